What follows belongs to an exercise in optimizing a design on an open flow for small area and a short achievable clock period; a production flow would make more cautious choices. Where RTL was checked, it was by simulation tests only, not by an equivalence proof against the original. The runs stand in the order in which they began. Some may have run side by side, so a run need not build on the results above it, and the first need not be the original design. Not every run is shown, and edits may drop behaviour that the tests do not exercise. Only the layout flow was run in runs 3 to 6, 8 to 13, 15, 16, 22, 25, 36, 40, 42 to 44 and 46; the RTL was not checked for function there. Power figures rest on the tool's default switching activity, not on a simulated workload.

==> design.v <==
module height_to_id (
    input  wire [4:0] strip_height_i,  
    output reg  [3:0] strip_id_o  
);
    always @(*) begin
        if ((9 <= strip_height_i) && (strip_height_i <= 12)) begin  
            strip_id_o = (strip_height_i << 1) - 15;  
        end else if ((4 <= strip_height_i) && (strip_height_i <= 7)) begin  
            strip_id_o = -(strip_height_i << 1) + 18;  
        end else begin  
            strip_id_o = 4'd0;  
        end
    end
endmodule
module program_height_to_id (
    input  wire [4:0] program_height_i,  
    output reg  [3:0] strip_id_0_o,  
    output reg  [3:0] strip_id_1_o,  
    output reg  [3:0] strip_id_2_o  
);
    wire [3:0] strip_id_h0;
    wire [3:0] strip_id_h1;
    height_to_id hti_0 (
        .strip_height_i(program_height_i),
        .strip_id_o(strip_id_h0)
    );
    height_to_id hti_1 (
        .strip_height_i(program_height_i + 5'b1),
        .strip_id_o(strip_id_h1)
    );
    always @(*) begin
        if (program_height_i == 8) begin  
            strip_id_0_o = 4'd1;  
            strip_id_1_o = 4'd2;
            strip_id_2_o = strip_id_h1;
        end else if (program_height_i == 7) begin  
            strip_id_0_o = strip_id_h0;  
            strip_id_1_o = 4'd1;  
            strip_id_2_o = 4'd2;
        end else if (program_height_i >= 13) begin  
            strip_id_0_o = 4'd13;  
            strip_id_1_o = 4'd12;
            strip_id_2_o = 4'd11;
        end else begin
            strip_id_0_o = strip_id_h0;  
            strip_id_1_o = (program_height_i == 12) ? 4'd0 : strip_id_h1;  
            strip_id_2_o = 4'd0;  
        end
    end
endmodule
module latency #(
    parameter LENGTH = 5,  
    parameter WIDTH = 8  
) (
    input  wire clk,
    input  wire rst,
    input  wire [WIDTH-1:0] in,
    output wire [WIDTH-1:0] out
);
    reg [WIDTH-1:0] ff_chain [LENGTH-1:0];    
    integer i;
    always @(posedge clk) begin
        if(rst) begin
            for (i = 0; i < LENGTH; i=i+1) begin
                ff_chain[i] <= 8'b0;
            end
        end else begin
            ff_chain[0] <= in;
            for (i = 1; i < LENGTH; i=i+1) begin
                ff_chain[i] <= ff_chain[i-1];
            end
        end
    end
    assign out = ff_chain[LENGTH-1];
endmodule
module least_strip #(
    parameter MAX_WIDTH = 128
) (
    input  wire       clk_i,
    input  wire       rst_i,
    input  wire [3:0] strip_id_0_i,
    input  wire [7:0] strip_width_0_i,
    input  wire [3:0] strip_id_1_i,
    input  wire [7:0] strip_width_1_i,
    input  wire [3:0] strip_id_2_i,
    input  wire [7:0] strip_width_2_i,
    output reg [3:0] strip_id_o,
    output reg [7:0] strip_width_o
);
    reg id_0_smallest_reg, id_1_smallest_reg, id_2_smallest_reg;
    always @(posedge clk_i) begin
        if(rst_i) begin
            id_0_smallest_reg <= 1'b0;
            id_1_smallest_reg <= 1'b0;
            id_2_smallest_reg <= 1'b0;
            strip_id_o <= 4'b0;
            strip_width_o <= MAX_WIDTH;
        end else begin
            id_0_smallest_reg <= (strip_width_0_i <= strip_width_1_i) && (strip_width_0_i <= strip_width_2_i);
            id_1_smallest_reg <= (strip_width_1_i <= strip_width_0_i) && (strip_width_1_i <= strip_width_2_i);
            id_2_smallest_reg <= (strip_width_2_i <= strip_width_0_i) && (strip_width_2_i <= strip_width_1_i);
            if (id_0_smallest_reg) begin
                strip_id_o <= strip_id_0_i;
                strip_width_o <= strip_width_0_i;
            end else if (id_1_smallest_reg) begin
                strip_id_o <= strip_id_1_i;
                strip_width_o <= strip_width_1_i;
            end else if (id_2_smallest_reg) begin
                strip_id_o <= strip_id_2_i;
                strip_width_o <= strip_width_2_i;
            end else begin
                strip_id_o <= 4'b0;  
                strip_width_o <= MAX_WIDTH;  
            end
        end
    end
endmodule
module id_to_y (
    input  wire [3:0] strip_id_i,  
    output reg  [7:0] y_o  
);
    always @(*) begin
        if ((1 <= strip_id_i) && (strip_id_i <= 11)) begin
            if (strip_id_i[0] == 1'b1) begin  
                y_o = (strip_id_i - 1) << 3;
            end else begin  
                y_o = (strip_id_i << 3) - (9 - (strip_id_i >> 1));
            end
        end else if ((12 <= strip_id_i) && (strip_id_i <= 13)) begin  
            y_o = (strip_id_i << 4) - 96;
        end else begin
            y_o = 0;  
        end
    end
endmodule
module M216A_TopModule(
    input  wire       clk_i,
    input  wire       rst_i,
    input  wire [4:0] width_i,
    input  wire [4:0] height_i,
    output wire [7:0] index_x_o,
    output wire [7:0] index_y_o,
    output wire [3:0] strike_o
);
    localparam MAX_WIDTH = 128;
    localparam MAX_HEIGHT = 128;
    localparam CYCLES_PER_PROGRAM = 4;
    localparam OUTPUT_LATENCY = 8;
    wire valid_program = (width_i > 0) && (height_i > 0);
    reg started;
    always @(posedge clk_i) begin
        if(rst_i) begin
            started <= 1'b0;
        end else if (valid_program) begin
            started <= 1'b1;
        end
    end
    wire active = valid_program | started;
    reg [2:0] counter;
    wire [2:0] program_cycle = counter + active;
    always @(posedge clk_i) begin
        if(rst_i) begin
            counter <= 0;
        end else if (active) begin
            counter <= (counter >= CYCLES_PER_PROGRAM - 1) ? 0 : counter + 1;
        end
    end
    reg [4:0] width_i_reg, height_i_reg;
    always @(posedge clk_i) begin
        if(rst_i) begin
            width_i_reg <= 5'b0;
            height_i_reg <= 5'b0;
        end else if (program_cycle == 1) begin
            width_i_reg <= width_i;
            height_i_reg <= height_i;
        end
    end
    wire [4:0] delayed_width_i_reg, delayed_height_i_reg;
    latency #(
        .LENGTH(2),
        .WIDTH(10)
    ) latency_width_i (
        .clk(clk_i),
        .rst(rst_i),
        .in({width_i_reg, height_i_reg}),
        .out({delayed_width_i_reg, delayed_height_i_reg})
    );
    wire [4:0] extra_delayed_width_i_reg;
    latency #(
        .LENGTH(1),
        .WIDTH(5)
    ) latency_delayed_width_i_reg (
        .clk(clk_i),
        .rst(rst_i),
        .in(delayed_width_i_reg),
        .out(extra_delayed_width_i_reg)
    );
    reg [7:0] strip_widths [13:0];
    wire [3:0] strip_id_0, strip_id_1, strip_id_2;
    reg  [3:0] strip_id_0_reg, strip_id_1_reg, strip_id_2_reg;  
    program_height_to_id program_height_to_id_0 (
        .program_height_i(delayed_height_i_reg),
        .strip_id_0_o(strip_id_0),
        .strip_id_1_o(strip_id_1),
        .strip_id_2_o(strip_id_2)
    );
    always @(posedge clk_i) begin
        if(rst_i) begin
            strip_id_0_reg <= 4'b0;
            strip_id_1_reg <= 4'b0;
            strip_id_2_reg <= 4'b0;
        end else if (program_cycle == 4) begin
            strip_id_0_reg <= strip_id_0;
            strip_id_1_reg <= strip_id_1;
            strip_id_2_reg <= strip_id_2;
        end
    end
    wire [3:0] chosen_strip_id_reg;
    wire [7:0] chosen_strip_width_reg;
    least_strip #(
        .MAX_WIDTH(MAX_WIDTH)
    ) least_strip_0 (
        .clk_i(clk_i),
        .rst_i(rst_i),
        .strip_id_0_i(strip_id_0_reg),
        .strip_width_0_i(strip_widths[strip_id_0_reg]),
        .strip_id_1_i(strip_id_1_reg),
        .strip_width_1_i(strip_widths[strip_id_1_reg]),
        .strip_id_2_i(strip_id_2_reg),
        .strip_width_2_i(strip_widths[strip_id_2_reg]),
        .strip_id_o(chosen_strip_id_reg),
        .strip_width_o(chosen_strip_width_reg)
    );
    wire [7:0] new_width = chosen_strip_width_reg + extra_delayed_width_i_reg;
    reg  [7:0] new_width_reg;
    always @(posedge clk_i) begin
        if(rst_i) begin
            new_width_reg <= MAX_WIDTH;
        end else if (program_cycle == 3) begin
            new_width_reg <= new_width;
        end
    end
    wire place_program = (chosen_strip_id_reg != 0) & (new_width_reg <= MAX_WIDTH);
    integer i;
    always @(posedge clk_i) begin
        if(rst_i) begin
            for (i = 1; i <= 13; i=i+1) begin
                strip_widths[i] <= 8'b0;
            end
            strip_widths[0] <= MAX_WIDTH[7:0];
        end else if (program_cycle == 4) begin
            if (place_program) begin
                strip_widths[chosen_strip_id_reg] <= new_width_reg;
            end
        end
    end
    wire [7:0] strip_y_position;
    id_to_y ity_0 (
        .strip_id_i(chosen_strip_id_reg),
        .y_o(strip_y_position)
    );
    reg [7:0] index_x_o_reg;
    reg [7:0] index_y_o_reg;
    reg [3:0] strike_o_reg;
    always @(posedge clk_i) begin
        if(rst_i) begin
            index_x_o_reg <= 8'b0;
            index_y_o_reg <= 8'b0;
            strike_o_reg <= 4'b0;
        end else if (program_cycle == 4) begin
            if (place_program) begin
                index_x_o_reg <= chosen_strip_width_reg;
                index_y_o_reg <= strip_y_position;
            end else if (chosen_strip_id_reg != 0) begin
                index_x_o_reg <= MAX_WIDTH;
                index_y_o_reg <= MAX_HEIGHT;
                strike_o_reg <= strike_o_reg + 1;
            end
        end
    end
    assign index_x_o = index_x_o_reg;
    assign index_y_o = index_y_o_reg;
    assign strike_o = strike_o_reg;
endmodule
==> run.sh <==
#!/bin/bash
# synth_recipe.tcl (not shown) runs the flow's synth.tcl, then flattens the netlist and writes it again
# the make line also repeats each setting of config.mk as NAME=value (left out here)
make -C /OpenROAD-flow-scripts/flow DESIGN_CONFIG=/design/flow/config.mk WORK_HOME=/design/flow/orfs CLKGATE_MAP_FILE= SYNTH_SCRIPT=/design/flow/synth_recipe.tcl finish
==> config.mk <==
export PLATFORM = sky130hd
export DESIGN_NAME = M216A_TopModule
export DESIGN_NICKNAME = M216A_TopModule
export VERILOG_FILES = /design/flow/design.v
export SDC_FILE = /design/flow/constraint.sdc
export NUM_CORES = 4
export LEC_CHECK = 0
export CAP_MARGIN = 20
export CORE_MARGIN = 2
export CORE_UTILIZATION = 40
export SLEW_MARGIN = 20
==> constraint.sdc <==
create_clock -name core_clock -period 4.0 [get_ports {clk_i}]
set_input_delay 0.8000 -clock core_clock [delete_from_list [all_inputs] [get_ports {clk_i}]]
set_output_delay 0.8000 -clock core_clock [all_outputs]
set_load 0.01 [all_outputs]
==> out/results.ini, run 1 <==
[logic_synthesis]
synth_edf_count = 128
synth_area_um2 = 12900
synth_cells = 1071
yosysSeqAreaShare = 0.463
async_reset_ff_frac = 0
synth_area_per_cell_um2 = 12.0
synth_warnings = 9
ys_ff_latch = 234
synthDistinctLibCells = 64
synthFlopType = edfxtp_1

[drt]
avgRoutedWirePerCell_um = 24.5
drt-pass1-iter-count = 6
drt_iter0_drc = 876
drt-total-wl_mm = 38.3
vias_per_cell = 5.91
antenna_left = 0
vias = 9251
drc_errors = 0

[critical_path]
cp-start-kind = input pin
crit_family = simple AND/OR/NAND/NOR gates
cp.required_ns = 4.25
path_buf_inv = 3
end_kind = register
slowest_stage = or4_1
crit_chain = clkdlybuf4s50_1 > or4_1 > o22ai_1 > nand2b_1 > ha_1 > ha_1 > nor2_1 > and3_1 > nand2_2 > buf_4 > nor3_1 > and3_1 > or2_1 > buf_4
critPathMaxStageDelay_ns = 0.57
worstPathArrival_ns = 3.97
criticalPathCategory = input pin to register
path_max_fanout = 5
r2r_slack_ns = 0.59

[floorplanning]
initial_core_util = 0.407
die_h_um = 183
num_io_pins = 32
die_w_um = 183
num_rows = 65
floorplan.die_area_um2 = 33700
core_um2 = 31600

[timing]
setup_viol = 0
slew_violations = 0
fin_tns_setup_ns = 0
grt_setup_unrepaired = no
timing.fmax_mhz = 270
finalWorstSetupSlack_ns = 0.290
hold_viol = 0
relSlewSlack = 0.294
finalClockSkew_ns = 0.00818
finalCritPeriodShare = 0.928
tightestPinTransition_ns = 1.06
period_minus_slack_ns = 3.71

[placement]
io_buffers = 31
gp_congestion = 0.950
post-place-ws_ns = -0.267
hpwl_mm = 27.7

[clock_network]
ctsHtreeMaxLevel = 1
ctsLongestPathBuffers = 3
postCtsHoldBufs = 0
cts_resized = 0
clkLatencyLatePin_ns = 0.54
clkTransAtPathRegs_ns = 0.06
cts_sinks = 234
root_buffer = clkbuf_16
cts_tree = done
cts_buffers = 26
post_cts_buffers = 0

[power]
irDropWorstVdd_mv = 0.375
p_per_area_nw_per_um2 = 412
leakage_uw = 0.00569

[layout]
biggestRegsByFlops = strip_widths (128), latency_width_i.ff_chain (20)
final_nets = 1208
top_register = strip_widths
area_growth_pct = 17.2
largest_reg_flops = 128
drive_gt1_frac = 0.208
utilization = 0.477

[global_route]
grt_first_pass_wirelength_mm = 57.5
grt_pass1_vias = 9016
grt_overflow_total = 0
grt_use_total = 0.232
antenna_found_initial = 0
grt_max_degree = 39

[outcome]
outcome = complete, no violations

[run]
cap_violations = 0

[min_path]
hold_class = register to register

## path summary, 6_finish.rpt
kind              cells after the start                               to                      startpoint
setup / recovery                     14              strip_widths[10][5]                      width_i[1]
hold / removal                        1   latency_width_i.ff_chain[1][4]  latency_width_i.ff_chain[0][4]
setup reg to reg                     10  least_strip_0.id_0_smallest_reg                        register
hold reg to reg                       1   latency_width_i.ff_chain[1][4]  latency_width_i.ff_chain[0][4]
## logic make-up after synthesis
group / synth area share
AO/OA/AOI/OAI: 0.0854
XOR/XNOR: 0.0102
adder cells (fa/ha/maj): 0.0530
buffers and inverters: 0.0371
flip-flops: 0.463
multiplexers: 0.202
other: 0.000583
AND/OR/NAND/NOR: 0.148
## worst register-to-register path: stages, from the launching register on
cell	delay (ns)
dfxtp_1	0.92
mux4_2	0.38
mux2i_1	0.08
a21oi_1	0.63
ha_1	0.36
nor2b_1	0.13
o21a_1	0.17
o21a_1	0.16
o21bai_1	0.16
nand2_1	0.07
o221a_2	0.24
## power by group
part           internal, uW  switching, uW
Clock                  1650           1010
Sequential             2650            179
Combinational           348            390
## synth_stat cells (all sizes together), types with 4 or more instances
library cell,number,area share
edfxtp,128,0.30
dfxtp,106,0.16
mux4,94,0.16
and2,76,0.037
nor2,72,0.021
clkbuf,54,0.016
ha,53,0.051
a21oi,49,0.019
nor2b,45,0.022
mux2i,44,0.034
nand2,43,0.013
and3,42,0.020
inv,38,0.011
buf,23,0.010
a211oi,22,0.013
o21ai,20,0.0078
a221oi,16,0.011
nor3,16,0.0062
a21o,11,0.0064
nand3,11,0.0043
or2,9,0.0044
xor2,9,0.0061
nand4,7,0.0034
xnor2,6,0.0041
a22o,5,0.0034
a22oi,5,0.0029
a31oi,4,0.0019
mux2,4,0.0035
nand3b,4,0.0023
nor4b,4,0.0032
o21a,4,0.0023
or4,4,0.0023
## metal layers
layer  vias to the layer above  share of wire  global-route usage
met4                         0          0.048               0.101
met1                      4566           0.41               0.320
met3                        89          0.085              0.0412
met2                       427           0.45               0.359
met5                         -              0                   0
li1                       4169              -                   -
## cells in the final DEF, fill, tap and decap left out, types with 4 or more instances in the layout
| cell type | instances |
|---|---|
| nor2_1 | 71 |
| a21oi_1 | 49 |
| ha_1 | 53 |
| nand3b_1 | 4 |
| a221oi_1 | 16 |
| dfxtp_1 | 103 |
| inv_2 | 5 |
| nand2_1 | 42 |
| bufinv_16 | 5 |
| o21ai_1 | 6 |
| xor2_1 | 9 |
| clkinv_2 | 4 |
| edfxtp_1 | 128 |
| nand3_1 | 11 |
| and3_1 | 42 |
| or2_1 | 9 |
| a31oi_1 | 4 |
| and2_1 | 76 |
| buf_12 | 9 |
| a22oi_1 | 5 |
| mux2_2 | 4 |
| buf_4 | 75 |
| or4_1 | 4 |
| conb_1 | 8 |
| nor2b_1 | 45 |
| o21a_1 | 4 |
| a22o_1 | 5 |
| inv_1 | 33 |
| a21o_1 | 11 |
| clkdlybuf4s50_1 | 30 |
| o21ai_0 | 14 |
| clkbuf_16 | 28 |
| nand4_1 | 7 |
| mux2i_1 | 44 |
| nor3_1 | 16 |
| xnor2_1 | 6 |
| mux4_2 | 94 |
| a211oi_1 | 22 |
## final cells by class
cell class                      instances  area [um2]
Clock inverter                         14         215
Multi-Input combinational cell        727        6460
Fill cell                            2824       16500
Tap cell                              402         503
Sequential cell                       234        5970
Inverter                               39         146
Antenna cell                            1        2.50
Clock buffer                           34         753
Timing Repair Buffer                  114        1040
## per-stage QoR
step	std cells	instance area (um2)	power [uW]	hold WS [ns]
finish	1565	15100	6220	0.435
global route	1564	15100	6450	0.467
CTS	1564	15100	6260	0.439
detailed placement	1516	14100	3610	0.424
global placement	1516	14100	3600	0.420
floorplan	1077	12900	3290	0.414
==> run 2, diff against run 1 <==
==> design.v (replaced) <==
module M216A_TopModule(
    input  wire       clk_i,
    input  wire       rst_i,
    input  wire [4:0] width_i,
    input  wire [4:0] height_i,
    output wire [7:0] index_x_o,
    output wire [7:0] index_y_o,
    output wire [3:0] strike_o
);
    wire [4:0] h = height_i;
    wire [4:0] w = width_i;
    wire valid = |h[4:2];
    reg       started;
    reg [1:0] q;
    always @(posedge clk_i) begin
        if (rst_i) begin
            started <= 1'b0;
            q <= 2'd0;
        end else begin
            if (valid) started <= 1'b1;
            if (valid | started) q <= q + 2'd1;
        end
    end
    wire clr = rst_i | ~started;
    reg  [52:1] RH, RT;
    wire [3:0] T1  = RT[4:1],   T2  = RT[8:5],   T3  = RT[12:9],  T4  = RT[16:13];
    wire [3:0] T5  = RT[20:17], T6  = RT[24:21], T7  = RT[28:25], T8  = RT[32:29];
    wire [3:0] T9  = RT[36:33], T10 = RT[40:37], T11 = RT[44:41], T12 = RT[48:45];
    wire [3:0] T13 = RT[52:49];
    reg [3:0] A0, A1, A2;
    always @(*) begin
        A1 = 4'hF;
        A2 = 4'hF;
        case (h)
            5'd4:  begin A0 = T10; A1 = T8;  end
            5'd5:  begin A0 = T8;  A1 = T6;  end
            5'd6:  begin A0 = T6;  A1 = T4;  end
            5'd7:  begin A0 = T4;  A1 = T1;  A2 = T2; end
            5'd8:  begin A0 = T1;  A1 = T2;  A2 = T3; end
            5'd9:  begin A0 = T3;  A1 = T5;  end
            5'd10: begin A0 = T5;  A1 = T7;  end
            5'd11: begin A0 = T7;  A1 = T9;  end
            5'd12: begin A0 = T9;  end
            default: begin A0 = T13; A1 = T12; A2 = T11; end
        endcase
    end
    wire [3:0] klo = 4'd0 - w[3:0];           
    reg le01_l, le02_l, le12_l, f0_l, f1_l, f2_l;
    always @(posedge clk_i) begin
        le01_l <= ~started | (A0 <= A1);
        le02_l <= ~started | (A0 <= A2);
        le12_l <= ~started | (A1 <= A2);
        f0_l   <= ~started | (A0 <= klo);
        f1_l   <= ~started | (A1 <= klo);
        f2_l   <= ~started | (A2 <= klo);
    end
    wire le01 = (A0 < A1) | ((A0 == A1) & le01_l);
    wire le02 = (A0 < A2) | ((A0 == A2) & le02_l);
    wire le12 = (A1 < A2) | ((A1 == A2) & le12_l);
    wire f0 = (A0 < 4'd7) | ((A0 == 4'd7) & f0_l);
    wire f1 = (A1 < 4'd7) | ((A1 == 4'd7) & f1_l);
    wire f2 = (A2 < 4'd7) | ((A2 == 4'd7) & f2_l);
    wire win0 = le01 & le02;
    wire win1 = ~le01 & le12;
    wire fit = win0 ? f0 : (win1 ? f1 : f2);
    reg [1:0] dec;
    always @(posedge clk_i) begin
        if (q == 2'd1)
            dec <= ~fit ? 2'd3 : (win0 ? 2'd0 : (win1 ? 2'd1 : 2'd2));
    end
    wire place = valid & ~dec[1] | valid & ~dec[0];
    wire [3:0] Tsel = dec[1] ? A2 : (dec[0] ? A1 : A0);
    reg [3:0] cid;    
    always @(*) begin
        cid = 4'd13;
        case (h)
            5'd4:  cid = dec[0] ? 4'd8 : 4'd10;
            5'd5:  cid = dec[0] ? 4'd6 : 4'd8;
            5'd6:  cid = dec[0] ? 4'd4 : 4'd6;
            5'd7:  cid = dec[1] ? 4'd2 : (dec[0] ? 4'd1 : 4'd4);
            5'd8:  cid = dec[1] ? 4'd3 : (dec[0] ? 4'd2 : 4'd1);
            5'd9:  cid = dec[0] ? 4'd5 : 4'd3;
            5'd10: cid = dec[0] ? 4'd7 : 4'd5;
            5'd11: cid = dec[0] ? 4'd9 : 4'd7;
            5'd12: cid = 4'd9;
            default: cid = dec[1] ? 4'd11 : (dec[0] ? 4'd12 : 4'd13);
        endcase
    end
    reg inc;
    wire [3:0] addend = q[0] ? {3'b0, inc} : w[3:0];
    wire [4:0] sum = Tsel + addend;
    reg [3:0] xlo1;
    always @(posedge clk_i) begin
        inc  <= sum[4] | w[4];
        xlo1 <= Tsel;
    end
    wire upd = q[1] & place;
    integer s;
    always @(posedge clk_i) begin
        for (s = 1; s <= 13; s = s + 1) begin
            RT[4*s -: 4] <= RH[4*s -: 4];
            if (clr)
                RH[4*s -: 4] <= 4'd0;
            else if (upd && cid == s)
                RH[4*s -: 4] <= sum[3:0];
            else
                RH[4*s -: 4] <= RT[4*s -: 4];
        end
    end
    reg [7:0] xq;
    reg [3:0] code;    
    always @(posedge clk_i) begin
        if (q == 2'd3) begin
            xq <= place ? {Tsel, xlo1} : 8'd128;
        end
    end
    always @(posedge clk_i) begin
        if (rst_i)
            code <= 4'd0;
        else if (q == 2'd3)
            code <= ~valid ? 4'd0 : (place ? cid : 4'd15);
    end
    reg [7:0] ytab;
    always @(*) begin
        case (code)
            4'd1:  ytab = 8'd0;
            4'd2:  ytab = 8'd8;
            4'd3:  ytab = 8'd16;
            4'd4:  ytab = 8'd25;
            4'd5:  ytab = 8'd32;
            4'd6:  ytab = 8'd42;
            4'd7:  ytab = 8'd48;
            4'd8:  ytab = 8'd59;
            4'd9:  ytab = 8'd64;
            4'd10: ytab = 8'd76;
            4'd11: ytab = 8'd80;
            4'd12: ytab = 8'd96;
            4'd13: ytab = 8'd112;
            default: ytab = 8'd128;
        endcase
    end
    reg [7:0] xo, yo;
    reg [3:0] so;
    always @(posedge clk_i) begin
        if (rst_i) begin
            xo <= 8'd0;
            yo <= 8'd0;
            so <= 4'd0;
        end else if (q == 2'd3 && code != 4'd0) begin
            xo <= xq;
            yo <= ytab;
            if (code == 4'd15) so <= so + 4'd1;
        end
    end
    assign index_x_o = xo;
    assign index_y_o = yo;
    assign strike_o  = so;
endmodule
==> run 2 against run 1 <==
Still clean on timing, DRC and antenna. Via count down 35%. Fmax shrank 5.1%. Sequential power shrank 43%. Cell area down 40%. Flip-flop and latch count decreased by 82. Global-route usage up 0.56 points. Worst setup slack lost 0.20 ns. First-iteration DRC count decreased by 41%. Largest cell class unchanged. Largest power group is now clock. Highest routed layer unchanged.
==> out/results.ini, run 2 <==
[outcome]
outcome = complete, no violations

[timing]
tightestPinTransition_ns = 0.926
setup_viol = 0
hold_viol = 0
relSlewSlack = 0.380
timing.fmax_mhz = 256
finalClockSkew_ns = 0.0154
slew_violations = 0
finalCritPeriodShare = 0.978
period_minus_slack_ns = 3.91

[drt]
drt-pass1-iter-count = 5
drt-total-wl_mm = 21.4
avgRoutedWirePerCell_um = 19.5
drc_errors = 0
antenna_left = 0
drt_iter0_drc = 521
vias = 5982
vias_per_cell = 5.44

[clock_network]
ctsLongestPathBuffers = 2
cts_sinks = 152
clkLatencyLatePin_ns = 0.43
ctsHtreeMaxLevel = 4
clkTransAtPathRegs_ns = 0.07
cts_tree = done
postCtsHoldBufs = 0
root_buffer = clkbuf_16
cts_buffers = 17

[floorplanning]
core_um2 = 17400
die_w_um = 137
initial_core_util = 0.410
num_io_pins = 32
floorplan.die_area_um2 = 18900
num_rows = 48
die_h_um = 137

[power]
irDropWorstVdd_mv = 0.325
p_per_area_nw_per_um2 = 428
leakage_uw = 0.00388
total_power_uw = 3900

[critical_path]
rr_endpoint = dec[1]
worstPathArrival_ns = 4.08
r2r-start = RT[31]
endpoint = dec[1]
cp-start-kind = input pin
cp.required_ns = 4.17
criticalPathCategory = input pin to register
end_kind = register
r2r_slack_ns = 0.86
cp-startpoint = height_i[2]
path_max_fanout = 8
ff2ff_path_depth = 13

[placement]
gp_congestion = 0.990
io_buffers = 31
hpwl_mm = 16.0
placed_cells = 1065

[logic_synthesis]
synth_common_cells = 142 x dfxtp_1, 100 x nand2_1, 57 x mux2i_1, 41 x a21oi_1, 37 x ha_1
yosys.area.top_type = dfxtp_1
netlist.area_leader.share = 0.399
synth_edf_count = 10
yosys.cell_count.top_type = dfxtp_1
synthFlopType = dfxtp_1
yosysSeqAreaShare = 0.441
synth_warnings = 1
synth_area_um2 = 7120
synth_area_per_cell_um2 = 9.56
synth_area_leaders = dfxtp_1 40%, mux2i_1 8.0%, ha_1 6.5%
synth_cells = 745
ys_ff_latch = 152
async_reset_ff_frac = 0
synthDistinctLibCells = 88

[layout]
area_growth_pct = 28.1
final_nets = 911
stdcell_count = 1099
diodes = 0
biggestRegsByFlops = RH (52), RT (52)
layout_common_cells = 142 x dfxtp_1, 105 x buf_4, 100 x nand2_1, 56 x mux2i_1, 39 x a21oi_1
num-fill-cells = 1572
layout_commonest_cell = dfxtp_1
drive_gt1_frac = 0.222

[global_route]
antenna_found_initial = 0
grt_first_pass_wirelength_mm = 33.4
grt_overflow_total = 0
grt_pass1_vias = 6057
grt_max_degree = 34
grt_use_total = 0.237

[min_path]
hold_class = register to register

[run]
cap_violations = 0

## run 2: layout make-up
class | instances | area (um2) | area share
Clock inverter | 13 | 155 | 0.0170
Timing Repair Buffer | 144 | 1260 | 0.138
Sequential cell | 152 | 3140 | 0.345
Inverter | 32 | 120 | 0.0132
Clock buffer | 19 | 464 | 0.0509
Tap cell | 225 | 282 | 0.0309
Multi-Input combinational cell | 514 | 3700 | 0.406
## run 2: kinds of logic (layout without fill, tap and decap cells)
kind of cell,count (synthesis),in the layout,synth area share
buffers and inverters,79,208,0.0502
flip-flops,152,152,0.441
AND/OR/NAND/NOR,237,237,0.174
XOR/XNOR,9,9,0.0111
AO/OA/AOI/OAI,161,161,0.157
adder cells (fa/ha/maj),38,38,0.0678
multiplexers,69,69,0.0991
## run 2: worst min-delay path by stage
stage | start | to | slack (ns) | cells after the start
after CTS | RH[14] | RT[14] | 0.32 | 0
after floorplan | RH[10] | RT[10] | 0.31 | 0
after global placement | RH[40] | RT[40] | 0.31 | 0
after global routing | RH[43] | RT[43] | 0.33 | 0
after detailed placement | RH[1] | RT[1] | 0.31 | 0
final | RH[14] | RT[14] | 0.32 | 0
## run 2: power by group
group / internal, uW / switching [uW] / leakage (uW)
clock: 992 / 689 / 0.000306
sequential: 1570 / 31.9 / 0.00124
combinational: 283 / 339 / 0.00233
## run 2: what timing repair did
action,in CTS,in global routing
cloned,0,0
setup endpoints to repair,15,27
resized for setup,3,13
buffers inserted,1,1
pin swaps,1,4
## run 2: per-stage QoR
step | util | area [um2] | hold WS (ns) | setup TNS (ns) | worst slack [ns]
after CTS | 0.522 | 9060 | 0.318 | 0 | 0.000148
final | 0.526 | 9120 | 0.320 | 0 | 0.0887
after detailed placement | 0.485 | 8420 | 0.312 | -14.52 | -0.740
after floorplan | - | 7120 | 0.310 | 0 | 0.334
after global placement | 0.485 | 8420 | 0.310 | -11.69 | -0.667
after global routing | 0.526 | 9120 | 0.331 | -0.0528 | -0.0288
## run 2: metal layers
metal | up-vias | wire length, um | track usage
li1 | 2906 | - | -
met1 | 2862 | 9710 | 0.304
met2 | 174 | 10100 | 0.391
met3 | 40 | 974 | 0.0423
met4 | 0 | 679 | 0.104
met5 | - | 0 | 0
## run 2: critical path, cell delays in order
cell             delay, ns
clkdlybuf4s50_1       0.46
buf_4                 0.20
and2_1                0.21
a222oi_1              0.36
nor2b_2               0.15
nor4_2                0.19
buf_4                 0.17
inv_1                 0.09
ha_1                  0.31
nand4_1               0.12
or2_2                 0.30
a22o_1                0.29
a311oi_2              0.22
buf_4                 0.16
a31oi_1               0.04
==> run 3, diff against run 2 <==
--- a/design.v
+++ b/design.v
@@ -46,2 +46,14 @@
     end
+    function cmp4;
+        input [3:0] a, b;
+        input c;
+        integer i;
+        reg r;
+        begin
+            r = c;
+            for (i = 0; i < 4; i = i + 1)
+                r = (~a[i] & b[i]) | (~a[i] & r) | (b[i] & r);
+            cmp4 = r;
+        end
+    endfunction
     wire [3:0] klo = 4'd0 - w[3:0];           
@@ -49,15 +61,15 @@
     always @(posedge clk_i) begin
-        le01_l <= ~started | (A0 <= A1);
-        le02_l <= ~started | (A0 <= A2);
-        le12_l <= ~started | (A1 <= A2);
-        f0_l   <= ~started | (A0 <= klo);
-        f1_l   <= ~started | (A1 <= klo);
-        f2_l   <= ~started | (A2 <= klo);
+        le01_l <= ~started | cmp4(A0, A1, 1'b1);
+        le02_l <= ~started | cmp4(A0, A2, 1'b1);
+        le12_l <= ~started | cmp4(A1, A2, 1'b1);
+        f0_l   <= ~started | cmp4(A0, klo, 1'b1);
+        f1_l   <= ~started | cmp4(A1, klo, 1'b1);
+        f2_l   <= ~started | cmp4(A2, klo, 1'b1);
     end
-    wire le01 = (A0 < A1) | ((A0 == A1) & le01_l);
-    wire le02 = (A0 < A2) | ((A0 == A2) & le02_l);
-    wire le12 = (A1 < A2) | ((A1 == A2) & le12_l);
-    wire f0 = (A0 < 4'd7) | ((A0 == 4'd7) & f0_l);
-    wire f1 = (A1 < 4'd7) | ((A1 == 4'd7) & f1_l);
-    wire f2 = (A2 < 4'd7) | ((A2 == 4'd7) & f2_l);
+    wire le01 = cmp4(A0, A1, le01_l);
+    wire le02 = cmp4(A0, A2, le02_l);
+    wire le12 = cmp4(A1, A2, le12_l);
+    wire f0 = cmp4(A0, 4'd7, f0_l);
+    wire f1 = cmp4(A1, 4'd7, f1_l);
+    wire f2 = cmp4(A2, 4'd7, f2_l);
     wire win0 = le01 & le02;
@@ -97,3 +109,9 @@
     wire upd = q[1] & place;
+    wire [3:0] wdat = clr ? 4'd0 : sum[3:0];
+    reg  [13:1] wen;
     integer s;
+    always @(*) begin
+        for (s = 1; s <= 13; s = s + 1)
+            wen[s] = clr | (upd & (cid == s));
+    end
     always @(posedge clk_i) begin
@@ -101,8 +119,3 @@
             RT[4*s -: 4] <= RH[4*s -: 4];
-            if (clr)
-                RH[4*s -: 4] <= 4'd0;
-            else if (upd && cid == s)
-                RH[4*s -: 4] <= sum[3:0];
-            else
-                RH[4*s -: 4] <= RT[4*s -: 4];
+            RH[4*s -: 4] <= wen[s] ? wdat : RT[4*s -: 4];
         end
--- a/config.mk
+++ b/config.mk
@@ -10,2 +10,3 @@
 export CORE_UTILIZATION = 40
+export GPL_TIMING_DRIVEN = 0
 export SLEW_MARGIN = 20
==> run 3 against run 2 <==
Critical path type unchanged. Total power down 0.75%. Fmax about the same. Worst hold slack better by 0.0044 ns. Sequential share of layout area up 3.2 points. Core utilization down 2.1 points. Cell area down 8.5%. Register-to-register slack worse by 0.14 ns. Clock skew down 0.0033 ns. Highest routed layer unchanged.
==> out/results.ini, run 3 <==
[logic_synthesis]
async_reset_ff_frac = 0
synth_area_leaders = dfxtp_1 42%, nor2_1 5.5%, mux2i_1 4.9%
synth_cells = 726
synthFlopType = dfxtp_1
synth_common_cells = 142 x dfxtp_1, 99 x nor2_1, 59 x nand2_1, 42 x a21oi_1, 33 x mux2i_1
yosys.area.top_type = dfxtp_1
yosysSeqAreaShare = 0.467
netlist.area_leader.share = 0.422
yosys.cell_count.top_type = dfxtp_1
synthDistinctLibCells = 87
ys_ff_latch = 152
synth_area_per_cell_um2 = 9.27
synth_edf_count = 10
synth_area_um2 = 6730
synth_warnings = 1

[critical_path]
cp-startpoint = height_i[4]
criticalPathCategory = input pin to register
slowest_stage = clkdlybuf4s50_1
cp.required_ns = 4.30
end_kind = register
crit_chain = clkdlybuf4s50_1 > or2_4 > nor3_2 > a221o_1 > o32a_1 > buf_6 > and2_1 > o31ai_4 > inv_1 > ha_1 > a21o_1 > a21oi_4 > xnor2_4 > buf_8 > mux2i_2 > nor2_1
critPathMaxStageDelay_ns = 0.53
worstPathArrival_ns = 4.21
path_max_fanout = 10
path_buf_inv = 4
crit_family = compound AO/OA/AOI/OAI gates
cp-start-kind = input pin
r2r-start = RT[26]

[layout]
num-fill-cells = 1535
drive_gt1_frac = 0.163
area_growth_pct = 23.9
utilization = 0.505
stdcell_count = 1025
layout_common_cells = 142 x dfxtp_1, 97 x nor2_1, 56 x nand2_1, 39 x a21oi_1, 32 x mux2i_1
final_nets = 817
layout_commonest_cell = dfxtp_1
biggestRegsByFlops = RH (52), RT (52)
regArea_um2 = 3140
diodes = 0
multi_input_area_um2 = 3520

[timing]
whs_ns = 0.324
tightestPinTransition_ns = 0.820
relSlewSlack = 0.451
finalClockSkew_ns = 0.0121
setup_viol = 0
period_minus_slack_ns = 3.91
hold_viol = 0
slew_violations = 0
timing.fmax_mhz = 256
finalCritPeriodShare = 0.978

[placement]
io_buffers = 30
placed_cells = 976
hpwl_mm = 14.3
gp_congestion = 0.954

[floorplanning]
num_io_pins = 32
num_rows = 47
floorplan.die_area_um2 = 17900
die_h_um = 134
die_w_um = 134
core_um2 = 16500
initial_core_util = 0.407

[drt]
vias = 5817
drc_errors = 0
vias_per_cell = 5.68
drt-pass1-iter-count = 6
drt_iter0_drc = 485
antenna_left = 0
avgRoutedWirePerCell_um = 19.5
drt-total-wl_mm = 20.0

[clock_network]
cts_sinks = 152
postCtsHoldBufs = 0
cts_tree = done
ctsLongestPathBuffers = 2
clkLatencyLatePin_ns = 0.44
ctsHtreeMaxLevel = 4
root_buffer = clkbuf_16
cts_buffers = 17
clkTransAtPathRegs_ns = 0.07

[global_route]
grt_use_total = 0.229
antenna_found_initial = 0
grt_overflow_total = 0
grt_first_pass_wirelength_mm = 31.2
grt_pass1_vias = 5578
grt_max_degree = 17

[min_path]
min-delay-start = RH[25]
hold_class = register to register

[outcome]
outcome = complete, no violations

[power]
leakage_uw = 0.00318
irDropWorstVdd_mv = 0.321
p_per_area_nw_per_um2 = 464

[run]
cap_violations = 0

run 3: cell count changes in the layout (fill, tap and decap cells not counted), sizes merged, moves of 10 or more:
cell,change
buf,-74
clkbuf,+25
ha,-25
inv,-10
mux2i,-24
nand2,-41
nand3,-13
nor2,+77
o21a,-10
run 3: worst reg2reg max path: cells and delay by family, from the launching register on:
kind,cells,cell delay [ns]
flops,1,0.35
compound gates,7,1.54
simple gates,2,0.24
xor+xnor,1,0.15
buf+inv,3,0.41
fa+ha+maj,1,0.30
mux,1,0.16
run 3: worst paths after layout:
check           end  slack (ns)  cells past startpoint
max          RH[12]        0.09                     16
min          RT[25]        0.32                      0
max reg2reg  RH[12]        0.72                     15
min reg2reg  RT[25]        0.32                      0
run 3: final cells by class:
| cell class | instances | area share |
|---|---|---|
| clock inverter | 13 | 0.0187 |
| buffer | 47 | 0.0343 |
| timing repair buffer | 47 | 0.0532 |
| sequential | 152 | 0.377 |
| clock buffer | 19 | 0.0531 |
| inverter | 20 | 0.00900 |
| tap | 220 | 0.0330 |
| multi-input combinational | 507 | 0.422 |
run 3: layer usage:
metal / routed length (um) / vias up / GRT usage
li1: - / 2745 / -
met1: 9100 / 2796 / 0.315
met2: 9030 / 240 / 0.355
met3: 1410 / 36 / 0.0502
met4: 473 / 0 / 0.0816
met5: 0 / - / 0
run 3: through the flow:
step,instance area (um2),worst slack [ns],total power (uW),TNS (ns)
global placement,7310,-1.13,2130,-39.63
detailed placement,7310,-1.24,2140,-42.79
CTS,8120,0.00586,3830,0
global route,8340,-0.0267,4020,-0.190
floorplan,6730,0.0868,1980,0
finish,8340,0.0886,3870,0
run 3: kinds of logic (layout without fill, tap and decap cells):
group | count (synthesis) | count (layout) | synth area share
xor gates and xnor gates | 7 | 7 | 0.00911
adders and majority gates | 21 | 21 | 0.0379
buffers and inverters | 67 | 146 | 0.0468
DFF | 152 | 152 | 0.467
AOI/OAI and AO/OA | 174 | 174 | 0.181
and+or+nand+nor | 260 | 260 | 0.189
muxes | 45 | 45 | 0.0691
run 3: repair_timing:
item,in CTS,in global routing
gates resized for setup,38,36
setup endpoints to repair,50,49
setup buffers,4,10
pin swaps,5,11
gates cloned,1,2
run 3: power by group:
| group | switching [uW] | internal, uW | total [uW] |
|---|---|---|---|
| clock | 683 | 954 | 1640 |
| combinational | 363 | 253 | 615 |
| sequential | 36.0 | 1590 | 1620 |
==> run 4, diff against run 3 <==
--- a/config.mk
+++ b/config.mk
@@ -11,2 +11,3 @@
 export GPL_TIMING_DRIVEN = 0
+export SETUP_SLACK_MARGIN = 1.5
 export SLEW_MARGIN = 20
==> run 4 against run 3 <==
Cell count up 5.9%. Wire length grew 8.5%. Worst hold slack got worse by 0.0091 ns. Cell area is 13% higher. Sequential power about the same. Via count is 5.9% higher. Total power grew 4.7%. Sequential share of layout area is 4.4 points lower. Clock-buffer cell count up 2. Flip-flop and latch count unchanged. Clock power fell by 4%.
==> out/results.ini, run 4 <==
[placement]
gp_congestion = 0.936
hpwl_mm = 14.9
io_buffers = 30
place_area_um2 = 7530

[drt]
antenna_left = 0
vias_per_cell = 5.68
drt-pass1-iter-count = 6
vias = 6160
avgRoutedWirePerCell_um = 20.0
drt-total-wl_mm = 21.7
drc_errors = 0
drt_iter0_drc = 648

[clock_network]
ctsLongestPathBuffers = 2
cts_tree = done
postCtsHoldBufs = 0
cts_sinks = 152
clkLatencyLatePin_ns = 0.44
ctsHtreeMaxLevel = 4
clkTransAtPathRegs_ns = 0.07
cts_buffers = 17
root_buffer = clkbuf_16

[timing]
finalCritPeriodShare = 0.866
grt_setup_unrepaired = yes
relSlewSlack = 0.496
hold_viol = 0
finalClockSkew_ns = 0.0163
period_minus_slack_ns = 3.46
tightestPinTransition_ns = 0.756
setup_viol = 0
slew_violations = 0
timing.fmax_mhz = 289

[critical_path]
cp-start-kind = input pin
rr_endpoint = RH[8]
path_max_fanout = 8
end_kind = register
crit_chain = buf_8 > buf_6 > buf_8 > nand2_2 > o21ai_2 > a221o_1 > o32a_1 > buf_6 > and2_4 > o31ai_4 > inv_2 > ha_4 > a21o_1 > a21oi_2 > xnor2_2 > clkbuf_8 > mux2i_1 > nor2_1
slowest_stage = o32a_1
ff2ff_path_depth = 15
criticalPathCategory = input pin to register
r2r_slack_ns = 0.78
cp.required_ns = 4.36
worstPathArrival_ns = 3.82
critPathMaxStageDelay_ns = 0.39
r2r-start = RT[26]

[global_route]
grt_max_degree = 17
grt_pass1_vias = 5936
antenna_found_initial = 0
grt_first_pass_wirelength_mm = 33.5
grt_use_total = 0.247
grt_overflow_total = 0

[outcome]
outcome = complete, no violations

[layout]
layout_commonest_cell = dfxtp_1
layout_common_cells = 142 x dfxtp_1, 83 x nor2_1, 58 x buf_4, 52 x nand2_1
num-fill-cells = 1419
final_nets = 877
biggestRegsByFlops = RH (52), RT (52)
utilization = 0.572
drive_gt1_frac = 0.319
area_growth_pct = 40.4
diodes = 0
final_cell_area_um2 = 9450

[min_path]
hold_class = register to register
min_to = RT[28]
hold_depth = 0
min-delay-start = RH[28]

[logic_synthesis]
synth_area_per_cell_um2 = 9.27
yosysSeqAreaShare = 0.467
synth_warnings = 1
synthFlopType = dfxtp_1
netlist.area_leader.share = 0.422
synth_common_cells = 142 x dfxtp_1, 99 x nor2_1, 59 x nand2_1, 42 x a21oi_1, 33 x mux2i_1
synth_cells = 726
ys_ff_latch = 152
synth_area_leaders = dfxtp_1 42%, nor2_1 5.5%, mux2i_1 4.9%
synthDistinctLibCells = 87
synth_edf_count = 10
yosys.area.top_type = dfxtp_1
async_reset_ff_frac = 0
synth_area_um2 = 6730
yosys.cell_count.top_type = dfxtp_1

[power]
irDropWorstVdd_mv = 0.509
leakage_uw = 0.00362
total_power_uw = 4060
p_per_area_nw_per_um2 = 429

[floorplanning]
die_w_um = 134
num_io_pins = 32
floorplan.die_area_um2 = 17900
core_um2 = 16500
die_h_um = 134
initial_core_util = 0.407
num_rows = 47

[run]
cap_violations = 0

[run 4: cell counts after synthesis]
Identical to the previous run, type by type.
[run 4: worst max path at each step]
stage,start,slack [ns],cells after the start,endpoint
3_3_place_gp,height_i[4],-0.73,17,RH[28]
4_1_cts,height_i[2],0.60,17,RH[20]
3_5_place_dp,height_i[4],-0.74,17,RH[28]
6_report,height_i[2],0.54,18,RH[8]
2_1_floorplan,height_i[2],0.42,16,RH[28]
5_1_grt,height_i[2],0.46,18,RH[36]
[run 4: routing by layer]
metal	vias to the layer above	wire length (um)	track usage
met4	0	412	0.0898
li1	2874	-	-
met1	2994	9510	0.318
met3	39	1490	0.0647
met5	-	0	0
met2	253	10300	0.398
[run 4: report_power, final]
part	switching [uW]	total, uW	leakage, uW	internal [uW]
logic	452	859	0.00210	407
registers	38.1	1620	0.00124	1590
clock network	623	1570	0.000280	950
total	1110	4060	0.00362	2940
[run 4: cell families after synthesis]
group                      after synthesis  share of synthesized area
muxes                                   45                     0.0691
and+or+nand+nor                        260                      0.189
xor gates and xnor gates                 7                    0.00911
adders and majority gates               21                     0.0379
DFF                                    152                      0.467
buffers and inverters                   67                     0.0468
AOI/OAI and AO/OA                      174                      0.181
[run 4: cell type report]
type	instances	area (um2)	share of cell area
clock buffer	21	460	0.0487
timing repair buffer	107	1000	0.106
inverter	20	82.6	0.00874
buffer	47	407	0.0430
tap	220	275	0.0291
sequential	152	3140	0.333
clock inverter	11	121	0.0128
multi-input combinational	507	3960	0.419
[run 4: what timing repair did]
item | CTS | global route
hold endpoints to repair | 0 | 0
setup endpoints to repair | 72 | 66
resized for setup | 128 | 65
buffers inserted | 56 | 17
pin swaps | 50 | 43
gates cloned | 4 | 0
[run 4: per-stage QoR]
step / setup TNS (ns) / std cells / hold slack, ns / setup WS, ns
floorplan: 0 / 726 / 0.310 / 0.421
global placement: -23.08 / 976 / 0.310 / -0.732
detailed placement: -23.94 / 976 / 0.312 / -0.736
CTS: 0 / 1068 / 0.326 / 0.598
global route: 0 / 1085 / 0.325 / 0.461
finish: 0 / 1085 / 0.315 / 0.538
[run 4: worst max-delay path, delay by kind of cell]
family,cells,cell delay [ns]
adder cells (fa/ha/maj),1,0.26
multiplexers,1,0.08
AO/OA/AOI/OAI,6,1.21
buffers and inverters,6,0.80
XOR/XNOR,1,0.34
AND/OR/NAND/NOR,3,0.32
==> run 5, diff against run 4 <==
==> design.v (replaced) <==
module M216A_TopModule(
    input  wire       clk_i,
    input  wire       rst_i,
    input  wire [4:0] width_i,
    input  wire [4:0] height_i,
    output wire [7:0] index_x_o,
    output wire [7:0] index_y_o,
    output wire [3:0] strike_o
);
    reg [4:0] hr, wr;
    always @(posedge clk_i) begin
        hr <= height_i;
        wr <= width_i;
    end
    wire valid = |hr[4:2];
    reg       started;
    reg [1:0] p;
    always @(posedge clk_i) begin
        if (rst_i) begin
            started <= 1'b0;
            p <= 2'd0;
        end else begin
            if (valid) started <= 1'b1;
            if (valid | started) p <= p + 2'd1;
        end
    end
    wire clr = rst_i | ~started;
    reg  [52:1] RH, RT;
    wire [3:0] T1  = RT[4:1],   T2  = RT[8:5],   T3  = RT[12:9],  T4  = RT[16:13];
    wire [3:0] T5  = RT[20:17], T6  = RT[24:21], T7  = RT[28:25], T8  = RT[32:29];
    wire [3:0] T9  = RT[36:33], T10 = RT[40:37], T11 = RT[44:41], T12 = RT[48:45];
    wire [3:0] T13 = RT[52:49];
    reg [3:0] A0, A1, A2;
    always @(*) begin
        A1 = 4'hF;
        A2 = 4'hF;
        case (hr)
            5'd4:  begin A0 = T10; A1 = T8;  end
            5'd5:  begin A0 = T8;  A1 = T6;  end
            5'd6:  begin A0 = T6;  A1 = T4;  end
            5'd7:  begin A0 = T4;  A1 = T1;  A2 = T2; end
            5'd8:  begin A0 = T1;  A1 = T2;  A2 = T3; end
            5'd9:  begin A0 = T3;  A1 = T5;  end
            5'd10: begin A0 = T5;  A1 = T7;  end
            5'd11: begin A0 = T7;  A1 = T9;  end
            5'd12: begin A0 = T9;  end
            default: begin A0 = T13; A1 = T12; A2 = T11; end
        endcase
    end
    function cmp4;
        input [3:0] a, b;
        input c;
        integer i;
        reg r;
        begin
            r = c;
            for (i = 0; i < 4; i = i + 1)
                r = (~a[i] & b[i]) | (~a[i] & r) | (b[i] & r);
            cmp4 = r;
        end
    endfunction
    wire [3:0] klo = 4'd0 - wr[3:0];
    reg le01_l, le02_l, le12_l, f0_l, f1_l, f2_l;
    always @(posedge clk_i) begin
        le01_l <= cmp4(A0, A1, 1'b1);
        le02_l <= cmp4(A0, A2, 1'b1);
        le12_l <= cmp4(A1, A2, 1'b1);
        f0_l   <= cmp4(A0, klo, 1'b1);
        f1_l   <= cmp4(A1, klo, 1'b1);
        f2_l   <= cmp4(A2, klo, 1'b1);
    end
    reg le01, le02, le12, f0, f1, f2;
    always @(posedge clk_i) begin
        if (p == 2'd1) begin
            le01 <= cmp4(A0, A1, le01_l);
            le02 <= cmp4(A0, A2, le02_l);
            le12 <= cmp4(A1, A2, le12_l);
            f0   <= cmp4(A0, 4'd7, f0_l);
            f1   <= cmp4(A1, 4'd7, f1_l);
            f2   <= cmp4(A2, 4'd7, f2_l);
        end
    end
    wire win0 = le01 & le02;
    wire win1 = ~le01 & le12;
    wire win2 = ~win0 & ~win1;
    wire fit = win0 & f0 | win1 & f1 | win2 & f2;
    wire [3:0] Tsel = {4{win0}} & A0 | {4{win1}} & A1 | {4{win2}} & A2;
    reg [3:0] cid;    
    always @(*) begin
        case (hr)
            5'd4:  cid = win0 ? 4'd10 : 4'd8;
            5'd5:  cid = win0 ? 4'd8  : 4'd6;
            5'd6:  cid = win0 ? 4'd6  : 4'd4;
            5'd7:  cid = win0 ? 4'd4  : (win1 ? 4'd1 : 4'd2);
            5'd8:  cid = win0 ? 4'd1  : (win1 ? 4'd2 : 4'd3);
            5'd9:  cid = win0 ? 4'd3  : 4'd5;
            5'd10: cid = win0 ? 4'd5  : 4'd7;
            5'd11: cid = win0 ? 4'd7  : 4'd9;
            5'd12: cid = 4'd9;
            default: cid = win0 ? 4'd13 : (win1 ? 4'd12 : 4'd11);
        endcase
    end
    reg inc;
    wire [3:0] addend = p[0] ? {3'b0, inc} : wr[3:0];
    wire [4:0] sum = Tsel + addend;
    reg [3:0] sumr, xlo;
    always @(posedge clk_i) begin
        inc  <= sum[4] | wr[4];
        sumr <= sum[3:0];
        xlo  <= Tsel;
    end
    reg [3:0] code;
    reg [7:0] xq;
    always @(posedge clk_i) begin
        if (rst_i)
            code <= 4'd0;
        else if (p == 2'd2)
            code <= ~valid ? 4'd0 : (fit ? cid : 4'd15);
    end
    always @(posedge clk_i) begin
        if (p == 2'd3)
            xq <= (code == 4'd15) ? 8'd128 : {Tsel, xlo};
    end
    wire wph = p[0] ~^ p[1];    
    wire [3:0] wdat = clr ? 4'd0 : sumr;
    reg  [13:1] wen;
    integer s;
    always @(*) begin
        for (s = 1; s <= 13; s = s + 1)
            wen[s] = clr | (wph & (code == s));
    end
    always @(posedge clk_i) begin
        for (s = 1; s <= 13; s = s + 1) begin
            RH[4*s -: 4] <= RT[4*s -: 4];
            RT[4*s -: 4] <= wen[s] ? wdat : RH[4*s -: 4];
        end
    end
    reg [7:0] ytab;
    always @(*) begin
        case (code)
            4'd1:  ytab = 8'd0;
            4'd2:  ytab = 8'd8;
            4'd3:  ytab = 8'd16;
            4'd4:  ytab = 8'd25;
            4'd5:  ytab = 8'd32;
            4'd6:  ytab = 8'd42;
            4'd7:  ytab = 8'd48;
            4'd8:  ytab = 8'd59;
            4'd9:  ytab = 8'd64;
            4'd10: ytab = 8'd76;
            4'd11: ytab = 8'd80;
            4'd12: ytab = 8'd96;
            4'd13: ytab = 8'd112;
            default: ytab = 8'd128;
        endcase
    end
    reg [7:0] xo, yo;
    reg [3:0] so;
    always @(posedge clk_i) begin
        if (rst_i) begin
            xo <= 8'd0;
            yo <= 8'd0;
            so <= 4'd0;
        end else if (p == 2'd2 && code != 4'd0) begin
            xo <= xq;
            yo <= ytab;
            if (code == 4'd15) so <= so + 4'd1;
        end
    end
    assign index_x_o = xo;
    assign index_y_o = yo;
    assign strike_o  = so;
endmodule
--- a/config.mk
+++ b/config.mk
@@ -11,3 +11,2 @@
 export GPL_TIMING_DRIVEN = 0
-export SETUP_SLACK_MARGIN = 1.5
 export SLEW_MARGIN = 20
==> run 5 against run 4 <==
Worst setup slack worse by 0.017 ns. Clock skew is 0.0090 ns lower. Cell area is 11% lower. Total power is 1.1% higher. Clock-buffer cell count shrank 4. Synthesized cell count rose by 0.41%. Die area up 6.6%. First-iteration DRC count fell by 34%. Clock power up 12%. Still clean. Sequential power is 13% higher. Fmax down 0.50%. Wire length shrank 16%.
==> out/results.ini, run 5 <==
[critical_path]
cp-start-kind = register
end_kind = register
ff2ff_path_depth = 11
criticalPathCategory = register to register
worstPathArrival_ns = 3.80
path_max_fanout = 10
cp.required_ns = 4.32

[power]
p_per_area_nw_per_um2 = 488
irDropWorstVdd_mv = 0.318
total_power_uw = 4100
leakage_uw = 0.00337

[layout]
drive_gt1_frac = 0.0999
area_growth_pct = 16.9
layout_common_cells = 156 x dfxtp_1, 99 x nor2_1, 69 x mux2i_1, 57 x nand2_1, 40 x a21oi_1
multi_input_area_um2 = 3360
biggestRegsByFlops = RH (52), RT (52)
final_nets = 804
layout_commonest_cell = dfxtp_1
regArea_um2 = 3540
utilization = 0.473
diodes = 0
num-fill-cells = 1656

[drt]
avgRoutedWirePerCell_um = 18.0
drt-total-wl_mm = 18.3
drt-pass1-iter-count = 5
drc_errors = 0
vias = 5516
antenna_left = 0
vias_per_cell = 5.41
drt_iter0_drc = 428

[logic_synthesis]
synth_common_cells = 156 x dfxtp_1, 99 x nor2_1, 69 x mux2i_1, 57 x nand2_1, 40 x a21oi_1
ys_ff_latch = 170
synth_warnings = 1
synth_area_per_cell_um2 = 9.87
synthDistinctLibCells = 81
synth_area_leaders = dfxtp_1 43%, mux2i_1 9.6%, edfxtp_1 5.8%
netlist.area_leader.share = 0.434
synthFlopType = dfxtp_1
synth_edf_count = 14
synth_cells = 729
async_reset_ff_frac = 0
synth_area_um2 = 7190
yosys.cell_count.top_type = dfxtp_1
yosysSeqAreaShare = 0.493
yosys.area.top_type = dfxtp_1

[floorplanning]
core_um2 = 17800
die_w_um = 138
initial_core_util = 0.405
floorplan.die_area_um2 = 19100
die_h_um = 138
num_io_pins = 32
num_rows = 49

[clock_network]
clkLatencyLatePin_ns = 0.43
clkTransAtPathRegs_ns = 0.07
post_cts_buffers = 0
postCtsHoldBufs = 0
ctsLongestPathBuffers = 2
cts_resized = 0
cts_sinks = 170
ctsHtreeMaxLevel = 4
cts_tree = done
root_buffer = clkbuf_16
cts_buffers = 17

[timing]
timing.fmax_mhz = 287
slew_violations = 0
finalCritPeriodShare = 0.870
setup_viol = 0
grt_setup_unrepaired = no
hold_viol = 0
finalClockSkew_ns = 0.00732
tightestPinTransition_ns = 1.13
relSlewSlack = 0.244
period_minus_slack_ns = 3.48
fin_tns_setup_ns = 0

[placement]
gp_congestion = 0.921
io_buffers = 30
hpwl_mm = 13.4

[min_path]
hold_depth = 0
hold_class = register to register

[global_route]
grt_first_pass_wirelength_mm = 29.7
grt_max_degree = 17
antenna_found_initial = 0
grt_pass1_vias = 5392
grt_overflow_total = 0
grt_use_total = 0.197

[outcome]
outcome = complete, no violations

[run]
cap_violations = 0

[run 5: changes by cell type after synthesis, moves of 5 or more]
cell / before / now
dfxtp_1: 142 / 156
o22ai_1: 10 / 2
o41ai_1: 5 / 0
nand2b_1: 16 / 6
mux2i_1: 33 / 69
o211ai_1: 7 / 2
nor2b_1: 8 / 14
a22oi_1: 10 / 2
[run 5: final cells by class]
cell class,count,share of cell area
multi-input combinational,493,0.399
clock buffer,17,0.0506
clock inverter,15,0.0244
buffer,44,0.0251
tap,229,0.0341
inverter,22,0.00982
sequential,170,0.421
timing repair buffer,30,0.0357
[run 5: critical path, cell delays in order (launching register included)]
cell and delay, ns:
dfxtp_1 0.30, buf_4 0.17, nor3b_2 0.62, buf_2 0.37
a22oi_1 0.13, a21oi_1 0.59, a21oi_1 0.15, a21oi_1 0.35
ha_1 0.33, nor2b_1 0.14, o21ai_0 0.15, nand2_1 0.07
[run 5: where the power goes]
part	total, uW	internal (uW)	switching (uW)
registers	1830	1790	45.8
clock network	1760	1060	707
logic	505	185	320
total	4100	3030	1070
[run 5: path summary, 6_finish.rpt]
check,startpoint,end,slack (ns)
hold reg to reg,RT[50],RH[50],0.35
setup / recovery,hr[4],inc,0.52
hold / removal,RT[50],RH[50],0.35
setup reg to reg,hr[4],inc,0.52
[run 5: per-layer routing]
metal,global-route usage,routed length [um],vias to the layer above
met1,0.258,8190,2609
met2,0.324,8640,182
met5,0,0,-
li1,-,-,2683
met4,0.0752,547,0
met3,0.0371,926,42
[run 5: stage by stage]
step	std cells	setup WS (ns)	hold WS, ns	instance area, um2
floorplan	729	1.20	0.330	7190
global placement	988	0.515	0.336	7780
detailed placement	988	0.573	0.343	7780
CTS	1020	0.553	0.351	8410
global route	1020	0.238	0.359	8410
finish	1020	0.520	0.352	8410
[run 5: kinds of logic after synthesis]
logic type	count (synthesis)	synth area share
AND/OR/NAND/NOR	240	0.155
multiplexers	77	0.113
XOR/XNOR	8	0.00974
adder cells (fa/ha/maj)	22	0.0376
AO/OA/AOI/OAI	146	0.151
flip-flops	170	0.493
buffers and inverters	66	0.0409
==> run 6, diff against run 5 <==
--- a/config.mk
+++ b/config.mk
@@ -10,3 +10,5 @@
 export CORE_UTILIZATION = 40
+export CTS_BUF_LIST = sky130_fd_sc_hd__clkbuf_4 sky130_fd_sc_hd__clkbuf_8
 export GPL_TIMING_DRIVEN = 0
+export SETUP_SLACK_MARGIN = 1.5
 export SLEW_MARGIN = 20
==> run 6 against run 5 <==
Still clean on timing, DRC and antenna. Sequential share of layout area shrank 3.6 points. Wire length grew 9.6%. Non-clock buffer count grew 58. First-iteration DRC count grew 7.9%. Flip-flop and latch count is the same. Total power shrank 7.9%. Highest routed layer unchanged.
==> out/results.ini, run 6 <==
[power]
total_power_uw = 3780
irDropWorstVdd_mv = 0.217
share_comb_of_total_power = 0.172
leakage_uw = 0.00369
p_per_area_nw_per_um2 = 409
seq_power_share = 0.485
p_sw_uw = 1090
clockPowerShare = 0.343
sw_frac_of_total = 0.288
p_int_uw = 2690

[logic_synthesis]
async_reset_ff_frac = 0
synth_cells = 729
synthDistinctLibCells = 81
synth_area_um2 = 7190
yosysSeqAreaShare = 0.493
synth_common_cells = 156 x dfxtp_1, 99 x nor2_1, 69 x mux2i_1, 57 x nand2_1, 40 x a21oi_1
synth_warnings = 1
ys_ff_latch = 170
synth_edf_count = 14
yosys.cell_count.top_type = dfxtp_1
netlist.area_leader.share = 0.434
synth_area_leaders = dfxtp_1 43%, mux2i_1 9.6%, edfxtp_1 5.8%
synth_area_per_cell_um2 = 9.87
yosys.area.top_type = dfxtp_1
synthFlopType = dfxtp_1

[layout]
final_nets = 862
diodes = 0
biggestRegsByFlops = RH (52), RT (52)
area_growth_pct = 28.5
layout_common_cells = 151 x dfxtp_1, 95 x nor2_1, 66 x mux2i_1, 55 x nand2_1, 41 x buf_4
drive_gt1_frac = 0.243
layout_commonest_cell = dfxtp_1

[timing]
finalCritPeriodShare = 0.674
finalClockSkew_ns = 0.0178
timing.fmax_mhz = 371
fin_tns_setup_ns = 0
finalWorstSetupSlack_ns = 1.30
grt_setup_unrepaired = yes
slew_violations = 0
setup_viol = 0
period_minus_slack_ns = 2.70
relSlewSlack = 0.534
hold_viol = 0
tightestPinTransition_ns = 0.691

[placement]
post-place-ws_ns = 0.519
io_buffers = 30
hpwl_mm = 13.8
gp_congestion = 0.928

[critical_path]
criticalPathCategory = register to register
worstPathArrival_ns = 3.10
path_max_fanout = 4
cp-start-kind = register
cp.required_ns = 4.40
end_kind = register

[floorplanning]
floorplan.die_area_um2 = 19100
die_w_um = 138
initial_core_util = 0.405
core_um2 = 17800
die_h_um = 138
num_rows = 49
num_io_pins = 32

[global_route]
grt_pass1_vias = 5742
grt_overflow_total = 0
grt_max_degree = 17
grt_use_total = 0.209
grt_first_pass_wirelength_mm = 31.7
antenna_found_initial = 0

[clock_network]
clkTransAtPathRegs_ns = 0.09
postCtsHoldBufs = 0
ctsHtreeMaxLevel = 4
clkLatencyLatePin_ns = 0.47
cts_buffers = 17
ctsLongestPathBuffers = 2
root_buffer = clkbuf_8
cts_sinks = 170
cts_tree = done

[drt]
drt_iter0_drc = 462
vias = 5937
avgRoutedWirePerCell_um = 18.6
drt-pass1-iter-count = 8
antenna_left = 0
vias_per_cell = 5.51
drc_errors = 0
drt-total-wl_mm = 20.1

[min_path]
hold_class = register to register

[run]
cap_violations = 0

[outcome]
outcome = complete, no violations

run 6: cell counts after synthesis:
No cell type changed its count.
run 6: power by group through the flow:
| stage | Clock [uW] | Sequential (uW) | Combinational [uW] |
|---|---|---|---|
| floorplan | 0 | 1860 | 356 |
| global placement | 0 | 1870 | 499 |
| detailed placement | 0 | 1870 | 510 |
| CTS | 1310 | 1830 | 594 |
| global route | 1390 | 1840 | 700 |
| finish | 1290 | 1830 | 651 |
run 6: cell families after synthesis:
logic type,after synthesis,synth area share
and+or+nand+nor,240,0.155
xor gates and xnor gates,8,0.00974
adders and majority gates,22,0.0376
muxes,77,0.113
AOI/OAI and AO/OA,146,0.151
DFF,170,0.493
buffers and inverters,66,0.0409
run 6: through the flow:
stage | area, um2 | cells | hold WS [ns] | util
CTS | 8870 | 1056 | 0.359 | 0.499
detailed placement | 7840 | 988 | 0.343 | 0.441
global placement | 7840 | 988 | 0.338 | 0.441
finish | 9240 | 1078 | 0.352 | 0.520
global route | 9240 | 1078 | 0.365 | 0.520
floorplan | 7250 | 729 | 0.330 | -
run 6: area by class of cell:
type                       instances  area, um2
inverter                          22       82.6
tap                              229        287
multi-input combinational        493       3730
timing repair buffer              88        866
clock inverter                    15        184
sequential                       170       3560
buffer                            44        303
fill                            1560       8540
clock buffer                      17        234
run 6: repair_timing:
action / 4_1_cts / 5_1_grt
resized for setup: 79 / 52
setup endpoints to repair: 23 / 19
cloned: 1 / 2
pin swaps: 31 / 35
buffers inserted: 35 / 20
run 6: critical path, cell delays in order (launching register included):
cell	delay, ns
dfxtp_2	0.32
buf_6	0.13
nor3b_4	0.30
buf_4	0.18
nor2_4	0.04
a311o_1	0.34
o22ai_4	0.20
a21oi_2	0.07
mux2_4	0.31
ha_4	0.17
inv_2	0.04
fa_2	0.43
inv_2	0.09
run 6: routing by layer:
| metal | vias up | track usage | wire length, um |
|---|---|---|---|
| met3 | 43 | 0.0506 | 1340 |
| met1 | 2861 | 0.270 | 8710 |
| met5 | - | 0 | 0 |
| li1 | 2799 | - | - |
| met2 | 234 | 0.349 | 9650 |
| met4 | 0 | 0.0639 | 380 |
run 6: final timing paths:
check	from	to	slack (ns)	depth (start not counted)
worst max-delay path	hr[4]	sumr[1]	1.30	12
worst min register to register	RT[47]	RH[47]	0.35	0
worst min-delay path	RT[47]	RH[47]	0.35	0
worst max register to register	hr[4]	sumr[1]	1.30	12
==> run 7, diff against run 6 <==
--- a/design.v
+++ b/design.v
@@ -9,8 +9,18 @@
 );
-    reg [4:0] hr, wr;
+    reg k4, k5, k6, k7, k8, k9, k10, k11, k12, k13;
+    reg [4:0] wr;
     always @(posedge clk_i) begin
-        hr <= height_i;
-        wr <= width_i;
+        k4  <= height_i == 5'd4;
+        k5  <= height_i == 5'd5;
+        k6  <= height_i == 5'd6;
+        k7  <= height_i == 5'd7;
+        k8  <= height_i == 5'd8;
+        k9  <= height_i == 5'd9;
+        k10 <= height_i == 5'd10;
+        k11 <= height_i == 5'd11;
+        k12 <= height_i == 5'd12;
+        k13 <= height_i >= 5'd13;
+        wr  <= width_i;
     end
-    wire valid = |hr[4:2];
+    wire valid = k4 | k5 | k6 | k7 | k8 | k9 | k10 | k11 | k12 | k13;
     reg       started;
@@ -32,19 +42,10 @@
     wire [3:0] T13 = RT[52:49];
-    reg [3:0] A0, A1, A2;
-    always @(*) begin
-        A1 = 4'hF;
-        A2 = 4'hF;
-        case (hr)
-            5'd4:  begin A0 = T10; A1 = T8;  end
-            5'd5:  begin A0 = T8;  A1 = T6;  end
-            5'd6:  begin A0 = T6;  A1 = T4;  end
-            5'd7:  begin A0 = T4;  A1 = T1;  A2 = T2; end
-            5'd8:  begin A0 = T1;  A1 = T2;  A2 = T3; end
-            5'd9:  begin A0 = T3;  A1 = T5;  end
-            5'd10: begin A0 = T5;  A1 = T7;  end
-            5'd11: begin A0 = T7;  A1 = T9;  end
-            5'd12: begin A0 = T9;  end
-            default: begin A0 = T13; A1 = T12; A2 = T11; end
-        endcase
-    end
+    wire [3:0] A0 = {4{k4}} & T10 | {4{k5}} & T8 | {4{k6}} & T6 | {4{k7}} & T4
+                  | {4{k8}} & T1  | {4{k9}} & T3 | {4{k10}} & T5 | {4{k11}} & T7
+                  | {4{k12}} & T9 | {4{k13}} & T13;
+    wire [3:0] A1 = {4{k4}} & T8  | {4{k5}} & T6 | {4{k6}} & T4 | {4{k7}} & T1
+                  | {4{k8}} & T2  | {4{k9}} & T5 | {4{k10}} & T7 | {4{k11}} & T9
+                  | {4{k12}} | {4{k13}} & T12;
+    wire [3:0] A2 = {4{k7}} & T2 | {4{k8}} & T3 | {4{k13}} & T11
+                  | {4{~(k7 | k8 | k13)}};
     function cmp4;
@@ -87,17 +88,12 @@
     wire [3:0] Tsel = {4{win0}} & A0 | {4{win1}} & A1 | {4{win2}} & A2;
-    reg [3:0] cid;    
-    always @(*) begin
-        case (hr)
-            5'd4:  cid = win0 ? 4'd10 : 4'd8;
-            5'd5:  cid = win0 ? 4'd8  : 4'd6;
-            5'd6:  cid = win0 ? 4'd6  : 4'd4;
-            5'd7:  cid = win0 ? 4'd4  : (win1 ? 4'd1 : 4'd2);
-            5'd8:  cid = win0 ? 4'd1  : (win1 ? 4'd2 : 4'd3);
-            5'd9:  cid = win0 ? 4'd3  : 4'd5;
-            5'd10: cid = win0 ? 4'd5  : 4'd7;
-            5'd11: cid = win0 ? 4'd7  : 4'd9;
-            5'd12: cid = 4'd9;
-            default: cid = win0 ? 4'd13 : (win1 ? 4'd12 : 4'd11);
-        endcase
-    end
+    wire [3:0] cid = {4{k4 & win0}} & 4'd10 | {4{k4 & ~win0}} & 4'd8
+                   | {4{k5 & win0}} & 4'd8  | {4{k5 & ~win0}} & 4'd6
+                   | {4{k6 & win0}} & 4'd6  | {4{k6 & ~win0}} & 4'd4
+                   | {4{k7 & win0}} & 4'd4  | {4{k7 & win1}} & 4'd1 | {4{k7 & win2}} & 4'd2
+                   | {4{k8 & win0}} & 4'd1  | {4{k8 & win1}} & 4'd2 | {4{k8 & win2}} & 4'd3
+                   | {4{k9 & win0}} & 4'd3  | {4{k9 & ~win0}} & 4'd5
+                   | {4{k10 & win0}} & 4'd5 | {4{k10 & ~win0}} & 4'd7
+                   | {4{k11 & win0}} & 4'd7 | {4{k11 & ~win0}} & 4'd9
+                   | {4{k12}} & 4'd9
+                   | {4{k13 & win0}} & 4'd13 | {4{k13 & win1}} & 4'd12 | {4{k13 & win2}} & 4'd11;
     reg inc;
--- a/config.mk
+++ b/config.mk
@@ -12,3 +12,3 @@
 export GPL_TIMING_DRIVEN = 0
-export SETUP_SLACK_MARGIN = 1.5
+export SETUP_SLACK_MARGIN = 2.2
 export SLEW_MARGIN = 20
==> run 7 against run 6 <==
Cell count is 6.2% lower. Clock skew is 0.0059 ns lower. Synthesized area is 6.9% lower. Die area is 6.7% lower. Highest routed layer unchanged. Wire length is 12% lower. Critical endpoint unchanged. Clock power hardly changed. Worst hold slack better by 0.0059 ns. Combinational power is 46% lower. Via count is 10% lower. Non-clock buffer count is 5 higher. Cell area is 3.1% lower. Largest power group unchanged.
==> out/results.ini, run 7 <==
[logic_synthesis]
yosys.area.top_type = dfxtp_1
synth_xor_area_frac = 0.0105
synth_warnings = 1
synth_common_cells = 161 x dfxtp_1, 83 x nor2_1, 53 x mux2i_1, 49 x nand2_1, 35 x a22oi_1
netlist.area_leader.share = 0.481
synth_edf_count = 14
async_reset_ff_frac = 0
synth_area_um2 = 6700
synth_mux_area_frac = 0.0792
synth_area_leaders = dfxtp_1 48%, mux2i_1 7.9%, edfxtp_1 6.3%
synth_cells = 662
synthFlopType = dfxtp_1
synth_area_per_cell_um2 = 10.1
yosys.cell_count.top_type = dfxtp_1
ys_ff_latch = 175
synth_compound_area_frac = 0.118
synthDistinctLibCells = 55
yosysSeqAreaShare = 0.544
synth-simple-area-share = 0.157
synthAdderAreaFrac = 0.0551
synth_top_family_by_area = simple AND/OR/NAND/NOR gates

[power]
p_per_area_nw_per_um2 = 386
clockPowerShare = 0.371
p_int_uw = 2550
p_sw_uw = 901
irDropWorstVdd_mv = 0.230
seq_power_share = 0.528
share_comb_of_total_power = 0.101
sw_frac_of_total = 0.261
total_power_uw = 3450
leakage_uw = 0.00363

[placement]
post-place-ws_ns = 1.46
io_buffers = 30
hpwl_mm = 11.8
gp_congestion = 0.848
place_area_um2 = 7420

[layout]
final_nets = 804
final_cell_area_um2 = 8960
num-fill-cells = 1463
biggestRegsByFlops = RH (52), RT (52)
utilization = 0.544
layout_commonest_cell = dfxtp_1
area_growth_pct = 33.7
drive_gt1_frac = 0.350
diodes = 0
layout_common_cells = 130 x dfxtp_1, 78 x nor2_1, 53 x mux2i_1, 47 x nand2_1, 43 x buf_4

[clock_network]
postCtsHoldBufs = 0
ctsHtreeMaxLevel = 4
clkLatencyLatePin_ns = 0.47
cts_buffers = 17
cts_sinks = 175
clkTransAtPathRegs_ns = 0.09
root_buffer = clkbuf_8
cts_tree = done
ctsLongestPathBuffers = 2

[critical_path]
cp-start-kind = register
ff2ff_path_depth = 11
r2r-start = k13
worstPathArrival_ns = 2.70
cp.required_ns = 4.37
r2r_slack_ns = 1.67
end_kind = register
path_max_fanout = 6
rr_endpoint = sumr[1]
criticalPathCategory = register to register

[timing]
finalWorstSetupSlack_ns = 1.67
hold_viol = 0
slew_violations = 0
finalClockSkew_ns = 0.0119
finalCritPeriodShare = 0.583
timing.fmax_mhz = 429
fin_tns_setup_ns = 0
relSlewSlack = 0.636
grt_setup_unrepaired = yes
tightestPinTransition_ns = 0.546
period_minus_slack_ns = 2.33
setup_viol = 0

[drt]
drt-total-wl_mm = 17.8
antenna_left = 0
drt_iter0_drc = 357
avgRoutedWirePerCell_um = 17.6
vias = 5334
vias_per_cell = 5.28
drc_errors = 0
drt-pass1-iter-count = 5

[floorplanning]
num_rows = 47
num_io_pins = 32
die_h_um = 133
floorplan.die_area_um2 = 17800
core_um2 = 16500
initial_core_util = 0.407
die_w_um = 133

[min_path]
min-delay-start = RT[43]
hold_depth = 0
hold_class = register to register
min_to = RH[43]

[run]
cap_violations = 0

[global_route]
grt_first_pass_wirelength_mm = 27.2
grt_pass1_vias = 5193
grt_overflow_total = 0
grt_use_total = 0.198
grt_max_degree = 17
antenna_found_initial = 0

[outcome]
outcome = complete, no violations

[run 7: changes by cell type after synthesis, moves of 7 or more]
cell / delta
nand2b_1: +7
a31oi_1: -12
a22oi_1: +33
nand2_1: -8
maj3_1: +11
a21oi_1: -11
nand4_1: +9
nor2_1: -16
mux2i_1: -16
[run 7: timing repair]
| item | in CTS | in global routing |
|---|---|---|
| setup endpoints to repair | 114 | 90 |
| pin swaps | 41 | 36 |
| setup buffers | 44 | 23 |
| resized for setup | 201 | 74 |
[run 7: final cells by class]
cell class              count  area (um2)  area share
well taps                 220         275      0.0307
multi-input cells         431        3360       0.375
repair buffers             97         831      0.0928
clock buffers              20         269      0.0300
clock inverters            12         149      0.0166
plain buffers              40         325      0.0363
inverters                  16        60.1     0.00670
flip-flops and latches    175        3690       0.412
[run 7: worst max path at each step]
| stage | start | to | slack (ns) | depth (start not counted) |
|---|---|---|---|---|
| final | k13 | sumr[1] | 1.67 | 11 |
| after global routing | k6 | sumr[3] | 1.59 | 11 |
| after CTS | k4 | sumr[3] | 1.75 | 11 |
| after detailed placement | k6 | sumr[3] | 1.46 | 11 |
| after global placement | k9 | inc | 1.52 | 10 |
| after floorplan | k10 | sumr[3] | 1.84 | 11 |
[run 7: routing by layer]
metal  global-route usage  wire, um  part of all wire
met1                0.239      7700              0.43
met2                0.348      8780              0.49
met3               0.0479       833             0.047
met4               0.0668       456             0.026
met5                    0         0                 0
[run 7: critical path, stage by stage, from the launching register on]
cell	delay [ns]
dfxtp_2	0.32
buf_6	0.14
or3_4	0.33
buf_6	0.13
and4_4	0.14
buf_6	0.13
nor2_4	0.12
a211oi_4	0.06
buf_4	0.16
buf_6	0.11
fa_2	0.56
inv_2	0.04
[run 7: metrics by stage]
step | instances | hold slack, ns
3_5_place_dp | 912 | 0.342
6_report | 1011 | 0.358
2_1_floorplan | 662 | 0.330
3_3_place_gp | 912 | 0.338
4_1_cts | 988 | 0.359
5_1_grt | 1011 | 0.366
[run 7: power groups by stage]
stage,registers (uW),clock network [uW],logic (uW)
finish,1820,1280,349
global route,1830,1370,374
CTS,1820,1300,301
detailed placement,1860,0,254
global placement,1860,0,250
floorplan,1860,0,172
[run 7: kinds of logic (layout without fill, tap and decap cells)]
kind of cell / Yosys count / in the layout
AND/OR/NAND/NOR: 222 / 222
flip-flops: 175 / 175
AO/OA/AOI/OAI: 116 / 116
buffers and inverters: 56 / 185
multiplexers: 53 / 53
adder cells (fa/ha/maj): 32 / 32
XOR/XNOR: 8 / 8
==> run 8, diff against run 7 <==
--- a/design.v
+++ b/design.v
@@ -63,20 +63,12 @@
     wire [3:0] klo = 4'd0 - wr[3:0];
-    reg le01_l, le02_l, le12_l, f0_l, f1_l, f2_l;
-    always @(posedge clk_i) begin
-        le01_l <= cmp4(A0, A1, 1'b1);
-        le02_l <= cmp4(A0, A2, 1'b1);
-        le12_l <= cmp4(A1, A2, 1'b1);
-        f0_l   <= cmp4(A0, klo, 1'b1);
-        f1_l   <= cmp4(A1, klo, 1'b1);
-        f2_l   <= cmp4(A2, klo, 1'b1);
-    end
+    wire [3:0] kn  = p[0] ? 4'd7 : klo;
     reg le01, le02, le12, f0, f1, f2;
     always @(posedge clk_i) begin
-        if (p == 2'd1) begin
-            le01 <= cmp4(A0, A1, le01_l);
-            le02 <= cmp4(A0, A2, le02_l);
-            le12 <= cmp4(A1, A2, le12_l);
-            f0   <= cmp4(A0, 4'd7, f0_l);
-            f1   <= cmp4(A1, 4'd7, f1_l);
-            f2   <= cmp4(A2, 4'd7, f2_l);
+        if (~p[1]) begin
+            le01 <= cmp4(A0, A1, ~p[0] | le01);
+            le02 <= cmp4(A0, A2, ~p[0] | le02);
+            le12 <= cmp4(A1, A2, ~p[0] | le12);
+            f0   <= cmp4(A0, kn, ~p[0] | f0);
+            f1   <= cmp4(A1, kn, ~p[0] | f1);
+            f2   <= cmp4(A2, kn, ~p[0] | f2);
         end
@@ -101,3 +93,3 @@
     wire [4:0] sum = Tsel + addend;
-    reg [3:0] sumr, xlo;
+    reg [3:0] sumr;
     always @(posedge clk_i) begin
@@ -105,3 +97,2 @@
         sumr <= sum[3:0];
-        xlo  <= Tsel;
     end
@@ -116,4 +107,4 @@
     always @(posedge clk_i) begin
-        if (p == 2'd3)
-            xq <= (code == 4'd15) ? 8'd128 : {Tsel, xlo};
+        if (p == 2'd2) xq[3:0] <= Tsel;
+        if (p == 2'd3) xq[7:4] <= Tsel;
     end
@@ -160,3 +151,3 @@
         end else if (p == 2'd2 && code != 4'd0) begin
-            xo <= xq;
+            xo <= (code == 4'd15) ? 8'd128 : xq;
             yo <= ytab;
==> flow/run.sh (new file) <==
#!/bin/bash
# Standard layout, but with faster port buffers than the default pick.
cp standard.sh standard_sh.txt
export BUFFER_PORTS_ARGS="-buffer_cell sky130_fd_sc_hd__buf_4"
bash standard.sh > standard.log 2>&1
==> standard.sh (new file) <==
#!/bin/bash
# synth_recipe.tcl (not shown) runs the flow's synth.tcl, then flattens the netlist and writes it again
# the make line also repeats each setting of config.mk as NAME=value (left out here)
make -C /OpenROAD-flow-scripts/flow DESIGN_CONFIG=/design/flow/config.mk WORK_HOME=/design/flow/orfs CLKGATE_MAP_FILE= SYNTH_SCRIPT=/design/flow/synth_recipe.tcl "${@:-finish}"
--- a/config.mk
+++ b/config.mk
@@ -12,3 +12,3 @@
 export GPL_TIMING_DRIVEN = 0
-export SETUP_SLACK_MARGIN = 2.2
+export SETUP_SLACK_MARGIN = 1.5
 export SLEW_MARGIN = 20
removed: run.sh
==> run 8 against run 7 <==
Core utilization decreased by 6.8 points. Cell area fell by 16%. Fmax down 12%. Combinational power shrank 28%. Worst hold slack got worse by 0.0025 ns. Critical path type unchanged. Highest routed layer unchanged.
==> out/results.ini, run 8 <==
[timing]
grt_setup_unrepaired = yes
timing.fmax_mhz = 379
slew_violations = 0
tightestPinTransition_ns = 0.572
setup_viol = 0
finalCritPeriodShare = 0.659
relSlewSlack = 0.618
hold_viol = 0
fin_tns_setup_ns = 0
finalClockSkew_ns = 0.0100
period_minus_slack_ns = 2.64

[drt]
avgRoutedWirePerCell_um = 16.7
drt_iter0_drc = 387
vias_per_cell = 5.29
drt-total-wl_mm = 15.4
vias = 4879
drc_errors = 0
drt-pass1-iter-count = 5
antenna_left = 0

[critical_path]
worstPathArrival_ns = 2.85
crit_family = adder cells
critPathMaxStageDelay_ns = 0.34
criticalPathCategory = register to register
path_max_fanout = 3
cp_common_cell = maj3_2
end_kind = register
cp-start-kind = register
path_buf_inv = 1
cp.required_ns = 4.21
slowest_stage = dfxtp_2
crit_chain = buf_8 > a22o_1 > a221oi_2 > nand4_1 > maj3_2 > maj3_2 > maj3_2 > maj3_2

[layout]
area_growth_pct = 17.4
layout_common_cells = 147 x dfxtp_1, 84 x nor2_1, 53 x mux2i_1, 42 x buf_4, 36 x nand2_1
final_nets = 719
biggestRegsByFlops = RH (52), RT (52)
drive_gt1_frac = 0.167
num-fill-cells = 1473
layout_commonest_cell = dfxtp_1
diodes = 0

[logic_synthesis]
ys_ff_latch = 165
synth_warnings = 1
yosys.cell_count.top_type = dfxtp_1
yosysSeqAreaShare = 0.540
synth_area_per_cell_um2 = 10.1
synth_edf_count = 14
synthFlopType = dfxtp_1
synth_cells = 632
synth_common_cells = 151 x dfxtp_1, 84 x nor2_1, 53 x mux2i_1, 38 x nand2_1, 29 x clkbuf_1
synth_area_leaders = dfxtp_1 47%, mux2i_1 8.3%, edfxtp_1 6.6%
netlist.area_leader.share = 0.474
async_reset_ff_frac = 0
synthDistinctLibCells = 57
yosys.area.top_type = dfxtp_1
synth_area_um2 = 6380

[placement]
gp_congestion = 0.870
hpwl_mm = 11.0
io_buffers = 30

[run]
cap_violations = 0

[global_route]
grt_first_pass_wirelength_mm = 25.0
antenna_found_initial = 0
grt_pass1_vias = 4716
grt_use_total = 0.194
grt_max_degree = 17
grt_overflow_total = 0

[power]
total_power_uw = 3280
p_per_area_nw_per_um2 = 438
leakage_uw = 0.00304
irDropWorstVdd_mv = 0.229

[clock_network]
cts_tree = done
clkLatencyLatePin_ns = 0.46
postCtsHoldBufs = 0
cts_buffers = 17
cts_sinks = 165
ctsHtreeMaxLevel = 4
ctsLongestPathBuffers = 2
root_buffer = clkbuf_8
clkTransAtPathRegs_ns = 0.09

[floorplanning]
num_io_pins = 32
num_rows = 46
floorplan.die_area_um2 = 17000
core_um2 = 15700
die_w_um = 130
die_h_um = 130
initial_core_util = 0.406

[outcome]
outcome = complete, no violations

[min_path]
hold_class = register to register

## run 8: changes by cell type in the layout (fill, tap and decap cells not counted), moves of 8 or more
cell             change
buf_6               -27
maj3_2              -11
a22oi_2             -15
clkdlybuf4s50_1     -10
nand3_4              -8
dfxtp_1             +17
dfxtp_2             -25
clkbuf_2            -10
nand2_1             -11
buf_2               -14
clkbuf_1            +18
nand3_1             +22
## run 8: cell families after synthesis
| family | synth area share |
|---|---|
| AO/OA/AOI/OAI | 0.130 |
| flip-flops | 0.540 |
| buffers and inverters | 0.0384 |
| AND/OR/NAND/NOR | 0.152 |
| multiplexers | 0.0849 |
| adder cells (fa/ha/maj) | 0.0432 |
| XOR/XNOR | 0.0110 |
## run 8: routing by layer
| metal | GRT usage | up-vias | part of all wire |
|---|---|---|---|
| met3 | 0.0385 | 25 | 0.053 |
| met1 | 0.256 | 2323 | 0.45 |
| met2 | 0.312 | 158 | 0.47 |
| met4 | 0.0803 | 0 | 0.025 |
| met5 | 0 | - | 0 |
| li1 | - | 2373 | - |
## run 8: final cells by class
type | count | area (um2) | share of cell area
Buffer | 40 | 203 | 0.0271
Clock buffer | 20 | 269 | 0.0359
Clock inverter | 12 | 164 | 0.0219
Inverter | 17 | 63.8 | 0.00852
Multi-Input combinational cell | 410 | 2750 | 0.367
Sequential cell | 165 | 3450 | 0.461
Tap cell | 216 | 270 | 0.0361
Timing Repair Buffer | 43 | 320 | 0.0428
## run 8: power breakdown
part	switching [uW]	internal [uW]	total (uW)
clock network	633	671	1300
logic	166	85.6	251
registers	24.4	1700	1720
## run 8: timing repair
| action | 4_1_cts | 5_1_grt |
|---|---|---|
| hold endpoints to repair | 0 | 0 |
| setup endpoints to repair | 4 | 7 |
| gates resized for setup | 15 | 18 |
| cloned | 0 | 0 |
| buffers inserted | 9 | 3 |
| pin swaps | 9 | 5 |
## run 8: metrics by stage
step	instance area [um2]	worst slack (ns)	hold WS, ns	std cells	utilization
final	7490	1.36	0.355	923	0.476
after global routing	7490	1.34	0.368	923	0.476
after CTS	7430	1.40	0.360	920	0.473
after detailed placement	6890	1.13	0.341	879	0.438
after global placement	6870	0.764	0.338	878	0.437
after floorplan	6380	1.59	0.330	632	-
## run 8: worst paths after layout
kind | startpoint | endpoint | slack (ns) | depth (start not counted)
worst min-delay path | RT[44] | RH[44] | 0.36 | 0
worst min register to register | RT[44] | RH[44] | 0.36 | 0
worst max-delay path | k5 | le01 | 1.36 | 8
worst max register to register | k5 | le01 | 1.36 | 8
==> run 9, diff against run 8 <==
==> run.sh (new file) <==
#!/bin/bash
# synth_recipe.tcl (not shown) runs the flow's synth.tcl, then flattens the netlist and writes it again
# the make line also repeats each setting of config.mk as NAME=value (left out here)
make -C /OpenROAD-flow-scripts/flow DESIGN_CONFIG=/design/flow/config.mk WORK_HOME=/design/flow/orfs CLKGATE_MAP_FILE= SYNTH_SCRIPT=/design/flow/synth_recipe.tcl finish
removed: flow/run.sh
removed: standard.sh
==> run 9 against run 8 <==
Cell area rose by 0.75%. Still clean. Fmax rose by 1.4%. Register-to-register slack better by 0.04 ns. Critical endpoint unchanged. Synthesized cell count stayed put. Highest routed layer unchanged.
==> out/results.ini, run 9 <==
[drt]
antenna_left = 0
drt-total-wl_mm = 15.8
avgRoutedWirePerCell_um = 17.1
vias = 4936
vias_per_cell = 5.35
drt-pass1-iter-count = 6
drt_iter0_drc = 281
drc_errors = 0

[layout]
final_nets = 719
biggestRegsByFlops = RH (52), RT (52)
layout_commonest_cell = dfxtp_1
utilization = 0.480
num-fill-cells = 1488
drive_gt1_frac = 0.129
layout_common_cells = 149 x dfxtp_1, 84 x nor2_1, 53 x mux2i_1, 37 x nand2_1, 30 x clkdlybuf4s50_1
area_growth_pct = 18.2
diodes = 0

[floorplanning]
floorplan.die_area_um2 = 17000
die_w_um = 130
num_io_pins = 32
initial_core_util = 0.406
die_h_um = 130
num_rows = 46
core_um2 = 15700

[global_route]
grt_use_total = 0.196
grt_first_pass_wirelength_mm = 25.1
antenna_found_initial = 0
grt_max_degree = 17
grt_overflow_total = 0
grt_pass1_vias = 4882

[logic_synthesis]
synth_warnings = 1
synth_area_per_cell_um2 = 10.1
netlist.area_leader.share = 0.474
synthDistinctLibCells = 57
async_reset_ff_frac = 0
synthFlopType = dfxtp_1
ys_ff_latch = 165
yosys.cell_count.top_type = dfxtp_1
synth_cells = 632
synth_area_leaders = dfxtp_1 47%, mux2i_1 8.3%, edfxtp_1 6.6%
synth_edf_count = 14
yosysSeqAreaShare = 0.540
synth_common_cells = 151 x dfxtp_1, 84 x nor2_1, 53 x mux2i_1, 38 x nand2_1, 29 x clkbuf_1
yosys.area.top_type = dfxtp_1
synth_area_um2 = 6380

[clock_network]
clkTransAtPathRegs_ns = 0.09
cts_sinks = 165
clkLatencyLatePin_ns = 0.47
ctsHtreeMaxLevel = 4
cts_tree = done
root_buffer = clkbuf_8
cts_buffers = 17
ctsLongestPathBuffers = 2

[timing]
grt_setup_unrepaired = yes
finalCritPeriodShare = 0.650
whs_ns = 0.355
slew_violations = 0
hold_viol = 0
fin_tns_setup_ns = 0
finalClockSkew_ns = 0.0109
timing.fmax_mhz = 385
period_minus_slack_ns = 2.60
setup_viol = 0
tightestPinTransition_ns = 0.556
relSlewSlack = 0.629

[placement]
hpwl_mm = 11.2
io_buffers = 30
gp_congestion = 0.871

[outcome]
outcome = complete, no violations

[power]
total_power_uw = 3200
p_per_area_nw_per_um2 = 424
leakage_uw = 0.00297
irDropWorstVdd_mv = 0.270

[critical_path]
path_max_fanout = 2
crit_family = adder cells
criticalPathCategory = register to register
cp-start-kind = register
path_buf_inv = 1
end_kind = register
critPathMaxStageDelay_ns = 0.33
cp.required_ns = 4.22
worstPathArrival_ns = 2.82
crit_chain = buf_6 > a22o_1 > a221oi_2 > nand4_1 > maj3_2 > maj3_2 > maj3_2 > maj3_2
slowest_stage = dfxtp_2
cp_common_cell = maj3_2

[min_path]
hold_class = register to register

[run]
cap_violations = 0

-- run 9: cell count changes in the layout (fill, tap and decap cells not counted), moves of 4 or more --
cell and change:
nand3_1 -4, nand3_2 +4, buf_4 -29, clkdlybuf4s50_1 +30
-- run 9: path summary, 6_finish.rpt --
check        startpoint     end  slack [ns]  cells past startpoint
max                  k5    le01        1.40                      8
min              RT[42]  RH[42]        0.35                      0
max reg2reg          k5    le01        1.40                      8
min reg2reg      RT[42]  RH[42]        0.35                      0
-- run 9: cell type report --
class                      instances  area [um2]  area share
inverter                          17        63.8     0.00846
timing repair buffer              43         395      0.0524
clock buffer                      18         241      0.0320
clock inverter                    13         149      0.0197
tap                              216         270      0.0358
sequential                       165        3450       0.457
multi-input combinational        410        2780       0.368
buffer                            40         198      0.0262
-- run 9: routing by layer --
| metal | up-vias | GRT usage | part of all wire |
|---|---|---|---|
| met1 | 2366 | 0.244 | 0.44 |
| met2 | 155 | 0.321 | 0.48 |
| met4 | 0 | 0.0911 | 0.030 |
| met5 | - | 0 | 0 |
| li1 | 2379 | - | - |
| met3 | 36 | 0.0484 | 0.050 |
-- run 9: what timing repair did --
item	4_1_cts	5_1_grt
hold buffers	0	0
setup endpoints to repair	4	17
pin swaps	8	5
cloned	0	0
gates resized for setup	13	24
setup buffers	8	4
-- run 9: cells by family after synthesis --
logic type / count (synthesis) / share of synthesized area
buffers and inverters: 57 / 0.0384
adder cells (fa/ha/maj): 23 / 0.0432
multiplexers: 54 / 0.0849
flip-flops: 165 / 0.540
AND/OR/NAND/NOR: 210 / 0.152
AO/OA/AOI/OAI: 115 / 0.130
XOR/XNOR: 8 / 0.0110
-- run 9: where the power goes --
group	internal, uW	total (uW)	switching, uW	leakage [uW]
Combinational	90.7	263	172	0.00143
Sequential	1700	1720	24.2	0.00135
Clock	570	1210	642	0.000197
-- run 9: through the flow --
stage	setup slack [ns]	instance area (um2)	std cells
global placement	0.763	6950	878
floorplan	1.59	6380	632
global route	1.34	7540	922
detailed placement	1.14	6960	879
CTS	1.42	7440	918
finish	1.40	7540	922
==> run 10, diff against run 9 <==
--- a/design.v
+++ b/design.v
@@ -25,4 +25,4 @@
     wire valid = k4 | k5 | k6 | k7 | k8 | k9 | k10 | k11 | k12 | k13;
-    reg       started;
-    reg [1:0] p;
+    reg started;
+    reg ph0, ph1, ph2, ph3;
     always @(posedge clk_i) begin
@@ -30,6 +30,6 @@
             started <= 1'b0;
-            p <= 2'd0;
+            {ph0, ph1, ph2, ph3} <= 4'b1000;
         end else begin
             if (valid) started <= 1'b1;
-            if (valid | started) p <= p + 2'd1;
+            if (valid | started) {ph0, ph1, ph2, ph3} <= {ph3, ph0, ph1, ph2};
         end
@@ -53,9 +53,8 @@
         input c;
-        integer i;
-        reg r;
+        reg [3:0] lt, le;
         begin
-            r = c;
-            for (i = 0; i < 4; i = i + 1)
-                r = (~a[i] & b[i]) | (~a[i] & r) | (b[i] & r);
-            cmp4 = r;
+            lt = ~a & b;
+            le = ~a | b;
+            cmp4 = lt[3] | le[3] & lt[2] | le[3] & le[2] & lt[1]
+                 | le[3] & le[2] & le[1] & lt[0] | (&le) & c;
         end
@@ -63,12 +62,12 @@
     wire [3:0] klo = 4'd0 - wr[3:0];
-    wire [3:0] kn  = p[0] ? 4'd7 : klo;
+    wire [3:0] kn  = ph1 ? 4'd7 : klo;
     reg le01, le02, le12, f0, f1, f2;
     always @(posedge clk_i) begin
-        if (~p[1]) begin
-            le01 <= cmp4(A0, A1, ~p[0] | le01);
-            le02 <= cmp4(A0, A2, ~p[0] | le02);
-            le12 <= cmp4(A1, A2, ~p[0] | le12);
-            f0   <= cmp4(A0, kn, ~p[0] | f0);
-            f1   <= cmp4(A1, kn, ~p[0] | f1);
-            f2   <= cmp4(A2, kn, ~p[0] | f2);
+        if (ph0 | ph1) begin
+            le01 <= cmp4(A0, A1, ph0 | le01);
+            le02 <= cmp4(A0, A2, ph0 | le02);
+            le12 <= cmp4(A1, A2, ph0 | le12);
+            f0   <= cmp4(A0, kn, ph0 | f0);
+            f1   <= cmp4(A1, kn, ph0 | f1);
+            f2   <= cmp4(A2, kn, ph0 | f2);
         end
@@ -91,8 +90,12 @@
     reg inc;
-    wire [3:0] addend = p[0] ? {3'b0, inc} : wr[3:0];
-    wire [4:0] sum = Tsel + addend;
+    wire [3:0] d = ph3 ? {3'b0, inc} : wr[3:0];
+    wire c1 = d[0] & Tsel[0];
+    wire c2 = d[1] ? (Tsel[1] | c1) : (Tsel[1] & c1);
+    wire c3 = d[2] ? (Tsel[2] | c2) : (Tsel[2] & c2);
+    wire c4 = d[3] ? (Tsel[3] | c3) : (Tsel[3] & c3);
+    wire [3:0] sum = Tsel ^ d ^ {c3, c2, c1, 1'b0};
     reg [3:0] sumr;
     always @(posedge clk_i) begin
-        inc  <= sum[4] | wr[4];
-        sumr <= sum[3:0];
+        inc  <= c4 | wr[4];
+        sumr <= sum;
     end
@@ -103,3 +106,3 @@
             code <= 4'd0;
-        else if (p == 2'd2)
+        else if (ph2)
             code <= ~valid ? 4'd0 : (fit ? cid : 4'd15);
@@ -107,13 +110,7 @@
     always @(posedge clk_i) begin
-        if (p == 2'd2) xq[3:0] <= Tsel;
-        if (p == 2'd3) xq[7:4] <= Tsel;
+        if (ph2) xq[3:0] <= Tsel;
+        if (ph3) xq[7:4] <= Tsel;
     end
-    wire wph = p[0] ~^ p[1];    
-    wire [3:0] wdat = clr ? 4'd0 : sumr;
-    reg  [13:1] wen;
+    wire wph = ph3 | ph0;
     integer s;
-    always @(*) begin
-        for (s = 1; s <= 13; s = s + 1)
-            wen[s] = clr | (wph & (code == s));
-    end
     always @(posedge clk_i) begin
@@ -121,4 +118,14 @@
             RH[4*s -: 4] <= RT[4*s -: 4];
-            RT[4*s -: 4] <= wen[s] ? wdat : RH[4*s -: 4];
+            if (clr)
+                RT[4*s -: 4] <= 4'd0;
+            else if (wph && code == s)
+                RT[4*s -: 4] <= sumr;
+            else
+                RT[4*s -: 4] <= RH[4*s -: 4];
         end
+    end
+    reg ld, strk;
+    always @(posedge clk_i) begin
+        ld   <= ~rst_i & ph1 & (code != 4'd0);
+        strk <= code == 4'd15;
     end
@@ -150,6 +157,6 @@
             so <= 4'd0;
-        end else if (p == 2'd2 && code != 4'd0) begin
-            xo <= (code == 4'd15) ? 8'd128 : xq;
+        end else if (ld) begin
+            xo <= strk ? 8'd128 : xq;
             yo <= ytab;
-            if (code == 4'd15) so <= so + 4'd1;
+            if (strk) so <= so + 4'd1;
         end
--- a/config.mk
+++ b/config.mk
@@ -7,2 +7,3 @@
 export LEC_CHECK = 0
+export ABC_CLOCK_PERIOD_IN_PS = 1500
 export CAP_MARGIN = 20
@@ -12,3 +13,3 @@
 export GPL_TIMING_DRIVEN = 0
-export SETUP_SLACK_MARGIN = 1.5
+export SETUP_SLACK_MARGIN = 1.8
 export SLEW_MARGIN = 20
==> run 10 against run 9 <==
Still clean on timing, DRC and antenna. Worst setup slack improved by 0.11 ns. Clock skew is 0.0062 ns higher. Sequential share of layout area decreased by 0.99 points. Synthesized cell count increased by 11%. Global-route usage shrank 0.20 points. Clock-buffer cell count grew 1. First-iteration DRC count rose by 97%. Wire length increased by 8.0%. Critical path depth increased by 1. Flip-flop and latch count is 4 higher. Critical path type unchanged. Highest routed layer unchanged.
==> out/results.ini, run 10 <==
[global_route]
grt_first_pass_wirelength_mm = 26.7
antenna_found_initial = 0
grt_pass1_vias = 4962
grt_overflow_total = 0
grt_use_total = 0.194
grt_max_degree = 17

[drt]
drt-total-wl_mm = 17.0
vias_per_cell = 5.39
antenna_left = 0
drt_iter0_drc = 554
avgRoutedWirePerCell_um = 17.1
vias = 5350
drt-pass1-iter-count = 5
drc_errors = 0

[floorplanning]
num_rows = 47
floorplan.die_area_um2 = 17600
die_w_um = 133
num_io_pins = 32
die_h_um = 133
initial_core_util = 0.404
core_um2 = 16400

[clock_network]
clkLatencyLatePin_ns = 0.47
cts_buffers = 17
cts_sinks = 169
ctsHtreeMaxLevel = 4
root_buffer = clkbuf_8
clkTransAtPathRegs_ns = 0.09
postCtsHoldBufs = 0
cts_tree = done
ctsLongestPathBuffers = 2

[placement]
post-place-ws_ns = 1.15
io_buffers = 31
gp_congestion = 0.926
hpwl_mm = 12.2
place_area_um2 = 7220
placed_cells = 950

[critical_path]
criticalPathCategory = register to register
path_max_fanout = 8
cp.required_ns = 4.33
worstPathArrival_ns = 2.82
cp-start-kind = register
end_kind = register

[logic_synthesis]
synthFlopType = dfxtp_1
netlist.area_leader.share = 0.468
yosys.cell_count.top_type = dfxtp_1
async_reset_ff_frac = 0
synth_warnings = 1
synth_cells = 699
synth_edf_count = 14
ys_ff_latch = 169
synthDistinctLibCells = 58
synth_area_leaders = dfxtp_1 47%, edfxtp_1 6.3%, a21oi_1 4.6%
synth_area_um2 = 6630
yosys.area.top_type = dfxtp_1
yosysSeqAreaShare = 0.531
synth_common_cells = 155 x dfxtp_1, 72 x nand2_1, 68 x nor2_1, 61 x a21oi_1, 50 x nand3_1
synth_area_per_cell_um2 = 9.49

[layout]
area_growth_pct = 19.1
final_cell_area_um2 = 7900
layout_common_cells = 150 x dfxtp_1, 69 x nand2_1, 66 x nor2_1, 59 x a21oi_1, 50 x nand3_1
diodes = 0
layout_commonest_cell = dfxtp_1
drive_gt1_frac = 0.136
final_nets = 779
num-fill-cells = 1539
regArea_um2 = 3530
biggestRegsByFlops = RH (52), RT (52)
multi_input_area_um2 = 2970
utilization = 0.481
stdcell_count = 993

[power]
leakage_uw = 0.00296
p_per_area_nw_per_um2 = 416
total_power_uw = 3290
irDropWorstVdd_mv = 0.234

[timing]
slew_violations = 0
grt_setup_unrepaired = yes
whs_ns = 0.371
finalWorstSetupSlack_ns = 1.51
period_minus_slack_ns = 2.49
finalCritPeriodShare = 0.621
relSlewSlack = 0.400
setup_viol = 0
timing.fmax_mhz = 402
tightestPinTransition_ns = 0.900
fin_tns_setup_ns = 0
finalClockSkew_ns = 0.0171
hold_viol = 0

[min_path]
hold_class = register to register

[outcome]
outcome = complete, no violations

[run]
cap_violations = 0

run 10: cell count changes after synthesis, moves of 5 or more:
| cell | delta |
|---|---|
| ha_1 | -5 |
| nor2_1 | -16 |
| clkbuf_1 | +7 |
| nand2_1 | +34 |
| mux2i_1 | -25 |
| a21oi_1 | +35 |
| nand3_1 | +22 |
| maj3_2 | +6 |
| o21ai_0 | -6 |
run 10: power breakdown:
group / total [uW] / switching [uW] / internal (uW)
clock: 1310 / 654 / 659
sequential: 1750 / 22.2 / 1730
combinational: 225 / 143 / 81.6
run 10: timing repair:
| item | 4_1_cts | 5_1_grt |
|---|---|---|
| buffers inserted | 9 | 2 |
| pin swaps | 15 | 22 |
| gates resized for setup | 30 | 24 |
| endpoints found under the setup margin | 25 | 42 |
run 10: cell families after synthesis:
kind of cell / count (synthesis) / synth area share
xor+xnor: 8 / 0.0106
compound gates: 156 / 0.163
fa+ha+maj: 22 / 0.0377
mux: 28 / 0.0423
flops: 169 / 0.531
buf+inv: 63 / 0.0385
simple gates: 253 / 0.177
run 10: area by class of cell:
class,count,area share
buffer,48,0.0282
clock buffer,19,0.0323
clock inverter,13,0.0231
inverter,15,0.00713
multi-input combinational,467,0.376
sequential,169,0.447
tap,220,0.0349
timing repair buffer,42,0.0516
run 10: worst max-delay path, cell delays in order (launching register included):
cell and delay (ns):
dfxtp_2 0.32, buf_6 0.13, a222oi_1 0.49, nand2_2 0.22, o21ai_1 0.26, o32ai_4 0.18, maj3_2 0.37, a2bb2oi_1 0.14
o211a_1 0.13, xnor2_1 0.12
run 10: final timing paths:
kind / startpoint / to / slack, ns / cells past startpoint
worst min-delay path: RT[45] / RH[45] / 0.37 / 0
worst min register to register: RT[45] / RH[45] / 0.37 / 0
worst max register to register: k13 / sumr[3] / 1.51 / 9
worst max-delay path: k13 / sumr[3] / 1.51 / 9
run 10: metal layers:
metal | GRT usage | up-vias | part of all wire
met3 | 0.0464 | 39 | 0.063
met1 | 0.268 | 2520 | 0.46
met4 | 0.0717 | 0 | 0.030
met5 | 0 | - | 0
met2 | 0.296 | 192 | 0.45
li1 | - | 2599 | -
==> run 11, diff against run 10 <==
==> flow/run.sh (new file) <==
#!/bin/bash
# Standard layout, but with faster port buffers than the default pick.
cp standard.sh standard_sh.txt
export BUFFER_PORTS_ARGS="-buffer_cell sky130_fd_sc_hd__buf_4"
bash standard.sh > standard.log 2>&1
==> standard.sh (new file) <==
#!/bin/bash
# synth_recipe.tcl (not shown) runs the flow's synth.tcl, then flattens the netlist and writes it again
# the make line also repeats each setting of config.mk as NAME=value (left out here)
make -C /OpenROAD-flow-scripts/flow DESIGN_CONFIG=/design/flow/config.mk WORK_HOME=/design/flow/orfs CLKGATE_MAP_FILE= SYNTH_SCRIPT=/design/flow/synth_recipe.tcl "${@:-finish}"
--- a/config.mk
+++ b/config.mk
@@ -13,3 +13,3 @@
 export GPL_TIMING_DRIVEN = 0
-export SETUP_SLACK_MARGIN = 1.8
+export SETUP_SLACK_MARGIN = 2.2
 export SLEW_MARGIN = 20
removed: run.sh
==> run 11 against run 10 <==
Still clean. Largest power group unchanged. Total power shrank 3.2%. Critical endpoint unchanged. Critical path type unchanged. First-iteration DRC count shrank 29%. Highest routed layer unchanged. Via count grew 2.9%.
==> out/results.ini, run 11 <==
[logic_synthesis]
async_reset_ff_frac = 0
synth_area_um2 = 6630
synth_area_per_cell_um2 = 9.49
synthFlopType = dfxtp_1
netlist.area_leader.share = 0.468
synth_area_leaders = dfxtp_1 47%, edfxtp_1 6.3%, a21oi_1 4.6%
yosys.area.top_type = dfxtp_1
synthDistinctLibCells = 58
ys_ff_latch = 169
synth_edf_count = 14
yosys.cell_count.top_type = dfxtp_1
synth_cells = 699
synth_common_cells = 155 x dfxtp_1, 72 x nand2_1, 68 x nor2_1, 61 x a21oi_1, 50 x nand3_1
synth_warnings = 1
yosysSeqAreaShare = 0.531

[floorplanning]
die_h_um = 133
num_rows = 47
initial_core_util = 0.404
num_io_pins = 32
die_w_um = 133
floorplan.die_area_um2 = 17600
core_um2 = 16400

[drt]
vias = 5507
drt_iter0_drc = 391
avgRoutedWirePerCell_um = 17.6
antenna_left = 0
drt-total-wl_mm = 17.8
vias_per_cell = 5.45
drt-pass1-iter-count = 5
drc_errors = 0

[global_route]
met1_usage = 0.276
grt_use_met2 = 0.316
grt_pass1_vias = 5175
grt-busiest-layer = met2
grt_overflow_total = 0
grt_max_degree = 19
grt_first_pass_wirelength_mm = 28.1
grt_use_total = 0.203
grt_use_met3 = 0.0406
antenna_found_initial = 0

[power]
p_int_uw = 2300
seq_power_share = 0.550
irDropWorstVdd_mv = 0.236
clockPowerShare = 0.371
p_sw_uw = 881
p_per_area_nw_per_um2 = 391
sw_frac_of_total = 0.277
share_comb_of_total_power = 0.078
leakage_uw = 0.00307

[critical_path]
rr_endpoint = sumr[3]
worstPathArrival_ns = 2.86
path_buf_inv = 1
crit_family = compound AO/OA/AOI/OAI gates
cp.required_ns = 4.36
r2r_slack_ns = 1.50
criticalPathCategory = register to register
critPathMaxStageDelay_ns = 0.34
crit_chain = buf_8 > a22o_1 > a221oi_2 > and4_4 > nand2_2 > o211ai_1 > o21ai_2 > ha_4 > maj3_2 > a2bb2oi_2 > o211a_1 > xnor2_1
r2r-start = k12
end_kind = register
path_max_fanout = 4
cp-start-kind = register
ff2ff_path_depth = 12
slowest_stage = dfxtp_2

[min_path]
hold_depth = 0
min_to = RH[38]
min-delay-start = RT[38]
hold_class = register to register

[clock_network]
clkLatencyLatePin_ns = 0.47
postCtsHoldBufs = 0
cts_sinks = 169
cts_tree = done
clkTransAtPathRegs_ns = 0.10
ctsLongestPathBuffers = 2
ctsHtreeMaxLevel = 4
root_buffer = clkbuf_8
cts_buffers = 17

[timing]
finalCritPeriodShare = 0.626
fin_tns_setup_ns = 0
finalClockSkew_ns = 0.0155
grt_setup_unrepaired = yes
relSlewSlack = 0.453
tightestPinTransition_ns = 0.819
period_minus_slack_ns = 2.50
setup_viol = 0
timing.fmax_mhz = 400
slew_violations = 0
hold_viol = 0

[placement]
gp_congestion = 0.946
hpwl_mm = 12.5
io_buffers = 31

[layout]
drive_gt1_frac = 0.246
final_nets = 796
num-fill-cells = 1515
layout_commonest_cell = dfxtp_1
utilization = 0.497
biggestRegsByFlops = RH (52), RT (52)
layout_common_cells = 142 x dfxtp_1, 67 x nand2_1, 62 x nor2_1, 58 x a21oi_1, 53 x buf_4
diodes = 0
area_growth_pct = 22.9

[run]
cap_violations = 0

[outcome]
outcome = complete, no violations

[run 11: cell counts after synthesis]
No cell type changed its count.
[run 11: logic make-up after synthesis]
group,count (synthesis),synth area share
multiplexers,28,0.0423
XOR/XNOR,8,0.0106
AND/OR/NAND/NOR,253,0.177
adder cells (fa/ha/maj),22,0.0377
AO/OA/AOI/OAI,156,0.163
buffers and inverters,63,0.0385
flip-flops,169,0.531
[run 11: layer usage]
layer,routed length [um],share of wire
met1,8070,0.45
met2,8190,0.46
met3,964,0.054
met4,529,0.030
met5,0,0
[run 11: worst reg2reg max path: stages (launching register included)]
cell and delay, ns:
dfxtp_2 0.34, buf_8 0.11, a22o_1 0.21, a221oi_2 0.21, and4_4 0.29, nand2_2 0.05, o211ai_1 0.11, o21ai_2 0.12
ha_4 0.19, maj3_2 0.34, a2bb2oi_2 0.17, o211a_1 0.13, xnor2_1 0.12
[run 11: timing repair]
item	4_1_cts	5_1_grt
pin swaps	24	29
buffers inserted	18	10
gates cloned	0	0
gates resized for setup	69	50
setup endpoints to repair	76	70
hold endpoints to repair	0	0
[run 11: final cells by class]
cell class | count | area, um2 | share of cell area
Clock buffer | 18 | 248 | 0.0304
Multi-Input combinational cell | 467 | 3120 | 0.383
Buffer | 48 | 277 | 0.0339
Clock inverter | 14 | 146 | 0.0180
Timing Repair Buffer | 59 | 477 | 0.0585
Tap cell | 220 | 275 | 0.0338
Inverter | 15 | 56.3 | 0.00691
Sequential cell | 169 | 3550 | 0.435
[run 11: power groups by stage]
| stage | clock network [uW] | registers (uW) | logic [uW] |
|---|---|---|---|
| global placement | 0 | 1790 | 203 |
| detailed placement | 0 | 1790 | 206 |
| CTS | 1200 | 1750 | 231 |
| global route | 1280 | 1760 | 271 |
| floorplan | 0 | 1780 | 142 |
| finish | 1180 | 1750 | 250 |
[run 11: worst max-delay path by stage]
stage,startpoint,end,cells after the start
final,k12,sumr[3],12
after floorplan,k12,sumr[3],12
after global placement,k4,le01,7
after CTS,k12,sumr[3],12
after detailed placement,k4,le01,7
after global routing,k13,sumr[3],13
[run 11: through the flow]
step / hold WS (ns) / total power, uW / area, um2 / cells / setup WS [ns]
finish: 0.373 / 3190 / 8150 / 1010 / 1.50
global route: 0.389 / 3300 / 8150 / 1010 / 1.41
CTS: 0.378 / 3190 / 7940 / 1000 / 1.51
detailed placement: 0.358 / 2000 / 7160 / 950 / 1.15
global placement: 0.358 / 1990 / 7160 / 950 / 1.17
floorplan: 0.330 / 1930 / 6660 / 699 / 1.66
==> run 12, diff against run 11 <==
--- a/design.v
+++ b/design.v
@@ -9,18 +9,24 @@
 );
-    reg k4, k5, k6, k7, k8, k9, k10, k11, k12, k13;
+    wire [4:0] h = height_i;
+    reg s10, s4, s3, s9, s13, s8, s78, s5, s6, s7;
+    reg ab0, ab1, ab2, vr;
     reg [4:0] wr;
     always @(posedge clk_i) begin
-        k4  <= height_i == 5'd4;
-        k5  <= height_i == 5'd5;
-        k6  <= height_i == 5'd6;
-        k7  <= height_i == 5'd7;
-        k8  <= height_i == 5'd8;
-        k9  <= height_i == 5'd9;
-        k10 <= height_i == 5'd10;
-        k11 <= height_i == 5'd11;
-        k12 <= height_i == 5'd12;
-        k13 <= height_i >= 5'd13;
+        s10 <= h == 5'd4;
+        s4  <= h == 5'd6 || h == 5'd7;
+        s3  <= h == 5'd8 || h == 5'd9;
+        s9  <= h == 5'd11 || h == 5'd12;
+        s13 <= h >= 5'd13;
+        s8  <= h == 5'd4 || h == 5'd5;
+        s78 <= h == 5'd7 || h == 5'd8;
+        s5  <= h == 5'd9 || h == 5'd10;
+        s6  <= h == 5'd5 || h == 5'd6;
+        s7  <= h == 5'd10 || h == 5'd11;
+        ab0 <= h == 5'd5 || h == 5'd10;
+        ab1 <= h == 5'd6 || h == 5'd11 || h == 5'd12;
+        ab2 <= h == 5'd4 || h == 5'd9 || h == 5'd12;
+        vr  <= |h[4:2];
         wr  <= width_i;
     end
-    wire valid = k4 | k5 | k6 | k7 | k8 | k9 | k10 | k11 | k12 | k13;
+    wire valid = vr;
     reg started;
@@ -42,10 +48,11 @@
     wire [3:0] T13 = RT[52:49];
-    wire [3:0] A0 = {4{k4}} & T10 | {4{k5}} & T8 | {4{k6}} & T6 | {4{k7}} & T4
-                  | {4{k8}} & T1  | {4{k9}} & T3 | {4{k10}} & T5 | {4{k11}} & T7
-                  | {4{k12}} & T9 | {4{k13}} & T13;
-    wire [3:0] A1 = {4{k4}} & T8  | {4{k5}} & T6 | {4{k6}} & T4 | {4{k7}} & T1
-                  | {4{k8}} & T2  | {4{k9}} & T5 | {4{k10}} & T7 | {4{k11}} & T9
-                  | {4{k12}} | {4{k13}} & T12;
-    wire [3:0] A2 = {4{k7}} & T2 | {4{k8}} & T3 | {4{k13}} & T11
-                  | {4{~(k7 | k8 | k13)}};
+    wire [3:0] A0 = {4{s10}} & T10 | {4{s4}} & T4 | {4{s3}} & T3 | {4{s9}} & T9
+                  | {4{s13}} & T13 | {4{ab0}};
+    wire [3:0] A1 = {4{s8}} & T8 | {4{s78}} & T1 | {4{s5}} & T5 | {4{s13}} & T12
+                  | {4{ab1}};
+    wire [3:0] A2 = {4{s6}} & T6 | {4{s78}} & T2 | {4{s7}} & T7 | {4{s13}} & T11
+                  | {4{ab2}};
+    wire k8 = s78 & s3;
+    wire p01 = ~k8;
+    wire p02 = ~(k8 | s4 & s6 | s9 & s7);
     function cmp4;
@@ -66,4 +73,4 @@
         if (ph0 | ph1) begin
-            le01 <= cmp4(A0, A1, ph0 | le01);
-            le02 <= cmp4(A0, A2, ph0 | le02);
+            le01 <= cmp4(A0, A1, ph0 ? p01 : le01);
+            le02 <= cmp4(A0, A2, ph0 ? p02 : le02);
             le12 <= cmp4(A1, A2, ph0 | le12);
@@ -79,12 +86,8 @@
     wire [3:0] Tsel = {4{win0}} & A0 | {4{win1}} & A1 | {4{win2}} & A2;
-    wire [3:0] cid = {4{k4 & win0}} & 4'd10 | {4{k4 & ~win0}} & 4'd8
-                   | {4{k5 & win0}} & 4'd8  | {4{k5 & ~win0}} & 4'd6
-                   | {4{k6 & win0}} & 4'd6  | {4{k6 & ~win0}} & 4'd4
-                   | {4{k7 & win0}} & 4'd4  | {4{k7 & win1}} & 4'd1 | {4{k7 & win2}} & 4'd2
-                   | {4{k8 & win0}} & 4'd1  | {4{k8 & win1}} & 4'd2 | {4{k8 & win2}} & 4'd3
-                   | {4{k9 & win0}} & 4'd3  | {4{k9 & ~win0}} & 4'd5
-                   | {4{k10 & win0}} & 4'd5 | {4{k10 & ~win0}} & 4'd7
-                   | {4{k11 & win0}} & 4'd7 | {4{k11 & ~win0}} & 4'd9
-                   | {4{k12}} & 4'd9
-                   | {4{k13 & win0}} & 4'd13 | {4{k13 & win1}} & 4'd12 | {4{k13 & win2}} & 4'd11;
+    wire [3:0] cid = {4{win0 & s10}} & 4'd10 | {4{win0 & s4}} & 4'd4 | {4{win0 & s3}} & 4'd3
+                   | {4{win0 & s9}} & 4'd9 | {4{win0 & s13}} & 4'd13
+                   | {4{win1 & s8}} & 4'd8 | {4{win1 & s78}} & 4'd1 | {4{win1 & s5}} & 4'd5
+                   | {4{win1 & s13}} & 4'd12
+                   | {4{win2 & s6}} & 4'd6 | {4{win2 & s78}} & 4'd2 | {4{win2 & s7}} & 4'd7
+                   | {4{win2 & s13}} & 4'd11;
     reg inc;
--- a/config.mk
+++ b/config.mk
@@ -7,3 +7,2 @@
 export LEC_CHECK = 0
-export ABC_CLOCK_PERIOD_IN_PS = 1500
 export CAP_MARGIN = 20
==> run 12 against run 11 <==
Highest routed layer unchanged. Largest cell class unchanged. Register-to-register slack worse by 0.05 ns. Cell count down 3.4%. Combinational power up 47%. Wire length is 4.3% lower. Still clean.
==> out/results.ini, run 12 <==
[critical_path]
cp.required_ns = 4.35
path_max_fanout = 4
cp-start-kind = register
r2r_slack_ns = 1.45
worstPathArrival_ns = 2.90
path_buf_inv = 1
critical_path_depth = 9
cp-startpoint = s6
slowest_stage = a222oi_1
crit_chain = a222oi_1 > and2_1 > buf_6 > nor3_2 > a221o_2 > ha_4 > or3_4 > a32oi_2 > xnor2_1
r2r-start = s6
criticalPathCategory = register to register
crit_family = compound AO/OA/AOI/OAI gates
end_kind = register
ff2ff_path_depth = 9
critPathMaxStageDelay_ns = 0.49

[timing]
whs_ns = 0.356
grt_setup_unrepaired = yes
setup_viol = 0
tightestPinTransition_ns = 0.680
relSlewSlack = 0.547
finalWorstSetupSlack_ns = 1.45
slew_violations = 0
timing.fmax_mhz = 392
hold_viol = 0
fin_tns_setup_ns = 0
finalClockSkew_ns = 0.00668
period_minus_slack_ns = 2.55
finalCritPeriodShare = 0.638

[global_route]
antenna_found_initial = 0
grt_overflow_total = 0
grt_first_pass_wirelength_mm = 26.6
grt_pass1_vias = 4948
grt_max_degree = 17
grt_use_total = 0.197

[drt]
dr.max_layer_used = met4
vias_per_cell = 5.34
antenna_left = 0
drt-total-wl_mm = 17.0
vias = 5212
drt_iter0_drc = 562
drt-pass1-iter-count = 6
m1WireLength_mm = 7.71
wl_met3_um = 896
avgRoutedWirePerCell_um = 17.4
drc_errors = 0
wl_met2_mm = 7.86

[clock_network]
cts_buffers = 17
cts_sinks = 173
cts_tree = done
clkTransAtPathRegs_ns = 0.08
ctsHtreeMaxLevel = 4
root_buffer = clkbuf_8
clkLatencyLatePin_ns = 0.46
ctsLongestPathBuffers = 2

[logic_synthesis]
ys_ff_latch = 173
synth_area_um2 = 6480
synth_area_per_cell_um2 = 9.70
yosys.cell_count.top_type = dfxtp_1
synth_edf_count = 14
synthFlopType = dfxtp_1
synth_common_cells = 159 x dfxtp_1, 81 x nor2_1, 62 x a21oi_1, 58 x nand2_1, 39 x o21ai_0
yosysSeqAreaShare = 0.556
synth_area_leaders = dfxtp_1 49%, edfxtp_1 6.5%, mux2i_1 4.9%
yosys.area.top_type = dfxtp_1
async_reset_ff_frac = 0
synth_warnings = 1
synthDistinctLibCells = 55
synth_cells = 668
netlist.area_leader.share = 0.491

[layout]
diodes = 0
final_nets = 766
biggestRegsByFlops = RH (52), RT (52)
area_growth_pct = 21.7
drive_gt1_frac = 0.232
layout_common_cells = 150 x dfxtp_1, 75 x nor2_1, 60 x a21oi_1, 56 x nand2_1, 52 x buf_4
layout_commonest_cell = dfxtp_1

[floorplanning]
num_io_pins = 32
initial_core_util = 0.408
floorplan.die_area_um2 = 17200
die_h_um = 131
die_w_um = 131
num_rows = 46
core_um2 = 15900

[power]
p_sw_uw = 869
irDropWorstVdd_mv = 0.335
leakage_uw = 0.00292
sw_frac_of_total = 0.261
clockPowerShare = 0.341
share_comb_of_total_power = 0.110
p_per_area_nw_per_um2 = 421
p_int_uw = 2450
seq_power_share = 0.548

[placement]
post-place-ws_ns = 1.28
io_buffers = 30
hpwl_mm = 11.6
gp_congestion = 0.880

[min_path]
hold_class = register to register
min-delay-start = RT[35]
hold_depth = 0

[outcome]
outcome = complete, no violations

[run]
cap_violations = 0

[run 12: power groups by stage]
stage | Combinational [uW] | Clock [uW] | Sequential (uW)
after global placement | 289 | 0 | 1860
after detailed placement | 294 | 0 | 1860
after global routing | 393 | 1230 | 1830
after floorplan | 205 | 0 | 1850
final | 367 | 1130 | 1820
after CTS | 343 | 1160 | 1820
[run 12: area by class of cell]
type,instances,area (um2)
inverters,14,52.6
multi-input cells,440,2850
well taps,216,270
fillers,1496,8000
plain buffers,41,244
repair buffers,60,480
flip-flops and latches,173,3620
clock inverters,11,92.6
clock buffers,21,270
[run 12: path summary, 6_finish.rpt]
kind | to
worst max-delay path | sumr[3]
worst min-delay path | RH[35]
worst max register to register | sumr[3]
worst min register to register | RH[35]
[run 12: cell families (layout without fill, tap and decap cells)]
family	Yosys count	count (layout)	synth area share
AO/OA/AOI/OAI	160	160	0.154
adder cells (fa/ha/maj)	19	19	0.0332
multiplexers	33	33	0.0512
buffers and inverters	55	147	0.0379
AND/OR/NAND/NOR	216	216	0.151
XOR/XNOR	12	12	0.0162
flip-flops	173	173	0.556
[run 12: metrics by stage]
| stage | power, uW | instances | util | instance area, um2 |
|---|---|---|---|---|
| 6_report | 3320 | 976 | 0.496 | 7880 |
| 3_5_place_dp | 2160 | 914 | 0.441 | 7000 |
| 3_3_place_gp | 2150 | 914 | 0.441 | 7000 |
| 5_1_grt | 3450 | 976 | 0.496 | 7880 |
| 4_1_cts | 3320 | 969 | 0.489 | 7760 |
| 2_1_floorplan | 2050 | 668 | - | 6510 |
[run 12: metal layers]
layer  up-vias  global-route usage
li1       2497                   -
met3        40              0.0432
met5         -                   0
met2       191               0.314
met1      2484               0.258
met4         0              0.0870
[run 12: repair_timing]
action | 4_1_cts | 5_1_grt
cloned | 0 | 0
setup buffers | 23 | 7
hold buffers | 0 | 0
gates resized for setup | 64 | 27
pin swaps | 33 | 23
setup endpoints to repair | 76 | 79
==> run 13, diff against run 12 <==
==> run.sh (new file) <==
#!/bin/bash
# synth_recipe.tcl (not shown) runs the flow's synth.tcl, then flattens the netlist and writes it again
# the make line also repeats each setting of config.mk as NAME=value (left out here)
make -C /OpenROAD-flow-scripts/flow DESIGN_CONFIG=/design/flow/config.mk WORK_HOME=/design/flow/orfs CLKGATE_MAP_FILE= SYNTH_SCRIPT=/design/flow/synth_recipe.tcl finish
--- a/config.mk
+++ b/config.mk
@@ -12,3 +12,3 @@
 export GPL_TIMING_DRIVEN = 0
-export SETUP_SLACK_MARGIN = 2.2
+export SETUP_SLACK_MARGIN = 1.8
 export SLEW_MARGIN = 20
removed: flow/run.sh
removed: standard.sh
==> run 13 against run 12 <==
Sequential power about the same. Worst hold slack worse by 0.0077 ns. Register-to-register slack better by 0.02 ns. Clock-buffer cell count down 4. Die area did not move. Critical endpoint unchanged. Largest cell class unchanged.
==> out/results.ini, run 13 <==
[outcome]
outcome = complete, no violations

[critical_path]
cp-startpoint = s7
worstPathArrival_ns = 2.93
path_max_fanout = 6
end_kind = register
cp-start-kind = register
path_buf_inv = 1
r2r-start = s7
cp.required_ns = 4.39
crit_family = compound AO/OA/AOI/OAI gates
critPathMaxStageDelay_ns = 0.47
slowest_stage = a222oi_1
criticalPathCategory = register to register
crit_chain = a222oi_1 > and2_1 > buf_6 > nor3_2 > a221o_2 > ha_4 > or3_4 > a32oi_4 > xnor2_1

[timing]
finalWorstSetupSlack_ns = 1.47
period_minus_slack_ns = 2.53
timing.fmax_mhz = 395
hold_viol = 0
finalCritPeriodShare = 0.633
whs_ns = 0.348
tightestPinTransition_ns = 0.685
fin_tns_setup_ns = 0
relSlewSlack = 0.543
slew_violations = 0
finalClockSkew_ns = 0.0105
grt_setup_unrepaired = yes
setup_viol = 0

[drt]
vias_per_cell = 5.25
drt_iter0_drc = 418
drc_errors = 0
vias = 5062
drt-total-wl_mm = 16.3
avgRoutedWirePerCell_um = 16.9
drt-pass1-iter-count = 5
antenna_left = 0

[global_route]
antenna_found_initial = 0
grt_use_total = 0.192
grt_max_degree = 18
grt_overflow_total = 0
grt_pass1_vias = 4871
grt_first_pass_wirelength_mm = 25.9

[placement]
post-place-ws_ns = 1.35
hpwl_mm = 11.5
io_buffers = 30
place_area_um2 = 7070
gp_congestion = 0.910
placed_cells = 914

[power]
clockPowerShare = 0.368
sw_frac_of_total = 0.269
share_comb_of_total_power = 0.098
seq_power_share = 0.534
total_power_uw = 3410
p_int_uw = 2490
irDropWorstVdd_mv = 0.236
p_sw_uw = 918
p_per_area_nw_per_um2 = 438
leakage_uw = 0.00283

[layout]
area_growth_pct = 20.2
utilization = 0.490
layout_commonest_cell = dfxtp_1
biggestRegsByFlops = RH (52), RT (52)
layout_common_cells = 154 x dfxtp_1, 81 x nor2_1, 61 x a21oi_1, 56 x nand2_1, 37 x o21ai_0
drive_gt1_frac = 0.136
stdcell_count = 964
final_nets = 754
diodes = 0
final_cell_area_um2 = 7790

[logic_synthesis]
yosys.cell_count.top_type = dfxtp_1
synth_area_um2 = 6480
yosysSeqAreaShare = 0.556
synth_top_family_by_area = compound AO/OA/AOI/OAI gates
ys_ff_latch = 173
synth_cells = 668
netlist.area_leader.share = 0.491
synth_mux_area_frac = 0.0512
synthAdderAreaFrac = 0.0332
async_reset_ff_frac = 0
synthFlopType = dfxtp_1
synth_compound_area_frac = 0.154
synth_edf_count = 14
synth-simple-area-share = 0.151
synth_warnings = 1
synth_area_per_cell_um2 = 9.70
yosys.area.top_type = dfxtp_1
synth_xor_area_frac = 0.0162
synth_area_leaders = dfxtp_1 49%, edfxtp_1 6.5%, mux2i_1 4.9%
synth_common_cells = 159 x dfxtp_1, 81 x nor2_1, 62 x a21oi_1, 58 x nand2_1, 39 x o21ai_0
synthDistinctLibCells = 55

[floorplanning]
die_w_um = 131
num_io_pins = 32
die_h_um = 131
num_rows = 46
floorplan.die_area_um2 = 17200
core_um2 = 15900
initial_core_util = 0.408

[clock_network]
cts_tree = done
ctsHtreeMaxLevel = 4
cts_sinks = 173
root_buffer = clkbuf_8
ctsLongestPathBuffers = 2
clkTransAtPathRegs_ns = 0.10
postCtsHoldBufs = 0
clkLatencyLatePin_ns = 0.46
cts_buffers = 17

[min_path]
hold_class = register to register
min-delay-start = RT[35]

[run]
cap_violations = 0

==> run 13: cell types whose count changed in the layout (fill, tap and decap cells not counted), sizes merged <==
| cell | before | now |
|---|---|---|
| buf | 70 | 29 |
| bufinv | 1 | 2 |
| clkbuf | 52 | 47 |
| clkdlybuf4s50 | 0 | 26 |
| clkinv | 6 | 3 |
| clkinvlp | 3 | 1 |
| dlygate4sd2 | 0 | 2 |
| dlymetal6s2s | 0 | 2 |
| inv | 15 | 23 |
==> run 13: layer usage <==
layer / share of wire / vias to the layer above / routed length [um] / GRT usage
met2: 0.46 / 168 / 7470 / 0.318
met3: 0.046 / 37 / 757 / 0.0374
li1: - / 2470 / - / -
met5: 0 / - / 0 / 0
met1: 0.46 / 2387 / 7560 / 0.247
met4: 0.032 / 0 / 530 / 0.0791
==> run 13: area by class of cell <==
class	instances	area (um2)
flip-flops and latches	173	3610
plain buffers	41	219
clock buffers	17	234
repair buffers	48	457
well taps	216	270
clock inverters	15	174
multi-input cells	440	2770
fillers	1512	8100
inverters	14	52.6
==> run 13: power by group through the flow <==
stage	logic (uW)	clock network [uW]	registers (uW)
5_1_grt	367	1340	1830
6_report	336	1250	1820
2_1_floorplan	205	0	1850
3_3_place_gp	293	0	1860
3_5_place_dp	298	0	1860
4_1_cts	320	1280	1820
==> run 13: timing repair <==
item                                    CTS  global route
gates cloned                              0             0
pin swaps                                23            17
endpoints found under the setup margin   16            21
resized for setup                        25            22
buffers inserted                         14             4
==> run 13: worst paths after layout <==
kind         cells past startpoint  endpoint  slack (ns)
min reg2reg                      0    RH[35]        0.35
max                              9   sumr[3]        1.47
max reg2reg                      9   sumr[3]        1.47
min                              0    RH[35]        0.35
==> run 13: cell families (layout without fill, tap and decap cells) <==
family / after synthesis / count (layout)
AO/OA/AOI/OAI: 160 / 160
XOR/XNOR: 12 / 12
adder cells (fa/ha/maj): 19 / 19
buffers and inverters: 55 / 135
flip-flops: 173 / 173
multiplexers: 33 / 33
AND/OR/NAND/NOR: 216 / 216
==> run 13: worst reg2reg max path, delay by kind of cell (launching register included) <==
| kind | cells | cell delay (ns) |
|---|---|---|
| AO/OA/AOI/OAI | 3 | 1.08 |
| AND/OR/NAND/NOR | 3 | 0.58 |
| flip-flops | 1 | 0.39 |
| adder cells (fa/ha/maj) | 1 | 0.18 |
| XOR/XNOR | 1 | 0.14 |
| buffers and inverters | 1 | 0.10 |
==> run 14, diff against run 13 <==
==> design.v: back to that of run 7 <==
--- a/config.mk
+++ b/config.mk
@@ -12,3 +12,3 @@
 export GPL_TIMING_DRIVEN = 0
-export SETUP_SLACK_MARGIN = 1.8
+export SETUP_SLACK_MARGIN = 1.5
 export SLEW_MARGIN = 20
==> run 14 against run 13 <==
Synthesized area grew 3.4%. Total power shrank 1.9%. Worst hold slack gained 0.0076 ns. Clock skew shrank 0.0019 ns. Die area grew 3.3%. Cell count shrank 1.0%. Core utilization shrank 0.92 points. Sequential power is essentially flat. Critical endpoint is now inc. Synthesized cell count shrank 0.90%. Fmax grew 4.4%. First-iteration DRC count shrank 38%. Combinational power shrank 24%.
==> out/results.ini, run 14 <==
[layout]
drive_gt1_frac = 0.123
utilization = 0.481
diodes = 0
layout_commonest_cell = dfxtp_1
layout_common_cells = 158 x dfxtp_1, 80 x nor2_1, 53 x mux2i_1, 48 x nand2_1, 30 x clkdlybuf4s50_1
regArea_um2 = 3650
area_growth_pct = 18.3
biggestRegsByFlops = RH (52), RT (52)
multi_input_area_um2 = 2920
final_nets = 747
num-fill-cells = 1575

[logic_synthesis]
synth_compound_area_frac = 0.118
synth_mux_area_frac = 0.0792
synth_cells = 662
synth_top_family_by_area = simple AND/OR/NAND/NOR gates
synth_xor_area_frac = 0.0105
synth_area_per_cell_um2 = 10.1
synth_area_leaders = dfxtp_1 48%, mux2i_1 7.9%, edfxtp_1 6.3%
synth_area_um2 = 6700
synth_edf_count = 14
yosys.cell_count.top_type = dfxtp_1
yosys.area.top_type = dfxtp_1
synth_warnings = 1
ys_ff_latch = 175
synth_common_cells = 161 x dfxtp_1, 83 x nor2_1, 53 x mux2i_1, 49 x nand2_1, 35 x a22oi_1
synth-simple-area-share = 0.157
netlist.area_leader.share = 0.481
synthDistinctLibCells = 55
async_reset_ff_frac = 0
synthFlopType = dfxtp_1
synthAdderAreaFrac = 0.0551
yosysSeqAreaShare = 0.544

[global_route]
grt_pass1_vias = 4980
grt_first_pass_wirelength_mm = 26.5
grt_max_degree = 17
antenna_found_initial = 0
grt_overflow_total = 0
grt_use_total = 0.192

[timing]
hold_viol = 0
timing.fmax_mhz = 412
tightestPinTransition_ns = 0.618
finalCritPeriodShare = 0.606
setup_viol = 0
finalClockSkew_ns = 0.00856
relSlewSlack = 0.584
fin_tns_setup_ns = 0
period_minus_slack_ns = 2.42
grt_setup_unrepaired = yes
slew_violations = 0

[critical_path]
worstPathArrival_ns = 2.79
cp-start-kind = register
cp.required_ns = 4.37
end_kind = register
path_max_fanout = 10
criticalPathCategory = register to register

[placement]
hpwl_mm = 11.8
io_buffers = 30
gp_congestion = 0.834

[floorplanning]
floorplan.die_area_um2 = 17800
num_io_pins = 32
initial_core_util = 0.407
die_w_um = 133
num_rows = 47
die_h_um = 133
core_um2 = 16500

[drt]
drt-pass1-iter-count = 5
drc_errors = 0
vias_per_cell = 5.29
avgRoutedWirePerCell_um = 17.4
vias = 5045
drt-total-wl_mm = 16.6
drt_iter0_drc = 261
antenna_left = 0

[power]
total_power_uw = 3350
leakage_uw = 0.00311
p_per_area_nw_per_um2 = 422
irDropWorstVdd_mv = 0.232

[clock_network]
ctsLongestPathBuffers = 2
clkTransAtPathRegs_ns = 0.09
clkLatencyLatePin_ns = 0.47
cts_sinks = 175
cts_buffers = 17
root_buffer = clkbuf_8
cts_tree = done
ctsHtreeMaxLevel = 4

[outcome]
outcome = complete, no violations

[min_path]
hold_class = register to register

[run]
cap_violations = 0

[run 14: cell type report]
class | instances | share of cell area
clock buffers | 19 | 0.0330
inverters | 16 | 0.00758
clock inverters | 13 | 0.0190
plain buffers | 40 | 0.0295
well taps | 220 | 0.0347
multi-input cells | 431 | 0.368
flip-flops and latches | 175 | 0.460
repair buffers | 40 | 0.0474
[run 14: timing repair]
action,in CTS,in global routing
setup buffers,7,3
setup endpoints to repair,9,5
hold buffers,0,0
pin swaps,7,12
gates resized for setup,13,36
[run 14: logic make-up (layout without fill, tap and decap cells)]
| group | Yosys count | count (layout) |
|---|---|---|
| XOR/XNOR | 8 | 8 |
| flip-flops | 175 | 175 |
| adder cells (fa/ha/maj) | 32 | 32 |
| AND/OR/NAND/NOR | 222 | 222 |
| AO/OA/AOI/OAI | 116 | 116 |
| multiplexers | 53 | 53 |
| buffers and inverters | 56 | 128 |
[run 14: power by group]
group | internal, uW | switching (uW) | leakage (uW)
Clock | 600 | 667 | 0.000205
Sequential | 1800 | 25.9 | 0.00142
Combinational | 94.6 | 161 | 0.00148
[run 14: worst paths after layout]
kind	startpoint	end	slack, ns	depth (start not counted)
worst max-delay path	k13	inc	1.58	9
worst min-delay path	RT[41]	RH[41]	0.36	0
worst max register to register	k13	inc	1.58	9
worst min register to register	RT[41]	RH[41]	0.36	0
[run 14: critical path, stage by stage (launching register included)]
cell and delay, ns:
dfxtp_1 0.30, buf_4 0.16, clkbuf_4 0.20, a22oi_1 0.18, nand4_1 0.17, a211oi_4 0.44
o221ai_1 0.31, ha_1 0.38, o21ai_0 0.09, nand2_1 0.07
[run 14: routing by layer]
layer / wire, um / share of wire / up-vias / track usage
li1: - / - / 2461 / -
met1: 7560 / 0.46 / 2414 / 0.246
met2: 7970 / 0.48 / 132 / 0.322
met3: 666 / 0.040 / 38 / 0.0411
met4: 370 / 0.022 / 0 / 0.0703
met5: 0 / 0 / - / 0
[run 14: stage by stage]
step	std cells	hold WS (ns)	setup slack [ns]	area, um2
finish	954	0.356	1.58	7920
global route	954	0.370	1.46	7920
CTS	951	0.357	1.50	7810
detailed placement	912	0.339	0.717	7290
global placement	912	0.338	0.757	7280
floorplan	662	0.330	1.51	6710
==> run 15, diff against run 14 <==
==> design.v (replaced) <==
module M216A_TopModule(
    input  wire       clk_i,
    input  wire       rst_i,
    input  wire [4:0] width_i,
    input  wire [4:0] height_i,
    output wire [7:0] index_x_o,
    output wire [7:0] index_y_o,
    output wire [3:0] strike_o
);
    wire [4:0] h = height_i;
    reg s10, s4, s3, s9, s13, s8, s78, s5, s6, s7;
    reg ab0, ab1, ab2, vr;
    reg [4:0] wr;
    always @(posedge clk_i) begin
        s10 <= h == 5'd4;
        s4  <= h == 5'd6 || h == 5'd7;
        s3  <= h == 5'd8 || h == 5'd9;
        s9  <= h == 5'd11 || h == 5'd12;
        s13 <= h >= 5'd13;
        s8  <= h == 5'd4 || h == 5'd5;
        s78 <= h == 5'd7 || h == 5'd8;
        s5  <= h == 5'd9 || h == 5'd10;
        s6  <= h == 5'd5 || h == 5'd6;
        s7  <= h == 5'd10 || h == 5'd11;
        ab0 <= h == 5'd5 || h == 5'd10;
        ab1 <= h == 5'd6 || h == 5'd11 || h == 5'd12;
        ab2 <= h == 5'd4 || h == 5'd9 || h == 5'd12;
        vr  <= |h[4:2];
        wr  <= width_i;
    end
    wire valid = vr;
    reg started;
    reg ph0, ph1, ph2, ph3;
    always @(posedge clk_i) begin
        if (rst_i) begin
            started <= 1'b0;
            {ph0, ph1, ph2, ph3} <= 4'b1000;
        end else begin
            if (valid) started <= 1'b1;
            if (valid | started) {ph0, ph1, ph2, ph3} <= {ph3, ph0, ph1, ph2};
        end
    end
    wire clr = rst_i | ~started;
    reg  [52:1] RH, RT;
    wire [3:0] T1  = RT[4:1],   T2  = RT[8:5],   T3  = RT[12:9],  T4  = RT[16:13];
    wire [3:0] T5  = RT[20:17], T6  = RT[24:21], T7  = RT[28:25], T8  = RT[32:29];
    wire [3:0] T9  = RT[36:33], T10 = RT[40:37], T11 = RT[44:41], T12 = RT[48:45];
    wire [3:0] T13 = RT[52:49];
    wire [3:0] A0 = {4{s10}} & T10 | {4{s4}} & T4 | {4{s3}} & T3 | {4{s9}} & T9
                  | {4{s13}} & T13 | {4{ab0}};
    wire [3:0] A1 = {4{s8}} & T8 | {4{s78}} & T1 | {4{s5}} & T5 | {4{s13}} & T12
                  | {4{ab1}};
    wire [3:0] A2 = {4{s6}} & T6 | {4{s78}} & T2 | {4{s7}} & T7 | {4{s13}} & T11
                  | {4{ab2}};
    wire k8 = s78 & s3;
    wire p01 = ~k8;
    wire p02 = ~(k8 | s4 & s6 | s9 & s7);
    function cmp4;
        input [3:0] a, b;
        input c;
        reg [3:0] lt, le;
        begin
            lt = ~a & b;
            le = ~a | b;
            cmp4 = lt[3] | le[3] & lt[2] | le[3] & le[2] & lt[1]
                 | le[3] & le[2] & le[1] & lt[0] | (&le) & c;
        end
    endfunction
    wire [3:0] klo = 4'd0 - wr[3:0];
    wire [3:0] kn  = ph1 ? 4'd7 : klo;
    reg le01, le02, le12, f0, f1, f2;
    always @(posedge clk_i) begin
        le01 <= cmp4(A0, A1, ph0 ? p01 : le01);
        le02 <= cmp4(A0, A2, ph0 ? p02 : le02);
        le12 <= cmp4(A1, A2, ph0 | le12);
        f0   <= cmp4(A0, kn, ph0 | f0);
        f1   <= cmp4(A1, kn, ph0 | f1);
        f2   <= cmp4(A2, kn, ph0 | f2);
    end
    wire win0 = le01 & le02;
    wire win1 = ~le01 & le12;
    wire win2 = ~win0 & ~win1;
    wire fit = win0 & f0 | win1 & f1 | win2 & f2;
    reg w0r, w1r, w2r;
    always @(posedge clk_i) begin
        w0r <= win0;
        w1r <= win1;
        w2r <= win2;
    end
    wire [3:0] Tsel = ph3 ? ({4{w0r}} & A0 | {4{w1r}} & A1 | {4{w2r}} & A2)
                          : ({4{win0}} & A0 | {4{win1}} & A1 | {4{win2}} & A2);
    wire [3:0] cid = {4{win0 & s10}} & 4'd10 | {4{win0 & s4}} & 4'd4 | {4{win0 & s3}} & 4'd3
                   | {4{win0 & s9}} & 4'd9 | {4{win0 & s13}} & 4'd13
                   | {4{win1 & s8}} & 4'd8 | {4{win1 & s78}} & 4'd1 | {4{win1 & s5}} & 4'd5
                   | {4{win1 & s13}} & 4'd12
                   | {4{win2 & s6}} & 4'd6 | {4{win2 & s78}} & 4'd2 | {4{win2 & s7}} & 4'd7
                   | {4{win2 & s13}} & 4'd11;
    function [4:0] add4;
        input [3:0] t, d;
        reg c1, c2, c3, c4;
        begin
            c1 = d[0] & t[0];
            c2 = d[1] ? (t[1] | c1) : (t[1] & c1);
            c3 = d[2] ? (t[2] | c2) : (t[2] & c2);
            c4 = d[3] ? (t[3] | c3) : (t[3] & c3);
            add4 = {c4, t ^ d ^ {c3, c2, c1, 1'b0}};
        end
    endfunction
    reg [4:0] S0, S1, S2;
    always @(posedge clk_i) begin
        if (ph0) begin
            S0 <= add4(A0, wr[3:0]);
            S1 <= add4(A1, wr[3:0]);
            S2 <= add4(A2, wr[3:0]);
        end
    end
    wire [4:0] Ssel = {5{win0}} & S0 | {5{win1}} & S1 | {5{win2}} & S2;
    reg inc;
    wire [3:0] hinc = Tsel + {3'b0, inc};
    reg [3:0] sumr;
    always @(posedge clk_i) begin
        inc  <= Ssel[4] | wr[4];
        sumr <= ph3 ? hinc : Ssel[3:0];
    end
    reg [3:0] code;
    reg [7:0] xq;
    always @(posedge clk_i) begin
        if (rst_i)
            code <= 4'd0;
        else if (ph2)
            code <= ~valid ? 4'd0 : (fit ? cid : 4'd15);
    end
    always @(posedge clk_i) begin
        if (ph2) xq[3:0] <= Tsel;
        if (ph3) xq[7:4] <= Tsel;
    end
    wire wph = ph3 | ph0;
    integer s;
    always @(posedge clk_i) begin
        for (s = 1; s <= 13; s = s + 1) begin
            RH[4*s -: 4] <= RT[4*s -: 4];
            if (clr)
                RT[4*s -: 4] <= 4'd0;
            else if (wph && code == s)
                RT[4*s -: 4] <= sumr;
            else
                RT[4*s -: 4] <= RH[4*s -: 4];
        end
    end
    reg ld, strk;
    always @(posedge clk_i) begin
        ld   <= ~rst_i & ph1 & (code != 4'd0);
        strk <= code == 4'd15;
    end
    reg [7:0] ytab;
    always @(*) begin
        case (code)
            4'd1:  ytab = 8'd0;
            4'd2:  ytab = 8'd8;
            4'd3:  ytab = 8'd16;
            4'd4:  ytab = 8'd25;
            4'd5:  ytab = 8'd32;
            4'd6:  ytab = 8'd42;
            4'd7:  ytab = 8'd48;
            4'd8:  ytab = 8'd59;
            4'd9:  ytab = 8'd64;
            4'd10: ytab = 8'd76;
            4'd11: ytab = 8'd80;
            4'd12: ytab = 8'd96;
            4'd13: ytab = 8'd112;
            default: ytab = 8'd128;
        endcase
    end
    reg [7:0] xo, yo;
    reg [3:0] so;
    always @(posedge clk_i) begin
        if (rst_i) begin
            xo <= 8'd0;
            yo <= 8'd0;
            so <= 4'd0;
        end else if (ld) begin
            xo <= strk ? 8'd128 : xq;
            yo <= ytab;
            if (strk) so <= so + 4'd1;
        end
    end
    assign index_x_o = xo;
    assign index_y_o = yo;
    assign strike_o  = so;
endmodule
==> flow/run.sh (new file) <==
#!/bin/bash
# Standard layout, but with faster port buffers than the default pick.
cp standard.sh standard_sh.txt
export BUFFER_PORTS_ARGS="-buffer_cell sky130_fd_sc_hd__buf_2"
bash standard.sh > standard.log 2>&1
==> standard.sh (new file) <==
#!/bin/bash
# synth_recipe.tcl (not shown) runs the flow's synth.tcl, then flattens the netlist and writes it again
# the make line also repeats each setting of config.mk as NAME=value (left out here)
make -C /OpenROAD-flow-scripts/flow DESIGN_CONFIG=/design/flow/config.mk WORK_HOME=/design/flow/orfs CLKGATE_MAP_FILE= SYNTH_SCRIPT=/design/flow/synth_recipe.tcl "${@:-finish}"
--- a/config.mk
+++ b/config.mk
@@ -12,3 +12,3 @@
 export GPL_TIMING_DRIVEN = 0
-export SETUP_SLACK_MARGIN = 1.5
+export SETUP_SLACK_MARGIN = 2.2
 export SLEW_MARGIN = 20
removed: run.sh
==> run 15 against run 14 <==
Sequential share of layout area down 3.0 points. Critical path depth up 5. Die area up 11%.
==> out/results.ini, run 15 <==
[timing]
period_minus_slack_ns = 2.59
tightestPinTransition_ns = 0.798
relSlewSlack = 0.468
grt_setup_unrepaired = yes
hold_viol = 0
finalCritPeriodShare = 0.647
fin_tns_setup_ns = 0
slew_violations = 0
finalClockSkew_ns = 0.0126
setup_viol = 0
timing.fmax_mhz = 386
finalWorstSetupSlack_ns = 1.41

[drt]
drt-pass1-iter-count = 8
vias_per_cell = 5.48
antenna_left = 0
drt-total-wl_mm = 20.8
drt_iter0_drc = 550
drc_errors = 0
avgRoutedWirePerCell_um = 18.3
vias = 6249

[global_route]
grt_overflow_total = 0
grt_first_pass_wirelength_mm = 32.1
grt_use_total = 0.214
grt_pass1_vias = 5851
antenna_found_initial = 1
grt_max_degree = 18

[floorplanning]
die_w_um = 140
die_h_um = 140
initial_core_util = 0.411
num_rows = 49
num_io_pins = 32
core_um2 = 18100
floorplan.die_area_um2 = 19700

[logic_synthesis]
yosys.area.top_type = dfxtp_1
synth_edf_count = 23
async_reset_ff_frac = 0
synth_area_per_cell_um2 = 9.64
synth_area_um2 = 7430
synth_common_cells = 168 x dfxtp_1, 91 x nand2_1, 87 x a21oi_1, 53 x nand3_1, 45 x clkbuf_1
synth_area_leaders = dfxtp_1 45%, edfxtp_1 9.3%, a21oi_1 5.9%
netlist.area_leader.share = 0.453
synthDistinctLibCells = 58
synth_warnings = 1
ys_ff_latch = 191
synthFlopType = dfxtp_1
yosys.cell_count.top_type = dfxtp_1
synth_cells = 770
yosysSeqAreaShare = 0.546

[clock_network]
ctsHtreeMaxLevel = 4
clkLatencyLatePin_ns = 0.48
cts_buffers = 17
cts_sinks = 191
cts_tree = done
clkTransAtPathRegs_ns = 0.10
ctsLongestPathBuffers = 2
root_buffer = clkbuf_8

[placement]
placed_cells = 1029
post-place-ws_ns = 1.05
hpwl_mm = 13.9
io_buffers = 30
gp_congestion = 0.861

[critical_path]
crit_chain = buf_6 > buf_4 > a22oi_2 > and3_4 > buf_4 > o22ai_1 > a211oi_1 > a21oi_2 > ha_4 > inv_1 > a311oi_1 > a311oi_2 > a41o_1 > nor3_1
cp_common_cell = buf_4
path_max_fanout = 6
critPathMaxStageDelay_ns = 0.33
critical_path_depth = 14
criticalPathCategory = register to register
ff2ff_path_depth = 14
cp-start-kind = register
endpoint = sumr[3]
crit_family = compound AO/OA/AOI/OAI gates
cp.required_ns = 4.39
r2r_slack_ns = 1.41
path_buf_inv = 4
r2r-start = s13
end_kind = register
cp-startpoint = s13
rr_endpoint = sumr[3]
worstPathArrival_ns = 2.98
slowest_stage = dfxtp_2

[power]
irDropWorstVdd_mv = 0.213
p_per_area_nw_per_um2 = 406
leakage_uw = 0.00358

[layout]
area_growth_pct = 28.6
utilization = 0.528
final_nets = 922
diodes = 0
biggestRegsByFlops = RH (52), RT (52)
drive_gt1_frac = 0.316
stdcell_count = 1141
layout_commonest_cell = dfxtp_1
layout_common_cells = 144 x dfxtp_1, 83 x nand2_1, 81 x a21oi_1, 51 x nand3_1, 51 x buf_4

[outcome]
outcome = complete, no violations

[run]
cap_violations = 0

[min_path]
hold_class = register to register

-- run 15: cell types whose count changed after synthesis, sizes merged, moves of 8 or more --
cell and delta:
mux2i -40, nand3 +37, a22oi -16, nand4 -8, edfxtp +9, nor2 -42, a21oi +58, xnor2 +13
nand2 +43, a222oi +10, clkbuf +18, o211ai +11
-- run 15: per-layer routing --
| metal | GRT usage | share of wire |
|---|---|---|
| met1 | 0.284 | 0.44 |
| met5 | 0 | 0 |
| met4 | 0.0898 | 0.030 |
| met2 | 0.337 | 0.46 |
| met3 | 0.0489 | 0.068 |
-- run 15: final cells by class --
| type | count | area [um2] |
|---|---|---|
| Inverter | 17 | 73.8 |
| Buffer | 51 | 308 |
| Clock buffer | 22 | 297 |
| Tap cell | 229 | 287 |
| Clock inverter | 10 | 75.1 |
| Multi-Input combinational cell | 511 | 3530 |
| Fill cell | 1639 | 8540 |
| Timing Repair Buffer | 110 | 875 |
| Sequential cell | 191 | 4110 |
-- run 15: worst min-delay path by stage --
stage               startpoint      to  slack [ns]  depth (start not counted)
finish                   RT[8]   RH[8]        0.35                          0
global route             RT[4]   RH[4]        0.36                          0
CTS                      RT[4]   RH[4]        0.35                          0
detailed placement       RT[8]   RH[8]        0.34                          0
global placement        RT[17]  RH[17]        0.33                          0
floorplan               RT[17]  RH[17]        0.33                          0
-- run 15: logic make-up after synthesis --
| kind of cell | Yosys count | synth area share |
|---|---|---|
| XOR/XNOR | 25 | 0.0295 |
| buffers and inverters | 68 | 0.0366 |
| AND/OR/NAND/NOR | 252 | 0.159 |
| adder cells (fa/ha/maj) | 27 | 0.0411 |
| flip-flops | 191 | 0.546 |
| AO/OA/AOI/OAI | 193 | 0.169 |
| multiplexers | 14 | 0.0190 |
-- run 15: what timing repair did --
item                                    4_1_cts  5_1_grt
setup buffers                                62       18
resized for setup                           113       69
pin swaps                                    50       32
hold buffers                                  0        0
endpoints found under the setup margin       87       83
-- run 15: through the flow --
step / hold WS, ns / total power (uW) / cell area (um2)
finish: 0.353 / 3880 / 9550
global route: 0.361 / 4020 / 9550
CTS: 0.355 / 3820 / 9180
detailed placement: 0.338 / 2560 / 7950
global placement: 0.332 / 2560 / 7950
floorplan: 0.330 / 2400 / 7510
-- run 15: report_power, final --
| group | internal [uW] | leakage (uW) | total, uW | switching [uW] |
|---|---|---|---|---|
| logic | 241 | 0.00179 | 584 | 344 |
| registers | 2010 | 0.00160 | 2080 | 73.5 |
| clock network | 513 | 0.000199 | 1210 | 702 |
==> run 16, diff against run 15 <==
--- a/design.v
+++ b/design.v
@@ -97,28 +97,13 @@
                    | {4{win2 & s13}} & 4'd11;
-    function [4:0] add4;
-        input [3:0] t, d;
-        reg c1, c2, c3, c4;
-        begin
-            c1 = d[0] & t[0];
-            c2 = d[1] ? (t[1] | c1) : (t[1] & c1);
-            c3 = d[2] ? (t[2] | c2) : (t[2] & c2);
-            c4 = d[3] ? (t[3] | c3) : (t[3] & c3);
-            add4 = {c4, t ^ d ^ {c3, c2, c1, 1'b0}};
-        end
-    endfunction
-    reg [4:0] S0, S1, S2;
-    always @(posedge clk_i) begin
-        if (ph0) begin
-            S0 <= add4(A0, wr[3:0]);
-            S1 <= add4(A1, wr[3:0]);
-            S2 <= add4(A2, wr[3:0]);
-        end
-    end
-    wire [4:0] Ssel = {5{win0}} & S0 | {5{win1}} & S1 | {5{win2}} & S2;
     reg inc;
-    wire [3:0] hinc = Tsel + {3'b0, inc};
+    wire [3:0] d = ph3 ? {3'b0, inc} : wr[3:0];
+    wire c1 = d[0] & Tsel[0];
+    wire c2 = d[1] ? (Tsel[1] | c1) : (Tsel[1] & c1);
+    wire c3 = d[2] ? (Tsel[2] | c2) : (Tsel[2] & c2);
+    wire c4 = d[3] ? (Tsel[3] | c3) : (Tsel[3] & c3);
+    wire [3:0] sum = Tsel ^ d ^ {c3, c2, c1, 1'b0};
     reg [3:0] sumr;
     always @(posedge clk_i) begin
-        inc  <= Ssel[4] | wr[4];
-        sumr <= ph3 ? hinc : Ssel[3:0];
+        inc  <= c4 | wr[4];
+        sumr <= sum;
     end
==> run 16 against run 15 <==
Register-to-register slack lost 0.39 ns. Cell area down 16%. Critical endpoint unchanged. Clock skew shrank 0.0018 ns. Clock-buffer cell count grew 1. Total power shrank 6.3%. Fmax is 13% lower. Sequential power fell by about 10%. Synthesized area fell by 11%. Sequential share of layout area grew 2.2 points. Combinational power shrank 29%. Wire length shrank 16%. Via count decreased by 15%.
==> out/results.ini, run 16 <==
[floorplanning]
initial_core_util = 0.411
floorplan.die_area_um2 = 17500
num_rows = 46
num_io_pins = 32
die_w_um = 132
die_h_um = 132
core_um2 = 16000

[placement]
io_buffers = 30
gp_congestion = 0.903
post-place-ws_ns = 0.918
hpwl_mm = 12.3
place_area_um2 = 7080

[global_route]
antenna_found_initial = 0
grt_pass1_vias = 5201
grt_max_degree = 17
grt_first_pass_wirelength_mm = 27.9
grt_overflow_total = 0
grt_use_total = 0.204

[timing]
relSlewSlack = 0.470
fin_tns_setup_ns = 0
finalWorstSetupSlack_ns = 1.02
setup_viol = 0
timing.fmax_mhz = 336
period_minus_slack_ns = 2.98
finalCritPeriodShare = 0.745
whs_ns = 0.354
slew_violations = 0
hold_viol = 0
grt_setup_unrepaired = yes
tightestPinTransition_ns = 0.796
finalClockSkew_ns = 0.0108

[critical_path]
end_kind = register
crit_chain = buf_6 > a222oi_1 > nand2_1 > a222oi_1 > a21oi_2 > ha_4 > a2111oi_4 > o31ai_4 > and2_1 > a2bb2oi_1 > o221ai_1
critical_path_depth = 11
crit_family = compound AO/OA/AOI/OAI gates
path_buf_inv = 1
path_max_fanout = 5
ff2ff_path_depth = 11
criticalPathCategory = register to register
cp.required_ns = 4.33
cp_common_cell = a222oi_1
critPathMaxStageDelay_ns = 0.46
slowest_stage = a222oi_1
cp-start-kind = register
worstPathArrival_ns = 3.31

[clock_network]
cts_buffers = 17
cts_sinks = 176
ctsLongestPathBuffers = 2
clkTransAtPathRegs_ns = 0.09
cts_tree = done
ctsHtreeMaxLevel = 4
clkLatencyLatePin_ns = 0.46
postCtsHoldBufs = 0
root_buffer = clkbuf_8

[layout]
diodes = 0
layout_commonest_cell = dfxtp_1
drive_gt1_frac = 0.232
regArea_um2 = 3620
biggestRegsByFlops = RH (52), RT (52)
layout_common_cells = 162 x dfxtp_1, 71 x nor2_1, 63 x a21oi_1, 57 x nand2_1, 38 x o21ai_0
final_cell_area_um2 = 7990
final_nets = 787
num-fill-cells = 1507
utilization = 0.500
multi_input_area_um2 = 2950
area_growth_pct = 21.6

[drt]
drt-total-wl_mm = 17.4
drc_errors = 0
drt-pass1-iter-count = 6
antenna_left = 0
avgRoutedWirePerCell_um = 17.5
vias = 5324
drt_iter0_drc = 492
vias_per_cell = 5.34

[logic_synthesis]
synth_warnings = 1
ys_ff_latch = 176
async_reset_ff_frac = 0
synth_cells = 682
synthDistinctLibCells = 58
yosysSeqAreaShare = 0.548
netlist.area_leader.share = 0.512
synth_area_leaders = dfxtp_1 51%, a21oi_1 4.9%, mux2i_1 4.7%
yosys.cell_count.top_type = dfxtp_1
synth_edf_count = 8
synthFlopType = dfxtp_1
synth_area_um2 = 6570
synth_common_cells = 168 x dfxtp_1, 78 x nor2_1, 65 x a21oi_1, 61 x nand2_1, 38 x o21ai_0
synth_area_per_cell_um2 = 9.64
yosys.area.top_type = dfxtp_1

[power]
irDropWorstVdd_mv = 0.309
leakage_uw = 0.00302
p_per_area_nw_per_um2 = 455

[run]
cap_violations = 0

[outcome]
outcome = complete, no violations

[min_path]
hold_class = register to register
hold_depth = 0

==> run 16: changes by cell type after synthesis, moves of 12 or more <==
cell      change
xnor2_1      -15
mux2i_1      +18
a21oi_1      -22
nand2_1      -30
nor2_1       +37
o211ai_1     -12
edfxtp_1     -15
nand3_1      -40
clkbuf_1     -18
o21ai_0      +29
==> run 16: power by group <==
| group | internal [uW] | total, uW | switching [uW] |
|---|---|---|---|
| sequential | 1810 | 1870 | 53.1 |
| combinational | 156 | 414 | 258 |
| clock | 743 | 1360 | 614 |
==> run 16: layout make-up <==
cell class | instances | share of cell area
Timing Repair Buffer | 67 | 0.0563
Clock buffer | 23 | 0.0365
Buffer | 37 | 0.0233
Inverter | 20 | 0.00970
Tap cell | 216 | 0.0338
Multi-Input combinational cell | 449 | 0.369
Sequential cell | 176 | 0.452
Clock inverter | 9 | 0.0194
==> run 16: final timing paths <==
| check | start | endpoint | slack (ns) |
|---|---|---|---|
| max | s78 | sumr[3] | 1.02 |
| min | RT[40] | RH[40] | 0.35 |
| max reg2reg | s78 | sumr[3] | 1.02 |
| min reg2reg | RT[40] | RH[40] | 0.35 |
==> run 16: repair_timing <==
| item | CTS | global route |
|---|---|---|
| endpoints found under the setup margin | 79 | 80 |
| pin swaps | 27 | 16 |
| gates resized for setup | 27 | 45 |
| buffers inserted | 23 | 14 |
| cloned | 0 | 0 |
==> run 16: through the flow <==
stage	power, uW	cells
3_3_place_gp	2250	928
2_1_floorplan	2130	682
3_5_place_dp	2260	928
6_report	3640	997
4_1_cts	3630	983
5_1_grt	3770	997
==> run 16: metal layers <==
metal | up-vias | track usage | share of wire
met5 | - | 0 | 0
met4 | 0 | 0.0639 | 0.016
met3 | 22 | 0.0431 | 0.044
met2 | 148 | 0.331 | 0.48
met1 | 2585 | 0.273 | 0.46
li1 | 2569 | - | -
==> run 16: kinds of logic (layout without fill, tap and decap cells) <==
logic type,after synthesis,after routing,synth area share
buffers and inverters,57,156,0.0352
AO/OA/AOI/OAI,166,166,0.159
AND/OR/NAND/NOR,212,212,0.145
adder cells (fa/ha/maj),29,29,0.0499
flip-flops,176,176,0.548
XOR/XNOR,9,9,0.0120
multiplexers,33,33,0.0510
==> run 17, diff against run 16 <==
==> design.v: back to that of run 7 <==
==> run.sh (new file) <==
#!/bin/bash
# synth_recipe.tcl (not shown) runs the flow's synth.tcl, then flattens the netlist and writes it again
# the make line also repeats each setting of config.mk as NAME=value (left out here)
make -C /OpenROAD-flow-scripts/flow DESIGN_CONFIG=/design/flow/config.mk WORK_HOME=/design/flow/orfs CLKGATE_MAP_FILE= SYNTH_SCRIPT=/design/flow/synth_recipe.tcl finish
--- a/config.mk
+++ b/config.mk
@@ -11,4 +11,6 @@
 export CTS_BUF_LIST = sky130_fd_sc_hd__clkbuf_4 sky130_fd_sc_hd__clkbuf_8
+export CTS_CLUSTER_DIAMETER = 200
+export CTS_CLUSTER_SIZE = 50
 export GPL_TIMING_DRIVEN = 0
-export SETUP_SLACK_MARGIN = 2.2
+export SETUP_SLACK_MARGIN = 1.5
 export SLEW_MARGIN = 20
removed: flow/run.sh
removed: standard.sh
==> run 17 against run 16 <==
Synthesized cell count fell by 2.9%. Via count fell by 5.2%. Non-clock buffer count fell by 24. Register-to-register slack better by 0.56 ns. Clock-buffer cell count down 4. Critical path depth decreased by 2. Cell count decreased by 4.3%. Highest routed layer unchanged.
==> out/results.ini, run 17 <==
[outcome]
outcome = complete, no violations

[power]
p_seq_uw = 1820
p_int_uw = 2490
irDropWorstVdd_mv = 0.232
p_clk_uw = 1270
pg_comb_uw = 255
p_per_area_nw_per_um2 = 422
share_comb_of_total_power = 0.076
p_sw_uw = 854
sw_frac_of_total = 0.255
clockPowerShare = 0.379
power_leader = sequential cells
seq_power_share = 0.545
leakage_uw = 0.00311

[layout]
stdcell_count = 954
diodes = 0
final_nets = 747
area_growth_pct = 18.3
biggestRegsByFlops = RH (52), RT (52)
layout_common_cells = 158 x dfxtp_1, 80 x nor2_1, 53 x mux2i_1, 48 x nand2_1, 30 x clkdlybuf4s50_1
layout_commonest_cell = dfxtp_1
drive_gt1_frac = 0.123

[timing]
finalClockSkew_ns = 0.00856
grt_setup_unrepaired = yes
fin_tns_setup_ns = 0
tightestPinTransition_ns = 0.618
finalCritPeriodShare = 0.606
hold_viol = 0
setup_viol = 0
relSlewSlack = 0.584
timing.fmax_mhz = 412
slew_violations = 0
period_minus_slack_ns = 2.42

[critical_path]
path_max_fanout = 10
slowest_stage = a211oi_4
crit_chain = buf_4 > clkbuf_4 > a22oi_1 > nand4_1 > a211oi_4 > o221ai_1 > ha_1 > o21ai_0 > nand2_1
r2r_slack_ns = 1.58
cp.required_ns = 4.37
worstPathArrival_ns = 2.79
cp-start-kind = register
cp-startpoint = k13
endpoint = inc
critPathMaxStageDelay_ns = 0.44
rr_endpoint = inc
criticalPathCategory = register to register
end_kind = register
r2r-start = k13
ff2ff_path_depth = 9

[global_route]
grt_overflow_total = 0
grt_first_pass_wirelength_mm = 26.5
grt-busiest-layer = met2
grt_pass1_vias = 4980
grt_use_total = 0.192
grt_max_degree = 17
grt_use_met3 = 0.0411
met1_usage = 0.246
grt_use_met2 = 0.322
antenna_found_initial = 0

[logic_synthesis]
synth_warnings = 1
synthDistinctLibCells = 55
synth_area_per_cell_um2 = 10.1
synth_edf_count = 14
async_reset_ff_frac = 0
yosysSeqAreaShare = 0.544
synth_cells = 662
synth_common_cells = 161 x dfxtp_1, 83 x nor2_1, 53 x mux2i_1, 49 x nand2_1, 35 x a22oi_1
synth_area_um2 = 6700
netlist.area_leader.share = 0.481
yosys.area.top_type = dfxtp_1
yosys.cell_count.top_type = dfxtp_1
synthFlopType = dfxtp_1
ys_ff_latch = 175
synth_area_leaders = dfxtp_1 48%, mux2i_1 7.9%, edfxtp_1 6.3%

[placement]
placed_cells = 912
io_buffers = 30
gp_congestion = 0.834
hpwl_mm = 11.8

[min_path]
hold_class = register to register

[drt]
dr.max_layer_used = met4
avgRoutedWirePerCell_um = 17.4
drt_iter0_drc = 261
drt-total-wl_mm = 16.6
m1WireLength_mm = 7.56
wl_met3_um = 666
wl_met2_mm = 7.97
drt-pass1-iter-count = 5
vias_per_cell = 5.29
vias = 5045
antenna_left = 0
drc_errors = 0

[floorplanning]
die_w_um = 133
initial_core_util = 0.407
num_rows = 47
core_um2 = 16500
num_io_pins = 32
die_h_um = 133
floorplan.die_area_um2 = 17800

[clock_network]
clkTransAtPathRegs_ns = 0.09
root_buffer = clkbuf_8
ctsHtreeMaxLevel = 4
ctsLongestPathBuffers = 2
cts_buffers = 17
cts_sinks = 175
cts_tree = done
clkLatencyLatePin_ns = 0.47

[run]
cap_violations = 0

## run 17: cell count changes in the layout (fill, tap and decap cells not counted), sizes merged, moves of 13 or more
cell,change
clkdlybuf4s50,+30
nand2,-13
a21oi,-36
o21ai,-26
buf,-55
a22oi,+25
mux2i,+21
## run 17: critical path: cells and delay by family (launching register included)
| family | cells | cell delay, ns |
|---|---|---|
| compound gates | 4 | 1.02 |
| fa+ha+maj | 1 | 0.38 |
| buf+inv | 2 | 0.36 |
| flops | 1 | 0.30 |
| simple gates | 2 | 0.24 |
## run 17: repair_timing
item | CTS | global route
gates cloned | 0 | 0
endpoints found under the setup margin | 9 | 5
resized for setup | 13 | 36
pin swaps | 7 | 12
hold buffers | 0 | 0
setup buffers | 7 | 3
## run 17: worst min-delay path by stage
| stage | startpoint | endpoint | slack, ns | cells after the start |
|---|---|---|---|---|
| after floorplan | RT[44] | RH[44] | 0.33 | 0 |
| after global placement | RT[39] | RH[39] | 0.34 | 0 |
| after detailed placement | RT[41] | RH[41] | 0.34 | 0 |
| after CTS | RT[41] | RH[41] | 0.36 | 0 |
| after global routing | RT[41] | RH[41] | 0.37 | 0 |
| final | RT[41] | RH[41] | 0.36 | 0 |
## run 17: kinds of logic (layout without fill, tap and decap cells)
logic type               count (synthesis)  count (layout)  synth area share
adder cells (fa/ha/maj)                 32              32            0.0551
buffers and inverters                   56             128            0.0370
multiplexers                            53              53            0.0792
AND/OR/NAND/NOR                        222             222             0.157
XOR/XNOR                                 8               8            0.0105
AO/OA/AOI/OAI                          116             116             0.118
flip-flops                             175             175             0.544
## run 17: final cells by class
| type | instances | area [um2] |
|---|---|---|
| inverters | 16 | 60.1 |
| flip-flops and latches | 175 | 3650 |
| repair buffers | 40 | 375 |
| well taps | 220 | 275 |
| clock buffers | 19 | 262 |
| fillers | 1575 | 8540 |
| clock inverters | 13 | 150 |
| plain buffers | 40 | 234 |
| multi-input cells | 431 | 2920 |
## run 17: through the flow
step | utilization | setup WS, ns | total power (uW) | hold slack [ns] | area, um2
4_1_cts | 0.474 | 1.50 | 3360 | 0.357 | 7810
2_1_floorplan | - | 1.51 | 2020 | 0.330 | 6710
3_5_place_dp | 0.442 | 0.717 | 2110 | 0.339 | 7290
3_3_place_gp | 0.442 | 0.757 | 2110 | 0.338 | 7280
5_1_grt | 0.481 | 1.46 | 3480 | 0.370 | 7920
6_report | 0.481 | 1.58 | 3350 | 0.356 | 7920
==> run 18, diff against run 17 <==
--- a/design.v
+++ b/design.v
@@ -10,3 +10,2 @@
     reg k4, k5, k6, k7, k8, k9, k10, k11, k12, k13;
-    reg [4:0] wr;
     always @(posedge clk_i) begin
@@ -22,4 +21,4 @@
         k13 <= height_i >= 5'd13;
-        wr  <= width_i;
     end
+    wire [4:0] w = width_i;
     wire valid = k4 | k5 | k6 | k7 | k8 | k9 | k10 | k11 | k12 | k13;
@@ -62,3 +61,3 @@
     endfunction
-    wire [3:0] klo = 4'd0 - wr[3:0];
+    wire [3:0] klo = 4'd0 - w[3:0];
     reg le01_l, le02_l, le12_l, f0_l, f1_l, f2_l;
@@ -99,9 +98,8 @@
     reg inc;
-    wire [3:0] addend = p[0] ? {3'b0, inc} : wr[3:0];
+    wire [3:0] addend = p[0] ? {3'b0, inc} : w[3:0];
     wire [4:0] sum = Tsel + addend;
-    reg [3:0] sumr, xlo;
+    reg [3:0] sumr;
     always @(posedge clk_i) begin
-        inc  <= sum[4] | wr[4];
+        inc  <= sum[4] | w[4];
         sumr <= sum[3:0];
-        xlo  <= Tsel;
     end
@@ -116,7 +114,7 @@
     always @(posedge clk_i) begin
-        if (p == 2'd3)
-            xq <= (code == 4'd15) ? 8'd128 : {Tsel, xlo};
+        if (p == 2'd2) xq[3:0] <= Tsel;
+        if (p == 2'd3) xq[7:4] <= Tsel;
     end
     wire wph = p[0] ~^ p[1];    
-    wire [3:0] wdat = clr ? 4'd0 : sumr;
+    wire [3:0] wdat = sumr & {4{~clr}};
     reg  [13:1] wen;
@@ -160,3 +158,3 @@
         end else if (p == 2'd2 && code != 4'd0) begin
-            xo <= xq;
+            xo <= (code == 4'd15) ? 8'd128 : xq;
             yo <= ytab;
==> flow/run.sh (new file) <==
#!/bin/bash
# Standard layout, but with faster port buffers than the default pick.
cp standard.sh standard_sh.txt
export BUFFER_PORTS_ARGS="-buffer_cell sky130_fd_sc_hd__buf_2"
bash standard.sh > standard.log 2>&1
==> standard.sh (new file) <==
#!/bin/bash
# synth_recipe.tcl (not shown) runs the flow's synth.tcl, then flattens the netlist and writes it again
# the make line also repeats each setting of config.mk as NAME=value (left out here)
make -C /OpenROAD-flow-scripts/flow DESIGN_CONFIG=/design/flow/config.mk WORK_HOME=/design/flow/orfs CLKGATE_MAP_FILE= SYNTH_SCRIPT=/design/flow/synth_recipe.tcl "${@:-finish}"
--- a/config.mk
+++ b/config.mk
@@ -11,6 +11,4 @@
 export CTS_BUF_LIST = sky130_fd_sc_hd__clkbuf_4 sky130_fd_sc_hd__clkbuf_8
-export CTS_CLUSTER_DIAMETER = 200
-export CTS_CLUSTER_SIZE = 50
 export GPL_TIMING_DRIVEN = 0
-export SETUP_SLACK_MARGIN = 1.5
+export SETUP_SLACK_MARGIN = 1.8
 export SLEW_MARGIN = 20
removed: run.sh
==> run 18 against run 17 <==
Register-to-register slack better by 0.13 ns. Flip-flop and latch count fell by 9. Cell area shrank 1.5%. Via count up 0.20%. Synthesized cell count decreased by 2.9%. Sequential share of layout area fell by 1.6 points. Total power up 0.35%. Sequential power is 5% lower. Clock power is 6% higher. Highest routed layer unchanged.
==> out/results.ini, run 18 <==
[floorplanning]
floorplan.die_area_um2 = 17300
die_w_um = 131
core_um2 = 15900
num_rows = 46
num_io_pins = 32
die_h_um = 131
initial_core_util = 0.409

[logic_synthesis]
async_reset_ff_frac = 0
synth_area_per_cell_um2 = 10.1
synthFlopType = dfxtp_1
yosys.cell_count.top_type = dfxtp_1
synth_edf_count = 14
yosysSeqAreaShare = 0.533
yosys.area.top_type = dfxtp_1
ys_ff_latch = 166
synth_warnings = 1
synthDistinctLibCells = 56
synth_area_um2 = 6490
synth_area_leaders = dfxtp_1 47%, mux2i_1 8.3%, edfxtp_1 6.5%
synth_cells = 643
synth_common_cells = 152 x dfxtp_1, 81 x nor2_1, 54 x mux2i_1, 41 x nand2_1, 29 x a22oi_1
netlist.area_leader.share = 0.469

[layout]
multi_input_area_um2 = 2990
drive_gt1_frac = 0.213
area_growth_pct = 20.2
regArea_um2 = 3470
utilization = 0.491
diodes = 0
biggestRegsByFlops = RH (52), RT (52)
final_nets = 740
final_cell_area_um2 = 7800
layout_commonest_cell = dfxtp_1
layout_common_cells = 150 x dfxtp_1, 79 x nor2_1, 54 x mux2i_1, 37 x nand2_1, 34 x buf_2
num-fill-cells = 1474

[placement]
hpwl_mm = 11.5
io_buffers = 30
place_area_um2 = 6990
gp_congestion = 0.823
post-place-ws_ns = 1.33

[clock_network]
root_buffer = clkbuf_8
cts_buffers = 17
postCtsHoldBufs = 0
cts_sinks = 166
clkLatencyLatePin_ns = 0.46
ctsHtreeMaxLevel = 4
ctsLongestPathBuffers = 2
cts_tree = done
clkTransAtPathRegs_ns = 0.09

[critical_path]
criticalPathCategory = register to register
end_kind = register
crit_chain = buf_4 > a22oi_1 > nand2_1 > nor2_4 > o221ai_4 > ha_2 > buf_4 > a21o_1 > a21oi_2 > xnor2_1
cp.required_ns = 4.38
slowest_stage = a22oi_1
path_max_fanout = 10
critPathMaxStageDelay_ns = 0.35
cp_common_cell = buf_4
worstPathArrival_ns = 2.68
cp-start-kind = register

[power]
irDropWorstVdd_mv = 0.299
leakage_uw = 0.00317
p_per_area_nw_per_um2 = 430

[timing]
hold_viol = 0
setup_viol = 0
finalWorstSetupSlack_ns = 1.70
finalCritPeriodShare = 0.575
finalClockSkew_ns = 0.00986
slew_violations = 0
tightestPinTransition_ns = 0.608
relSlewSlack = 0.594
timing.fmax_mhz = 435
fin_tns_setup_ns = 0
period_minus_slack_ns = 2.30
grt_setup_unrepaired = yes

[outcome]
outcome = complete, no violations

[drt]
drt_iter0_drc = 319
vias = 5055
avgRoutedWirePerCell_um = 17.7
drc_errors = 0
drt-total-wl_mm = 16.7
drt-pass1-iter-count = 5
antenna_left = 0
vias_per_cell = 5.37

[global_route]
grt_pass1_vias = 5034
grt_max_degree = 17
grt_overflow_total = 0
antenna_found_initial = 0
grt_first_pass_wirelength_mm = 26.4
grt_use_total = 0.193

[run]
cap_violations = 0

[min_path]
hold_class = register to register

-- run 18: cell types whose count changed after synthesis, moves of 4 or more --
cell      previous run  this run
a22oi_1             35        29
a221oi_1             2         8
a21oi_1             29        25
nor2b_1             11         7
nand3_1             17        26
maj3_1              13         4
nand2_1             49        41
dfxtp_1            161       152
-- run 18: layer usage --
layer	global-route usage	vias to the layer above	wire length, um
met5	0	-	0
met4	0.0707	0	269
met3	0.0378	27	795
met2	0.329	154	8160
met1	0.242	2437	7450
li1	-	2437	-
-- run 18: cell type report --
class	instances	area share
Buffer	40	0.0314
Clock buffer	18	0.0317
Clock inverter	13	0.0245
Inverter	17	0.00818
Multi-Input combinational cell	420	0.383
Sequential cell	166	0.444
Tap cell	216	0.0346
Timing Repair Buffer	52	0.0418
-- run 18: kinds of logic (layout without fill, tap and decap cells) --
family	count (synthesis)	count (layout)	synth area share
and+or+nand+nor	211	211	0.153
muxes	54	54	0.0832
AOI/OAI and AO/OA	123	123	0.138
DFF	166	166	0.533
buffers and inverters	57	140	0.0376
adders and majority gates	24	24	0.0447
xor gates and xnor gates	8	8	0.0108
-- run 18: what timing repair did --
action / CTS / global route
endpoints found under the setup margin: 10 / 63
hold endpoints to repair: 0 / 0
gates resized for setup: 28 / 34
pin swaps: 16 / 16
buffers inserted: 14 / 8
-- run 18: metrics by stage --
stage,hold slack [ns],instances,total power [uW]
final,0.356,942,3360
after CTS,0.358,934,3350
after floorplan,0.330,643,1940
after global routing,0.363,942,3480
after detailed placement,0.343,889,2020
after global placement,0.337,889,2010
-- run 18: critical path: cells and delay by family (launching register included) --
| kind | cells | cell delay, ns |
|---|---|---|
| xor gates and xnor gates | 1 | 0.14 |
| adders and majority gates | 1 | 0.22 |
| buffers and inverters | 2 | 0.31 |
| DFF | 1 | 0.33 |
| and+or+nand+nor | 2 | 0.44 |
| AOI/OAI and AO/OA | 4 | 0.79 |
-- run 18: where the power goes --
| group | switching [uW] | leakage, uW | total (uW) | internal, uW |
|---|---|---|---|---|
| logic | 180 | 0.00160 | 285 | 105 |
| clock network | 638 | 0.000227 | 1340 | 705 |
| registers | 23.0 | 0.00135 | 1730 | 1710 |
-- run 18: final timing paths --
kind | slack (ns) | cells after the start | endpoint | startpoint
max | 1.70 | 10 | sumr[3] | k4
min | 0.36 | 0 | RH[42] | RT[42]
max reg2reg | 1.70 | 10 | sumr[3] | k4
min reg2reg | 0.36 | 0 | RH[42] | RT[42]
==> run 19, diff against run 18 <==
==> flow/run.sh (replaced) <==
#!/bin/bash
# Standard layout with two changes: the port buffers are buf_2 cells, and
# synthesis maps the logic with flow/abc.script instead of ORFS's
# abc_speed.script (same synthesis otherwise, so the registers are the
# standard synthesis's).  Each step's output goes to its own log here.
set -e
rm -rf scripts_abc
cp -r "$FLOW_HOME/scripts" scripts_abc
cp flow/abc.script scripts_abc/abc_speed.script
export BUFFER_PORTS_ARGS="-buffer_cell sky130_fd_sc_hd__buf_2"
bash standard.sh SCRIPTS_DIR="$PWD/scripts_abc" finish > standard.log 2>&1
==> flow/abc.script (new file) <==
strash
&get -n
&fraig -x
&put
scorr
dc2
dretime
strash
&get -n
&dch -f
&nf
&put
==> run 19 against run 18 <==
Sequential share of layout area up 3.2 points. Largest cell class unchanged. Clock skew up 0.0054 ns. Critical path depth unchanged. Largest power group unchanged.
==> out/results.ini, run 19 <==
[outcome]
outcome = complete, no violations

[timing]
finalCritPeriodShare = 0.569
tightestPinTransition_ns = 0.736
whs_ns = 0.355
setup_viol = 0
grt_setup_unrepaired = yes
fin_tns_setup_ns = 0
finalClockSkew_ns = 0.0153
slew_violations = 0
hold_viol = 0
timing.fmax_mhz = 439
relSlewSlack = 0.510
period_minus_slack_ns = 2.28
finalWorstSetupSlack_ns = 1.72

[global_route]
antenna_found_initial = 0
grt_overflow_total = 0
grt_pass1_vias = 4567
grt_first_pass_wirelength_mm = 25.2
grt_use_total = 0.204
grt_max_degree = 30

[clock_network]
clkLatencyLatePin_ns = 0.47
ctsLongestPathBuffers = 2
clkTransAtPathRegs_ns = 0.09
cts_sinks = 166
cts_buffers = 17
root_buffer = clkbuf_8
cts_tree = done
postCtsHoldBufs = 0
ctsHtreeMaxLevel = 4

[critical_path]
path_max_fanout = 8
critPathMaxStageDelay_ns = 0.39
cp.required_ns = 4.39
crit_family = compound AO/OA/AOI/OAI gates
worstPathArrival_ns = 2.67
crit_chain = buf_6 > a222oi_1 > and2_4 > nor3_2 > a221oi_4 > clkinv_2 > ha_4 > a21o_1 > a21oi_2 > xnor2_1
path_buf_inv = 2
slowest_stage = dfxtp_4
end_kind = register
criticalPathCategory = register to register
cp-start-kind = register

[layout]
diodes = 0
layout_common_cells = 141 x dfxtp_1, 57 x nand2_1, 50 x nor2_1, 49 x a22o_1, 32 x buf_2
layout_commonest_cell = dfxtp_1
final_nets = 680
area_growth_pct = 23.1
drive_gt1_frac = 0.231
biggestRegsByFlops = RH (52), RT (52)

[placement]
io_buffers = 31
hpwl_mm = 10.6
post-place-ws_ns = 1.24
gp_congestion = 0.895

[logic_synthesis]
synthFlopType = dfxtp_1
async_reset_ff_frac = 0
yosys.area.top_type = dfxtp_1
synthDistinctLibCells = 48
synth_edf_count = 14
synth_cells = 571
synth_common_cells = 152 x dfxtp_1, 59 x nor2_1, 58 x nand2_1, 49 x a22o_1, 29 x a21oi_1
yosysSeqAreaShare = 0.580
synth_warnings = 1
yosys.cell_count.top_type = dfxtp_1
synth_area_per_cell_um2 = 10.5
synth_area_um2 = 5970
synth_area_leaders = dfxtp_1 51%, a22o_1 7.2%, edfxtp_1 7.0%
netlist.area_leader.share = 0.510
ys_ff_latch = 166

[min_path]
hold_class = register to register

[drt]
drt-total-wl_mm = 16.1
drt_iter0_drc = 591
vias_per_cell = 5.77
antenna_left = 0
drt-pass1-iter-count = 6
drc_errors = 0
vias = 4911
avgRoutedWirePerCell_um = 18.9

[floorplanning]
num_rows = 44
die_w_um = 126
num_io_pins = 32
core_um2 = 14500
floorplan.die_area_um2 = 15900
die_h_um = 126
initial_core_util = 0.411

[power]
p_per_area_nw_per_um2 = 456
irDropWorstVdd_mv = 0.234
leakage_uw = 0.00282

[run]
cap_violations = 0

## run 19: cell types whose count changed after synthesis, moves of 11 or more
cell      previous run  this run
buf_2               12         0
a22o_1               4        49
nor2_1              81        59
inv_1               17         0
clkinv_1             0        11
clkbuf_1            25         0
nand2_1             41        58
mux2i_1             54         0
## run 19: area by class of cell
cell class / count / area (um2)
Clock buffer: 20 / 269
Clock inverter: 12 / 191
Fill cell: 1308 / 7190
Inverter: 11 / 43.8
Multi-Input combinational cell: 394 / 2700
Sequential cell: 166 / 3500
Tap cell: 184 / 230
Timing Repair Buffer: 64 / 415
## run 19: power by group
part	internal [uW]	leakage [uW]	total [uW]	switching, uW
clock	734	0.000231	1370	635
sequential	1710	0.00135	1740	34.6
combinational	85.1	0.00124	240	155
## run 19: metal layers
layer	wire length (um)	GRT usage	part of all wire	up-vias
li1	-	-	-	2332
met1	7310	0.280	0.45	2330
met2	7360	0.312	0.46	217
met3	1030	0.0472	0.064	32
met4	394	0.0840	0.024	0
met5	0	0	0	-
## run 19: per-stage QoR
step / std cells / util / total power [uW] / instance area [um2]
after floorplan: 571 / - / 1910 / 5990
after global placement: 786 / 0.439 / 1990 / 6380
after detailed placement: 786 / 0.439 / 1990 / 6380
after CTS: 838 / 0.493 / 3350 / 7170
after global routing: 851 / 0.506 / 3460 / 7350
final: 851 / 0.506 / 3350 / 7350
## run 19: logic make-up after synthesis
group,after synthesis,synth area share
XOR/XNOR,6,0.00881
flip-flops,166,0.580
adder cells (fa/ha/maj),14,0.0306
multiplexers,1,0.00189
AO/OA/AOI/OAI,174,0.218
buffers and inverters,11,0.00692
AND/OR/NAND/NOR,199,0.154
## run 19: path summary, 6_finish.rpt
path / from / endpoint / slack, ns / cells after the start
worst max-delay path: k8 / sumr[3] / 1.72 / 10
worst min-delay path: RT[44] / RH[44] / 0.35 / 0
worst max register to register: k8 / sumr[3] / 1.72 / 10
worst min register to register: RT[44] / RH[44] / 0.35 / 0
## run 19: repair_timing
item	in CTS	in global routing
setup endpoints to repair	59	34
setup buffers	20	13
resized for setup	57	27
pin swaps	15	14
==> run 20, diff against run 19 <==
--- a/flow/abc.script
+++ b/flow/abc.script
@@ -12 +12,4 @@
 &put
+buffer
+upsize
+dnsize
==> run 20 against run 19 <==
Largest cell class unchanged. Sequential share of layout area is 1.1 points lower. Synthesized area is 3.1% higher. Core utilization is 0.99 points lower. Clock-buffer cell count is 3 lower. Combinational power is 12% higher. Still clean. Cell count is 2.6% higher.
==> out/results.ini, run 20 <==
[floorplanning]
core_um2 = 15100
floorplan.die_area_um2 = 16400
die_w_um = 128
num_rows = 45
die_h_um = 128
initial_core_util = 0.408
num_io_pins = 32

[outcome]
outcome = complete, no violations

[clock_network]
clkLatencyLatePin_ns = 0.47
cts_tree = done
ctsHtreeMaxLevel = 4
root_buffer = clkbuf_8
cts_sinks = 166
ctsLongestPathBuffers = 2
postCtsHoldBufs = 0
clkTransAtPathRegs_ns = 0.08
cts_buffers = 17

[critical_path]
cp-start-kind = register
criticalPathCategory = register to register
worstPathArrival_ns = 2.74
crit_chain = buf_6 > a22oi_2 > nand3_2 > or2_4 > a221oi_4 > inv_2 > ha_1 > a21o_1 > a21oi_2 > xnor2_2
critPathMaxStageDelay_ns = 0.33
slowest_stage = dfxtp_1
end_kind = register
path_max_fanout = 10
path_buf_inv = 2
cp.required_ns = 4.40
crit_family = compound AO/OA/AOI/OAI gates

[placement]
io_buffers = 31
place_area_um2 = 6630
gp_congestion = 0.907
placed_cells = 819
post-place-ws_ns = 1.38
hpwl_mm = 11.8

[global_route]
grt_overflow_total = 0
grt_use_total = 0.213
grt_max_degree = 17
grt_pass1_vias = 4759
grt_first_pass_wirelength_mm = 26.4
antenna_found_initial = 0

[power]
irDropWorstVdd_mv = 0.193
seq_power_share = 0.511
p_per_area_nw_per_um2 = 454
share_comb_of_total_power = 0.079
p_int_uw = 2560
clockPowerShare = 0.410
total_power_uw = 3390
sw_frac_of_total = 0.247
leakage_uw = 0.00294
p_sw_uw = 839

[timing]
slew_violations = 0
fin_tns_setup_ns = 0
finalCritPeriodShare = 0.585
hold_viol = 0
finalWorstSetupSlack_ns = 1.66
relSlewSlack = 0.509
timing.fmax_mhz = 428
tightestPinTransition_ns = 0.736
period_minus_slack_ns = 2.34
grt_setup_unrepaired = yes
finalClockSkew_ns = 0.0117
setup_viol = 0

[layout]
area_growth_pct = 21.6
drive_gt1_frac = 0.241
final_cell_area_um2 = 7480
biggestRegsByFlops = RH (52), RT (52)
diodes = 0
final_nets = 700
layout_commonest_cell = dfxtp_1
stdcell_count = 873
layout_common_cells = 147 x dfxtp_1, 56 x nand2_1, 53 x nor2_1, 49 x a22o_1, 31 x buf_2

[drt]
drt-total-wl_mm = 16.7
drt-pass1-iter-count = 6
antenna_left = 0
avgRoutedWirePerCell_um = 19.1
vias = 4969
vias_per_cell = 5.69
drt_iter0_drc = 627
drc_errors = 0

[min_path]
hold_class = register to register

[run]
cap_violations = 0

[logic_synthesis]
synth_cells = 600
synth_area_leaders = dfxtp_1 49%, a22o_1 7.0%, edfxtp_1 6.8%
synth_area_um2 = 6150
synthDistinctLibCells = 63
ys_ff_latch = 166
synth_common_cells = 152 x dfxtp_1, 59 x nor2_1, 58 x nand2_1, 49 x a22o_1, 29 x a21oi_1
synth_area_per_cell_um2 = 10.3
yosys.area.top_type = dfxtp_1
async_reset_ff_frac = 0
synthFlopType = dfxtp_1
yosys.cell_count.top_type = dfxtp_1
synth_edf_count = 14
synth_warnings = 1
netlist.area_leader.share = 0.495
yosysSeqAreaShare = 0.563

[run 20: final timing paths]
path | from | cells after the start | endpoint | slack [ns]
worst max-delay path | k6 | 10 | sumr[3] | 1.66
worst min-delay path | RT[43] | 0 | RH[43] | 0.36
worst max register to register | k6 | 10 | sumr[3] | 1.66
worst min register to register | RT[43] | 0 | RH[43] | 0.36
[run 20: what timing repair did]
action / CTS / global route
setup endpoints to repair: 20 / 27
setup buffers: 16 / 8
endpoints found under the hold margin: 0 / 0
gates resized for setup: 40 / 33
pin swaps: 16 / 23
[run 20: power groups by stage]
stage	Sequential [uW]	Clock [uW]	Combinational [uW]
after floorplan	1770	0	167
after global placement	1770	0	235
after detailed placement	1780	0	239
after CTS	1740	1410	254
after global routing	1740	1480	294
final	1740	1390	268
[run 20: metrics by stage]
stage / utilization / hold slack [ns]
floorplan: - / 0.330
global placement: 0.439 / 0.349
detailed placement: 0.439 / 0.340
CTS: 0.486 / 0.362
global route: 0.496 / 0.366
finish: 0.496 / 0.359
[run 20: kinds of logic after synthesis]
group,count (synthesis),synth area share
fa+ha+maj,14,0.0297
flops,166,0.563
mux,1,0.00183
buf+inv,40,0.0287
simple gates,199,0.154
compound gates,174,0.214
xor+xnor,6,0.00854
[run 20: metal layers]
layer / vias to the layer above / global-route usage / wire length [um]
met5: - / 0 / 0
met4: 0 / 0.0905 / 597
met3: 46 / 0.0526 / 911
met2: 185 / 0.321 / 7300
met1: 2380 / 0.293 / 7870
li1: 2358 / - / -
[run 20: cell type report]
type	instances	area [um2]
plain buffers	29	206
clock buffers	17	234
clock inverters	13	220
fillers	1380	7610
inverters	11	41.3
multi-input cells	394	2730
flip-flops and latches	166	3470
well taps	188	235
repair buffers	55	335
==> run 21, diff against run 20 <==
--- a/design.v
+++ b/design.v
@@ -62,20 +62,12 @@
     wire [3:0] klo = 4'd0 - w[3:0];
-    reg le01_l, le02_l, le12_l, f0_l, f1_l, f2_l;
-    always @(posedge clk_i) begin
-        le01_l <= cmp4(A0, A1, 1'b1);
-        le02_l <= cmp4(A0, A2, 1'b1);
-        le12_l <= cmp4(A1, A2, 1'b1);
-        f0_l   <= cmp4(A0, klo, 1'b1);
-        f1_l   <= cmp4(A1, klo, 1'b1);
-        f2_l   <= cmp4(A2, klo, 1'b1);
-    end
+    wire [3:0] kn  = p[0] ? 4'd7 : klo;
     reg le01, le02, le12, f0, f1, f2;
     always @(posedge clk_i) begin
-        if (p == 2'd1) begin
-            le01 <= cmp4(A0, A1, le01_l);
-            le02 <= cmp4(A0, A2, le02_l);
-            le12 <= cmp4(A1, A2, le12_l);
-            f0   <= cmp4(A0, 4'd7, f0_l);
-            f1   <= cmp4(A1, 4'd7, f1_l);
-            f2   <= cmp4(A2, 4'd7, f2_l);
+        if (~p[1]) begin
+            le01 <= cmp4(A0, A1, ~p[0] | le01);
+            le02 <= cmp4(A0, A2, ~p[0] | le02);
+            le12 <= cmp4(A1, A2, ~p[0] | le12);
+            f0   <= cmp4(A0, kn, ~p[0] | f0);
+            f1   <= cmp4(A1, kn, ~p[0] | f1);
+            f2   <= cmp4(A2, kn, ~p[0] | f2);
         end
@@ -106,3 +98,3 @@
     reg [3:0] code;
-    reg [7:0] xq;
+    reg [6:0] xq;    
     always @(posedge clk_i) begin
@@ -115,3 +107,3 @@
         if (p == 2'd2) xq[3:0] <= Tsel;
-        if (p == 2'd3) xq[7:4] <= Tsel;
+        if (p == 2'd3) xq[6:4] <= Tsel[2:0];
     end
@@ -150,17 +142,21 @@
     end
-    reg [7:0] xo, yo;
+    reg [6:0] xo, yo;
+    reg       xy7;
     reg [3:0] so;
+    wire strike = code == 4'd15;
     always @(posedge clk_i) begin
         if (rst_i) begin
-            xo <= 8'd0;
-            yo <= 8'd0;
-            so <= 4'd0;
+            xo  <= 7'd0;
+            yo  <= 7'd0;
+            xy7 <= 1'b0;
+            so  <= 4'd0;
         end else if (p == 2'd2 && code != 4'd0) begin
-            xo <= (code == 4'd15) ? 8'd128 : xq;
-            yo <= ytab;
-            if (code == 4'd15) so <= so + 4'd1;
+            xo  <= strike ? 7'd0 : xq;
+            yo  <= ytab[6:0];
+            xy7 <= strike;
+            if (strike) so <= so + 4'd1;
         end
     end
-    assign index_x_o = xo;
-    assign index_y_o = yo;
+    assign index_x_o = {xy7, xo};
+    assign index_y_o = {xy7, yo};
     assign strike_o  = so;
==> flow/abc.script (replaced) <==
strash
&get -n
&fraig -x
&put
scorr
dc2
dretime
strash
&get -n
&dch -f
&nf
&put
==> run 21 against run 20 <==
Still clean. Clock skew barely moved. Clock power decreased by 17%. Fmax is 5.1% higher. Clock-buffer cell count is the same. Cell count is 4.2% lower. Sequential power is 5% lower. Sequential share of layout area grew 0.25 points. Via count down 1.9%. Critical path type unchanged. Largest cell class unchanged. Highest routed layer unchanged.
==> out/results.ini, run 21 <==
[outcome]
outcome = complete, no violations

[critical_path]
criticalPathCategory = register to register
critPathMaxStageDelay_ns = 0.48
r2r-start = le01
worstPathArrival_ns = 2.61
end_kind = register
crit_chain = nor2b_2 > nor2_4 > inv_2 > a21oi_1 > nor3_4 > clkinv_2 > ha_4 > a21o_1 > a21oi_2 > xnor2_1
cp.required_ns = 4.39
r2r_slack_ns = 1.77
path_max_fanout = 5
cp-startpoint = le01
slowest_stage = edfxtp_1
cp-start-kind = register

[layout]
layout_commonest_cell = dfxtp_1
layout_common_cells = 133 x dfxtp_1, 55 x nand2_1, 53 x a22o_1, 49 x nor2_1, 44 x buf_4
num-fill-cells = 1259
final_nets = 668
diodes = 0
drive_gt1_frac = 0.258
final_cell_area_um2 = 7130
biggestRegsByFlops = RH (52), RT (52)
area_growth_pct = 24.7

[placement]
hpwl_mm = 10.1
post-place-ws_ns = 1.12
io_buffers = 31
gp_congestion = 0.875
place_area_um2 = 6110

[global_route]
antenna_found_initial = 0
grt_pass1_vias = 4402
grt_max_degree = 29
grt_use_met2 = 0.329
grt-busiest-layer = met2
met1_usage = 0.283
grt_first_pass_wirelength_mm = 24.0
grt_use_met3 = 0.0420
grt_use_total = 0.210
grt_overflow_total = 0

[drt]
antenna_left = 0
drt-pass1-iter-count = 6
vias_per_cell = 5.83
drc_errors = 0
drt_iter0_drc = 616
drt-total-wl_mm = 15.6
vias = 4875
avgRoutedWirePerCell_um = 18.7

[floorplanning]
initial_core_util = 0.410
die_w_um = 124
die_h_um = 124
core_um2 = 13900
floorplan.die_area_um2 = 15300
num_rows = 43
num_io_pins = 32

[logic_synthesis]
synthFlopType = dfxtp_1
yosys.cell_count.top_type = dfxtp_1
netlist.area_leader.share = 0.508
synth_edf_count = 13
synthDistinctLibCells = 49
yosys.area.top_type = dfxtp_1
synth_common_cells = 145 x dfxtp_1, 60 x nor2_1, 58 x nand2_1, 53 x a22o_1, 33 x a21oi_1
synth_warnings = 1
synth_area_leaders = dfxtp_1 51%, a22o_1 8.1%, edfxtp_1 6.8%
synth_area_per_cell_um2 = 10.5
ys_ff_latch = 158
async_reset_ff_frac = 0
synth_cells = 547
synth_area_um2 = 5720
yosysSeqAreaShare = 0.576

[min_path]
hold_class = register to register
min-delay-start = RT[48]

[timing]
fin_tns_setup_ns = 0
tightestPinTransition_ns = 0.732
whs_ns = 0.360
hold_viol = 0
grt_setup_unrepaired = yes
timing.fmax_mhz = 449
relSlewSlack = 0.512
slew_violations = 0
finalWorstSetupSlack_ns = 1.77
finalCritPeriodShare = 0.556
setup_viol = 0
finalClockSkew_ns = 0.0118
period_minus_slack_ns = 2.23

[power]
irDropWorstVdd_mv = 0.208
total_power_uw = 3050
p_per_area_nw_per_um2 = 427
leakage_uw = 0.00280

[clock_network]
postCtsHoldBufs = 0
ctsHtreeMaxLevel = 4
cts_sinks = 158
clkLatencyLatePin_ns = 0.46
clkTransAtPathRegs_ns = 0.09
root_buffer = clkbuf_8
cts_buffers = 17
ctsLongestPathBuffers = 2
cts_tree = done

[run]
cap_violations = 0

run 21: final timing paths:
kind | to | cells past startpoint
min reg2reg | RH[48] | 0
max | sumr[3] | 10
min | RH[48] | 0
max reg2reg | sumr[3] | 10
run 21: metal layers:
| metal | vias to the layer above | part of all wire |
|---|---|---|
| met5 | - | 0 |
| met4 | 0 | 0.028 |
| met3 | 47 | 0.068 |
| met2 | 228 | 0.46 |
| met1 | 2330 | 0.44 |
| li1 | 2270 | - |
run 21: layout make-up:
type                       instances  area [um2]  share of cell area
timing repair buffer              77         509              0.0714
tap                              180         225              0.0316
multi-input combinational        372        2610               0.366
clock inverter                    15         146              0.0205
inverter                          15        61.3             0.00860
clock buffer                      17         234              0.0328
buffer                             2        15.0             0.00211
sequential                       158        3330               0.467
run 21: critical path: cells and delay by family (launching register included):
family | cells | cell delay, ns
buffers and inverters | 2 | 0.22
adders and majority gates | 1 | 0.25
AOI/OAI and AO/OA | 3 | 0.37
DFF | 1 | 0.48
and+or+nand+nor | 3 | 0.71
xor gates and xnor gates | 1 | 0.12
run 21: per-stage QoR:
step,util,instances
5_1_grt,0.512,836
6_report,0.512,836
4_1_cts,0.493,815
2_1_floorplan,-,547
3_5_place_dp,0.438,758
3_3_place_gp,0.438,758
run 21: where the power goes:
group,internal [uW],total (uW),switching [uW]
registers,1620,1660,37.8
clock network,510,1150,639
logic,84.9,237,152
run 21: cell families after synthesis:
family / share of synthesized area
adders and majority gates: 0.0315
and+or+nand+nor: 0.145
AOI/OAI and AO/OA: 0.229
xor gates and xnor gates: 0.00613
DFF: 0.576
buffers and inverters: 0.0125
run 21: what timing repair did:
item,CTS,global route
endpoints found under the setup margin,77,50
gates cloned,0,0
setup buffers,25,21
resized for setup,71,27
pin swaps,14,22
==> run 22, diff against run 21 <==
--- a/design.v
+++ b/design.v
@@ -9,17 +9,18 @@
 );
-    reg k4, k5, k6, k7, k8, k9, k10, k11, k12, k13;
+    wire [4:0] h = height_i;
+    reg s10, s4, s3, s9, s13, s8, s78, s5, s6, s7;
     always @(posedge clk_i) begin
-        k4  <= height_i == 5'd4;
-        k5  <= height_i == 5'd5;
-        k6  <= height_i == 5'd6;
-        k7  <= height_i == 5'd7;
-        k8  <= height_i == 5'd8;
-        k9  <= height_i == 5'd9;
-        k10 <= height_i == 5'd10;
-        k11 <= height_i == 5'd11;
-        k12 <= height_i == 5'd12;
-        k13 <= height_i >= 5'd13;
+        s10 <= h == 5'd4;
+        s4  <= h == 5'd6 || h == 5'd7;
+        s3  <= h == 5'd8 || h == 5'd9;
+        s9  <= h == 5'd11 || h == 5'd12;
+        s13 <= h >= 5'd13;
+        s8  <= h == 5'd4 || h == 5'd5;
+        s78 <= h == 5'd7 || h == 5'd8;
+        s5  <= h == 5'd9 || h == 5'd10;
+        s6  <= h == 5'd5 || h == 5'd6;
+        s7  <= h == 5'd10 || h == 5'd11;
     end
     wire [4:0] w = width_i;
-    wire valid = k4 | k5 | k6 | k7 | k8 | k9 | k10 | k11 | k12 | k13;
+    wire valid = s10 | s4 | s3 | s9 | s13 | s8 | s78 | s5 | s6 | s7;
     reg       started;
@@ -41,10 +42,13 @@
     wire [3:0] T13 = RT[52:49];
-    wire [3:0] A0 = {4{k4}} & T10 | {4{k5}} & T8 | {4{k6}} & T6 | {4{k7}} & T4
-                  | {4{k8}} & T1  | {4{k9}} & T3 | {4{k10}} & T5 | {4{k11}} & T7
-                  | {4{k12}} & T9 | {4{k13}} & T13;
-    wire [3:0] A1 = {4{k4}} & T8  | {4{k5}} & T6 | {4{k6}} & T4 | {4{k7}} & T1
-                  | {4{k8}} & T2  | {4{k9}} & T5 | {4{k10}} & T7 | {4{k11}} & T9
-                  | {4{k12}} | {4{k13}} & T12;
-    wire [3:0] A2 = {4{k7}} & T2 | {4{k8}} & T3 | {4{k13}} & T11
-                  | {4{~(k7 | k8 | k13)}};
+    wire ab0 = ~(s10 | s4 | s3 | s9 | s13);
+    wire ab1 = ~(s8 | s78 | s5 | s13);
+    wire ab2 = ~(s6 | s78 | s7 | s13);
+    wire [3:0] A0 = {4{s10}} & T10 | {4{s4}} & T4 | {4{s3}} & T3 | {4{s9}} & T9
+                  | {4{s13}} & T13 | {4{ab0}};
+    wire [3:0] A1 = {4{s8}} & T8 | {4{s78}} & T1 | {4{s5}} & T5 | {4{s13}} & T12
+                  | {4{ab1}};
+    wire [3:0] A2 = {4{s6}} & T6 | {4{s78}} & T2 | {4{s7}} & T7 | {4{s13}} & T11
+                  | {4{ab2}};
+    wire p01 = ~(s78 & s3);
+    wire p02 = ~(s78 & s3 | s4 & s6 | s9 & s7);
     function cmp4;
@@ -66,4 +70,4 @@
         if (~p[1]) begin
-            le01 <= cmp4(A0, A1, ~p[0] | le01);
-            le02 <= cmp4(A0, A2, ~p[0] | le02);
+            le01 <= cmp4(A0, A1, p[0] ? le01 : p01);
+            le02 <= cmp4(A0, A2, p[0] ? le02 : p02);
             le12 <= cmp4(A1, A2, ~p[0] | le12);
@@ -79,12 +83,8 @@
     wire [3:0] Tsel = {4{win0}} & A0 | {4{win1}} & A1 | {4{win2}} & A2;
-    wire [3:0] cid = {4{k4 & win0}} & 4'd10 | {4{k4 & ~win0}} & 4'd8
-                   | {4{k5 & win0}} & 4'd8  | {4{k5 & ~win0}} & 4'd6
-                   | {4{k6 & win0}} & 4'd6  | {4{k6 & ~win0}} & 4'd4
-                   | {4{k7 & win0}} & 4'd4  | {4{k7 & win1}} & 4'd1 | {4{k7 & win2}} & 4'd2
-                   | {4{k8 & win0}} & 4'd1  | {4{k8 & win1}} & 4'd2 | {4{k8 & win2}} & 4'd3
-                   | {4{k9 & win0}} & 4'd3  | {4{k9 & ~win0}} & 4'd5
-                   | {4{k10 & win0}} & 4'd5 | {4{k10 & ~win0}} & 4'd7
-                   | {4{k11 & win0}} & 4'd7 | {4{k11 & ~win0}} & 4'd9
-                   | {4{k12}} & 4'd9
-                   | {4{k13 & win0}} & 4'd13 | {4{k13 & win1}} & 4'd12 | {4{k13 & win2}} & 4'd11;
+    wire [3:0] cid = {4{win0 & s10}} & 4'd10 | {4{win0 & s4}} & 4'd4 | {4{win0 & s3}} & 4'd3
+                   | {4{win0 & s9}} & 4'd9 | {4{win0 & s13}} & 4'd13
+                   | {4{win1 & s8}} & 4'd8 | {4{win1 & s78}} & 4'd1 | {4{win1 & s5}} & 4'd5
+                   | {4{win1 & s13}} & 4'd12
+                   | {4{win2 & s6}} & 4'd6 | {4{win2 & s78}} & 4'd2 | {4{win2 & s7}} & 4'd7
+                   | {4{win2 & s13}} & 4'd11;
     reg inc;
--- a/flow/run.sh
+++ b/flow/run.sh
@@ -10,2 +10,2 @@
 export BUFFER_PORTS_ARGS="-buffer_cell sky130_fd_sc_hd__buf_2"
-bash standard.sh SCRIPTS_DIR="$PWD/scripts_abc" finish > standard.log 2>&1
+bash standard.sh SCRIPTS_DIR="$PWD/scripts_abc" CTS_ARGS='-sink_clustering_enable -repair_clock_nets -dont_use_dummy_load -buf_list {sky130_fd_sc_hd__clkbuf_4 sky130_fd_sc_hd__clkbuf_8}' finish > standard.log 2>&1
==> run 22 against run 21 <==
Clock-buffer cell count did not move. Combinational power rose to 2.7 times the previous value. Via count fell by 10%. Core utilization fell by 2.5 points. Largest cell class unchanged. Sequential share of layout area rose by 2.6 points. Worst setup slack got worse by 0.068 ns. Still clean. Flip-flop and latch count did not move. Global-route usage fell by 1.2 points. Highest routed layer unchanged. Synthesized cell count fell by 2.2%.
==> out/results.ini, run 22 <==
[outcome]
outcome = complete, no violations

[logic_synthesis]
synth_warnings = 1
async_reset_ff_frac = 0
synthDistinctLibCells = 44
synth_area_per_cell_um2 = 10.5
yosysSeqAreaShare = 0.585
synth_area_leaders = dfxtp_1 52%, a22o_1 7.6%, edfxtp_1 6.9%
synthFlopType = dfxtp_1
yosys.area.top_type = dfxtp_1
synth_area_um2 = 5630
yosys.cell_count.top_type = dfxtp_1
synth_cells = 535
ys_ff_latch = 158
netlist.area_leader.share = 0.516
synth_edf_count = 13
synth_common_cells = 145 x dfxtp_1, 57 x nand2_1, 49 x a22o_1, 46 x nor2_1, 32 x a21oi_1

[floorplanning]
num_io_pins = 32
initial_core_util = 0.407
num_rows = 43
die_h_um = 123
die_w_um = 123
floorplan.die_area_um2 = 15000
core_um2 = 13800

[layout]
diodes = 0
layout_common_cells = 135 x dfxtp_1, 57 x nand2_1, 49 x a22o_1, 34 x nor2_1, 32 x buf_2
biggestRegsByFlops = RH (52), RT (52)
regArea_um2 = 3320
num-fill-cells = 1275
multi_input_area_um2 = 2510
utilization = 0.487
area_growth_pct = 19.7
layout_commonest_cell = dfxtp_1
drive_gt1_frac = 0.222
final_nets = 634

[power]
share_comb_of_total_power = 0.194
irDropWorstVdd_mv = 0.258
sw_frac_of_total = 0.285
clockPowerShare = 0.263
seq_power_share = 0.542
p_sw_uw = 926
p_per_area_nw_per_um2 = 482
p_int_uw = 2320
leakage_uw = 0.00262

[drt]
antenna_left = 0
avgRoutedWirePerCell_um = 17.8
drt-total-wl_mm = 14.0
drt_iter0_drc = 422
drt-pass1-iter-count = 5
vias_per_cell = 5.55
vias = 4364
drc_errors = 0

[timing]
relSlewSlack = 0.499
grt_setup_unrepaired = yes
slew_violations = 0
whs_ns = 0.336
finalCritPeriodShare = 0.573
period_minus_slack_ns = 2.29
tightestPinTransition_ns = 0.751
setup_viol = 0
hold_viol = 0
fin_tns_setup_ns = 0
timing.fmax_mhz = 436
finalWorstSetupSlack_ns = 1.71
finalClockSkew_ns = 0.0215

[global_route]
grt_pass1_vias = 4316
grt_first_pass_wirelength_mm = 22.3
grt_overflow_total = 0
grt_max_degree = 29
grt_use_total = 0.197
antenna_found_initial = 0

[min_path]
hold_class = register to register

[critical_path]
cp-startpoint = s13
r2r_slack_ns = 1.71
end_kind = register
ff2ff_path_depth = 7
criticalPathCategory = register to register
rr_endpoint = f2
r2r-start = s13
crit_family = simple AND/OR/NAND/NOR gates
endpoint = f2
cp.required_ns = 4.20
critical_path_depth = 7
slowest_stage = or4_4
path_buf_inv = 3
crit_chain = or4_4 > buf_4 > nand3_2 > buf_4 > clkinv_1 > maj3_2 > maj3_2
cp-start-kind = register
path_max_fanout = 6
worstPathArrival_ns = 2.49
critPathMaxStageDelay_ns = 0.55

[placement]
post-place-ws_ns = 1.16
io_buffers = 31
hpwl_mm = 9.35
gp_congestion = 0.905

[run]
cap_violations = 0

[clock_network]
clkLatencyLatePin_ns = 0.45
cts_sinks = 158
cts_buffers = 17
clkTransAtPathRegs_ns = 0.08
cts_tree = done
root_buffer = clkbuf_8
ctsHtreeMaxLevel = 4
postCtsHoldBufs = 0
ctsLongestPathBuffers = 2

-- run 22: cell types whose count changed after synthesis, sizes merged, moves of 3 or more --
| cell | delta |
|---|---|
| o21ai | +4 |
| nor3b | +3 |
| nand3 | +7 |
| a22o | -4 |
| and3 | -3 |
| maj3 | +5 |
| a21o | -4 |
| a22oi | +8 |
| a222oi | -12 |
| nor2 | -14 |
| o21a | +3 |
| nor2b | +3 |
-- run 22: what timing repair did --
action	in CTS	in global routing
endpoints found under the hold margin	0	0
pin swaps	10	17
buffers inserted	19	5
resized for setup	44	32
endpoints found under the setup margin	78	59
-- run 22: power by group through the flow --
stage | registers, uW | logic (uW) | clock network [uW]
floorplan | 1780 | 347 | 0
global placement | 1800 | 480 | 0
detailed placement | 1800 | 484 | 0
CTS | 1760 | 576 | 880
global route | 1770 | 686 | 947
finish | 1760 | 631 | 854
-- run 22: worst min path at each step --
stage                      start  endpoint  slack, ns  depth (start not counted)
after floorplan           RT[30]    RH[30]       0.33                          0
after global placement     RT[3]     RH[3]       0.34                          0
after detailed placement  RT[13]    RH[13]       0.34                          0
after CTS                 RT[38]    RH[38]       0.34                          0
after global routing      RT[38]    RH[38]       0.34                          0
final                     RT[38]    RH[38]       0.34                          0
-- run 22: kinds of logic (layout without fill, tap and decap cells) --
logic type      Yosys count  in the layout  synth area share
compound gates          157            157             0.204
xor+xnor                  5              5           0.00779
fa+ha+maj                19             19            0.0409
buf+inv                  18             90            0.0133
flops                   158            158             0.585
mux                       1              1           0.00200
simple gates            177            177             0.147
-- run 22: worst register-to-register path, delay by kind of cell (launching register included) --
kind | cells | cell delay (ns)
DFF | 1 | 0.38
adders and majority gates | 2 | 0.60
and+or+nand+nor | 2 | 0.70
buffers and inverters | 3 | 0.38
-- run 22: cell type report --
cell class	count	share of cell area
well taps	180	0.0334
repair buffers	55	0.0524
multi-input cells	359	0.373
plain buffers	2	0.00223
flip-flops and latches	158	0.493
inverters	16	0.0108
clock buffers	17	0.0347
-- run 22: through the flow --
step                      instances  instance area, um2  power, uW
after floorplan                 535                5680       2120
after global placement          746                6060       2280
after detailed placement        746                6060       2280
after CTS                       782                6580       3210
after global routing            787                6730       3400
final                           787                6730       3250
-- run 22: routing by layer --
metal | part of all wire | GRT usage
met1 | 0.45 | 0.254
met5 | 0 | 0
met4 | 0.021 | 0.0790
met3 | 0.047 | 0.0534
met2 | 0.48 | 0.315
==> run 23, diff against run 22 <==
==> design.v: back to that of run 21 <==
==> run 23 against run 22 <==
Global-route usage rose by 0.90 points. Synthesized area rose by 1.6%. Worst setup slack improved by 0.12 ns. Cell area rose by 1.1%. Non-clock buffer count rose by 5. Fmax rose by 5.6%. Cell count rose by 2.2%. Total power fell by 15%. Sequential share of layout area fell by 0.37 points. Synthesized cell count rose by 2.2%. Via count rose by 6.9%. Critical path type unchanged. Critical endpoint is now sumr[3]. Largest cell class unchanged. Largest power group unchanged.
==> out/results.ini, run 23 <==
[power]
p_per_area_nw_per_um2 = 404
irDropWorstVdd_mv = 0.211
seq_power_share = 0.604
total_power_uw = 2750
share_comb_of_total_power = 0.083
sw_frac_of_total = 0.245
clockPowerShare = 0.313
leakage_uw = 0.00262
p_sw_uw = 674
p_int_uw = 2080

[timing]
finalWorstSetupSlack_ns = 1.83
timing.fmax_mhz = 460
hold_viol = 0
period_minus_slack_ns = 2.17
finalClockSkew_ns = 0.0334
slew_violations = 0
whs_ns = 0.353
setup_viol = 0
tightestPinTransition_ns = 0.706
grt_setup_unrepaired = yes
finalCritPeriodShare = 0.543
relSlewSlack = 0.529
fin_tns_setup_ns = 0

[drt]
drt-pass1-iter-count = 6
wl_met3_um = 893
drt_iter0_drc = 570
vias = 4665
avgRoutedWirePerCell_um = 18.6
m1WireLength_mm = 6.83
wl_met2_mm = 6.84
dr.max_layer_used = met4
vias_per_cell = 5.80
antenna_left = 0
drt-total-wl_mm = 15.0
drc_errors = 0

[critical_path]
r2r_slack_ns = 1.83
slowest_stage = dfxtp_4
cp-start-kind = register
critPathMaxStageDelay_ns = 0.38
cp.required_ns = 4.37
crit_family = simple AND/OR/NAND/NOR gates
worstPathArrival_ns = 2.54
criticalPathCategory = register to register
end_kind = register
path_max_fanout = 7
path_buf_inv = 2
crit_chain = buf_4 > a22oi_1 > nand2_1 > nor2_4 > nor2_2 > nor3_4 > clkinv_2 > ha_4 > a21o_1 > a21oi_2 > xnor2_1

[floorplanning]
num_io_pins = 32
num_rows = 43
die_h_um = 124
core_um2 = 13900
die_w_um = 124
floorplan.die_area_um2 = 15300
initial_core_util = 0.410

[logic_synthesis]
synth_common_cells = 145 x dfxtp_1, 60 x nor2_1, 58 x nand2_1, 53 x a22o_1, 33 x a21oi_1
synth_edf_count = 13
synth_area_um2 = 5720
ys_ff_latch = 158
synth_cells = 547
synth_warnings = 1
yosys.area.top_type = dfxtp_1
netlist.area_leader.share = 0.508
synth_area_leaders = dfxtp_1 51%, a22o_1 8.1%, edfxtp_1 6.8%
yosysSeqAreaShare = 0.576
synth_area_per_cell_um2 = 10.5
async_reset_ff_frac = 0
yosys.cell_count.top_type = dfxtp_1
synthFlopType = dfxtp_1
synthDistinctLibCells = 49

[clock_network]
clkTransAtPathRegs_ns = 0.08
postCtsHoldBufs = 0
cts_sinks = 158
clkLatencyLatePin_ns = 0.46
cts_tree = done
root_buffer = clkbuf_8
ctsLongestPathBuffers = 2
ctsHtreeMaxLevel = 4
cts_buffers = 17

[placement]
gp_congestion = 0.875
io_buffers = 31
post-place-ws_ns = 1.12
hpwl_mm = 10.1

[run]
cap_violations = 0

[layout]
layout_common_cells = 133 x dfxtp_1, 55 x nand2_1, 53 x a22o_1, 48 x nor2_1
final_nets = 651
num-fill-cells = 1293
area_growth_pct = 19.1
biggestRegsByFlops = RH (52), RT (52)
drive_gt1_frac = 0.216
layout_commonest_cell = dfxtp_1
utilization = 0.489
diodes = 0

[global_route]
grt_use_total = 0.206
grt_overflow_total = 0
grt_max_degree = 29
grt_first_pass_wirelength_mm = 23.6
grt_pass1_vias = 4363
antenna_found_initial = 0

[outcome]
outcome = complete, no violations

[min_path]
hold_class = register to register

[run 23: changes by cell type after synthesis, moves of 3 or more]
cell | previous run | this run
a21o_1 | 1 | 5
a222oi_1 | 8 | 20
a22o_1 | 49 | 53
a22oi_1 | 20 | 12
and3_1 | 7 | 10
maj3_1 | 6 | 1
nand3_1 | 18 | 11
nor2_1 | 46 | 60
nor2b_1 | 10 | 7
nor3b_1 | 3 | 0
o21a_1 | 4 | 1
o21ai_0 | 15 | 11
[run 23: kinds of logic after synthesis]
kind of cell / synth area share
simple gates: 0.145
fa+ha+maj: 0.0315
flops: 0.576
compound gates: 0.229
xor+xnor: 0.00613
buf+inv: 0.0125
[run 23: timing repair]
item,4_1_cts,5_1_grt
pin swaps,16,14
buffers inserted,20,9
gates resized for setup,68,20
endpoints found under the setup margin,78,51
[run 23: path summary, 6_finish.rpt]
check,startpoint,end,cells past startpoint
worst max-delay path,k5,sumr[3],11
worst min-delay path,RT[49],RH[49],0
worst max register to register,k5,sumr[3],11
worst min register to register,RT[49],RH[49],0
[run 23: final cells by class]
type | instances | area, um2 | area share
well taps | 180 | 225 | 0.0331
repair buffers | 60 | 373 | 0.0547
plain buffers | 2 | 15.0 | 0.00220
inverters | 15 | 60.1 | 0.00882
flip-flops and latches | 158 | 3330 | 0.489
multi-input cells | 372 | 2570 | 0.377
clock buffers | 17 | 234 | 0.0344
[run 23: power by group through the flow]
stage	combinational (uW)	clock (uW)	sequential [uW]
2_1_floorplan	138	0	1690
3_3_place_gp	196	0	1700
3_5_place_dp	200	0	1700
4_1_cts	216	878	1660
5_1_grt	253	940	1660
6_report	228	861	1660
[run 23: per-stage QoR]
stage | area (um2) | std cells
finish | 6810 | 804
global route | 6810 | 804
CTS | 6680 | 795
detailed placement | 6110 | 758
global placement | 6110 | 758
floorplan | 5730 | 547
[run 23: metal layers]
metal	global-route usage	up-vias
met5	0	-
met4	0.0845	0
met3	0.0475	33
met2	0.319	183
met1	0.279	2227
li1	-	2222
==> run 24, diff against run 23 <==
--- a/design.v
+++ b/design.v
@@ -9,17 +9,18 @@
 );
-    reg k4, k5, k6, k7, k8, k9, k10, k11, k12, k13;
+    wire [4:0] h = height_i;
+    reg s10, s4, s3, s9, s13, s8, s78, s5, s6, s7;
     always @(posedge clk_i) begin
-        k4  <= height_i == 5'd4;
-        k5  <= height_i == 5'd5;
-        k6  <= height_i == 5'd6;
-        k7  <= height_i == 5'd7;
-        k8  <= height_i == 5'd8;
-        k9  <= height_i == 5'd9;
-        k10 <= height_i == 5'd10;
-        k11 <= height_i == 5'd11;
-        k12 <= height_i == 5'd12;
-        k13 <= height_i >= 5'd13;
+        s10 <= h == 5'd4;
+        s4  <= h == 5'd6 || h == 5'd7;
+        s3  <= h == 5'd8 || h == 5'd9;
+        s9  <= h == 5'd11 || h == 5'd12;
+        s13 <= h >= 5'd13;
+        s8  <= h == 5'd4 || h == 5'd5;
+        s78 <= h == 5'd7 || h == 5'd8;
+        s5  <= h == 5'd9 || h == 5'd10;
+        s6  <= h == 5'd5 || h == 5'd6;
+        s7  <= h == 5'd10 || h == 5'd11;
     end
     wire [4:0] w = width_i;
-    wire valid = k4 | k5 | k6 | k7 | k8 | k9 | k10 | k11 | k12 | k13;
+    wire valid = s10 | s4 | s3 | s9 | s13 | s8 | s78 | s5 | s6 | s7;
     reg       started;
@@ -35,3 +36,3 @@
     end
-    wire clr = rst_i | ~started;
+    wire clr = ~started;
     reg  [52:1] RH, RT;
@@ -41,10 +42,13 @@
     wire [3:0] T13 = RT[52:49];
-    wire [3:0] A0 = {4{k4}} & T10 | {4{k5}} & T8 | {4{k6}} & T6 | {4{k7}} & T4
-                  | {4{k8}} & T1  | {4{k9}} & T3 | {4{k10}} & T5 | {4{k11}} & T7
-                  | {4{k12}} & T9 | {4{k13}} & T13;
-    wire [3:0] A1 = {4{k4}} & T8  | {4{k5}} & T6 | {4{k6}} & T4 | {4{k7}} & T1
-                  | {4{k8}} & T2  | {4{k9}} & T5 | {4{k10}} & T7 | {4{k11}} & T9
-                  | {4{k12}} | {4{k13}} & T12;
-    wire [3:0] A2 = {4{k7}} & T2 | {4{k8}} & T3 | {4{k13}} & T11
-                  | {4{~(k7 | k8 | k13)}};
+    wire ab0 = ~(s10 | s4 | s3 | s9 | s13);
+    wire ab1 = ~(s8 | s78 | s5 | s13);
+    wire ab2 = ~(s6 | s78 | s7 | s13);
+    wire [3:0] A0 = {4{s10}} & T10 | {4{s4}} & T4 | {4{s3}} & T3 | {4{s9}} & T9
+                  | {4{s13}} & T13 | {4{ab0}};
+    wire [3:0] A1 = {4{s8}} & T8 | {4{s78}} & T1 | {4{s5}} & T5 | {4{s13}} & T12
+                  | {4{ab1}};
+    wire [3:0] A2 = {4{s6}} & T6 | {4{s78}} & T2 | {4{s7}} & T7 | {4{s13}} & T11
+                  | {4{ab2}};
+    wire p01 = ~(s78 & s3);
+    wire p02 = ~(s78 & s3 | s4 & s6 | s9 & s7);
     function cmp4;
@@ -66,4 +70,4 @@
         if (~p[1]) begin
-            le01 <= cmp4(A0, A1, ~p[0] | le01);
-            le02 <= cmp4(A0, A2, ~p[0] | le02);
+            le01 <= cmp4(A0, A1, p[0] ? le01 : p01);
+            le02 <= cmp4(A0, A2, p[0] ? le02 : p02);
             le12 <= cmp4(A1, A2, ~p[0] | le12);
@@ -79,22 +83,21 @@
     wire [3:0] Tsel = {4{win0}} & A0 | {4{win1}} & A1 | {4{win2}} & A2;
-    wire [3:0] cid = {4{k4 & win0}} & 4'd10 | {4{k4 & ~win0}} & 4'd8
-                   | {4{k5 & win0}} & 4'd8  | {4{k5 & ~win0}} & 4'd6
-                   | {4{k6 & win0}} & 4'd6  | {4{k6 & ~win0}} & 4'd4
-                   | {4{k7 & win0}} & 4'd4  | {4{k7 & win1}} & 4'd1 | {4{k7 & win2}} & 4'd2
-                   | {4{k8 & win0}} & 4'd1  | {4{k8 & win1}} & 4'd2 | {4{k8 & win2}} & 4'd3
-                   | {4{k9 & win0}} & 4'd3  | {4{k9 & ~win0}} & 4'd5
-                   | {4{k10 & win0}} & 4'd5 | {4{k10 & ~win0}} & 4'd7
-                   | {4{k11 & win0}} & 4'd7 | {4{k11 & ~win0}} & 4'd9
-                   | {4{k12}} & 4'd9
-                   | {4{k13 & win0}} & 4'd13 | {4{k13 & win1}} & 4'd12 | {4{k13 & win2}} & 4'd11;
+    wire [3:0] cid = {4{win0 & s10}} & 4'd10 | {4{win0 & s4}} & 4'd4 | {4{win0 & s3}} & 4'd3
+                   | {4{win0 & s9}} & 4'd9 | {4{win0 & s13}} & 4'd13
+                   | {4{win1 & s8}} & 4'd8 | {4{win1 & s78}} & 4'd1 | {4{win1 & s5}} & 4'd5
+                   | {4{win1 & s13}} & 4'd12
+                   | {4{win2 & s6}} & 4'd6 | {4{win2 & s78}} & 4'd2 | {4{win2 & s7}} & 4'd7
+                   | {4{win2 & s13}} & 4'd11;
+    reg [4:0] wr;    
+    reg [6:0] xq;
     reg inc;
-    wire [3:0] addend = p[0] ? {3'b0, inc} : w[3:0];
-    wire [4:0] sum = Tsel + addend;
-    reg [3:0] sumr;
     always @(posedge clk_i) begin
-        inc  <= sum[4] | w[4];
-        sumr <= sum[3:0];
+        wr <= width_i;
+        if (p == 2'd2) xq[3:0] <= Tsel;
+        if (p == 2'd3) xq[6:4] <= Tsel[2:0];
     end
+    wire [4:0] lsum = xq[3:0] + wr[3:0];
+    always @(posedge clk_i) inc <= lsum[4] | wr[4];
+    wire [3:0] hsum = {1'b0, xq[6:4]} + {3'b0, inc};
+    wire [3:0] sum = p[0] ? lsum[3:0] : hsum;    
     reg [3:0] code;
-    reg [6:0] xq;    
     always @(posedge clk_i) begin
@@ -105,8 +108,4 @@
     end
-    always @(posedge clk_i) begin
-        if (p == 2'd2) xq[3:0] <= Tsel;
-        if (p == 2'd3) xq[6:4] <= Tsel[2:0];
-    end
     wire wph = p[0] ~^ p[1];    
-    wire [3:0] wdat = sumr & {4{~clr}};
+    wire [3:0] wdat = sum & {4{~clr}};
     reg  [13:1] wen;
@@ -142,2 +141,7 @@
     end
+    reg ld, strike;
+    always @(posedge clk_i) begin
+        ld     <= ~rst_i & (p == 2'd1) & (code != 4'd0);
+        strike <= code == 4'd15;
+    end
     reg [6:0] xo, yo;
@@ -145,3 +149,2 @@
     reg [3:0] so;
-    wire strike = code == 4'd15;
     always @(posedge clk_i) begin
@@ -152,3 +155,3 @@
             so  <= 4'd0;
-        end else if (p == 2'd2 && code != 4'd0) begin
+        end else if (ld) begin
             xo  <= strike ? 7'd0 : xq;
--- a/flow/run.sh
+++ b/flow/run.sh
@@ -10,2 +10,2 @@
 export BUFFER_PORTS_ARGS="-buffer_cell sky130_fd_sc_hd__buf_2"
-bash standard.sh SCRIPTS_DIR="$PWD/scripts_abc" CTS_ARGS='-sink_clustering_enable -repair_clock_nets -dont_use_dummy_load -buf_list {sky130_fd_sc_hd__clkbuf_4 sky130_fd_sc_hd__clkbuf_8}' finish > standard.log 2>&1
+bash standard.sh SCRIPTS_DIR="$PWD/scripts_abc" CTS_ARGS='-sink_clustering_enable -repair_clock_nets -dont_use_dummy_load -buf_list {sky130_fd_sc_hd__clkbuf_4 sky130_fd_sc_hd__clkbuf_8}' RECOVER_POWER=100 finish > standard.log 2>&1
==> run 24 against run 23 <==
Cell area decreased by 5.0%. Flip-flop and latch count increased by 3. Fmax decreased by 22%. Sequential power increased by 8%. Combinational power increased by 110%. Synthesized area increased by 0.81%. Critical path type unchanged. Largest cell class unchanged.
==> out/results.ini, run 24 <==
[outcome]
outcome = complete, no violations

[drt]
antenna_left = 0
wl_met3_um = 891
vias_per_cell = 5.54
wl_met2_mm = 6.28
avgRoutedWirePerCell_um = 17.1
m1WireLength_mm = 6.56
vias = 4522
drt_iter0_drc = 321
drc_errors = 0
dr.max_layer_used = met4
drt-pass1-iter-count = 5
drt-total-wl_mm = 14.0

[placement]
io_buffers = 31
place_area_um2 = 6200
hpwl_mm = 9.59
placed_cells = 793
gp_congestion = 0.878

[global_route]
grt_overflow_total = 0
grt_first_pass_wirelength_mm = 22.3
grt_pass1_vias = 4296
grt_use_total = 0.193
antenna_found_initial = 0
grt_max_degree = 39

[logic_synthesis]
yosysSeqAreaShare = 0.582
synth_edf_count = 13
synth_warnings = 1
synth_area_um2 = 5760
netlist.area_leader.share = 0.514
ys_ff_latch = 161
synth_common_cells = 148 x dfxtp_1, 74 x o21ai_0, 64 x nand2_1, 56 x nand3_1, 35 x nor2_1
synth_area_leaders = dfxtp_1 51%, edfxtp_1 6.8%, o21ai_0 6.4%
synthDistinctLibCells = 49
synth_cells = 579
yosys.area.top_type = dfxtp_1
yosys.cell_count.top_type = dfxtp_1
async_reset_ff_frac = 0
synthFlopType = dfxtp_1
synth_area_per_cell_um2 = 9.95

[floorplanning]
die_w_um = 124
floorplan.die_area_um2 = 15400
initial_core_util = 0.412
core_um2 = 14000
die_h_um = 124
num_rows = 43
num_io_pins = 32

[timing]
fin_tns_setup_ns = 0
tightestPinTransition_ns = 0.916
finalCritPeriodShare = 0.693
finalClockSkew_ns = 0.0100
period_minus_slack_ns = 2.77
slew_violations = 0
relSlewSlack = 0.388
hold_viol = 0
grt_setup_unrepaired = yes
setup_viol = 0
timing.fmax_mhz = 361

[critical_path]
worstPathArrival_ns = 3.06
cp-start-kind = register
cp.required_ns = 4.29
criticalPathCategory = register to register
path_max_fanout = 21
end_kind = register

[min_path]
hold_class = register to register

[layout]
stdcell_count = 816
layout_common_cells = 144 x dfxtp_1, 74 x o21ai_0, 63 x nand2_1, 56 x nand3_1, 35 x nor2_1
layout_commonest_cell = dfxtp_1
diodes = 0
area_growth_pct = 12.2
final_cell_area_um2 = 6470
biggestRegsByFlops = RH (52), RT (52)
drive_gt1_frac = 0.0676
final_nets = 666

[power]
p_per_area_nw_per_um2 = 483
irDropWorstVdd_mv = 0.227
leakage_uw = 0.00234
total_power_uw = 3120

[clock_network]
clkLatencyLatePin_ns = 0.44
ctsHtreeMaxLevel = 4
cts_buffers = 17
cts_sinks = 161
clkTransAtPathRegs_ns = 0.07
ctsLongestPathBuffers = 2
root_buffer = clkbuf_8
cts_tree = done
postCtsHoldBufs = 0

[run]
cap_violations = 0

-- run 24: worst max-delay path: stages, from the launching register on --
cell and delay (ns):
dfxtp_1 0.85, clkinvlp_2 0.56, ha_4 0.47, nand4_1 0.26
and2_0 0.31, nand2_1 0.08, o21ai_0 0.08
-- run 24: cells by family (layout without fill, tap and decap cells) --
| group | count (synthesis) | after routing | synth area share |
|---|---|---|---|
| and+or+nand+nor | 217 | 217 | 0.181 |
| AOI/OAI and AO/OA | 165 | 165 | 0.179 |
| DFF | 161 | 161 | 0.582 |
| adders and majority gates | 17 | 17 | 0.0378 |
| buffers and inverters | 12 | 69 | 0.00912 |
| xor gates and xnor gates | 5 | 5 | 0.00760 |
| muxes | 2 | 2 | 0.00369 |
-- run 24: what timing repair did --
action	CTS	global route
pin swaps	2	0
setup buffers	3	3
resized for setup	8	9
endpoints found under the setup margin	67	32
-- run 24: stage by stage --
stage	hold slack, ns	setup slack [ns]	util
final	0.347	1.23	0.462
after global routing	0.356	1.00	0.462
after CTS	0.347	1.80	0.463
after detailed placement	0.340	1.12	0.443
after global placement	0.335	0.959	0.440
after floorplan	0.330	1.82	-
-- run 24: area by class of cell --
cell class	instances	area (um2)
multi-input combinational	406	2390
timing repair buffer	40	206
sequential	161	3360
fill	1375	7520
tap	180	225
inverter	10	38.8
clock buffer	17	234
buffer	2	15.0
-- run 24: final timing paths --
path         start  endpoint  slack [ns]  cells past startpoint
max reg2reg   p[0]    RT[45]        1.23                      6
max           p[0]    RT[45]        1.23                      6
min reg2reg  RT[2]     RH[2]        0.35                      0
min          RT[2]     RH[2]        0.35                      0
-- run 24: power breakdown --
group	total [uW]	internal [uW]	switching [uW]	leakage (uW)
Combinational	474	174	300	0.000897
Clock	857	375	482	0.000122
Sequential	1790	1710	81.5	0.00132
-- run 24: routing by layer --
metal,vias up,track usage
met5,-,0
met3,17,0.0453
met4,0,0.0709
met2,155,0.307
met1,2117,0.256
li1,2233,-
==> run 25, diff against run 24 <==
--- a/design.v
+++ b/design.v
@@ -10,4 +10,5 @@
     wire [4:0] h = height_i;
-    reg s10, s4, s3, s9, s13, s8, s78, s5, s6, s7;
+    reg s10, s4, s3, s9, s13, s8, s78, s5, s6, s7, valid;
     always @(posedge clk_i) begin
+        valid <= |h[4:2];
         s10 <= h == 5'd4;
@@ -24,3 +25,2 @@
     wire [4:0] w = width_i;
-    wire valid = s10 | s4 | s3 | s9 | s13 | s8 | s78 | s5 | s6 | s7;
     reg       started;
--- a/flow/run.sh
+++ b/flow/run.sh
@@ -10,2 +10,2 @@
 export BUFFER_PORTS_ARGS="-buffer_cell sky130_fd_sc_hd__buf_2"
-bash standard.sh SCRIPTS_DIR="$PWD/scripts_abc" CTS_ARGS='-sink_clustering_enable -repair_clock_nets -dont_use_dummy_load -buf_list {sky130_fd_sc_hd__clkbuf_4 sky130_fd_sc_hd__clkbuf_8}' RECOVER_POWER=100 finish > standard.log 2>&1
+bash standard.sh SCRIPTS_DIR="$PWD/scripts_abc" CTS_ARGS='-sink_clustering_enable -repair_clock_nets -dont_use_dummy_load -buf_list {sky130_fd_sc_hd__clkbuf_4 sky130_fd_sc_hd__clkbuf_8}' finish > standard.log 2>&1
==> run 25 against run 24 <==
Cell count fell by 1.5%. Synthesized area down 0.35%. Fmax rose by 28%. Total power down 1.4%. Wire length up 0.36%. Via count shrank 1.2%. First-iteration DRC count is 3.4% lower. Global-route usage is 0.11 points lower. Largest power group unchanged.
==> out/results.ini, run 25 <==
[outcome]
outcome = complete, no violations

[layout]
area_growth_pct = 13.5
drive_gt1_frac = 0.125
layout_common_cells = 144 x dfxtp_1, 62 x o21ai_0, 53 x nand2_1, 51 x nand3_1, 32 x a21oi_1
multi_input_area_um2 = 2370
layout_commonest_cell = dfxtp_1
diodes = 0
num-fill-cells = 1314
stdcell_count = 804
final_nets = 654
regArea_um2 = 3380
biggestRegsByFlops = RH (52), RT (52)

[critical_path]
end_kind = register
ff2ff_path_depth = 5
r2r_slack_ns = 1.84
path_max_fanout = 19
r2r-start = s13
rr_endpoint = le12
worstPathArrival_ns = 2.37
cp-start-kind = register
criticalPathCategory = register to register
cp.required_ns = 4.20

[drt]
avgRoutedWirePerCell_um = 17.5
vias = 4467
antenna_left = 0
drt-pass1-iter-count = 5
drc_errors = 0
drt-total-wl_mm = 14.0
vias_per_cell = 5.56
drt_iter0_drc = 310

[logic_synthesis]
yosysSeqAreaShare = 0.587
synth_warnings = 1
synth_area_leaders = dfxtp_1 52%, edfxtp_1 6.8%, o21ai_0 5.6%
yosys.cell_count.top_type = dfxtp_1
synth_cells = 566
yosys.area.top_type = dfxtp_1
synth_edf_count = 13
synth_common_cells = 149 x dfxtp_1, 64 x o21ai_0, 53 x nand2_1, 53 x nand3_1, 33 x a21oi_1
synth_area_per_cell_um2 = 10.1
ys_ff_latch = 162
synthDistinctLibCells = 51
async_reset_ff_frac = 0
netlist.area_leader.share = 0.519
synth_area_um2 = 5740
synthFlopType = dfxtp_1

[placement]
io_buffers = 31
placed_cells = 780
gp_congestion = 0.845
hpwl_mm = 9.57

[clock_network]
root_buffer = clkbuf_8
ctsHtreeMaxLevel = 4
cts_buffers = 17
ctsLongestPathBuffers = 2
cts_sinks = 162
clkLatencyLatePin_ns = 0.46
cts_tree = done
clkTransAtPathRegs_ns = 0.08

[power]
total_power_uw = 3080
leakage_uw = 0.00246
p_int_uw = 2240
p_per_area_nw_per_um2 = 472
irDropWorstVdd_mv = 0.233
seq_power_share = 0.577
p_sw_uw = 835
share_comb_of_total_power = 0.138
clockPowerShare = 0.285
sw_frac_of_total = 0.271

[min_path]
min-delay-start = RT[16]
hold_depth = 0
min_to = RH[16]
hold_class = register to register

[timing]
grt_setup_unrepaired = yes
finalClockSkew_ns = 0.0199
slew_violations = 0
tightestPinTransition_ns = 0.843
fin_tns_setup_ns = 0
finalCritPeriodShare = 0.541
timing.fmax_mhz = 462
relSlewSlack = 0.437
setup_viol = 0
period_minus_slack_ns = 2.16
hold_viol = 0

[global_route]
grt_use_total = 0.192
grt_pass1_vias = 4232
met1_usage = 0.244
grt_use_met2 = 0.306
grt_first_pass_wirelength_mm = 22.1
grt_overflow_total = 0
grt-busiest-layer = met2
grt_use_met3 = 0.0531
grt_max_degree = 35
antenna_found_initial = 0

[floorplanning]
core_um2 = 13900
floorplan.die_area_um2 = 15300
num_rows = 43
die_w_um = 124
num_io_pins = 32
die_h_um = 124
initial_core_util = 0.412

[run]
cap_violations = 0

-- run 25: per-layer routing --
metal / vias up / share of wire
li1: 2187 / -
met1: 2101 / 0.46
met2: 153 / 0.46
met3: 26 / 0.059
met4: 0 / 0.024
met5: - / 0
-- run 25: worst max-delay path, cell delays in order, from the launching register on --
cell	delay, ns
dfxtp_4	0.43
or4_1	0.61
and3_2	0.26
maj3_1	0.35
o221ai_1	0.15
a21oi_1	0.11
-- run 25: worst max-delay path by stage --
stage | start | to | slack [ns]
2_1_floorplan | width_i[0] | f0 | 1.81
3_3_place_gp | xq[0] | RT[11] | 0.55
3_5_place_dp | p[0] | RT[9] | 1.19
4_1_cts | p[0] | RT[9] | 1.83
5_1_grt | le01 | code[1] | 1.76
6_report | s13 | le12 | 1.84
-- run 25: cell families after synthesis --
| family | Yosys count | share of synthesized area |
|---|---|---|
| buffers and inverters | 14 | 0.0105 |
| adders and majority gates | 20 | 0.0431 |
| DFF | 162 | 0.587 |
| muxes | 1 | 0.00174 |
| xor gates and xnor gates | 5 | 0.00762 |
| and+or+nand+nor | 195 | 0.164 |
| AOI/OAI and AO/OA | 169 | 0.186 |
-- run 25: repair_timing --
action                     4_1_cts  5_1_grt
gates resized for setup          9        9
hold buffers                     0        0
pin swaps                        1        2
setup endpoints to repair       63       27
buffers inserted                 1        6
-- run 25: layout make-up --
class / instances / area share
Sequential cell: 162 / 0.519
Tap cell: 180 / 0.0346
Buffer: 2 / 0.00230
Clock buffer: 17 / 0.0359
Multi-Input combinational cell: 390 / 0.363
Timing Repair Buffer: 41 / 0.0378
Inverter: 12 / 0.00710
-- run 25: power groups by stage --
stage | logic (uW) | registers, uW | clock network, uW
after global routing | 465 | 1790 | 961
after global placement | 355 | 1820 | 0
after detailed placement | 380 | 1810 | 0
after floorplan | 253 | 1790 | 0
after CTS | 390 | 1780 | 901
final | 425 | 1780 | 877
-- run 25: stage by stage --
| stage | setup WS (ns) | util | area, um2 | hold slack, ns |
|---|---|---|---|---|
| floorplan | 1.81 | - | 5750 | 0.330 |
| global placement | 0.552 | 0.440 | 6130 | 0.335 |
| detailed placement | 1.19 | 0.444 | 6180 | 0.338 |
| CTS | 1.83 | 0.463 | 6450 | 0.341 |
| global route | 1.76 | 0.468 | 6520 | 0.347 |
| finish | 1.84 | 0.468 | 6520 | 0.345 |
==> run 26, diff against run 25 <==
--- a/design.v
+++ b/design.v
@@ -10,5 +10,4 @@
     wire [4:0] h = height_i;
-    reg s10, s4, s3, s9, s13, s8, s78, s5, s6, s7, valid;
+    reg s10, s4, s3, s9, s13, s8, s78, s5, s6, s7;
     always @(posedge clk_i) begin
-        valid <= |h[4:2];
         s10 <= h == 5'd4;
@@ -25,2 +24,3 @@
     wire [4:0] w = width_i;
+    wire valid = s10 | s4 | s3 | s9 | s13 | s8 | s78 | s5 | s6 | s7;
     reg       started;
==> run 26 against run 25 <==
Still clean. Cell area increased by 0.25%. Highest routed layer unchanged. Synthesized area increased by 0.35%. Wire length decreased by 0.42%.
==> out/results.ini, run 26 <==
[global_route]
grt_first_pass_wirelength_mm = 22.3
grt_use_total = 0.193
grt_overflow_total = 0
antenna_found_initial = 0
grt_max_degree = 39
grt_pass1_vias = 4296

[logic_synthesis]
netlist.area_leader.share = 0.514
ys_ff_latch = 161
yosysSeqAreaShare = 0.582
synthFlopType = dfxtp_1
yosys.cell_count.top_type = dfxtp_1
synth_cells = 579
synth_warnings = 1
yosys.area.top_type = dfxtp_1
async_reset_ff_frac = 0
synth_edf_count = 13
synthDistinctLibCells = 49
synth_area_leaders = dfxtp_1 51%, edfxtp_1 6.8%, o21ai_0 6.4%
synth_area_per_cell_um2 = 9.95
synth_common_cells = 148 x dfxtp_1, 74 x o21ai_0, 64 x nand2_1, 56 x nand3_1, 35 x nor2_1
synth_area_um2 = 5760

[timing]
period_minus_slack_ns = 2.14
fin_tns_setup_ns = 0
finalCritPeriodShare = 0.534
grt_setup_unrepaired = yes
timing.fmax_mhz = 468
relSlewSlack = 0.438
finalWorstSetupSlack_ns = 1.86
slew_violations = 0
hold_viol = 0
tightestPinTransition_ns = 0.842
finalClockSkew_ns = 0.0106
setup_viol = 0

[power]
share_comb_of_total_power = 0.154
sw_frac_of_total = 0.276
p_sw_uw = 866
p_per_area_nw_per_um2 = 479
p_int_uw = 2270
clockPowerShare = 0.274
irDropWorstVdd_mv = 0.228
seq_power_share = 0.572
total_power_uw = 3130
leakage_uw = 0.00246

[floorplanning]
floorplan.die_area_um2 = 15400
num_rows = 43
die_w_um = 124
initial_core_util = 0.412
die_h_um = 124
num_io_pins = 32
core_um2 = 14000

[critical_path]
crit_family = simple AND/OR/NAND/NOR gates
r2r-start = s13
slowest_stage = or4_4
path_buf_inv = 0
r2r_slack_ns = 1.86
end_kind = register
rr_endpoint = p[1]
ff2ff_path_depth = 5
criticalPathCategory = register to register
cp-start-kind = register
worstPathArrival_ns = 2.51
path_max_fanout = 8
crit_chain = or4_4 > or4b_4 > nor2_4 > mux2_1 > nor2_1
cp.required_ns = 4.37
critPathMaxStageDelay_ns = 0.58

[layout]
area_growth_pct = 13.4
num-fill-cells = 1358
final_cell_area_um2 = 6530
regArea_um2 = 3370
drive_gt1_frac = 0.118
multi_input_area_um2 = 2410
biggestRegsByFlops = RH (52), RT (52)
final_nets = 666
stdcell_count = 816
layout_commonest_cell = dfxtp_1
diodes = 0
layout_common_cells = 143 x dfxtp_1, 74 x o21ai_0, 63 x nand2_1, 56 x nand3_1, 34 x nor2_1

[drt]
drt_iter0_drc = 312
drt-pass1-iter-count = 8
vias_per_cell = 5.52
drc_errors = 0
antenna_left = 0
wl_met3_um = 814
wl_met2_mm = 6.30
vias = 4504
m1WireLength_mm = 6.61
drt-total-wl_mm = 14.0
dr.max_layer_used = met4
avgRoutedWirePerCell_um = 17.1

[clock_network]
ctsLongestPathBuffers = 2
clkTransAtPathRegs_ns = 0.07
root_buffer = clkbuf_8
clkLatencyLatePin_ns = 0.44
cts_tree = done
cts_sinks = 161
ctsHtreeMaxLevel = 4
cts_buffers = 17

[placement]
gp_congestion = 0.878
post-place-ws_ns = 1.12
placed_cells = 793
place_area_um2 = 6200
io_buffers = 31
hpwl_mm = 9.59

[outcome]
outcome = complete, no violations

[run]
cap_violations = 0

[min_path]
hold_depth = 0
min_to = RH[2]
hold_class = register to register
min-delay-start = RT[2]

==> run 26: how the worst max path moves through the flow <==
stage / start / end / slack (ns) / depth (start not counted)
finish: s13 / p[1] / 1.86 / 5
global route: s3 / le02 / 1.80 / 5
CTS: xq[0] / RT[11] / 1.80 / 7
detailed placement: p[0] / RT[45] / 1.12 / 6
global placement: started / RT[4] / 0.96 / 2
floorplan: s13 / p[1] / 1.82 / 5
==> run 26: what timing repair did <==
action                                  CTS  global route
setup buffers                             3             3
pin swaps                                 2             0
gates resized for setup                   8             9
endpoints found under the setup margin   67            32
hold buffers                              0             0
==> run 26: layer usage <==
| metal | global-route usage | vias to the layer above |
|---|---|---|
| li1 | - | 2229 |
| met1 | 0.256 | 2125 |
| met2 | 0.307 | 131 |
| met3 | 0.0453 | 19 |
| met4 | 0.0709 | 0 |
| met5 | 0 | - |
==> run 26: cells by family after synthesis <==
family,share of synthesized area
and+or+nand+nor,0.181
xor gates and xnor gates,0.00760
AOI/OAI and AO/OA,0.179
buffers and inverters,0.00912
adders and majority gates,0.0378
DFF,0.582
muxes,0.00369
==> run 26: per-stage QoR <==
stage                      util  hold WS (ns)
after floorplan               -         0.330
after global placement    0.440         0.335
after detailed placement  0.443         0.340
after CTS                 0.463         0.347
after global routing      0.467         0.356
final                     0.467         0.348
==> run 26: final cells by class <==
type / instances / area share
sequential: 161 / 0.515
multi-input combinational: 406 / 0.369
inverter: 10 / 0.00632
timing repair buffer: 40 / 0.0366
clock buffer: 17 / 0.0358
tap: 180 / 0.0345
buffer: 2 / 0.00230
==> run 26: power groups by stage <==
stage,combinational (uW),clock (uW),sequential [uW]
2_1_floorplan,299,0,1810
3_3_place_gp,420,0,1830
3_5_place_dp,452,0,1830
4_1_cts,463,884,1790
5_1_grt,537,951,1800
6_report,483,857,1790
==> run 27, diff against run 26 <==
--- a/design.v
+++ b/design.v
@@ -10,4 +10,9 @@
     wire [4:0] h = height_i;
-    reg s10, s4, s3, s9, s13, s8, s78, s5, s6, s7;
+    reg s10, s4, s3, s9, s13, s8, s78, s5, s6, s7, valid;
+    reg ab0, ab1, ab2;    
     always @(posedge clk_i) begin
+        valid <= |h[4:2];
+        ab0 <= h == 5'd5 || h == 5'd10;
+        ab1 <= h == 5'd6 || h == 5'd11 || h == 5'd12;
+        ab2 <= h == 5'd4 || h == 5'd9 || h == 5'd12;
         s10 <= h == 5'd4;
@@ -24,3 +29,2 @@
     wire [4:0] w = width_i;
-    wire valid = s10 | s4 | s3 | s9 | s13 | s8 | s78 | s5 | s6 | s7;
     reg       started;
@@ -42,5 +46,2 @@
     wire [3:0] T13 = RT[52:49];
-    wire ab0 = ~(s10 | s4 | s3 | s9 | s13);
-    wire ab1 = ~(s8 | s78 | s5 | s13);
-    wire ab2 = ~(s6 | s78 | s7 | s13);
     wire [3:0] A0 = {4{s10}} & T10 | {4{s4}} & T4 | {4{s3}} & T3 | {4{s9}} & T9
@@ -69,10 +70,8 @@
     always @(posedge clk_i) begin
-        if (~p[1]) begin
-            le01 <= cmp4(A0, A1, p[0] ? le01 : p01);
-            le02 <= cmp4(A0, A2, p[0] ? le02 : p02);
-            le12 <= cmp4(A1, A2, ~p[0] | le12);
-            f0   <= cmp4(A0, kn, ~p[0] | f0);
-            f1   <= cmp4(A1, kn, ~p[0] | f1);
-            f2   <= cmp4(A2, kn, ~p[0] | f2);
-        end
+        le01 <= cmp4(A0, A1, p[0] ? le01 : p01);
+        le02 <= cmp4(A0, A2, p[0] ? le02 : p02);
+        le12 <= cmp4(A1, A2, ~p[0] | le12);
+        f0   <= cmp4(A0, kn, ~p[0] | f0);
+        f1   <= cmp4(A1, kn, ~p[0] | f1);
+        f2   <= cmp4(A2, kn, ~p[0] | f2);
     end
@@ -82,3 +81,12 @@
     wire fit = win0 & f0 | win1 & f1 | win2 & f2;
-    wire [3:0] Tsel = {4{win0}} & A0 | {4{win1}} & A1 | {4{win2}} & A2;
+    reg wr0, wr1, wr2;
+    always @(posedge clk_i) begin
+        wr0 <= win0;
+        wr1 <= win1;
+        wr2 <= win2;
+    end
+    wire sel0 = p[0] ? wr0 : win0;    
+    wire sel1 = p[0] ? wr1 : win1;
+    wire sel2 = p[0] ? wr2 : win2;
+    wire [3:0] Tsel = {4{sel0}} & A0 | {4{sel1}} & A1 | {4{sel2}} & A2;
     wire [3:0] cid = {4{win0 & s10}} & 4'd10 | {4{win0 & s4}} & 4'd4 | {4{win0 & s3}} & 4'd3
==> run 27 against run 26 <==
First-iteration DRC count is 13% higher. Cell count is 0.12% higher. Clock skew is 0.010 ns higher. Combinational power is 34% lower. Largest cell class unchanged. Cell area is 0.25% lower.
==> out/results.ini, run 27 <==
[min_path]
hold_class = register to register

[timing]
setup_viol = 0
tightestPinTransition_ns = 0.862
period_minus_slack_ns = 2.06
slew_violations = 0
finalCritPeriodShare = 0.515
finalClockSkew_ns = 0.0210
grt_setup_unrepaired = no
fin_tns_setup_ns = 0
hold_viol = 0
timing.fmax_mhz = 485
relSlewSlack = 0.425

[clock_network]
cts_sinks = 168
clkLatencyLatePin_ns = 0.45
clkTransAtPathRegs_ns = 0.08
ctsHtreeMaxLevel = 4
root_buffer = clkbuf_8
cts_buffers = 17
ctsLongestPathBuffers = 2
cts_tree = done
postCtsHoldBufs = 0

[floorplanning]
num_rows = 44
die_h_um = 125
num_io_pins = 32
floorplan.die_area_um2 = 15500
die_w_um = 125
core_um2 = 14400
initial_core_util = 0.405

[logic_synthesis]
synth_common_cells = 161 x dfxtp_1, 69 x o21ai_0, 63 x nand2_1, 48 x nand3_1, 37 x a21oi_1
synth_area_um2 = 5820
synth_area_per_cell_um2 = 10.0
synthFlopType = dfxtp_1
synth_warnings = 1
yosys.area.top_type = dfxtp_1
synth_area_leaders = dfxtp_1 55%, o21ai_0 5.9%, nand3_1 4.1%
async_reset_ff_frac = 0
synth_edf_count = 7
synth_cells = 581
netlist.area_leader.share = 0.554
synthDistinctLibCells = 45
yosys.cell_count.top_type = dfxtp_1
ys_ff_latch = 168
yosysSeqAreaShare = 0.590

[global_route]
grt_pass1_vias = 4275
antenna_found_initial = 0
grt_use_total = 0.185
grt_first_pass_wirelength_mm = 22.5
grt_max_degree = 39
grt_overflow_total = 0

[layout]
biggestRegsByFlops = RH (52), RT (52)
final_cell_area_um2 = 6520
diodes = 0
layout_commonest_cell = dfxtp_1
drive_gt1_frac = 0.0995
area_growth_pct = 12.0
final_nets = 663
layout_common_cells = 158 x dfxtp_1, 69 x o21ai_0, 62 x nand2_1, 48 x nand3_1, 37 x a21oi_1

[drt]
vias_per_cell = 5.54
drt-total-wl_mm = 13.9
antenna_left = 0
drc_errors = 0
drt-pass1-iter-count = 5
vias = 4523
drt_iter0_drc = 354
avgRoutedWirePerCell_um = 17.0

[power]
p_per_area_nw_per_um2 = 459
irDropWorstVdd_mv = 0.229
leakage_uw = 0.00248

[critical_path]
criticalPathCategory = register to register
path_max_fanout = 13
cp.required_ns = 4.37
worstPathArrival_ns = 2.43
end_kind = register
cp-start-kind = register

[placement]
place_area_um2 = 6240
io_buffers = 31
hpwl_mm = 9.61
gp_congestion = 0.806

[outcome]
outcome = complete, no violations

[run]
cap_violations = 0

run 27: cell count changes in the layout (fill, tap and decap cells not counted), sizes merged, moves of 4 or more:
cell	before	now
a21oi	21	37
dfxtp	148	161
nand3	56	48
edfxtp	13	7
buf	42	37
clkinv	9	14
nor3	10	5
nor3b	6	1
o21ai	74	69
a22oi	17	13
run 27: where the power goes:
| part | total, uW | switching (uW) | internal [uW] | leakage (uW) |
|---|---|---|---|---|
| clock | 878 | 503 | 375 | 0.000122 |
| sequential | 1800 | 54.6 | 1740 | 0.00137 |
| combinational | 318 | 200 | 118 | 0.000984 |
run 27: logic make-up after synthesis:
family                   Yosys count  share of synthesized area
adder cells (fa/ha/maj)           18                     0.0391
flip-flops                       168                      0.590
XOR/XNOR                           5                    0.00752
AND/OR/NAND/NOR                  197                      0.159
AO/OA/AOI/OAI                    174                      0.187
multiplexers                       3                    0.00559
buffers and inverters             16                     0.0116
run 27: worst max-delay path, cell delays in order, from the launching register on:
cell	delay [ns]
edfxtp_1	0.43
ha_1	0.25
fa_1	0.41
nand2_1	0.11
nand2_1	0.06
o22ai_1	0.18
nand2_2	0.28
o21ai_0	0.28
run 27: path summary, 6_finish.rpt:
check / startpoint / to / slack, ns / cells after the start
setup / recovery: xq[0] / RT[3] / 1.94 / 7
setup reg to reg: xq[0] / RT[3] / 1.94 / 7
hold reg to reg: RT[34] / RH[34] / 0.35 / 0
hold / removal: RT[34] / RH[34] / 0.35 / 0
run 27: repair_timing:
action                     in CTS  in global routing
buffers inserted                1                  1
pin swaps                       1                  1
setup endpoints to repair      64                  9
gates resized for setup         5                  3
run 27: routing by layer:
layer,global-route usage,share of wire
met3,0.0442,0.060
met4,0.0820,0.023
met1,0.248,0.47
met2,0.284,0.45
met5,0,0
run 27: cell type report:
cell class              count  area [um2]
multi-input cells         397        2350
inverters                  14        53.8
repair buffers             35         198
flip-flops and latches    168        3440
well taps                 184         230
plain buffers               2        15.0
fillers                  1375        7850
clock buffers              17         234
run 27: through the flow:
stage	util	hold WS, ns	power (uW)	setup WS (ns)	cells
after floorplan	-	0.330	2020	1.86	581
after global placement	0.432	0.334	2120	0.992	796
after detailed placement	0.434	0.336	2140	1.10	798
after CTS	0.452	0.352	3010	1.86	816
after global routing	0.454	0.353	3120	1.84	817
final	0.454	0.348	2990	1.94	817
==> run 28, diff against run 27 <==
--- a/flow/run.sh
+++ b/flow/run.sh
@@ -10,2 +10,2 @@
 export BUFFER_PORTS_ARGS="-buffer_cell sky130_fd_sc_hd__buf_2"
-bash standard.sh SCRIPTS_DIR="$PWD/scripts_abc" CTS_ARGS='-sink_clustering_enable -repair_clock_nets -dont_use_dummy_load -buf_list {sky130_fd_sc_hd__clkbuf_4 sky130_fd_sc_hd__clkbuf_8}' finish > standard.log 2>&1
+bash standard.sh SCRIPTS_DIR="$PWD/scripts_abc" CTS_ARGS='-sink_clustering_enable -repair_clock_nets -dont_use_dummy_load -sink_clustering_size 30 -sink_clustering_max_diameter 100 -buf_list {sky130_fd_sc_hd__clkbuf_4 sky130_fd_sc_hd__clkbuf_8}' finish > standard.log 2>&1
==> run 28 against run 27 <==
Flip-flop and latch count stayed put. Global-route usage stayed put. Wire length did not move. Via count did not move. Core utilization unchanged. Clock-buffer cell count is the same. Combinational power about the same. Synthesized area is the same. Cell count unchanged. Clock power hardly changed. Clock skew unchanged.
==> out/results.ini, run 28 <==
[placement]
gp_congestion = 0.806
placed_cells = 798
post-place-ws_ns = 1.10
hpwl_mm = 9.61
io_buffers = 31

[global_route]
grt_use_total = 0.185
grt_max_degree = 39
grt_overflow_total = 0
grt_first_pass_wirelength_mm = 22.5
antenna_found_initial = 0
grt_pass1_vias = 4275

[layout]
num-fill-cells = 1375
diodes = 0
drive_gt1_frac = 0.0995
area_growth_pct = 12.0
layout_common_cells = 158 x dfxtp_1, 69 x o21ai_0, 62 x nand2_1, 48 x nand3_1, 37 x a21oi_1
final_nets = 663
layout_commonest_cell = dfxtp_1
biggestRegsByFlops = RH (52), RT (52)
stdcell_count = 817
utilization = 0.454

[floorplanning]
initial_core_util = 0.405
core_um2 = 14400
num_rows = 44
num_io_pins = 32
floorplan.die_area_um2 = 15500
die_h_um = 125
die_w_um = 125

[power]
irDropWorstVdd_mv = 0.229
total_power_uw = 2990
p_per_area_nw_per_um2 = 459
leakage_uw = 0.00248

[critical_path]
cp.required_ns = 4.37
criticalPathCategory = register to register
critPathMaxStageDelay_ns = 0.43
path_max_fanout = 13
r2r_slack_ns = 1.94
ff2ff_path_depth = 7
end_kind = register
slowest_stage = edfxtp_1
worstPathArrival_ns = 2.43
rr_endpoint = RT[3]
r2r-start = xq[0]
cp-start-kind = register
crit_chain = ha_1 > fa_1 > nand2_1 > nand2_1 > o22ai_1 > nand2_2 > o21ai_0
cp_common_cell = nand2_1

[logic_synthesis]
yosysSeqAreaShare = 0.590
yosys.area.top_type = dfxtp_1
synth_area_leaders = dfxtp_1 55%, o21ai_0 5.9%, nand3_1 4.1%
synthFlopType = dfxtp_1
synth_area_per_cell_um2 = 10.0
synth_area_um2 = 5820
synth_common_cells = 161 x dfxtp_1, 69 x o21ai_0, 63 x nand2_1, 48 x nand3_1, 37 x a21oi_1
ys_ff_latch = 168
async_reset_ff_frac = 0
synthDistinctLibCells = 45
yosys.cell_count.top_type = dfxtp_1
synth_edf_count = 7
netlist.area_leader.share = 0.554
synth_warnings = 1
synth_cells = 581

[min_path]
hold_depth = 0
min-delay-start = RT[34]
hold_class = register to register
min_to = RH[34]

[drt]
drc_errors = 0
drt-total-wl_mm = 13.9
vias_per_cell = 5.54
drt_iter0_drc = 354
drt-pass1-iter-count = 5
vias = 4523
avgRoutedWirePerCell_um = 17.0
antenna_left = 0

[clock_network]
cts_buffers = 17
ctsHtreeMaxLevel = 4
postCtsHoldBufs = 0
clkTransAtPathRegs_ns = 0.08
root_buffer = clkbuf_8
cts_tree = done
cts_sinks = 168
clkLatencyLatePin_ns = 0.45
ctsLongestPathBuffers = 2

[timing]
tightestPinTransition_ns = 0.862
grt_setup_unrepaired = no
setup_viol = 0
period_minus_slack_ns = 2.06
hold_viol = 0
timing.fmax_mhz = 485
relSlewSlack = 0.425
finalClockSkew_ns = 0.0210
finalCritPeriodShare = 0.515
finalWorstSetupSlack_ns = 1.94
fin_tns_setup_ns = 0
slew_violations = 0

[outcome]
outcome = complete, no violations

[run]
cap_violations = 0

run 28: cell counts after synthesis:
Identical to the previous run, type by type.
run 28: worst max-delay path by stage:
stage | start | to | cells past startpoint
2_1_floorplan | width_i[0] | f2 | 7
3_3_place_gp | started | RT[32] | 2
3_5_place_dp | p[0] | RT[7] | 6
4_1_cts | s13 | xq[6] | 4
5_1_grt | xq[0] | RT[51] | 7
6_report | xq[0] | RT[3] | 7
run 28: cell families after synthesis:
logic type                 after synthesis  synth area share
and+or+nand+nor                        197             0.159
AOI/OAI and AO/OA                      174             0.187
xor gates and xnor gates                 5           0.00752
muxes                                    3           0.00559
DFF                                    168             0.590
adders and majority gates               18            0.0391
buffers and inverters                   16            0.0116
run 28: per-stage QoR:
stage                     hold WS (ns)  instance area, um2
after global routing             0.353                6520
after detailed placement         0.336                6240
after CTS                        0.352                6490
final                            0.348                6520
after floorplan                  0.330                5820
after global placement           0.334                6200
run 28: where the power goes:
part,leakage (uW),total [uW],internal (uW),switching (uW)
clock,0.000122,878,375,503
combinational,0.000984,318,118,200
sequential,0.00137,1800,1740,54.6
total,0.00248,2990,2240,758
run 28: what timing repair did:
| item | CTS | global route |
|---|---|---|
| gates resized for setup | 5 | 3 |
| cloned | 0 | 0 |
| buffers inserted | 1 | 1 |
| pin swaps | 1 | 1 |
| endpoints found under the setup margin | 64 | 9 |
| hold endpoints to repair | 0 | 0 |
run 28: metal layers:
metal / global-route usage / wire (um) / up-vias
li1: - / - / 2206
met2: 0.284 / 6180 / 148
met5: 0 / 0 / -
met1: 0.248 / 6550 / 2143
met3: 0.0442 / 833 / 26
met4: 0.0820 / 314 / 0
run 28: worst max-delay path: cells and delay by family (launching register included):
kind | cells | cell delay [ns]
fa+ha+maj | 2 | 0.66
flops | 1 | 0.43
compound gates | 2 | 0.46
simple gates | 3 | 0.45
run 28: cell type report:
class	instances	area, um2	area share
inverters	14	53.8	0.00825
clock buffers	17	234	0.0359
plain buffers	2	15.0	0.00230
repair buffers	35	198	0.0303
well taps	184	230	0.0353
multi-input cells	397	2350	0.360
flip-flops and latches	168	3440	0.528
==> run 29, diff against run 28 <==
--- a/flow/run.sh
+++ b/flow/run.sh
@@ -10,2 +10,2 @@
 export BUFFER_PORTS_ARGS="-buffer_cell sky130_fd_sc_hd__buf_2"
-bash standard.sh SCRIPTS_DIR="$PWD/scripts_abc" CTS_ARGS='-sink_clustering_enable -repair_clock_nets -dont_use_dummy_load -sink_clustering_size 30 -sink_clustering_max_diameter 100 -buf_list {sky130_fd_sc_hd__clkbuf_4 sky130_fd_sc_hd__clkbuf_8}' finish > standard.log 2>&1
+bash standard.sh SCRIPTS_DIR="$PWD/scripts_abc" CTS_ARGS='-sink_clustering_enable -repair_clock_nets -dont_use_dummy_load -buf_list {sky130_fd_sc_hd__clkbuf_4 sky130_fd_sc_hd__clkbuf_8}' finish > standard.log 2>&1
--- a/config.mk
+++ b/config.mk
@@ -12,3 +12,3 @@
 export GPL_TIMING_DRIVEN = 0
-export SETUP_SLACK_MARGIN = 1.8
+export SETUP_SLACK_MARGIN = 2.4
 export SLEW_MARGIN = 20
==> run 29 against run 28 <==
Still clean. Combinational power is 65% higher. Synthesized area stayed put. Critical path depth stayed put. Cell count is 7.7% higher. Register-to-register slack better by 0.22 ns. Critical endpoint is now le12. Largest cell class unchanged.
==> out/results.ini, run 29 <==
[drt]
vias_per_cell = 5.62
drt-pass1-iter-count = 6
drt-total-wl_mm = 16.3
drc_errors = 0
drt_iter0_drc = 397
vias = 4945
antenna_left = 0
avgRoutedWirePerCell_um = 18.5

[run]
cap_violations = 0

[clock_network]
postCtsHoldBufs = 0
cts_buffers = 17
clkLatencyLatePin_ns = 0.46
root_buffer = clkbuf_8
cts_sinks = 168
ctsHtreeMaxLevel = 4
clkTransAtPathRegs_ns = 0.08
cts_tree = done
ctsLongestPathBuffers = 2

[power]
total_power_uw = 3230
p_per_area_nw_per_um2 = 413
leakage_uw = 0.00299
irDropWorstVdd_mv = 0.258

[logic_synthesis]
yosysSeqAreaShare = 0.590
synth_area_leaders = dfxtp_1 55%, o21ai_0 5.9%, nand3_1 4.1%
synth_area_per_cell_um2 = 10.0
synth_area_um2 = 5820
synth_cells = 581
yosys.cell_count.top_type = dfxtp_1
yosys.area.top_type = dfxtp_1
synth_common_cells = 161 x dfxtp_1, 69 x o21ai_0, 63 x nand2_1, 48 x nand3_1, 37 x a21oi_1
synth_warnings = 1
synth_edf_count = 7
synthFlopType = dfxtp_1
ys_ff_latch = 168
netlist.area_leader.share = 0.554
async_reset_ff_frac = 0
synthDistinctLibCells = 45

[global_route]
grt_use_total = 0.209
grt_pass1_vias = 4759
grt_max_degree = 44
grt_overflow_total = 0
antenna_found_initial = 0
grt_first_pass_wirelength_mm = 25.3

[layout]
biggestRegsByFlops = RH (52), RT (52)
final_nets = 726
drive_gt1_frac = 0.353
area_growth_pct = 34.3
num-fill-cells = 1212
diodes = 0
layout_common_cells = 128 x dfxtp_1, 53 x nand2_1, 48 x buf_4, 36 x nand3_1, 36 x buf_6
layout_commonest_cell = dfxtp_1

[floorplanning]
num_rows = 44
core_um2 = 14400
die_h_um = 125
initial_core_util = 0.405
floorplan.die_area_um2 = 15500
die_w_um = 125
num_io_pins = 32

[critical_path]
criticalPathCategory = register to register
end_kind = register
cp.required_ns = 4.38
critPathMaxStageDelay_ns = 0.45
slowest_stage = a222oi_1
worstPathArrival_ns = 2.22
ff2ff_path_depth = 7
cp-start-kind = register
crit_chain = a222oi_1 > nand2_1 > buf_4 > buf_6 > a22o_1 > a21o_1 > a22oi_1
path_max_fanout = 5

[timing]
setup_viol = 0
grt_setup_unrepaired = yes
slew_violations = 0
period_minus_slack_ns = 1.84
finalCritPeriodShare = 0.461
tightestPinTransition_ns = 0.588
finalClockSkew_ns = 0.0225
relSlewSlack = 0.608
fin_tns_setup_ns = 0
timing.fmax_mhz = 542
hold_viol = 0

[placement]
gp_congestion = 0.828
hpwl_mm = 9.76
io_buffers = 31

[min_path]
hold_depth = 0
hold_class = register to register

[outcome]
outcome = complete, no violations

[run 29: cell counts after synthesis]
No cell type changed its count.
[run 29: per-layer routing]
metal,track usage,share of wire,vias up
met5,0,0,-
met4,0.0879,0.032,0
met3,0.0524,0.059,44
met2,0.338,0.48,184
met1,0.266,0.43,2369
li1,-,-,2348
[run 29: kinds of logic (layout without fill, tap and decap cells)]
logic type	after synthesis	count (layout)	share of synthesized area
multiplexers	3	3	0.00559
AND/OR/NAND/NOR	197	198	0.159
buffers and inverters	16	129	0.0116
AO/OA/AOI/OAI	174	175	0.187
flip-flops	168	168	0.590
XOR/XNOR	5	5	0.00752
adder cells (fa/ha/maj)	18	18	0.0391
[run 29: report_power, final]
part,internal [uW],switching [uW]
Clock,375,519
Sequential,1740,65.5
Combinational,238,288
Total,2360,872
[run 29: per-stage QoR]
stage                     utilization  hold WS (ns)  cells  worst slack [ns]  cell area, um2
after floorplan                     -         0.330    581              2.06            5920
after global placement          0.439         0.335    796              1.28            6310
after detailed placement        0.440         0.337    798              1.73            6330
after CTS                       0.520         0.347    866              2.16            7480
after global routing            0.544         0.356    880              2.09            7820
final                           0.544         0.345    880              2.16            7820
[run 29: final cells by class]
type | count | area, um2 | share of cell area
buffer | 2 | 22.5 | 0.00288
clock buffer | 17 | 234 | 0.0299
inverter | 14 | 90.1 | 0.0115
multi-input combinational | 399 | 2870 | 0.367
sequential | 168 | 3490 | 0.447
tap | 184 | 230 | 0.0295
timing repair buffer | 96 | 878 | 0.112
[run 29: worst paths after layout]
check	slack [ns]	endpoint	startpoint
setup / recovery	2.16	le12	s8
hold / removal	0.34	RH[14]	RT[14]
setup reg to reg	2.16	le12	s8
hold reg to reg	0.34	RH[14]	RT[14]
[run 29: what timing repair did]
item | 4_1_cts | 5_1_grt
cloned | 2 | 0
resized for setup | 164 | 54
endpoints found under the setup margin | 102 | 94
buffers inserted | 49 | 14
pin swaps | 58 | 21
[run 29: critical path, delay by kind of cell (launching register included)]
kind,cells,cell delay [ns]
AO/OA/AOI/OAI,4,0.93
flip-flops,1,0.36
buffers and inverters,2,0.29
AND/OR/NAND/NOR,1,0.17
==> run 30, diff against run 29 <==
--- a/config.mk
+++ b/config.mk
@@ -12,3 +12,3 @@
 export GPL_TIMING_DRIVEN = 0
-export SETUP_SLACK_MARGIN = 2.4
+export SETUP_SLACK_MARGIN = 1.5
 export SLEW_MARGIN = 20
==> run 30 against run 29 <==
Still clean on timing, DRC and antenna. Clock power is 1% lower. Core utilization is 9.2 points lower. Synthesized cell count stayed put. Fmax is 18% lower. Cell count is 7.3% lower. Register-to-register slack worse by 0.41 ns. Sequential power hardly changed. Global-route usage is 2.4 points lower. Sequential share of layout area is 8.2 points higher. Worst hold slack better by 0.0027 ns. Critical path type unchanged.
==> out/results.ini, run 30 <==
[outcome]
outcome = complete, no violations

[timing]
period_minus_slack_ns = 2.25
timing.fmax_mhz = 444
slew_violations = 0
finalCritPeriodShare = 0.563
fin_tns_setup_ns = 0
grt_setup_unrepaired = no
setup_viol = 0
finalClockSkew_ns = 0.0236
hold_viol = 0
relSlewSlack = 0.427
tightestPinTransition_ns = 0.858

[clock_network]
clkTransAtPathRegs_ns = 0.08
clkLatencyLatePin_ns = 0.46
cts_buffers = 17
root_buffer = clkbuf_8
ctsHtreeMaxLevel = 4
cts_sinks = 168
postCtsHoldBufs = 0
cts_tree = done
ctsLongestPathBuffers = 2

[critical_path]
cp.required_ns = 4.37
worstPathArrival_ns = 2.62
ff2ff_path_depth = 7
criticalPathCategory = register to register
rr_endpoint = RT[3]
r2r_slack_ns = 1.75
end_kind = register
path_max_fanout = 13
cp-start-kind = register
r2r-start = xq[0]

[logic_synthesis]
yosys.cell_count.top_type = dfxtp_1
async_reset_ff_frac = 0
synth_cells = 581
yosysSeqAreaShare = 0.590
synth_edf_count = 7
synth_common_cells = 161 x dfxtp_1, 69 x o21ai_0, 63 x nand2_1, 48 x nand3_1, 37 x a21oi_1
ys_ff_latch = 168
synth_area_per_cell_um2 = 10.0
netlist.area_leader.share = 0.554
synthFlopType = dfxtp_1
synth_area_um2 = 5820
yosys.area.top_type = dfxtp_1
synth_area_leaders = dfxtp_1 55%, o21ai_0 5.9%, nand3_1 4.1%
synthDistinctLibCells = 45
synth_warnings = 1

[floorplanning]
die_w_um = 125
initial_core_util = 0.405
num_io_pins = 32
core_um2 = 14400
die_h_um = 125
floorplan.die_area_um2 = 15500
num_rows = 44

[layout]
layout_commonest_cell = dfxtp_1
num-fill-cells = 1375
drive_gt1_frac = 0.0934
final_nets = 662
biggestRegsByFlops = RH (52), RT (52)
diodes = 0
area_growth_pct = 11.6
layout_common_cells = 159 x dfxtp_1, 69 x o21ai_0, 63 x nand2_1, 48 x nand3_1, 37 x a21oi_1

[power]
leakage_uw = 0.00247
sw_frac_of_total = 0.254
p_int_uw = 2230
irDropWorstVdd_mv = 0.228
p_sw_uw = 759
seq_power_share = 0.601
share_comb_of_total_power = 0.105
total_power_uw = 2990
clockPowerShare = 0.295
p_per_area_nw_per_um2 = 461

[drt]
drt_iter0_drc = 359
antenna_left = 0
drt-total-wl_mm = 13.9
drt-pass1-iter-count = 5
drc_errors = 0
vias_per_cell = 5.51
vias = 4495
avgRoutedWirePerCell_um = 17.0

[run]
cap_violations = 0

[min_path]
min-delay-start = RT[34]
min_to = RH[34]
hold_depth = 0
hold_class = register to register

[placement]
gp_congestion = 0.806
io_buffers = 31
hpwl_mm = 9.61

[global_route]
antenna_found_initial = 0
grt_first_pass_wirelength_mm = 22.5
grt_max_degree = 39
grt_overflow_total = 0
grt_pass1_vias = 4261
grt_use_total = 0.185

==> run 30: stage by stage <==
stage	cells	instance area [um2]	setup slack, ns	hold WS [ns]	util
global route	816	6490	1.61	0.353	0.452
detailed placement	798	6240	1.10	0.336	0.434
floorplan	581	5820	1.86	0.330	-
CTS	815	6480	1.56	0.352	0.451
finish	816	6490	1.75	0.348	0.452
global placement	796	6200	0.992	0.334	0.432
==> run 30: power groups by stage <==
| stage | clock network, uW | registers, uW | logic, uW |
|---|---|---|---|
| 6_report | 881 | 1800 | 313 |
| 5_1_grt | 968 | 1800 | 345 |
| 4_1_cts | 901 | 1800 | 310 |
| 3_5_place_dp | 0 | 1830 | 306 |
| 3_3_place_gp | 0 | 1840 | 285 |
| 2_1_floorplan | 0 | 1820 | 200 |
==> run 30: critical path, stage by stage, from the launching register on <==
cell and delay [ns]:
edfxtp_1 0.42, ha_1 0.25, fa_1 0.41, nand2_1 0.11
nand2_1 0.06, o22ai_1 0.15, nand2_1 0.44, o21ai_0 0.34
==> run 30: how the worst max path moves through the flow <==
stage / endpoint / startpoint / slack (ns) / cells after the start
after detailed placement: RT[7] / p[0] / 1.10 / 6
after floorplan: f2 / width_i[0] / 1.86 / 7
after global placement: RT[32] / started / 0.99 / 2
final: RT[3] / xq[0] / 1.75 / 7
after global routing: RT[51] / xq[0] / 1.61 / 7
after CTS: RT[7] / p[0] / 1.56 / 6
==> run 30: area by class of cell <==
class	count	area [um2]	share of cell area
inverters	14	56.3	0.00867
plain buffers	2	15.0	0.00231
flip-flops and latches	168	3440	0.530
clock buffers	17	234	0.0360
multi-input cells	397	2330	0.359
repair buffers	34	190	0.0293
well taps	184	230	0.0355
==> run 30: per-layer routing <==
layer,GRT usage,routed length (um)
met1,0.247,6550
met2,0.284,6170
met3,0.0442,799
met4,0.0820,341
met5,0,0
==> run 30: kinds of logic (layout without fill, tap and decap cells) <==
logic type                 count (synthesis)  after routing  share of synthesized area
adders and majority gates                 18             18                     0.0391
AOI/OAI and AO/OA                        174            174                      0.187
buffers and inverters                     16             67                     0.0116
and+or+nand+nor                          197            197                      0.159
xor gates and xnor gates                   5              5                    0.00752
muxes                                      3              3                    0.00559
DFF                                      168            168                      0.590
==> run 30: repair_timing <==
item / 4_1_cts / 5_1_grt
resized for setup: 2 / 2
buffers inserted: 0 / 1
endpoints found under the setup margin: 54 / 26
pin swaps: 0 / 1
==> run 31, diff against run 30 <==
--- a/config.mk
+++ b/config.mk
@@ -12,3 +12,3 @@
 export GPL_TIMING_DRIVEN = 0
-export SETUP_SLACK_MARGIN = 1.5
+export SETUP_SLACK_MARGIN = 2.2
 export SLEW_MARGIN = 20
==> run 31 against run 30 <==
Worst setup slack better by 0.41 ns. Wire length increased by 10%. Flip-flop and latch count did not move. Combinational power grew 32%. Core utilization grew 4.0 points. Global-route usage grew 1.2 points. Sequential share of layout area is 3.9 points lower. Worst hold slack got worse by 0.016 ns. Critical path type unchanged. Largest cell class unchanged.
==> out/results.ini, run 31 <==
[clock_network]
ctsHtreeMaxLevel = 4
cts_sinks = 168
cts_tree = done
ctsLongestPathBuffers = 2
clkLatencyLatePin_ns = 0.45
cts_buffers = 17
clkTransAtPathRegs_ns = 0.07
root_buffer = clkbuf_8

[critical_path]
criticalPathCategory = register to register
worstPathArrival_ns = 2.16
end_kind = register
cp-start-kind = register
r2r_slack_ns = 2.16
cp.required_ns = 4.32
path_max_fanout = 4

[outcome]
outcome = complete, no violations

[drt]
drt-pass1-iter-count = 5
drt-total-wl_mm = 15.3
avgRoutedWirePerCell_um = 18.2
vias = 4660
vias_per_cell = 5.55
antenna_left = 0
drt_iter0_drc = 342
drc_errors = 0

[timing]
setup_viol = 0
hold_viol = 0
period_minus_slack_ns = 1.84
finalCritPeriodShare = 0.461
finalClockSkew_ns = 0.0203
grt_setup_unrepaired = yes
slew_violations = 0
relSlewSlack = 0.500
tightestPinTransition_ns = 0.750
fin_tns_setup_ns = 0
timing.fmax_mhz = 542
finalWorstSetupSlack_ns = 2.16

[global_route]
grt_pass1_vias = 4302
grt_use_total = 0.197
grt_max_degree = 39
grt_overflow_total = 0
antenna_found_initial = 0
grt_first_pass_wirelength_mm = 23.7

[floorplanning]
num_rows = 44
die_h_um = 125
num_io_pins = 32
die_w_um = 125
core_um2 = 14400
initial_core_util = 0.405
floorplan.die_area_um2 = 15500

[placement]
hpwl_mm = 9.62
placed_cells = 798
io_buffers = 31
gp_congestion = 0.831
post-place-ws_ns = 1.53
place_area_um2 = 6300

[logic_synthesis]
synth_area_leaders = dfxtp_1 55%, o21ai_0 5.9%, nand3_1 4.1%
yosysSeqAreaShare = 0.590
synth_edf_count = 7
ys_ff_latch = 168
synthDistinctLibCells = 45
synth_warnings = 1
synth_common_cells = 161 x dfxtp_1, 69 x o21ai_0, 63 x nand2_1, 48 x nand3_1, 37 x a21oi_1
async_reset_ff_frac = 0
synthFlopType = dfxtp_1
synth_cells = 581
yosys.area.top_type = dfxtp_1
synth_area_per_cell_um2 = 10.0
yosys.cell_count.top_type = dfxtp_1
synth_area_um2 = 5820
netlist.area_leader.share = 0.554

[power]
irDropWorstVdd_mv = 0.175
p_int_uw = 2280
p_per_area_nw_per_um2 = 437
seq_power_share = 0.581
sw_frac_of_total = 0.262
leakage_uw = 0.00270
share_comb_of_total_power = 0.133
p_sw_uw = 808
clockPowerShare = 0.285

[layout]
stdcell_count = 839
layout_common_cells = 147 x dfxtp_1, 55 x nand2_1, 48 x nand3_1, 39 x o21ai_0, 36 x a21oi_1
layout_commonest_cell = dfxtp_1
drive_gt1_frac = 0.220
diodes = 0
biggestRegsByFlops = RH (52), RT (52)
final_nets = 685
final_cell_area_um2 = 7070
area_growth_pct = 21.5
utilization = 0.492

[min_path]
hold_class = register to register

[run]
cap_violations = 0

run 31: cell counts after synthesis:
No cell type changed its count.
run 31: worst max-delay path, stage by stage (launching register included):
cell and delay (ns):
edfxtp_1 0.47, ha_4 0.25, a21o_1 0.19, a21oi_2 0.15
xnor2_1 0.09, o211ai_1 0.16, buf_4 0.21, buf_8 0.15
o21ai_1 0.06
run 31: stage by stage:
| step | total power, uW | hold WS [ns] |
|---|---|---|
| 3_3_place_gp | 2130 | 0.337 |
| 4_1_cts | 3080 | 0.337 |
| 3_5_place_dp | 2150 | 0.337 |
| 2_1_floorplan | 2030 | 0.330 |
| 5_1_grt | 3230 | 0.352 |
| 6_report | 3090 | 0.332 |
run 31: path summary, 6_finish.rpt:
check | from | to | cells past startpoint
min | RT[28] | RH[28] | 0
max reg2reg | xq[1] | RT[8] | 8
min reg2reg | RT[28] | RH[28] | 0
max | xq[1] | RT[8] | 8
run 31: layout make-up:
type                       count  area (um2)
sequential                   168        3470
buffer                         2        22.5
tap                          184         230
fill                        1319        7300
multi-input combinational    399        2620
inverter                      14        82.6
timing repair buffer          55         417
clock buffer                  17         234
run 31: layer usage:
layer,routed length (um),vias to the layer above,part of all wire,GRT usage
li1,-,2259,-,-
met1,7030,2246,0.46,0.259
met2,7010,131,0.46,0.297
met3,844,24,0.055,0.0588
met4,377,0,0.025,0.0932
met5,0,-,0,0
run 31: cell families after synthesis:
group	Yosys count	share of synthesized area
AOI/OAI and AO/OA	174	0.187
xor gates and xnor gates	5	0.00752
adders and majority gates	18	0.0391
buffers and inverters	16	0.0116
DFF	168	0.590
muxes	3	0.00559
and+or+nand+nor	197	0.159
run 31: power by group through the flow:
| stage | combinational, uW | clock (uW) | sequential, uW |
|---|---|---|---|
| floorplan | 207 | 0 | 1820 |
| global placement | 293 | 0 | 1840 |
| detailed placement | 313 | 0 | 1840 |
| CTS | 373 | 909 | 1790 |
| global route | 448 | 982 | 1800 |
| finish | 412 | 881 | 1790 |
run 31: repair_timing:
item                       in CTS  in global routing
gates cloned                    2                  1
setup endpoints to repair      72                 71
resized for setup              52                 69
hold buffers                    0                  0
setup buffers                  12                  9
pin swaps                      17                 19
==> run 32, diff against run 31 <==
--- a/config.mk
+++ b/config.mk
@@ -9,6 +9,7 @@
 export CORE_MARGIN = 2
-export CORE_UTILIZATION = 40
+export CORE_UTILIZATION = 65
 export CTS_BUF_LIST = sky130_fd_sc_hd__clkbuf_4 sky130_fd_sc_hd__clkbuf_8
 export GPL_TIMING_DRIVEN = 0
-export SETUP_SLACK_MARGIN = 2.2
+export PLACE_DENSITY = 0.75
+export SETUP_SLACK_MARGIN = 2.05
 export SLEW_MARGIN = 20
==> run 32 against run 31 <==
Still clean. Clock power fell by 1%. Core utilization rose by 27 points. Worst setup slack worse by 0.057 ns. Synthesized area stayed put. Clock-buffer cell count unchanged. Via count fell by 0.26%. Combinational power shrank 14%. Critical endpoint is now xq[6]. Highest routed layer unchanged.
==> out/results.ini, run 32 <==
[logic_synthesis]
synthFlopType = dfxtp_1
synth_mux_area_frac = 0.00559
yosys.cell_count.top_type = dfxtp_1
netlist.area_leader.share = 0.554
synth_cells = 581
ys_ff_latch = 168
synth_xor_area_frac = 0.00753
yosysSeqAreaShare = 0.590
synth_common_cells = 161 x dfxtp_1, 69 x o21ai_0, 63 x nand2_1, 48 x nand3_1, 37 x a21oi_1
synthAdderAreaFrac = 0.0391
synth_top_family_by_area = compound AO/OA/AOI/OAI gates
async_reset_ff_frac = 0
synth_area_per_cell_um2 = 10.0
synth_area_um2 = 5820
synth_area_leaders = dfxtp_1 55%, o21ai_0 5.9%, nand3_1 4.1%
yosys.area.top_type = dfxtp_1
synth_warnings = 1
synthDistinctLibCells = 45
synth_edf_count = 7
synth_compound_area_frac = 0.187
synth-simple-area-share = 0.159

[global_route]
grt_max_degree = 29
met1_usage = 0.371
grt_overflow_total = 0
grt-busiest-layer = met2
grt_use_total = 0.285
grt_pass1_vias = 4445
antenna_found_initial = 0
grt_use_met3 = 0.0738
grt_use_met2 = 0.465
grt_first_pass_wirelength_mm = 21.7

[layout]
biggestRegsByFlops = RH (52), RT (52)
layout_commonest_cell = dfxtp_1
layout_common_cells = 154 x dfxtp_1, 61 x nand2_1, 60 x o21ai_0, 48 x nand3_1, 37 x a21oi_1
diodes = 0
drive_gt1_frac = 0.146
final_nets = 675
stdcell_count = 753
area_growth_pct = 13.7
num-fill-cells = 640

[power]
irDropWorstVdd_mv = 0.356
p_per_area_nw_per_um2 = 456
leakage_uw = 0.00257

[critical_path]
crit_family = compound AO/OA/AOI/OAI gates
r2r-start = s5
cp_common_cell = a222oi_1
cp-startpoint = s5
cp-start-kind = register
endpoint = xq[6]
end_kind = register
criticalPathCategory = register to register
path_buf_inv = 1
ff2ff_path_depth = 4
cp.required_ns = 4.17
rr_endpoint = xq[6]
critical_path_depth = 4
worstPathArrival_ns = 2.07
crit_chain = a222oi_1 > nand2_1 > a222oi_1 > inv_2
r2r_slack_ns = 2.10
critPathMaxStageDelay_ns = 0.49
slowest_stage = a222oi_1
path_max_fanout = 6

[clock_network]
cts_tree = done
clkTransAtPathRegs_ns = 0.09
ctsHtreeMaxLevel = 4
cts_sinks = 168
clkLatencyLatePin_ns = 0.44
cts_buffers = 17
root_buffer = clkbuf_8
postCtsHoldBufs = 0
ctsLongestPathBuffers = 2

[floorplanning]
die_h_um = 98.6
num_rows = 34
initial_core_util = 0.667
core_um2 = 8720
die_w_um = 98.6
floorplan.die_area_um2 = 9730
num_io_pins = 32

[timing]
whs_ns = 0.329
finalCritPeriodShare = 0.475
period_minus_slack_ns = 1.90
grt_setup_unrepaired = yes
finalClockSkew_ns = 0.0321
tightestPinTransition_ns = 0.814
hold_viol = 0
relSlewSlack = 0.456
timing.fmax_mhz = 526
slew_violations = 0
setup_viol = 0
fin_tns_setup_ns = 0

[outcome]
outcome = complete, no violations

[drt]
vias_per_cell = 6.17
drc_errors = 0
drt_iter0_drc = 393
antenna_left = 0
drt-pass1-iter-count = 7
avgRoutedWirePerCell_um = 17.9
vias = 4648
drt-total-wl_mm = 13.5

[placement]
io_buffers = 31
gp_congestion = 0.905
hpwl_mm = 9.19
placed_cells = 722

[run]
cap_violations = 0

[min_path]
hold_class = register to register

## run 32: how the worst min path moves through the flow
stage / end / startpoint / slack [ns] / cells past startpoint
after floorplan: RH[31] / RT[31] / 0.33 / 0
after global placement: RH[21] / RT[21] / 0.34 / 0
after detailed placement: RH[30] / RT[30] / 0.34 / 0
after CTS: RH[27] / RT[27] / 0.32 / 0
after global routing: RH[4] / RT[4] / 0.33 / 0
final: RH[27] / RT[27] / 0.33 / 0
## run 32: logic make-up after synthesis
| group | Yosys count |
|---|---|
| flops | 168 |
| compound gates | 174 |
| simple gates | 197 |
| mux | 3 |
| buf+inv | 16 |
| fa+ha+maj | 18 |
| xor+xnor | 5 |
## run 32: what timing repair did
item / 4_1_cts / 5_1_grt
setup endpoints to repair: 61 / 56
resized for setup: 18 / 18
setup buffers: 5 / 8
pin swaps: 4 / 5
cloned: 1 / 0
## run 32: per-layer routing
| layer | up-vias | wire [um] |
|---|---|---|
| met3 | 35 | 923 |
| met4 | 0 | 310 |
| met5 | - | 0 |
| li1 | 2238 | - |
| met1 | 2183 | 5880 |
| met2 | 192 | 6380 |
## run 32: layout make-up
| type | count | area [um2] | area share |
|---|---|---|---|
| Clock buffer | 17 | 234 | 0.0353 |
| Tap cell | 108 | 135 | 0.0204 |
| Sequential cell | 168 | 3450 | 0.521 |
| Inverter | 14 | 57.6 | 0.00870 |
| Buffer | 2 | 15.0 | 0.00227 |
| Multi-Input combinational cell | 398 | 2430 | 0.367 |
| Timing Repair Buffer | 46 | 300 | 0.0454 |
## run 32: power breakdown
| group | leakage (uW) | internal (uW) | total (uW) | switching (uW) |
|---|---|---|---|---|
| clock | 0.000122 | 376 | 871 | 495 |
| sequential | 0.00138 | 1740 | 1800 | 53.6 |
| combinational | 0.00107 | 140 | 355 | 215 |
| total | 0.00257 | 2260 | 3020 | 763 |
## run 32: metrics by stage
stage	instance area [um2]	setup WS (ns)	utilization	total power, uW
2_1_floorplan	5850	1.99	-	2030
3_3_place_gp	6140	1.08	0.704	2120
3_5_place_dp	6180	1.49	0.709	2140
4_1_cts	6520	2.04	0.747	3010
5_1_grt	6620	1.98	0.759	3130
6_report	6620	2.10	0.759	3020
==> run 33, diff against run 32 <==
--- a/config.mk
+++ b/config.mk
@@ -9,6 +9,5 @@
 export CORE_MARGIN = 2
-export CORE_UTILIZATION = 65
+export CORE_UTILIZATION = 40
 export CTS_BUF_LIST = sky130_fd_sc_hd__clkbuf_4 sky130_fd_sc_hd__clkbuf_8
 export GPL_TIMING_DRIVEN = 0
-export PLACE_DENSITY = 0.75
 export SETUP_SLACK_MARGIN = 2.05
==> run 33 against run 32 <==
Synthesized area did not move. Flip-flop and latch count did not move. Cell area rose by 1.6%.
==> out/results.ini, run 33 <==
[layout]
drive_gt1_frac = 0.154
final_cell_area_um2 = 6730
final_nets = 674
biggestRegsByFlops = RH (52), RT (52)
multi_input_area_um2 = 2470
layout_common_cells = 157 x dfxtp_1, 59 x nand2_1, 58 x o21ai_0, 48 x nand3_1, 36 x a21oi_1
regArea_um2 = 3440
area_growth_pct = 15.6
num-fill-cells = 1360
layout_commonest_cell = dfxtp_1
diodes = 0

[clock_network]
clkLatencyLatePin_ns = 0.46
ctsHtreeMaxLevel = 4
postCtsHoldBufs = 0
clkTransAtPathRegs_ns = 0.08
cts_tree = done
cts_buffers = 17
root_buffer = clkbuf_8
ctsLongestPathBuffers = 2
cts_sinks = 168

[drt]
drt_iter0_drc = 287
antenna_left = 0
drt-pass1-iter-count = 5
drc_errors = 0
vias = 4578
vias_per_cell = 5.53
drt-total-wl_mm = 14.5
avgRoutedWirePerCell_um = 17.5

[global_route]
grt_pass1_vias = 4415
grt_max_degree = 39
grt_overflow_total = 0
grt_first_pass_wirelength_mm = 23.1
antenna_found_initial = 0
grt_use_total = 0.189

[logic_synthesis]
synthFlopType = dfxtp_1
synth_warnings = 1
ys_ff_latch = 168
synth_edf_count = 7
synth_area_um2 = 5820
synth_area_leaders = dfxtp_1 55%, o21ai_0 5.9%, nand3_1 4.1%
synth_mux_area_frac = 0.00559
synth_top_family_by_area = compound AO/OA/AOI/OAI gates
synth_area_per_cell_um2 = 10.0
synth_cells = 581
synth-simple-area-share = 0.159
synth_compound_area_frac = 0.187
synthAdderAreaFrac = 0.0391
yosys.area.top_type = dfxtp_1
async_reset_ff_frac = 0
synth_common_cells = 161 x dfxtp_1, 69 x o21ai_0, 63 x nand2_1, 48 x nand3_1, 37 x a21oi_1
synthDistinctLibCells = 45
netlist.area_leader.share = 0.554
yosys.cell_count.top_type = dfxtp_1
yosysSeqAreaShare = 0.590
synth_xor_area_frac = 0.00753

[power]
p_per_area_nw_per_um2 = 452
irDropWorstVdd_mv = 0.256
leakage_uw = 0.00256

[critical_path]
crit_chain = ha_2 > fa_2 > nand2_2 > nand2_2 > o22ai_4 > nand2_8 > o21ai_2
worstPathArrival_ns = 2.28
criticalPathCategory = register to register
slowest_stage = edfxtp_1
end_kind = register
path_max_fanout = 7
cp-start-kind = register
cp.required_ns = 4.38
critPathMaxStageDelay_ns = 0.42
cp_common_cell = nand2_2

[outcome]
outcome = complete, no violations

[timing]
whs_ns = 0.349
finalWorstSetupSlack_ns = 2.10
slew_violations = 0
timing.fmax_mhz = 527
tightestPinTransition_ns = 0.835
period_minus_slack_ns = 1.90
grt_setup_unrepaired = yes
relSlewSlack = 0.442
finalCritPeriodShare = 0.475
setup_viol = 0
hold_viol = 0
fin_tns_setup_ns = 0
finalClockSkew_ns = 0.0184

[floorplanning]
die_w_um = 125
num_rows = 44
die_h_um = 125
num_io_pins = 32
core_um2 = 14400
floorplan.die_area_um2 = 15500
initial_core_util = 0.405

[placement]
post-place-ws_ns = 1.34
gp_congestion = 0.815
place_area_um2 = 6270
io_buffers = 31
hpwl_mm = 9.85

[min_path]
hold_class = register to register

[run]
cap_violations = 0

## run 33: cell counts after synthesis
No cell type changed its count.
## run 33: area by class of cell
type                    count  area share
flip-flops and latches    168       0.512
repair buffers             45      0.0406
multi-input cells         398       0.367
plain buffers               2     0.00223
inverters                  14     0.00893
well taps                 184      0.0342
clock buffers              17      0.0348
## run 33: report_power, final
group | switching, uW | leakage [uW] | internal [uW]
registers | 54.1 | 0.00137 | 1740
clock network | 511 | 0.000122 | 374
logic | 222 | 0.00107 | 137
total | 786 | 0.00256 | 2250
## run 33: logic make-up after synthesis
| family | Yosys count |
|---|---|
| AO/OA/AOI/OAI | 174 |
| multiplexers | 3 |
| adder cells (fa/ha/maj) | 18 |
| XOR/XNOR | 5 |
| flip-flops | 168 |
| buffers and inverters | 16 |
| AND/OR/NAND/NOR | 197 |
## run 33: layer usage
layer | vias up | track usage | share of wire
met4 | 0 | 0.0839 | 0.028
li1 | 2234 | - | -
met5 | - | 0 | 0
met2 | 157 | 0.286 | 0.45
met1 | 2159 | 0.248 | 0.46
met3 | 28 | 0.0593 | 0.063
## run 33: path summary, 6_finish.rpt
kind               start      to  slack, ns  cells past startpoint
setup / recovery   xq[0]  RT[27]       2.10                      7
hold / removal    RT[50]  RH[50]       0.35                      0
setup reg to reg   xq[0]  RT[27]       2.10                      7
hold reg to reg   RT[50]  RH[50]       0.35                      0
## run 33: stage by stage
stage	cells	utilization	total power, uW
floorplan	581	-	2030
CTS	821	0.459	3030
finish	828	0.468	3040
global placement	796	0.434	2130
global route	828	0.468	3170
detailed placement	798	0.436	2150
## run 33: repair_timing
action                     4_1_cts  5_1_grt
pin swaps                        3        9
resized for setup               10       34
setup endpoints to repair       64       58
gates cloned                     0        1
setup buffers                    6        6
## run 33: critical path: cells and delay by family (launching register included)
family / cells / cell delay [ns]
fa+ha+maj: 2 / 0.56
compound gates: 2 / 0.50
flops: 1 / 0.42
simple gates: 3 / 0.33
==> run 34, diff against run 33 <==
==> flow/abc.script (replaced) <==
strash
&get -n
&fraig -x
&put
scorr
dc2
dretime
strash
&get -n
&dch -f
&nf -R 1000
&put
==> run 34 against run 33 <==
Core utilization rose by 1.6 points. Die area fell by 0.38%. Clock power fell by 1%. Worst setup slack got worse by 0.042 ns. Still clean. Worst hold slack got worse by 0.013 ns. Fmax fell by 2.1%. Critical path depth rose by 1. Synthesized cell count rose by 1.4%. Flip-flop and latch count did not move. Largest power group unchanged.
==> out/results.ini, run 34 <==
[outcome]
outcome = complete, no violations

[timing]
setup_viol = 0
whs_ns = 0.336
period_minus_slack_ns = 1.94
tightestPinTransition_ns = 0.847
finalClockSkew_ns = 0.0156
hold_viol = 0
finalWorstSetupSlack_ns = 2.06
grt_setup_unrepaired = yes
fin_tns_setup_ns = 0
relSlewSlack = 0.434
slew_violations = 0
finalCritPeriodShare = 0.485
timing.fmax_mhz = 515

[layout]
biggestRegsByFlops = RH (52), RT (52)
layout_common_cells = 151 x dfxtp_1, 67 x o21ai_0, 65 x nand2_1, 51 x nand3_1, 39 x a21oi_1
area_growth_pct = 17.3
layout_commonest_cell = dfxtp_1
diodes = 0
drive_gt1_frac = 0.172
final_nets = 691

[clock_network]
ctsHtreeMaxLevel = 4
cts_buffers = 17
root_buffer = clkbuf_8
ctsLongestPathBuffers = 2
postCtsHoldBufs = 0
clkTransAtPathRegs_ns = 0.08
clkLatencyLatePin_ns = 0.45
cts_tree = done
cts_sinks = 168

[min_path]
hold_class = register to register

[global_route]
grt_pass1_vias = 4319
antenna_found_initial = 0
grt_max_degree = 38
grt_use_total = 0.181
grt_first_pass_wirelength_mm = 22.5
grt_overflow_total = 0

[logic_synthesis]
yosys.cell_count.top_type = dfxtp_1
synth_area_um2 = 5800
synth_cells = 589
yosysSeqAreaShare = 0.592
yosys.area.top_type = dfxtp_1
netlist.area_leader.share = 0.556
synth_common_cells = 161 x dfxtp_1, 72 x o21ai_0, 70 x nand2_1, 51 x nand3_1
synthFlopType = dfxtp_1
synth_edf_count = 7
synth_warnings = 1
synth_area_leaders = dfxtp_1 56%, o21ai_0 6.2%, nand2_1 4.5%
async_reset_ff_frac = 0
synthDistinctLibCells = 41
synth_area_per_cell_um2 = 9.84
ys_ff_latch = 168

[critical_path]
ff2ff_path_depth = 8
criticalPathCategory = register to register
path_max_fanout = 6
critPathMaxStageDelay_ns = 0.41
r2r_slack_ns = 2.06
cp_common_cell = nand2_1
slowest_stage = edfxtp_1
cp.required_ns = 4.36
worstPathArrival_ns = 2.30
crit_chain = ha_1 > fa_1 > nand2_1 > nand2_1 > o22ai_4 > buf_12 > nand2_4 > o21ai_0
r2r-start = xq[0]
cp-startpoint = xq[0]
cp-start-kind = register
endpoint = RT[47]
end_kind = register
rr_endpoint = RT[47]

[drt]
vias = 4616
avgRoutedWirePerCell_um = 17.0
drt_iter0_drc = 369
vias_per_cell = 5.49
drc_errors = 0
antenna_left = 0
drt-total-wl_mm = 14.3
drt-pass1-iter-count = 7

[floorplanning]
die_w_um = 124
floorplan.die_area_um2 = 15500
core_um2 = 14000
num_rows = 43
initial_core_util = 0.413
num_io_pins = 32
die_h_um = 124

[run]
cap_violations = 0

[power]
leakage_uw = 0.00259
irDropWorstVdd_mv = 0.238
p_per_area_nw_per_um2 = 447

[placement]
post-place-ws_ns = 1.48
io_buffers = 31
gp_congestion = 0.853
hpwl_mm = 9.63

-- run 34: cell count changes after synthesis, sizes merged, moves of 3 or more --
cell     previous run  this run
o211ai              1         4
a21oi              37        40
nand2              63        70
o21ai              69        72
nor2               34        40
nand3              48        51
a2bb2oi             4         0
maj3                2         5
a22oi              13         6
-- run 34: worst min path at each step --
stage / cells past startpoint / from / slack (ns) / end
finish: 0 / RT[52] / 0.34 / RH[52]
global route: 0 / RT[36] / 0.35 / RH[36]
CTS: 0 / RT[52] / 0.34 / RH[52]
detailed placement: 0 / RT[37] / 0.34 / RH[37]
global placement: 0 / RT[23] / 0.33 / RH[23]
floorplan: 0 / RT[31] / 0.33 / RH[31]
-- run 34: layout make-up --
class / instances / area [um2]
Sequential cell: 168 / 3460
Tap cell: 180 / 225
Timing Repair Buffer: 54 / 363
Inverter: 15 / 80.1
Buffer: 2 / 15.0
Multi-Input combinational cell: 405 / 2430
Fill cell: 1313 / 7240
Clock buffer: 17 / 234
-- run 34: critical path: cells and delay by family, from the launching register on --
family	cells	cell delay [ns]
flops	1	0.41
fa+ha+maj	2	0.62
simple gates	3	0.27
buf+inv	1	0.15
compound gates	2	0.42
-- run 34: cells by family after synthesis --
| group | after synthesis | share of synthesized area |
|---|---|---|
| AND/OR/NAND/NOR | 213 | 0.171 |
| multiplexers | 1 | 0.00194 |
| AO/OA/AOI/OAI | 164 | 0.171 |
| flip-flops | 168 | 0.592 |
| XOR/XNOR | 5 | 0.00755 |
| adder cells (fa/ha/maj) | 21 | 0.0445 |
| buffers and inverters | 17 | 0.0123 |
-- run 34: report_power, final --
group,switching (uW),internal [uW],leakage (uW)
Combinational,230,148,0.00109
Clock,498,375,0.000122
Sequential,49.0,1740,0.00138
-- run 34: per-layer routing --
metal  vias to the layer above  GRT usage  wire length, um
li1                       2261          -                -
met4                         0     0.0522              148
met2                       157      0.280             6450
met5                         -          0                0
met1                      2176      0.248             6870
met3                        22     0.0515              844
-- run 34: repair_timing --
| item | in CTS | in global routing |
|---|---|---|
| cloned | 0 | 1 |
| endpoints found under the setup margin | 63 | 55 |
| resized for setup | 20 | 29 |
| buffers inserted | 5 | 15 |
| pin swaps | 3 | 7 |
-- run 34: through the flow --
stage | total power [uW] | utilization | cell area [um2] | cells
floorplan | 2030 | - | 5840 | 589
global placement | 2130 | 0.443 | 6220 | 800
detailed placement | 2150 | 0.447 | 6270 | 803
CTS | 3020 | 0.469 | 6590 | 825
global route | 3170 | 0.484 | 6800 | 841
finish | 3040 | 0.484 | 6800 | 841
==> run 35, diff against run 34 <==
--- a/flow/run.sh
+++ b/flow/run.sh
@@ -9,3 +9,3 @@
 cp flow/abc.script scripts_abc/abc_speed.script
-export BUFFER_PORTS_ARGS="-buffer_cell sky130_fd_sc_hd__buf_2"
+export BUFFER_PORTS_ARGS="-buffer_cell sky130_fd_sc_hd__buf_1"
 bash standard.sh SCRIPTS_DIR="$PWD/scripts_abc" CTS_ARGS='-sink_clustering_enable -repair_clock_nets -dont_use_dummy_load -buf_list {sky130_fd_sc_hd__clkbuf_4 sky130_fd_sc_hd__clkbuf_8}' finish > standard.log 2>&1
==> flow/abc.script (replaced) <==
strash
&get -n
&fraig -x
&put
scorr
dc2
dretime
strash
&get -n
&dch -f
&nf
&put
==> run 35 against run 34 <==
Still clean. Synthesized cell count down 1.4%. Non-clock buffer count is 3 lower. Die area up 0.38%. Global-route usage hardly changed. Core utilization down 1.5 points. Register-to-register slack better by 0.06 ns. Combinational power shrank 3%. Critical path type unchanged.
==> out/results.ini, run 35 <==
[drt]
drt-total-wl_mm = 14.4
vias = 4529
drc_errors = 0
drt-pass1-iter-count = 5
vias_per_cell = 5.43
avgRoutedWirePerCell_um = 17.3
antenna_left = 0
drt_iter0_drc = 318

[logic_synthesis]
netlist.area_leader.share = 0.554
yosys.area.top_type = dfxtp_1
synth_edf_count = 7
synth_area_leaders = dfxtp_1 55%, o21ai_0 5.9%, nand3_1 4.1%
synth_area_per_cell_um2 = 10.0
synthFlopType = dfxtp_1
synth_warnings = 1
async_reset_ff_frac = 0
yosys.cell_count.top_type = dfxtp_1
synth_cells = 581
yosysSeqAreaShare = 0.590
synth_area_um2 = 5820
synth_common_cells = 161 x dfxtp_1, 69 x o21ai_0, 63 x nand2_1, 48 x nand3_1, 37 x a21oi_1
synthDistinctLibCells = 45
ys_ff_latch = 168

[critical_path]
criticalPathCategory = register to register
rr_endpoint = RT[51]
r2r-start = xq[0]
crit_chain = ha_1 > fa_2 > nand2_2 > nand2_1 > o22ai_4 > buf_12 > nand2_4 > o21ai_1
path_buf_inv = 1
ff2ff_path_depth = 8
cp-start-kind = register
path_max_fanout = 6
slowest_stage = edfxtp_1
r2r_slack_ns = 2.12
worstPathArrival_ns = 2.26
end_kind = register
critPathMaxStageDelay_ns = 0.41
crit_family = adder cells
cp.required_ns = 4.38

[clock_network]
clkLatencyLatePin_ns = 0.46
ctsHtreeMaxLevel = 4
ctsLongestPathBuffers = 2
root_buffer = clkbuf_8
cts_sinks = 168
cts_buffers = 17
clkTransAtPathRegs_ns = 0.09
cts_tree = done

[layout]
final_cell_area_um2 = 6740
diodes = 0
area_growth_pct = 15.8
layout_common_cells = 153 x dfxtp_1, 58 x nand2_1, 51 x o21ai_0, 48 x nand3_1, 36 x a21oi_1
biggestRegsByFlops = RH (52), RT (52)
drive_gt1_frac = 0.112
layout_commonest_cell = dfxtp_1
utilization = 0.469
final_nets = 680

[min_path]
min-delay-start = RT[34]
min_to = RH[34]
hold_class = register to register
hold_depth = 0

[timing]
slew_violations = 0
period_minus_slack_ns = 1.88
finalCritPeriodShare = 0.470
finalWorstSetupSlack_ns = 2.12
setup_viol = 0
relSlewSlack = 0.437
timing.fmax_mhz = 532
grt_setup_unrepaired = no
hold_viol = 0
tightestPinTransition_ns = 0.844
finalClockSkew_ns = 0.0259
fin_tns_setup_ns = 0

[placement]
gp_congestion = 0.809
post-place-ws_ns = 1.39
io_buffers = 31
hpwl_mm = 9.70
place_area_um2 = 6230

[global_route]
antenna_found_initial = 0
met1_usage = 0.239
grt_use_total = 0.182
grt_pass1_vias = 4252
grt_overflow_total = 0
grt_max_degree = 38
grt_first_pass_wirelength_mm = 22.3
grt_use_met2 = 0.287
grt-busiest-layer = met2
grt_use_met3 = 0.0511

[power]
p_per_area_nw_per_um2 = 451
leakage_uw = 0.00248
total_power_uw = 3040
irDropWorstVdd_mv = 0.197

[floorplanning]
num_io_pins = 32
floorplan.die_area_um2 = 15500
die_w_um = 125
num_rows = 44
core_um2 = 14400
initial_core_util = 0.405
die_h_um = 125

[run]
cap_violations = 0

[outcome]
outcome = complete, no violations

run 35: cell count changes after synthesis, moves of 3 or more:
cell,change
a21oi_1,-3
a22oi_1,+7
a2bb2oi_1,+4
maj3_1,-3
nand2_1,-7
nand3_1,-3
nor2_1,-6
o211ai_1,-3
o21ai_0,-3
run 35: report_power, final:
group / switching [uW] / internal, uW / total, uW / leakage, uW
Sequential: 51.8 / 1740 / 1790 / 0.00138
Clock: 508 / 375 / 883 / 0.000122
Combinational: 224 / 142 / 366 / 0.000980
Total: 784 / 2260 / 3040 / 0.00248
run 35: per-stage QoR:
stage          cells  hold slack, ns
3_5_place_dp     798           0.339
2_1_floorplan    581           0.330
5_1_grt          834           0.354
4_1_cts          820           0.349
3_3_place_gp     796           0.335
6_report         834           0.343
run 35: cell families (layout without fill, tap and decap cells):
kind of cell             count (synthesis)  count (layout)  synth area share
AO/OA/AOI/OAI                          174             174             0.187
XOR/XNOR                                 5               5           0.00752
adder cells (fa/ha/maj)                 18              18            0.0391
multiplexers                             3               3           0.00559
flip-flops                             168             168             0.590
buffers and inverters                   16              84            0.0116
AND/OR/NAND/NOR                        197             198             0.159
run 35: timing repair:
| action | CTS | global route |
|---|---|---|
| pin swaps | 4 | 6 |
| setup endpoints to repair | 67 | 57 |
| hold buffers | 0 | 0 |
| resized for setup | 9 | 43 |
| cloned | 0 | 1 |
| setup buffers | 5 | 13 |
run 35: worst max-delay path by stage:
stage / startpoint / slack (ns) / endpoint / depth (start not counted)
after global placement: started / 1.03 / RT[12] / 2
after CTS: xq[0] / 2.04 / RT[19] / 7
after detailed placement: p[0] / 1.39 / RT[6] / 6
final: xq[0] / 2.12 / RT[51] / 8
after floorplan: width_i[1] / 1.99 / f2 / 7
after global routing: xq[1] / 2.05 / RT[44] / 8
run 35: layout make-up:
| cell class | count | area (um2) |
|---|---|---|
| Multi-Input combinational cell | 398 | 2460 |
| Inverter | 14 | 60.1 |
| Tap cell | 184 | 230 |
| Buffer | 2 | 15.0 |
| Sequential cell | 168 | 3450 |
| Clock buffer | 17 | 234 |
| Fill cell | 1354 | 7630 |
| Timing Repair Buffer | 51 | 297 |
run 35: per-layer routing:
metal  vias up  share of wire
met5         -              0
met4         0          0.016
met3        22          0.058
met2       130           0.46
met1      2135           0.47
li1       2242              -
==> run 36, diff against run 35 <==
--- a/design.v
+++ b/design.v
@@ -105,3 +105,5 @@
     end
-    wire [4:0] lsum = xq[3:0] + wr[3:0];
+    reg [3:0] xl;    
+    always @(posedge clk_i) xl <= Tsel;
+    wire [4:0] lsum = xl + wr[3:0];
     always @(posedge clk_i) inc <= lsum[4] | wr[4];
--- a/flow/run.sh
+++ b/flow/run.sh
@@ -9,3 +9,3 @@
 cp flow/abc.script scripts_abc/abc_speed.script
-export BUFFER_PORTS_ARGS="-buffer_cell sky130_fd_sc_hd__buf_1"
+export BUFFER_PORTS_ARGS="-buffer_cell sky130_fd_sc_hd__buf_2"
 bash standard.sh SCRIPTS_DIR="$PWD/scripts_abc" CTS_ARGS='-sink_clustering_enable -repair_clock_nets -dont_use_dummy_load -buf_list {sky130_fd_sc_hd__clkbuf_4 sky130_fd_sc_hd__clkbuf_8}' finish > standard.log 2>&1
==> run 36 against run 35 <==
Cell count fell by 0.84%. Non-clock buffer count down 8. Synthesized cell count rose by 0.34%. Clock power up 2%. Wire length down 0.88%. Synthesized area grew 1.3%. Flip-flop and latch count is 4 higher. Global-route usage increased by 0.68 points. Highest routed layer unchanged.
==> out/results.ini, run 36 <==
[logic_synthesis]
synthFlopType = dfxtp_1
netlist.area_leader.share = 0.560
ys_ff_latch = 172
synth_edf_count = 7
synth_common_cells = 165 x dfxtp_1, 66 x o21ai_0, 64 x nand2_1, 50 x nand3_1, 35 x a21oi_1
yosys.cell_count.top_type = dfxtp_1
yosysSeqAreaShare = 0.596
synth_area_per_cell_um2 = 10.1
async_reset_ff_frac = 0
synth_warnings = 1
synth_cells = 583
synth_area_leaders = dfxtp_1 56%, o21ai_0 5.6%, nand3_1 4.2%
yosys.area.top_type = dfxtp_1
synthDistinctLibCells = 45
synth_area_um2 = 5900

[drt]
vias = 4594
drt-pass1-iter-count = 5
avgRoutedWirePerCell_um = 17.2
drt-total-wl_mm = 14.3
drt_iter0_drc = 273
vias_per_cell = 5.56
drc_errors = 0
antenna_left = 0

[power]
p_per_area_nw_per_um2 = 459
seq_power_share = 0.597
p_int_uw = 2300
p_sw_uw = 794
sw_frac_of_total = 0.257
share_comb_of_total_power = 0.112
clockPowerShare = 0.291
leakage_uw = 0.00259
irDropWorstVdd_mv = 0.203

[critical_path]
path_max_fanout = 6
slowest_stage = a222oi_1
crit_family = compound AO/OA/AOI/OAI gates
path_buf_inv = 1
worstPathArrival_ns = 2.07
crit_chain = a222oi_1 > nand2_2 > a222oi_1 > inv_2
end_kind = register
criticalPathCategory = register to register
cp_common_cell = a222oi_1
critPathMaxStageDelay_ns = 0.52
cp-start-kind = register
cp.required_ns = 4.18

[timing]
finalClockSkew_ns = 0.0270
slew_violations = 0
hold_viol = 0
setup_viol = 0
fin_tns_setup_ns = 0
grt_setup_unrepaired = yes
timing.fmax_mhz = 528
finalCritPeriodShare = 0.474
tightestPinTransition_ns = 0.838
relSlewSlack = 0.441
period_minus_slack_ns = 1.90

[placement]
place_area_um2 = 6350
hpwl_mm = 9.76
io_buffers = 31
gp_congestion = 0.870

[layout]
layout_common_cells = 159 x dfxtp_1, 66 x o21ai_0, 61 x nand2_1, 49 x nand3_1, 35 x a21oi_1
area_growth_pct = 14.3
biggestRegsByFlops = RH (52), RT (52)
final_nets = 673
diodes = 0
layout_commonest_cell = dfxtp_1
final_cell_area_um2 = 6740
drive_gt1_frac = 0.145

[global_route]
grt_max_degree = 38
grt_use_total = 0.188
grt_first_pass_wirelength_mm = 23.3
grt_overflow_total = 0
grt_pass1_vias = 4519
antenna_found_initial = 0

[floorplanning]
die_w_um = 125
initial_core_util = 0.407
floorplan.die_area_um2 = 15700
num_rows = 44
die_h_um = 125
num_io_pins = 32
core_um2 = 14500

[clock_network]
root_buffer = clkbuf_8
ctsLongestPathBuffers = 2
clkTransAtPathRegs_ns = 0.08
clkLatencyLatePin_ns = 0.46
cts_buffers = 17
ctsHtreeMaxLevel = 4
cts_tree = done
cts_sinks = 172

[outcome]
outcome = complete, no violations

[run]
cap_violations = 0

[min_path]
hold_class = register to register

run 36: changes by cell type after synthesis, moves of 2 or more:
cell and change:
a22oi_1 +2, and2_0 -2, a21o_1 -2, dfxtp_1 +4
o21ai_0 -3, nand3_1 +2, a221o_1 +2, a21oi_1 -2
and3_1 +2
run 36: worst paths after layout:
| path | cells past startpoint | slack [ns] | to | from |
|---|---|---|---|---|
| worst max-delay path | 4 | 2.10 | xq[6] | s3 |
| worst min-delay path | 0 | 0.34 | RH[13] | RT[13] |
| worst max register to register | 4 | 2.10 | xq[6] | s3 |
| worst min register to register | 0 | 0.34 | RH[13] | RT[13] |
run 36: per-layer routing:
metal / routed length, um / global-route usage
met1: 6620 / 0.241
met2: 6670 / 0.311
met3: 734 / 0.0449
met4: 242 / 0.0693
met5: 0 / 0
run 36: cell families after synthesis:
family / count (synthesis) / share of synthesized area
compound gates: 171 / 0.184
xor+xnor: 5 / 0.00743
fa+ha+maj: 19 / 0.0403
buf+inv: 15 / 0.0108
flops: 172 / 0.596
mux: 2 / 0.00361
simple gates: 199 / 0.158
run 36: power by group through the flow:
stage	Sequential [uW]	Clock [uW]	Combinational (uW)
global placement	1890	0	291
finish	1850	901	348
global route	1850	992	383
detailed placement	1880	0	310
floorplan	1870	0	204
CTS	1840	916	329
run 36: layout make-up:
type                            count  area [um2]
Clock buffer                       17         234
Sequential cell                   172        3520
Timing Repair Buffer               43         258
Tap cell                          184         230
Multi-Input combinational cell    396        2420
Buffer                              2        15.0
Inverter                           13        52.6
Fill cell                        1399        7740
run 36: repair_timing:
| action | in CTS | in global routing |
|---|---|---|
| endpoints found under the setup margin | 70 | 37 |
| buffers inserted | 6 | 4 |
| pin swaps | 6 | 8 |
| resized for setup | 11 | 16 |
| hold buffers | 0 | 0 |
run 36: metrics by stage:
step	utilization	hold slack, ns	std cells	worst slack [ns]	power [uW]
after CTS	0.460	0.339	823	2.05	3090
after floorplan	-	0.330	583	2.04	2070
final	0.465	0.338	827	2.10	3090
after global placement	0.436	0.336	798	1.00	2180
after detailed placement	0.438	0.339	800	1.37	2190
after global routing	0.465	0.342	827	1.99	3230
==> run 37, diff against run 36 <==
--- a/design.v
+++ b/design.v
@@ -105,5 +105,3 @@
     end
-    reg [3:0] xl;    
-    always @(posedge clk_i) xl <= Tsel;
-    wire [4:0] lsum = xl + wr[3:0];
+    wire [4:0] lsum = xq[3:0] + wr[3:0];
     always @(posedge clk_i) inc <= lsum[4] | wr[4];
--- a/flow/run.sh
+++ b/flow/run.sh
@@ -9,3 +9,3 @@
 cp flow/abc.script scripts_abc/abc_speed.script
-export BUFFER_PORTS_ARGS="-buffer_cell sky130_fd_sc_hd__buf_2"
+export BUFFER_PORTS_ARGS="-buffer_cell sky130_fd_sc_hd__buf_1"
 bash standard.sh SCRIPTS_DIR="$PWD/scripts_abc" CTS_ARGS='-sink_clustering_enable -repair_clock_nets -dont_use_dummy_load -buf_list {sky130_fd_sc_hd__clkbuf_4 sky130_fd_sc_hd__clkbuf_8}' finish > standard.log 2>&1
--- a/config.mk
+++ b/config.mk
@@ -14 +14,2 @@
 export SLEW_MARGIN = 20
+export TNS_END_PERCENT = 5
==> run 37 against run 36 <==
Cell count decreased by 0.73%. Global-route usage decreased by 0.75 points. Total power down 2.7%. Core utilization down 0.99 points. Register-to-register slack worse by 0.11 ns. Synthesized area is 1.3% lower. Worst setup slack worse by 0.11 ns. Sequential power shrank 3%. Flip-flop and latch count fell by 4.
==> out/results.ini, run 37 <==
[timing]
whs_ns = 0.340
relSlewSlack = 0.447
hold_viol = 0
finalCritPeriodShare = 0.502
setup_viol = 0
timing.fmax_mhz = 498
fin_tns_setup_ns = 0
finalClockSkew_ns = 0.0230
tightestPinTransition_ns = 0.829
period_minus_slack_ns = 2.01
slew_violations = 0
grt_setup_unrepaired = yes

[logic_synthesis]
synth_cells = 581
synth_common_cells = 161 x dfxtp_1, 69 x o21ai_0, 63 x nand2_1, 48 x nand3_1, 37 x a21oi_1
netlist.area_leader.share = 0.554
synth-simple-area-share = 0.159
synth_edf_count = 7
synth_area_per_cell_um2 = 10.0
synth_compound_area_frac = 0.187
synth_area_um2 = 5820
synth_area_leaders = dfxtp_1 55%, o21ai_0 5.9%, nand3_1 4.1%
synthFlopType = dfxtp_1
synthDistinctLibCells = 45
yosysSeqAreaShare = 0.590
async_reset_ff_frac = 0
yosys.area.top_type = dfxtp_1
synth_xor_area_frac = 0.00753
yosys.cell_count.top_type = dfxtp_1
synth_mux_area_frac = 0.00559
ys_ff_latch = 168
synth_warnings = 1
synth_top_family_by_area = compound AO/OA/AOI/OAI gates
synthAdderAreaFrac = 0.0391

[clock_network]
ctsHtreeMaxLevel = 4
cts_tree = done
postCtsHoldBufs = 0
ctsLongestPathBuffers = 2
root_buffer = clkbuf_8
cts_buffers = 17
clkTransAtPathRegs_ns = 0.08
cts_sinks = 168
clkLatencyLatePin_ns = 0.45

[global_route]
grt_overflow_total = 0
grt_max_degree = 39
grt_pass1_vias = 4157
antenna_found_initial = 0
grt_first_pass_wirelength_mm = 22.1
grt_use_total = 0.181

[placement]
io_buffers = 31
hpwl_mm = 9.55
gp_congestion = 0.816

[drt]
drc_errors = 0
vias = 4524
avgRoutedWirePerCell_um = 17.3
drt-pass1-iter-count = 5
drt-total-wl_mm = 14.2
vias_per_cell = 5.51
drt_iter0_drc = 338
antenna_left = 0

[critical_path]
slowest_stage = dfxtp_2
cp-start-kind = register
path_max_fanout = 16
criticalPathCategory = register to register
critPathMaxStageDelay_ns = 0.45
worstPathArrival_ns = 2.16
end_kind = register
crit_chain = a221oi_1 > nand2_1 > a222oi_1 > clkinv_1
cp.required_ns = 4.15

[power]
leakage_uw = 0.00239
irDropWorstVdd_mv = 0.251
p_per_area_nw_per_um2 = 460

[floorplanning]
die_h_um = 125
core_um2 = 14400
floorplan.die_area_um2 = 15500
num_io_pins = 32
initial_core_util = 0.405
die_w_um = 125
num_rows = 44

[layout]
layout_common_cells = 158 x dfxtp_1, 67 x o21ai_0, 62 x nand2_1, 48 x nand3_1, 37 x a21oi_1
final_nets = 667
area_growth_pct = 12.4
layout_commonest_cell = dfxtp_1
drive_gt1_frac = 0.0628
biggestRegsByFlops = RH (52), RT (52)
diodes = 0

[min_path]
hold_class = register to register

[outcome]
outcome = complete, no violations

[run]
cap_violations = 0

## run 37: changes by cell type in the layout (fill, tap and decap cells not counted), moves of 3 or more
cell      change
buf_2        -31
buf_1        +30
and2_0        +5
buf_4         -5
clkinv_1      +5
a221oi_1      +3
clkinv_2      -3
dfxtp_2       -3
## run 37: cell type report
cell class	count	area, um2
fillers	1372	7830
flip-flops and latches	168	3440
multi-input cells	398	2380
clock buffers	17	234
well taps	184	230
repair buffers	38	183
inverters	14	57.6
plain buffers	2	15.0
## run 37: cells by family (layout without fill, tap and decap cells)
| family | Yosys count | after routing |
|---|---|---|
| compound gates | 174 | 175 |
| xor+xnor | 5 | 5 |
| fa+ha+maj | 18 | 18 |
| buf+inv | 16 | 71 |
| flops | 168 | 168 |
| mux | 3 | 3 |
| simple gates | 197 | 197 |
## run 37: final timing paths
kind | end | slack, ns | start | cells after the start
setup / recovery | xq[6] | 1.99 | s13 | 4
hold / removal | RH[17] | 0.34 | RT[17] | 0
setup reg to reg | xq[6] | 1.99 | s13 | 4
hold reg to reg | RH[17] | 0.34 | RT[17] | 0
## run 37: repair_timing
item / 4_1_cts / 5_1_grt
resized for setup: 9 / 6
buffers inserted: 4 / 1
pin swaps: 2 / 1
setup endpoints to repair: 67 / 62
cloned: 0 / 1
## run 37: metal layers
| metal | vias up | part of all wire | GRT usage |
|---|---|---|---|
| li1 | 2222 | - | - |
| met1 | 2130 | 0.47 | 0.244 |
| met2 | 155 | 0.45 | 0.278 |
| met3 | 17 | 0.069 | 0.0438 |
| met4 | 0 | 0.018 | 0.0760 |
| met5 | - | 0 | 0 |
## run 37: metrics by stage
stage	power, uW	setup WS [ns]	area, um2	cells	util
2_1_floorplan	2020	1.89	5820	581	-
4_1_cts	3020	1.98	6500	819	0.452
6_report	3010	1.99	6540	821	0.455
5_1_grt	3130	1.87	6540	821	0.455
3_3_place_gp	2120	1.07	6170	796	0.429
3_5_place_dp	2140	1.43	6210	798	0.432
## run 37: worst max-delay path: cells and delay by family, from the launching register on
family          cells  cell delay [ns]
flops               1             0.45
buf+inv             1             0.17
simple gates        1             0.28
compound gates      2             0.80
## run 37: power breakdown
group          switching [uW]  internal, uW  leakage, uW
clock                     506           375     0.000122
sequential               58.0          1740      0.00137
combinational             207           121     0.000892
total                     770          2240      0.00239
==> run 38, diff against run 37 <==
--- a/config.mk
+++ b/config.mk
@@ -12,4 +12,4 @@
 export GPL_TIMING_DRIVEN = 0
-export SETUP_SLACK_MARGIN = 2.05
+export SETUP_SLACK_MARGIN = 2.2
 export SLEW_MARGIN = 20
-export TNS_END_PERCENT = 5
+export TNS_END_PERCENT = 0
==> run 38 against run 37 <==
Cell area increased by 3.2%. Clock power increased by 0.6%. Flip-flop and latch count unchanged. Critical path depth increased by 1. Worst hold slack improved by 0.013 ns. Synthesized cell count unchanged. Worst setup slack improved by 0.14 ns. Cell count increased by 0.97%.
==> out/results.ini, run 38 <==
[layout]
area_growth_pct = 16.1
layout_common_cells = 154 x dfxtp_1, 57 x nand2_1, 56 x o21ai_0, 48 x nand3_1, 36 x a21oi_1
final_nets = 674
final_cell_area_um2 = 6750
drive_gt1_frac = 0.118
biggestRegsByFlops = RH (52), RT (52)
regArea_um2 = 3450
layout_commonest_cell = dfxtp_1
num-fill-cells = 1338
multi_input_area_um2 = 2500

[placement]
place_area_um2 = 6270
hpwl_mm = 9.69
io_buffers = 31
post-place-ws_ns = 1.52
gp_congestion = 0.822

[global_route]
grt_max_degree = 39
grt_overflow_total = 0
grt_use_total = 0.186
grt_pass1_vias = 4243
grt_first_pass_wirelength_mm = 22.7
antenna_found_initial = 1

[timing]
fin_tns_setup_ns = 0
period_minus_slack_ns = 1.87
finalCritPeriodShare = 0.467
tightestPinTransition_ns = 0.855
grt_setup_unrepaired = yes
relSlewSlack = 0.430
finalClockSkew_ns = 0.0237
slew_violations = 0
finalWorstSetupSlack_ns = 2.13
hold_viol = 0
timing.fmax_mhz = 535
setup_viol = 0

[min_path]
hold_class = register to register
min-delay-start = RT[23]
hold_depth = 0
min_to = RH[23]

[power]
clockPowerShare = 0.290
leakage_uw = 0.00247
seq_power_share = 0.589
p_per_area_nw_per_um2 = 452
irDropWorstVdd_mv = 0.189
sw_frac_of_total = 0.261
p_sw_uw = 796
share_comb_of_total_power = 0.121
p_int_uw = 2250

[drt]
drt-pass1-iter-count = 5
drc_errors = 0
antenna_left = 0
avgRoutedWirePerCell_um = 17.8
vias = 4590
drt_iter0_drc = 287
drt-total-wl_mm = 14.7
vias_per_cell = 5.54

[critical_path]
crit_chain = ha_2 > fa_2 > o21ai_4 > o21bai_4 > o21ai_0
r2r_slack_ns = 2.13
ff2ff_path_depth = 5
r2r-start = xq[0]
path_max_fanout = 7
rr_endpoint = RT[2]
criticalPathCategory = register to register
cp-start-kind = register
path_buf_inv = 0
crit_family = compound AO/OA/AOI/OAI gates
end_kind = register
cp.required_ns = 4.33
slowest_stage = fa_2
worstPathArrival_ns = 2.20
critPathMaxStageDelay_ns = 0.44

[logic_synthesis]
synth_warnings = 1
synthFlopType = dfxtp_1
yosys.area.top_type = dfxtp_1
synth_area_per_cell_um2 = 10.0
synth_area_leaders = dfxtp_1 55%, o21ai_0 5.9%, nand3_1 4.1%
synthDistinctLibCells = 45
synth_area_um2 = 5820
netlist.area_leader.share = 0.554
yosysSeqAreaShare = 0.590
yosys.cell_count.top_type = dfxtp_1
async_reset_ff_frac = 0
ys_ff_latch = 168
synth_common_cells = 161 x dfxtp_1, 69 x o21ai_0, 63 x nand2_1, 48 x nand3_1, 37 x a21oi_1
synth_edf_count = 7
synth_cells = 581

[floorplanning]
die_h_um = 125
num_io_pins = 32
floorplan.die_area_um2 = 15500
num_rows = 44
initial_core_util = 0.405
die_w_um = 125
core_um2 = 14400

[clock_network]
postCtsHoldBufs = 0
ctsLongestPathBuffers = 2
clkTransAtPathRegs_ns = 0.08
cts_buffers = 17
cts_tree = done
clkLatencyLatePin_ns = 0.46
root_buffer = clkbuf_8
cts_sinks = 168
ctsHtreeMaxLevel = 4

[run]
cap_violations = 0

[outcome]
outcome = complete, no violations

## run 38: cell counts after synthesis
Identical to the previous run, type by type.
## run 38: logic make-up (layout without fill, tap and decap cells)
logic type	Yosys count	count (layout)	synth area share
flops	168	168	0.590
simple gates	197	198	0.159
mux	3	3	0.00559
buf+inv	16	77	0.0116
compound gates	174	175	0.187
xor+xnor	5	5	0.00752
fa+ha+maj	18	18	0.0391
other cells	0	1	0
## run 38: worst max path at each step
stage / cells after the start / end / from
finish: 5 / RT[2] / xq[0]
global route: 4 / xq[6] / s3
CTS: 8 / f2 / width_i[1]
detailed placement: 6 / RT[6] / p[0]
global placement: 2 / RT[12] / started
floorplan: 7 / f2 / width_i[1]
## run 38: what timing repair did
item,CTS,global route
resized for setup,22,33
setup buffers,6,4
setup endpoints to repair,74,83
gates cloned,1,1
pin swaps,4,12
## run 38: final cells by class
| cell class | count | share of cell area |
|---|---|---|
| Sequential cell | 168 | 0.511 |
| Multi-Input combinational cell | 399 | 0.370 |
| Timing Repair Buffer | 44 | 0.0359 |
| Clock buffer | 17 | 0.0346 |
| Tap cell | 184 | 0.0341 |
| Inverter | 14 | 0.0122 |
| Buffer | 2 | 0.00222 |
| Antenna cell | 1 | 0.000371 |
## run 38: through the flow
stage          instances  total power, uW  utilization  hold WS, ns
2_1_floorplan        581             2030            -        0.330
3_3_place_gp         796             2130        0.433        0.337
3_5_place_dp         799             2150        0.436        0.336
4_1_cts              823             3040        0.461        0.351
5_1_grt              828             3170        0.470        0.349
6_report             829             3050        0.470        0.353
## run 38: power by group through the flow
| stage | registers [uW] | logic (uW) | clock network, uW |
|---|---|---|---|
| after global placement | 1840 | 289 | 0 |
| after detailed placement | 1840 | 310 | 0 |
| final | 1800 | 370 | 886 |
| after global routing | 1800 | 402 | 967 |
| after CTS | 1790 | 340 | 911 |
| after floorplan | 1820 | 207 | 0 |
## run 38: metal layers
layer	vias up	GRT usage	wire, um
li1	2242	-	-
met1	2173	0.246	6650
met2	155	0.292	6890
met3	20	0.0451	939
met4	0	0.0773	271
met5	-	0	0
==> run 39, diff against run 38 <==
--- a/config.mk
+++ b/config.mk
@@ -12,4 +12,4 @@
 export GPL_TIMING_DRIVEN = 0
-export SETUP_SLACK_MARGIN = 2.2
+export SETUP_SLACK_MARGIN = 2.35
 export SLEW_MARGIN = 20
-export TNS_END_PERCENT = 0
+export TNS_END_PERCENT = 5
==> run 39 against run 38 <==
Worst setup slack gained 0.0017 ns. Synthesized area is the same. Wire length up 1.3%. Clock power fell by 0.7%. Critical path depth is the same. Clock-buffer cell count unchanged. Total power is 0.37% higher. Critical endpoint is now RT[30]. Sequential share of layout area decreased by 0.35 points. Sequential power about the same. Fmax is essentially flat. Cell count up 0.12%. First-iteration DRC count grew 70%.
==> out/results.ini, run 39 <==
[logic_synthesis]
synth_area_per_cell_um2 = 10.0
synth_common_cells = 161 x dfxtp_1, 69 x o21ai_0, 63 x nand2_1, 48 x nand3_1, 37 x a21oi_1
ys_ff_latch = 168
synthDistinctLibCells = 45
yosys.cell_count.top_type = dfxtp_1
netlist.area_leader.share = 0.554
async_reset_ff_frac = 0
synth_area_um2 = 5820
synth_warnings = 1
yosysSeqAreaShare = 0.590
synth_cells = 581
yosys.area.top_type = dfxtp_1
synthFlopType = dfxtp_1
synth_area_leaders = dfxtp_1 55%, o21ai_0 5.9%, nand3_1 4.1%
synth_edf_count = 7

[critical_path]
crit_chain = ha_4 > fa_2 > o21ai_2 > o21bai_4 > o21ai_0
path_max_fanout = 7
cp-start-kind = register
critical_path_depth = 5
r2r-start = xq[0]
ff2ff_path_depth = 5
path_buf_inv = 0
slowest_stage = edfxtp_1
criticalPathCategory = register to register
end_kind = register
cp.required_ns = 4.31
critPathMaxStageDelay_ns = 0.43
r2r_slack_ns = 2.13
cp-startpoint = xq[0]
endpoint = RT[30]
crit_family = compound AO/OA/AOI/OAI gates
worstPathArrival_ns = 2.18
rr_endpoint = RT[30]

[timing]
finalClockSkew_ns = 0.0319
slew_violations = 0
tightestPinTransition_ns = 0.802
hold_viol = 0
setup_viol = 0
finalCritPeriodShare = 0.467
period_minus_slack_ns = 1.87
timing.fmax_mhz = 536
grt_setup_unrepaired = yes
fin_tns_setup_ns = 0
relSlewSlack = 0.465

[clock_network]
ctsLongestPathBuffers = 2
clkTransAtPathRegs_ns = 0.09
root_buffer = clkbuf_8
cts_sinks = 168
postCtsHoldBufs = 0
cts_tree = done
cts_buffers = 17
clkLatencyLatePin_ns = 0.45
ctsHtreeMaxLevel = 4

[power]
leakage_uw = 0.00250
p_per_area_nw_per_um2 = 451
irDropWorstVdd_mv = 0.235

[layout]
layout_common_cells = 155 x dfxtp_1, 58 x nand2_1, 48 x nand3_1, 46 x o21ai_0, 36 x a21oi_1
diodes = 0
biggestRegsByFlops = RH (52), RT (52)
final_cell_area_um2 = 6790
area_growth_pct = 16.7
drive_gt1_frac = 0.124
final_nets = 676
layout_commonest_cell = dfxtp_1

[run]
cap_violations = 0

[drt]
drt-total-wl_mm = 14.9
vias = 4594
drc_errors = 0
antenna_left = 0
vias_per_cell = 5.53
avgRoutedWirePerCell_um = 18.0
drt_iter0_drc = 489
drt-pass1-iter-count = 5

[placement]
place_area_um2 = 6290
io_buffers = 31
hpwl_mm = 9.71
gp_congestion = 0.809

[floorplanning]
num_rows = 44
die_w_um = 125
die_h_um = 125
num_io_pins = 32
initial_core_util = 0.405
core_um2 = 14400
floorplan.die_area_um2 = 15500

[min_path]
hold_class = register to register

[global_route]
grt_pass1_vias = 4420
grt_overflow_total = 0
grt_max_degree = 29
grt_first_pass_wirelength_mm = 23.9
antenna_found_initial = 0
grt_use_total = 0.197

[outcome]
outcome = complete, no violations

[run 39: cell counts after synthesis]
Identical to the previous run, type by type.
[run 39: how the worst min path moves through the flow]
stage          cells past startpoint   start      to  slack [ns]
2_1_floorplan                      0  RT[31]  RH[31]        0.33
3_3_place_gp                       0   RT[2]   RH[2]        0.34
3_5_place_dp                       0   RT[2]   RH[2]        0.34
4_1_cts                            0  RT[23]  RH[23]        0.34
5_1_grt                            0  RT[45]  RH[45]        0.34
6_report                           0  RT[23]  RH[23]        0.33
[run 39: cell families after synthesis]
logic type | count (synthesis) | synth area share
buffers and inverters | 16 | 0.0116
adders and majority gates | 18 | 0.0391
DFF | 168 | 0.590
xor gates and xnor gates | 5 | 0.00752
muxes | 3 | 0.00559
AOI/OAI and AO/OA | 174 | 0.187
and+or+nand+nor | 197 | 0.159
[run 39: what timing repair did]
| item | CTS | global route |
|---|---|---|
| setup buffers | 10 | 3 |
| pin swaps | 11 | 10 |
| resized for setup | 39 | 23 |
| cloned | 2 | 0 |
| setup endpoints to repair | 99 | 100 |
| endpoints found under the hold margin | 0 | 0 |
[run 39: worst register-to-register path, stage by stage, from the launching register on]
cell and delay [ns]:
edfxtp_1 0.43, ha_4 0.19, fa_2 0.41, o21ai_2 0.26, o21bai_4 0.28, o21ai_0 0.16
[run 39: area by class of cell]
cell class | count | area (um2)
repair buffers | 46 | 279
clock buffers | 17 | 234
multi-input cells | 399 | 2510
flip-flops and latches | 168 | 3450
plain buffers | 2 | 15.0
inverters | 14 | 82.6
fillers | 1356 | 7580
well taps | 184 | 230
[run 39: report_power, final]
group	switching, uW	total (uW)	internal [uW]
Sequential	55.2	1800	1740
Clock	506	880	375
Combinational	236	384	149
Total	796	3060	2270
[run 39: metrics by stage]
stage                     setup WS [ns]  hold WS, ns  utilization  instances  power [uW]
after floorplan                    2.06        0.330            -        581        2040
after global placement            0.972        0.337        0.435        796        2140
after detailed placement           1.58        0.336        0.438        798        2150
after CTS                          2.15        0.338        0.467        827        3060
after global routing               2.03        0.342        0.473        830        3200
final                              2.13        0.335        0.473        830        3060
[run 39: metal layers]
metal / up-vias / part of all wire / track usage
li1: 2238 / - / -
met1: 2187 / 0.47 / 0.264
met2: 152 / 0.46 / 0.310
met3: 17 / 0.057 / 0.0485
met4: 0 / 0.019 / 0.0740
met5: - / 0 / 0
==> run 40, diff against run 39 <==
--- a/design.v
+++ b/design.v
@@ -10,9 +10,9 @@
     wire [4:0] h = height_i;
-    reg s10, s4, s3, s9, s13, s8, s78, s5, s6, s7, valid;
+    reg s10, s4, s3, s9, s13, s8, s78, s5, s6, s7;
     reg ab0, ab1, ab2;    
+    wire idle = ~|h[4:2];
     always @(posedge clk_i) begin
-        valid <= |h[4:2];
-        ab0 <= h == 5'd5 || h == 5'd10;
-        ab1 <= h == 5'd6 || h == 5'd11 || h == 5'd12;
-        ab2 <= h == 5'd4 || h == 5'd9 || h == 5'd12;
+        ab0 <= idle || h == 5'd5 || h == 5'd10;
+        ab1 <= idle || h == 5'd6 || h == 5'd11 || h == 5'd12;
+        ab2 <= idle || h == 5'd4 || h == 5'd9 || h == 5'd12;
         s10 <= h == 5'd4;
@@ -29,2 +29,3 @@
     wire [4:0] w = width_i;
+    wire valid = ~(ab0 & ab1 & ab2);
     reg       started;
@@ -149,7 +150,4 @@
     end
-    reg ld, strike;
-    always @(posedge clk_i) begin
-        ld     <= ~rst_i & (p == 2'd1) & (code != 4'd0);
-        strike <= code == 4'd15;
-    end
+    wire ld = (p == 2'd2) & (code != 4'd0);
+    wire strike = code == 4'd15;
     reg [6:0] xo, yo;
--- a/config.mk
+++ b/config.mk
@@ -12,3 +12,3 @@
 export GPL_TIMING_DRIVEN = 0
-export SETUP_SLACK_MARGIN = 2.35
+export SETUP_SLACK_MARGIN = 2.2
 export SLEW_MARGIN = 20
==> run 40 against run 39 <==
Cell count is 2.5% lower. Largest cell class unchanged. Critical path depth is the same. Clock power about the same. Fmax is 1.5% lower. Still clean. Worst hold slack improved by 0.011 ns. Clock skew down 0.015 ns. Highest routed layer unchanged. Total power shrank 1.2%. First-iteration DRC count shrank 22%.
==> out/results.ini, run 40 <==
[clock_network]
root_buffer = clkbuf_8
postCtsHoldBufs = 0
ctsLongestPathBuffers = 2
cts_buffers = 17
ctsHtreeMaxLevel = 4
cts_sinks = 165
clkLatencyLatePin_ns = 0.46
cts_tree = done
clkTransAtPathRegs_ns = 0.08

[critical_path]
cp-start-kind = register
worstPathArrival_ns = 2.06
cp.required_ns = 4.17
end_kind = register
path_max_fanout = 6
criticalPathCategory = register to register

[layout]
area_growth_pct = 15.0
final_cell_area_um2 = 6570
layout_common_cells = 153 x dfxtp_1, 58 x nand3_1, 58 x nand2_1, 52 x o21ai_0, 36 x a21oi_1
biggestRegsByFlops = RH (52), RT (52)
layout_commonest_cell = dfxtp_1
diodes = 0
final_nets = 658
stdcell_count = 809
drive_gt1_frac = 0.108

[global_route]
grt_max_degree = 39
grt_first_pass_wirelength_mm = 22.5
grt_pass1_vias = 4252
antenna_found_initial = 0
grt_overflow_total = 0
grt_use_total = 0.196

[drt]
drc_errors = 0
vias_per_cell = 5.62
antenna_left = 0
drt-total-wl_mm = 14.3
drt_iter0_drc = 379
avgRoutedWirePerCell_um = 17.7
drt-pass1-iter-count = 5
vias = 4545

[floorplanning]
initial_core_util = 0.410
die_h_um = 124
num_io_pins = 32
num_rows = 43
floorplan.die_area_um2 = 15300
core_um2 = 13900
die_w_um = 124

[logic_synthesis]
yosys.area.top_type = dfxtp_1
async_reset_ff_frac = 0
synth_edf_count = 7
synthFlopType = dfxtp_1
synth_common_cells = 158 x dfxtp_1, 63 x nand2_1, 62 x o21ai_0, 60 x nand3_1, 37 x a21oi_1
synth_warnings = 1
yosysSeqAreaShare = 0.590
ys_ff_latch = 165
synthDistinctLibCells = 48
synth_area_per_cell_um2 = 10.1
yosys.cell_count.top_type = dfxtp_1
synth_area_um2 = 5710
netlist.area_leader.share = 0.554
synth_cells = 567
synth_area_leaders = dfxtp_1 55%, o21ai_0 5.4%, nand3_1 5.3%

[timing]
period_minus_slack_ns = 1.90
finalCritPeriodShare = 0.474
grt_setup_unrepaired = yes
whs_ns = 0.346
fin_tns_setup_ns = 0
timing.fmax_mhz = 527
relSlewSlack = 0.474
hold_viol = 0
finalWorstSetupSlack_ns = 2.10
finalClockSkew_ns = 0.0171
setup_viol = 0
slew_violations = 0
tightestPinTransition_ns = 0.788

[placement]
io_buffers = 31
place_area_um2 = 6130
hpwl_mm = 9.59
gp_congestion = 0.878
placed_cells = 780
post-place-ws_ns = 1.69

[power]
leakage_uw = 0.00236
p_per_area_nw_per_um2 = 461
irDropWorstVdd_mv = 0.234

[run]
cap_violations = 0

[min_path]
hold_class = register to register

[outcome]
outcome = complete, no violations

[run 40: cell types whose count changed in the layout (fill, tap and decap cells not counted), moves of 6 or more]
cell	before	now
a221oi_1	3	9
nor2b_1	11	4
nand3_1	48	58
o21ai_1	16	5
o21ai_0	46	52
nor2_1	32	21
[run 40: critical path: stages (launching register included)]
cell,delay (ns)
dfxtp_1,0.40
a222oi_1,0.37
buf_4,0.18
nand2_1,0.14
a222oi_1,0.36
clkinv_1,0.17
[run 40: power by group]
| group | switching [uW] | total [uW] | internal, uW |
|---|---|---|---|
| Combinational | 238 | 373 | 135 |
| Clock | 506 | 881 | 375 |
| Sequential | 52.7 | 1770 | 1720 |
[run 40: area by class of cell]
class | instances | area (um2)
inverters | 14 | 63.8
flip-flops and latches | 165 | 3390
fillers | 1317 | 7370
repair buffers | 44 | 228
clock buffers | 17 | 234
multi-input cells | 387 | 2410
well taps | 180 | 225
plain buffers | 2 | 15.0
[run 40: final timing paths]
path           end  slack (ns)  startpoint  cells past startpoint
max          xq[1]        2.10         s10                      5
min          RH[5]        0.35       RT[5]                      0
max reg2reg  xq[1]        2.10         s10                      5
min reg2reg  RH[5]        0.35       RT[5]                      0
[run 40: routing by layer]
layer / vias to the layer above / part of all wire / track usage
met5: - / 0 / 0
met4: 0 / 0.017 / 0.0845
met3: 21 / 0.045 / 0.0466
met2: 123 / 0.47 / 0.300
met1: 2181 / 0.47 / 0.265
li1: 2220 / - / -
[run 40: through the flow]
step,power [uW],utilization
2_1_floorplan,2020,-
3_3_place_gp,2120,0.438
3_5_place_dp,2140,0.440
4_1_cts,3020,0.463
5_1_grt,3160,0.471
6_report,3030,0.471
[run 40: kinds of logic (layout without fill, tap and decap cells)]
logic type,Yosys count,in the layout,share of synthesized area
AND/OR/NAND/NOR,194,195,0.161
AO/OA/AOI/OAI,167,167,0.186
adder cells (fa/ha/maj),17,17,0.0377
XOR/XNOR,5,5,0.00767
multiplexers,3,3,0.00569
buffers and inverters,16,77,0.0118
flip-flops,165,165,0.590
[run 40: repair_timing]
item	in CTS	in global routing
pin swaps	8	7
cloned	0	1
endpoints found under the setup margin	88	88
gates resized for setup	16	24
setup buffers	6	5
==> run 41, diff against run 40 <==
--- a/design.v
+++ b/design.v
@@ -10,9 +10,9 @@
     wire [4:0] h = height_i;
-    reg s10, s4, s3, s9, s13, s8, s78, s5, s6, s7;
+    reg s10, s4, s3, s9, s13, s8, s78, s5, s6, s7, valid;
     reg ab0, ab1, ab2;    
-    wire idle = ~|h[4:2];
     always @(posedge clk_i) begin
-        ab0 <= idle || h == 5'd5 || h == 5'd10;
-        ab1 <= idle || h == 5'd6 || h == 5'd11 || h == 5'd12;
-        ab2 <= idle || h == 5'd4 || h == 5'd9 || h == 5'd12;
+        valid <= |h[4:2];
+        ab0 <= h == 5'd5 || h == 5'd10;
+        ab1 <= h == 5'd6 || h == 5'd11 || h == 5'd12;
+        ab2 <= h == 5'd4 || h == 5'd9 || h == 5'd12;
         s10 <= h == 5'd4;
@@ -29,3 +29,2 @@
     wire [4:0] w = width_i;
-    wire valid = ~(ab0 & ab1 & ab2);
     reg       started;
@@ -150,4 +149,7 @@
     end
-    wire ld = (p == 2'd2) & (code != 4'd0);
-    wire strike = code == 4'd15;
+    reg ld, strike;
+    always @(posedge clk_i) begin
+        ld     <= ~rst_i & (p == 2'd1) & (code != 4'd0);
+        strike <= code == 4'd15;
+    end
     reg [6:0] xo, yo;
==> run 41 against run 40 <==
Still clean. Global-route usage fell by 1.1 points. First-iteration DRC count fell by 21%. Fmax rose by 1.5%. Wire length rose by 2.8%. Core utilization rose by 0.082 points. Cell count rose by 2.3%. Worst setup slack improved by 0.028 ns. Die area rose by 1.8%. Clock power rose by 0.8%. Sequential share of layout area fell by 0.72 points. Non-clock buffer count did not move. Highest routed layer unchanged.
==> out/results.ini, run 41 <==
[critical_path]
path_max_fanout = 7
critPathMaxStageDelay_ns = 0.47
crit_family = adder cells
r2r_slack_ns = 2.13
worstPathArrival_ns = 2.20
end_kind = register
slowest_stage = fa_2
cp-start-kind = register
rr_endpoint = RT[22]
r2r-start = xq[0]
ff2ff_path_depth = 5
crit_chain = ha_4 > fa_2 > o21ai_4 > o21bai_4 > o21ai_1
path_buf_inv = 0
cp.required_ns = 4.34
criticalPathCategory = register to register

[global_route]
antenna_found_initial = 0
grt_pass1_vias = 4240
grt_overflow_total = 0
grt_first_pass_wirelength_mm = 22.7
grt_use_total = 0.186
grt_max_degree = 39

[clock_network]
ctsHtreeMaxLevel = 4
clkLatencyLatePin_ns = 0.47
cts_tree = done
cts_sinks = 168
root_buffer = clkbuf_8
clkTransAtPathRegs_ns = 0.07
ctsLongestPathBuffers = 2
cts_buffers = 17
postCtsHoldBufs = 0

[logic_synthesis]
ys_ff_latch = 168
synth_edf_count = 7
yosys.cell_count.top_type = dfxtp_1
synthDistinctLibCells = 45
synth_area_um2 = 5820
netlist.area_leader.share = 0.554
async_reset_ff_frac = 0
synth_area_per_cell_um2 = 10.0
synth_cells = 581
synth_common_cells = 161 x dfxtp_1, 69 x o21ai_0, 63 x nand2_1, 48 x nand3_1, 37 x a21oi_1
yosys.area.top_type = dfxtp_1
yosysSeqAreaShare = 0.590
synthFlopType = dfxtp_1
synth_warnings = 1
synth_area_leaders = dfxtp_1 55%, o21ai_0 5.9%, nand3_1 4.1%

[timing]
finalWorstSetupSlack_ns = 2.13
tightestPinTransition_ns = 0.866
finalClockSkew_ns = 0.0221
relSlewSlack = 0.422
slew_violations = 0
fin_tns_setup_ns = 0
whs_ns = 0.353
grt_setup_unrepaired = yes
timing.fmax_mhz = 535
hold_viol = 0
finalCritPeriodShare = 0.467
period_minus_slack_ns = 1.87
setup_viol = 0

[layout]
final_nets = 674
drive_gt1_frac = 0.121
final_cell_area_um2 = 6780
regArea_um2 = 3450
biggestRegsByFlops = RH (52), RT (52)
diodes = 0
num-fill-cells = 1334
layout_commonest_cell = dfxtp_1
utilization = 0.472
multi_input_area_um2 = 2530
layout_common_cells = 154 x dfxtp_1, 57 x nand2_1, 52 x o21ai_0, 48 x nand3_1, 36 x a21oi_1
area_growth_pct = 16.6

[drt]
vias = 4623
drt-pass1-iter-count = 5
avgRoutedWirePerCell_um = 17.7
antenna_left = 0
drc_errors = 0
drt-total-wl_mm = 14.7
drt_iter0_drc = 299
vias_per_cell = 5.58

[power]
p_per_area_nw_per_um2 = 451
leakage_uw = 0.00248
irDropWorstVdd_mv = 0.189

[floorplanning]
die_w_um = 125
num_io_pins = 32
initial_core_util = 0.405
core_um2 = 14400
die_h_um = 125
num_rows = 44
floorplan.die_area_um2 = 15500

[min_path]
hold_class = register to register
min-delay-start = RT[23]
hold_depth = 0
min_to = RH[23]

[run]
cap_violations = 0

[placement]
io_buffers = 31
gp_congestion = 0.822
post-place-ws_ns = 1.52
place_area_um2 = 6270
hpwl_mm = 9.69

[outcome]
outcome = complete, no violations

-- run 41: worst max path at each step --
| stage | end | depth (start not counted) | slack [ns] | from |
|---|---|---|---|---|
| 3_3_place_gp | RT[12] | 2 | 1.13 | started |
| 6_report | RT[22] | 5 | 2.13 | xq[0] |
| 3_5_place_dp | RT[6] | 6 | 1.52 | p[0] |
| 5_1_grt | RT[23] | 7 | 2.07 | xq[0] |
| 2_1_floorplan | f2 | 7 | 2.06 | width_i[1] |
| 4_1_cts | f2 | 8 | 2.08 | width_i[1] |
-- run 41: final cells by class --
class | instances | area share
Timing Repair Buffer | 44 | 0.0358
Clock buffer | 17 | 0.0345
Inverter | 14 | 0.0122
Sequential cell | 168 | 0.508
Multi-Input combinational cell | 399 | 0.373
Tap cell | 184 | 0.0339
Buffer | 2 | 0.00221
-- run 41: worst register-to-register path, stage by stage (launching register included) --
cell and delay [ns]:
edfxtp_1 0.43, ha_4 0.19, fa_2 0.47, o21ai_4 0.26
o21bai_4 0.28, o21ai_1 0.12
-- run 41: metrics by stage --
stage | total power [uW] | std cells
after global routing | 3180 | 828
after detailed placement | 2150 | 799
after global placement | 2130 | 796
after floorplan | 2030 | 581
after CTS | 3050 | 823
final | 3060 | 828
-- run 41: what timing repair did --
item                       CTS  global route
gates resized for setup     25            40
buffers inserted             6             4
setup endpoints to repair   74            83
cloned                       1             1
pin swaps                    6            20
-- run 41: where the power goes --
group,internal [uW],total (uW),switching (uW),leakage (uW)
Sequential,1740,1800,55.2,0.00138
Combinational,141,372,230,0.000978
Clock,374,888,513,0.000122
Total,2260,3060,799,0.00248
-- run 41: kinds of logic after synthesis --
kind of cell             synth area share
AO/OA/AOI/OAI                       0.187
XOR/XNOR                          0.00752
multiplexers                      0.00559
AND/OR/NAND/NOR                     0.159
buffers and inverters              0.0116
adder cells (fa/ha/maj)            0.0391
flip-flops                          0.590
-- run 41: routing by layer --
layer | vias up | track usage | share of wire | wire, um
met3 | 35 | 0.0451 | 0.067 | 984
met1 | 2194 | 0.246 | 0.44 | 6530
met4 | 0 | 0.0773 | 0.033 | 487
met2 | 162 | 0.292 | 0.46 | 6690
li1 | 2232 | - | - | -
met5 | - | 0 | 0 | 0
==> run 42, diff against run 41 <==
--- a/design.v
+++ b/design.v
@@ -10,9 +10,9 @@
     wire [4:0] h = height_i;
-    reg s10, s4, s3, s9, s13, s8, s78, s5, s6, s7, valid;
+    reg s10, s4, s3, s9, s13, s8, s78, s5, s6, s7;
     reg ab0, ab1, ab2;    
+    wire idle = ~|h[4:2];
     always @(posedge clk_i) begin
-        valid <= |h[4:2];
-        ab0 <= h == 5'd5 || h == 5'd10;
-        ab1 <= h == 5'd6 || h == 5'd11 || h == 5'd12;
-        ab2 <= h == 5'd4 || h == 5'd9 || h == 5'd12;
+        ab0 <= idle || h == 5'd5 || h == 5'd10;
+        ab1 <= idle || h == 5'd6 || h == 5'd11 || h == 5'd12;
+        ab2 <= idle || h == 5'd4 || h == 5'd9 || h == 5'd12;
         s10 <= h == 5'd4;
@@ -29,2 +29,3 @@
     wire [4:0] w = width_i;
+    wire valid = ~(ab0 & ab1 & ab2);
     reg       started;
@@ -149,7 +150,4 @@
     end
-    reg ld, strike;
-    always @(posedge clk_i) begin
-        ld     <= ~rst_i & (p == 2'd1) & (code != 4'd0);
-        strike <= code == 4'd15;
-    end
+    wire ld = (p == 2'd2) & (code != 4'd0);
+    wire strike = code == 4'd15;
     reg [6:0] xo, yo;
--- a/flow/run.sh
+++ b/flow/run.sh
@@ -10,2 +10,2 @@
 export BUFFER_PORTS_ARGS="-buffer_cell sky130_fd_sc_hd__buf_1"
-bash standard.sh SCRIPTS_DIR="$PWD/scripts_abc" CTS_ARGS='-sink_clustering_enable -repair_clock_nets -dont_use_dummy_load -buf_list {sky130_fd_sc_hd__clkbuf_4 sky130_fd_sc_hd__clkbuf_8}' finish > standard.log 2>&1
+bash standard.sh SCRIPTS_DIR="$PWD/scripts_abc" CTS_ARGS='-sink_clustering_enable -repair_clock_nets -dont_use_dummy_load -buf_list {sky130_fd_sc_hd__clkbuf_4 sky130_fd_sc_hd__clkbuf_8} -root_buf sky130_fd_sc_hd__clkbuf_16 -sink_clustering_buffer sky130_fd_sc_hd__clkbuf_4' finish > standard.log 2>&1
==> run 42 against run 41 <==
Still clean on timing, DRC and antenna. Critical endpoint is now f1. Clock skew down 0.0079 ns. Core utilization hardly changed. Sequential share of layout area up 0.64 points. Highest routed layer unchanged.
==> out/results.ini, run 42 <==
[critical_path]
cp-start-kind = input pin
end_kind = register
r2r_slack_ns = 2.09
criticalPathCategory = input pin to register
path_max_fanout = 6
cp.required_ns = 4.26
worstPathArrival_ns = 2.22

[logic_synthesis]
netlist.area_leader.share = 0.554
synthFlopType = dfxtp_1
yosysSeqAreaShare = 0.590
synthDistinctLibCells = 48
ys_ff_latch = 165
async_reset_ff_frac = 0
synth_area_leaders = dfxtp_1 55%, o21ai_0 5.4%, nand3_1 5.3%
synth_warnings = 1
synth_common_cells = 158 x dfxtp_1, 63 x nand2_1, 62 x o21ai_0, 60 x nand3_1, 37 x a21oi_1
synth_area_um2 = 5710
synth_cells = 567
synth_area_per_cell_um2 = 10.1
synth_edf_count = 7
yosys.cell_count.top_type = dfxtp_1
yosys.area.top_type = dfxtp_1

[global_route]
antenna_found_initial = 0
grt_max_degree = 39
grt_overflow_total = 0
grt_pass1_vias = 4261
grt_use_total = 0.197
grt_first_pass_wirelength_mm = 22.5

[placement]
io_buffers = 31
hpwl_mm = 9.59
gp_congestion = 0.878

[timing]
slew_violations = 0
tightestPinTransition_ns = 0.759
whs_ns = 0.345
finalClockSkew_ns = 0.0141
setup_viol = 0
fin_tns_setup_ns = 0
finalCritPeriodShare = 0.491
relSlewSlack = 0.494
timing.fmax_mhz = 509
grt_setup_unrepaired = yes
period_minus_slack_ns = 1.96
hold_viol = 0

[power]
p_int_uw = 2260
share_comb_of_total_power = 0.122
clockPowerShare = 0.297
leakage_uw = 0.00237
p_sw_uw = 797
irDropWorstVdd_mv = 0.273
seq_power_share = 0.580
p_per_area_nw_per_um2 = 464
sw_frac_of_total = 0.261

[floorplanning]
core_um2 = 13900
initial_core_util = 0.410
floorplan.die_area_um2 = 15300
num_rows = 43
die_w_um = 124
die_h_um = 124
num_io_pins = 32

[clock_network]
ctsHtreeMaxLevel = 4
clkTransAtPathRegs_ns = 0.07
root_buffer = clkbuf_16
postCtsHoldBufs = 0
ctsLongestPathBuffers = 2
clkLatencyLatePin_ns = 0.38
cts_tree = done
cts_buffers = 17
cts_sinks = 165

[min_path]
hold_class = register to register

[drt]
avgRoutedWirePerCell_um = 17.6
vias_per_cell = 5.64
antenna_left = 0
vias = 4566
drt-total-wl_mm = 14.3
drt_iter0_drc = 429
drc_errors = 0
drt-pass1-iter-count = 6

[layout]
drive_gt1_frac = 0.108
diodes = 0
final_nets = 658
area_growth_pct = 15.2
layout_common_cells = 153 x dfxtp_1, 58 x nand3_1, 58 x nand2_1, 52 x o21ai_0, 36 x a21oi_1
layout_commonest_cell = dfxtp_1
biggestRegsByFlops = RH (52), RT (52)

[outcome]
outcome = complete, no violations

[run]
cap_violations = 0

## run 42: cell count changes in the layout (fill, tap and decap cells not counted), sizes merged, moves of 4 or more
cell | before | now
a211oi | 5 | 1
a221oi | 5 | 10
nand3 | 48 | 60
nor2 | 34 | 23
nor2b | 13 | 5
o21ai | 69 | 62
## run 42: power by group through the flow
stage          Combinational, uW  Sequential (uW)  Clock [uW]
4_1_cts                      347             1770         928
3_3_place_gp                 308             1820           0
2_1_floorplan                223             1800           0
3_5_place_dp                 329             1810           0
5_1_grt                      412             1780         996
6_report                     374             1770         907
## run 42: layout make-up
class / instances / area (um2)
Multi-Input combinational cell: 387 / 2410
Buffer: 2 / 15.0
Inverter: 14 / 63.8
Fill cell: 1315 / 7360
Tap cell: 180 / 225
Timing Repair Buffer: 44 / 228
Clock buffer: 17 / 245
Sequential cell: 165 / 3390
## run 42: per-stage QoR
step	instances	utilization	total power, uW	cell area, um2	setup WS (ns)
after floorplan	567	-	2020	5760	2.06
after global placement	778	0.438	2120	6100	0.978
after detailed placement	780	0.440	2140	6130	1.69
after CTS	803	0.464	3050	6470	2.05
after global routing	809	0.472	3190	6580	1.95
final	809	0.472	3050	6580	2.04
## run 42: worst paths after layout
path,startpoint,endpoint,cells after the start
setup / recovery,width_i[0],f1,8
hold / removal,RT[5],RH[5],0
setup reg to reg,s10,xq[1],5
hold reg to reg,RT[5],RH[5],0
## run 42: repair_timing
| action | in CTS | in global routing |
|---|---|---|
| resized for setup | 16 | 24 |
| endpoints found under the hold margin | 0 | 0 |
| buffers inserted | 6 | 5 |
| cloned | 0 | 1 |
| pin swaps | 8 | 7 |
| setup endpoints to repair | 84 | 81 |
## run 42: routing by layer
layer  share of wire  GRT usage
met5               0          0
met4           0.015     0.0696
met3           0.063     0.0590
met2            0.46      0.300
met1            0.46      0.266
## run 42: cells by family after synthesis
family / synth area share
buffers and inverters: 0.0118
and+or+nand+nor: 0.161
muxes: 0.00569
xor gates and xnor gates: 0.00767
AOI/OAI and AO/OA: 0.186
DFF: 0.590
adders and majority gates: 0.0377
## run 42: worst max-delay path, stage by stage
cell and delay [ns]:
buf_1 0.19, clkinv_2 0.10, ha_4 0.17, xnor2_2 0.13, nor2_2 0.25, o22ai_1 0.13
a2bb2oi_1 0.15, maj3_2 0.29
==> run 43, diff against run 42 <==
--- a/flow/run.sh
+++ b/flow/run.sh
@@ -10,2 +10,2 @@
 export BUFFER_PORTS_ARGS="-buffer_cell sky130_fd_sc_hd__buf_1"
-bash standard.sh SCRIPTS_DIR="$PWD/scripts_abc" CTS_ARGS='-sink_clustering_enable -repair_clock_nets -dont_use_dummy_load -buf_list {sky130_fd_sc_hd__clkbuf_4 sky130_fd_sc_hd__clkbuf_8} -root_buf sky130_fd_sc_hd__clkbuf_16 -sink_clustering_buffer sky130_fd_sc_hd__clkbuf_4' finish > standard.log 2>&1
+bash standard.sh SCRIPTS_DIR="$PWD/scripts_abc" CTS_ARGS='-repair_clock_nets -dont_use_dummy_load -buf_list {sky130_fd_sc_hd__clkbuf_8}' finish > standard.log 2>&1
==> run 43 against run 42 <==
Largest cell class unchanged. Global-route usage down 0.098 points. Worst setup slack better by 0.067 ns. Clock-buffer cell count unchanged. Die area unchanged. Core utilization down 0.081 points. Clock power down 2.9%. Worst hold slack better by 0.0014 ns. Register-to-register slack about the same. Cell count unchanged. Synthesized cell count unchanged. Critical path depth down 3.
==> out/results.ini, run 43 <==
[timing]
fin_tns_setup_ns = 0
period_minus_slack_ns = 1.90
setup_viol = 0
finalCritPeriodShare = 0.474
tightestPinTransition_ns = 0.788
finalClockSkew_ns = 0.0171
relSlewSlack = 0.474
grt_setup_unrepaired = yes
slew_violations = 0
hold_viol = 0
timing.fmax_mhz = 527

[drt]
vias_per_cell = 5.62
avgRoutedWirePerCell_um = 17.7
drt-total-wl_mm = 14.3
drt-pass1-iter-count = 5
drc_errors = 0
vias = 4545
drt_iter0_drc = 379
antenna_left = 0

[clock_network]
cts_buffers = 17
postCtsHoldBufs = 0
ctsLongestPathBuffers = 2
ctsHtreeMaxLevel = 4
clkTransAtPathRegs_ns = 0.08
clkLatencyLatePin_ns = 0.46
cts_sinks = 165
cts_tree = done
root_buffer = clkbuf_8

[layout]
layout_common_cells = 153 x dfxtp_1, 58 x nand3_1, 58 x nand2_1, 52 x o21ai_0, 36 x a21oi_1
stdcell_count = 809
area_growth_pct = 15.0
final_nets = 658
diodes = 0
biggestRegsByFlops = RH (52), RT (52)
layout_commonest_cell = dfxtp_1
drive_gt1_frac = 0.108
num-fill-cells = 1317

[min_path]
hold_class = register to register
min-delay-start = RT[5]

[global_route]
grt_max_degree = 39
antenna_found_initial = 0
grt_overflow_total = 0
grt_use_total = 0.196
grt_pass1_vias = 4252
grt_first_pass_wirelength_mm = 22.5

[power]
irDropWorstVdd_mv = 0.234
p_per_area_nw_per_um2 = 461
leakage_uw = 0.00236
total_power_uw = 3030

[placement]
placed_cells = 780
io_buffers = 31
gp_congestion = 0.878
hpwl_mm = 9.59

[logic_synthesis]
async_reset_ff_frac = 0
synth_cells = 567
synthFlopType = dfxtp_1
synth_common_cells = 158 x dfxtp_1, 63 x nand2_1, 62 x o21ai_0, 60 x nand3_1, 37 x a21oi_1
yosysSeqAreaShare = 0.590
synth_area_um2 = 5710
ys_ff_latch = 165
yosys.area.top_type = dfxtp_1
synth_area_leaders = dfxtp_1 55%, o21ai_0 5.4%, nand3_1 5.3%
synth_edf_count = 7
yosys.cell_count.top_type = dfxtp_1
synthDistinctLibCells = 48
synth_warnings = 1
synth_area_per_cell_um2 = 10.1
netlist.area_leader.share = 0.554

[floorplanning]
die_w_um = 124
initial_core_util = 0.410
floorplan.die_area_um2 = 15300
num_io_pins = 32
die_h_um = 124
core_um2 = 13900
num_rows = 43

[critical_path]
criticalPathCategory = register to register
cp.required_ns = 4.17
worstPathArrival_ns = 2.06
cp-start-kind = register
r2r-start = s10
cp-startpoint = s10
path_max_fanout = 6
end_kind = register

[outcome]
outcome = complete, no violations

[run]
cap_violations = 0

[run 43: changes by cell type in the layout (fill, tap and decap cells not counted)]
| cell | change |
|---|---|
| clkbuf_16 | -1 |
| clkbuf_8 | +1 |
[run 43: power breakdown]
part,switching (uW),leakage [uW],internal (uW),total [uW]
registers,52.7,0.00135,1720,1770
clock network,506,0.000122,375,881
logic,238,0.000892,135,373
total,797,0.00236,2230,3030
[run 43: path summary, 6_finish.rpt]
check             endpoint  cells past startpoint  slack, ns
setup reg to reg     xq[1]                      5       2.10
setup / recovery     xq[1]                      5       2.10
hold reg to reg      RH[5]                      0       0.35
hold / removal       RH[5]                      0       0.35
[run 43: metal layers]
metal	global-route usage	share of wire	vias up
li1	-	-	2220
met5	0	0	-
met1	0.265	0.47	2181
met4	0.0845	0.017	0
met3	0.0466	0.045	21
met2	0.300	0.47	123
[run 43: cells by family after synthesis]
logic type,synth area share
xor+xnor,0.00767
mux,0.00569
fa+ha+maj,0.0377
buf+inv,0.0118
simple gates,0.161
flops,0.590
compound gates,0.186
[run 43: layout make-up]
| cell class | count | area [um2] | area share |
|---|---|---|---|
| Multi-Input combinational cell | 387 | 2410 | 0.368 |
| Buffer | 2 | 15.0 | 0.00229 |
| Clock buffer | 17 | 234 | 0.0356 |
| Sequential cell | 165 | 3390 | 0.516 |
| Tap cell | 180 | 225 | 0.0343 |
| Inverter | 14 | 63.8 | 0.00972 |
| Timing Repair Buffer | 44 | 228 | 0.0347 |
[run 43: critical path, stage by stage (launching register included)]
cell,delay [ns]
dfxtp_1,0.40
a222oi_1,0.37
buf_4,0.18
nand2_1,0.14
a222oi_1,0.36
clkinv_1,0.17
[run 43: timing repair]
item / 4_1_cts / 5_1_grt
gates cloned: 0 / 1
gates resized for setup: 16 / 24
pin swaps: 8 / 7
setup buffers: 6 / 5
endpoints found under the setup margin: 88 / 88
[run 43: per-stage QoR]
| step | setup slack, ns | utilization | hold slack [ns] | cell area [um2] |
|---|---|---|---|---|
| floorplan | 2.06 | - | 0.330 | 5760 |
| global placement | 0.978 | 0.438 | 0.335 | 6100 |
| detailed placement | 1.69 | 0.440 | 0.338 | 6130 |
| CTS | 2.05 | 0.463 | 0.345 | 6460 |
| global route | 1.95 | 0.471 | 0.348 | 6570 |
| finish | 2.10 | 0.471 | 0.346 | 6570 |
==> run 44, diff against run 43 <==
--- a/design.v
+++ b/design.v
@@ -42,13 +42,19 @@
     wire clr = ~started;
-    reg  [52:1] RH, RT;
-    wire [3:0] T1  = RT[4:1],   T2  = RT[8:5],   T3  = RT[12:9],  T4  = RT[16:13];
-    wire [3:0] T5  = RT[20:17], T6  = RT[24:21], T7  = RT[28:25], T8  = RT[32:29];
-    wire [3:0] T9  = RT[36:33], T10 = RT[40:37], T11 = RT[44:41], T12 = RT[48:45];
-    wire [3:0] T13 = RT[52:49];
-    wire [3:0] A0 = {4{s10}} & T10 | {4{s4}} & T4 | {4{s3}} & T3 | {4{s9}} & T9
-                  | {4{s13}} & T13 | {4{ab0}};
-    wire [3:0] A1 = {4{s8}} & T8 | {4{s78}} & T1 | {4{s5}} & T5 | {4{s13}} & T12
-                  | {4{ab1}};
-    wire [3:0] A2 = {4{s6}} & T6 | {4{s78}} & T2 | {4{s7}} & T7 | {4{s13}} & T11
-                  | {4{ab2}};
+    wire lo_ph = ~p[0];    
+    reg  [39:1] RH, RT;
+    reg  [13:1] L3;
+    wire [3:0] T1  = {L3[1],  RT[3:1]},   T2  = {L3[2],  RT[6:4]};
+    wire [3:0] T3  = {L3[3],  RT[9:7]},   T4  = {L3[4],  RT[12:10]};
+    wire [3:0] T5  = {L3[5],  RT[15:13]}, T6  = {L3[6],  RT[18:16]};
+    wire [3:0] T7  = {L3[7],  RT[21:19]}, T8  = {L3[8],  RT[24:22]};
+    wire [3:0] T9  = {L3[9],  RT[27:25]}, T10 = {L3[10], RT[30:28]};
+    wire [3:0] T11 = {L3[11], RT[33:31]}, T12 = {L3[12], RT[36:34]};
+    wire [3:0] T13 = {L3[13], RT[39:37]};
+    wire [3:0] P0 = {4{s10}} & T10 | {4{s4}} & T4 | {4{s3}} & T3 | {4{s9}} & T9
+                  | {4{s13}} & T13;
+    wire [3:0] P1 = {4{s8}} & T8 | {4{s78}} & T1 | {4{s5}} & T5 | {4{s13}} & T12;
+    wire [3:0] P2 = {4{s6}} & T6 | {4{s78}} & T2 | {4{s7}} & T7 | {4{s13}} & T11;
+    wire [3:0] A0 = {P0[3] & lo_ph, P0[2:0]} | {4{ab0}};
+    wire [3:0] A1 = {P1[3] & lo_ph, P1[2:0]} | {4{ab1}};
+    wire [3:0] A2 = {P2[3] & lo_ph, P2[2:0]} | {4{ab2}};
     wire p01 = ~(s78 & s3);
@@ -67,5 +73,4 @@
     endfunction
-    wire [3:0] klo = 4'd0 - w[3:0];
-    wire [3:0] kn  = p[0] ? 4'd7 : klo;
-    reg le01, le02, le12, f0, f1, f2;
+    wire [3:0] kn = p[0] ? {3'b011, ~w[4]} : ~w[3:0];
+    reg le01, le02, le12, f0, f1, f2, z0, z1, z2;
     always @(posedge clk_i) begin
@@ -77,2 +82,5 @@
         f2   <= cmp4(A2, kn, ~p[0] | f2);
+        z0   <= ~|A0 & (~p[0] | z0);
+        z1   <= ~|A1 & (~p[0] | z1);
+        z2   <= ~|A2 & (~p[0] | z2);
     end
@@ -98,14 +106,17 @@
                    | {4{win2 & s13}} & 4'd11;
-    reg [4:0] wr;    
+    reg [3:0] wm;    
     reg [6:0] xq;
-    reg inc;
+    reg emp, inc;
     always @(posedge clk_i) begin
-        wr <= width_i;
-        if (p == 2'd2) xq[3:0] <= Tsel;
+        wm <= width_i[3:0] - 4'd1;
+        if (p == 2'd2) begin
+            xq[3:0] <= Tsel;
+            emp <= win0 & z0 | win1 & z1 | win2 & z2;
+        end
         if (p == 2'd3) xq[6:4] <= Tsel[2:0];
     end
-    wire [4:0] lsum = xq[3:0] + wr[3:0];
-    always @(posedge clk_i) inc <= lsum[4] | wr[4];
-    wire [3:0] hsum = {1'b0, xq[6:4]} + {3'b0, inc};
-    wire [3:0] sum = p[0] ? lsum[3:0] : hsum;    
+    wire [4:0] lsum = xq[3:0] + wm + {3'b0, ~emp};
+    always @(posedge clk_i) inc <= lsum[4];
+    wire [2:0] hsum = xq[6:4] + {2'b0, inc};
+    wire [3:0] sum = p[0] ? lsum[3:0] : {1'b0, hsum};    
     reg [3:0] code;
@@ -119,2 +130,3 @@
     wire [3:0] wdat = sum & {4{~clr}};
+    wire lo_wr = clr | p[0];    
     reg  [13:1] wen;
@@ -127,4 +139,5 @@
         for (s = 1; s <= 13; s = s + 1) begin
-            RH[4*s -: 4] <= RT[4*s -: 4];
-            RT[4*s -: 4] <= wen[s] ? wdat : RH[4*s -: 4];
+            RH[3*s -: 3] <= RT[3*s -: 3];
+            RT[3*s -: 3] <= wen[s] ? wdat[2:0] : RH[3*s -: 3];
+            if (wen[s] & lo_wr) L3[s] <= wdat[3];
         end
@@ -152,2 +165,3 @@
     wire strike = code == 4'd15;
+    wire [6:0] xw = emp ? 7'd0 : xq + 7'd1;
     reg [6:0] xo, yo;
@@ -162,3 +176,3 @@
         end else if (ld) begin
-            xo  <= strike ? 7'd0 : xq;
+            xo  <= strike ? 7'd0 : xw;
             yo  <= ytab[6:0];
--- a/flow/run.sh
+++ b/flow/run.sh
@@ -10,2 +10,2 @@
 export BUFFER_PORTS_ARGS="-buffer_cell sky130_fd_sc_hd__buf_1"
-bash standard.sh SCRIPTS_DIR="$PWD/scripts_abc" CTS_ARGS='-repair_clock_nets -dont_use_dummy_load -buf_list {sky130_fd_sc_hd__clkbuf_8}' finish > standard.log 2>&1
+bash standard.sh SCRIPTS_DIR="$PWD/scripts_abc" CTS_ARGS='-sink_clustering_enable -repair_clock_nets -dont_use_dummy_load -buf_list {sky130_fd_sc_hd__clkbuf_4 sky130_fd_sc_hd__clkbuf_8}' finish > standard.log 2>&1
==> run 44 against run 43 <==
Via count up 1.1%. Worst hold slack worse by 0.0069 ns. Cell area up 3.2%. Flip-flop and latch count down 10. Clock-buffer cell count unchanged. Combinational power up 85%. Die area up 1.1%. Wire length up 0.66%. Critical endpoint is now RT[2]. Largest power group unchanged.
==> out/results.ini, run 44 <==
[power]
p_per_area_nw_per_um2 = 515
irDropWorstVdd_mv = 0.229
leakage_uw = 0.00259

[layout]
diodes = 0
drive_gt1_frac = 0.132
num-fill-cells = 1328
biggestRegsByFlops = RH (39), RT (39), L3 (13)
layout_common_cells = 125 x dfxtp_1, 76 x nor2_1, 65 x a21oi_1, 43 x nand2_1, 30 x buf_1
area_growth_pct = 17.3
layout_commonest_cell = dfxtp_1
final_nets = 672

[clock_network]
clkTransAtPathRegs_ns = 0.07
ctsHtreeMaxLevel = 4
postCtsHoldBufs = 0
cts_tree = done
cts_buffers = 17
root_buffer = clkbuf_8
ctsLongestPathBuffers = 2
cts_sinks = 155
clkLatencyLatePin_ns = 0.46

[critical_path]
end_kind = register
crit_family = adder cells
critPathMaxStageDelay_ns = 0.45
cp_common_cell = fa_2
cp-start-kind = register
path_max_fanout = 13
slowest_stage = fa_2
worstPathArrival_ns = 2.24
cp.required_ns = 4.38
criticalPathCategory = register to register
path_buf_inv = 2
crit_chain = fa_2 > inv_2 > fa_2 > nor2_4 > a21oi_4 > buf_12 > a21oi_1

[logic_synthesis]
synth_area_per_cell_um2 = 10.1
synth_compound_area_frac = 0.201
synth_common_cells = 134 x dfxtp_1, 79 x nor2_1, 70 x a21oi_1, 48 x nand2_1, 22 x o21ai_0
ys_ff_latch = 155
async_reset_ff_frac = 0
synth_area_um2 = 5780
synth_cells = 573
synth_warnings = 1
synth_area_leaders = dfxtp_1 46%, edfxtp_1 11%, a21oi_1 6.1%
synthFlopType = dfxtp_1
synthDistinctLibCells = 51
yosys.cell_count.top_type = dfxtp_1
synth_xor_area_frac = 0.0106
synth_mux_area_frac = 0.00931
synth_edf_count = 21
yosysSeqAreaShare = 0.573
synth_top_family_by_area = compound AO/OA/AOI/OAI gates
synthAdderAreaFrac = 0.0390
netlist.area_leader.share = 0.464
yosys.area.top_type = dfxtp_1
synth-simple-area-share = 0.155

[global_route]
grt_use_total = 0.199
grt_max_degree = 27
antenna_found_initial = 0
grt_pass1_vias = 4526
grt_first_pass_wirelength_mm = 23.0
grt_overflow_total = 0

[timing]
finalCritPeriodShare = 0.466
grt_setup_unrepaired = yes
finalWorstSetupSlack_ns = 2.14
tightestPinTransition_ns = 0.564
timing.fmax_mhz = 536
finalClockSkew_ns = 0.0320
hold_viol = 0
slew_violations = 0
fin_tns_setup_ns = 0
setup_viol = 0
period_minus_slack_ns = 1.86
relSlewSlack = 0.624

[placement]
gp_congestion = 0.869
io_buffers = 31
hpwl_mm = 10.1
post-place-ws_ns = 1.39

[drt]
avgRoutedWirePerCell_um = 17.5
drt-pass1-iter-count = 5
vias_per_cell = 5.59
drt-total-wl_mm = 14.4
drt_iter0_drc = 416
vias = 4596
antenna_left = 0
drc_errors = 0

[floorplanning]
die_h_um = 124
core_um2 = 14000
num_rows = 43
initial_core_util = 0.413
num_io_pins = 32
floorplan.die_area_um2 = 15400
die_w_um = 124

[run]
cap_violations = 0

[outcome]
outcome = complete, no violations

[min_path]
hold_class = register to register

[run 44: changes by cell type in the layout (fill, tap and decap cells not counted), sizes merged, moves of 7 or more]
cell / before / now
a21oi: 37 / 70
a22oi: 13 / 20
and2: 12 / 5
buf: 45 / 53
dfxtp: 158 / 134
edfxtp: 7 / 21
nand2: 64 / 48
nand3: 60 / 11
nor2: 23 / 79
nor2b: 5 / 19
o21ai: 62 / 22
[run 44: repair_timing]
item	4_1_cts	5_1_grt
gates resized for setup	37	14
setup buffers	14	6
pin swaps	13	10
setup endpoints to repair	98	90
[run 44: cell families after synthesis]
logic type,count (synthesis)
AOI/OAI and AO/OA,176
muxes,5
DFF,155
xor gates and xnor gates,7
buffers and inverters,16
and+or+nand+nor,197
adders and majority gates,17
[run 44: through the flow]
| step | hold slack [ns] | instances | instance area (um2) | total power, uW | util |
|---|---|---|---|---|---|
| 6_report | 0.339 | 822 | 6780 | 3490 | 0.484 |
| 2_1_floorplan | 0.330 | 573 | 5830 | 2360 | - |
| 4_1_cts | 0.340 | 816 | 6680 | 3480 | 0.478 |
| 3_5_place_dp | 0.339 | 785 | 6190 | 2570 | 0.443 |
| 5_1_grt | 0.346 | 822 | 6780 | 3670 | 0.484 |
| 3_3_place_gp | 0.336 | 784 | 6170 | 2540 | 0.441 |
[run 44: layout make-up]
type | count | area, um2 | share of cell area
inverter | 14 | 60.1 | 0.00886
timing repair buffer | 52 | 304 | 0.0449
multi-input combinational | 402 | 2600 | 0.384
buffer | 2 | 15.0 | 0.00222
clock buffer | 17 | 234 | 0.0345
sequential | 155 | 3330 | 0.492
tap | 180 | 225 | 0.0332
[run 44: power breakdown]
part           total (uW)  leakage (uW)  switching (uW)  internal [uW]
Combinational         689       0.00114             406            284
Clock                 852      0.000122             478            374
Sequential           1950       0.00133             134           1810
Total                3490       0.00259            1020           2470
[run 44: final timing paths]
kind              startpoint     end  slack (ns)  depth (start not counted)
setup / recovery       xq[0]   RT[2]        2.14                          7
hold / removal        RT[32]  RH[32]        0.34                          0
setup reg to reg       xq[0]   RT[2]        2.14                          7
hold reg to reg       RT[32]  RH[32]        0.34                          0
[run 44: routing by layer]
layer | global-route usage | part of all wire
met1 | 0.253 | 0.45
met2 | 0.325 | 0.47
met3 | 0.0504 | 0.057
met4 | 0.0801 | 0.024
met5 | 0 | 0
==> run 45, diff against run 44 <==
==> design.v (replaced) <==
module M216A_TopModule(
    input  wire       clk_i,
    input  wire       rst_i,
    input  wire [4:0] width_i,
    input  wire [4:0] height_i,
    output wire [7:0] index_x_o,
    output wire [7:0] index_y_o,
    output wire [3:0] strike_o
);
    wire [4:0] h = height_i;
    reg s10, s4, s3, s9, s13, s8, s78, s5, s6, s7;
    reg ab0, ab1, ab2;    
    wire idle = ~|h[4:2];
    always @(posedge clk_i) begin
        ab0 <= idle || h == 5'd5 || h == 5'd10;
        ab1 <= idle || h == 5'd6 || h == 5'd11 || h == 5'd12;
        ab2 <= idle || h == 5'd4 || h == 5'd9 || h == 5'd12;
        s10 <= h == 5'd4;
        s4  <= h == 5'd6 || h == 5'd7;
        s3  <= h == 5'd8 || h == 5'd9;
        s9  <= h == 5'd11 || h == 5'd12;
        s13 <= h >= 5'd13;
        s8  <= h == 5'd4 || h == 5'd5;
        s78 <= h == 5'd7 || h == 5'd8;
        s5  <= h == 5'd9 || h == 5'd10;
        s6  <= h == 5'd5 || h == 5'd6;
        s7  <= h == 5'd10 || h == 5'd11;
    end
    wire [4:0] w = width_i;
    wire valid = ~(ab0 & ab1 & ab2);
    reg       started;
    reg [1:0] p;
    always @(posedge clk_i) begin
        if (rst_i) begin
            started <= 1'b0;
            p <= 2'd0;
        end else begin
            if (valid) started <= 1'b1;
            if (valid | started) p <= p + 2'd1;
        end
    end
    wire clr = ~started;
    reg  [52:1] RH, RT;
    wire [3:0] T1  = RT[4:1],   T2  = RT[8:5],   T3  = RT[12:9],  T4  = RT[16:13];
    wire [3:0] T5  = RT[20:17], T6  = RT[24:21], T7  = RT[28:25], T8  = RT[32:29];
    wire [3:0] T9  = RT[36:33], T10 = RT[40:37], T11 = RT[44:41], T12 = RT[48:45];
    wire [3:0] T13 = RT[52:49];
    wire [3:0] A0 = {4{s10}} & T10 | {4{s4}} & T4 | {4{s3}} & T3 | {4{s9}} & T9
                  | {4{s13}} & T13 | {4{ab0}};
    wire [3:0] A1 = {4{s8}} & T8 | {4{s78}} & T1 | {4{s5}} & T5 | {4{s13}} & T12
                  | {4{ab1}};
    wire [3:0] A2 = {4{s6}} & T6 | {4{s78}} & T2 | {4{s7}} & T7 | {4{s13}} & T11
                  | {4{ab2}};
    wire p01 = ~(s78 & s3);
    wire p02 = ~(s78 & s3 | s4 & s6 | s9 & s7);
    function cmp4;
        input [3:0] a, b;
        input c;
        integer i;
        reg r;
        begin
            r = c;
            for (i = 0; i < 4; i = i + 1)
                r = (~a[i] & b[i]) | (~a[i] & r) | (b[i] & r);
            cmp4 = r;
        end
    endfunction
    wire [3:0] klo = 4'd0 - w[3:0];
    wire [3:0] kn  = p[0] ? 4'd7 : klo;
    reg le01, le02, le12, f0, f1, f2;
    always @(posedge clk_i) begin
        le01 <= cmp4(A0, A1, p[0] ? le01 : p01);
        le02 <= cmp4(A0, A2, p[0] ? le02 : p02);
        le12 <= cmp4(A1, A2, ~p[0] | le12);
        f0   <= cmp4(A0, kn, ~p[0] | f0);
        f1   <= cmp4(A1, kn, ~p[0] | f1);
        f2   <= cmp4(A2, kn, ~p[0] | f2);
    end
    wire win0 = le01 & le02;
    wire win1 = ~le01 & le12;
    wire win2 = ~win0 & ~win1;
    wire fit = win0 & f0 | win1 & f1 | win2 & f2;
    reg wr0, wr1, wr2;
    always @(posedge clk_i) begin
        wr0 <= win0;
        wr1 <= win1;
        wr2 <= win2;
    end
    wire sel0 = p[0] ? wr0 : win0;    
    wire sel1 = p[0] ? wr1 : win1;
    wire sel2 = p[0] ? wr2 : win2;
    wire [3:0] Tsel = {4{sel0}} & A0 | {4{sel1}} & A1 | {4{sel2}} & A2;
    wire [3:0] cid = {4{win0 & s10}} & 4'd9 | {4{win0 & s4}} & 4'd3 | {4{win0 & s3}} & 4'd2
                   | {4{win0 & s9}} & 4'd8 | {4{win0 & s13}} & 4'd14
                   | {4{win1 & s8}} & 4'd7 | {4{win1 & s78}} & 4'd0 | {4{win1 & s5}} & 4'd4
                   | {4{win1 & s13}} & 4'd12
                   | {4{win2 & s6}} & 4'd5 | {4{win2 & s78}} & 4'd1 | {4{win2 & s7}} & 4'd6
                   | {4{win2 & s13}} & 4'd10;
    reg [4:0] wr;    
    reg [6:0] xq;
    reg inc;
    always @(posedge clk_i) begin
        wr <= width_i;
        if (p == 2'd2) xq[3:0] <= Tsel;
        if (p == 2'd3) xq[6:4] <= Tsel[2:0];
    end
    wire [4:0] lsum = xq[3:0] + wr[3:0];
    always @(posedge clk_i) inc <= lsum[4] | wr[4];
    wire [3:0] hsum = {1'b0, xq[6:4]} + {3'b0, inc};
    wire [3:0] sum = p[0] ? lsum[3:0] : hsum;    
    localparam NONE = 4'd15, STRIKE = 4'd13;
    reg [3:0] code;
    always @(posedge clk_i) begin
        if (rst_i)
            code <= NONE;
        else if (p == 2'd2)
            code <= ~valid ? NONE : (fit ? cid : STRIKE);
    end
    wire wph = p[0] ~^ p[1];    
    function [3:0] sc;    
        input integer s;
        sc = s <= 11 ? s - 1 : (s == 12 ? 4'd12 : 4'd14);
    endfunction
    wire [3:0] wdat = sum & {4{~clr}};
    reg  [13:1] wen;
    integer s;
    always @(*) begin
        for (s = 1; s <= 13; s = s + 1)
            wen[s] = clr | (wph & (code == sc(s)));
    end
    always @(posedge clk_i) begin
        for (s = 1; s <= 13; s = s + 1) begin
            RH[4*s -: 4] <= RT[4*s -: 4];
            RT[4*s -: 4] <= wen[s] ? wdat : RH[4*s -: 4];
        end
    end
    wire [6:0] ytab = {code, code == 4'd9, code == 4'd5 || code == 4'd7,
                       code == 4'd3 || code == 4'd7};
    wire ld = (p == 2'd2) & (code != NONE);
    wire strike = code == STRIKE;
    reg [6:0] xo, yo;
    reg       xy7;
    reg [3:0] so;
    always @(posedge clk_i) begin
        if (rst_i) begin
            xo  <= 7'd0;
            yo  <= 7'd0;
            xy7 <= 1'b0;
            so  <= 4'd0;
        end else if (ld) begin
            xo  <= strike ? 7'd0 : xq;
            yo  <= strike ? 7'd0 : ytab;
            xy7 <= strike;
            if (strike) so <= so + 4'd1;
        end
    end
    assign index_x_o = {xy7, xo};
    assign index_y_o = {xy7, yo};
    assign strike_o  = so;
endmodule
==> run 45 against run 44 <==
Still clean. Sequential share of layout area grew 1.1 points. Clock-buffer cell count unchanged. Wire length is 0.28% lower. Via count down 4.3%. Flip-flop and latch count rose by 10. Critical endpoint is now RT[51]. Largest power group unchanged.
==> out/results.ini, run 45 <==
[clock_network]
cts_tree = done
root_buffer = clkbuf_8
clkTransAtPathRegs_ns = 0.09
clkLatencyLatePin_ns = 0.45
cts_buffers = 17
ctsLongestPathBuffers = 2
cts_sinks = 165
postCtsHoldBufs = 0
ctsHtreeMaxLevel = 4

[floorplanning]
die_w_um = 123
floorplan.die_area_um2 = 15100
core_um2 = 13800
initial_core_util = 0.409
num_rows = 43
die_h_um = 123
num_io_pins = 32

[timing]
finalClockSkew_ns = 0.0258
period_minus_slack_ns = 1.89
finalWorstSetupSlack_ns = 2.11
tightestPinTransition_ns = 0.531
relSlewSlack = 0.645
finalCritPeriodShare = 0.474
setup_viol = 0
fin_tns_setup_ns = 0
slew_violations = 0
grt_setup_unrepaired = yes
hold_viol = 0
timing.fmax_mhz = 528

[min_path]
hold_class = register to register
hold_depth = 0

[global_route]
grt_pass1_vias = 4204
grt_first_pass_wirelength_mm = 22.5
grt_overflow_total = 0
antenna_found_initial = 0
grt_use_total = 0.202
grt_max_degree = 26

[logic_synthesis]
synth_area_leaders = dfxtp_1 56%, a22o_1 8.2%, edfxtp_1 3.7%
netlist.area_leader.share = 0.560
synth_warnings = 1
yosys.area.top_type = dfxtp_1
yosys.cell_count.top_type = dfxtp_1
synth_common_cells = 158 x dfxtp_1, 53 x a22o_1, 40 x nand2_1, 39 x nor2_1, 38 x a21oi_1
ys_ff_latch = 165
yosysSeqAreaShare = 0.597
synth_area_per_cell_um2 = 10.9
synthFlopType = dfxtp_1
synth_cells = 519
synth_edf_count = 7
synth_area_um2 = 5650
async_reset_ff_frac = 0
synthDistinctLibCells = 50

[critical_path]
rr_endpoint = RT[51]
criticalPathCategory = register to register
cp-startpoint = xq[0]
cp.required_ns = 4.37
r2r_slack_ns = 2.11
ff2ff_path_depth = 7
cp_common_cell = nand2_2
slowest_stage = edfxtp_1
critPathMaxStageDelay_ns = 0.44
r2r-start = xq[0]
endpoint = RT[51]
end_kind = register
crit_chain = ha_4 > fa_2 > nand2_2 > nand2_2 > o22ai_4 > and2_4 > a22o_1
cp-start-kind = register
path_max_fanout = 7
worstPathArrival_ns = 2.27

[drt]
drt_iter0_drc = 314
drt-total-wl_mm = 14.3
drc_errors = 0
vias_per_cell = 5.71
vias = 4397
antenna_left = 0
drt-pass1-iter-count = 5
avgRoutedWirePerCell_um = 18.6

[power]
leakage_uw = 0.00253
p_per_area_nw_per_um2 = 455
irDropWorstVdd_mv = 0.204

[placement]
gp_congestion = 0.877
io_buffers = 31
hpwl_mm = 9.40
post-place-ws_ns = 1.70

[layout]
biggestRegsByFlops = RH (52), RT (52)
layout_commonest_cell = dfxtp_1
final_nets = 615
num-fill-cells = 1269
layout_common_cells = 152 x dfxtp_1, 53 x a22o_1, 36 x nand2_1, 36 x a21oi_1, 30 x buf_1
diodes = 0
drive_gt1_frac = 0.161
area_growth_pct = 19.1

[outcome]
outcome = complete, no violations

[run]
cap_violations = 0

run 45: cell type report:
type / count / area (um2) / share of cell area
inverter: 10 / 46.3 / 0.00688
sequential: 165 / 3380 / 0.503
timing repair buffer: 53 / 320 / 0.0476
tap: 180 / 225 / 0.0335
buffer: 2 / 15.0 / 0.00223
multi-input combinational: 343 / 2500 / 0.372
clock buffer: 17 / 234 / 0.0348
run 45: cells by family (layout without fill, tap and decap cells):
family,Yosys count,after routing,synth area share
buf+inv,12,82,0.00930
flops,165,165,0.597
fa+ha+maj,12,12,0.0275
compound gates,167,167,0.220
simple gates,155,156,0.132
mux,4,4,0.00753
xor+xnor,4,4,0.00620
run 45: where the power goes:
part | total (uW) | leakage (uW) | switching, uW | internal [uW]
combinational | 403 | 0.00106 | 244 | 158
sequential | 1780 | 0.00135 | 65.0 | 1720
clock | 875 | 0.000122 | 500 | 375
run 45: what timing repair did:
item	4_1_cts	5_1_grt
hold endpoints to repair	0	0
setup buffers	11	11
pin swaps	9	16
resized for setup	35	27
cloned	1	0
endpoints found under the setup margin	87	99
run 45: worst min path at each step:
stage | startpoint | slack (ns) | to
floorplan | RT[17] | 0.33 | RH[17]
global placement | RT[6] | 0.34 | RH[6]
detailed placement | RT[38] | 0.34 | RH[38]
CTS | RT[52] | 0.35 | RH[52]
global route | RT[20] | 0.35 | RH[20]
finish | RT[20] | 0.34 | RH[20]
run 45: metal layers:
layer	vias up	routed length, um	global-route usage	share of wire
met5	-	0	0	0
met4	0	432	0.106	0.030
met3	35	742	0.0493	0.052
met2	142	6610	0.305	0.46
met1	2112	6570	0.266	0.46
li1	2108	-	-	-
run 45: critical path, delay by kind of cell (launching register included):
kind,cells,cell delay [ns]
and+or+nand+nor,3,0.43
AOI/OAI and AO/OA,2,0.39
adders and majority gates,2,0.57
DFF,1,0.44
run 45: through the flow:
stage	power [uW]	hold slack (ns)	cell area, um2	cells	util
after floorplan	2030	0.330	5710	519	-
after global placement	2130	0.336	6050	730	0.438
after detailed placement	2140	0.338	6060	730	0.438
after CTS	3060	0.346	6520	759	0.471
after global routing	3200	0.351	6730	770	0.486
final	3060	0.345	6730	770	0.486
==> run 46, diff against run 45 <==
--- a/design.v
+++ b/design.v
@@ -10,9 +10,9 @@
     wire [4:0] h = height_i;
-    reg s10, s4, s3, s9, s13, s8, s78, s5, s6, s7;
+    reg s10, s4, s3, s9, s13, s8, s78, s5, s6, s7, valid;
     reg ab0, ab1, ab2;    
-    wire idle = ~|h[4:2];
     always @(posedge clk_i) begin
-        ab0 <= idle || h == 5'd5 || h == 5'd10;
-        ab1 <= idle || h == 5'd6 || h == 5'd11 || h == 5'd12;
-        ab2 <= idle || h == 5'd4 || h == 5'd9 || h == 5'd12;
+        valid <= |h[4:2];
+        ab0 <= h == 5'd5 || h == 5'd10;
+        ab1 <= h == 5'd6 || h == 5'd11 || h == 5'd12;
+        ab2 <= h == 5'd4 || h == 5'd9 || h == 5'd12;
         s10 <= h == 5'd4;
@@ -29,3 +29,2 @@
     wire [4:0] w = width_i;
-    wire valid = ~(ab0 & ab1 & ab2);
     reg       started;
@@ -138,4 +137,7 @@
                        code == 4'd3 || code == 4'd7};
-    wire ld = (p == 2'd2) & (code != NONE);
-    wire strike = code == STRIKE;
+    reg ld, strike;
+    always @(posedge clk_i) begin
+        ld     <= ~rst_i & (p == 2'd1) & (code != NONE);
+        strike <= code == STRIKE;
+    end
     reg [6:0] xo, yo;
==> run 46 against run 45 <==
Die area grew 1.0%. Combinational power down 4%. Flip-flop and latch count grew 3. Clock skew is 0.0045 ns lower. Sequential share of layout area up 0.97 points. Clock-buffer cell count stayed put. Register-to-register slack is essentially flat. Non-clock buffer count fell by 2. Critical path depth is 3 lower. Wire length down 2.0%. Synthesized area grew 1.1%. Total power up 0.54%. Largest cell class unchanged.
==> out/results.ini, run 46 <==
[global_route]
grt_max_degree = 28
grt_use_total = 0.196
grt_overflow_total = 0
antenna_found_initial = 0
grt_first_pass_wirelength_mm = 22.1
grt_pass1_vias = 4117

[clock_network]
clkTransAtPathRegs_ns = 0.08
cts_buffers = 17
ctsLongestPathBuffers = 2
root_buffer = clkbuf_8
postCtsHoldBufs = 0
clkLatencyLatePin_ns = 0.45
cts_tree = done
ctsHtreeMaxLevel = 4
cts_sinks = 168

[logic_synthesis]
synth_area_leaders = dfxtp_1 56%, a22o_1 8.3%, edfxtp_1 3.7%
netlist.area_leader.share = 0.565
synth_cells = 519
yosysSeqAreaShare = 0.601
yosys.cell_count.top_type = dfxtp_1
synthDistinctLibCells = 47
yosys.area.top_type = dfxtp_1
synth_common_cells = 161 x dfxtp_1, 54 x a22o_1, 47 x nand2_1, 44 x nor2_1, 26 x a21oi_1
synth_edf_count = 7
synth_area_per_cell_um2 = 11.0
ys_ff_latch = 168
async_reset_ff_frac = 0
synth_area_um2 = 5710
synth_warnings = 1
synthFlopType = dfxtp_1

[power]
p_per_area_nw_per_um2 = 456
leakage_uw = 0.00260
total_power_uw = 3080
irDropWorstVdd_mv = 0.209

[critical_path]
worstPathArrival_ns = 2.07
crit_chain = a222oi_1 > nand2_1 > a222oi_1 > clkinv_1
cp.required_ns = 4.17
cp-startpoint = s10
r2r-start = s10
cp_common_cell = a222oi_1
cp-start-kind = register
slowest_stage = a222oi_1
endpoint = xq[0]
critPathMaxStageDelay_ns = 0.48
criticalPathCategory = register to register
r2r_slack_ns = 2.10
end_kind = register
ff2ff_path_depth = 4
rr_endpoint = xq[0]
path_max_fanout = 3

[floorplanning]
floorplan.die_area_um2 = 15200
core_um2 = 13900
num_io_pins = 32
initial_core_util = 0.410
die_h_um = 123
num_rows = 43
die_w_um = 123

[timing]
relSlewSlack = 0.644
period_minus_slack_ns = 1.90
setup_viol = 0
finalClockSkew_ns = 0.0214
finalCritPeriodShare = 0.475
tightestPinTransition_ns = 0.531
slew_violations = 0
hold_viol = 0
fin_tns_setup_ns = 0
grt_setup_unrepaired = yes
timing.fmax_mhz = 526

[drt]
antenna_left = 0
avgRoutedWirePerCell_um = 18.3
drt-total-wl_mm = 14.1
drt-pass1-iter-count = 7
vias = 4276
drt_iter0_drc = 286
vias_per_cell = 5.57
drc_errors = 0

[layout]
biggestRegsByFlops = RH (52), RT (52)
stdcell_count = 768
diodes = 0
layout_common_cells = 150 x dfxtp_1, 54 x a22o_1, 45 x nand2_1, 30 x nor2_1, 28 x buf_1
drive_gt1_frac = 0.160
layout_commonest_cell = dfxtp_1
final_nets = 614
area_growth_pct = 18.1
utilization = 0.484

[placement]
gp_congestion = 0.859
hpwl_mm = 9.16
placed_cells = 730
io_buffers = 31

[run]
cap_violations = 0

[outcome]
outcome = complete, no violations

[min_path]
hold_class = register to register

## run 46: critical path, delay by kind of cell (launching register included)
kind	cells	cell delay, ns
and+or+nand+nor	1	0.21
DFF	1	0.36
buffers and inverters	1	0.15
AOI/OAI and AO/OA	2	0.89
## run 46: layout make-up
type	count	area (um2)
repair buffers	51	315
multi-input cells	337	2420
fillers	1257	7190
flip-flops and latches	168	3460
plain buffers	2	15.0
clock buffers	17	234
well taps	180	225
inverters	13	72.6
## run 46: cell families (layout without fill, tap and decap cells)
kind of cell             Yosys count  in the layout  synth area share
multiplexers                       4              4           0.00767
flip-flops                       168            168             0.601
XOR/XNOR                           5              5           0.00767
buffers and inverters             15             83            0.0112
AND/OR/NAND/NOR                  155            156             0.128
adder cells (fa/ha/maj)           17             17            0.0364
AO/OA/AOI/OAI                    155            155             0.208
## run 46: report_power, final
group	total [uW]	leakage [uW]	switching (uW)	internal, uW
logic	386	0.00110	228	158
clock network	885	0.000122	510	375
registers	1810	0.00137	64.0	1740
## run 46: worst min path at each step
stage               endpoint  cells after the start   start
floorplan             RH[18]                      0  RT[18]
global placement       RH[3]                      0   RT[3]
detailed placement    RH[51]                      0  RT[51]
CTS                   RH[10]                      0  RT[10]
global route          RH[42]                      0  RT[42]
finish                RH[10]                      0  RT[10]
## run 46: per-stage QoR
stage	instance area, um2	setup slack [ns]	hold WS, ns
2_1_floorplan	5770	1.75	0.330
3_3_place_gp	6110	1.33	0.335
3_5_place_dp	6120	1.33	0.339
4_1_cts	6700	2.13	0.347
5_1_grt	6740	2.00	0.360
6_report	6740	2.10	0.345
## run 46: timing repair
| action | CTS | global route |
|---|---|---|
| gates resized for setup | 56 | 7 |
| endpoints found under the setup margin | 68 | 84 |
| pin swaps | 15 | 2 |
| setup buffers | 19 | 1 |
| cloned | 1 | 0 |
## run 46: per-layer routing
metal | part of all wire | routed length, um | GRT usage
met1 | 0.47 | 6670 | 0.258
met5 | 0 | 0 | 0
met2 | 0.46 | 6430 | 0.307
met3 | 0.046 | 654 | 0.0526
met4 | 0.022 | 314 | 0.0739
==> run 47, diff against run 46 <==
==> design.v: back to that of run 27 <==
--- a/flow/run.sh
+++ b/flow/run.sh
@@ -1,6 +1,9 @@
 #!/bin/bash
-# Standard layout with two changes: the port buffers are buf_2 cells, and
-# synthesis maps the logic with flow/abc.script instead of ORFS's
-# abc_speed.script (same synthesis otherwise, so the registers are the
-# standard synthesis's).  Each step's output goes to its own log here.
+# The standard layout (standard.sh) with three changes:
+#  - synthesis maps the logic with flow/abc.script in place of ORFS's
+#    abc_speed.script; the synthesis is otherwise the standard one, so the
+#    registers are the standard synthesis's;
+#  - the port buffers are buf_1 cells;
+#  - clock tree synthesis inserts no dummy loads.
+# ORFS's logs stay under orfs/logs/; make's own output goes to standard.log.
 set -e
==> run 47 against run 46 <==
Still clean. Clock power hardly changed. Global-route usage is 1.0 points lower. Combinational power is 4% lower. Cell count is 7.8% higher. Clock-buffer cell count stayed put. Synthesized area is 1.9% higher. Via count is 8.1% higher. Non-clock buffer count is 7 lower. Sequential share of layout area is 0.42 points lower. Fmax is 1.8% higher. Largest cell class unchanged. Highest routed layer unchanged.
==> out/results.ini, run 47 <==
[layout]
diodes = 0
layout_commonest_cell = dfxtp_1
final_cell_area_um2 = 6780
num-fill-cells = 1334
layout_common_cells = 154 x dfxtp_1, 57 x nand2_1, 52 x o21ai_0, 48 x nand3_1, 36 x a21oi_1
stdcell_count = 828
area_growth_pct = 16.6
multi_input_area_um2 = 2530
biggestRegsByFlops = RH (52), RT (52)
final_nets = 674
regArea_um2 = 3450
drive_gt1_frac = 0.121

[logic_synthesis]
synthDistinctLibCells = 45
synth_top_family_by_area = compound AO/OA/AOI/OAI gates
synth_common_cells = 161 x dfxtp_1, 69 x o21ai_0, 63 x nand2_1, 48 x nand3_1, 37 x a21oi_1
synth_warnings = 1
yosys.cell_count.top_type = dfxtp_1
synth_compound_area_frac = 0.187
synth_area_um2 = 5820
async_reset_ff_frac = 0
synth_mux_area_frac = 0.00559
synth_cells = 581
yosys.area.top_type = dfxtp_1
yosysSeqAreaShare = 0.590
ys_ff_latch = 168
synth_edf_count = 7
synth_area_per_cell_um2 = 10.0
netlist.area_leader.share = 0.554
synthFlopType = dfxtp_1
synth-simple-area-share = 0.159
synthAdderAreaFrac = 0.0391
synth_area_leaders = dfxtp_1 55%, o21ai_0 5.9%, nand3_1 4.1%
synth_xor_area_frac = 0.00753

[clock_network]
ctsHtreeMaxLevel = 4
clkLatencyLatePin_ns = 0.47
clkTransAtPathRegs_ns = 0.07
postCtsHoldBufs = 0
cts_buffers = 17
cts_tree = done
ctsLongestPathBuffers = 2
cts_sinks = 168
root_buffer = clkbuf_8

[power]
leakage_uw = 0.00248
irDropWorstVdd_mv = 0.189
p_per_area_nw_per_um2 = 451
total_power_uw = 3060

[placement]
hpwl_mm = 9.69
placed_cells = 799
io_buffers = 31
post-place-ws_ns = 1.52
place_area_um2 = 6270
gp_congestion = 0.822

[timing]
fin_tns_setup_ns = 0
tightestPinTransition_ns = 0.866
finalCritPeriodShare = 0.467
slew_violations = 0
hold_viol = 0
period_minus_slack_ns = 1.87
timing.fmax_mhz = 535
finalWorstSetupSlack_ns = 2.13
finalClockSkew_ns = 0.0221
relSlewSlack = 0.422
setup_viol = 0
grt_setup_unrepaired = yes

[floorplanning]
die_w_um = 125
core_um2 = 14400
floorplan.die_area_um2 = 15500
num_io_pins = 32
num_rows = 44
die_h_um = 125
initial_core_util = 0.405

[global_route]
grt_max_degree = 39
grt_pass1_vias = 4240
grt_first_pass_wirelength_mm = 22.7
grt_overflow_total = 0
grt_use_total = 0.186
antenna_found_initial = 0

[critical_path]
cp.required_ns = 4.34
criticalPathCategory = register to register
cp-start-kind = register
end_kind = register
path_max_fanout = 7
worstPathArrival_ns = 2.20

[outcome]
outcome = complete, no violations

[drt]
antenna_left = 0
drt-pass1-iter-count = 5
vias_per_cell = 5.58
drc_errors = 0
vias = 4623
avgRoutedWirePerCell_um = 17.7
drt_iter0_drc = 299
drt-total-wl_mm = 14.7

[run]
cap_violations = 0

[min_path]
hold_class = register to register

-- run 47: cell types whose count changed after synthesis, moves of 3 or more --
cell,delta
a211oi_1,+5
a21oi_1,+11
a22o_1,-53
and2_0,+4
and3_1,+3
ha_1,+4
maj3_1,-3
nand2_1,+16
nand3_1,+43
nor2_1,-10
nor2b_1,-10
nor3_1,-3
o21ai_0,+56
o21bai_1,+4
-- run 47: worst max-delay path: stages, from the launching register on --
cell      delay, ns
edfxtp_1       0.43
ha_4           0.19
fa_2           0.47
o21ai_4        0.26
o21bai_4       0.28
o21ai_1        0.11
-- run 47: metal layers --
metal,global-route usage,wire (um)
met4,0.0773,487
met5,0,0
met3,0.0451,984
met1,0.246,6530
met2,0.292,6690
-- run 47: worst paths after layout --
kind / cells past startpoint / end / slack [ns] / start
min reg2reg: 0 / RH[23] / 0.35 / RT[23]
max: 5 / RT[22] / 2.13 / xq[0]
min: 0 / RH[23] / 0.35 / RT[23]
max reg2reg: 5 / RT[22] / 2.13 / xq[0]
-- run 47: layout make-up --
| cell class | count | share of cell area |
|---|---|---|
| Sequential cell | 168 | 0.508 |
| Multi-Input combinational cell | 399 | 0.373 |
| Timing Repair Buffer | 44 | 0.0358 |
| Clock buffer | 17 | 0.0345 |
| Tap cell | 184 | 0.0339 |
| Inverter | 14 | 0.0122 |
| Buffer | 2 | 0.00221 |
-- run 47: metrics by stage --
stage / hold slack (ns) / utilization
global placement: 0.337 / 0.433
floorplan: 0.330 / -
CTS: 0.351 / 0.461
global route: 0.349 / 0.472
detailed placement: 0.336 / 0.436
finish: 0.353 / 0.472
-- run 47: cells by family after synthesis --
group	after synthesis
XOR/XNOR	5
AO/OA/AOI/OAI	174
multiplexers	3
flip-flops	168
AND/OR/NAND/NOR	197
buffers and inverters	16
adder cells (fa/ha/maj)	18
-- run 47: power breakdown --
group	switching, uW	internal (uW)	leakage (uW)
Sequential	55.2	1740	0.00138
Combinational	230	141	0.000978
Clock	513	374	0.000122
Total	799	2260	0.00248
-- run 47: timing repair --
item	4_1_cts	5_1_grt
cloned	1	1
gates resized for setup	25	40
hold endpoints to repair	0	0
setup buffers	6	4
pin swaps	6	20
endpoints found under the setup margin	74	83
==> run 48, diff against run 47 <==
==> design.v: back to that of run 45 <==
--- a/config.mk
+++ b/config.mk
@@ -12,3 +12,3 @@
 export GPL_TIMING_DRIVEN = 0
-export SETUP_SLACK_MARGIN = 2.2
+export SETUP_SLACK_MARGIN = 2.35
 export SLEW_MARGIN = 20
==> run 48 against run 47 <==
Still clean on timing, DRC and antenna. Wire length down 2.2%. Fmax decreased by 1.1%. Clock-buffer cell count did not move. Sequential power hardly changed. Cell count decreased by 6.8%. Sequential share of layout area down 0.86 points. Via count is 5.2% lower. Total power up 0.45%. Critical path depth rose by 2. Highest routed layer unchanged.
==> out/results.ini, run 48 <==
[outcome]
outcome = complete, no violations

[drt]
drt-pass1-iter-count = 5
vias = 4384
antenna_left = 0
drt-total-wl_mm = 14.4
drc_errors = 0
vias_per_cell = 5.68
drt_iter0_drc = 315
avgRoutedWirePerCell_um = 18.6

[layout]
layout_common_cells = 152 x dfxtp_1, 53 x a22o_1, 36 x a21oi_1, 34 x nand2_1, 30 x buf_1
diodes = 0
final_cell_area_um2 = 6780
biggestRegsByFlops = RH (52), RT (52)
multi_input_area_um2 = 2530
area_growth_pct = 20.0
final_nets = 617
layout_commonest_cell = dfxtp_1
regArea_um2 = 3390
num-fill-cells = 1267
drive_gt1_frac = 0.171

[clock_network]
root_buffer = clkbuf_8
clkLatencyLatePin_ns = 0.45
cts_sinks = 165
cts_tree = done
ctsLongestPathBuffers = 2
postCtsHoldBufs = 0
clkTransAtPathRegs_ns = 0.09
cts_buffers = 17
ctsHtreeMaxLevel = 4

[timing]
whs_ns = 0.344
period_minus_slack_ns = 1.89
slew_violations = 0
finalClockSkew_ns = 0.0267
grt_setup_unrepaired = yes
timing.fmax_mhz = 529
fin_tns_setup_ns = 0
finalWorstSetupSlack_ns = 2.11
setup_viol = 0
tightestPinTransition_ns = 0.538
finalCritPeriodShare = 0.472
relSlewSlack = 0.641
hold_viol = 0

[logic_synthesis]
async_reset_ff_frac = 0
synth_area_leaders = dfxtp_1 56%, a22o_1 8.2%, edfxtp_1 3.7%
synth_common_cells = 158 x dfxtp_1, 53 x a22o_1, 40 x nand2_1, 39 x nor2_1, 38 x a21oi_1
synth_warnings = 1
yosys.cell_count.top_type = dfxtp_1
synthFlopType = dfxtp_1
synthDistinctLibCells = 50
synth_area_um2 = 5650
synth_edf_count = 7
yosys.area.top_type = dfxtp_1
ys_ff_latch = 165
synth_cells = 519
netlist.area_leader.share = 0.560
yosysSeqAreaShare = 0.597
synth_area_per_cell_um2 = 10.9

[power]
leakage_uw = 0.00256
p_sw_uw = 814
irDropWorstVdd_mv = 0.205
share_comb_of_total_power = 0.133
total_power_uw = 3070
clockPowerShare = 0.285
sw_frac_of_total = 0.265
p_int_uw = 2260
seq_power_share = 0.582
p_per_area_nw_per_um2 = 453

[critical_path]
cp.required_ns = 4.37
cp_common_cell = nand2_2
worstPathArrival_ns = 2.26
critPathMaxStageDelay_ns = 0.44
end_kind = register
crit_family = adder cells
slowest_stage = edfxtp_1
cp-start-kind = register
crit_chain = ha_4 > fa_2 > nand2_2 > nand2_2 > o22ai_4 > and2_4 > a22o_1
criticalPathCategory = register to register
path_max_fanout = 7
path_buf_inv = 0

[floorplanning]
num_rows = 43
floorplan.die_area_um2 = 15100
die_w_um = 123
die_h_um = 123
num_io_pins = 32
core_um2 = 13800
initial_core_util = 0.409

[global_route]
antenna_found_initial = 0
grt_first_pass_wirelength_mm = 22.6
grt_pass1_vias = 4221
grt_max_degree = 26
grt_overflow_total = 0
grt_use_total = 0.202

[placement]
place_area_um2 = 6060
gp_congestion = 0.877
hpwl_mm = 9.40
post-place-ws_ns = 1.70
io_buffers = 31

[min_path]
hold_class = register to register

[run]
cap_violations = 0

==> run 48: layer usage <==
metal	routed length, um	track usage
met1	6540	0.266
met2	6640	0.306
met3	772	0.0493
met4	419	0.106
met5	0	0
==> run 48: worst register-to-register path, delay by kind of cell, from the launching register on <==
kind,cells,cell delay [ns]
compound gates,2,0.40
fa+ha+maj,2,0.56
simple gates,3,0.42
flops,1,0.44
==> run 48: final timing paths <==
| path | from | cells past startpoint | endpoint | slack (ns) |
|---|---|---|---|---|
| setup / recovery | xq[0] | 7 | RT[51] | 2.11 |
| hold / removal | RT[20] | 0 | RH[20] | 0.34 |
| setup reg to reg | xq[0] | 7 | RT[51] | 2.11 |
| hold reg to reg | RT[20] | 0 | RH[20] | 0.34 |
==> run 48: repair_timing <==
item / in CTS / in global routing
endpoints found under the setup margin: 106 / 108
buffers inserted: 11 / 13
gates cloned: 1 / 0
resized for setup: 36 / 35
endpoints found under the hold margin: 0 / 0
pin swaps: 10 / 17
==> run 48: final cells by class <==
| cell class | count | share of cell area |
|---|---|---|
| timing repair buffer | 55 | 0.0495 |
| buffer | 2 | 0.00222 |
| multi-input combinational | 343 | 0.373 |
| inverter | 10 | 0.00720 |
| sequential | 165 | 0.500 |
| tap | 180 | 0.0332 |
| clock buffer | 17 | 0.0345 |
==> run 48: metrics by stage <==
step           utilization  cells
4_1_cts              0.472    759
5_1_grt              0.490    772
6_report             0.490    772
3_3_place_gp         0.438    730
3_5_place_dp         0.438    730
2_1_floorplan            -    519
==> run 48: cell families after synthesis <==
family          count (synthesis)  synth area share
buf+inv                        12           0.00930
mux                             4           0.00753
compound gates                167             0.220
xor+xnor                        4           0.00620
flops                         165             0.597
fa+ha+maj                      12            0.0275
simple gates                  155             0.132
==> run 48: power groups by stage <==
stage | Sequential (uW) | Combinational [uW] | Clock, uW
final | 1790 | 410 | 875
after global routing | 1790 | 446 | 968
after global placement | 1820 | 313 | 0
after CTS | 1780 | 373 | 906
after detailed placement | 1820 | 323 | 0
after floorplan | 1800 | 228 | 0
==> run 49, diff against run 48 <==
--- a/config.mk
+++ b/config.mk
@@ -12,4 +12,4 @@
 export GPL_TIMING_DRIVEN = 0
-export SETUP_SLACK_MARGIN = 2.35
+export SETUP_SLACK_MARGIN = 2.1
 export SLEW_MARGIN = 20
-export TNS_END_PERCENT = 5
+export TNS_END_PERCENT = 20
==> run 49 against run 48 <==
Still clean on timing, DRC and antenna. Synthesized cell count unchanged. Clock skew shrank 0.00080 ns. Global-route usage decreased by 0.56 points. Clock-buffer cell count unchanged. Flip-flop and latch count is the same. Via count decreased by 1.4%. Synthesized area unchanged. First-iteration DRC count is 22% higher. Sequential share of layout area up 1.6 points. Sequential power barely moved. Core utilization decreased by 1.5 points. Cell area is 3.0% lower. Critical endpoint is now RT[4]. Largest cell class unchanged. Highest routed layer unchanged.
==> out/results.ini, run 49 <==
[placement]
placed_cells = 731
io_buffers = 31
gp_congestion = 0.862
hpwl_mm = 9.35

[layout]
diodes = 0
final_nets = 605
layout_commonest_cell = dfxtp_1
drive_gt1_frac = 0.129
layout_common_cells = 148 x dfxtp_1, 53 x a22o_1, 38 x nand2_1, 36 x a21oi_1
biggestRegsByFlops = RH (52), RT (52)
stdcell_count = 760
area_growth_pct = 16.4

[clock_network]
ctsHtreeMaxLevel = 4
postCtsHoldBufs = 0
cts_tree = done
cts_buffers = 17
root_buffer = clkbuf_8
clkLatencyLatePin_ns = 0.46
cts_sinks = 165
clkTransAtPathRegs_ns = 0.09
ctsLongestPathBuffers = 2

[drt]
drt-total-wl_mm = 13.8
avgRoutedWirePerCell_um = 18.2
drt_iter0_drc = 384
antenna_left = 0
drc_errors = 0
drt-pass1-iter-count = 8
vias = 4323
vias_per_cell = 5.69

[logic_synthesis]
synth_area_per_cell_um2 = 10.9
ys_ff_latch = 165
synth_common_cells = 158 x dfxtp_1, 53 x a22o_1, 40 x nand2_1, 39 x nor2_1, 38 x a21oi_1
synth_area_leaders = dfxtp_1 56%, a22o_1 8.2%, edfxtp_1 3.7%
async_reset_ff_frac = 0
synthFlopType = dfxtp_1
yosys.area.top_type = dfxtp_1
synth_warnings = 1
yosysSeqAreaShare = 0.597
synthDistinctLibCells = 50
synth_area_um2 = 5650
netlist.area_leader.share = 0.560
synth_cells = 519
yosys.cell_count.top_type = dfxtp_1
synth_edf_count = 7

[timing]
grt_setup_unrepaired = yes
tightestPinTransition_ns = 0.528
finalClockSkew_ns = 0.0259
slew_violations = 0
hold_viol = 0
finalCritPeriodShare = 0.478
fin_tns_setup_ns = 0
setup_viol = 0
timing.fmax_mhz = 523
period_minus_slack_ns = 1.91
relSlewSlack = 0.646

[critical_path]
cp-startpoint = p[0]
criticalPathCategory = register to register
r2r_slack_ns = 2.09
worstPathArrival_ns = 2.26
end_kind = register
rr_endpoint = RT[4]
endpoint = RT[4]
path_max_fanout = 8
cp.required_ns = 4.35
r2r-start = p[0]
cp-start-kind = register
ff2ff_path_depth = 6

[global_route]
grt_use_total = 0.196
grt_overflow_total = 0
grt_max_degree = 26
antenna_found_initial = 0
grt_pass1_vias = 3992
grt_first_pass_wirelength_mm = 22.0

[floorplanning]
num_rows = 43
floorplan.die_area_um2 = 15100
core_um2 = 13800
initial_core_util = 0.409
die_h_um = 123
num_io_pins = 32
die_w_um = 123

[power]
irDropWorstVdd_mv = 0.202
p_per_area_nw_per_um2 = 461
leakage_uw = 0.00247

[outcome]
outcome = complete, no violations

[min_path]
hold_class = register to register

[run]
cap_violations = 0

==> run 49: timing repair <==
action	CTS	global route
setup buffers	6	6
setup endpoints to repair	83	83
pin swaps	5	8
gates cloned	0	0
resized for setup	27	23
==> run 49: area by class of cell <==
class,count,area [um2]
Fill cell,1261,7250
Sequential cell,165,3390
Multi-Input combinational cell,342,2420
Timing Repair Buffer,44,244
Clock buffer,17,234
Tap cell,180,225
Inverter,10,43.8
Buffer,2,15.0
==> run 49: cells by family after synthesis <==
family	share of synthesized area
compound gates	0.220
xor+xnor	0.00620
mux	0.00753
buf+inv	0.00930
simple gates	0.132
flops	0.597
fa+ha+maj	0.0275
==> run 49: worst min path at each step <==
stage | from | endpoint | slack [ns] | depth (start not counted)
floorplan | RT[17] | RH[17] | 0.33 | 0
global placement | RT[6] | RH[6] | 0.33 | 0
detailed placement | RT[42] | RH[42] | 0.34 | 0
CTS | RT[25] | RH[25] | 0.34 | 0
global route | RT[41] | RH[41] | 0.35 | 0
finish | RT[25] | RH[25] | 0.35 | 0
==> run 49: per-layer routing <==
metal  wire length [um]  vias up  global-route usage
met2               6350      148               0.297
met3                779       23              0.0455
met1               6460     2076               0.274
li1                   -     2076                   -
met4                256        0              0.0711
met5                  0        -                   0
==> run 49: worst max-delay path, cell delays in order (launching register included) <==
cell and delay [ns]:
dfxtp_4 0.37, clkinv_4 0.10, ha_4 0.30, or3b_4 0.46
nor3_4 0.21, nor2b_1 0.12, a22o_1 0.25
==> run 49: stage by stage <==
stage / instance area [um2] / setup WS, ns / hold WS [ns] / power, uW / util
2_1_floorplan: 5690 / 2.09 / 0.330 / 2020 / -
3_3_place_gp: 6030 / 1.25 / 0.335 / 2130 / 0.436
3_5_place_dp: 6050 / 1.45 / 0.337 / 2140 / 0.438
4_1_cts: 6450 / 2.05 / 0.343 / 3030 / 0.466
5_1_grt: 6580 / 1.97 / 0.352 / 3170 / 0.476
6_report: 6580 / 2.09 / 0.346 / 3030 / 0.476
==> run 49: report_power, final <==
group | switching, uW | internal [uW] | total, uW
clock | 500 | 375 | 875
combinational | 232 | 146 | 378
sequential | 63.2 | 1720 | 1780
total | 795 | 2240 | 3030
==> run 50, diff against run 49 <==
--- a/flow/run.sh
+++ b/flow/run.sh
@@ -13,2 +13,2 @@
 export BUFFER_PORTS_ARGS="-buffer_cell sky130_fd_sc_hd__buf_1"
-bash standard.sh SCRIPTS_DIR="$PWD/scripts_abc" CTS_ARGS='-sink_clustering_enable -repair_clock_nets -dont_use_dummy_load -buf_list {sky130_fd_sc_hd__clkbuf_4 sky130_fd_sc_hd__clkbuf_8}' finish > standard.log 2>&1
+bash standard.sh SCRIPTS_DIR="$PWD/scripts_abc" CTS_ARGS='-repair_clock_nets -dont_use_dummy_load -buf_list {sky130_fd_sc_hd__clkbuf_16} -sink_clustering_enable -sink_clustering_size 40 -sink_clustering_max_diameter 300' finish > standard.log 2>&1
==> run 50 against run 49 <==
Critical path depth grew 1. Flip-flop and latch count is the same. Global-route usage grew 0.25 points. First-iteration DRC count shrank 13%. Cell count grew 0.26%. Wire length grew 0.37%. Register-to-register slack is essentially flat. Synthesized cell count is the same. Cell area grew 2.4%. Clock-buffer cell count is the same. Via count grew 0.25%. Core utilization grew 1.2 points. Largest power group unchanged.
==> out/results.ini, run 50 <==
[outcome]
outcome = complete, no violations

[logic_synthesis]
synth_xor_area_frac = 0.00620
synth-simple-area-share = 0.132
synth_area_um2 = 5650
synth_compound_area_frac = 0.220
synth_cells = 519
ys_ff_latch = 165
synth_mux_area_frac = 0.00753
synth_top_family_by_area = compound AO/OA/AOI/OAI gates
synth_edf_count = 7
synth_area_per_cell_um2 = 10.9
async_reset_ff_frac = 0
yosys.area.top_type = dfxtp_1
synth_common_cells = 158 x dfxtp_1, 53 x a22o_1, 40 x nand2_1, 39 x nor2_1, 38 x a21oi_1
synthAdderAreaFrac = 0.0275
synthDistinctLibCells = 50
synth_area_leaders = dfxtp_1 56%, a22o_1 8.2%, edfxtp_1 3.7%
yosysSeqAreaShare = 0.597
yosys.cell_count.top_type = dfxtp_1
synth_warnings = 1
netlist.area_leader.share = 0.560
synthFlopType = dfxtp_1

[timing]
slew_violations = 0
fin_tns_setup_ns = 0
tightestPinTransition_ns = 0.633
period_minus_slack_ns = 1.92
timing.fmax_mhz = 520
hold_viol = 0
finalCritPeriodShare = 0.481
grt_setup_unrepaired = yes
relSlewSlack = 0.577
setup_viol = 0
finalClockSkew_ns = 0.0203

[drt]
vias = 4334
antenna_left = 0
drt-total-wl_mm = 13.9
drc_errors = 0
avgRoutedWirePerCell_um = 18.2
drt_iter0_drc = 335
vias_per_cell = 5.69
drt-pass1-iter-count = 5

[critical_path]
path_max_fanout = 13
end_kind = register
cp_common_cell = nand2_1
crit_chain = ha_1 > fa_1 > nand2_1 > nand2_1 > o22ai_1 > and2_4 > a22o_1
cp.required_ns = 4.36
critPathMaxStageDelay_ns = 0.42
worstPathArrival_ns = 2.28
criticalPathCategory = register to register
cp-start-kind = register
r2r_slack_ns = 2.08
slowest_stage = edfxtp_1

[layout]
final_cell_area_um2 = 6740
biggestRegsByFlops = RH (52), RT (52)
final_nets = 607
area_growth_pct = 19.2
layout_common_cells = 153 x dfxtp_1, 53 x a22o_1, 39 x nand2_1, 36 x a21oi_1
diodes = 0
layout_commonest_cell = dfxtp_1
num-fill-cells = 1258
drive_gt1_frac = 0.117

[clock_network]
clkLatencyLatePin_ns = 0.43
postCtsHoldBufs = 0
cts_tree = done
clkTransAtPathRegs_ns = 0.06
root_buffer = clkbuf_16
cts_buffers = 17
cts_sinks = 165
ctsHtreeMaxLevel = 4
ctsLongestPathBuffers = 2

[power]
leakage_uw = 0.00253
irDropWorstVdd_mv = 0.322
p_per_area_nw_per_um2 = 511

[floorplanning]
die_h_um = 123
core_um2 = 13800
floorplan.die_area_um2 = 15100
die_w_um = 123
initial_core_util = 0.409
num_rows = 43
num_io_pins = 32

[global_route]
grt_pass1_vias = 4018
grt_first_pass_wirelength_mm = 22.2
grt_max_degree = 26
grt_overflow_total = 0
grt_use_total = 0.199
antenna_found_initial = 0

[run]
cap_violations = 0

[placement]
hpwl_mm = 9.35
place_area_um2 = 6050
io_buffers = 31
gp_congestion = 0.862

[min_path]
hold_class = register to register

==> run 50: layout make-up <==
class / instances / area [um2] / area share
Sequential cell: 165 / 3380 / 0.502
Multi-Input combinational cell: 342 / 2400 / 0.356
Clock buffer: 17 / 425 / 0.0632
Timing Repair Buffer: 46 / 246 / 0.0366
Tap cell: 180 / 225 / 0.0334
Inverter: 10 / 43.8 / 0.00650
Buffer: 2 / 15.0 / 0.00223
==> run 50: routing by layer <==
metal,vias to the layer above,GRT usage,wire (um)
li1,2084,-,-
met2,114,0.295,6260
met3,22,0.0511,683
met4,0,0.0826,276
met1,2114,0.275,6680
met5,-,0,0
==> run 50: worst paths after layout <==
check / from / to / cells past startpoint
setup / recovery: xq[0] / RT[47] / 7
hold / removal: RT[25] / RH[25] / 0
setup reg to reg: xq[0] / RT[47] / 7
hold reg to reg: RT[25] / RH[25] / 0
==> run 50: metrics by stage <==
| stage | hold slack, ns | util | total power, uW | setup WS, ns | instances |
|---|---|---|---|---|---|
| global placement | 0.335 | 0.436 | 2130 | 1.25 | 730 |
| floorplan | 0.330 | - | 2020 | 2.09 | 519 |
| CTS | 0.349 | 0.480 | 3460 | 2.00 | 754 |
| global route | 0.355 | 0.487 | 3590 | 1.94 | 762 |
| finish | 0.346 | 0.487 | 3440 | 2.08 | 762 |
| detailed placement | 0.337 | 0.438 | 2140 | 1.45 | 731 |
==> run 50: worst max-delay path, delay by kind of cell, from the launching register on <==
kind	cells	cell delay [ns]
AO/OA/AOI/OAI	2	0.33
adder cells (fa/ha/maj)	2	0.64
flip-flops	1	0.42
AND/OR/NAND/NOR	3	0.45
==> run 50: logic make-up after synthesis <==
kind of cell | count (synthesis)
XOR/XNOR | 4
AO/OA/AOI/OAI | 167
AND/OR/NAND/NOR | 155
adder cells (fa/ha/maj) | 12
buffers and inverters | 12
multiplexers | 4
flip-flops | 165
==> run 50: report_power, final <==
part           internal (uW)  switching, uW  leakage, uW
clock network            736            551     0.000209
logic                    141            231     0.000977
registers               1720           63.0      0.00135
total                   2600            845      0.00253
==> run 50: timing repair <==
item	in CTS	in global routing
resized for setup	28	9
pin swaps	4	6
buffers inserted	6	8
endpoints found under the hold margin	0	0
endpoints found under the setup margin	82	79
==> run 51, diff against run 50 <==
--- a/flow/run.sh
+++ b/flow/run.sh
@@ -13,2 +13,2 @@
 export BUFFER_PORTS_ARGS="-buffer_cell sky130_fd_sc_hd__buf_1"
-bash standard.sh SCRIPTS_DIR="$PWD/scripts_abc" CTS_ARGS='-repair_clock_nets -dont_use_dummy_load -buf_list {sky130_fd_sc_hd__clkbuf_16} -sink_clustering_enable -sink_clustering_size 40 -sink_clustering_max_diameter 300' finish > standard.log 2>&1
+bash standard.sh SCRIPTS_DIR="$PWD/scripts_abc" CTS_ARGS='-repair_clock_nets -dont_use_dummy_load -buf_list {sky130_fd_sc_hd__clkbuf_8} -root_buf sky130_fd_sc_hd__clkbuf_16 -sink_clustering_enable -sink_clustering_levels 1 -sink_clustering_size 30' finish > standard.log 2>&1
==> run 51 against run 50 <==
Die area stayed put. Register-to-register slack about the same. Worst hold slack worse by 0.0089 ns. Clock skew increased by 0.0065 ns. Clock-buffer cell count did not move. Core utilization is 1.1 points lower. First-iteration DRC count grew 13%. Wire length shrank 0.71%. Highest routed layer unchanged. Cell area is 2.2% lower. Still clean. Synthesized cell count stayed put.
==> out/results.ini, run 51 <==
[outcome]
outcome = complete, no violations

[power]
p_per_area_nw_per_um2 = 465
share_comb_of_total_power = 0.123
seq_power_share = 0.582
irDropWorstVdd_mv = 0.245
p_sw_uw = 796
sw_frac_of_total = 0.260
clockPowerShare = 0.295
p_int_uw = 2270
leakage_uw = 0.00248

[timing]
period_minus_slack_ns = 1.92
hold_viol = 0
fin_tns_setup_ns = 0
tightestPinTransition_ns = 0.525
timing.fmax_mhz = 521
finalClockSkew_ns = 0.0268
grt_setup_unrepaired = yes
relSlewSlack = 0.648
setup_viol = 0
slew_violations = 0
finalCritPeriodShare = 0.480

[clock_network]
cts_sinks = 165
clkLatencyLatePin_ns = 0.38
cts_buffers = 17
ctsLongestPathBuffers = 2
ctsHtreeMaxLevel = 4
cts_tree = done
postCtsHoldBufs = 0
root_buffer = clkbuf_16
clkTransAtPathRegs_ns = 0.09

[global_route]
grt_first_pass_wirelength_mm = 22.0
grt_use_total = 0.197
grt_overflow_total = 0
grt_pass1_vias = 3976
grt_max_degree = 26
antenna_found_initial = 0

[floorplanning]
initial_core_util = 0.409
num_io_pins = 32
floorplan.die_area_um2 = 15100
num_rows = 43
die_w_um = 123
die_h_um = 123
core_um2 = 13800

[logic_synthesis]
async_reset_ff_frac = 0
synth_warnings = 1
synth_area_per_cell_um2 = 10.9
yosysSeqAreaShare = 0.597
synth_edf_count = 7
yosys.area.top_type = dfxtp_1
synth_area_um2 = 5650
yosys.cell_count.top_type = dfxtp_1
synthDistinctLibCells = 50
synth_common_cells = 158 x dfxtp_1, 53 x a22o_1, 40 x nand2_1, 39 x nor2_1, 38 x a21oi_1
synth_cells = 519
ys_ff_latch = 165
synth_area_leaders = dfxtp_1 56%, a22o_1 8.2%, edfxtp_1 3.7%
netlist.area_leader.share = 0.560
synthFlopType = dfxtp_1

[drt]
drt-pass1-iter-count = 5
vias_per_cell = 5.65
drt-total-wl_mm = 13.8
antenna_left = 0
drc_errors = 0
vias = 4293
drt_iter0_drc = 379
avgRoutedWirePerCell_um = 18.2

[run]
cap_violations = 0

[min_path]
hold_depth = 0
hold_class = register to register

[critical_path]
crit_chain = clkinv_4 > ha_4 > or3b_4 > nor3_4 > nor2b_1 > a22o_1
path_max_fanout = 8
ff2ff_path_depth = 6
critical_path_depth = 6
cp-start-kind = register
end_kind = register
cp.required_ns = 4.27
r2r_slack_ns = 2.08
criticalPathCategory = register to register
slowest_stage = or3b_4
worstPathArrival_ns = 2.19
crit_family = simple AND/OR/NAND/NOR gates
path_buf_inv = 1
critPathMaxStageDelay_ns = 0.46

[placement]
placed_cells = 731
io_buffers = 31
gp_congestion = 0.862
hpwl_mm = 9.35

[layout]
diodes = 0
drive_gt1_frac = 0.129
area_growth_pct = 16.6
layout_common_cells = 148 x dfxtp_1, 53 x a22o_1, 38 x nand2_1, 36 x a21oi_1
layout_commonest_cell = dfxtp_1
biggestRegsByFlops = RH (52), RT (52)
final_nets = 605
stdcell_count = 760

run 51: cell counts after synthesis:
Identical to the previous run, type by type.
run 51: cells by family (layout without fill, tap and decap cells):
logic type      after synthesis  count (layout)  share of synthesized area
compound gates              167             167                      0.220
xor+xnor                      4               4                    0.00620
fa+ha+maj                    12              12                     0.0275
buf+inv                      12              73                    0.00930
flops                       165             165                      0.597
mux                           4               4                    0.00753
simple gates                155             155                      0.132
run 51: repair_timing:
action,in CTS,in global routing
hold endpoints to repair,0,0
setup endpoints to repair,83,82
setup buffers,6,6
pin swaps,5,8
resized for setup,27,23
run 51: worst paths after layout:
kind	startpoint	end
hold reg to reg	RT[25]	RH[25]
setup reg to reg	p[0]	RT[4]
hold / removal	RT[25]	RH[25]
setup / recovery	p[0]	RT[4]
run 51: cell type report:
class / count / area [um2]
Clock buffer: 17 / 245
Sequential cell: 165 / 3390
Tap cell: 180 / 225
Fill cell: 1260 / 7240
Multi-Input combinational cell: 342 / 2420
Inverter: 10 / 43.8
Buffer: 2 / 15.0
Timing Repair Buffer: 44 / 244
run 51: power groups by stage:
stage                     Combinational (uW)  Clock (uW)  Sequential [uW]
after floorplan                          225           0             1800
after global placement                   309           0             1820
after detailed placement                 321           0             1820
after CTS                                359         927             1780
after global routing                     414         999             1790
final                                    377         902             1780
run 51: metrics by stage:
step           instance area [um2]  hold WS [ns]  power (uW)   util  worst slack (ns)
2_1_floorplan                 5690         0.330        2020      -              2.09
3_3_place_gp                  6030         0.335        2130  0.436              1.25
3_5_place_dp                  6050         0.337        2140  0.438              1.45
4_1_cts                       6460         0.343        3060  0.467              2.05
5_1_grt                       6590         0.352        3200  0.476              1.97
6_report                      6590         0.337        3060  0.476              2.08
run 51: metal layers:
layer	part of all wire	vias up	wire, um	global-route usage
met5	0	-	0	0
met4	0.020	0	282	0.0711
met3	0.058	22	805	0.0469
met2	0.46	145	6300	0.297
met1	0.46	2051	6420	0.274
li1	-	2075	-	-

[separate check: timing with driven ports]
The flow's constraints put no driver on any port. The routed layouts listed below were extracted and timed again, unchanged, in two steps. Step 1 (the two cells are an assumption about what drives the block):
set clk [get_ports {clk_i}]
set_driving_cell -lib_cell sky130_fd_sc_hd__clkbuf_16 $clk
set_driving_cell -lib_cell sky130_fd_sc_hd__buf_2 [delete_from_list [all_inputs] $clk]
Step 2 also shifts input and output timing later by t, the mid clock arrival at the registers, as if the neighbouring blocks saw the same clock. Three values: no drivers, after step 1, after step 2; two values: the first two.
run	t, ns	setup slack, ns	worst setup path at the end	worst data-port slew with drivers (ns)	pins driven straight from the clock port
run 1	0.585	0.290 / 0.315 / -0.270	input to register	0.03	1
run 2	0.467	0.089 / 0.106 / -0.361	input to register	0.03	1
run 3	0.474	0.089 / 0.108 / -0.366	input to register	0.04	1
run 4	0.472	0.538 / 0.542 / 0.070	input to register	0.05	1
run 5	0.469	0.520 / 0.520 / 0.520	register to register	0.03	1
run 6	0.497	1.302 / 1.302 / 1.302	register to register	0.03	1
run 7	0.506	1.668 / 1.668 / 1.668	register to register	0.03	1
run 8	0.491	1.363 / 1.363 / 1.363	register to register	0.03	1
run 9	0.499	1.401 / 1.401 / 1.401	register to register	0.03	1
run 10	0.492	1.515 / 1.515 / 1.459	input to register	0.03	1
run 11	0.498	1.498 / 1.498 / 1.498	register to register	0.03	1
run 12	0.491	1.447 / 1.447 / 1.447	register to register	0.04	1
run 13	0.492	1.468 / 1.468 / 1.468	register to register	0.03	1
run 14	0.506	1.575 / 1.575 / 1.575	register to register	0.03	1
run 15	0.512	1.411 / 1.411 / 1.411	register to register	0.03	1
run 16	0.487	1.020 / 1.020 / 1.020	register to register	0.03	1
run 17	0.506	1.575 / 1.575 / 1.575	register to register	0.03	1
run 18	0.490	1.700 / 1.700 / 1.559	input to register	0.03	1
run 19	0.494	1.723 / 1.723 / 1.471	input to register	0.03	1
run 20	0.505	1.661 / 1.661 / 1.433	input to register	0.03	1
run 21	0.490	1.774 / 1.774 / 1.453	input to register	0.03	1
run 22	0.480	1.706 / 1.706 / 1.459	input to register	0.03	1
run 23	0.485	1.828 / 1.828 / 1.479	input to register	0.03	1
run 24	0.470	1.229 / 1.229 / 1.229	register to register	0.03	1
run 25	0.483	1.836 / 1.836 / 1.524	input to register	0.03	1
run 26	0.470	1.864 / 1.864 / 1.655	input to register	0.03	1
run 27	0.476	1.940 / 1.940 / 1.571	input to register	0.03	1
run 28	0.476	1.940 / 1.940 / 1.571	input to register	0.03	1
run 29	0.489	2.155 / 2.155 / 1.862	input to register	0.03	1
run 30	0.480	1.746 / 1.746 / 1.562	input to register	0.03	1
run 31	0.477	2.155 / 2.155 / 1.746	input to register	0.03	1
run 32	0.456	2.098 / 2.098 / 1.718	input to register	0.03	1
run 33	0.487	2.102 / 2.102 / 1.689	input to register	0.03	1
run 34	0.474	2.060 / 2.060 / 1.619	input to register	0.04	1
run 35	0.482	2.121 / 2.121 / 1.666	input to register	0.03	1
run 36	0.480	2.105 / 2.105 / 1.781	input to register	0.03	1
run 37	0.475	1.994 / 1.994 / 1.600	input to register	0.03	1
run 38	0.487	2.131 / 2.129 / 1.676	input to register	0.04	1
run 39	0.473	2.133 / 2.133 / 1.721	input to register	0.03	1
run 40	0.485	2.103 / 2.103 / 1.661	input to register	0.03	1
run 41	0.492	2.132 / 2.122 / 1.690	input to register	0.04	1
run 42	0.414	2.037 / 2.056 / 1.642	input to register	0.03	1
run 43	0.485	2.103 / 2.103 / 1.661	input to register	0.03	1
run 44	0.484	2.136 / 2.121 / 2.111	input to register	0.03	1
run 45	0.472	2.105 / 2.105 / 1.797	input to register	0.03	1
run 46	0.480	2.099 / 2.099 / 1.619	input to register	0.06	1
run 47	0.492	2.132 / 2.122 / 1.690	input to register	0.04	1
run 48	0.471	2.111 / 2.111 / 1.789	input to register	0.03	1
run 49	0.486	2.088 / 2.088 / 1.760	input to register	0.03	1
run 50	0.460	2.077 / 2.077 / 1.744	input to register	0.03	1
run 51	0.414	2.082 / 2.082 / 1.781	input to register	0.03	1
With both steps, setup timing fails in run 1, run 2 and run 3, where it was met with ideal ports. The setup slack of run 1, which loses most, moves by +0.025 ns with the drivers and by -0.560 ns with both steps.
